This design comes from an exercise in tuning for small area on the open sky130 flow, not from production work.
RTL that was checked went through simulation tests only; none was proved equivalent to the original.
The runs stand in the order in which they began. Some may have run side by side, so a run need not build on the results above it, and the first need not be the original design.
The series may have gaps, and a smaller design here may also do less where the tests do not look.
Function not checked in runs 2 to 6, 13 to 19, 21 to 27 and 36: the RTL went through the layout flow alone.

==> flow/design.v <==
module HR_estimator #(
        parameter CLK_FREQ = 200,  
        parameter NUM_PEAKS = 4
)(
    input  wire        clk,
    input  wire        rst,
    input  wire        sample_en,   
    input  signed [7:0] Xin,
    output wire [31:0] bpm
);
    wire signed [12:0] Yout;
    wire peak_detected;
    wire [31:0] avg_interval;
    preprocessing_stage filter_inst(
        .clk(clk),
        .ce(sample_en),
        .rst(rst),
        .Xin(Xin),
        .Yout(Yout)
    );
    peak_detector peak_detector_inst(
        .clk(clk),
        .ce(sample_en),
        .rst(rst),
        .transformed_signal(Yout),
        .peak_detected(peak_detected)
    );
    RR_Interval_Calc #(.NUM_PEAKS(NUM_PEAKS)) RR_inst(
        .clk(clk),
        .ce(sample_en),
        .rst(rst),
        .peak_detected(peak_detected),
        .avg_interval(avg_interval),
        .output_valid()
    );
     bpm_calc #(
        .CLK_FREQ(CLK_FREQ)
    ) bpm_calc (
        .clk(clk),
        .ce(sample_en),
        .rst(rst),
        .rr_cycles(avg_interval),
        .bpm(bpm)
    );
endmodule
module preprocessing_stage #(
    parameter signed [7:0] FLAT_THRESH = 8'sd20,
    parameter integer      FLAT_CYCLES = 16
)(
    input  wire              clk,
    input  wire              ce,
    input  wire              rst,
    input  wire signed [7:0] Xin,
    output wire signed [12:0] Yout
);
    reg  signed [7:0] Xin_prev;
    reg  [7:0]        flat_cnt;
    wire signed [8:0] diff     = Xin - Xin_prev;
    wire [8:0]        diff_abs = diff[8] ? (~diff + 9'sd1) : diff;
    always @(posedge clk or posedge rst) begin
        if (rst) begin
            Xin_prev <= 8'sd0;
            flat_cnt <= 8'd0;
        end else if (ce) begin
            Xin_prev <= Xin;
            if (diff_abs <= {1'b0, FLAT_THRESH}) begin
                    flat_cnt <= flat_cnt + 1'b1;
            end else begin
                flat_cnt <= 8'd0;
            end
        end
    end
    localparam STATE_ACTIVE = 1'b0;
    localparam STATE_SLEEP  = 1'b1;
    reg state;
    always @(posedge clk or posedge rst) begin
        if (rst) begin
            state <= STATE_ACTIVE;
        end else if (ce) begin
            case (state)
                STATE_ACTIVE:
                    if (flat_cnt >= FLAT_CYCLES[7:0])
                        state <= STATE_SLEEP;
                STATE_SLEEP:
                    if (diff_abs > {1'b0, FLAT_THRESH})
                        state <= STATE_ACTIVE;
            endcase
        end
    end
    wire pre_proc_ce = ce && (state == STATE_ACTIVE);
    reg signed [7:0] Xin_delay [4:0];
    integer k;
    always @(posedge clk or posedge rst) begin
        if (rst) begin
            for (k = 0; k < 5; k = k + 1)
                Xin_delay[k] <= 8'sd0;
        end else if (pre_proc_ce) begin
            Xin_delay[4] <= Xin_delay[3];
            Xin_delay[3] <= Xin_delay[2];
            Xin_delay[2] <= Xin_delay[1];
            Xin_delay[1] <= Xin_delay[0];
            Xin_delay[0] <= Xin;
        end
    end
    wire signed [12:0] diff_out;
    assign diff_out = ( -Xin_delay[2]
                        - (Xin_delay[1] <<< 1)
                        + (Xin_delay[3] <<< 1)
                        + Xin_delay[4] ) >>> 3;
    reg signed [8:0] rect_out;
    always @(posedge clk or posedge rst) begin
        if (rst) begin
            rect_out <= 9'd0;
        end else if (pre_proc_ce) begin
            rect_out <= (diff_out[12] ? (~diff_out[8:0] + 1'b1) : diff_out[8:0]);
        end
    end
    reg signed [8:0] Xin_Reg_Inte [15:0];
    integer i;
    always @(posedge clk or posedge rst) begin
        if (rst) begin
            for (i = 0; i < 16; i = i + 1)
                Xin_Reg_Inte[i] <= 9'd0;
        end else if (pre_proc_ce) begin
            for (i = 15; i > 0; i = i - 1)
                Xin_Reg_Inte[i] <= Xin_Reg_Inte[i - 1];
            Xin_Reg_Inte[0] <= rect_out;
        end
    end
    wire signed [12:0] sum_lvl_2;
    assign sum_lvl_2 = Xin_Reg_Inte[0]  + Xin_Reg_Inte[1]  + Xin_Reg_Inte[2]  +
                       Xin_Reg_Inte[3]  + Xin_Reg_Inte[4]  + Xin_Reg_Inte[5]  +
                       Xin_Reg_Inte[6]  + Xin_Reg_Inte[7]  + Xin_Reg_Inte[8]  +
                       Xin_Reg_Inte[9]  + Xin_Reg_Inte[10] + Xin_Reg_Inte[11] +
                       Xin_Reg_Inte[12] + Xin_Reg_Inte[13] + Xin_Reg_Inte[14] +
                       Xin_Reg_Inte[15];
    assign Yout = sum_lvl_2;
endmodule
module peak_detector #(
    parameter integer IDLE_SAMPLES = 50,    
    parameter integer DIV_SLOW    = 16
)(
    input  wire              clk,
    input  wire              ce,                   
    input  wire              rst,
    input  wire signed [12:0] transformed_signal,  
    output reg               peak_detected         
);
    reg signed [12:0] signal_buffer [0:255];
    reg [7:0]         index;
    integer           j;
    always @(posedge clk or posedge rst) begin
        if (rst)
            index <= 8'd0;
        else if (ce) begin
            if (index < 8'd255)
                index <= index + 8'd1;
            else
                index <= 8'd0;
        end
    end
    always @(posedge clk or posedge rst) begin
        if (rst) begin
            for (j = 0; j < 256; j = j + 1)
                signal_buffer[j] <= 13'd0;
        end else if (ce) begin
            signal_buffer[index] <= transformed_signal;
        end
    end
    wire slow_tick;
    clock_divider #(.DIV(DIV_SLOW)) u_div (
        .clk    (clk),
        .ce     (ce),
        .rst    (rst),
        .tick   (slow_tick)
    );
    localparam STATE_FAST = 1'b0;
    localparam STATE_SLOW = 1'b1;
    reg        ps_state;
    reg [15:0] idle_cnt;      
    reg  signed [12:0] threshold;
    wire       raw_peak;
    assign raw_peak = (transformed_signal > threshold);
    always @(posedge clk or posedge rst) begin
        if (rst) begin
            ps_state <= STATE_FAST;
            idle_cnt <= 16'd0;
        end else if (ce) begin
            case (ps_state)
                STATE_FAST: begin
                    if (raw_peak)
                        idle_cnt <= 16'd0;
                    else
                        idle_cnt <= idle_cnt + 16'd1;
                    if (idle_cnt >= IDLE_SAMPLES)
                        ps_state <= STATE_SLOW;   
                end
                STATE_SLOW: begin
                    if (raw_peak) begin
                        ps_state <= STATE_FAST;
                        idle_cnt <= 16'd0;
                    end
                end
            endcase
        end
    end
    wire heavy_ce = ce && ((ps_state == STATE_FAST) || slow_tick);
    reg signed [12:0] max_value, temp_max_value;
    always @(*) begin
        temp_max_value = 13'd0;
        for (j = 0; j < 256; j = j + 1)
            if (signal_buffer[j] > temp_max_value)
                temp_max_value = signal_buffer[j];
    end
    always @(posedge clk or posedge rst) begin
        if (rst) begin
            max_value      <= 13'd0;
        end else if (heavy_ce) begin
            max_value <= temp_max_value;
        end
    end
    always @(posedge clk or posedge rst) begin
        if (rst)
            threshold <= 13'd0;
        else if (heavy_ce)
            threshold <= (max_value >>> 1) + 13'd50;   
    end
    always @(posedge clk or posedge rst) begin
        if (rst)
            peak_detected <= 1'b0;
        else if (ce)
            peak_detected <= raw_peak;
    end
endmodule
module clock_divider #
(
    parameter integer DIV = 16       
)
(
    input  wire clk,
    input  wire ce,
    input  wire rst,
    output wire tick
);
    localparam HALF = DIV/2;
    reg [$clog2(DIV)-1:0] counter;
    reg clk_out;
    always @(posedge clk or posedge rst) begin
        if (rst) begin
            counter <= 0;
            clk_out <= 1'b0;
        end else if (ce) begin
            if (counter == DIV-1)
                counter <= 0;
            else
                counter <= counter + 1'b1;
            if (counter == HALF-1 || counter == DIV-1)
                clk_out <= ~clk_out;
        end
    end
    assign tick = !clk_out && (counter == HALF-1 || counter == DIV-1);
endmodule
module RR_Interval_Calc #(
    parameter integer NUM_PEAKS = 4  
)(
    input  wire       clk,
    input  wire       ce,              
    input  wire       rst,
    input  wire       peak_detected,   
    output reg [31:0] avg_interval,    
    output reg        output_valid     
);
    reg done;
    wire ce_rr = ce && !done;
    reg prev_peak_detected;
    wire peak_rising_edge = peak_detected && !prev_peak_detected;
    always @(posedge clk or posedge rst) begin
        if (rst)
            prev_peak_detected <= 1'b0;
        else if (ce_rr)
            prev_peak_detected <= peak_detected;
    end
    reg [15:0] current_time;
    reg [15:0] prev_time;
    always @(posedge clk or posedge rst) begin
        if (rst) begin
            current_time <= 16'd0;
        end else if (ce_rr) begin
            current_time <= current_time + 16'd1;
        end
    end
    reg [31:0] sum_intervals;
    reg [7:0]  interval_count;   
    always @(posedge clk or posedge rst) begin
        if (rst) begin
            prev_time      <= 16'd0;
            sum_intervals  <= 32'd0;
            interval_count <= 8'd0;
            avg_interval   <= 32'd0;
            output_valid   <= 1'b0;
            done           <= 1'b0;
        end else if (ce_rr) begin
            output_valid <= 1'b0;
            if (peak_rising_edge) begin
                if (prev_time != 16'd0) begin
                    sum_intervals  <= sum_intervals + (current_time - prev_time);
                    interval_count <= interval_count + 1'b1;
                    if (interval_count + 1 == NUM_PEAKS) begin
                        avg_interval <=
                            (sum_intervals + (current_time - prev_time)) / NUM_PEAKS;
                        output_valid <= 1'b1;
                        done         <= 1'b1;   
                    end
                end
                prev_time <= current_time;
            end
        end
    end
endmodule
module bpm_calc #(
    parameter CLK_FREQ = 200
)(
    input  wire        clk,
    input  wire        ce,
    input  wire        rst,
    input  wire [31:0] rr_cycles,
    output reg  [31:0] bpm
);
    always @(posedge clk or posedge rst) begin
        if (rst) begin
            bpm <= 0;
        end else if (ce && rr_cycles != 0) begin
            bpm <= (60 * CLK_FREQ) / rr_cycles;
        end
    end
endmodule
==> flow/run.sh <==
#!/bin/bash
# synth_recipe.tcl (not shown) runs the flow's synth.tcl, then flattens the netlist and writes it again
# the make line also repeats each setting of config.mk as NAME=value (left out here)
make -C /OpenROAD-flow-scripts/flow DESIGN_CONFIG=/design/flow/config.mk WORK_HOME=/design/flow/orfs CLKGATE_MAP_FILE= SYNTH_SCRIPT=/design/flow/synth_recipe.tcl finish
==> flow/config.mk <==
export PLATFORM = sky130hd
export DESIGN_NAME = HR_estimator
export DESIGN_NICKNAME = HR_estimator
export VERILOG_FILES = /design/flow/design.v
export SDC_FILE = /design/flow/constraint.sdc
export NUM_CORES = 8
export LEC_CHECK = 0
export CAP_MARGIN = 20
export CORE_MARGIN = 2
export CORE_UTILIZATION = 45
export PLACE_DENSITY = 0.6
export SLEW_MARGIN = 20
==> flow/constraint.sdc <==
create_clock -name core_clock -period 650.0 [get_ports {clk}]
set_input_delay 130.0000 -clock core_clock [delete_from_list [all_inputs] [get_ports {clk}]]
set_output_delay 130.0000 -clock core_clock [all_outputs]
set_load 0.01 [all_outputs]
==> flow_summary.yaml, run 1 <==
run_status:
  status: "timing/DRC/antenna clean"
clock_network:
  worstSkewPairLatency_ns: 1.10
  clk_path_buf_depth: 4
  clock-sinks: 3730
  cts-buffers-inserted: 447
  cts_tree: "built"
  root_buffer: "clkbuf_16"
  clkSlewWorstSetupHoldPaths_ns: 0.06
  htreeDepth: 5
min_path:
  min_path_cells: 1
  hold_start: "peak_detector_inst.u_div.clk_out$_DFFE_PP0P_"
  hold-path-endpoint: "peak_detector_inst.u_div.clk_out$_DFFE_PP0P_"
  hold_path.class: "register to register"
timing:
  skew_ns: 0.0656
  finalSetupViolCount: 0
  final.setup.tns_ns: 0
  period_share_pct: 92.7
  finalMaxSlewViolations: 0
  slew_headroom_pct: 21.8
  hold_slack_ns: 0.472
  fin_crit_ns: 602.85
  finalHoldViolCount: 0
  max_freq_mhz: 1.66
grt:
  gr-total-overflow: 0
  grt_pass1_wl_mm: 1700
  grt_use_total_pct: 26.1
  grt_max_degree: 169
  first_global_vias: 292597
  antenna_found_initial: 40
worst_setup_path:
  crit_top_cell: "ha_1"
  setup.worst_path.end_class: "register"
  critPathRequiredTime_ns: 650.98
  slowest_delay_ns: 0.86
  cp.arrival_ns: 603.83
  start_kind: "register"
  cp.depth: 684
  critPathBufInv: 12
  crit_end: "peak_detector_inst.max_value[11]$_DFFE_PP0P_"
  crit_family: "compound AO/OA/AOI/OAI gates"
  cp_max_fo: 29
  crit_slowest_cell: "mux2i_2"
  path_class: "register to register"
  cp-startpoint: "peak_detector_inst.signal_buffer[0][12]$_DFFE_PP0P_"
logic_synthesis:
  syn_avg_cell_area_um2: 8.56
  syn_inst: 41510
  netlist_area_um2: 355000
  synth_seq_cells: 3730
  seq_area_frac_synth_pct: 26.3
  yosysUniqueCellTypes: 259
  ys_warn_count: 8
  synth_edf_count: 0
  ys_async_sr_fraction_pct: 100
  synth-main-ff-cell: "dfrtp_1"
floorplan:
  dieArea_um2: 797000
  start_util_pct: 45.1
  core_area_um2: 788000
  die_h_um: 893
  num_rows: 326
  die_x_um: 893
  ios: 43
route:
  post_drt_wl_per_cell_um: 21.3
  vias: 303077
  antenna_left: 0
  initialDrtViolationCount: 23251
  routed_wl_mm: 1080
  via_per_inst: 5.95
  drc: 0
  dr.pass1.iters: 6
place:
  postPlaceCellArea_um2: 353000
  gp_congestion: 0.938
  hpwl_mm: 786
  port_buffers: 42
cells_and_area:
  syn_to_final_growth_pct: 4.10
  layout.nets: 42879
  layout-drive-gt1-share_pct: 15.9
  final_util_pct: 47.0
  stdcell_area_um2: 370000
job:
  maxCapViolCount: 0
[cell families (layout without fill, tap and decap cells)]
logic type	count (synthesis)	count (layout)	synth area share (%)
xor gates and xnor gates	1207	1207	3.04
other	2	39	0.00211
buffers and inverters	4442	3356	7.52
DFF	3730	3730	26.3
muxes	2572	2573	8.23
AOI/OAI and AO/OA	12382	12397	24.0
and+or+nand+nor	13992	13993	19.7
adders and majority gates	3183	3183	11.3
[metrics by stage]
stage	setup WS, ns	std cells
final	47.15	50974
after global routing	-0.0309	50941
after CTS	28.92	50888
after detailed placement	30.84	50059
after global placement	43.07	50058
after floorplan	121.65	41510
[cells in the final DEF, fill, tap and decap left out, drive strengths merged, types with 327 or more instances in the layout]
master	instances
nand3	1029
xnor2	908
mux2	1590
clkbuf	574
o21a	354
dfrtp	3730
a31oi	376
a21oi	2345
nand2	6139
nor3	723
inv	2212
a21o	628
o211ai	411
maj3	376
nand4	327
and2	424
a211oi	342
ha	2661
nor2	2766
mux2i	983
o21ai	5041
[sequential cells by signal, indices dropped and copies added (netlist names), 9 cells and up]
| signal | count |
|---|---|
| RR_inst.avg_interval | 30 |
| RR_inst.current_time | 16 |
| RR_inst.prev_time | 16 |
| RR_inst.sum_intervals | 32 |
| bpm_calc.bpm | 32 |
| filter_inst.Xin_Reg_Inte | 144 |
| filter_inst.Xin_delay | 40 |
| filter_inst.rect_out | 9 |
| peak_detector_inst.idle_cnt | 16 |
| peak_detector_inst.max_value | 12 |
| peak_detector_inst.signal_buffer | 3328 |
| peak_detector_inst.threshold | 13 |
[metal layers]
metal  vias up  wire length, um  global-route usage, %
li1     146951                -                      -
met1    146934           505000                   36.4
met2      7558           497000                   43.1
met3      1622            48500                   2.34
met4        12            32500                   7.40
met5         -               69                      0
[cells in the mapped netlist, drive strengths merged, types with 406 or more instances]
cell type	n	area [um2]
a21oi	2345	12600
nor2	2765	10900
xnor2	908	8140
nor3	723	4190
ha	2661	33300
mux2i	982	10700
clkbuf	1403	8490
a21o	628	4930
dfrtp	3730	93300
buf	705	7510
o211ai	406	3800
o21ai	5035	26000
nand3	1029	5560
and2	424	2970
nand2	6139	23800
inv	2177	8180
mux2	1590	18500
[area by class of cell]
cell class	count	area, um2
sequential	3730	93300
timing repair buffer	336	2810
inverter	2191	8310
fill	75974	418000
multi-input combinational	33355	236000
tap	10496	13100
clock inverter	255	3440
antenna	37	92.6
clock buffer	574	12500
[timing repair]
action / in CTS / in global routing
endpoints found under the hold margin: 0 / 0
resized for setup: 0 / 105
endpoints found under the setup margin: 0 / 12
hold buffers: 0 / 0
setup buffers: 0 / 30
Power of run 1 is not shown: the default activity estimate is doubtful for this run.
==> inputs of run 2 (changes only) <==
==> flow/design.v (replaced) <==
module HR_estimator #(
        parameter CLK_FREQ = 200,
        parameter NUM_PEAKS = 4
)(
    input  wire        clk,
    input  wire        rst,
    input  wire        sample_en,
    input  signed [7:0] Xin,
    output wire [31:0] bpm
);
    wire se = sample_en;
    reg        clr;
    reg  [7:0] c;         
    reg  [3:0] c2;        
    reg signed [7:0] xp;
    reg  [4:0] act;       
    wire signed [8:0] dx = Xin - xp;
    wire [8:0] dxa = dx[8] ? -dx : dx;
    wire flat = dxa <= 9'd20;
    wire sleep = (act == 5'd17);
    wire pre = se & ~sleep;
    always @(posedge clk or posedge rst) begin
        if (rst) begin
            xp  <= 8'sd0;
            act <= 5'd0;
        end else if (se) begin
            xp <= Xin;
            if (sleep)            act <= flat ? 5'd17 : 5'd0;
            else if (act == 5'd16) act <= 5'd17;
            else                  act <= flat ? act + 5'd1 : 5'd0;
        end
    end
    reg signed [7:0] d0, d1, d2, d3, d4;
    reg  [6:0] rect, hold;
    reg        wpend;
    wire signed [10:0] dsum = {{3{d4[7]}}, d4} + {{2{d3[7]}}, d3, 1'b0}
                            - {{3{d2[7]}}, d2} - {{2{d1[7]}}, d1, 1'b0};
    wire signed [7:0] dsh = dsum[10:3];
    wire [6:0] rnew = dsh[7] ? -dsh[6:0] : dsh[6:0];
    always @(posedge clk or posedge rst) begin
        if (rst) begin
            d0 <= 0; d1 <= 0; d2 <= 0; d3 <= 0; d4 <= 0;
            rect <= 0; hold <= 0;
        end else if (pre) begin
            d0 <= Xin; d1 <= d0; d2 <= d1; d3 <= d2; d4 <= d3;
            rect <= rnew;
            hold <= rect;
        end
    end
    reg  [6:0] w [0:15];
    reg [10:0] Y;
    wire       wins = wpend & (c2 == 4'd0);
    integer i;
    always @(posedge clk) begin
        for (i = 15; i > 0; i = i - 1)
            w[i] <= w[i-1];
        w[0] <= clr ? 7'd0 : (wins ? hold : w[15]);
    end
    always @(posedge clk or posedge rst) begin
        if (rst) begin
            c2    <= 4'd0;
            wpend <= 1'b0;
            Y     <= 11'd0;
        end else begin
            if (!wins) c2 <= c2 + 4'd1;
            if (pre) wpend <= 1'b1;
            else if (wins) wpend <= 1'b0;
            if (wins) Y <= Y + hold - w[15];
        end
    end
    reg  [9:0] thr, mv, mx;
    reg        pd;
    reg  [5:0] ps;        
    reg  [3:0] tcnt;
    wire slow = (ps == 6'd51);
    wire raw = {1'b0, Y} > ({2'b0, thr} + 12'd50);
    wire heavy = ~slow | (tcnt == 4'd7);
    always @(posedge clk or posedge rst) begin
        if (rst) begin
            thr <= 0; mv <= 0; pd <= 0; ps <= 0; tcnt <= 0;
        end else if (se) begin
            pd <= raw;
            tcnt <= tcnt + 4'd1;
            if (slow)             ps <= raw ? 6'd0 : 6'd51;
            else if (ps == 6'd50) ps <= 6'd51;
            else                  ps <= raw ? 6'd0 : ps + 6'd1;
            if (heavy) begin
                thr <= mv;
                mv  <= mx;
            end
        end
    end
    reg  [6:0] r [0:255];
    reg  [6:0] pend;
    reg        ipend, scan;
    reg  [9:0] base, acc;
    wire [6:0] tap = r[255];
    wire [6:0] dnew = Y[10:1] - acc;
    wire       ins = (c == 8'd0) & (ipend | se) & ~clr;
    wire [6:0] insv = se ? dnew : pend;
    wire [9:0] h = ((c == 8'd0) ? base : acc) + {{3{tap[6]}}, tap};
    integer j;
    always @(posedge clk) begin
        for (j = 255; j > 0; j = j - 1)
            r[j] <= r[j-1];
        r[0] <= clr ? 7'd0 : (ins ? insv : tap);
    end
    always @(posedge clk or posedge rst) begin
        if (rst) begin
            clr <= 1'b1; c <= 8'd0; pend <= 0; ipend <= 0; scan <= 0;
            base <= 0; acc <= 0; mx <= 0;
        end else begin
            if (clr & (c == 8'd255)) clr <= 1'b0;
            if (!ins) c <= c + 8'd1;
            if (se) pend <= dnew;
            if (ins) begin
                ipend <= 1'b0;
                scan  <= 1'b1;
                base  <= base + {{3{tap[6]}}, tap};
            end else begin
                if (se) ipend <= 1'b1;
                if (scan) begin
                    acc <= h;
                    if ((c == 8'd0) || (h > mx)) mx <= h;
                    if (c == 8'd255) scan <= 1'b0;
                end
            end
        end
    end
    reg        ppd, done, pz;
    reg [15:0] cur;
    reg [18:0] T;
    reg  [1:0] icnt;
    reg        run;
    reg  [3:0] dc;
    reg [13:0] q;
    wire rise = pd & ~ppd;
    wire [15:0] D = T[17:2];
    wire [13:0] DIVIDEND = 14'd12000;
    wire [16:0] R2 = {cur, DIVIDEND[dc]};
    wire [17:0] sub = {1'b0, R2} - {2'b0, D};
    wire ge = ~sub[17];
    always @(posedge clk or posedge rst) begin
        if (rst) begin
            ppd <= 0; done <= 0; pz <= 1'b1; cur <= 0; T <= 0; icnt <= 0;
            run <= 0; dc <= 0; q <= 0;
        end else if (!done) begin
            if (se) begin
                ppd <= pd;
                cur <= cur + 16'd1;
                if (rise) begin
                    pz <= (cur == 16'd0);
                    if (!pz) begin
                        icnt <= icnt + 2'd1;
                        if (icnt == 2'd3) begin
                            T <= T + {3'b0, cur};
                            done <= 1'b1;
                        end
                    end else begin
                        T <= T - {3'b0, cur};
                    end
                end
            end
        end else begin
            if (se && icnt == 2'd0) begin
                icnt <= 2'd1;
                if (!T[18] && D != 16'd0) begin
                    run <= 1'b1;
                    dc  <= 4'd13;
                    cur <= 16'd0;
                end
            end else if (run) begin
                cur <= ge ? sub[15:0] : R2[15:0];
                q   <= {q[12:0], ge};
                dc  <= dc - 4'd1;
                if (dc == 4'd0) run <= 1'b0;
            end
        end
    end
    assign bpm = {18'd0, q};
endmodule
==> run 2 against run 1 <==
Against the previous run:
- still clean on timing, DRC and antenna
- non-clock buffer count down 303
- die area decreased by 85%
- synthesized cell count down 92%
- count of clock-buffer cells in the layout shrank 304
- sequential share of layout area up 46 points
- design area is 83% lower
- global-route usage decreased by 14 points
- fmax rose to 4.5 times the previous value
- utilization increased by 5.7 points
- largest cell class is now sequential cells
- worst setup slack improved by 470 ns
==> flow_summary.yaml, run 2 <==
clock_network:
  clock-sinks: 2125
  cts_tree: "built"
  holdBufCountCts: 0
  clk_path_buf_depth: 3
  clkSlewWorstSetupHoldPaths_ns: 0.07
  htreeDepth: 4
  post-cts-setup-buffers: 0
  worstSkewPairLatency_ns: 0.76
  cts-buffers-inserted: 184
  root_buffer: "clkbuf_16"
  cts.repair.resized: 0
route:
  via_per_inst: 4.29
  drc: 0
  antenna_left: 0
  post_drt_wl_per_cell_um: 12.8
  dr.pass1.iters: 5
  vias: 22882
  routed_wl_mm: 68.3
  initialDrtViolationCount: 1060
grt:
  grt_pass1_wl_mm: 115
  first_global_vias: 22671
  antenna_found_initial: 3
  grt_use_total_pct: 11.7
  grt_max_degree: 88
  gr-total-overflow: 0
logic_synthesis:
  synth_edf_count: 0
  synth_area_leaders: "dfxtp_1 (72%), dfrtp_1 (10%), ha_1 (3.0%)"
  ys_warn_count: 3
  synth_commonest_cells: "dfxtp_1 (1,904), dfrtp_1 (219), nand2_1 (184), inv_1 (145), ha_1 (127)"
  syn_inst: 3495
  synth_largest_area_cell: "dfxtp_1"
  synth_seq_cells: 2125
  seq_area_frac_synth_pct: 82.3
  netlist_area_um2: 53000
  yosys.cell_count.top_type: "dfxtp_1"
  ys_async_sr_fraction_pct: 10.4
  synth-main-ff-cell: "dfxtp_1"
  syn_avg_cell_area_um2: 15.2
  yosysUniqueCellTypes: 71
  yosysTopAreaCellShare_pct: 71.9
worst_setup_path:
  cp.arrival_ns: 133.33
  setup.worst_path.end_class: "register"
  rr_endpoint: "mx[0]$_DFFE_PP0P_"
  critPathRequiredTime_ns: 650.66
  path_class: "input port to register"
  reg2reg_from: "c[0]$_DFFE_PP0N_"
  cp_max_fo: 8
  start_kind: "input port"
  worstRegToRegCells: 23
  rrSetupSlack_ns: 644.91
cells_and_area:
  final_cell_mix: "dfxtp_1 (1,904), dfrtp_1 (219), clkbuf_16 (192)"
  layout-drive-gt1-share_pct: 11.0
  layout.nets: 3827
  syn_to_final_growth_pct: 15.8
  reg_top3: "r x1792, w x112, T x19"
  largest_reg_flops: 1792
  layout_commonest_cell: "dfxtp_1"
  top_register: "r"
place:
  hpwl_mm: 38.8
  gp_congestion: 0.764
  port_buffers: 24
timing:
  final.setup.tns_ns: 0
  finalSetupViolCount: 0
  worst_slew_pin_slew_ns: 1.08
  finalHoldViolCount: 0
  skew_ns: 0.0667
  slew_headroom_pct: 27.5
  finalMaxSlewViolations: 0
  fin_crit_ns: 132.66
  hold_slack_ns: 0.280
  max_freq_mhz: 7.54
  rsz0062_at_grt: "no"
  period_share_pct: 20.4
min_path:
  min_path_cells: 0
  hold-path-endpoint: "r[248][4]$_DFF_P_"
  hold_path.class: "register to register"
  hold_start: "r[247][4]$_DFF_P_"
run_status:
  status: "timing/DRC/antenna clean"
floorplan:
  die_h_um: 347
  num_rows: 125
  start_util_pct: 45.5
  core_area_um2: 117000
  die_x_um: 347
  ios: 43
  dieArea_um2: 121000
job:
  maxCapViolCount: 0
==> run 2: through the flow <==
step	util (%)	setup slack, ns	std cells	instance area, um2
finish	52.7	517.34	5340	61400
CTS	52.7	517.43	5339	61400
global placement	47.2	516.63	4998	55000
floorplan	-	513.95	3512	53100
detailed placement	47.2	516.59	4998	55000
global route	52.7	517.12	5339	61400
==> run 2: cell families after synthesis <==
| logic type | after synthesis | synth area share, % |
|---|---|---|
| flops | 2125 | 82.3 |
| simple gates | 421 | 3.67 |
| compound gates | 362 | 4.24 |
| buf+inv | 216 | 1.67 |
| fa+ha+maj | 156 | 4.09 |
| xor+xnor | 110 | 1.82 |
| mux | 104 | 2.16 |
| other cells | 1 | 0.00707 |
==> run 2: worst max-delay path by stage <==
stage | from | cells after the start | end | slack, ns
3_3_place_gp | Xin[0] | 14 | act[2]$_DFFE_PP0P_ | 516.63
2_1_floorplan | rst | 1 | T[0]$_DFFE_PP0P_ | 513.95
5_1_grt | Xin[0] | 14 | act[2]$_DFFE_PP0P_ | 517.12
3_5_place_dp | Xin[0] | 14 | act[3]$_DFFE_PP0P_ | 516.59
6_report | Xin[0] | 14 | act[2]$_DFFE_PP0P_ | 517.34
4_1_cts | Xin[0] | 14 | act[3]$_DFFE_PP0P_ | 517.43
==> run 2: critical path, cell delays in order <==
cell and delay, ns:
clkdlybuf4s50_1 0.42, inv_1 0.08, ha_1 0.17, inv_1 0.05
fa_1 0.42, a21o_1 0.18, a21oi_1 0.16, xor2_1 0.30
o211ai_1 0.22, mux2i_1 0.16, o32a_1 0.29, a21oi_1 0.50
a41oi_1 0.19, a31oi_1 0.17
==> run 2: layout make-up <==
cell class / count / area [um2]
repair buffers: 33 / 303
diodes: 1 / 2.50
well taps: 1524 / 1910
clock inverters: 71 / 876
fillers: 9502 / 55100
multi-input cells: 1171 / 8560
flip-flops and latches: 2125 / 43600
clock buffers: 270 / 5530
inverters: 145 / 552
==> run 2: routing by layer <==
metal	share of wire, %	GRT usage [%]	routed length [um]	vias to the layer above
li1	-	-	-	11686
met1	53	17.3	36400	10752
met2	39	15.8	26600	311
met3	5.7	3.50	3900	131
met4	2.1	4.64	1460	2
met5	0.010	0	7	-
Power of run 2 is not shown: the default activity estimate is doubtful for this run.
==> inputs of run 3 (changes only) <==
--- a/flow/config.mk
+++ b/flow/config.mk
@@ -9,4 +9,5 @@
 export CORE_MARGIN = 2
 export CORE_UTILIZATION = 45
+export CTS_BUF_LIST = sky130_fd_sc_hd__clkbuf_4
 export PLACE_DENSITY = 0.6
 export SLEW_MARGIN = 20
==> run 3 against run 2 <==
Against the previous run:
- fmax grew 0.31%
- count of clock-buffer cells in the layout grew 479
- utilization shrank 0.38 points
- clock skew grew 0.068 ns
- register-to-register slack lost 0.10 ns
- hold slack lost 0.020 ns
- synthesized cell count is the same
- highest routed layer unchanged
==> flow_summary.yaml, run 3 <==
logic_synthesis:
  syn_avg_cell_area_um2: 15.2
  synth-main-ff-cell: "dfxtp_1"
  synth_edf_count: 0
  yosys.cell_count.top_type: "dfxtp_1"
  ys_async_sr_fraction_pct: 10.4
  synth_area_leaders: "dfxtp_1 (72%), dfrtp_1 (10%), ha_1 (3.0%)"
  synth_seq_cells: 2125
  seq_area_frac_synth_pct: 82.3
  ys_warn_count: 3
  synth_commonest_cells: "dfxtp_1 (1,904), dfrtp_1 (219), nand2_1 (184), inv_1 (145), ha_1 (127)"
  yosysTopAreaCellShare_pct: 71.9
  syn_inst: 3495
  yosysUniqueCellTypes: 71
  netlist_area_um2: 53000
  synth_largest_area_cell: "dfxtp_1"
clock_network:
  root_buffer: "clkbuf_4"
  cts_tree: "built"
  clock-sinks: 2125
  holdBufCountCts: 0
  worstSkewPairLatency_ns: 1.23
  htreeDepth: 5
  cts.repair.resized: 0
  clk_path_buf_depth: 4
  post-cts-setup-buffers: 0
  clkSlewWorstSetupHoldPaths_ns: 0.07
  cts-buffers-inserted: 477
worst_setup_path:
  crit_family: "buffers and inverters"
  cp_max_fo: 3
  reg2reg_from: "c[0]$_DFFE_PP0N_"
  slowest_delay_ns: 0.65
  crit_chain: "clkdlybuf4s50_1"
  critPathBufInv: 1
  cp.depth: 1
  worstRegToRegCells: 23
  path_class: "register to primary output"
  critPathRequiredTime_ns: 520.00
  setup.worst_path.end_class: "primary output"
  crit_slowest_cell: "clkdlybuf4s50_1"
  cp.arrival_ns: 2.25
  cp-startpoint: "q[7]$_DFFE_PP0P_"
  start_kind: "register"
cells_and_area:
  reg_top3: "r x1792, w x112, T x19"
  layout-drive-gt1-share_pct: 20.5
  top_register: "r"
  multi_input_area_um2: 8570
  syn_to_final_growth_pct: 14.9
  final_cell_mix: "dfxtp_1 (1,904), clkbuf_4 (749), dfrtp_1 (219)"
  layout.nets: 4120
  instances_no_fill: 5821
  ff_latch_area_um2: 43600
  nFillCells: 9838
  final_util_pct: 52.3
  largest_reg_flops: 1792
  layout_commonest_cell: "dfxtp_1"
  stdcell_area_um2: 60900
place:
  postPlaceCellArea_um2: 55000
  hpwl_mm: 38.8
  port_buffers: 24
  gp_congestion: 0.764
  place_inst: 4998
route:
  via_per_inst: 4.21
  dr.pass1.iters: 5
  post_drt_wl_per_cell_um: 12.1
  drc: 0
  routed_wl_mm: 70.7
  antenna_left: 0
  initialDrtViolationCount: 968
  vias: 24530
grt:
  gr-total-overflow: 0
  grt_use_total_pct: 12.2
  grt_max_degree: 88
  antenna_found_initial: 4
  grt_pass1_wl_mm: 121
  first_global_vias: 25321
timing:
  skew_ns: 0.135
  final.setup.tns_ns: 0
  rsz0062_at_grt: "no"
  worst_slew_pin_slew_ns: 0.991
  slew_headroom_pct: 33.9
  finalMaxSlewViolations: 0
  max_freq_mhz: 7.56
  fin_crit_ns: 132.26
  period_share_pct: 20.3
  finalHoldViolCount: 0
  finalSetupViolCount: 0
min_path:
  min_path_cells: 0
  hold_start: "r[61][3]$_DFF_P_"
  hold_path.class: "register to register"
floorplan:
  die_h_um: 347
  core_area_um2: 117000
  num_rows: 125
  start_util_pct: 45.5
  die_x_um: 347
  ios: 43
  dieArea_um2: 121000
run_status:
  status: "timing/DRC/antenna clean"
job:
  maxCapViolCount: 0
==> run 3: cell counts after synthesis <==
No cell type changed its count.
==> run 3: worst paths after layout <==
check	to	slack [ns]
setup / recovery	bpm[7]	517.75
hold / removal	r[62][3]$_DFF_P_	0.26
setup reg to reg	mx[0]$_DFFE_PP0P_	644.81
hold reg to reg	r[62][3]$_DFF_P_	0.26
max in group asynchronous	c[1]$_DFFE_PP0N_	519.17
min in group asynchronous	Y[10]$_DFFE_PP0P_	129.28
==> run 3: area by class of cell <==
cell class	count	area share, %
clock inverters	68	0.517
clock buffers	749	9.23
multi-input cells	1171	14.1
repair buffers	33	0.497
diodes	6	0.0246
inverters	145	0.906
flip-flops and latches	2125	71.6
well taps	1524	3.13
==> run 3: cells by family (layout without fill, tap and decap cells) <==
logic type      Yosys count  in the layout  share of synthesized area [%]
simple gates            421            421                           3.67
mux                     104            104                           2.16
flops                  2125           2125                           82.3
buf+inv                 216            995                           1.67
xor+xnor                110            110                           1.82
fa+ha+maj               156            156                           4.09
compound gates          362            362                           4.24
other cells               1             24                        0.00707
==> run 3: stage by stage <==
step           hold slack [ns]  setup WS [ns]
2_1_floorplan            0.310         513.95
6_report                 0.260         517.75
3_5_place_dp             0.312         516.59
4_1_cts                  0.247         517.50
5_1_grt                  0.252         517.50
3_3_place_gp             0.310         516.63
==> run 3: layer usage <==
| layer | up-vias | share of wire (%) | global-route usage (%) |
|---|---|---|---|
| li1 | 12563 | - | - |
| met1 | 11482 | 52 | 16.9 |
| met2 | 376 | 41 | 16.4 |
| met3 | 107 | 5.2 | 4.55 |
| met4 | 2 | 1.8 | 6.80 |
| met5 | - | 0.0099 | 0 |
Power of run 3 is not shown: the default activity estimate is doubtful for this run.
==> inputs of run 4 (changes only) <==
--- a/flow/design.v
+++ b/flow/design.v
@@ -11,5 +11,4 @@
     wire se = sample_en;
     reg        clr;
-    reg  [7:0] c;         
     reg  [3:0] c2;        
     reg signed [7:0] xp;
@@ -50,5 +49,5 @@
     reg  [6:0] w [0:15];
     reg [10:0] Y;
-    wire       wins = wpend & (c2 == 4'd0);
+    wire       wins = wpend & (c2 == 4'd0) & (mode == 2'd0) & ~se;
     integer i;
     always @(posedge clk) begin
@@ -69,5 +68,5 @@
         end
     end
-    reg  [9:0] thr, mv, mx;
+    reg  [9:0] thr, mv;
     reg        pd;
     reg  [5:0] ps;        
@@ -91,41 +90,100 @@
         end
     end
-    reg  [6:0] r [0:255];
-    reg  [6:0] pend;
-    reg        ipend, scan;
-    reg  [9:0] base, acc;
-    wire [6:0] tap = r[255];
-    wire [6:0] dnew = Y[10:1] - acc;
-    wire       ins = (c == 8'd0) & (ipend | se) & ~clr;
-    wire [6:0] insv = se ? dnew : pend;
-    wire [9:0] h = ((c == 8'd0) ? base : acc) + {{3{tap[6]}}, tap};
+    localparam NW = 198;                    
+    reg  [3:0] r [0:NW-1];
+    reg  [7:0] c;                           
+    reg  [1:0] f;                           
+    reg  [1:0] mode;                        
+    reg        fs;                          
+    reg  [9:0] V, MAXV;
+    reg  [8:0] z;
+    wire [3:0] tap = r[NW-1];
+    wire [9:0] H = Y[10:1];
+    wire       start = (mode == 2'd1) & (c == 8'd0);
+    wire [9:0]  X  = start ? MAXV : V;
+    wire [10:0] Dx = {1'b0, X} - {1'b0, H};
+    wire        lo = Dx[10];                  
+    wire [9:0]  v0 = lo ? H : X;
+    wire [9:0]  Dv  = lo ? 10'd0 : Dx[9:0];
+    wire [8:0]  z0 = start ? 9'd0 : z;
+    wire        Dhi = |Dv[9:3];
+    wire        zhi = (z0[8:3] == 6'b011111);  
+    wire        z256 = (z0 == 9'd256);
+    reg  [3:0] ow;
+    reg  [1:0] m;
+    reg  [2:0] o, zc;       
+    reg  [2:0] oat;         
+    reg        fsn, fnext, fhere;
+    reg  [1:0] fl;
+    reg  [3:0] lvl_gt;      
+    integer k;
+    function automatic deq(input [9:0] d, input dh, input [2:0] n);
+        deq = !dh && (d[2:0] == n);
+    endfunction
+    function automatic dgt(input [9:0] d, input dh, input [2:0] n);
+        dgt = dh || (d[2:0] > n);
+    endfunction
+    always @(*) begin
+        ow = tap; o = 3'd0; zc = 3'd0; oat = 3'd0; fsn = start ? 1'b0 : fs;
+        m = start ? 2'd2 : mode; fhere = 1'b0; fnext = 1'b0; fl = f;
+        for (k = 0; k < 4; k = k + 1) begin
+            if (!(start && k < f)) begin
+                if (m == 2'd2) begin
+                    if (!tap[k]) begin
+                        zc = zc + 3'd1;
+                        if (!fsn && (z0[8:2] == 7'd0) && (z0[1:0] + zc == 3'd2)) begin
+                            fsn = 1'b1; oat = o; fhere = 1'b1; fl = k;
+                        end
+                    end else begin
+                        o = o + 3'd1;
+                    end
+                    if (deq(Dv, Dhi, o) || (zhi && ({1'b0, z0[2:0]} + zc == 4'd8))) begin
+                        m = 2'd3;
+                        if (!fsn) begin
+                            fsn = 1'b1; oat = o;
+                            if (k == 3) begin fnext = 1'b1; fl = 2'd0; end
+                            else begin fhere = 1'b1; fl = k + 1; end
+                        end
+                    end
+                end else if (m == 2'd3) begin
+                    if (dgt(Dv, Dhi, o)) begin
+                        ow[k] = 1'b1; o = o + 3'd1;
+                    end else if (!((z256 && zc == 3'd1) || (zhi && ({1'b0, z0[2:0]} + zc == 4'd9)))) begin
+                        ow[k] = 1'b0; zc = zc + 3'd1;
+                    end else begin
+                        m = 2'd0;
+                    end
+                end
+            end
+        end
+        if (m == 2'd3 && !dgt(Dv, Dhi, o) && ((z256 && zc == 3'd1) || (zhi && ({1'b0, z0[2:0]} + zc == 4'd9)))) m = 2'd0;
+    end
+    wire [9:0] v  = v0 - {7'd0, o};
+    wire [8:0] zz = z0 + {6'd0, zc};
+    wire [9:0] mvx = fhere | fnext ? v0 - {7'd0, oat} : MAXV;
+    wire busy = start | mode[1];
     integer j;
     always @(posedge clk) begin
-        for (j = 255; j > 0; j = j - 1)
+        for (j = NW-1; j > 0; j = j - 1)
             r[j] <= r[j-1];
-        r[0] <= clr ? 7'd0 : (ins ? insv : tap);
-    end
-    always @(posedge clk or posedge rst) begin
-        if (rst) begin
-            clr <= 1'b1; c <= 8'd0; pend <= 0; ipend <= 0; scan <= 0;
-            base <= 0; acc <= 0; mx <= 0;
+        r[0] <= clr ? 4'd0 : (busy ? ow : tap);
+    end
+    always @(posedge clk or posedge rst) begin
+        if (rst) begin
+            clr <= 1'b1; c <= 8'd0; f <= 2'd0; mode <= 2'd0; fs <= 1'b0;
+            V <= 10'd0; MAXV <= 10'd0; z <= 9'd0;
         end else begin
-            if (clr & (c == 8'd255)) clr <= 1'b0;
-            if (!ins) c <= c + 8'd1;
-            if (se) pend <= dnew;
-            if (ins) begin
-                ipend <= 1'b0;
-                scan  <= 1'b1;
-                base  <= base + {{3{tap[6]}}, tap};
-            end else begin
-                if (se) ipend <= 1'b1;
-                if (scan) begin
-                    acc <= h;
-                    if ((c == 8'd0) || (h > mx)) mx <= h;
-                    if (c == 8'd255) scan <= 1'b0;
-                end
-            end
-        end
-    end
+            if (clr & (c == NW-1)) clr <= 1'b0;
+            if (busy & fhere)      c <= 8'd1;
+            else if (busy & fnext) c <= 8'd0;
+            else                   c <= (c == NW-1) ? 8'd0 : c + 8'd1;
+            if (busy) begin
+                mode <= m; V <= v; z <= zz; fs <= fsn; MAXV <= mvx; f <= fl;
+            end else if (se) begin
+                mode <= 2'd1;
+            end
+        end
+    end
+    wire [9:0] mx = MAXV;
     reg        ppd, done, pz;
     reg [15:0] cur;
--- a/flow/config.mk
+++ b/flow/config.mk
@@ -9,5 +9,7 @@
 export CORE_MARGIN = 2
 export CORE_UTILIZATION = 45
-export CTS_BUF_LIST = sky130_fd_sc_hd__clkbuf_4
+export CTS_BUF_LIST = sky130_fd_sc_hd__clkbuf_8
+export CTS_CLUSTER_DIAMETER = 50
+export CTS_CLUSTER_SIZE = 20
 export PLACE_DENSITY = 0.6
 export SLEW_MARGIN = 20
==> run 4 against run 3 <==
Against the previous run:
- fmax shrank 0.88%
- final cell count fell by 30%
- synthesized cell count fell by 18%
- via count shrank 20%
- register-to-register slack lost 8.2 ns
- critical path depth increased by 18
- first-iteration DRC count increased by 1.4%
- die area is 33% lower
- clock skew decreased by 0.078 ns
- worst setup slack lost 1.2 ns
- sequential share of layout area fell by 11 points
- non-clock buffer count up 6
==> flow_summary.yaml, run 4 <==
run_status:
  status: "timing/DRC/antenna clean"
timing:
  max_freq_mhz: 7.49
  worst_slew_pin_slew_ns: 0.937
  period_share_pct: 20.5
  finalSetupViolCount: 0
  final.setup.tns_ns: 0
  hold_slack_ns: 0.304
  slew_headroom_pct: 37.5
  rsz0062_at_grt: "no"
  skew_ns: 0.0562
  finalMaxSlewViolations: 0
  finalHoldViolCount: 0
  fin_crit_ns: 133.42
worst_setup_path:
  worstRegToRegCells: 52
  crit_top_cell: "o21ai_0"
  cp-startpoint: "Xin[0]"
  crit_family: "compound AO/OA/AOI/OAI gates"
  cp.arrival_ns: 134.09
  crit_slowest_cell: "or3b_2"
  setup.worst_path.end_class: "register"
  crit_end: "act[2]$_DFFE_PP0P_"
  cp.depth: 19
  rr_endpoint: "MAXV[7]$_DFFE_PP0P_"
  critPathBufInv: 2
  path_class: "input port to register"
  start_kind: "input port"
  cp_max_fo: 7
  critPathRequiredTime_ns: 650.66
  reg2reg_from: "c[3]$_DFF_PP0_"
  rrSetupSlack_ns: 636.64
  slowest_delay_ns: 0.50
  crit_chain: "clkdlybuf4s50_1, inv_1, ha_1, fa_1, nor2b_1, o21ai_0, a21boi_0, o21ai_0, a21o_1, a31oi_1, a21oi_1, o21ai_0, o21ai_0, a21oi_1, o21ai_0, a21o_1, or3b_2, nor3b_1, a21o_1"
cells_and_area:
  final_cell_mix: "dfxtp_1 (904), dfrtp_1 (214), nand2_1 (195)"
  top_register: "r"
  layout-drive-gt1-share_pct: 10.2
  largest_reg_flops: 792
  layout_commonest_cell: "dfxtp_1"
  syn_to_final_growth_pct: 9.69
  reg_top3: "r x792, w x112, T x19"
  final_util_pct: 49.6
  layout.nets: 3145
  instances_no_fill: 4062
  nFillCells: 6848
logic_synthesis:
  yosysTopAreaCellShare_pct: 50.9
  synth_area_leaders: "dfxtp_1 (51%), dfrtp_1 (15%), ha_1 (5.3%)"
  synth_compound_area_share_pct: 8.77
  syn_avg_cell_area_um2: 12.4
  seq_area_frac_synth_pct: 66.1
  synthXorXnorAreaFrac_pct: 3.23
  synth_largest_area_cell: "dfxtp_1"
  synthMuxAreaShare_pct: 3.50
  syn_inst: 2874
  yosys.cell_count.top_type: "dfxtp_1"
  synth_seq_cells: 1120
  synth-main-ff-cell: "dfxtp_1"
  synth_top_family_by_area: "compound AO/OA/AOI/OAI gates"
  synthAdderAreaFrac_pct: 7.48
  netlist_area_um2: 35600
  synth_edf_count: 0
  yosys.area_share.simple_pct: 8.13
  ys_warn_count: 3
  yosysUniqueCellTypes: 95
  synth_commonest_cells: "dfxtp_1 (904), dfrtp_1 (214), nand2_1 (196), inv_1 (160), nor2_1 (153)"
  ys_async_sr_fraction_pct: 19.3
floorplan:
  start_util_pct: 45.3
  dieArea_um2: 81300
  ios: 43
  die_x_um: 285
  num_rows: 103
  core_area_um2: 78600
  die_h_um: 285
clock_network:
  htreeDepth: 3
  clk_path_buf_depth: 3
  cts_tree: "built"
  cts.repair.resized: 0
  clkSlewWorstSetupHoldPaths_ns: 0.10
  holdBufCountCts: 0
  post-cts-setup-buffers: 0
  root_buffer: "clkbuf_8"
  clock-sinks: 1120
  worstSkewPairLatency_ns: 0.74
  cts-buffers-inserted: 92
grt:
  grt_use_total_pct: 15.2
  gr-total-overflow: 0
  first_global_vias: 19984
  antenna_found_initial: 3
  grt_max_degree: 95
  grt_pass1_wl_mm: 102
min_path:
  hold_path.class: "register to register"
  hold_start: "w[4][0]$_DFF_P_"
route:
  initialDrtViolationCount: 982
  antenna_left: 0
  dr.pass1.iters: 5
  post_drt_wl_per_cell_um: 14.9
  vias: 19592
  via_per_inst: 4.82
  routed_wl_mm: 60.6
  drc: 0
place:
  port_buffers: 24
  hpwl_mm: 41.1
  place_inst: 3900
  gp_congestion: 0.890
job:
  maxCapViolCount: 0
==> run 4: worst min-delay path by stage <==
stage,to,cells after the start
after CTS,w[5][0]$_DFF_P_,0
after floorplan,r[100][0]$_DFF_P_,0
after global placement,w[8][1]$_DFF_P_,0
final,w[5][0]$_DFF_P_,0
after detailed placement,r[102][1]$_DFF_P_,0
after global routing,w[5][0]$_DFF_P_,0
==> run 4: kinds of logic (layout without fill, tap and decap cells) <==
kind of cell	Yosys count	in the layout
compound gates	483	483
xor+xnor	128	128
mux	113	113
buf+inv	243	361
other cells	1	21
fa+ha+maj	190	190
simple gates	596	596
flops	1120	1120
==> run 4: through the flow <==
| stage | worst slack [ns] | cell area [um2] |
|---|---|---|
| final | 516.58 | 39000 |
| after global routing | 516.18 | 39000 |
| after floorplan | 514.10 | 35600 |
| after global placement | 515.82 | 36900 |
| after detailed placement | 515.82 | 36900 |
| after CTS | 516.62 | 39000 |
==> run 4: final cells by class <==
type,count,area [um2],area share (%)
Inverter,163,619,1.59
Clock buffer,97,1340,3.42
Multi-Input combinational cell,1528,11100,28.6
Antenna cell,3,7.51,0.0192
Tap cell,1050,1310,3.37
Sequential cell,1120,23500,60.2
Clock inverter,62,744,1.91
Timing Repair Buffer,39,353,0.904
==> run 4: metal layers <==
layer | global-route usage, % | routed length (um)
met5 | 0 | 0
met2 | 24.4 | 27200
met4 | 5.34 | 1980
met1 | 20.7 | 29100
met3 | 2.87 | 2320
==> run 4: worst reg2reg max path, delay by kind of cell, from the launching register on <==
family	cells	cell delay, ns
compound gates	18	3.72
xor+xnor	1	0.22
fa+ha+maj	8	2.58
buf+inv	4	0.62
flops	1	0.44
mux	4	1.00
simple gates	17	4.66
Power of run 4 is not shown: default switching activity piles up to over one toggle a cycle in this logic, so the estimate is an artifact.
==> inputs of run 5 (changes only) <==
--- a/flow/config.mk
+++ b/flow/config.mk
@@ -9,7 +9,4 @@
 export CORE_MARGIN = 2
 export CORE_UTILIZATION = 45
-export CTS_BUF_LIST = sky130_fd_sc_hd__clkbuf_8
-export CTS_CLUSTER_DIAMETER = 50
-export CTS_CLUSTER_SIZE = 20
 export PLACE_DENSITY = 0.6
 export SLEW_MARGIN = 20
==> run 5 against run 4 <==
Against the previous run:
- still clean
- synthesized cell count stayed put
- critical path depth stayed put
- first-iteration DRC count is 13% higher
- wire length is 2.4% higher
- area after synthesis stayed put
- critical endpoint is now act[3]$_DFFE_PP0P_
==> flow_summary.yaml, run 5 <==
timing:
  period_share_pct: 20.5
  finalSetupViolCount: 0
  hold_slack_ns: 0.274
  slew_headroom_pct: 37.8
  rsz0062_at_grt: "no"
  max_freq_mhz: 7.49
  skew_ns: 0.0653
  worst_slew_pin_slew_ns: 0.933
  finalMaxSlewViolations: 0
  final.setup.tns_ns: 0
  fin_crit_ns: 133.51
  finalHoldViolCount: 0
logic_synthesis:
  yosys.cell_count.top_type: "dfxtp_1"
  synth_edf_count: 0
  yosysUniqueCellTypes: 95
  synth_seq_cells: 1120
  synth-main-ff-cell: "dfxtp_1"
  netlist_area_um2: 35600
  syn_inst: 2874
  yosysTopAreaCellShare_pct: 50.9
  synth_commonest_cells: "dfxtp_1 (904), dfrtp_1 (214), nand2_1 (196), inv_1 (160), nor2_1 (153)"
  synth_area_leaders: "dfxtp_1 (51%), dfrtp_1 (15%), ha_1 (5.3%)"
  syn_avg_cell_area_um2: 12.4
  ys_warn_count: 3
  seq_area_frac_synth_pct: 66.1
  synth_largest_area_cell: "dfxtp_1"
  ys_async_sr_fraction_pct: 19.3
cells_and_area:
  layout.nets: 3157
  layout-drive-gt1-share_pct: 10.9
  instances_no_fill: 4094
  reg_top3: "r x792, w x112, T x19"
  n_antenna_cell: 0
  nFillCells: 6676
  layout_commonest_cell: "dfxtp_1"
  top_register: "r"
  final_cell_mix: "dfxtp_1 (904), dfrtp_1 (214), nand2_1 (195)"
  syn_to_final_growth_pct: 14.5
  largest_reg_flops: 792
route:
  antenna_left: 0
  routed_wl_mm: 62.1
  vias: 19710
  initialDrtViolationCount: 1107
  post_drt_wl_per_cell_um: 15.2
  drc: 0
  via_per_inst: 4.81
  dr.pass1.iters: 5
clock_network:
  cts.repair.resized: 0
  clock-sinks: 1120
  cts-buffers-inserted: 104
  post-cts-setup-buffers: 0
  htreeDepth: 3
  root_buffer: "clkbuf_16"
  cts_tree: "built"
  clkSlewWorstSetupHoldPaths_ns: 0.06
  worstSkewPairLatency_ns: 0.68
  holdBufCountCts: 0
  clk_path_buf_depth: 3
worst_setup_path:
  crit_slowest_cell: "or3b_2"
  path_class: "input port to register"
  crit_top_cell: "o21ai_0"
  critPathRequiredTime_ns: 650.58
  slowest_delay_ns: 0.50
  crit_chain: "clkdlybuf4s50_1, inv_1, ha_1, fa_1, nor2b_1, o21ai_0, a21boi_0, o21ai_0, a21o_1, a31oi_1, a21oi_1, o21ai_0, o21ai_0, a21oi_1, o21ai_0, a21o_1, or3b_2, nor3_1, a211o_1"
  setup.worst_path.end_class: "register"
  start_kind: "input port"
  cp_max_fo: 7
  cp.arrival_ns: 134.09
floorplan:
  dieArea_um2: 81300
  core_area_um2: 78600
  num_rows: 103
  start_util_pct: 45.3
  die_h_um: 285
  die_x_um: 285
  ios: 43
run_status:
  status: "timing/DRC/antenna clean"
place:
  gp_congestion: 0.890
  place_inst: 3900
  hpwl_mm: 41.1
  port_buffers: 24
job:
  maxCapViolCount: 0
grt:
  antenna_found_initial: 0
  grt_use_total_pct: 15.6
  gr-total-overflow: 0
  first_global_vias: 20345
  grt_max_degree: 95
  grt_pass1_wl_mm: 104
min_path:
  hold_path.class: "register to register"
==> run 5: cell counts after synthesis <==
No cell type changed its count.
==> run 5: through the flow <==
step	cell area [um2]	setup slack, ns	util [%]
3_5_place_dp	36900	515.82	47.0
6_report	40700	516.49	51.8
2_1_floorplan	35600	514.10	-
3_3_place_gp	36900	515.82	47.0
4_1_cts	40700	516.50	51.8
5_1_grt	40700	516.06	51.8
==> run 5: final timing paths <==
kind | cells after the start | slack, ns | to | startpoint
min in group asynchronous | 2 | 129.85 | z[0]$_DFFE_PP0N_ | rst
worst min-delay path | 0 | 0.27 | w[13][4]$_DFF_P_ | w[12][4]$_DFF_P_
worst max-delay path | 19 | 516.49 | act[3]$_DFFE_PP0P_ | Xin[0]
worst max register to register | 51 | 636.65 | MAXV[7]$_DFFE_PP0P_ | c[3]$_DFF_PP0_
worst min register to register | 0 | 0.27 | w[13][4]$_DFF_P_ | w[12][4]$_DFF_P_
max in group asynchronous | 4 | 518.00 | d0[0]$_DFFE_PP0P_ | rst
==> run 5: final cells by class <==
type	count	area [um2]	area share [%]
clock buffer	149	3100	7.61
inverter	163	619	1.52
tap	1050	1310	3.23
multi-input combinational	1528	11100	27.4
clock inverter	45	702	1.72
timing repair buffer	39	353	0.866
sequential	1120	23500	57.7
==> run 5: metal layers <==
metal  wire [um]  vias up  track usage (%)
met4        1770        0             5.59
met5           0        -                0
li1            -     9824                -
met1       29700     9438             21.2
met2       28500      331             25.3
met3        2090      117             2.46
==> run 5: cell families after synthesis <==
kind of cell | after synthesis | synth area share, %
xor+xnor | 128 | 3.23
mux | 113 | 3.50
compound gates | 483 | 8.77
other cells | 1 | 0.0105
buf+inv | 243 | 2.80
fa+ha+maj | 190 | 7.48
flops | 1120 | 66.1
simple gates | 596 | 8.13
==> run 5: critical path: cells and delay by family <==
| kind | cells | cell delay (ns) |
|---|---|---|
| compound gates | 12 | 2.12 |
| fa+ha+maj | 2 | 0.62 |
| buf+inv | 2 | 0.52 |
| simple gates | 3 | 0.82 |
Power of run 5 is left out for the same reason.
==> inputs of run 6 (changes only) <==
--- a/flow/design.v
+++ b/flow/design.v
@@ -9,7 +9,25 @@
     output wire [31:0] bpm
 );
-    wire se = sample_en;
-    reg        clr;
-    reg  [3:0] c2;        
+    wire [10:0] Y;
+    wire [9:0]  mx;
+    wire        pd, clr, idle;
+    wire [13:0] q;
+    hr_pre  u_pre  (.clk(clk), .rst(rst), .se(sample_en), .Xin(Xin), .clr(clr),
+                    .idle(idle), .Y(Y));
+    hr_peak u_peak (.clk(clk), .rst(rst), .se(sample_en), .Y(Y), .mx(mx), .pd(pd));
+    hr_ring u_ring (.clk(clk), .rst(rst), .se(sample_en), .H(Y[10:1]), .mx(mx),
+                    .idle(idle), .clr(clr));
+    hr_rr   u_rr   (.clk(clk), .rst(rst), .se(sample_en), .pd(pd), .q(q));
+    assign bpm = {18'd0, q};
+endmodule
+module hr_pre (
+    input  wire        clk,
+    input  wire        rst,
+    input  wire        se,
+    input  signed [7:0] Xin,
+    input  wire        clr,       
+    input  wire        idle,      
+    output reg  [10:0] Y
+);
     reg signed [7:0] xp;
     reg  [4:0] act;       
@@ -25,12 +43,11 @@
         end else if (se) begin
             xp <= Xin;
-            if (sleep)            act <= flat ? 5'd17 : 5'd0;
+            if (sleep)             act <= flat ? 5'd17 : 5'd0;
             else if (act == 5'd16) act <= 5'd17;
-            else                  act <= flat ? act + 5'd1 : 5'd0;
+            else                   act <= flat ? act + 5'd1 : 5'd0;
         end
     end
     reg signed [7:0] d0, d1, d2, d3, d4;
-    reg  [6:0] rect, hold;
-    reg        wpend;
+    reg  [6:0] rect;
     wire signed [10:0] dsum = {{3{d4[7]}}, d4} + {{2{d3[7]}}, d3, 1'b0}
                             - {{3{d2[7]}}, d2} - {{2{d1[7]}}, d1, 1'b0};
@@ -40,14 +57,15 @@
         if (rst) begin
             d0 <= 0; d1 <= 0; d2 <= 0; d3 <= 0; d4 <= 0;
-            rect <= 0; hold <= 0;
+            rect <= 0;
         end else if (pre) begin
             d0 <= Xin; d1 <= d0; d2 <= d1; d3 <= d2; d4 <= d3;
             rect <= rnew;
-            hold <= rect;
-        end
-    end
+        end
+    end
+    reg  [6:0] hold;
+    reg        wpend;
+    reg  [3:0] c2;
     reg  [6:0] w [0:15];
-    reg [10:0] Y;
-    wire       wins = wpend & (c2 == 4'd0) & (mode == 2'd0) & ~se;
+    wire       wins = wpend & (c2 == 4'd0) & idle;
     integer i;
     always @(posedge clk) begin
@@ -55,12 +73,12 @@
             w[i] <= w[i-1];
         w[0] <= clr ? 7'd0 : (wins ? hold : w[15]);
-    end
-    always @(posedge clk or posedge rst) begin
-        if (rst) begin
-            c2    <= 4'd0;
+        if (!wins) c2 <= c2 + 4'd1;
+        if (pre) hold <= rect;
+    end
+    always @(posedge clk or posedge rst) begin
+        if (rst) begin
             wpend <= 1'b0;
             Y     <= 11'd0;
         end else begin
-            if (!wins) c2 <= c2 + 4'd1;
             if (pre) wpend <= 1'b1;
             else if (wins) wpend <= 1'b0;
@@ -68,7 +86,15 @@
         end
     end
-    reg  [9:0] thr, mv;
-    reg        pd;
-    reg  [5:0] ps;        
+endmodule
+module hr_peak (
+    input  wire        clk,
+    input  wire        rst,
+    input  wire        se,
+    input  wire [10:0] Y,
+    input  wire [9:0]  mx,        
+    output reg         pd
+);
+    reg  [9:0] thr, mv;           
+    reg  [5:0] ps;                
     reg  [3:0] tcnt;
     wire slow = (ps == 6'd51);
@@ -90,4 +116,14 @@
         end
     end
+endmodule
+module hr_ring (
+    input  wire        clk,
+    input  wire        rst,
+    input  wire        se,
+    input  wire [9:0]  H,
+    output reg  [9:0]  mx,
+    output wire        idle,
+    output reg         clr
+);
     localparam NW = 198;                    
     reg  [3:0] r [0:NW-1];
@@ -96,17 +132,17 @@
     reg  [1:0] mode;                        
     reg        fs;                          
-    reg  [9:0] V, MAXV;
-    reg  [8:0] z;
+    reg  [9:0] V;                           
+    reg  [8:0] z;                           
     wire [3:0] tap = r[NW-1];
-    wire [9:0] H = Y[10:1];
     wire       start = (mode == 2'd1) & (c == 8'd0);
-    wire [9:0]  X  = start ? MAXV : V;
+    assign idle = (mode == 2'd0);
+    wire [9:0]  X  = start ? mx : V;
     wire [10:0] Dx = {1'b0, X} - {1'b0, H};
-    wire        lo = Dx[10];                  
+    wire        lo = Dx[10];                
     wire [9:0]  v0 = lo ? H : X;
-    wire [9:0]  Dv  = lo ? 10'd0 : Dx[9:0];
+    wire [9:0]  Dv = lo ? 10'd0 : Dx[9:0];  
     wire [8:0]  z0 = start ? 9'd0 : z;
     wire        Dhi = |Dv[9:3];
-    wire        zhi = (z0[8:3] == 6'b011111);  
+    wire        zhi = (z0[8:3] == 6'b011111);    
     wire        z256 = (z0 == 9'd256);
     reg  [3:0] ow;
@@ -116,12 +152,5 @@
     reg        fsn, fnext, fhere;
     reg  [1:0] fl;
-    reg  [3:0] lvl_gt;      
     integer k;
-    function automatic deq(input [9:0] d, input dh, input [2:0] n);
-        deq = !dh && (d[2:0] == n);
-    endfunction
-    function automatic dgt(input [9:0] d, input dh, input [2:0] n);
-        dgt = dh || (d[2:0] > n);
-    endfunction
     always @(*) begin
         ow = tap; o = 3'd0; zc = 3'd0; oat = 3'd0; fsn = start ? 1'b0 : fs;
@@ -138,5 +167,5 @@
                         o = o + 3'd1;
                     end
-                    if (deq(Dv, Dhi, o) || (zhi && ({1'b0, z0[2:0]} + zc == 4'd8))) begin
+                    if ((!Dhi && Dv[2:0] == o) || (zhi && ({1'b0, z0[2:0]} + zc == 4'd8))) begin
                         m = 2'd3;
                         if (!fsn) begin
@@ -147,5 +176,5 @@
                     end
                 end else if (m == 2'd3) begin
-                    if (dgt(Dv, Dhi, o)) begin
+                    if (Dhi || Dv[2:0] > o) begin
                         ow[k] = 1'b1; o = o + 3'd1;
                     end else if (!((z256 && zc == 3'd1) || (zhi && ({1'b0, z0[2:0]} + zc == 4'd9)))) begin
@@ -157,9 +186,8 @@
             end
         end
-        if (m == 2'd3 && !dgt(Dv, Dhi, o) && ((z256 && zc == 3'd1) || (zhi && ({1'b0, z0[2:0]} + zc == 4'd9)))) m = 2'd0;
-    end
-    wire [9:0] v  = v0 - {7'd0, o};
-    wire [8:0] zz = z0 + {6'd0, zc};
-    wire [9:0] mvx = fhere | fnext ? v0 - {7'd0, oat} : MAXV;
+        if (m == 2'd3 && !(Dhi || Dv[2:0] > o) &&
+            ((z256 && zc == 3'd1) || (zhi && ({1'b0, z0[2:0]} + zc == 4'd9))))
+            m = 2'd0;
+    end
     wire busy = start | mode[1];
     integer j;
@@ -168,9 +196,14 @@
             r[j] <= r[j-1];
         r[0] <= clr ? 4'd0 : (busy ? ow : tap);
-    end
-    always @(posedge clk or posedge rst) begin
-        if (rst) begin
-            clr <= 1'b1; c <= 8'd0; f <= 2'd0; mode <= 2'd0; fs <= 1'b0;
-            V <= 10'd0; MAXV <= 10'd0; z <= 9'd0;
+        if (busy) begin
+            V <= v0 - {7'd0, o};
+            z <= z0 + {6'd0, zc};
+            fs <= fsn;
+            f <= fl;
+        end
+    end
+    always @(posedge clk or posedge rst) begin
+        if (rst) begin
+            clr <= 1'b1; c <= 8'd0; mode <= 2'd0; mx <= 10'd0;
         end else begin
             if (clr & (c == NW-1)) clr <= 1'b0;
@@ -179,5 +212,6 @@
             else                   c <= (c == NW-1) ? 8'd0 : c + 8'd1;
             if (busy) begin
-                mode <= m; V <= v; z <= zz; fs <= fsn; MAXV <= mvx; f <= fl;
+                mode <= m;
+                if (fhere | fnext) mx <= v0 - {7'd0, oat};
             end else if (se) begin
                 mode <= 2'd1;
@@ -185,5 +219,12 @@
         end
     end
-    wire [9:0] mx = MAXV;
+endmodule
+module hr_rr (
+    input  wire        clk,
+    input  wire        rst,
+    input  wire        se,
+    input  wire        pd,
+    output reg  [13:0] q
+);
     reg        ppd, done, pz;
     reg [15:0] cur;
@@ -192,5 +233,4 @@
     reg        run;
     reg  [3:0] dc;
-    reg [13:0] q;
     wire rise = pd & ~ppd;
     wire [15:0] D = T[17:2];
@@ -199,8 +239,11 @@
     wire [17:0] sub = {1'b0, R2} - {2'b0, D};
     wire ge = ~sub[17];
+    always @(posedge clk)
+        if (run) dc <= dc - 4'd1;
+        else     dc <= 4'd13;
     always @(posedge clk or posedge rst) begin
         if (rst) begin
             ppd <= 0; done <= 0; pz <= 1'b1; cur <= 0; T <= 0; icnt <= 0;
-            run <= 0; dc <= 0; q <= 0;
+            run <= 0; q <= 0;
         end else if (!done) begin
             if (se) begin
@@ -225,5 +268,4 @@
                 if (!T[18] && D != 16'd0) begin
                     run <= 1'b1;
-                    dc  <= 4'd13;
                     cur <= 16'd0;
                 end
@@ -231,9 +273,7 @@
                 cur <= ge ? sub[15:0] : R2[15:0];
                 q   <= {q[12:0], ge};
-                dc  <= dc - 4'd1;
                 if (dc == 4'd0) run <= 1'b0;
             end
         end
     end
-    assign bpm = {18'd0, q};
-endmodule
+endmodule
--- a/flow/config.mk
+++ b/flow/config.mk
@@ -9,4 +9,7 @@
 export CORE_MARGIN = 2
 export CORE_UTILIZATION = 45
+export CTS_BUF_LIST = sky130_fd_sc_hd__clkbuf_8
+export CTS_CLUSTER_DIAMETER = 50
+export CTS_CLUSTER_SIZE = 20
 export PLACE_DENSITY = 0.6
 export SLEW_MARGIN = 20
==> run 6 against run 5 <==
Against the previous run:
- synthesized cell count shrank 0.24%
- wire length shrank 1.9%
- sequential cell count is the same
- via count shrank 0.62%
- register-to-register slack lost 0.55 ns
- hold slack gained 0.036 ns
- design area shrank 3.9%
- final cell count shrank 0.90%
- worst setup slack gained 0.17 ns
- clock skew shrank 0.039 ns
- critical path type unchanged
- largest cell class unchanged
==> flow_summary.yaml, run 6 <==
place:
  hpwl_mm: 40.9
  gp_congestion: 0.898
  port_buffers: 24
route:
  post_drt_wl_per_cell_um: 15.0
  antenna_left: 0
  routed_wl_mm: 60.9
  drc: 0
  via_per_inst: 4.83
  vias: 19587
  initialDrtViolationCount: 895
  dr.pass1.iters: 5
worst_setup_path:
  crit_chain: "clkdlybuf4s50_1, inv_1, ha_1, fa_1, inv_1, a21oi_1, o21bai_1, xnor2_1, nand3_1, or3b_2, nor3_1, o2111ai_1, a22o_1, or3b_2, or3_1, o221ai_1"
  rr_endpoint: "u_ring.mx[8]$_DFFE_PP0P_"
  reg2reg_from: "u_ring.c[0]$_DFF_PP0_"
  crit_family: "simple AND/OR/NAND/NOR gates"
  setup.worst_path.end_class: "register"
  slowest_delay_ns: 0.51
  start_kind: "input port"
  path_class: "input port to register"
  cp_max_fo: 6
  worstRegToRegCells: 56
  cp.arrival_ns: 133.97
  crit_slowest_cell: "or3b_2"
  critPathRequiredTime_ns: 650.62
  rrSetupSlack_ns: 636.10
  critPathBufInv: 3
grt:
  gr-total-overflow: 0
  grt_use_total_pct: 15.1
  antenna_found_initial: 1
  first_global_vias: 19630
  grt_pass1_wl_mm: 102
  grt_max_degree: 103
timing:
  final.setup.tns_ns: 0
  finalHoldViolCount: 0
  period_share_pct: 20.5
  finalSetupViolCount: 0
  skew_ns: 0.0267
  worst_slew_pin_slew_ns: 1.02
  max_freq_mhz: 7.50
  finalMaxSlewViolations: 0
  slew_headroom_pct: 31.1
  fin_crit_ns: 133.35
  rsz0062_at_grt: "no"
floorplan:
  die_h_um: 285
  start_util_pct: 45.3
  die_x_um: 285
  core_area_um2: 78700
  ios: 43
  num_rows: 103
  dieArea_um2: 81500
clock_network:
  holdBufCountCts: 0
  worstSkewPairLatency_ns: 0.71
  clock-sinks: 1120
  cts_tree: "built"
  clkSlewWorstSetupHoldPaths_ns: 0.11
  clk_path_buf_depth: 3
  cts-buffers-inserted: 93
  htreeDepth: 3
  cts.repair.resized: 0
  root_buffer: "clkbuf_8"
  post-cts-setup-buffers: 0
logic_synthesis:
  ys_async_sr_fraction_pct: 16.0
  yosysUniqueCellTypes: 98
  synth_area_leaders: "dfxtp_1 (51%), dfrtp_1 (12%), ha_1 (5.6%)"
  synth_largest_area_cell: "dfxtp_1"
  synth_edf_count: 33
  netlist_area_um2: 35700
  syn_avg_cell_area_um2: 12.4
  seq_area_frac_synth_pct: 66.3
  synth_seq_cells: 1120
  yosys.cell_count.top_type: "dfxtp_1"
  yosysTopAreaCellShare_pct: 51.0
  synth-main-ff-cell: "dfxtp_1"
  synth_commonest_cells: "dfxtp_1 (908), nand2_1 (193), dfrtp_1 (177), inv_1 (169), ha_1 (159)"
  ys_warn_count: 6
  syn_inst: 2867
run_status:
  status: "timing/DRC/antenna clean"
cells_and_area:
  layout_commonest_cell: "dfxtp_1"
  layout-drive-gt1-share_pct: 10.0
  largest_reg_flops: 792
  top_register: "u_ring.r"
  layout.nets: 3142
  reg_top3: "u_ring.r x792, u_pre.w x112, u_rr.T x19"
  final_cell_mix: "dfxtp_1 (908), nand2_1 (192), dfrtp_1 (177)"
  syn_to_final_growth_pct: 9.79
min_path:
  min_path_cells: 0
  hold_path.class: "register to register"
  hold-path-endpoint: "u_ring.r[197][0]$_DFF_P_"
  hold_start: "u_ring.r[196][0]$_DFF_P_"
job:
  maxCapViolCount: 0
==> run 6: area by class of cell <==
class | instances | area (um2)
Multi-Input combinational cell | 1515 | 11100
Clock buffer | 94 | 1290
Sequential cell | 1120 | 23700
Fill cell | 6813 | 39600
Inverter | 169 | 639
Timing Repair Buffer | 42 | 392
Antenna cell | 2 | 5.00
Clock inverter | 65 | 797
Tap cell | 1050 | 1310
==> run 6: cells by family (layout without fill, tap and decap cells) <==
family,count (synthesis),in the layout,synth area share (%)
fa+ha+maj,190,190,7.32
flops,1120,1120,66.3
mux,104,104,3.27
other cells,1,20,0.0105
compound gates,454,454,8.38
xor+xnor,139,139,3.49
simple gates,610,610,8.31
buf+inv,249,370,2.89
==> run 6: per-stage QoR <==
step | cell area (um2) | utilization (%) | cells | hold WS, ns | setup WS, ns
floorplan | 35700 | - | 2884 | 0.310 | 515.15
global placement | 37000 | 47.0 | 3895 | 0.310 | 515.98
detailed placement | 37000 | 47.0 | 3895 | 0.312 | 515.90
CTS | 39100 | 49.7 | 4054 | 0.310 | 516.72
global route | 39100 | 49.7 | 4057 | 0.308 | 516.42
finish | 39100 | 49.7 | 4057 | 0.310 | 516.65
==> run 6: worst max-delay path by stage <==
| stage | startpoint | to | slack [ns] | cells after the start |
|---|---|---|---|---|
| global placement | Xin[0] | u_pre.act[3]$_DFFE_PP0P_ | 515.98 | 16 |
| detailed placement | Xin[0] | u_pre.act[3]$_DFFE_PP0P_ | 515.90 | 16 |
| CTS | Xin[0] | u_pre.act[3]$_DFFE_PP0P_ | 516.72 | 16 |
| finish | Xin[0] | u_pre.act[3]$_DFFE_PP0P_ | 516.65 | 16 |
| global route | Xin[0] | u_pre.act[3]$_DFFE_PP0P_ | 516.42 | 16 |
| floorplan | rst | u_peak.mv[0]$_DFFE_PP0P_ | 515.15 | 1 |
==> run 6: metal layers <==
| layer | GRT usage [%] | up-vias | part of all wire [%] |
|---|---|---|---|
| met1 | 21.3 | 9377 | 49 |
| met4 | 4.88 | 0 | 2.6 |
| met5 | 0 | - | 0 |
| met2 | 23.8 | 316 | 45 |
| li1 | - | 9783 | - |
| met3 | 2.75 | 111 | 4.0 |
Power of run 6 is not shown: the default activity estimate is doubtful for this run.
==> inputs of run 7 (changes only) <==
--- a/flow/design.v
+++ b/flow/design.v
@@ -18,5 +18,5 @@
     hr_ring u_ring (.clk(clk), .rst(rst), .se(sample_en), .H(Y[10:1]), .mx(mx),
                     .idle(idle), .clr(clr));
-    hr_rr   u_rr   (.clk(clk), .rst(rst), .se(sample_en), .pd(pd), .q(q));
+    hr_rr   u_rr   (.clk(clk), .rst(rst), .se(sample_en), .pd(pd), .clr(clr), .q(q));
     assign bpm = {18'd0, q};
 endmodule
@@ -73,5 +73,6 @@
             w[i] <= w[i-1];
         w[0] <= clr ? 7'd0 : (wins ? hold : w[15]);
-        if (!wins) c2 <= c2 + 4'd1;
+        if (clr) c2 <= 4'd0;
+        else if (!wins) c2 <= c2 + 4'd1;
         if (pre) hold <= rect;
     end
@@ -196,4 +197,5 @@
             r[j] <= r[j-1];
         r[0] <= clr ? 4'd0 : (busy ? ow : tap);
+        if (clr) f <= 2'd0;
         if (busy) begin
             V <= v0 - {7'd0, o};
@@ -225,52 +227,81 @@
     input  wire        se,
     input  wire        pd,
+    input  wire        clr,
     output reg  [13:0] q
 );
-    reg        ppd, done, pz;
-    reg [15:0] cur;
-    reg [18:0] T;
-    reg  [1:0] icnt;
-    reg        run;
-    reg  [3:0] dc;
+    reg  [18:0] tr, cr;
+    reg  [4:0]  p;
+    reg         ppd, done, pz, pend, act, cya, cyb, sh, run, dpend;
+    reg  [1:0]  icnt, op;       
+    reg  [3:0]  dc;
     wire rise = pd & ~ppd;
-    wire [15:0] D = T[17:2];
+    wire go   = pend & (p == 5'd0);
+    wire en   = go | act;
+    wire p0   = (p == 5'd0);
+    wire tb   = tr[18];
+    wire cb   = cr[18];
+    wire low  = ~p[4];                           
     wire [13:0] DIVIDEND = 14'd12000;
-    wire [16:0] R2 = {cur, DIVIDEND[dc]};
-    wire [17:0] sub = {1'b0, R2} - {2'b0, D};
-    wire ge = ~sub[17];
-    always @(posedge clk)
-        if (run) dc <= dc - 4'd1;
-        else     dc <= 4'd13;
-    always @(posedge clk or posedge rst) begin
-        if (rst) begin
-            ppd <= 0; done <= 0; pz <= 1'b1; cur <= 0; T <= 0; icnt <= 0;
-            run <= 0; q <= 0;
-        end else if (!done) begin
-            if (se) begin
-                ppd <= pd;
-                cur <= cur + 16'd1;
-                if (rise) begin
-                    pz <= (cur == 16'd0);
-                    if (!pz) begin
-                        icnt <= icnt + 2'd1;
-                        if (icnt == 2'd3) begin
-                            T <= T + {3'b0, cur};
-                            done <= 1'b1;
-                        end
-                    end else begin
-                        T <= T - {3'b0, cur};
-                    end
+    wire tsub = (op == 2'd1);
+    wire tadd = (op[0] & ~tsub) | tsub;          
+    wire ta_b = cb ^ tsub;
+    wire ta_c = p0 ? tsub : cya;
+    wire tnew = tb ^ ta_b ^ ta_c;
+    wire first = (dc == 4'd13);
+    wire rold  = cb & ~first;
+    wire dsub  = first | q[0];
+    wire da    = p0 ? DIVIDEND[dc] : sh;
+    wire db    = (low & tr[16]) ^ dsub;
+    wire dcin  = p0 ? dsub : cyb;
+    wire dsum  = da ^ db ^ dcin;
+    wire icin  = p0 | cyb;
+    wire cinc  = low & (cb ^ icin);
+    always @(posedge clk) begin
+        p <= (p == 5'd18 || clr) ? 5'd0 : p + 5'd1;
+        tr <= {tr[17:0], clr ? 1'b0 : ((en & tadd) ? tnew : tb)};
+        cr <= {cr[17:0], clr ? 1'b0 : (run ? dsum : (en ? cinc : cb))};
+        cya <= (tb & ta_b) | (tb & ta_c) | (ta_b & ta_c);
+        cyb <= run ? ((da & db) | (da & dcin) | (db & dcin)) : (cb & icin);
+        sh  <= rold;
+        if (run) begin
+            if (p == 5'd18) dc <= dc - 4'd1;
+        end else dc <= 4'd13;
+    end
+    always @(posedge clk or posedge rst) begin
+        if (rst) begin
+            ppd <= 0; done <= 0; pz <= 1'b1; icnt <= 0; pend <= 0; act <= 0;
+            op <= 0; run <= 0; q <= 0; dpend <= 0;
+        end else begin
+            if (go) pend <= 1'b0;
+            if (go) act <= 1'b1;
+            else if (p == 5'd18) act <= 1'b0;
+            if (se && !done) begin
+                ppd  <= pd;
+                pend <= 1'b1;
+                op   <= !rise ? 2'd0 : pz ? 2'd1 : (icnt == 2'd3) ? 2'd3 : 2'd2;
+                if (rise && !pz) begin
+                    icnt <= icnt + 2'd1;
+                    if (icnt == 2'd3) done <= 1'b1;
                 end
             end
-        end else begin
-            if (se && icnt == 2'd0) begin
+            if (en && op != 2'd0) begin
+                if (op != 2'd3) begin
+                    if (low) pz <= (p0 | pz) & ~cb;
+                end else begin
+                    if (p == 5'd2)                  pz <= tnew;
+                    else if (p > 5'd2 && p < 5'd18) pz <= pz | tnew;
+                    else if (p == 5'd18)            pz <= pz & ~tnew;
+                end
+            end
+            if (done && se && icnt == 2'd0) begin
                 icnt <= 2'd1;
-                if (!T[18] && D != 16'd0) begin
-                    run <= 1'b1;
-                    cur <= 16'd0;
-                end
-            end else if (run) begin
-                cur <= ge ? sub[15:0] : R2[15:0];
-                q   <= {q[12:0], ge};
+                if (pz) dpend <= 1'b1;
+            end
+            if (dpend && p == 5'd18) begin
+                dpend <= 1'b0;
+                run <= 1'b1;
+            end
+            if (run && p == 5'd18) begin
+                q <= {q[12:0], ~dsum};
                 if (dc == 4'd0) run <= 1'b0;
             end
==> run 7 against run 6 <==
Against the previous run:
- die area shrank 5.0%
- non-clock buffer count shrank 8
- fmax is essentially flat
- sequential share of layout area grew 3.2 points
- still clean
- design area shrank 4.5%
- wire length shrank 9.9%
- final cell count shrank 7.0%
- area after synthesis shrank 5.0%
- critical endpoint unchanged
- hold slack gained 0.0031 ns
- sequential cell count grew 16
- critical path depth grew 1
==> flow_summary.yaml, run 7 <==
place:
  port_buffers: 24
  hpwl_mm: 35.8
  gp_congestion: 0.853
  place_inst: 3602
  postPlaceCellArea_um2: 35100
route:
  antenna_left: 0
  vias: 17912
  dr.pass1.iters: 7
  drc: 0
  via_per_inst: 4.75
  initialDrtViolationCount: 795
  routed_wl_mm: 54.9
  post_drt_wl_per_cell_um: 14.5
logic_synthesis:
  synth_seq_cells: 1136
  synth_largest_area_cell: "dfxtp_1"
  yosys.cell_count.top_type: "dfxtp_1"
  synth-main-ff-cell: "dfxtp_1"
  ys_warn_count: 6
  syn_inst: 2648
  synth_area_leaders: "dfxtp_1 (57%), dfrtp_1 (11%), ha_1 (4.7%)"
  ys_async_sr_fraction_pct: 13.1
  synth_commonest_cells: "dfxtp_1 (958), nand2_1 (280), dfrtp_1 (147), inv_1 (130), ha_1 (128)"
  syn_avg_cell_area_um2: 12.8
  yosysUniqueCellTypes: 101
  netlist_area_um2: 33900
  yosysTopAreaCellShare_pct: 56.6
  synth_edf_count: 29
  seq_area_frac_synth_pct: 70.2
worst_setup_path:
  setup.worst_path.end_class: "register"
  critPathRequiredTime_ns: 650.61
  cp.arrival_ns: 133.92
  cp_max_fo: 5
  start_kind: "input port"
  path_class: "input port to register"
  crit_slowest_cell: "clkdlybuf4s50_1"
  crit_chain: "clkdlybuf4s50_1, inv_1, ha_1, fa_1, nor2b_1, o21ai_0, a21boi_0, nor2_1, nor3_1, o21ai_0, mux2i_1, a21oi_1, nor3b_1, o221ai_1, a211o_1, or3_1, o221ai_1"
  slowest_delay_ns: 0.50
grt:
  gr-total-overflow: 0
  first_global_vias: 18186
  antenna_found_initial: 2
  grt_use_total_pct: 14.5
  grt_max_degree: 97
  grt_pass1_wl_mm: 92.4
cells_and_area:
  reg_top3: "u_ring.r x792, u_pre.w x112"
  final_cell_mix: "dfxtp_1 (958), nand2_1 (280), dfrtp_1 (147)"
  stdcell_area_um2: 37400
  largest_reg_flops: 792
  final_util_pct: 50.2
  layout_commonest_cell: "dfxtp_1"
  layout-drive-gt1-share_pct: 9.45
  top_register: "u_ring.r"
  layout.nets: 2899
  syn_to_final_growth_pct: 10.4
  instances_no_fill: 3773
timing:
  max_freq_mhz: 7.50
  slew_headroom_pct: 26.8
  period_share_pct: 20.5
  fin_crit_ns: 133.30
  finalHoldViolCount: 0
  worst_slew_pin_slew_ns: 1.10
  skew_ns: 0.0501
  final.setup.tns_ns: 0
  finalMaxSlewViolations: 0
  finalSetupViolCount: 0
  rsz0062_at_grt: "no"
floorplan:
  dieArea_um2: 77400
  core_area_um2: 74400
  ios: 43
  num_rows: 100
  die_x_um: 278
  start_util_pct: 45.5
  die_h_um: 278
clock_network:
  clk_path_buf_depth: 3
  cts.repair.resized: 0
  root_buffer: "clkbuf_8"
  htreeDepth: 3
  worstSkewPairLatency_ns: 0.74
  cts_tree: "built"
  post-cts-setup-buffers: 0
  cts-buffers-inserted: 94
  clkSlewWorstSetupHoldPaths_ns: 0.10
  clock-sinks: 1136
  holdBufCountCts: 0
min_path:
  hold_path.class: "register to register"
run_status:
  status: "timing/DRC/antenna clean"
job:
  maxCapViolCount: 0
## run 7: cell count changes after synthesis, moves of 37 or more
| cell | previous run | this run |
|---|---|---|
| dfxtp_1 | 908 | 958 |
| mux2_2 | 88 | 43 |
| a21oi_1 | 121 | 79 |
| nand2_1 | 193 | 280 |
| o21ai_0 | 122 | 85 |
| xnor2_1 | 98 | 57 |
| inv_1 | 169 | 130 |
## run 7: area by class of cell
class | count | area, um2
Clock buffer | 99 | 1360
Multi-Input combinational cell | 1330 | 9290
Fill cell | 6451 | 37100
Clock inverter | 71 | 913
Timing Repair Buffer | 34 | 315
Antenna cell | 1 | 2.50
Inverter | 133 | 504
Tap cell | 969 | 1210
Sequential cell | 1136 | 23800
## run 7: worst paths after layout
kind | from | end | slack, ns | cells after the start
setup / recovery | Xin[0] | u_pre.act[3]$_DFFE_PP0P_ | 516.70 | 17
hold / removal | u_rr.cr[13]$_DFF_P_ | u_rr.cr[14]$_DFF_P_ | 0.31 | 0
setup reg to reg | u_ring.c[0]$_DFF_PP0_ | u_ring.mx[6]$_DFFE_PP0P_ | 635.69 | 53
hold reg to reg | u_rr.cr[13]$_DFF_P_ | u_rr.cr[14]$_DFF_P_ | 0.31 | 0
max in group asynchronous | rst | u_rr.q[2]$_DFFE_PP0P_ | 518.87 | 3
min in group asynchronous | rst | u_ring.mode[0]$_DFFE_PP0P_ | 129.85 | 2
## run 7: per-stage QoR
step / hold WS (ns) / setup WS, ns
finish: 0.313 / 516.70
global route: 0.303 / 516.37
CTS: 0.303 / 516.76
detailed placement: 0.312 / 515.99
global placement: 0.310 / 516.12
floorplan: 0.310 / 516.00
## run 7: logic make-up (layout without fill, tap and decap cells)
group / count (synthesis) / in the layout / synth area share, %
flip-flops: 1136 / 1136 / 70.2
AND/OR/NAND/NOR: 647 / 647 / 9.07
AO/OA/AOI/OAI: 348 / 348 / 7.01
buffers and inverters: 199 / 337 / 2.51
adder cells (fa/ha/maj): 159 / 159 / 6.56
XOR/XNOR: 96 / 96 / 2.48
multiplexers: 62 / 62 / 2.11
other: 1 / 19 / 0.0111
## run 7: metal layers
| metal | vias up | track usage, % | wire [um] |
|---|---|---|---|
| met5 | - | 0 | 0 |
| met4 | 0 | 5.38 | 1700 |
| met3 | 112 | 2.70 | 1830 |
| met2 | 277 | 22.5 | 24000 |
| met1 | 8517 | 20.3 | 27300 |
| li1 | 9006 | - | - |
## run 7: worst max-delay path: cells and delay by family
kind / cells / cell delay, ns
AO/OA/AOI/OAI: 7 / 1.31
adder cells (fa/ha/maj): 2 / 0.64
buffers and inverters: 2 / 0.58
multiplexers: 1 / 0.16
AND/OR/NAND/NOR: 5 / 1.22
Power of run 7 is not shown: the default activity estimate is doubtful for this run.
==> inputs of run 8 (changes only) <==
--- a/flow/config.mk
+++ b/flow/config.mk
@@ -9,7 +9,7 @@
 export CORE_MARGIN = 2
 export CORE_UTILIZATION = 45
-export CTS_BUF_LIST = sky130_fd_sc_hd__clkbuf_8
+export CTS_BUF_LIST = sky130_fd_sc_hd__clkbuf_16
 export CTS_CLUSTER_DIAMETER = 50
-export CTS_CLUSTER_SIZE = 20
+export CTS_CLUSTER_SIZE = 30
 export PLACE_DENSITY = 0.6
 export SLEW_MARGIN = 20
==> run 8 against run 7 <==
Against the previous run:
- critical path type unchanged
- critical path depth unchanged
- largest cell class unchanged
- utilization increased by 1.8 points
- wire length increased by 0.17%
- register-to-register slack improved by 0.07 ns
- still clean
- area after synthesis unchanged
- via count increased by 0.38%
==> flow_summary.yaml, run 8 <==
route:
  vias: 17980
  via_per_inst: 4.76
  routed_wl_mm: 55.0
  dr.pass1.iters: 5
  initialDrtViolationCount: 848
  post_drt_wl_per_cell_um: 14.6
  antenna_left: 0
  drc: 0
cells_and_area:
  layout-drive-gt1-share_pct: 9.52
  layout.nets: 2897
  layout_commonest_cell: "dfxtp_1"
  final_cell_mix: "dfxtp_1 (958), nand2_1 (280), dfrtp_1 (147)"
  syn_to_final_growth_pct: 14.3
  reg_top3: "u_ring.r x792, u_pre.w x112"
  n_antenna_cell: 0
  top_register: "u_ring.r"
  instances_no_fill: 3775
  largest_reg_flops: 792
logic_synthesis:
  synth_area_leaders: "dfxtp_1 (57%), dfrtp_1 (11%), ha_1 (4.7%)"
  synth_seq_cells: 1136
  yosysUniqueCellTypes: 101
  synth_edf_count: 29
  synthAdderAreaFrac_pct: 6.56
  yosysTopAreaCellShare_pct: 56.6
  synth_commonest_cells: "dfxtp_1 (958), nand2_1 (280), dfrtp_1 (147), inv_1 (130), ha_1 (128)"
  ys_warn_count: 6
  synth_top_family_by_area: "simple AND/OR/NAND/NOR gates"
  ys_async_sr_fraction_pct: 13.1
  synth-main-ff-cell: "dfxtp_1"
  seq_area_frac_synth_pct: 70.2
  yosys.cell_count.top_type: "dfxtp_1"
  synth_largest_area_cell: "dfxtp_1"
  synthMuxAreaShare_pct: 2.11
  syn_avg_cell_area_um2: 12.8
  netlist_area_um2: 33900
  synthXorXnorAreaFrac_pct: 2.48
  yosys.area_share.simple_pct: 9.07
  synth_compound_area_share_pct: 7.01
  syn_inst: 2648
timing:
  final.setup.tns_ns: 0
  slew_headroom_pct: 27.6
  rsz0062_at_grt: "no"
  finalHoldViolCount: 0
  period_share_pct: 20.5
  finalSetupViolCount: 0
  skew_ns: 0.0285
  finalMaxSlewViolations: 0
  fin_crit_ns: 133.36
  max_freq_mhz: 7.50
  worst_slew_pin_slew_ns: 1.09
place:
  hpwl_mm: 35.8
  port_buffers: 24
  gp_congestion: 0.853
  place_inst: 3602
worst_setup_path:
  crit_family: "compound AO/OA/AOI/OAI gates"
  cp.arrival_ns: 133.90
  crit_slowest_cell: "clkdlybuf4s50_1"
  path_class: "input port to register"
  setup.worst_path.end_class: "register"
  crit_chain: "clkdlybuf4s50_1, inv_1, ha_1, fa_1, nor2b_1, o21ai_0, a21boi_0, nor2_1, nor3_1, o21ai_0, mux2i_1, a21oi_1, nor3b_1, o221ai_1, a211o_1, or3_1, o221ai_1"
  critPathBufInv: 2
  start_kind: "input port"
  critPathRequiredTime_ns: 650.55
  slowest_delay_ns: 0.50
  cp_max_fo: 5
floorplan:
  start_util_pct: 45.5
  ios: 43
  die_h_um: 278
  core_area_um2: 74400
  num_rows: 100
  dieArea_um2: 77400
  die_x_um: 278
clock_network:
  clock-sinks: 1136
  clkSlewWorstSetupHoldPaths_ns: 0.10
  post-cts-setup-buffers: 0
  clk_path_buf_depth: 3
  cts.repair.resized: 0
  htreeDepth: 3
  cts-buffers-inserted: 92
  worstSkewPairLatency_ns: 0.66
  holdBufCountCts: 0
  cts_tree: "built"
  root_buffer: "clkbuf_16"
grt:
  first_global_vias: 18201
  gr-total-overflow: 0
  antenna_found_initial: 1
  grt_use_total_pct: 14.6
  grt_max_degree: 97
  grt_pass1_wl_mm: 92.9
run_status:
  status: "timing/DRC/antenna clean"
min_path:
  hold_path.class: "register to register"
job:
  maxCapViolCount: 0
## run 8: cell counts after synthesis
No cell type changed its count.
## run 8: worst paths after layout
check / startpoint / slack, ns / to / cells past startpoint
max in group asynchronous: rst / 518.78 / u_pre.rect[0]$_DFFE_PP0P_ / 3
min in group asynchronous: rst / 129.93 / u_ring.mode[0]$_DFFE_PP0P_ / 2
worst min-delay path: u_ring.r[45][3]$_DFF_P_ / 0.31 / u_ring.r[46][3]$_DFF_P_ / 0
worst max register to register: u_ring.c[0]$_DFF_PP0_ / 635.76 / u_ring.mx[6]$_DFFE_PP0P_ / 53
worst min register to register: u_ring.r[45][3]$_DFF_P_ / 0.31 / u_ring.r[46][3]$_DFF_P_ / 0
worst max-delay path: Xin[0] / 516.64 / u_pre.act[3]$_DFFE_PP0P_ / 17
## run 8: cell families (layout without fill, tap and decap cells)
logic type / after synthesis / after routing
AND/OR/NAND/NOR: 647 / 647
multiplexers: 62 / 62
adder cells (fa/ha/maj): 159 / 159
other: 1 / 18
flip-flops: 1136 / 1136
XOR/XNOR: 96 / 96
buffers and inverters: 199 / 340
AO/OA/AOI/OAI: 348 / 348
## run 8: metal layers
layer	part of all wire, %	global-route usage, %
met1	49	20.4
met4	3.0	5.14
met5	0	0
met2	44	22.7
met3	3.6	2.84
## run 8: worst register-to-register path: cells and delay by family (launching register included)
kind / cells / cell delay, ns
XOR/XNOR: 2 / 0.53
flip-flops: 1 / 0.46
AND/OR/NAND/NOR: 21 / 5.46
multiplexers: 2 / 0.58
buffers and inverters: 5 / 0.53
adder cells (fa/ha/maj): 12 / 3.70
AO/OA/AOI/OAI: 11 / 2.89
## run 8: stage by stage
stage | utilization [%] | cell area, um2 | setup WS, ns | hold slack, ns
after floorplan | - | 33900 | 516.00 | 0.310
after global placement | 47.2 | 35100 | 516.12 | 0.310
after detailed placement | 47.2 | 35100 | 515.99 | 0.312
after CTS | 52.0 | 38700 | 516.67 | 0.308
after global routing | 52.0 | 38700 | 516.28 | 0.315
final | 52.0 | 38700 | 516.64 | 0.313
## run 8: layout make-up
| type | instances | area (um2) |
|---|---|---|
| Clock buffer | 93 | 2330 |
| Clock inverter | 80 | 1270 |
| Sequential cell | 1136 | 23800 |
| Tap cell | 969 | 1210 |
| Timing Repair Buffer | 34 | 315 |
| Multi-Input combinational cell | 1330 | 9290 |
| Fill cell | 6307 | 35700 |
| Inverter | 133 | 504 |
Power of run 8 is not shown: the default activity estimate is doubtful for this run.
==> inputs of run 9 (changes only) <==
--- a/flow/config.mk
+++ b/flow/config.mk
@@ -10,6 +10,6 @@
 export CORE_UTILIZATION = 45
 export CTS_BUF_LIST = sky130_fd_sc_hd__clkbuf_16
-export CTS_CLUSTER_DIAMETER = 50
-export CTS_CLUSTER_SIZE = 30
+export CTS_CLUSTER_DIAMETER = 60
+export CTS_CLUSTER_SIZE = 40
 export PLACE_DENSITY = 0.6
 export SLEW_MARGIN = 20
==> run 9 against run 8 <==
Against the previous run:
- sequential share of layout area is 1.8 points higher
- critical path depth is the same
- synthesized cell count stayed put
- area after synthesis unchanged
- final cell count decreased by 1.6%
- die area did not move
- via count shrank 1.7%
- critical path type unchanged
==> flow_summary.yaml, run 9 <==
floorplan:
  start_util_pct: 45.5
  core_area_um2: 74400
  dieArea_um2: 77400
  num_rows: 100
  die_x_um: 278
  ios: 43
  die_h_um: 278
timing:
  skew_ns: 0.0387
  finalHoldViolCount: 0
  max_freq_mhz: 7.50
  period_share_pct: 20.5
  finalSetupViolCount: 0
  slew_headroom_pct: 26.8
  rsz0062_at_grt: "no"
  worst_slew_pin_slew_ns: 1.10
  final.setup.tns_ns: 0
  finalMaxSlewViolations: 0
  fin_crit_ns: 133.36
worst_setup_path:
  setup.worst_path.end_class: "register"
  cp_max_fo: 5
  path_class: "input port to register"
  start_kind: "input port"
  cp-startpoint: "Xin[0]"
  worstRegToRegCells: 53
  reg2reg_from: "u_ring.c[1]$_DFF_PP0_"
  cp.arrival_ns: 133.93
  critPathRequiredTime_ns: 650.57
cells_and_area:
  layout_commonest_cell: "dfxtp_1"
  layout-drive-gt1-share_pct: 7.51
  n_antenna_cell: 0
  syn_to_final_growth_pct: 11.0
  final_cell_mix: "dfxtp_1 (958), nand2_1 (280), dfrtp_1 (147)"
  reg_top3: "u_ring.r x792, u_pre.w x112"
  top_register: "u_ring.r"
  layout.nets: 2864
  largest_reg_flops: 792
  nFillCells: 6420
logic_synthesis:
  yosys.cell_count.top_type: "dfxtp_1"
  synth-main-ff-cell: "dfxtp_1"
  ys_async_sr_fraction_pct: 13.1
  yosys.area_share.simple_pct: 9.07
  synthXorXnorAreaFrac_pct: 2.48
  synthMuxAreaShare_pct: 2.11
  syn_inst: 2648
  synth_compound_area_share_pct: 7.01
  yosysTopAreaCellShare_pct: 56.6
  ys_warn_count: 6
  synth_seq_cells: 1136
  synth_edf_count: 29
  synth_commonest_cells: "dfxtp_1 (958), nand2_1 (280), dfrtp_1 (147), inv_1 (130), ha_1 (128)"
  synthAdderAreaFrac_pct: 6.56
  yosysUniqueCellTypes: 101
  netlist_area_um2: 33900
  synth_area_leaders: "dfxtp_1 (57%), dfrtp_1 (11%), ha_1 (4.7%)"
  syn_avg_cell_area_um2: 12.8
  seq_area_frac_synth_pct: 70.2
  synth_top_family_by_area: "simple AND/OR/NAND/NOR gates"
  synth_largest_area_cell: "dfxtp_1"
route:
  post_drt_wl_per_cell_um: 14.7
  via_per_inst: 4.76
  antenna_left: 0
  drc: 0
  initialDrtViolationCount: 874
  routed_wl_mm: 54.4
  dr.pass1.iters: 5
  vias: 17668
grt:
  grt_use_total_pct: 14.3
  grt_pass1_wl_mm: 91.2
  gr-total-overflow: 0
  antenna_found_initial: 1
  grt_max_degree: 97
  first_global_vias: 17749
place:
  gp_congestion: 0.853
  hpwl_mm: 35.8
  port_buffers: 24
clock_network:
  post-cts-setup-buffers: 0
  worstSkewPairLatency_ns: 0.66
  clk_path_buf_depth: 3
  cts-buffers-inserted: 59
  root_buffer: "clkbuf_16"
  cts.repair.resized: 0
  holdBufCountCts: 0
  htreeDepth: 2
  cts_tree: "built"
  clock-sinks: 1136
  clkSlewWorstSetupHoldPaths_ns: 0.11
min_path:
  hold_path.class: "register to register"
  min_path_cells: 0
  hold_start: "u_ring.r[183][3]$_DFF_P_"
job:
  maxCapViolCount: 0
run_status:
  status: "timing/DRC/antenna clean"
[run 9: cell count changes in the layout (fill, tap and decap cells not counted), sizes merged]
cell      delta
clkbuf      -33
inv         -22
bufinv       -6
clkinvlp     -2
clkinv       +1
[run 9: final cells by class]
type                    instances  area [um2]  area share [%]
clock inverters                51         975            2.59
multi-input cells            1330        9290            24.7
inverters                     133         504            1.34
well taps                     969        1210            3.23
clock buffers                  60        1500            4.00
flip-flops and latches       1136       23800            63.3
repair buffers                 34         315           0.839
[run 9: routing by layer]
metal | up-vias | global-route usage, % | wire, um
li1 | 8889 | - | -
met1 | 8448 | 20.2 | 27300
met2 | 229 | 22.5 | 23800
met3 | 102 | 2.03 | 1680
met4 | 0 | 4.91 | 1620
met5 | - | 0 | 0
[run 9: kinds of logic (layout without fill, tap and decap cells)]
group,after synthesis,count (layout)
AO/OA/AOI/OAI,348,348
buffers and inverters,199,278
flip-flops,1136,1136
multiplexers,62,62
AND/OR/NAND/NOR,647,647
XOR/XNOR,96,96
other,1,18
adder cells (fa/ha/maj),159,159
[run 9: worst paths after layout]
check / end / slack [ns]
max: u_pre.act[3]$_DFFE_PP0P_ / 516.64
min: u_ring.r[184][3]$_DFF_P_ / 0.30
max reg2reg: u_ring.mx[6]$_DFFE_PP0P_ / 635.65
min reg2reg: u_ring.r[184][3]$_DFF_P_ / 0.30
max in group asynchronous: u_pre.rect[3]$_DFFE_PP0P_ / 518.79
min in group asynchronous: u_ring.mode[0]$_DFFE_PP0P_ / 129.90
[run 9: worst max-delay path: stages]
cell	delay (ns)
clkdlybuf4s50_1	0.50
inv_1	0.09
ha_1	0.24
fa_1	0.41
nor2b_1	0.13
o21ai_0	0.10
a21boi_0	0.26
nor2_1	0.13
nor3_1	0.39
o21ai_0	0.17
mux2i_1	0.16
a21oi_1	0.09
nor3b_1	0.19
o221ai_1	0.24
a211o_1	0.36
or3_1	0.37
o221ai_1	0.08
[run 9: through the flow]
stage	area [um2]	utilization [%]	setup slack, ns	hold slack [ns]	std cells
after global placement	35100	47.2	516.12	0.310	3602
after CTS	37600	50.5	516.69	0.308	3713
after detailed placement	35100	47.2	515.99	0.312	3602
final	37600	50.5	516.64	0.305	3713
after global routing	37600	50.5	516.30	0.299	3713
after floorplan	33900	-	516.00	0.310	2665
Power of run 9 is not shown: the default activity estimate is doubtful for this run.
==> inputs of run 10 (changes only) <==
--- a/flow/design.v
+++ b/flow/design.v
@@ -48,41 +48,45 @@
         end
     end
-    reg signed [7:0] d0, d1, d2, d3, d4;
-    reg  [6:0] rect;
-    wire signed [10:0] dsum = {{3{d4[7]}}, d4} + {{2{d3[7]}}, d3, 1'b0}
-                            - {{3{d2[7]}}, d2} - {{2{d1[7]}}, d1, 1'b0};
-    wire signed [7:0] dsh = dsum[10:3];
-    wire [6:0] rnew = dsh[7] ? -dsh[6:0] : dsh[6:0];
-    always @(posedge clk or posedge rst) begin
-        if (rst) begin
-            d0 <= 0; d1 <= 0; d2 <= 0; d3 <= 0; d4 <= 0;
-            rect <= 0;
-        end else if (pre) begin
-            d0 <= Xin; d1 <= d0; d2 <= d1; d3 <= d2; d4 <= d3;
-            rect <= rnew;
-        end
+    reg  [7:0] dr [0:5];
+    reg  [2:0] c6;
+    reg  [2:0] st;        
+    reg signed [10:0] acc;
+    wire [7:0] dt = dr[5];
+    wire       dins = (st == 3'd1) & (c6 == 3'd0);
+    integer i;
+    always @(posedge clk) begin
+        for (i = 5; i > 0; i = i - 1)
+            dr[i] <= dr[i-1];
+        dr[0] <= clr ? 8'd0 : (dins ? xp : dt);
+        if (clr) c6 <= 3'd0;
+        else if (!dins) c6 <= (c6 == 3'd5) ? 3'd0 : c6 + 3'd1;
     end
-    reg  [6:0] hold;
-    reg        wpend;
+    wire        dbl = (st == 3'd2) | (st == 3'd4);
+    wire        neg = (st == 3'd3) | (st == 3'd4);
+    wire [10:0] opd = dbl ? {{2{dt[7]}}, dt, 1'b0} : {{3{dt[7]}}, dt};
+    wire [10:0] sum = (dins ? 11'd0 : acc) + (neg ? ~opd : opd) + {10'd0, neg};
+    always @(posedge clk)
+        if (dins | (st == 3'd2) | (st == 3'd3) | (st == 3'd4)) acc <= sum;
+    wire signed [7:0] dsh = acc[10:3];
+    wire [6:0] rect = dsh[7] ? -dsh[6:0] : dsh[6:0];
     reg  [3:0] c2;
     reg  [6:0] w [0:15];
-    wire       wins = wpend & (c2 == 4'd0) & idle;
-    integer i;
+    wire       wins = (st == 3'd5) & (c2 == 4'd0) & idle;
     always @(posedge clk) begin
         for (i = 15; i > 0; i = i - 1)
             w[i] <= w[i-1];
-        w[0] <= clr ? 7'd0 : (wins ? hold : w[15]);
+        w[0] <= clr ? 7'd0 : (wins ? rect : w[15]);
         if (clr) c2 <= 4'd0;
         else if (!wins) c2 <= c2 + 4'd1;
-        if (pre) hold <= rect;
     end
     always @(posedge clk or posedge rst) begin
         if (rst) begin
-            wpend <= 1'b0;
-            Y     <= 11'd0;
+            st <= 3'd0;
+            Y  <= 11'd0;
         end else begin
-            if (pre) wpend <= 1'b1;
-            else if (wins) wpend <= 1'b0;
-            if (wins) Y <= Y + hold - w[15];
+            if (pre) st <= 3'd1;
+            else if (dins | (st == 3'd2) | (st == 3'd3) | (st == 3'd4)) st <= st + 3'd1;
+            else if (wins) st <= 3'd0;
+            if (wins) Y <= Y + rect - w[15];
         end
     end
--- a/flow/config.mk
+++ b/flow/config.mk
@@ -9,7 +9,7 @@
 export CORE_MARGIN = 2
 export CORE_UTILIZATION = 45
-export CTS_BUF_LIST = sky130_fd_sc_hd__clkbuf_16
-export CTS_CLUSTER_DIAMETER = 60
-export CTS_CLUSTER_SIZE = 40
+export CTS_BUF_LIST = sky130_fd_sc_hd__clkbuf_4
+export CTS_CLUSTER_DIAMETER = 30
+export CTS_CLUSTER_SIZE = 12
 export PLACE_DENSITY = 0.6
 export SLEW_MARGIN = 20
==> run 10 against run 9 <==
Against the previous run:
- global-route usage grew 0.78 points
- still clean on timing, DRC and antenna
- critical path type unchanged
- design area shrank 1.2%
- final cell count increased by 1.2%
- register-to-register slack got worse by 0.47 ns
- synthesized cell count decreased by 5.0%
- fmax rose by 0.22%
==> flow_summary.yaml, run 10 <==
cells_and_area:
  stdcell_area_um2: 37100
  top_register: "u_ring.r"
  reg_top3: "u_ring.r x792, u_pre.w x112, u_pre.dr x48"
  largest_reg_flops: 792
  layout-drive-gt1-share_pct: 13.2
  final_cell_mix: "dfxtp_1 (1,009), clkbuf_4 (188), nand2_1 (184)"
  layout.nets: 2827
  syn_to_final_growth_pct: 11.8
  layout_commonest_cell: "dfxtp_1"
logic_synthesis:
  synth_commonest_cells: "dfxtp_1 (1,009), nand2_1 (184), ha_1 (124), inv_1 (107)"
  netlist_area_um2: 33200
  ys_async_sr_fraction_pct: 9.08
  synth_seq_cells: 1146
  syn_avg_cell_area_um2: 13.2
  synth_edf_count: 33
  yosys.cell_count.top_type: "dfxtp_1"
  synth-main-ff-cell: "dfxtp_1"
  synth_area_leaders: "dfxtp_1 (61%), dfrtp_1 (7.7%), ha_1 (4.7%)"
  syn_inst: 2515
  yosysTopAreaCellShare_pct: 60.8
  yosysUniqueCellTypes: 95
  seq_area_frac_synth_pct: 71.7
  synth_largest_area_cell: "dfxtp_1"
  ys_warn_count: 7
worst_setup_path:
  rr_endpoint: "u_ring.mx[9]$_DFFE_PP0P_"
  reg2reg_from: "u_ring.mode[1]$_DFFE_PP0P_"
  start_kind: "input port"
  worstRegToRegCells: 51
  path_class: "input port to register"
  cp_max_fo: 5
  setup.worst_path.end_class: "register"
  critPathRequiredTime_ns: 650.88
  rrSetupSlack_ns: 635.18
  cp.arrival_ns: 133.95
clock_network:
  holdBufCountCts: 0
  worstSkewPairLatency_ns: 1.01
  cts.repair.resized: 0
  root_buffer: "clkbuf_4"
  clock-sinks: 1146
  post-cts-setup-buffers: 0
  cts-buffers-inserted: 164
  clkSlewWorstSetupHoldPaths_ns: 0.09
  htreeDepth: 4
  clk_path_buf_depth: 3
  cts_tree: "built"
timing:
  final.setup.tns_ns: 0
  finalSetupViolCount: 0
  skew_ns: 0.0737
  worst_slew_pin_slew_ns: 1.02
  finalHoldViolCount: 0
  rsz0062_at_grt: "no"
  max_freq_mhz: 7.52
  fin_crit_ns: 133.07
  finalMaxSlewViolations: 0
  period_share_pct: 20.5
  slew_headroom_pct: 31.6
min_path:
  hold_path.class: "register to register"
  hold-path-endpoint: "u_ring.r[8][3]$_DFF_P_"
  min_path_cells: 0
  hold_start: "u_ring.r[7][3]$_DFF_P_"
route:
  vias: 17779
  routed_wl_mm: 55.4
  antenna_left: 0
  initialDrtViolationCount: 867
  via_per_inst: 4.73
  post_drt_wl_per_cell_um: 14.7
  dr.pass1.iters: 5
  drc: 0
grt:
  use_met2_pct: 22.4
  grt_max_degree: 61
  grt_use_met3_pct: 3.71
  antenna_found_initial: 1
  gr-total-overflow: 0
  use_met1_pct: 20.7
  gr-max-usage-layer: "met2"
  first_global_vias: 18144
  grt_use_total_pct: 15.1
  grt_pass1_wl_mm: 91.9
floorplan:
  num_rows: 99
  start_util_pct: 45.5
  die_h_um: 276
  ios: 43
  core_area_um2: 73000
  dieArea_um2: 76000
  die_x_um: 276
run_status:
  status: "timing/DRC/antenna clean"
place:
  port_buffers: 24
  postPlaceCellArea_um2: 34500
  gp_congestion: 0.834
  hpwl_mm: 35.3
job:
  maxCapViolCount: 0
## run 10: cell types whose count changed after synthesis, sizes merged, moves of 22 or more
| cell | before | now |
|---|---|---|
| nand2 | 281 | 184 |
| dfxtp | 958 | 1009 |
| a21oi | 82 | 104 |
| inv | 131 | 107 |
| nor2 | 122 | 79 |
| dfrtp | 147 | 102 |
## run 10: logic make-up after synthesis
logic type               Yosys count  share of synthesized area [%]
flip-flops                      1146                           71.7
AND/OR/NAND/NOR                  499                           7.48
AO/OA/AOI/OAI                    366                           7.26
buffers and inverters            174                           2.25
adder cells (fa/ha/maj)          147                           6.06
XOR/XNOR                         107                           2.82
multiplexers                      75                           2.46
other                              1                         0.0113
## run 10: worst max-delay path by stage
stage	start	end	slack (ns)	cells after the start
finish	Xin[0]	u_pre.act[3]$_DFFE_PP0P_	516.93	17
global route	Xin[0]	u_pre.act[3]$_DFFE_PP0P_	516.80	17
CTS	Xin[0]	u_pre.act[3]$_DFFE_PP0P_	517.10	17
detailed placement	Xin[0]	u_pre.act[3]$_DFFE_PP0P_	515.97	17
global placement	Xin[0]	u_pre.act[3]$_DFFE_PP0P_	516.03	16
floorplan	Xin[0]	u_pre.act[3]$_DFFE_PP0P_	516.84	15
## run 10: critical path: stages
cell and delay, ns:
clkdlybuf4s50_1 0.48, inv_1 0.05, ha_1 0.22, fa_1 0.44
nor2b_1 0.13, o21ai_0 0.10, a21boi_0 0.26, o21a_1 0.17
o21ai_0 0.12, a31o_2 0.28, a31oi_1 0.17, a21oi_1 0.09
o21ai_0 0.25, nand3_1 0.17, or3b_2 0.55, or3_1 0.36
o221ai_1 0.08
## run 10: layout make-up
type                       instances  area, um2
fill                            6305      35800
sequential                      1146      23800
multi-input combinational       1212       8740
clock buffer                     188       1410
clock inverter                   107       1220
tap                              959       1200
inverter                         108        409
timing repair buffer              37        342
antenna                            2       5.00
## run 10: stage by stage
step                      hold slack, ns  util (%)  worst slack, ns  cells
final                              0.273      50.9           516.93   3759
after global placement             0.310      47.3           516.03   3461
after floorplan                    0.310         -           516.84   2532
after global routing               0.251      50.9           516.80   3759
after detailed placement           0.312      47.3           515.97   3462
after CTS                          0.244      50.9           517.10   3757
## run 10: routing by layer
metal | routed length (um) | vias up | share of wire, %
met5 | 0 | - | 0
met4 | 1440 | 0 | 2.6
met3 | 2510 | 117 | 4.5
met2 | 23800 | 337 | 43
met1 | 27700 | 8467 | 50
li1 | - | 8858 | -
Power of run 10 is not shown: the default activity estimate is doubtful for this run.
==> inputs of run 11 (changes only) <==
==> flow/flow/run.sh (new file) <==
#!/bin/bash
# The standard layout (standard.sh, which runs the ORFS flow unchanged),
# with two settings passed through the environment:
#  - the clock tree is built without dummy loads (CTS -dont_use_dummy_load);
#  - ports are buffered with the smallest buffer.
# Each tool's full output goes to standard_run.log in this folder.
set -euo pipefail
export CTS_ARGS="-sink_clustering_enable -repair_clock_nets -dont_use_dummy_load -sink_clustering_size 20 -sink_clustering_max_diameter 50 -buf_list sky130_fd_sc_hd__clkbuf_8"
export BUFFER_PORTS_ARGS="-buffer_cell sky130_fd_sc_hd__buf_1"
bash standard.sh > standard_run.log 2>&1
==> flow/standard.sh (new file) <==
#!/bin/bash
# synth_recipe.tcl (not shown) runs the flow's synth.tcl, then flattens the netlist and writes it again
# the make line also repeats each setting of config.mk as NAME=value (left out here)
make -C /OpenROAD-flow-scripts/flow DESIGN_CONFIG=/design/flow/config.mk WORK_HOME=/design/flow/orfs CLKGATE_MAP_FILE= SYNTH_SCRIPT=/design/flow/synth_recipe.tcl "${@:-finish}"
--- a/flow/config.mk
+++ b/flow/config.mk
@@ -9,7 +9,7 @@
 export CORE_MARGIN = 2
 export CORE_UTILIZATION = 45
-export CTS_BUF_LIST = sky130_fd_sc_hd__clkbuf_4
-export CTS_CLUSTER_DIAMETER = 30
-export CTS_CLUSTER_SIZE = 12
+export CTS_BUF_LIST = sky130_fd_sc_hd__clkbuf_8
+export CTS_CLUSTER_DIAMETER = 50
+export CTS_CLUSTER_SIZE = 20
 export PLACE_DENSITY = 0.6
 export SLEW_MARGIN = 20
removed: flow/run.sh
==> run 11 against run 10 <==
Against the previous run:
- critical path type unchanged
- via count decreased by 4.1%
- critical path depth decreased by 1
- non-clock buffer count fell by 3
- largest cell class unchanged
- utilization down 2.2 points
==> flow_summary.yaml, run 11 <==
run_status:
  status: "timing/DRC/antenna clean"
route:
  initialDrtViolationCount: 822
  routed_wl_mm: 53.7
  drc: 0
  via_per_inst: 4.80
  vias: 17042
  dr.pass1.iters: 5
  post_drt_wl_per_cell_um: 15.1
  antenna_left: 0
timing:
  finalHoldViolCount: 0
  worst_slew_pin_slew_ns: 1.12
  rsz0062_at_grt: "no"
  period_share_pct: 20.5
  skew_ns: 0.118
  finalMaxSlewViolations: 0
  final.setup.tns_ns: 0
  fin_crit_ns: 132.98
  slew_headroom_pct: 25.0
  finalSetupViolCount: 0
  max_freq_mhz: 7.52
logic_synthesis:
  synth_area_leaders: "dfxtp_1 (61%), dfrtp_1 (7.7%), ha_1 (4.7%)"
  synthMuxAreaShare_pct: 2.46
  seq_area_frac_synth_pct: 71.7
  yosysTopAreaCellShare_pct: 60.8
  synth-main-ff-cell: "dfxtp_1"
  synth_edf_count: 33
  synthAdderAreaFrac_pct: 6.06
  netlist_area_um2: 33200
  synth_commonest_cells: "dfxtp_1 (1,009), nand2_1 (184), ha_1 (124), inv_1 (107)"
  yosysUniqueCellTypes: 95
  syn_inst: 2515
  ys_warn_count: 7
  yosys.cell_count.top_type: "dfxtp_1"
  yosys.area_share.simple_pct: 7.48
  synth_top_family_by_area: "simple AND/OR/NAND/NOR gates"
  ys_async_sr_fraction_pct: 9.08
  syn_avg_cell_area_um2: 13.2
  synth_seq_cells: 1146
  synth_largest_area_cell: "dfxtp_1"
  synth_compound_area_share_pct: 7.26
  synthXorXnorAreaFrac_pct: 2.82
clock_network:
  clk_path_buf_depth: 3
  cts-buffers-inserted: 87
  worstSkewPairLatency_ns: 0.69
  post-cts-setup-buffers: 0
  cts_tree: "built"
  htreeDepth: 3
  clkSlewWorstSetupHoldPaths_ns: 0.10
  root_buffer: "clkbuf_8"
  cts.repair.resized: 0
  clock-sinks: 1146
  holdBufCountCts: 0
cells_and_area:
  nFillCells: 6379
  syn_to_final_growth_pct: 6.96
  top_register: "u_ring.r"
  layout_commonest_cell: "dfxtp_1"
  final_cell_mix: "dfxtp_1 (1,009), nand2_1 (184), ha_1 (124)"
  largest_reg_flops: 792
  reg_top3: "u_ring.r x792, u_pre.w x112, u_pre.dr x48"
  layout-drive-gt1-share_pct: 7.19
  layout.nets: 2747
grt:
  antenna_found_initial: 3
  grt_use_total_pct: 14.4
  grt_pass1_wl_mm: 88.6
  gr-total-overflow: 0
  grt_max_degree: 56
  first_global_vias: 17063
worst_setup_path:
  setup.worst_path.end_class: "register"
  path_class: "input port to register"
  start_kind: "input port"
  cp.arrival_ns: 133.53
  critPathRequiredTime_ns: 650.55
  cp_max_fo: 5
floorplan:
  start_util_pct: 45.5
  num_rows: 99
  die_x_um: 276
  ios: 43
  die_h_um: 276
  dieArea_um2: 76000
  core_area_um2: 73000
min_path:
  hold_path.class: "register to register"
job:
  maxCapViolCount: 0
place:
  hpwl_mm: 34.9
  port_buffers: 24
  gp_congestion: 0.847
-- run 11: cell count changes in the layout (fill, tap and decap cells not counted), sizes merged --
cell           previous run  this run
buf                      13        33
clkinv                   59         1
clkdlybuf4s50            24         0
bufinv                   21         0
clkinvlp                  9         0
clkbuf                  188        88
inv                     126       107
-- run 11: cell families (layout without fill, tap and decap cells) --
group	Yosys count	count (layout)
xor gates and xnor gates	107	107
DFF	1146	1146
adders and majority gates	147	147
other	1	20
buffers and inverters	174	229
and+or+nand+nor	499	499
AOI/OAI and AO/OA	366	366
muxes	75	75
-- run 11: worst paths after layout --
kind	endpoint	cells past startpoint	start	slack (ns)
max in group asynchronous	u_pre.xp[1]$_DFFE_PP0P_	3	rst	519.30
max	u_pre.act[3]$_DFFE_PP0P_	16	Xin[0]	517.02
min reg2reg	u_ring.r[180][0]$_DFF_P_	0	u_ring.r[179][0]$_DFF_P_	0.25
min in group asynchronous	u_pre.Y[5]$_DFFE_PP0P_	2	rst	129.44
min	u_ring.r[180][0]$_DFF_P_	0	u_ring.r[179][0]$_DFF_P_	0.25
max reg2reg	u_ring.mx[7]$_DFFE_PP0P_	51	u_ring.mode[0]$_DFFE_PP0P_	634.88
-- run 11: layout make-up --
cell class | instances | area (um2) | share of cell area (%)
Antenna cell | 2 | 5.00 | 0.0141
Clock buffer | 87 | 1200 | 3.37
Inverter | 108 | 409 | 1.15
Multi-Input combinational cell | 1212 | 8740 | 24.6
Sequential cell | 1146 | 23800 | 67.0
Timing Repair Buffer | 34 | 166 | 0.469
Tap cell | 959 | 1200 | 3.38
-- run 11: worst max-delay path, stage by stage --
cell and delay [ns]:
buf_1 0.10, inv_1 0.05, ha_1 0.22, fa_1 0.44, nor2b_1 0.12, o21ai_0 0.10
a21boi_0 0.27, o21a_1 0.16, o21ai_0 0.12, a31o_2 0.27, or3_1 0.34, mux2i_1 0.20
nand3_1 0.15, or3b_2 0.54, or3_1 0.36, o221ai_1 0.09
-- run 11: through the flow --
step	setup slack, ns	utilization [%]	hold slack (ns)	instance area [um2]	instances
after global routing	516.77	48.7	0.244	35500	3548
final	517.02	48.7	0.253	35500	3548
after detailed placement	516.33	47.0	0.312	34300	3459
after CTS	517.04	48.7	0.252	35500	3546
after global placement	516.42	47.0	0.310	34300	3459
after floorplan	516.84	-	0.310	33300	2532
-- run 11: routing by layer --
metal  share of wire (%)  vias up  track usage [%]
met2                  43      335             21.9
met1                  50     8082             20.5
li1                    -     8506                -
met4                 3.1        0             5.28
met5                   0        -                0
met3                 4.3      119             2.84
Power of run 11 is not shown: the default activity estimate is doubtful for this run.
==> inputs of run 12 (changes only) <==
--- a/flow/flow/run.sh
+++ b/flow/flow/run.sh
@@ -6,5 +6,5 @@
 # Each tool's full output goes to standard_run.log in this folder.
 set -euo pipefail
-export CTS_ARGS="-sink_clustering_enable -repair_clock_nets -dont_use_dummy_load -sink_clustering_size 20 -sink_clustering_max_diameter 50 -buf_list sky130_fd_sc_hd__clkbuf_8"
+export CTS_ARGS="-sink_clustering_enable -repair_clock_nets -dont_use_dummy_load -sink_clustering_size 40 -sink_clustering_max_diameter 60 -buf_list sky130_fd_sc_hd__clkbuf_16"
 export BUFFER_PORTS_ARGS="-buffer_cell sky130_fd_sc_hd__buf_1"
 bash standard.sh > standard_run.log 2>&1
==> run 12 against run 11 <==
Against the previous run:
- still clean
- utilization increased by 0.38 points
- synthesized cell count unchanged
- worst setup slack got worse by 0.040 ns
- area after synthesis unchanged
- fmax about the same
- largest cell class unchanged
==> flow_summary.yaml, run 12 <==
cells_and_area:
  layout.nets: 2719
  final_cell_mix: "dfxtp_1 (1,009), nand2_1 (184), ha_1 (124)"
  reg_top3: "u_ring.r x792, u_pre.w x112, u_pre.dr x48"
  layout-drive-gt1-share_pct: 6.17
  largest_reg_flops: 792
  stdcell_area_um2: 35800
  nFillCells: 6334
  n_antenna_cell: 0
  ff_latch_area_um2: 23800
  layout_commonest_cell: "dfxtp_1"
  multi_input_area_um2: 8740
  syn_to_final_growth_pct: 7.78
  top_register: "u_ring.r"
  instances_no_fill: 3518
timing:
  slew_headroom_pct: 23.1
  finalMaxSlewViolations: 0
  worst_slew_pin_slew_ns: 1.15
  period_share_pct: 20.5
  final.setup.tns_ns: 0
  skew_ns: 0.150
  fin_crit_ns: 133.02
  finalSetupViolCount: 0
  finalHoldViolCount: 0
  rsz0062_at_grt: "no"
  max_freq_mhz: 7.52
floorplan:
  die_x_um: 276
  start_util_pct: 45.5
  ios: 43
  dieArea_um2: 76000
  num_rows: 99
  core_area_um2: 73000
  die_h_um: 276
clock_network:
  clkSlewWorstSetupHoldPaths_ns: 0.12
  clk_path_buf_depth: 3
  cts.repair.resized: 0
  worstSkewPairLatency_ns: 0.69
  cts_tree: "built"
  holdBufCountCts: 0
  cts-buffers-inserted: 59
  post-cts-setup-buffers: 0
  clock-sinks: 1146
  htreeDepth: 2
  root_buffer: "clkbuf_16"
logic_synthesis:
  ys_warn_count: 7
  synth_edf_count: 33
  synth-main-ff-cell: "dfxtp_1"
  netlist_area_um2: 33200
  seq_area_frac_synth_pct: 71.7
  yosysUniqueCellTypes: 95
  ys_async_sr_fraction_pct: 9.08
  syn_avg_cell_area_um2: 13.2
  synth_seq_cells: 1146
  yosys.cell_count.top_type: "dfxtp_1"
  synth_largest_area_cell: "dfxtp_1"
  syn_inst: 2515
  yosysTopAreaCellShare_pct: 60.8
  synth_commonest_cells: "dfxtp_1 (1,009), nand2_1 (184), ha_1 (124), inv_1 (107)"
  synth_area_leaders: "dfxtp_1 (61%), dfrtp_1 (7.7%), ha_1 (4.7%)"
min_path:
  min_path_cells: 0
  hold_path.class: "register to register"
route:
  post_drt_wl_per_cell_um: 15.2
  initialDrtViolationCount: 881
  antenna_left: 0
  via_per_inst: 4.80
  dr.pass1.iters: 5
  drc: 0
  routed_wl_mm: 53.4
  vias: 16893
run_status:
  status: "timing/DRC/antenna clean"
grt:
  first_global_vias: 16774
  grt_max_degree: 56
  antenna_found_initial: 0
  grt_pass1_wl_mm: 88.0
  grt_use_total_pct: 14.3
  gr-total-overflow: 0
job:
  maxCapViolCount: 0
worst_setup_path:
  path_class: "input port to register"
  setup.worst_path.end_class: "register"
  cp_max_fo: 5
  crit_chain: "buf_1, inv_1, ha_1, fa_1, nor2b_1, o21ai_0, a21boi_0, o21a_1, o21ai_0, a31o_2, or3_1, mux2i_1, nand3_1, or3b_2, or3_1, o221ai_1"
  cp.depth: 16
  critPathBufInv: 2
  crit_slowest_cell: "or3b_2"
  worstRegToRegCells: 51
  cp.arrival_ns: 133.53
  slowest_delay_ns: 0.54
  crit_family: "simple AND/OR/NAND/NOR gates"
  start_kind: "input port"
  critPathRequiredTime_ns: 650.51
place:
  place_inst: 3459
  port_buffers: 24
  hpwl_mm: 34.9
  postPlaceCellArea_um2: 34300
  gp_congestion: 0.847
[run 12: cell count changes in the layout (fill, tap and decap cells not counted)]
cell       previous run  this run
clkbuf_16             0        59
diode_2               2         0
clkbuf_8             87         0
[run 12: cells by family (layout without fill, tap and decap cells)]
| group | after synthesis | count (layout) | synth area share [%] |
|---|---|---|---|
| flops | 1146 | 1146 | 71.7 |
| simple gates | 499 | 499 | 7.48 |
| compound gates | 366 | 366 | 7.26 |
| buf+inv | 174 | 201 | 2.25 |
| fa+ha+maj | 147 | 147 | 6.06 |
| xor+xnor | 107 | 107 | 2.82 |
| mux | 75 | 75 | 2.46 |
| other cells | 1 | 18 | 0.0113 |
[run 12: final cells by class]
class / count / share of cell area [%]
Tap cell: 959 / 3.35
Inverter: 108 / 1.14
Clock buffer: 59 / 4.13
Timing Repair Buffer: 34 / 0.465
Multi-Input combinational cell: 1212 / 24.4
Sequential cell: 1146 / 66.5
[run 12: path summary, 6_finish.rpt]
check | slack (ns) | start | to
min in group asynchronous | 129.45 | rst | u_pre.Y[5]$_DFFE_PP0P_
max in group asynchronous | 519.27 | rst | u_pre.xp[2]$_DFFE_PP0P_
worst min register to register | 0.25 | u_ring.r[2][2]$_DFF_P_ | u_ring.r[3][2]$_DFF_P_
worst max register to register | 634.93 | u_ring.mode[0]$_DFFE_PP0P_ | u_ring.mx[9]$_DFFE_PP0P_
worst max-delay path | 516.98 | Xin[0] | u_pre.act[3]$_DFFE_PP0P_
worst min-delay path | 0.25 | u_ring.r[2][2]$_DFF_P_ | u_ring.r[3][2]$_DFF_P_
[run 12: layer usage]
| metal | routed length (um) | GRT usage, % | part of all wire (%) |
|---|---|---|---|
| met5 | 0 | 0 | 0 |
| met4 | 1340 | 4.34 | 2.5 |
| met3 | 2050 | 2.44 | 3.8 |
| met1 | 26800 | 20.5 | 50 |
| met2 | 23200 | 22.0 | 44 |
[run 12: worst reg2reg max path, delay by kind of cell (launching register included)]
kind	cells	cell delay, ns
buffers and inverters	3	0.44
AOI/OAI and AO/OA	18	5.06
adders and majority gates	10	3.54
muxes	2	0.48
xor gates and xnor gates	1	0.08
DFF	1	0.79
and+or+nand+nor	17	4.62
[run 12: through the flow]
step / hold slack (ns) / worst slack (ns) / util [%]
finish: 0.251 / 516.98 / 49.1
global placement: 0.310 / 516.42 / 47.0
floorplan: 0.310 / 516.84 / -
CTS: 0.247 / 516.99 / 49.1
detailed placement: 0.312 / 516.33 / 47.0
global route: 0.238 / 516.71 / 49.1
Power of run 12 is not shown: the default activity estimate is doubtful for this run.
==> inputs of run 13 (changes only) <==
--- a/flow/design.v
+++ b/flow/design.v
@@ -127,5 +127,5 @@
     input  wire        se,
     input  wire [9:0]  H,
-    output reg  [9:0]  mx,
+    output wire [9:0]  mx,
     output wire        idle,
     output reg         clr
@@ -139,10 +139,12 @@
     reg  [9:0] V;                           
     reg  [8:0] z;                           
+    reg  [2:0] oatr;                        
     wire [3:0] tap = r[NW-1];
     wire       start = (mode == 2'd1) & (c == 8'd0);
     assign idle = (mode == 2'd0);
-    wire [9:0]  X  = start ? mx : V;
+    reg  [9:0]  mxr;                        
+    wire [9:0]  X  = mode[1] ? V : mxr;
     wire [10:0] Dx = {1'b0, X} - {1'b0, H};
-    wire        lo = Dx[10];                
+    wire        lo = Dx[10] & mode[0];      
     wire [9:0]  v0 = lo ? H : X;
     wire [9:0]  Dv = lo ? 10'd0 : Dx[9:0];  
@@ -150,5 +152,4 @@
     wire        Dhi = |Dv[9:3];
     wire        zhi = (z0[8:3] == 6'b011111);    
-    wire        z256 = (z0 == 9'd256);
     reg  [3:0] ow;
     reg  [1:0] m;
@@ -158,4 +159,6 @@
     reg  [1:0] fl;
     integer k;
+    wire [9:0] zn = {1'b0, z0} + {7'd0, zc};
+    wire       zdone = zn[8] & (|zn[7:0] | zn[9]);    
     always @(*) begin
         ow = tap; o = 3'd0; zc = 3'd0; oat = 3'd0; fsn = start ? 1'b0 : fs;
@@ -166,5 +169,5 @@
                     if (!tap[k]) begin
                         zc = zc + 3'd1;
-                        if (!fsn && (z0[8:2] == 7'd0) && (z0[1:0] + zc == 3'd2)) begin
+                        if (!fsn && !(start && k == f)) begin
                             fsn = 1'b1; oat = o; fhere = 1'b1; fl = k;
                         end
@@ -183,16 +186,14 @@
                     if (Dhi || Dv[2:0] > o) begin
                         ow[k] = 1'b1; o = o + 3'd1;
-                    end else if (!((z256 && zc == 3'd1) || (zhi && ({1'b0, z0[2:0]} + zc == 4'd9)))) begin
-                        ow[k] = 1'b0; zc = zc + 3'd1;
                     end else begin
-                        m = 2'd0;
+                        ow[k] = 1'b0; zc = zc + 3'd1;
                     end
                 end
             end
         end
-        if (m == 2'd3 && !(Dhi || Dv[2:0] > o) &&
-            ((z256 && zc == 3'd1) || (zhi && ({1'b0, z0[2:0]} + zc == 4'd9))))
-            m = 2'd0;
     end
+    wire [1:0] mnext = (m == 2'd3 && zdone) ? 2'd0 : m;
+    wire [9:0] vn = v0 - {7'd0, mode[1] | start ? o : oatr};
+    assign mx = vn;                         
     wire busy = start | mode[1];
     integer j;
@@ -203,5 +204,5 @@
         if (clr) f <= 2'd0;
         if (busy) begin
-            V <= v0 - {7'd0, o};
+            V <= vn;
             z <= z0 + {6'd0, zc};
             fs <= fsn;
@@ -211,5 +212,5 @@
     always @(posedge clk or posedge rst) begin
         if (rst) begin
-            clr <= 1'b1; c <= 8'd0; mode <= 2'd0; mx <= 10'd0;
+            clr <= 1'b1; c <= 8'd0; mode <= 2'd0; mxr <= 10'd0; oatr <= 3'd0;
         end else begin
             if (clr & (c == NW-1)) clr <= 1'b0;
@@ -218,8 +219,9 @@
             else                   c <= (c == NW-1) ? 8'd0 : c + 8'd1;
             if (busy) begin
-                mode <= m;
-                if (fhere | fnext) mx <= v0 - {7'd0, oat};
+                mode <= mnext;
+                if (fhere | fnext) begin mxr <= v0; oatr <= oat; end
             end else if (se) begin
                 mode <= 2'd1;
+                mxr <= vn; oatr <= 3'd0;
             end
         end
--- a/flow/flow/run.sh
+++ b/flow/flow/run.sh
@@ -6,5 +6,5 @@
 # Each tool's full output goes to standard_run.log in this folder.
 set -euo pipefail
-export CTS_ARGS="-sink_clustering_enable -repair_clock_nets -dont_use_dummy_load -sink_clustering_size 40 -sink_clustering_max_diameter 60 -buf_list sky130_fd_sc_hd__clkbuf_16"
+export CTS_ARGS="-sink_clustering_enable -repair_clock_nets -dont_use_dummy_load -sink_clustering_size 20 -sink_clustering_max_diameter 50 -buf_list sky130_fd_sc_hd__clkbuf_8"
 export BUFFER_PORTS_ARGS="-buffer_cell sky130_fd_sc_hd__buf_1"
 bash standard.sh > standard_run.log 2>&1
==> run 13 against run 12 <==
Against the previous run:
- still clean on timing, DRC and antenna
- non-clock buffer count down 1
- utilization down 0.15 points
- fmax up 0.11%
- sequential share of layout area up 1.6 points
- first-iteration DRC count up 1.7%
- critical endpoint unchanged
==> flow_summary.yaml, run 13 <==
cells_and_area:
  reg_top3: "u_ring.r x792, u_pre.w x112, u_pre.dr x48"
  nFillCells: 6207
  top_register: "u_ring.r"
  largest_reg_flops: 792
  layout_commonest_cell: "dfxtp_1"
  layout-drive-gt1-share_pct: 8.46
  syn_to_final_growth_pct: 7.19
  layout.nets: 2629
  final_cell_mix: "dfxtp_1 (1,009), nand2_1 (149), ha_1 (105), dfrtp_1 (105), nor2_1 (103)"
  stdcell_area_um2: 35100
clock_network:
  clk_path_buf_depth: 3
  worstSkewPairLatency_ns: 0.70
  cts.repair.resized: 0
  clock-sinks: 1149
  clkSlewWorstSetupHoldPaths_ns: 0.10
  holdBufCountCts: 0
  root_buffer: "clkbuf_8"
  cts_tree: "built"
  htreeDepth: 3
  post-cts-setup-buffers: 0
  cts-buffers-inserted: 90
timing:
  worst_slew_pin_slew_ns: 1.02
  finalSetupViolCount: 0
  skew_ns: 0.0922
  rsz0062_at_grt: "no"
  final.setup.tns_ns: 0
  period_share_pct: 20.4
  fin_crit_ns: 132.88
  hold_slack_ns: 0.243
  slew_headroom_pct: 31.2
  finalMaxSlewViolations: 0
  max_freq_mhz: 7.53
  finalHoldViolCount: 0
floorplan:
  num_rows: 98
  dieArea_um2: 74900
  core_area_um2: 71700
  start_util_pct: 45.6
  ios: 43
  die_h_um: 274
  die_x_um: 274
min_path:
  hold-path-endpoint: "u_ring.r[3][2]$_DFF_P_"
  min_path_cells: 0
  hold_path.class: "register to register"
  hold_start: "u_ring.r[2][2]$_DFF_P_"
worst_setup_path:
  crit_slowest_cell: "fa_1"
  crit_chain: "buf_1, inv_1, ha_1, fa_1, inv_1, a21oi_1, o21bai_1, xnor2_1, nand3_1, nor3_1, nand2_1, mux2i_1, nand3b_1, o31ai_1, nand3_1, a211o_1, or3_1, o221ai_1"
  setup.worst_path.end_class: "register"
  cp_max_fo: 5
  path_class: "input port to register"
  critPathBufInv: 3
  reg2reg_from: "u_ring.mode[1]$_DFFE_PP0P_"
  cp.arrival_ns: 133.39
  crit_family: "simple AND/OR/NAND/NOR gates"
  slowest_delay_ns: 0.41
  critPathRequiredTime_ns: 650.52
  rr_endpoint: "u_ring.mode[0]$_DFFE_PP0P_"
  start_kind: "input port"
  rrSetupSlack_ns: 638.04
  worstRegToRegCells: 40
route:
  routed_wl_mm: 51.0
  dr.pass1.iters: 5
  antenna_left: 0
  vias: 16502
  post_drt_wl_per_cell_um: 14.8
  initialDrtViolationCount: 896
  via_per_inst: 4.79
  drc: 0
logic_synthesis:
  synth-main-ff-cell: "dfxtp_1"
  ys_async_sr_fraction_pct: 9.31
  netlist_area_um2: 32700
  synth_seq_cells: 1149
  synth_area_leaders: "dfxtp_1 (62%), dfrtp_1 (8.0%), ha_1 (4.0%)"
  synth_edf_count: 33
  seq_area_frac_synth_pct: 72.9
  synth_largest_area_cell: "dfxtp_1"
  yosys.cell_count.top_type: "dfxtp_1"
  syn_inst: 2416
  syn_avg_cell_area_um2: 13.5
  yosysUniqueCellTypes: 92
  ys_warn_count: 7
  yosysTopAreaCellShare_pct: 61.7
  synth_commonest_cells: "dfxtp_1 (1,009), nand2_1 (149), dfrtp_1 (105), ha_1 (105), nor2_1 (103)"
grt:
  antenna_found_initial: 1
  first_global_vias: 16877
  grt_max_degree: 60
  grt_pass1_wl_mm: 85.2
  grt_use_total_pct: 13.9
  gr-total-overflow: 0
place:
  gp_congestion: 0.842
  postPlaceCellArea_um2: 33800
  port_buffers: 24
  hpwl_mm: 32.7
run_status:
  status: "timing/DRC/antenna clean"
job:
  maxCapViolCount: 0
==> run 13: cell count changes after synthesis, sizes merged, moves of 9 or more <==
| cell | delta |
|---|---|
| ha | -19 |
| a21oi | -13 |
| nand2 | -35 |
| inv | -16 |
| mux2 | +10 |
| o21ai | -25 |
| nand3 | -9 |
| nor2b | -12 |
| nor2 | +25 |
==> run 13: layout make-up <==
| class | instances | area [um2] | share of cell area (%) |
|---|---|---|---|
| inverter | 93 | 352 | 1.00 |
| timing repair buffer | 33 | 159 | 0.453 |
| antenna | 2 | 5.00 | 0.0143 |
| multi-input combinational | 1129 | 8270 | 23.6 |
| sequential | 1149 | 23900 | 68.0 |
| clock buffer | 90 | 1240 | 3.53 |
| tap | 950 | 1190 | 3.39 |
==> run 13: layer usage <==
| metal | GRT usage, % | share of wire [%] |
|---|---|---|
| met5 | 0 | 0 |
| met1 | 19.5 | 50 |
| met2 | 21.2 | 43 |
| met4 | 5.81 | 3.0 |
| met3 | 2.72 | 4.5 |
==> run 13: cell families (layout without fill, tap and decap cells) <==
logic type               count (synthesis)  count (layout)  share of synthesized area, %
XOR/XNOR                               106             106                          2.84
buffers and inverters                  155             216                          2.05
other                                    1              20                        0.0115
adder cells (fa/ha/maj)                122             122                          5.05
multiplexers                            91              91                          3.17
AO/OA/AOI/OAI                          334             334                          7.04
flip-flops                            1149            1149                          72.9
AND/OR/NAND/NOR                        458             458                          6.90
==> run 13: worst max path at each step <==
stage,from,end,slack (ns),cells after the start
floorplan,rst,u_peak.mv[0]$_DFFE_PP0P_,517.19,1
global placement,Xin[0],u_pre.act[3]$_DFFE_PP0P_,516.68,17
detailed placement,Xin[0],u_pre.act[3]$_DFFE_PP0P_,516.55,18
CTS,Xin[0],u_pre.act[3]$_DFFE_PP0P_,517.21,18
global route,Xin[0],u_pre.act[3]$_DFFE_PP0P_,516.89,18
finish,Xin[0],u_pre.act[3]$_DFFE_PP0P_,517.12,18
==> run 13: worst reg2reg max path: cells and delay by family (launching register included) <==
kind | cells | cell delay (ns)
AO/OA/AOI/OAI | 11 | 3.50
XOR/XNOR | 2 | 0.28
multiplexers | 2 | 0.82
flip-flops | 1 | 1.01
adder cells (fa/ha/maj) | 7 | 2.49
AND/OR/NAND/NOR | 16 | 3.56
buffers and inverters | 2 | 0.21
==> run 13: through the flow <==
| step | util [%] | instances | worst slack [ns] |
|---|---|---|---|
| 2_1_floorplan | - | 2433 | 517.19 |
| 3_3_place_gp | 47.2 | 3354 | 516.68 |
| 3_5_place_dp | 47.2 | 3354 | 516.55 |
| 4_1_cts | 48.9 | 3444 | 517.21 |
| 5_1_grt | 48.9 | 3446 | 516.89 |
| 6_report | 48.9 | 3446 | 517.12 |
Power of run 13 is not shown: the default activity estimate is doubtful for this run.
==> inputs of run 14 (changes only) <==
--- a/flow/flow/run.sh
+++ b/flow/flow/run.sh
@@ -6,5 +6,5 @@
 # Each tool's full output goes to standard_run.log in this folder.
 set -euo pipefail
-export CTS_ARGS="-sink_clustering_enable -repair_clock_nets -dont_use_dummy_load -sink_clustering_size 20 -sink_clustering_max_diameter 50 -buf_list sky130_fd_sc_hd__clkbuf_8"
+export CTS_ARGS="-sink_clustering_enable -repair_clock_nets -dont_use_dummy_load -sink_clustering_size 22 -sink_clustering_max_diameter 40 -buf_list {sky130_fd_sc_hd__clkbuf_8}"
 export BUFFER_PORTS_ARGS="-buffer_cell sky130_fd_sc_hd__buf_1"
 bash standard.sh > standard_run.log 2>&1
==> run 14 against run 13 <==
Against the previous run:
- final cell count rose by 0.38%
- hold slack improved by 0.010 ns
- clock skew fell by 0.0052 ns
==> flow_summary.yaml, run 14 <==
clock_network:
  post-cts-setup-buffers: 0
  cts_tree: "built"
  cts-buffers-inserted: 104
  holdBufCountCts: 0
  clkSlewWorstSetupHoldPaths_ns: 0.11
  worstSkewPairLatency_ns: 0.70
  clk_path_buf_depth: 3
  clock-sinks: 1149
  htreeDepth: 3
  cts.repair.resized: 0
  root_buffer: "clkbuf_8"
timing:
  skew_ns: 0.0870
  period_share_pct: 20.4
  slew_headroom_pct: 30.6
  max_freq_mhz: 7.53
  rsz0062_at_grt: "no"
  finalHoldViolCount: 0
  fin_crit_ns: 132.88
  finalMaxSlewViolations: 0
  worst_slew_pin_slew_ns: 1.04
  finalSetupViolCount: 0
  final.setup.tns_ns: 0
logic_synthesis:
  yosysTopAreaCellShare_pct: 61.7
  synth_commonest_cells: "dfxtp_1 (1,009), nand2_1 (149), dfrtp_1 (105), ha_1 (105), nor2_1 (103)"
  synth_area_leaders: "dfxtp_1 (62%), dfrtp_1 (8.0%), ha_1 (4.0%)"
  synth_edf_count: 33
  yosys.cell_count.top_type: "dfxtp_1"
  syn_inst: 2416
  synth-main-ff-cell: "dfxtp_1"
  netlist_area_um2: 32700
  syn_avg_cell_area_um2: 13.5
  yosysUniqueCellTypes: 92
  synth_seq_cells: 1149
  ys_async_sr_fraction_pct: 9.31
  seq_area_frac_synth_pct: 72.9
  synth_largest_area_cell: "dfxtp_1"
  ys_warn_count: 7
route:
  antenna_left: 0
  routed_wl_mm: 51.1
  dr.pass1.iters: 5
  vias: 16555
  initialDrtViolationCount: 875
  drc: 0
  via_per_inst: 4.79
  post_drt_wl_per_cell_um: 14.8
cells_and_area:
  final_cell_mix: "dfxtp_1 (1,009), nand2_1 (149), ha_1 (105), dfrtp_1 (105), clkbuf_8 (104)"
  stdcell_area_um2: 35300
  reg_top3: "u_ring.r x792, u_pre.w x112, u_pre.dr x48"
  layout.nets: 2643
  nFillCells: 6189
  largest_reg_flops: 792
  syn_to_final_growth_pct: 7.78
  top_register: "u_ring.r"
  layout-drive-gt1-share_pct: 8.97
  layout_commonest_cell: "dfxtp_1"
place:
  port_buffers: 24
  postPlaceCellArea_um2: 33800
  hpwl_mm: 32.7
  gp_congestion: 0.842
grt:
  grt_max_degree: 60
  grt_pass1_wl_mm: 85.1
  grt_use_total_pct: 13.9
  antenna_found_initial: 1
  gr-total-overflow: 0
  first_global_vias: 16945
worst_setup_path:
  critPathRequiredTime_ns: 650.53
  cp_max_fo: 5
  start_kind: "input port"
  cp.arrival_ns: 133.41
  setup.worst_path.end_class: "register"
  path_class: "input port to register"
floorplan:
  ios: 43
  die_x_um: 274
  core_area_um2: 71700
  start_util_pct: 45.6
  num_rows: 98
  dieArea_um2: 74900
  die_h_um: 274
job:
  maxCapViolCount: 0
min_path:
  hold_path.class: "register to register"
run_status:
  status: "timing/DRC/antenna clean"
==> run 14: metrics by stage <==
| step | utilization, % | hold WS, ns | setup slack (ns) | instances |
|---|---|---|---|---|
| 3_5_place_dp | 47.2 | 0.312 | 516.55 | 3354 |
| 5_1_grt | 49.2 | 0.238 | 516.90 | 3459 |
| 4_1_cts | 49.2 | 0.247 | 517.22 | 3458 |
| 3_3_place_gp | 47.2 | 0.310 | 516.68 | 3354 |
| 2_1_floorplan | - | 0.310 | 517.19 | 2433 |
| 6_report | 49.2 | 0.253 | 517.12 | 3459 |
==> run 14: cells by family after synthesis <==
kind of cell,after synthesis,synth area share [%]
buffers and inverters,155,2.05
multiplexers,91,3.17
AO/OA/AOI/OAI,334,7.04
other,1,0.0115
AND/OR/NAND/NOR,458,6.90
adder cells (fa/ha/maj),122,5.05
flip-flops,1149,72.9
XOR/XNOR,106,2.84
==> run 14: routing by layer <==
metal / vias up / wire [um] / GRT usage [%]
li1: 8192 / - / -
met1: 7937 / 25300 / 19.3
met2: 308 / 21900 / 21.1
met3: 118 / 2260 / 2.77
met4: 0 / 1630 / 6.14
met5: - / 0 / 0
==> run 14: critical path: stages <==
cell and delay [ns]:
buf_1 0.17, inv_1 0.07, ha_1 0.23, fa_1 0.41, inv_1 0.07, a21oi_1 0.08, o21bai_1 0.24, xnor2_1 0.21
nand3_1 0.11, nor3_1 0.38, nand2_1 0.11, mux2i_1 0.16, nand3b_1 0.10, o31ai_1 0.08, nand3_1 0.20, a211o_1 0.37
or3_1 0.35, o221ai_1 0.08
==> run 14: final timing paths <==
| kind | start | to | slack (ns) | cells after the start |
|---|---|---|---|---|
| worst max-delay path | Xin[0] | u_pre.act[3]$_DFFE_PP0P_ | 517.12 | 18 |
| worst min-delay path | u_ring.r[2][2]$_DFF_P_ | u_ring.r[3][2]$_DFF_P_ | 0.25 | 0 |
| worst max register to register | u_ring.mode[1]$_DFFE_PP0P_ | u_ring.mode[0]$_DFFE_PP0P_ | 637.97 | 40 |
| worst min register to register | u_ring.r[2][2]$_DFF_P_ | u_ring.r[3][2]$_DFF_P_ | 0.25 | 0 |
| max in group asynchronous | rst | u_peak.mv[1]$_DFFE_PP0P_ | 519.30 | 3 |
| min in group asynchronous | rst | u_rr.q[4]$_DFFE_PP0P_ | 129.48 | 2 |
==> run 14: area by class of cell <==
class | count | area [um2] | area share (%)
inverter | 93 | 352 | 0.997
antenna | 1 | 2.50 | 0.00709
clock buffer | 104 | 1430 | 4.06
sequential | 1149 | 23900 | 67.7
multi-input combinational | 1129 | 8270 | 23.4
tap | 950 | 1190 | 3.37
timing repair buffer | 33 | 159 | 0.450
Power of run 14 is not shown: the default activity estimate is doubtful for this run.
==> inputs of run 15 (changes only) <==
--- a/flow/flow/run.sh
+++ b/flow/flow/run.sh
@@ -6,5 +6,5 @@
 # Each tool's full output goes to standard_run.log in this folder.
 set -euo pipefail
-export CTS_ARGS="-sink_clustering_enable -repair_clock_nets -dont_use_dummy_load -sink_clustering_size 22 -sink_clustering_max_diameter 40 -buf_list {sky130_fd_sc_hd__clkbuf_8}"
+export CTS_ARGS="-sink_clustering_enable -repair_clock_nets -dont_use_dummy_load -sink_clustering_size 20 -sink_clustering_max_diameter 50 -buf_list {sky130_fd_sc_hd__clkbuf_4 sky130_fd_sc_hd__clkbuf_8 sky130_fd_sc_hd__clkbuf_16}"
 export BUFFER_PORTS_ARGS="-buffer_cell sky130_fd_sc_hd__buf_1"
 bash standard.sh > standard_run.log 2>&1
==> run 15 against run 14 <==
Against the previous run:
- fmax is essentially flat
- die area did not move
- utilization up 1.1 points
- synthesized cell count is the same
- worst setup slack got worse by 0.016 ns
==> flow_summary.yaml, run 15 <==
run_status:
  status: "timing/DRC/antenna clean"
grt:
  first_global_vias: 16955
  grt_max_degree: 60
  gr-total-overflow: 0
  grt_use_total_pct: 14.1
  grt_pass1_wl_mm: 85.9
  antenna_found_initial: 0
cells_and_area:
  syn_to_final_growth_pct: 10.3
  layout-drive-gt1-share_pct: 8.46
  stdcell_area_um2: 36100
  layout.nets: 2629
  n_antenna_cell: 0
  final_cell_mix: "dfxtp_1 (1,009), nand2_1 (149), ha_1 (105), dfrtp_1 (105), nor2_1 (103)"
  reg_top3: "u_ring.r x792, u_pre.w x112, u_pre.dr x48"
  layout_commonest_cell: "dfxtp_1"
  top_register: "u_ring.r"
  largest_reg_flops: 792
timing:
  finalSetupViolCount: 0
  rsz0062_at_grt: "no"
  max_freq_mhz: 7.52
  skew_ns: 0.0673
  final.setup.tns_ns: 0
  finalHoldViolCount: 0
  worst_slew_pin_slew_ns: 1.01
  slew_headroom_pct: 32.6
  finalWorstSetupSlack_ns: 517.10
  hold_slack_ns: 0.261
  period_share_pct: 20.4
  finalMaxSlewViolations: 0
  fin_crit_ns: 132.90
floorplan:
  die_h_um: 274
  dieArea_um2: 74900
  ios: 43
  core_area_um2: 71700
  die_x_um: 274
  start_util_pct: 45.6
  num_rows: 98
worst_setup_path:
  rrSetupSlack_ns: 637.99
  slowest_delay_ns: 0.43
  setup.worst_path.end_class: "register"
  cp_max_fo: 6
  crit_slowest_cell: "a31oi_1"
  crit_chain: "buf_1, inv_1, ha_1, fa_1, inv_1, a21oi_1, o21bai_1, a21o_1, a21o_1, nand2_1, a31oi_1, a31oi_1, o31ai_1, nand3_1, a211o_1, or3_1, o221ai_1"
  critPathRequiredTime_ns: 650.48
  start_kind: "input port"
  path_class: "input port to register"
  cp.arrival_ns: 133.37
logic_synthesis:
  synth_compound_area_share_pct: 7.04
  netlist_area_um2: 32700
  yosysTopAreaCellShare_pct: 61.7
  synthAdderAreaFrac_pct: 5.05
  synth_area_leaders: "dfxtp_1 (62%), dfrtp_1 (8.0%), ha_1 (4.0%)"
  ys_async_sr_fraction_pct: 9.31
  yosysUniqueCellTypes: 92
  synth_edf_count: 33
  seq_area_frac_synth_pct: 72.9
  synth-main-ff-cell: "dfxtp_1"
  yosys.cell_count.top_type: "dfxtp_1"
  ys_warn_count: 7
  syn_avg_cell_area_um2: 13.5
  synth_seq_cells: 1149
  synthXorXnorAreaFrac_pct: 2.84
  synth_top_family_by_area: "compound AO/OA/AOI/OAI gates"
  synth_commonest_cells: "dfxtp_1 (1,009), nand2_1 (149), dfrtp_1 (105), ha_1 (105), nor2_1 (103)"
  yosys.area_share.simple_pct: 6.90
  synthMuxAreaShare_pct: 3.17
  synth_largest_area_cell: "dfxtp_1"
  syn_inst: 2416
route:
  dr.pass1.iters: 5
  vias: 16561
  drc: 0
  initialDrtViolationCount: 916
  post_drt_wl_per_cell_um: 14.9
  via_per_inst: 4.81
  antenna_left: 0
  routed_wl_mm: 51.4
place:
  gp_congestion: 0.842
  port_buffers: 24
  hpwl_mm: 32.7
  postPlaceCellArea_um2: 33800
  preCtsSetupSlack_ns: 516.55
clock_network:
  htreeDepth: 3
  post-cts-setup-buffers: 0
  worstSkewPairLatency_ns: 0.63
  cts-buffers-inserted: 90
  holdBufCountCts: 0
  clkSlewWorstSetupHoldPaths_ns: 0.07
  cts_tree: "built"
  clock-sinks: 1149
  clk_path_buf_depth: 3
  root_buffer: "clkbuf_16"
  cts.repair.resized: 0
min_path:
  hold_path.class: "register to register"
job:
  maxCapViolCount: 0
## run 15: cell count changes in the layout (fill, tap and decap cells not counted)
| cell | delta |
|---|---|
| clkbuf_8 | -104 |
| diode_2 | -1 |
| clkbuf_16 | +90 |
## run 15: metrics by stage
step,utilization [%],cells
final,50.3,3444
after global routing,50.3,3444
after CTS,50.3,3444
after detailed placement,47.2,3354
after global placement,47.2,3354
after floorplan,-,2433
## run 15: final timing paths
path,endpoint,from,cells after the start
max in group asynchronous,u_pre.act[2]$_DFFE_PP0P_,rst,3
setup / recovery,u_pre.act[3]$_DFFE_PP0P_,Xin[0],17
hold reg to reg,u_ring.r[3][2]$_DFF_P_,u_ring.r[2][2]$_DFF_P_,0
setup reg to reg,u_ring.mode[0]$_DFFE_PP0P_,u_ring.mode[1]$_DFFE_PP0P_,40
min in group asynchronous,u_rr.q[10]$_DFFE_PP0P_,rst,2
hold / removal,u_ring.r[3][2]$_DFF_P_,u_ring.r[2][2]$_DFF_P_,0
## run 15: layer usage
metal | wire length [um] | global-route usage [%]
met5 | 0 | 0
met4 | 1550 | 5.98
met3 | 2400 | 2.72
met2 | 22200 | 21.5
met1 | 25200 | 19.5
## run 15: final cells by class
class                   count  area, um2
multi-input cells        1129       8270
flip-flops and latches   1149      23900
fillers                  6087      35600
clock buffers              90       2250
well taps                 950       1190
repair buffers             33        159
inverters                  93        352
## run 15: cell families (layout without fill, tap and decap cells)
group,count (synthesis),in the layout
mux,91,91
simple gates,458,458
flops,1149,1149
buf+inv,155,216
fa+ha+maj,122,122
compound gates,334,334
other cells,1,18
xor+xnor,106,106
## run 15: worst max-delay path, delay by kind of cell
| kind | cells | cell delay (ns) |
|---|---|---|
| compound gates | 9 | 1.83 |
| buf+inv | 3 | 0.30 |
| simple gates | 3 | 0.61 |
| fa+ha+maj | 2 | 0.64 |
Power of run 15 is not shown: the default activity estimate is doubtful for this run.
==> inputs of run 16 (changes only) <==
--- a/flow/design.v
+++ b/flow/design.v
@@ -31,19 +31,20 @@
 );
     reg signed [7:0] xp;
-    reg  [4:0] act;       
+    reg  [4:0] act;
+    wire [4:0] astep = {act[3:0], act[4] ^ act[2]};
     wire signed [8:0] dx = Xin - xp;
-    wire [8:0] dxa = dx[8] ? -dx : dx;
-    wire flat = dxa <= 9'd20;
+    wire flat = (dx <= 9'sd20) && (dx >= -9'sd20);
     wire sleep = (act == 5'd17);
+    wire a16   = (act == 5'd24);
     wire pre = se & ~sleep;
     always @(posedge clk or posedge rst) begin
         if (rst) begin
             xp  <= 8'sd0;
-            act <= 5'd0;
+            act <= 5'd1;
         end else if (se) begin
             xp <= Xin;
-            if (sleep)             act <= flat ? 5'd17 : 5'd0;
-            else if (act == 5'd16) act <= 5'd17;
-            else                   act <= flat ? act + 5'd1 : 5'd0;
+            if (sleep)      act <= flat ? 5'd17 : 5'd1;
+            else if (a16)   act <= 5'd17;
+            else            act <= flat ? astep : 5'd1;
         end
     end
@@ -101,18 +102,18 @@
 );
     reg  [9:0] thr, mv;           
-    reg  [5:0] ps;                
+    reg  [5:0] ps;
     reg  [3:0] tcnt;
-    wire slow = (ps == 6'd51);
+    wire slow = (ps == 6'd42);
     wire raw = {1'b0, Y} > ({2'b0, thr} + 12'd50);
     wire heavy = ~slow | (tcnt == 4'd7);
     always @(posedge clk or posedge rst) begin
         if (rst) begin
-            thr <= 0; mv <= 0; pd <= 0; ps <= 0; tcnt <= 0;
+            thr <= 0; mv <= 0; pd <= 0; ps <= 6'd1; tcnt <= 0;
         end else if (se) begin
             pd <= raw;
             tcnt <= tcnt + 4'd1;
-            if (slow)             ps <= raw ? 6'd0 : 6'd51;
-            else if (ps == 6'd50) ps <= 6'd51;
-            else                  ps <= raw ? 6'd0 : ps + 6'd1;
+            if (ps == 6'd53)  ps <= 6'd42;      
+            else if (raw)     ps <= 6'd1;
+            else if (!slow)   ps <= {ps[4:0], ps[5] ^ ps[4]};
             if (heavy) begin
                 thr <= mv;
==> flow/flow/run.sh (replaced) <==
#!/bin/bash
# The standard layout (standard.sh, which runs the ORFS flow unchanged),
# with two settings passed through the environment:
#  - the clock tree is built without dummy loads (CTS -dont_use_dummy_load);
#  - ports are buffered with the smallest buffer.
# Each tool's full output goes to standard_run.log in this folder.
set -euo pipefail
export CTS_ARGS="-sink_clustering_enable -repair_clock_nets -dont_use_dummy_load -sink_clustering_size 20 -sink_clustering_max_diameter 50 -buf_list sky130_fd_sc_hd__clkbuf_8"
export BUFFER_PORTS_ARGS="-buffer_cell sky130_fd_sc_hd__buf_1"
bash standard.sh > standard_run.log 2>&1
==> run 16 against run 15 <==
Against the previous run:
- area after synthesis shrank 1.3%
- sequential share of layout area grew 2.8 points
- count of clock-buffer cells in the layout shrank 1
- first-iteration DRC count shrank 4.7%
- register-to-register slack gained 1.0 ns
==> flow_summary.yaml, run 16 <==
cells_and_area:
  multi_input_area_um2: 7790
  syn_to_final_growth_pct: 7.17
  final_cell_mix: "dfxtp_1 (1,009), nand2_1 (148), nor2_1 (103), dfrtp_1 (103), ha_1 (102)"
  stdcell_area_um2: 34600
  top_register: "u_ring.r"
  largest_reg_flops: 792
  ff_latch_area_um2: 23900
  reg_top3: "u_ring.r x792, u_pre.w x112, u_pre.dr x48"
  layout_commonest_cell: "dfxtp_1"
  layout-drive-gt1-share_pct: 7.85
  layout.nets: 2577
  nFillCells: 6185
route:
  routed_wl_mm: 48.0
  antenna_left: 0
  via_per_inst: 4.70
  vias: 15948
  post_drt_wl_per_cell_um: 14.1
  dr.pass1.iters: 5
  drc: 0
  initialDrtViolationCount: 873
logic_synthesis:
  synth_area_leaders: "dfxtp_1 (63%), dfrtp_1 (8.0%), ha_1 (4.0%)"
  synth-main-ff-cell: "dfxtp_1"
  yosysTopAreaCellShare_pct: 62.5
  synth_commonest_cells: "dfxtp_1 (1,009), nand2_1 (148), dfrtp_1 (103), nor2_1 (103), ha_1 (102)"
  syn_inst: 2370
  synth_largest_area_cell: "dfxtp_1"
  syn_avg_cell_area_um2: 13.6
  ys_warn_count: 7
  synth_seq_cells: 1149
  netlist_area_um2: 32300
  synth_edf_count: 33
  ys_async_sr_fraction_pct: 9.31
  yosys.cell_count.top_type: "dfxtp_1"
  yosysUniqueCellTypes: 98
  seq_area_frac_synth_pct: 73.9
grt:
  grt_max_degree: 80
  antenna_found_initial: 1
  use_met1_pct: 19.2
  grt_use_met3_pct: 2.66
  first_global_vias: 16047
  gr-total-overflow: 0
  use_met2_pct: 19.8
  grt_pass1_wl_mm: 81.4
  grt_use_total_pct: 13.3
  gr-max-usage-layer: "met2"
timing:
  worst_slew_pin_slew_ns: 0.978
  finalHoldViolCount: 0
  rsz0062_at_grt: "no"
  finalMaxSlewViolations: 0
  final.setup.tns_ns: 0
  max_freq_mhz: 7.56
  period_share_pct: 20.3
  hold_slack_ns: 0.206
  skew_ns: 0.117
  finalSetupViolCount: 0
  slew_headroom_pct: 34.8
  fin_crit_ns: 132.20
worst_setup_path:
  start_kind: "input port"
  cp.arrival_ns: 132.80
  crit_chain: "buf_1, inv_1, ha_1, fa_1, nor2b_1, o21ai_0, nand2b_1, a21o_1, a21o_1, a2111oi_0, a21oi_1, o41a_1, nand2b_1, o21ai_0, a21oi_1, a21oi_1"
  critPathBufInv: 2
  crit_slowest_cell: "o41a_1"
  crit_family: "compound AO/OA/AOI/OAI gates"
  cp_max_fo: 5
  crit_top_cell: "a21oi_1"
  setup.worst_path.end_class: "register"
  slowest_delay_ns: 0.50
  path_class: "input port to register"
  critPathRequiredTime_ns: 650.61
min_path:
  hold_path.class: "register to register"
clock_network:
  htreeDepth: 3
  holdBufCountCts: 0
  clkSlewWorstSetupHoldPaths_ns: 0.10
  root_buffer: "clkbuf_8"
  worstSkewPairLatency_ns: 0.71
  post-cts-setup-buffers: 0
  cts-buffers-inserted: 89
  clock-sinks: 1149
  clk_path_buf_depth: 3
  cts_tree: "built"
  cts.repair.resized: 0
floorplan:
  die_x_um: 272
  ios: 43
  die_h_um: 272
  core_area_um2: 71200
  dieArea_um2: 73900
  num_rows: 98
  start_util_pct: 45.3
run_status:
  status: "timing/DRC/antenna clean"
job:
  maxCapViolCount: 0
place:
  postPlaceCellArea_um2: 33400
  port_buffers: 24
  gp_congestion: 0.804
  hpwl_mm: 30.0
-- run 16: cell count changes after synthesis, sizes merged, moves of 5 or more --
cell,delta
xnor2,-11
nor3,-8
o211ai,-8
xor2,+8
a21oi,-6
o31ai,-6
or2,-6
buf,+5
inv,+5
o2111ai,+5
o211a,-5
o21a,-5
-- run 16: cell families after synthesis --
group	share of synthesized area, %
xor gates and xnor gates	2.79
and+or+nand+nor	6.52
other	0.0116
AOI/OAI and AO/OA	6.54
adders and majority gates	5.01
buffers and inverters	2.16
DFF	73.9
muxes	3.05
-- run 16: worst paths after layout --
path / slack [ns] / endpoint / cells after the start / from
min: 0.21 / u_ring.r[186][1]$_DFF_P_ / 0 / u_ring.r[185][1]$_DFF_P_
min in group asynchronous: 129.27 / u_peak.pd$_DFFE_PP0P_ / 2 / rst
max in group asynchronous: 519.58 / u_pre.Y[1]$_DFFE_PP0P_ / 3 / rst
min reg2reg: 0.21 / u_ring.r[186][1]$_DFF_P_ / 0 / u_ring.r[185][1]$_DFF_P_
max: 517.80 / u_pre.act[4]$_DFFE_PP0P_ / 16 / Xin[0]
max reg2reg: 639.00 / u_ring.mode[0]$_DFFE_PP0P_ / 42 / u_ring.mode[1]$_DFFE_PP0P_
-- run 16: layout make-up --
class | instances | share of cell area, %
antenna | 1 | 0.00723
inverter | 96 | 1.05
sequential | 1149 | 69.0
multi-input combinational | 1077 | 22.5
tap | 950 | 3.43
clock buffer | 89 | 3.54
timing repair buffer | 34 | 0.492
-- run 16: worst reg2reg max path, delay by kind of cell (launching register included) --
kind                     cells  cell delay [ns]
adder cells (fa/ha/maj)      7             2.52
buffers and inverters        2             0.37
AND/OR/NAND/NOR             16             2.65
multiplexers                 3             0.98
XOR/XNOR                     1             0.16
AO/OA/AOI/OAI               13             3.60
flip-flops                   1             0.62
-- run 16: stage by stage --
stage	util (%)	worst slack (ns)	cells
global route	48.6	517.45	3396
global placement	46.9	517.22	3306
floorplan	-	517.19	2387
detailed placement	46.9	517.05	3306
finish	48.6	517.80	3396
CTS	48.6	517.84	3395
-- run 16: per-layer routing --
metal / up-vias / wire length, um
li1: 7973 / -
met1: 7597 / 24400
met2: 269 / 20300
met3: 109 / 1770
met4: 0 / 1490
met5: - / 0
Power of run 16 is not shown: the default activity estimate is doubtful for this run.
==> inputs of run 17 (changes only) <==
--- a/flow/flow/run.sh
+++ b/flow/flow/run.sh
@@ -6,5 +6,5 @@
 # Each tool's full output goes to standard_run.log in this folder.
 set -euo pipefail
-export CTS_ARGS="-sink_clustering_enable -repair_clock_nets -dont_use_dummy_load -sink_clustering_size 20 -sink_clustering_max_diameter 50 -buf_list sky130_fd_sc_hd__clkbuf_8"
+export CTS_ARGS="-sink_clustering_enable -repair_clock_nets -dont_use_dummy_load -sink_clustering_size 30 -sink_clustering_max_diameter 30 -buf_list {sky130_fd_sc_hd__clkbuf_16}"
 export BUFFER_PORTS_ARGS="-buffer_cell sky130_fd_sc_hd__buf_1"
 bash standard.sh > standard_run.log 2>&1
==> run 17 against run 16 <==
Against the previous run:
- still clean
- global-route usage up 0.70 points
- wire length up 3.8%
- worst setup slack better by 0.018 ns
- synthesized cell count unchanged
- via count up 2.7%
- count of clock-buffer cells in the layout up 65
- sequential cell count unchanged
- design area up 7.6%
- hold slack better by 0.039 ns
- register-to-register slack better by 0.02 ns
- clock skew down 0.022 ns
- largest cell class unchanged
==> flow_summary.yaml, run 17 <==
run_status:
  status: "timing/DRC/antenna clean"
place:
  hpwl_mm: 30.0
  gp_congestion: 0.804
  port_buffers: 24
cells_and_area:
  final_cell_mix: "dfxtp_1 (1,009), clkbuf_16 (154), nand2_1 (148)"
  top_register: "u_ring.r"
  layout-drive-gt1-share_pct: 10.2
  syn_to_final_growth_pct: 15.3
  reg_top3: "u_ring.r x792, u_pre.w x112, u_pre.dr x48"
  layout.nets: 2642
  largest_reg_flops: 792
  layout_commonest_cell: "dfxtp_1"
  n_antenna_cell: 0
timing:
  fin_crit_ns: 132.18
  rsz0062_at_grt: "no"
  finalSetupViolCount: 0
  period_share_pct: 20.3
  slew_headroom_pct: 34.7
  finalHoldViolCount: 0
  max_freq_mhz: 7.57
  finalMaxSlewViolations: 0
  worst_slew_pin_slew_ns: 0.979
  skew_ns: 0.0949
  final.setup.tns_ns: 0
worst_setup_path:
  cp.depth: 16
  path_class: "input port to register"
  crit_family: "compound AO/OA/AOI/OAI gates"
  worstRegToRegCells: 42
  slowest_delay_ns: 0.50
  critPathRequiredTime_ns: 650.59
  cp_max_fo: 5
  start_kind: "input port"
  crit_top_cell: "a21oi_1"
  crit_slowest_cell: "o41a_1"
  crit_chain: "buf_1, inv_1, ha_1, fa_1, nor2b_1, o21ai_0, nand2b_1, a21o_1, a21o_1, a2111oi_0, a21oi_1, o41a_1, nand2b_1, o21ai_0, a21oi_1, a21oi_1"
  cp.arrival_ns: 132.77
  setup.worst_path.end_class: "register"
  critPathBufInv: 2
route:
  vias: 16373
  via_per_inst: 4.73
  drc: 0
  routed_wl_mm: 49.8
  post_drt_wl_per_cell_um: 14.4
  antenna_left: 0
  initialDrtViolationCount: 908
  dr.pass1.iters: 7
logic_synthesis:
  synth_area_leaders: "dfxtp_1 (63%), dfrtp_1 (8.0%), ha_1 (4.0%)"
  seq_area_frac_synth_pct: 73.9
  netlist_area_um2: 32300
  synth_commonest_cells: "dfxtp_1 (1,009), nand2_1 (148), dfrtp_1 (103), nor2_1 (103), ha_1 (102)"
  synthAdderAreaFrac_pct: 5.01
  synth_compound_area_share_pct: 6.54
  synth_edf_count: 33
  yosys.cell_count.top_type: "dfxtp_1"
  syn_inst: 2370
  synth_seq_cells: 1149
  yosysTopAreaCellShare_pct: 62.5
  synth_largest_area_cell: "dfxtp_1"
  synthXorXnorAreaFrac_pct: 2.79
  syn_avg_cell_area_um2: 13.6
  yosysUniqueCellTypes: 98
  synth-main-ff-cell: "dfxtp_1"
  synthMuxAreaShare_pct: 3.05
  synth_top_family_by_area: "compound AO/OA/AOI/OAI gates"
  yosys.area_share.simple_pct: 6.52
  ys_warn_count: 7
  ys_async_sr_fraction_pct: 9.31
clock_network:
  root_buffer: "clkbuf_16"
  holdBufCountCts: 0
  clkSlewWorstSetupHoldPaths_ns: 0.06
  cts.repair.resized: 0
  post-cts-setup-buffers: 0
  clock-sinks: 1149
  cts_tree: "built"
  cts-buffers-inserted: 154
  clk_path_buf_depth: 3
  htreeDepth: 4
  worstSkewPairLatency_ns: 0.69
grt:
  grt_max_degree: 80
  gr-total-overflow: 0
  grt_pass1_wl_mm: 84.9
  antenna_found_initial: 0
  grt_use_total_pct: 14.0
  first_global_vias: 16882
min_path:
  hold_path.class: "register to register"
  min_path_cells: 0
floorplan:
  ios: 43
  die_x_um: 272
  die_h_um: 272
  start_util_pct: 45.3
  core_area_um2: 71200
  num_rows: 98
  dieArea_um2: 73900
job:
  maxCapViolCount: 0
-- run 17: metal layers --
metal / GRT usage [%] / share of wire [%] / up-vias
li1: - / - / 8116
met1: 19.3 / 50 / 7791
met2: 20.6 / 42 / 335
met3: 3.42 / 4.5 / 131
met4: 6.97 / 3.4 / 0
met5: 0 / 0 / -
-- run 17: path summary, 6_finish.rpt --
path | startpoint | slack, ns | endpoint
max reg2reg | u_ring.mode[1]$_DFFE_PP0P_ | 639.02 | u_ring.mode[0]$_DFFE_PP0P_
min | u_ring.r[56][0]$_DFF_P_ | 0.25 | u_ring.r[57][0]$_DFF_P_
max | Xin[0] | 517.82 | u_pre.act[4]$_DFFE_PP0P_
min in group asynchronous | rst | 129.30 | u_peak.ps[2]$_DFFE_PP0P_
min reg2reg | u_ring.r[56][0]$_DFF_P_ | 0.25 | u_ring.r[57][0]$_DFF_P_
max in group asynchronous | rst | 519.57 | u_pre.Y[1]$_DFFE_PP0P_
-- run 17: kinds of logic after synthesis --
family                     count (synthesis)
DFF                                     1149
xor gates and xnor gates                 103
AOI/OAI and AO/OA                        311
buffers and inverters                    161
and+or+nand+nor                          437
muxes                                     89
other                                      1
adders and majority gates                119
-- run 17: cell type report --
cell class | instances | area (um2)
Sequential cell | 1149 | 23900
Inverter | 96 | 363
Tap cell | 950 | 1190
Multi-Input combinational cell | 1077 | 7790
Timing Repair Buffer | 34 | 170
Clock buffer | 154 | 3850
Fill cell | 5903 | 34000
-- run 17: through the flow --
stage,hold WS (ns),worst slack (ns),util (%),cell area [um2],instances
CTS,0.246,517.85,52.3,37200,3460
detailed placement,0.312,517.05,46.9,33400,3306
finish,0.246,517.82,52.3,37200,3460
floorplan,0.310,517.19,-,32400,2387
global route,0.243,517.54,52.3,37200,3460
global placement,0.311,517.22,46.9,33400,3306
Power of run 17 is not shown: the default activity estimate is doubtful for this run.
==> inputs of run 18 (changes only) <==
--- a/flow/flow/run.sh
+++ b/flow/flow/run.sh
@@ -6,5 +6,5 @@
 # Each tool's full output goes to standard_run.log in this folder.
 set -euo pipefail
-export CTS_ARGS="-sink_clustering_enable -repair_clock_nets -dont_use_dummy_load -sink_clustering_size 30 -sink_clustering_max_diameter 30 -buf_list {sky130_fd_sc_hd__clkbuf_16}"
+export CTS_ARGS="-sink_clustering_enable -repair_clock_nets -dont_use_dummy_load -sink_clustering_size 16 -sink_clustering_max_diameter 35 -buf_list {sky130_fd_sc_hd__clkbuf_8}"
 export BUFFER_PORTS_ARGS="-buffer_cell sky130_fd_sc_hd__buf_1"
 bash standard.sh > standard_run.log 2>&1
==> run 18 against run 17 <==
Against the previous run:
- still clean
- area after synthesis did not move
- wire length down 1.9%
- die area did not move
- first-iteration DRC count decreased by 5.9%
- highest routed layer unchanged
- worst setup slack improved by 0.0050 ns
- fmax is essentially flat
- global-route usage shrank 0.35 points
- clock skew down 0.0038 ns
- design area shrank 5.4%
- critical path type unchanged
- sequential cell count stayed put
- register-to-register slack about the same
- count of clock-buffer cells in the layout shrank 19
- critical endpoint unchanged
==> flow_summary.yaml, run 18 <==
run_status:
  status: "timing/DRC/antenna clean"
logic_synthesis:
  synth-main-ff-cell: "dfxtp_1"
  ys_async_sr_fraction_pct: 9.31
  synth_seq_cells: 1149
  synth_commonest_cells: "dfxtp_1 (1,009), nand2_1 (148), dfrtp_1 (103), nor2_1 (103), ha_1 (102)"
  yosysTopAreaCellShare_pct: 62.5
  ys_warn_count: 7
  yosysUniqueCellTypes: 98
  seq_area_frac_synth_pct: 73.9
  synth_area_leaders: "dfxtp_1 (63%), dfrtp_1 (8.0%), ha_1 (4.0%)"
  synth_edf_count: 33
  syn_inst: 2370
  syn_avg_cell_area_um2: 13.6
  netlist_area_um2: 32300
  synth_largest_area_cell: "dfxtp_1"
  yosys.cell_count.top_type: "dfxtp_1"
cells_and_area:
  largest_reg_flops: 792
  reg_top3: "u_ring.r x792, u_pre.w x112, u_pre.dr x48"
  syn_to_final_growth_pct: 9.13
  multi_input_area_um2: 7790
  top_register: "u_ring.r"
  ff_latch_area_um2: 23900
  layout-drive-gt1-share_pct: 9.55
  layout_commonest_cell: "dfxtp_1"
  layout.nets: 2623
  final_cell_mix: "dfxtp_1 (1,009), nand2_1 (148), clkbuf_8 (135)"
  nFillCells: 6112
floorplan:
  die_h_um: 272
  start_util_pct: 45.3
  num_rows: 98
  core_area_um2: 71200
  ios: 43
  die_x_um: 272
  dieArea_um2: 73900
timing:
  finalHoldViolCount: 0
  period_share_pct: 20.3
  max_freq_mhz: 7.57
  finalMaxSlewViolations: 0
  rsz0062_at_grt: "no"
  finalSetupViolCount: 0
  skew_ns: 0.0911
  final.setup.tns_ns: 0
  worst_slew_pin_slew_ns: 0.978
  fin_crit_ns: 132.17
  slew_headroom_pct: 34.8
worst_setup_path:
  path_class: "input port to register"
  reg2reg_from: "u_ring.mode[1]$_DFFE_PP0P_"
  start_kind: "input port"
  critPathRequiredTime_ns: 650.63
  rrSetupSlack_ns: 639.01
  worstRegToRegCells: 42
  crit_slowest_cell: "o41a_1"
  setup.worst_path.end_class: "register"
  rr_endpoint: "u_ring.mode[0]$_DFFE_PP0P_"
  slowest_delay_ns: 0.50
  crit_chain: "buf_1, inv_1, ha_1, fa_1, nor2b_1, o21ai_0, nand2b_1, a21o_1, a21o_1, a2111oi_0, a21oi_1, o41a_1, nand2b_1, o21ai_0, a21oi_1, a21oi_1"
  cp.arrival_ns: 132.80
  cp_max_fo: 5
  crit_top_cell: "a21oi_1"
route:
  routed_wl_mm: 48.9
  vias: 16190
  initialDrtViolationCount: 854
  dr.pass1.iters: 5
  antenna_left: 0
  via_per_inst: 4.70
  post_drt_wl_per_cell_um: 14.2
  drc: 0
place:
  gp_congestion: 0.804
  hpwl_mm: 30.0
  port_buffers: 24
grt:
  gr-total-overflow: 0
  grt_pass1_wl_mm: 82.7
  grt_max_degree: 80
  antenna_found_initial: 1
  first_global_vias: 16466
  grt_use_total_pct: 13.6
job:
  maxCapViolCount: 0
clock_network:
  cts_tree: "built"
  root_buffer: "clkbuf_8"
  cts.repair.resized: 0
  clock-sinks: 1149
  post-cts-setup-buffers: 0
  holdBufCountCts: 0
  cts-buffers-inserted: 135
  clkSlewWorstSetupHoldPaths_ns: 0.09
  worstSkewPairLatency_ns: 0.75
  htreeDepth: 4
  clk_path_buf_depth: 3
min_path:
  min_path_cells: 0
  hold_path.class: "register to register"
  hold_start: "u_ring.r[58][1]$_DFF_P_"
  hold-path-endpoint: "u_ring.r[59][1]$_DFF_P_"
run 18: cell counts after synthesis:
No cell type changed its count.
run 18: metrics by stage:
stage          setup slack, ns  utilization (%)  hold WS, ns  area (um2)  instances
6_report                517.83             49.5        0.241       35200       3442
5_1_grt                 517.47             49.5        0.224       35200       3442
4_1_cts                 517.87             49.5        0.219       35200       3441
3_5_place_dp            517.05             46.9        0.312       33400       3306
3_3_place_gp            517.22             46.9        0.311       33400       3306
2_1_floorplan           517.19                -        0.310       32400       2387
run 18: how the worst max path moves through the flow:
stage | start | endpoint | cells past startpoint
6_report | Xin[0] | u_pre.act[4]$_DFFE_PP0P_ | 16
5_1_grt | Xin[0] | u_pre.act[4]$_DFFE_PP0P_ | 16
4_1_cts | Xin[0] | u_pre.act[4]$_DFFE_PP0P_ | 16
3_5_place_dp | Xin[0] | u_pre.act[4]$_DFFE_PP0P_ | 16
3_3_place_gp | Xin[0] | u_pre.act[4]$_DFFE_PP0P_ | 16
2_1_floorplan | rst | u_peak.mv[0]$_DFFE_PP0P_ | 1
run 18: logic make-up after synthesis:
logic type	Yosys count	synth area share (%)
DFF	1149	73.9
xor gates and xnor gates	103	2.79
muxes	89	3.05
adders and majority gates	119	5.01
buffers and inverters	161	2.16
AOI/OAI and AO/OA	311	6.54
and+or+nand+nor	437	6.52
other	1	0.0116
run 18: critical path: cells and delay by family:
kind,cells,cell delay [ns]
and+or+nand+nor,3,0.36
adders and majority gates,2,0.41
buffers and inverters,2,0.13
AOI/OAI and AO/OA,9,1.91
run 18: per-layer routing:
layer  vias to the layer above  wire length, um  global-route usage [%]  share of wire [%]
met5                         -                0                       0                  0
met4                         0             1670                    6.80                3.4
met3                       137             2300                    3.25                4.7
met2                       318            20200                    19.8                 41
met1                      7664            24700                    19.1                 50
li1                       8071                -                       -                  -
run 18: layout make-up:
class	instances	share of cell area, %
antenna	1	0.00710
clock buffer	135	5.27
inverter	96	1.03
multi-input combinational	1077	22.1
sequential	1149	67.7
tap	950	3.37
timing repair buffer	34	0.483
Power of run 18 is not shown: the default activity estimate is doubtful for this run.
==> inputs of run 19 (changes only) <==
--- a/flow/flow/run.sh
+++ b/flow/flow/run.sh
@@ -6,5 +6,5 @@
 # Each tool's full output goes to standard_run.log in this folder.
 set -euo pipefail
-export CTS_ARGS="-sink_clustering_enable -repair_clock_nets -dont_use_dummy_load -sink_clustering_size 16 -sink_clustering_max_diameter 35 -buf_list {sky130_fd_sc_hd__clkbuf_8}"
+export CTS_ARGS="-sink_clustering_enable -repair_clock_nets -dont_use_dummy_load -sink_clustering_size 12 -sink_clustering_max_diameter 30 -buf_list {sky130_fd_sc_hd__clkbuf_4 sky130_fd_sc_hd__clkbuf_8} -sink_clustering_buffer sky130_fd_sc_hd__clkbuf_4 -tree_buf sky130_fd_sc_hd__clkbuf_8 -root_buf sky130_fd_sc_hd__clkbuf_8"
 export BUFFER_PORTS_ARGS="-buffer_cell sky130_fd_sc_hd__buf_1"
 bash standard.sh > standard_run.log 2>&1
==> run 19 against run 18 <==
Against the previous run:
- global-route usage about the same
- final cell count increased by 0.67%
- synthesized cell count unchanged
- critical path type unchanged
==> flow_summary.yaml, run 19 <==
run_status:
  status: "timing/DRC/antenna clean"
place:
  place_inst: 3306
  gp_congestion: 0.804
  port_buffers: 24
  hpwl_mm: 30.0
clock_network:
  cts.repair.resized: 0
  holdBufCountCts: 0
  cts-buffers-inserted: 158
  worstSkewPairLatency_ns: 0.76
  htreeDepth: 4
  post-cts-setup-buffers: 0
  clkSlewWorstSetupHoldPaths_ns: 0.10
  clk_path_buf_depth: 3
  clock-sinks: 1149
  cts_tree: "built"
  root_buffer: "clkbuf_8"
timing:
  slew_headroom_pct: 34.8
  finalSetupViolCount: 0
  rsz0062_at_grt: "no"
  finalHoldViolCount: 0
  final.setup.tns_ns: 0
  fin_crit_ns: 132.19
  hold_slack_ns: 0.254
  max_freq_mhz: 7.56
  worst_slew_pin_slew_ns: 0.978
  period_share_pct: 20.3
  skew_ns: 0.113
  finalMaxSlewViolations: 0
route:
  dr.pass1.iters: 5
  wl_met2_mm: 20.4
  vias: 16406
  wl_met1_mm: 24.2
  routed_wl_mm: 48.3
  drc: 0
  via_per_inst: 4.73
  met3_length_mm: 2.33
  dr.max_layer_used: "met4"
  initialDrtViolationCount: 771
  antenna_left: 0
  post_drt_wl_per_cell_um: 14.0
worst_setup_path:
  worstRegToRegCells: 42
  rr_endpoint: "u_ring.mode[0]$_DFFE_PP0P_"
  rrSetupSlack_ns: 639.02
  path_class: "input port to register"
  start_kind: "input port"
  cp_max_fo: 5
  cp.arrival_ns: 132.80
  critPathRequiredTime_ns: 650.61
  setup.worst_path.end_class: "register"
  reg2reg_from: "u_ring.mode[1]$_DFFE_PP0P_"
logic_synthesis:
  ys_warn_count: 7
  yosys.cell_count.top_type: "dfxtp_1"
  synthAdderAreaFrac_pct: 5.01
  synth_seq_cells: 1149
  synthXorXnorAreaFrac_pct: 2.79
  ys_async_sr_fraction_pct: 9.31
  yosys.area_share.simple_pct: 6.52
  synth_largest_area_cell: "dfxtp_1"
  syn_avg_cell_area_um2: 13.6
  synthMuxAreaShare_pct: 3.05
  synth_area_leaders: "dfxtp_1 (63%), dfrtp_1 (8.0%), ha_1 (4.0%)"
  seq_area_frac_synth_pct: 73.9
  yosysUniqueCellTypes: 98
  netlist_area_um2: 32300
  synth_compound_area_share_pct: 6.54
  synth_top_family_by_area: "compound AO/OA/AOI/OAI gates"
  synth_edf_count: 33
  yosysTopAreaCellShare_pct: 62.5
  syn_inst: 2370
  synth_commonest_cells: "dfxtp_1 (1,009), nand2_1 (148), dfrtp_1 (103), nor2_1 (103), ha_1 (102)"
  synth-main-ff-cell: "dfxtp_1"
grt:
  grt_pass1_wl_mm: 82.8
  antenna_found_initial: 1
  first_global_vias: 16706
  grt_use_total_pct: 13.6
  grt_max_degree: 80
  gr-total-overflow: 0
cells_and_area:
  top_register: "u_ring.r"
  instances_no_fill: 3465
  syn_to_final_growth_pct: 7.38
  layout_commonest_cell: "dfxtp_1"
  final_cell_mix: "dfxtp_1 (1,009), nand2_1 (148), clkbuf_4 (141)"
  nFillCells: 6223
  largest_reg_flops: 792
  reg_top3: "u_ring.r x792, u_pre.w x112, u_pre.dr x48"
  layout.nets: 2646
  final_util_pct: 48.7
  layout-drive-gt1-share_pct: 10.4
floorplan:
  ios: 43
  num_rows: 98
  die_h_um: 272
  die_x_um: 272
  core_area_um2: 71200
  start_util_pct: 45.3
  dieArea_um2: 73900
min_path:
  hold-path-endpoint: "u_ring.r[5][0]$_DFF_P_"
  hold_start: "u_ring.r[4][0]$_DFF_P_"
  hold_path.class: "register to register"
  min_path_cells: 0
job:
  maxCapViolCount: 0
[run 19: kinds of logic after synthesis]
kind of cell | after synthesis
flops | 1149
simple gates | 437
compound gates | 311
buf+inv | 161
fa+ha+maj | 119
xor+xnor | 103
mux | 89
other cells | 1
[run 19: per-stage QoR]
| step | setup slack [ns] | cell area [um2] |
|---|---|---|
| 2_1_floorplan | 517.19 | 32400 |
| 3_3_place_gp | 517.22 | 33400 |
| 3_5_place_dp | 517.05 | 33400 |
| 4_1_cts | 517.86 | 34700 |
| 5_1_grt | 517.46 | 34700 |
| 6_report | 517.81 | 34700 |
[run 19: how the worst max path moves through the flow]
stage | from | endpoint
6_report | Xin[0] | u_pre.act[4]$_DFFE_PP0P_
5_1_grt | Xin[0] | u_pre.act[4]$_DFFE_PP0P_
4_1_cts | Xin[0] | u_pre.act[4]$_DFFE_PP0P_
3_5_place_dp | Xin[0] | u_pre.act[4]$_DFFE_PP0P_
3_3_place_gp | Xin[0] | u_pre.act[4]$_DFFE_PP0P_
2_1_floorplan | rst | u_peak.mv[0]$_DFFE_PP0P_
[run 19: per-layer routing]
metal	GRT usage (%)	up-vias
met5	0	-
met4	6.77	0
met1	19.0	7768
li1	-	8160
met3	3.44	116
met2	19.8	362
[run 19: layout make-up]
| type | count | area (um2) | share of cell area [%] |
|---|---|---|---|
| diodes | 1 | 2.50 | 0.00722 |
| clock buffers | 158 | 1290 | 3.73 |
| inverters | 96 | 363 | 1.05 |
| multi-input cells | 1077 | 7790 | 22.5 |
| flip-flops and latches | 1149 | 23900 | 68.8 |
| well taps | 950 | 1190 | 3.43 |
| repair buffers | 34 | 170 | 0.491 |
[run 19: critical path: stages]
cell       delay (ns)
buf_1            0.08
inv_1            0.05
ha_1             0.19
fa_1             0.22
nor2b_1          0.05
o21ai_0          0.14
nand2b_1         0.11
a21o_1           0.19
a21o_1           0.19
a2111oi_0        0.43
a21oi_1          0.13
o41a_1           0.50
nand2b_1         0.20
o21ai_0          0.10
a21oi_1          0.09
a21oi_1          0.14
Power of run 19 is not shown: the default activity estimate is doubtful for this run.
==> inputs of run 20 (changes only) <==
--- a/flow/design.v
+++ b/flow/design.v
@@ -49,15 +49,12 @@
         end
     end
-    reg  [7:0] dr [0:5];
+    reg  [47:0] dr;       
     reg  [2:0] c6;
     reg  [2:0] st;        
     reg signed [10:0] acc;
-    wire [7:0] dt = dr[5];
+    wire [7:0] dt = dr[47:40];
     wire       dins = (st == 3'd1) & (c6 == 3'd0);
-    integer i;
     always @(posedge clk) begin
-        for (i = 5; i > 0; i = i - 1)
-            dr[i] <= dr[i-1];
-        dr[0] <= clr ? 8'd0 : (dins ? xp : dt);
+        dr <= {dr[39:0], clr ? 8'd0 : (dins ? xp : dt)};
         if (clr) c6 <= 3'd0;
         else if (!dins) c6 <= (c6 == 3'd5) ? 3'd0 : c6 + 3'd1;
@@ -72,10 +69,9 @@
     wire [6:0] rect = dsh[7] ? -dsh[6:0] : dsh[6:0];
     reg  [3:0] c2;
-    reg  [6:0] w [0:15];
+    reg  [111:0] w;       
+    wire [6:0] wt = w[111:105];
     wire       wins = (st == 3'd5) & (c2 == 4'd0) & idle;
     always @(posedge clk) begin
-        for (i = 15; i > 0; i = i - 1)
-            w[i] <= w[i-1];
-        w[0] <= clr ? 7'd0 : (wins ? rect : w[15]);
+        w <= {w[104:0], clr ? 7'd0 : (wins ? rect : wt)};
         if (clr) c2 <= 4'd0;
         else if (!wins) c2 <= c2 + 4'd1;
@@ -89,5 +85,5 @@
             else if (dins | (st == 3'd2) | (st == 3'd3) | (st == 3'd4)) st <= st + 3'd1;
             else if (wins) st <= 3'd0;
-            if (wins) Y <= Y + rect - w[15];
+            if (wins) Y <= Y + rect - wt;
         end
     end
@@ -133,5 +129,5 @@
 );
     localparam NW = 198;                    
-    reg  [3:0] r [0:NW-1];
+    reg  [4*NW-1:0] r;                      
     reg  [7:0] c;                           
     reg  [1:0] f;                           
@@ -141,5 +137,5 @@
     reg  [8:0] z;                           
     reg  [2:0] oatr;                        
-    wire [3:0] tap = r[NW-1];
+    wire [3:0] tap = r[4*NW-1:4*NW-4];
     wire       start = (mode == 2'd1) & (c == 8'd0);
     assign idle = (mode == 2'd0);
@@ -198,9 +194,6 @@
     assign mx = vn;                         
     wire busy = start | mode[1];
-    integer j;
     always @(posedge clk) begin
-        for (j = NW-1; j > 0; j = j - 1)
-            r[j] <= r[j-1];
-        r[0] <= clr ? 4'd0 : (busy ? ow : tap);
+        r <= {r[4*NW-5:0], clr ? 4'd0 : (busy ? ow : tap)};
         if (clr) f <= 2'd0;
         if (busy) begin
==> flow/flow/run.sh (replaced) <==
#!/bin/bash
# The standard layout (standard.sh, which runs the ORFS flow unchanged),
# with two settings passed through the environment:
#  - the clock tree is built without dummy loads (CTS -dont_use_dummy_load);
#  - ports are buffered with the smallest buffer.
# Each tool's full output goes to standard_run.log in this folder.
set -euo pipefail
export CTS_ARGS="-sink_clustering_enable -repair_clock_nets -dont_use_dummy_load -sink_clustering_size 20 -sink_clustering_max_diameter 50 -buf_list sky130_fd_sc_hd__clkbuf_8"
export BUFFER_PORTS_ARGS="-buffer_cell sky130_fd_sc_hd__buf_1"
bash standard.sh > standard_run.log 2>&1
==> run 20 against run 19 <==
Against the previous run:
- worst setup slack better by 0.19 ns
- hold slack got worse by 0.0022 ns
- die area shrank 0.20%
- final cell count is 2.2% lower
- via count down 3.0%
- sequential share of layout area rose by 0.22 points
- synthesized cell count is 0.34% lower
- global-route usage up 0.074 points
- fmax up 0.15%
- largest cell class unchanged
==> flow_summary.yaml, run 20 <==
logic_synthesis:
  synthAdderAreaFrac_pct: 5.02
  synth_largest_area_cell: "dfxtp_1"
  seq_area_frac_synth_pct: 74.1
  synth_seq_cells: 1149
  synth_area_leaders: "dfxtp_1 (63%), dfrtp_1 (8.0%), ha_1 (4.0%)"
  synth-main-ff-cell: "dfxtp_1"
  netlist_area_um2: 32200
  synth_commonest_cells: "dfxtp_1 (1,009), nand2_1 (134), nor2_1 (106), dfrtp_1 (103)"
  syn_avg_cell_area_um2: 13.6
  yosysTopAreaCellShare_pct: 62.7
  synthXorXnorAreaFrac_pct: 2.77
  ys_async_sr_fraction_pct: 9.31
  yosysUniqueCellTypes: 87
  synth_edf_count: 33
  synth_compound_area_share_pct: 6.57
  yosys.area_share.simple_pct: 6.17
  syn_inst: 2362
  synth_top_family_by_area: "compound AO/OA/AOI/OAI gates"
  yosys.cell_count.top_type: "dfxtp_1"
  synthMuxAreaShare_pct: 3.11
  ys_warn_count: 4
route:
  routed_wl_mm: 49.2
  dr.pass1.iters: 5
  via_per_inst: 4.70
  vias: 15912
  wl_met1_mm: 24.9
  wl_met2_mm: 21.2
  post_drt_wl_per_cell_um: 14.5
  initialDrtViolationCount: 679
  met3_length_mm: 1.82
  drc: 0
  antenna_left: 0
  dr.max_layer_used: "met4"
timing:
  finalSetupViolCount: 0
  worst_slew_pin_slew_ns: 1.04
  slew_headroom_pct: 30.6
  period_share_pct: 20.3
  max_freq_mhz: 7.58
  rsz0062_at_grt: "no"
  fin_crit_ns: 132.00
  hold_slack_ns: 0.252
  skew_ns: 0.101
  finalHoldViolCount: 0
  final.setup.tns_ns: 0
  finalMaxSlewViolations: 0
cells_and_area:
  reg_top3: "u_ring.r x792, u_pre.w x112, u_pre.dr x48"
  final_cell_mix: "dfxtp_1 (1,009), nand2_1 (134), nor2_1 (105)"
  layout.nets: 2569
  nFillCells: 6142
  largest_reg_flops: 792
  syn_to_final_growth_pct: 7.25
  layout_commonest_cell: "dfxtp_1"
  stdcell_area_um2: 34600
  layout-drive-gt1-share_pct: 7.96
  top_register: "u_ring.r"
clock_network:
  htreeDepth: 3
  cts-buffers-inserted: 93
  worstSkewPairLatency_ns: 0.70
  cts_tree: "built"
  clock-sinks: 1149
  clk_path_buf_depth: 3
  post-cts-setup-buffers: 0
  root_buffer: "clkbuf_8"
  cts.repair.resized: 0
  holdBufCountCts: 0
  clkSlewWorstSetupHoldPaths_ns: 0.10
place:
  gp_congestion: 0.839
  hpwl_mm: 31.3
  postPlaceCellArea_um2: 33300
  port_buffers: 24
grt:
  first_global_vias: 16248
  grt_pass1_wl_mm: 83.4
  grt_use_total_pct: 13.7
  gr-total-overflow: 0
  antenna_found_initial: 2
  grt_max_degree: 60
worst_setup_path:
  critPathRequiredTime_ns: 650.60
  setup.worst_path.end_class: "register"
  crit_chain: "buf_1, inv_1, ha_1, fa_1, nor2b_1, o21ai_0, nand2b_1, a21o_1, a21o_1, a211oi_1, mux2_2, o31a_1, nand2b_1, o21ai_0, a21oi_1, a21oi_1"
  path_class: "input port to register"
  cp_max_fo: 5
  cp-startpoint: "Xin[0]"
  start_kind: "input port"
  slowest_delay_ns: 0.42
  reg2reg_from: "u_ring.mode[1]$_DFFE_PP0P_"
  crit_slowest_cell: "fa_1"
  cp.arrival_ns: 132.59
  critPathBufInv: 2
  crit_family: "compound AO/OA/AOI/OAI gates"
min_path:
  hold_path.class: "register to register"
  hold_start: "u_ring.r[773]$_DFF_P_"
floorplan:
  core_area_um2: 71200
  num_rows: 98
  start_util_pct: 45.2
  die_x_um: 272
  ios: 43
  dieArea_um2: 73800
  die_h_um: 272
run_status:
  status: "timing/DRC/antenna clean"
job:
  maxCapViolCount: 0
-- run 20: cell types whose count changed after synthesis, sizes merged, moves of 6 or more --
cell / previous run / this run
nand2: 149 / 134
buf: 33 / 25
xnor2: 56 / 65
inv: 96 / 103
a21oi: 85 / 77
clkbuf: 32 / 41
nor3: 19 / 27
o21a: 5 / 11
xor2: 47 / 37
-- run 20: final timing paths --
check / to / slack (ns) / cells past startpoint
setup reg to reg: u_ring.mode[0]$_DFFE_PP0P_ / 638.83 / 42
max in group asynchronous: u_ring.mxr[1]$_DFFE_PP0P_ / 519.34 / 3
hold reg to reg: u_ring.r[777]$_DFF_P_ / 0.25 / 0
setup / recovery: u_pre.act[4]$_DFFE_PP0P_ / 518.00 / 16
hold / removal: u_ring.r[777]$_DFF_P_ / 0.25 / 0
min in group asynchronous: u_pre.act[3]$_DFFE_PP0P_ / 129.43 / 2
-- run 20: metrics by stage --
step | std cells | setup WS, ns | utilization, %
after floorplan | 2379 | 517.19 | -
after global placement | 3294 | 517.47 | 46.7
after detailed placement | 3294 | 517.32 | 46.7
after CTS | 3387 | 518.07 | 48.5
after global routing | 3388 | 517.86 | 48.5
final | 3388 | 518.00 | 48.5
-- run 20: cell type report --
type | count | area (um2) | share of cell area [%]
Sequential cell | 1149 | 23900 | 69.1
Multi-Input combinational cell | 1061 | 7690 | 22.2
Clock buffer | 93 | 1280 | 3.70
Tap cell | 950 | 1190 | 3.44
Inverter | 103 | 389 | 1.13
Timing Repair Buffer | 31 | 144 | 0.416
Antenna cell | 1 | 2.50 | 0.00724
-- run 20: kinds of logic (layout without fill, tap and decap cells) --
| group | Yosys count | count (layout) |
|---|---|---|
| DFF | 1149 | 1149 |
| and+or+nand+nor | 417 | 417 |
| AOI/OAI and AO/OA | 316 | 316 |
| adders and majority gates | 119 | 119 |
| other | 1 | 19 |
| buffers and inverters | 169 | 227 |
| muxes | 89 | 89 |
| xor gates and xnor gates | 102 | 102 |
-- run 20: layer usage --
metal / track usage (%) / up-vias
li1: - / 7933
met3: 2.83 / 94
met4: 4.96 / 0
met2: 21.0 / 240
met5: 0 / -
met1: 19.2 / 7645
Power of run 20 is not shown: the default activity estimate is doubtful for this run.
==> inputs of run 21 (changes only) <==
--- a/flow/design.v
+++ b/flow/design.v
@@ -128,5 +128,5 @@
     output reg         clr
 );
-    localparam NW = 198;                    
+    localparam NW = 197;                    
     reg  [4*NW-1:0] r;                      
     reg  [7:0] c;                           
==> run 21 against run 20 <==
Against the previous run:
- count of clock-buffer cells in the layout is 9 lower
- clock skew up 0.028 ns
- hold slack better by 0.011 ns
- die area increased by 0.56%
- critical endpoint unchanged
- largest cell class unchanged
- still clean
- critical path depth grew 1
- wire length is 1.3% higher
- fmax shrank 0.31%
- worst setup slack worse by 0.40 ns
- global-route usage rose by 0.11 points
- sequential cell count fell by 4
==> flow_summary.yaml, run 21 <==
route:
  vias: 16199
  via_per_inst: 4.74
  drc: 0
  dr.pass1.iters: 8
  antenna_left: 0
  post_drt_wl_per_cell_um: 14.6
  initialDrtViolationCount: 864
  routed_wl_mm: 49.9
place:
  preCtsSetupSlack_ns: 516.90
  hpwl_mm: 31.8
  port_buffers: 24
  gp_congestion: 0.817
clock_network:
  clkSlewWorstSetupHoldPaths_ns: 0.11
  cts.repair.resized: 0
  holdBufCountCts: 0
  post-cts-setup-buffers: 0
  worstSkewPairLatency_ns: 0.72
  root_buffer: "clkbuf_8"
  clock-sinks: 1145
  cts-buffers-inserted: 84
  clk_path_buf_depth: 3
  cts_tree: "built"
  htreeDepth: 3
logic_synthesis:
  yosys.cell_count.top_type: "dfxtp_1"
  syn_inst: 2395
  synth-main-ff-cell: "dfxtp_1"
  synth_seq_cells: 1145
  synth_edf_count: 33
  ys_warn_count: 4
  syn_avg_cell_area_um2: 13.5
  synth_area_leaders: "dfxtp_1 (62%), dfrtp_1 (8.0%), ha_1 (3.9%)"
  synth_commonest_cells: "dfxtp_1 (1,005), nand2_1 (137), nor2_1 (113), dfrtp_1 (103), ha_1 (101)"
  netlist_area_um2: 32400
  yosysUniqueCellTypes: 94
  yosysTopAreaCellShare_pct: 62.1
  synth_largest_area_cell: "dfxtp_1"
  seq_area_frac_synth_pct: 73.4
  ys_async_sr_fraction_pct: 9.34
grt:
  grt_pass1_wl_mm: 84.1
  first_global_vias: 16314
  grt_use_total_pct: 13.8
  antenna_found_initial: 2
  gr-total-overflow: 0
  grt_max_degree: 59
min_path:
  hold_path.class: "register to register"
job:
  maxCapViolCount: 0
worst_setup_path:
  setup.worst_path.end_class: "register"
  cp_max_fo: 6
  start_kind: "input port"
  critPathRequiredTime_ns: 650.60
  path_class: "input port to register"
  cp.arrival_ns: 133.00
timing:
  period_share_pct: 20.4
  worst_slew_pin_slew_ns: 1.07
  skew_ns: 0.129
  slew_headroom_pct: 28.1
  finalMaxSlewViolations: 0
  finalWorstSetupSlack_ns: 517.60
  finalSetupViolCount: 0
  final.setup.tns_ns: 0
  finalHoldViolCount: 0
  max_freq_mhz: 7.55
  fin_crit_ns: 132.40
  rsz0062_at_grt: "no"
cells_and_area:
  syn_to_final_growth_pct: 6.89
  reg_top3: "u_ring.r x788, u_pre.w x112, u_pre.dr x48"
  largest_reg_flops: 788
  layout_commonest_cell: "dfxtp_1"
  final_cell_mix: "dfxtp_1 (1,005), nand2_1 (137), nor2_1 (113)"
  layout-drive-gt1-share_pct: 7.87
  layout.nets: 2597
  top_register: "u_ring.r"
floorplan:
  die_h_um: 272
  ios: 43
  die_x_um: 272
  start_util_pct: 45.4
  dieArea_um2: 74200
  core_area_um2: 71400
  num_rows: 98
run_status:
  status: "timing/DRC/antenna clean"
==> run 21: layer usage <==
layer | share of wire, % | wire length [um] | GRT usage (%) | up-vias
met5 | 0 | 0 | 0 | -
met4 | 3.1 | 1560 | 5.06 | 0
met3 | 4.3 | 2140 | 2.87 | 106
met2 | 41 | 20600 | 20.1 | 274
met1 | 51 | 25500 | 20.3 | 7760
li1 | - | - | - | 8059
==> run 21: final cells by class <==
cell class                 instances  area (um2)
antenna                            2        5.00
clock buffer                      84        1160
fill                            6202       36700
inverter                          97         367
multi-input combinational       1106        7970
sequential                      1145       23800
tap                              950        1190
timing repair buffer              34         166
==> run 21: worst max-delay path: stages <==
cell and delay (ns):
buf_1 0.11, inv_1 0.05, ha_1 0.22, fa_1 0.42
nor2b_1 0.13, o21ai_0 0.08, nand2b_1 0.12, a21o_1 0.14
a21o_1 0.14, xor2_1 0.19, nand2_1 0.07, or3_1 0.30
mux2i_1 0.39, mux2i_1 0.15, nor4b_1 0.28, a21oi_1 0.07
a21oi_1 0.15
==> run 21: path summary, 6_finish.rpt <==
| path | from | end | slack [ns] | cells past startpoint |
|---|---|---|---|---|
| setup / recovery | Xin[0] | u_pre.act[4]$_DFFE_PP0P_ | 517.60 | 17 |
| hold / removal | u_ring.r[773]$_DFF_P_ | u_ring.r[777]$_DFF_P_ | 0.26 | 0 |
| setup reg to reg | u_ring.mode[1]$_DFFE_PP0P_ | u_ring.mxr[9]$_DFFE_PP0P_ | 638.59 | 42 |
| hold reg to reg | u_ring.r[773]$_DFF_P_ | u_ring.r[777]$_DFF_P_ | 0.26 | 0 |
| max in group asynchronous | rst | u_pre.Y[2]$_DFFE_PP0P_ | 519.37 | 3 |
| min in group asynchronous | rst | u_ring.mxr[3]$_DFFE_PP0P_ | 129.49 | 2 |
==> run 21: through the flow <==
stage | cell area (um2) | std cells | hold slack (ns) | utilization [%]
floorplan | 32500 | 2412 | 0.310 | -
global placement | 33500 | 3332 | 0.310 | 46.9
detailed placement | 33500 | 3332 | 0.312 | 46.9
CTS | 34600 | 3416 | 0.266 | 48.5
global route | 34600 | 3418 | 0.273 | 48.5
finish | 34600 | 3418 | 0.263 | 48.5
==> run 21: logic make-up (layout without fill, tap and decap cells) <==
kind of cell             count (synthesis)  count (layout)  synth area share (%)
multiplexers                            86              86                  2.98
other                                    1              20                0.0116
buffers and inverters                  161             215                  2.22
AO/OA/AOI/OAI                          335             335                  7.04
AND/OR/NAND/NOR                        454             454                  6.83
adder cells (fa/ha/maj)                118             118                  4.95
flip-flops                            1145            1145                  73.4
XOR/XNOR                                95              95                  2.57
Power of run 21 is not shown: the default activity estimate is doubtful for this run.
==> inputs of run 22 (changes only) <==
--- a/flow/config.mk
+++ b/flow/config.mk
@@ -6,5 +6,5 @@
 export NUM_CORES = 8
 export LEC_CHECK = 0
-export CAP_MARGIN = 20
+export CAP_MARGIN = 0
 export CORE_MARGIN = 2
 export CORE_UTILIZATION = 45
@@ -13,3 +13,3 @@
 export CTS_CLUSTER_SIZE = 20
 export PLACE_DENSITY = 0.6
-export SLEW_MARGIN = 20
+export SLEW_MARGIN = 0
==> run 22 against run 21 <==
Against the previous run:
- via count is 0.36% lower
- largest cell class unchanged
- worst setup slack worse by 0.0030 ns
- global-route usage stayed put
- still clean on timing, DRC and antenna
==> flow_summary.yaml, run 22 <==
run_status:
  status: "timing/DRC/antenna clean"
timing:
  skew_ns: 0.127
  finalMaxSlewViolations: 0
  finalSetupViolCount: 0
  period_share_pct: 20.4
  max_freq_mhz: 7.55
  fin_crit_ns: 132.40
  final.setup.tns_ns: 0
  finalHoldViolCount: 0
  slew_headroom_pct: 27.4
  rsz0062_at_grt: "no"
  worst_slew_pin_slew_ns: 1.06
logic_synthesis:
  synth_largest_area_cell: "dfxtp_1"
  yosysUniqueCellTypes: 94
  yosys.area_share.simple_pct: 6.83
  synth_commonest_cells: "dfxtp_1 (1,005), nand2_1 (137), nor2_1 (113), dfrtp_1 (103), ha_1 (101)"
  ys_warn_count: 4
  synth_area_leaders: "dfxtp_1 (62%), dfrtp_1 (8.0%), ha_1 (3.9%)"
  syn_avg_cell_area_um2: 13.5
  seq_area_frac_synth_pct: 73.4
  synthXorXnorAreaFrac_pct: 2.57
  synth-main-ff-cell: "dfxtp_1"
  yosysTopAreaCellShare_pct: 62.1
  synthAdderAreaFrac_pct: 4.95
  synth_edf_count: 33
  synth_compound_area_share_pct: 7.04
  syn_inst: 2395
  ys_async_sr_fraction_pct: 9.34
  synth_seq_cells: 1145
  synth_top_family_by_area: "compound AO/OA/AOI/OAI gates"
  synthMuxAreaShare_pct: 2.98
  netlist_area_um2: 32400
  yosys.cell_count.top_type: "dfxtp_1"
cells_and_area:
  layout-drive-gt1-share_pct: 7.83
  final_cell_mix: "dfxtp_1 (1,005), nand2_1 (137), nor2_1 (113)"
  stdcell_area_um2: 34600
  nFillCells: 6203
  layout.nets: 2597
  layout_commonest_cell: "dfxtp_1"
  largest_reg_flops: 788
  top_register: "u_ring.r"
  syn_to_final_growth_pct: 6.88
  reg_top3: "u_ring.r x788, u_pre.w x112, u_pre.dr x48"
grt:
  grt_use_total_pct: 13.8
  antenna_found_initial: 2
  gr-total-overflow: 0
  grt_pass1_wl_mm: 84.1
  first_global_vias: 16314
  grt_max_degree: 59
clock_network:
  root_buffer: "clkbuf_8"
  cts_tree: "built"
  clk_path_buf_depth: 3
  worstSkewPairLatency_ns: 0.72
  holdBufCountCts: 0
  post-cts-setup-buffers: 0
  cts-buffers-inserted: 84
  clkSlewWorstSetupHoldPaths_ns: 0.11
  clock-sinks: 1145
  cts.repair.resized: 0
  htreeDepth: 3
floorplan:
  core_area_um2: 71400
  die_h_um: 272
  ios: 43
  die_x_um: 272
  num_rows: 98
  start_util_pct: 45.4
  dieArea_um2: 74200
job:
  maxCapViolCount: 0
route:
  via_per_inst: 4.72
  routed_wl_mm: 49.8
  post_drt_wl_per_cell_um: 14.6
  drc: 0
  dr.pass1.iters: 8
  vias: 16141
  initialDrtViolationCount: 911
  antenna_left: 0
worst_setup_path:
  cp.arrival_ns: 133.00
  critPathRequiredTime_ns: 650.60
  start_kind: "input port"
  path_class: "input port to register"
  setup.worst_path.end_class: "register"
  cp_max_fo: 6
min_path:
  hold_path.class: "register to register"
place:
  port_buffers: 24
  hpwl_mm: 31.8
  gp_congestion: 0.817
  postPlaceCellArea_um2: 33500
## run 22: cell count changes in the layout (fill, tap and decap cells not counted)
cell | previous run | this run
diode_2 | 2 | 3
mux2i_2 | 1 | 0
mux2i_1 | 22 | 23
## run 22: layout make-up
cell class	count	area, um2	share of cell area, %
antenna	3	7.51	0.0217
clock buffer	84	1160	3.34
inverter	97	367	1.06
multi-input combinational	1106	7970	23.0
sequential	1145	23800	68.7
tap	950	1190	3.43
timing repair buffer	34	166	0.480
## run 22: layer usage
metal	GRT usage, %	vias to the layer above	wire length [um]
met2	20.1	273	20700
met4	5.06	0	1480
met5	0	-	0
met3	2.87	107	2170
li1	-	8063	-
met1	20.3	7698	25500
## run 22: path summary, 6_finish.rpt
check | startpoint | endpoint | slack [ns] | cells past startpoint
setup / recovery | Xin[0] | u_pre.act[4]$_DFFE_PP0P_ | 517.60 | 17
hold / removal | u_ring.r[773]$_DFF_P_ | u_ring.r[777]$_DFF_P_ | 0.26 | 0
setup reg to reg | u_ring.mode[1]$_DFFE_PP0P_ | u_ring.mxr[9]$_DFFE_PP0P_ | 638.58 | 42
hold reg to reg | u_ring.r[773]$_DFF_P_ | u_ring.r[777]$_DFF_P_ | 0.26 | 0
max in group asynchronous | rst | u_pre.Y[2]$_DFFE_PP0P_ | 519.36 | 3
min in group asynchronous | rst | u_ring.mxr[3]$_DFFE_PP0P_ | 129.49 | 2
## run 22: worst max-delay path, stage by stage
cell	delay (ns)
buf_1	0.11
inv_1	0.05
ha_1	0.22
fa_1	0.41
nor2b_1	0.13
o21ai_0	0.08
nand2b_1	0.12
a21o_1	0.14
a21o_1	0.14
xor2_1	0.19
nand2_1	0.07
or3_1	0.30
mux2i_1	0.39
mux2i_1	0.15
nor4b_1	0.28
a21oi_1	0.07
a21oi_1	0.15
## run 22: cell families after synthesis
family,Yosys count
xor gates and xnor gates,95
adders and majority gates,118
AOI/OAI and AO/OA,335
muxes,86
DFF,1145
buffers and inverters,161
other,1
and+or+nand+nor,454
## run 22: stage by stage
step / hold WS, ns / utilization, % / instances / setup slack (ns)
floorplan: 0.310 / - / 2412 / 517.19
global placement: 0.310 / 46.9 / 3332 / 516.88
detailed placement: 0.312 / 46.9 / 3332 / 516.90
CTS: 0.266 / 48.5 / 3416 / 517.64
global route: 0.273 / 48.5 / 3418 / 517.42
finish: 0.265 / 48.5 / 3419 / 517.60
Power of run 22 is not shown: the default activity estimate is doubtful for this run.
==> inputs of run 23 (changes only) <==
--- a/flow/config.mk
+++ b/flow/config.mk
@@ -6,10 +6,10 @@
 export NUM_CORES = 8
 export LEC_CHECK = 0
-export CAP_MARGIN = 0
+export CAP_MARGIN = 20
 export CORE_MARGIN = 2
-export CORE_UTILIZATION = 45
+export CORE_UTILIZATION = 60
 export CTS_BUF_LIST = sky130_fd_sc_hd__clkbuf_8
 export CTS_CLUSTER_DIAMETER = 50
 export CTS_CLUSTER_SIZE = 20
-export PLACE_DENSITY = 0.6
-export SLEW_MARGIN = 0
+export PLACE_DENSITY = 0.75
+export SLEW_MARGIN = 20
==> run 23 against run 22 <==
Against the previous run:
- utilization grew 15 points
- register-to-register slack worse by 0.39 ns
- critical path type unchanged
- global-route usage up 4.7 points
- count of clock-buffer cells in the layout is 4 lower
- still clean on timing, DRC and antenna
- final cell count shrank 7.7%
- hold slack worse by 0.059 ns
- critical path depth unchanged
==> flow_summary.yaml, run 23 <==
clock_network:
  root_buffer: "clkbuf_8"
  clkSlewWorstSetupHoldPaths_ns: 0.11
  htreeDepth: 3
  cts_tree: "built"
  holdBufCountCts: 0
  post-cts-setup-buffers: 0
  worstSkewPairLatency_ns: 0.69
  clock-sinks: 1145
  cts.repair.resized: 0
  cts-buffers-inserted: 80
  clk_path_buf_depth: 3
floorplan:
  core_area_um2: 53600
  die_h_um: 236
  ios: 43
  dieArea_um2: 55900
  num_rows: 85
  die_x_um: 236
  start_util_pct: 60.5
logic_synthesis:
  synth_largest_area_cell: "dfxtp_1"
  ys_warn_count: 4
  syn_inst: 2395
  syn_avg_cell_area_um2: 13.5
  synth_commonest_cells: "dfxtp_1 (1,005), nand2_1 (137), nor2_1 (113), dfrtp_1 (103), ha_1 (101)"
  netlist_area_um2: 32400
  seq_area_frac_synth_pct: 73.4
  yosys.cell_count.top_type: "dfxtp_1"
  synth-main-ff-cell: "dfxtp_1"
  synth_area_leaders: "dfxtp_1 (62%), dfrtp_1 (8.0%), ha_1 (3.9%)"
  yosysUniqueCellTypes: 94
  yosysTopAreaCellShare_pct: 62.1
  ys_async_sr_fraction_pct: 9.34
  synth_edf_count: 33
  synth_seq_cells: 1145
cells_and_area:
  reg_top3: "u_ring.r x788, u_pre.w x112, u_pre.dr x48"
  nFillCells: 3887
  layout-drive-gt1-share_pct: 7.49
  largest_reg_flops: 788
  multi_input_area_um2: 7970
  layout.nets: 2587
  ff_latch_area_um2: 23800
  layout_commonest_cell: "dfxtp_1"
  syn_to_final_growth_pct: 5.61
  final_cell_mix: "dfxtp_1 (1,005), nand2_1 (137), nor2_1 (113)"
  top_register: "u_ring.r"
worst_setup_path:
  path_class: "input port to register"
  setup.worst_path.end_class: "register"
  critPathRequiredTime_ns: 650.59
  cp_max_fo: 6
  start_kind: "input port"
  cp.arrival_ns: 132.95
grt:
  grt_use_total_pct: 18.6
  gr-total-overflow: 0
  grt_max_degree: 69
  grt_pass1_wl_mm: 84.0
  antenna_found_initial: 4
  first_global_vias: 16486
job:
  maxCapViolCount: 0
route:
  dr.pass1.iters: 5
  initialDrtViolationCount: 939
  drc: 0
  routed_wl_mm: 50.6
  post_drt_wl_per_cell_um: 16.1
  vias: 16220
  antenna_left: 0
  via_per_inst: 5.14
timing:
  max_freq_mhz: 7.55
  slew_headroom_pct: 26.6
  finalMaxSlewViolations: 0
  finalSetupViolCount: 0
  rsz0062_at_grt: "no"
  period_share_pct: 20.4
  fin_crit_ns: 132.36
  worst_slew_pin_slew_ns: 1.10
  skew_ns: 0.111
  finalHoldViolCount: 0
  final.setup.tns_ns: 0
run_status:
  status: "timing/DRC/antenna clean"
min_path:
  hold_path.class: "register to register"
place:
  hpwl_mm: 32.6
  gp_congestion: 0.852
  port_buffers: 24
## run 23: final timing paths
| path | depth (start not counted) | start | slack [ns] | endpoint |
|---|---|---|---|---|
| worst min-delay path | 0 | u_ring.r[4]$_DFF_P_ | 0.21 | u_ring.r[8]$_DFF_P_ |
| min in group asynchronous | 2 | rst | 129.36 | u_ring.c[4]$_DFF_PP0_ |
| worst max register to register | 42 | u_ring.mode[1]$_DFFE_PP0P_ | 638.19 | u_ring.mxr[9]$_DFFE_PP0P_ |
| worst max-delay path | 17 | Xin[0] | 517.64 | u_pre.act[4]$_DFFE_PP0P_ |
| worst min register to register | 0 | u_ring.r[4]$_DFF_P_ | 0.21 | u_ring.r[8]$_DFF_P_ |
| max in group asynchronous | 3 | rst | 519.32 | u_rr.icnt[0]$_DFFE_PP0P_ |
## run 23: critical path: stages
cell      delay, ns
buf_1          0.10
inv_1          0.05
ha_1           0.22
fa_1           0.42
nor2b_1        0.12
o21ai_0        0.09
nand2b_1       0.12
a21o_1         0.13
a21o_1         0.15
xor2_1         0.19
nand2_1        0.07
or3_1          0.30
mux2i_1        0.38
mux2i_1        0.15
nor4b_1        0.28
a21oi_1        0.07
a21oi_1        0.14
## run 23: metrics by stage
stage | setup WS, ns | instances | util [%] | area, um2 | hold slack (ns)
floorplan | 517.19 | 2412 | - | 32500 | 0.310
global placement | 517.08 | 3072 | 61.8 | 33100 | 0.310
detailed placement | 516.99 | 3072 | 61.8 | 33100 | 0.312
CTS | 517.72 | 3152 | 63.8 | 34200 | 0.194
global route | 517.31 | 3155 | 63.9 | 34200 | 0.201
finish | 517.64 | 3155 | 63.9 | 34200 | 0.205
## run 23: area by class of cell
cell class                 instances  area share [%]
antenna                            3          0.0219
timing repair buffer              28           0.355
multi-input combinational       1106            23.3
clock buffer                      80            3.22
sequential                      1145            69.5
inverter                          97            1.07
tap                              696            2.54
## run 23: routing by layer
metal | up-vias | share of wire (%) | track usage, %
met4 | 2 | 2.8 | 6.50
met2 | 304 | 44 | 27.9
met1 | 7762 | 49 | 27.0
li1 | 8056 | - | -
met3 | 96 | 4.1 | 3.66
met5 | - | 0.026 | 0
## run 23: cells by family (layout without fill, tap and decap cells)
logic type,after synthesis,after routing,synth area share [%]
xor gates and xnor gates,95,95,2.57
other,1,21,0.0116
AOI/OAI and AO/OA,335,335,7.04
DFF,1145,1145,73.4
adders and majority gates,118,118,4.95
buffers and inverters,161,205,2.22
and+or+nand+nor,454,454,6.83
muxes,86,86,2.98
Power of run 23 is not shown: the default activity estimate is doubtful for this run.
==> inputs of run 24 (changes only) <==
--- a/flow/config.mk
+++ b/flow/config.mk
@@ -8,8 +8,8 @@
 export CAP_MARGIN = 20
 export CORE_MARGIN = 2
-export CORE_UTILIZATION = 60
+export CORE_UTILIZATION = 75
 export CTS_BUF_LIST = sky130_fd_sc_hd__clkbuf_8
 export CTS_CLUSTER_DIAMETER = 50
 export CTS_CLUSTER_SIZE = 20
-export PLACE_DENSITY = 0.75
+export PLACE_DENSITY = 0.9
 export SLEW_MARGIN = 20
==> run 24 against run 23 <==
Against the previous run:
- sequential cell count unchanged
- wire length up 10%
- final cell count down 3.7%
- sequential share of layout area up 0.42 points
- clock skew down 0.040 ns
- first-iteration DRC count up 60%
- count of clock-buffer cells in the layout down 8
- non-clock buffer count up 6
- hold slack better by 0.065 ns
- worst setup slack worse by 0.086 ns
- die area down 20%
- fmax about the same
==> flow_summary.yaml, run 24 <==
clock_network:
  clk_path_buf_depth: 3
  cts_tree: "built"
  clkSlewWorstSetupHoldPaths_ns: 0.12
  clock-sinks: 1145
  cts-buffers-inserted: 72
  root_buffer: "clkbuf_8"
  holdBufCountCts: 0
  worstSkewPairLatency_ns: 0.65
  htreeDepth: 3
  cts.repair.resized: 0
  post-cts-setup-buffers: 0
cells_and_area:
  layout_commonest_cell: "dfxtp_1"
  syn_to_final_growth_pct: 4.97
  layout.nets: 2585
  reg_top3: "u_ring.r x788, u_pre.w x112, u_pre.dr x48"
  n_antenna_cell: 0
  layout-drive-gt1-share_pct: 7.46
  largest_reg_flops: 788
  top_register: "u_ring.r"
  final_cell_mix: "dfxtp_1 (1,005), nand2_1 (137), nor2_1 (113)"
  final_util_pct: 79.3
logic_synthesis:
  syn_avg_cell_area_um2: 13.5
  synth-main-ff-cell: "dfxtp_1"
  synth_area_leaders: "dfxtp_1 (62%), dfrtp_1 (8.0%), ha_1 (3.9%)"
  netlist_area_um2: 32400
  yosysUniqueCellTypes: 94
  ys_warn_count: 4
  yosysTopAreaCellShare_pct: 62.1
  synth_seq_cells: 1145
  ys_async_sr_fraction_pct: 9.34
  seq_area_frac_synth_pct: 73.4
  syn_inst: 2395
  synth_largest_area_cell: "dfxtp_1"
  synth_edf_count: 33
  synth_commonest_cells: "dfxtp_1 (1,005), nand2_1 (137), nor2_1 (113), dfrtp_1 (103), ha_1 (101)"
  yosys.cell_count.top_type: "dfxtp_1"
route:
  post_drt_wl_per_cell_um: 18.4
  via_per_inst: 5.53
  initialDrtViolationCount: 1500
  routed_wl_mm: 55.8
  antenna_left: 0
  dr.pass1.iters: 8
  vias: 16791
  drc: 0
timing:
  finalHoldViolCount: 0
  worst_slew_pin_slew_ns: 0.901
  finalSetupViolCount: 0
  finalMaxSlewViolations: 0
  max_freq_mhz: 7.55
  fin_crit_ns: 132.45
  rsz0062_at_grt: "no"
  skew_ns: 0.0706
  final.setup.tns_ns: 0
  slew_headroom_pct: 39.4
  period_share_pct: 20.4
worst_setup_path:
  critPathRequiredTime_ns: 650.58
  crit_slowest_cell: "fa_1"
  setup.worst_path.end_class: "register"
  slowest_delay_ns: 0.42
  crit_chain: "buf_1, inv_1, ha_1, fa_1, nor2b_1, o21ai_0, nand2b_1, a21o_1, a21o_1, xor2_1, nand2_1, or3_1, mux2i_1, mux2i_1, nor4b_1, a21oi_1, a21oi_1"
  crit_family: "simple AND/OR/NAND/NOR gates"
  start_kind: "input port"
  cp_max_fo: 6
  path_class: "input port to register"
  critPathBufInv: 2
  cp.arrival_ns: 133.03
job:
  maxCapViolCount: 0
floorplan:
  dieArea_um2: 44900
  core_area_um2: 42900
  die_h_um: 212
  start_util_pct: 75.6
  die_x_um: 212
  ios: 43
  num_rows: 76
grt:
  first_global_vias: 17325
  grt_max_degree: 73
  gr-total-overflow: 0
  antenna_found_initial: 3
  grt_pass1_wl_mm: 90.4
  grt_use_total_pct: 25.7
run_status:
  status: "timing/DRC/antenna clean"
place:
  gp_congestion: 0.896
  port_buffers: 24
  hpwl_mm: 37.7
min_path:
  hold_path.class: "register to register"
[run 24: worst paths after layout]
path,start,endpoint,slack [ns],cells after the start
min reg2reg,u_pre.dr[25]$_DFF_P_,u_pre.dr[33]$_DFF_P_,0.27,0
max,Xin[0],u_pre.act[4]$_DFFE_PP0P_,517.55,17
max in group asynchronous,rst,u_pre.xp[2]$_DFFE_PP0P_,519.31,3
min,u_pre.dr[25]$_DFF_P_,u_pre.dr[33]$_DFF_P_,0.27,0
min in group asynchronous,rst,u_pre.Y[1]$_DFFE_PP0P_,129.35,2
max reg2reg,u_ring.mode[1]$_DFFE_PP0P_,u_ring.mxr[9]$_DFFE_PP0P_,638.64,42
[run 24: through the flow]
step	setup slack, ns	std cells	hold WS, ns	instance area (um2)
finish	517.55	3039	0.270	34000
global route	517.27	3039	0.278	34000
floorplan	517.19	2412	0.310	32500
CTS	517.59	3039	0.275	34000
global placement	517.12	2967	0.310	33000
detailed placement	516.90	2967	0.312	33000
[run 24: layer usage]
layer / share of wire (%) / global-route usage, % / vias up
li1: - / - / 8031
met1: 44 / 35.2 / 8025
met2: 47 / 41.4 / 583
met3: 6.0 / 4.94 / 150
met4: 3.3 / 9.18 / 2
met5: 0.020 / 0 / -
[run 24: kinds of logic after synthesis]
group,count (synthesis),share of synthesized area [%]
flip-flops,1145,73.4
multiplexers,86,2.98
AND/OR/NAND/NOR,454,6.83
AO/OA/AOI/OAI,335,7.04
other,1,0.0116
buffers and inverters,161,2.22
adder cells (fa/ha/maj),118,4.95
XOR/XNOR,95,2.57
[run 24: final cells by class]
class | instances | area (um2)
clock buffers | 72 | 991
fillers | 2245 | 8860
inverters | 97 | 367
multi-input cells | 1106 | 7970
flip-flops and latches | 1145 | 23800
well taps | 585 | 732
repair buffers | 34 | 166
[run 24: worst register-to-register path, delay by kind of cell, from the launching register on]
kind	cells	cell delay (ns)
xor+xnor	1	0.16
compound gates	20	4.83
mux	2	0.70
simple gates	11	2.65
flops	1	0.90
buf+inv	2	0.26
fa+ha+maj	6	1.79
Power of run 24 is not shown: the default activity estimate is doubtful for this run.
==> inputs of run 25 (changes only) <==
--- a/flow/config.mk
+++ b/flow/config.mk
@@ -8,8 +8,8 @@
 export CAP_MARGIN = 20
 export CORE_MARGIN = 2
-export CORE_UTILIZATION = 75
+export CORE_UTILIZATION = 68
 export CTS_BUF_LIST = sky130_fd_sc_hd__clkbuf_8
 export CTS_CLUSTER_DIAMETER = 50
 export CTS_CLUSTER_SIZE = 20
-export PLACE_DENSITY = 0.9
+export PLACE_DENSITY = 0.82
 export SLEW_MARGIN = 20
==> run 25 against run 24 <==
Against the previous run:
- largest cell class unchanged
- critical path depth unchanged
- final cell count rose by 1.1%
- utilization down 7.3 points
- die area up 10%
- count of clock-buffer cells in the layout grew 5
==> flow_summary.yaml, run 25 <==
cells_and_area:
  syn_to_final_growth_pct: 5.22
  n_antenna_cell: 0
  layout-drive-gt1-share_pct: 7.49
  reg_top3: "u_ring.r x788, u_pre.w x112, u_pre.dr x48"
  final_util_pct: 72.0
  layout_commonest_cell: "dfxtp_1"
  largest_reg_flops: 788
  layout.nets: 2587
  final_cell_mix: "dfxtp_1 (1,005), nand2_1 (137), nor2_1 (113)"
  top_register: "u_ring.r"
  stdcell_area_um2: 34100
clock_network:
  cts-buffers-inserted: 77
  clock-sinks: 1145
  cts.repair.resized: 0
  worstSkewPairLatency_ns: 0.67
  holdBufCountCts: 0
  clkSlewWorstSetupHoldPaths_ns: 0.10
  clk_path_buf_depth: 3
  htreeDepth: 3
  cts_tree: "built"
  root_buffer: "clkbuf_8"
  post-cts-setup-buffers: 0
route:
  initialDrtViolationCount: 888
  vias: 16254
  antenna_left: 0
  routed_wl_mm: 50.8
  drc: 0
  post_drt_wl_per_cell_um: 16.5
  dr.pass1.iters: 5
  via_per_inst: 5.29
logic_synthesis:
  syn_inst: 2395
  synthMuxAreaShare_pct: 2.98
  ys_warn_count: 4
  synth_compound_area_share_pct: 7.04
  synth_largest_area_cell: "dfxtp_1"
  synthXorXnorAreaFrac_pct: 2.57
  seq_area_frac_synth_pct: 73.4
  synth_edf_count: 33
  synth_top_family_by_area: "compound AO/OA/AOI/OAI gates"
  synthAdderAreaFrac_pct: 4.95
  synth_area_leaders: "dfxtp_1 (62%), dfrtp_1 (8.0%), ha_1 (3.9%)"
  yosys.area_share.simple_pct: 6.83
  ys_async_sr_fraction_pct: 9.34
  synth-main-ff-cell: "dfxtp_1"
  synth_seq_cells: 1145
  yosys.cell_count.top_type: "dfxtp_1"
  yosysTopAreaCellShare_pct: 62.1
  netlist_area_um2: 32400
  syn_avg_cell_area_um2: 13.5
  synth_commonest_cells: "dfxtp_1 (1,005), nand2_1 (137), nor2_1 (113), dfrtp_1 (103), ha_1 (101)"
  yosysUniqueCellTypes: 94
timing:
  slew_headroom_pct: 37.6
  rsz0062_at_grt: "no"
  max_freq_mhz: 7.55
  worst_slew_pin_slew_ns: 0.937
  finalHoldViolCount: 0
  skew_ns: 0.0995
  final.setup.tns_ns: 0
  period_share_pct: 20.4
  finalSetupViolCount: 0
  fin_crit_ns: 132.47
  finalMaxSlewViolations: 0
worst_setup_path:
  setup.worst_path.end_class: "register"
  reg2reg_from: "u_ring.mode[1]$_DFFE_PP0P_"
  rr_endpoint: "u_ring.mxr[9]$_DFFE_PP0P_"
  worstRegToRegCells: 42
  cp_max_fo: 6
  start_kind: "input port"
  cp.arrival_ns: 133.01
  critPathRequiredTime_ns: 650.54
  rrSetupSlack_ns: 638.31
  path_class: "input port to register"
min_path:
  hold_start: "u_ring.r[747]$_DFF_P_"
  hold_path.class: "register to register"
  hold-path-endpoint: "u_ring.r[751]$_DFF_P_"
  min_path_cells: 0
place:
  port_buffers: 24
  postPlaceCellArea_um2: 33000
  hpwl_mm: 32.5
  gp_congestion: 0.892
floorplan:
  die_h_um: 222
  dieArea_um2: 49400
  die_x_um: 222
  start_util_pct: 68.5
  ios: 43
  core_area_um2: 47300
  num_rows: 80
grt:
  first_global_vias: 16549
  antenna_found_initial: 0
  grt_use_total_pct: 21.0
  gr-total-overflow: 0
  grt_max_degree: 87
  grt_pass1_wl_mm: 83.6
job:
  maxCapViolCount: 0
run_status:
  status: "timing/DRC/antenna clean"
==> run 25: final cells by class <==
type	count	area, um2
Tap cell	615	769
Sequential cell	1145	23800
Multi-Input combinational cell	1106	7970
Fill cell	3034	13200
Clock buffer	77	1060
Inverter	97	367
Timing Repair Buffer	31	148
==> run 25: worst max-delay path by stage <==
stage                       from  cells past startpoint                  endpoint
after detailed placement  Xin[0]                     17  u_pre.act[4]$_DFFE_PP0P_
after global routing      Xin[0]                     17  u_pre.act[4]$_DFFE_PP0P_
after CTS                 Xin[0]                     17  u_pre.act[4]$_DFFE_PP0P_
after global placement    Xin[0]                     17  u_pre.act[4]$_DFFE_PP0P_
final                     Xin[0]                     17  u_pre.act[4]$_DFFE_PP0P_
after floorplan              rst                      1  u_peak.mv[0]$_DFFE_PP0P_
==> run 25: cells by family after synthesis <==
group | after synthesis
multiplexers | 86
flip-flops | 1145
adder cells (fa/ha/maj) | 118
AND/OR/NAND/NOR | 454
other | 1
XOR/XNOR | 95
AO/OA/AOI/OAI | 335
buffers and inverters | 161
==> run 25: metal layers <==
metal	GRT usage [%]	vias up	share of wire (%)
met2	32.9	292	45
met3	4.09	107	4.3
li1	-	8037	-
met1	29.6	7818	48
met4	7.11	0	2.5
met5	0	-	0
==> run 25: per-stage QoR <==
stage	setup WS [ns]	hold slack, ns	instances
2_1_floorplan	517.19	0.310	2412
3_3_place_gp	517.04	0.310	2994
3_5_place_dp	516.91	0.312	2994
4_1_cts	517.58	0.240	3071
5_1_grt	517.21	0.230	3071
6_report	517.53	0.255	3071
==> run 25: worst max-delay path: stages <==
cell and delay (ns):
buf_1 0.09, inv_1 0.06, ha_1 0.23, fa_1 0.42, nor2b_1 0.13, o21ai_0 0.09, nand2b_1 0.12, a21o_1 0.12
a21o_1 0.13, xor2_1 0.19, nand2_1 0.07, or3_1 0.31, mux2i_1 0.39, mux2i_1 0.14, nor4b_1 0.28, a21oi_1 0.07
a21oi_1 0.16
Power of run 25 is not shown: the default activity estimate is doubtful for this run.
==> inputs of run 26 (changes only) <==
--- a/flow/flow/run.sh
+++ b/flow/flow/run.sh
@@ -6,5 +6,5 @@
 # Each tool's full output goes to standard_run.log in this folder.
 set -euo pipefail
-export CTS_ARGS="-sink_clustering_enable -repair_clock_nets -dont_use_dummy_load -sink_clustering_size 20 -sink_clustering_max_diameter 50 -buf_list sky130_fd_sc_hd__clkbuf_8"
+export CTS_ARGS="-sink_clustering_enable -repair_clock_nets -dont_use_dummy_load -sink_clustering_size 18 -sink_clustering_max_diameter 45 -buf_list sky130_fd_sc_hd__clkbuf_8"
 export BUFFER_PORTS_ARGS="-buffer_cell sky130_fd_sc_hd__buf_1"
 bash standard.sh > standard_run.log 2>&1
--- a/flow/config.mk
+++ b/flow/config.mk
@@ -8,8 +8,8 @@
 export CAP_MARGIN = 20
 export CORE_MARGIN = 2
-export CORE_UTILIZATION = 68
+export CORE_UTILIZATION = 75
 export CTS_BUF_LIST = sky130_fd_sc_hd__clkbuf_8
-export CTS_CLUSTER_DIAMETER = 50
-export CTS_CLUSTER_SIZE = 20
-export PLACE_DENSITY = 0.82
+export CTS_CLUSTER_DIAMETER = 45
+export CTS_CLUSTER_SIZE = 18
+export PLACE_DENSITY = 0.9
 export SLEW_MARGIN = 20
==> run 26 against run 25 <==
Against the previous run:
- still clean
- critical path depth stayed put
- fmax hardly changed
- sequential cell count stayed put
- hold slack better by 0.013 ns
- synthesized cell count stayed put
- utilization is 7.7 points higher
- worst setup slack better by 0.022 ns
- via count is 7.1% higher
- final cell count is 0.65% lower
==> flow_summary.yaml, run 26 <==
clock_network:
  post-cts-setup-buffers: 0
  cts.repair.resized: 0
  holdBufCountCts: 0
  worstSkewPairLatency_ns: 0.68
  cts_tree: "built"
  clock-sinks: 1145
  clkSlewWorstSetupHoldPaths_ns: 0.11
  htreeDepth: 3
  clk_path_buf_depth: 3
  cts-buffers-inserted: 83
  root_buffer: "clkbuf_8"
timing:
  final.setup.tns_ns: 0
  hold_slack_ns: 0.268
  worst_slew_pin_slew_ns: 1.01
  fin_crit_ns: 132.45
  max_freq_mhz: 7.55
  skew_ns: 0.0740
  finalMaxSlewViolations: 0
  period_share_pct: 20.4
  finalHoldViolCount: 0
  finalSetupViolCount: 0
  finalWorstSetupSlack_ns: 517.55
  slew_headroom_pct: 32.2
  rsz0062_at_grt: "no"
route:
  via_per_inst: 5.71
  antenna_left: 0
  drc: 0
  dr.pass1.iters: 6
  routed_wl_mm: 61.8
  post_drt_wl_per_cell_um: 20.3
  vias: 17410
  initialDrtViolationCount: 1755
cells_and_area:
  layout-drive-gt1-share_pct: 7.87
  top_register: "u_ring.r"
  nFillCells: 2175
  syn_to_final_growth_pct: 5.44
  reg_top3: "u_ring.r x788, u_pre.w x112, u_pre.dr x48"
  layout_commonest_cell: "dfxtp_1"
  final_cell_mix: "dfxtp_1 (1,005), nand2_1 (137), nor2_1 (113)"
  layout.nets: 2596
  largest_reg_flops: 788
worst_setup_path:
  path_class: "input port to register"
  crit_chain: "buf_1, inv_1, ha_1, fa_1, nor2b_1, o21ai_0, nand2b_1, a21o_1, a21o_1, xor2_1, nand2_1, or3_1, mux2i_1, mux2i_1, nor4b_1, a21oi_1, a21oi_1"
  crit_slowest_cell: "fa_1"
  critPathBufInv: 2
  start_kind: "input port"
  cp.arrival_ns: 133.03
  setup.worst_path.end_class: "register"
  critPathRequiredTime_ns: 650.58
  crit_family: "simple AND/OR/NAND/NOR gates"
  cp_max_fo: 6
  slowest_delay_ns: 0.42
logic_synthesis:
  synth_edf_count: 33
  yosysTopAreaCellShare_pct: 62.1
  syn_avg_cell_area_um2: 13.5
  ys_async_sr_fraction_pct: 9.34
  synth_seq_cells: 1145
  ys_warn_count: 4
  yosys.cell_count.top_type: "dfxtp_1"
  seq_area_frac_synth_pct: 73.4
  netlist_area_um2: 32400
  synth_largest_area_cell: "dfxtp_1"
  yosysUniqueCellTypes: 94
  synth_area_leaders: "dfxtp_1 (62%), dfrtp_1 (8.0%), ha_1 (3.9%)"
  synth_commonest_cells: "dfxtp_1 (1,005), nand2_1 (137), nor2_1 (113), dfrtp_1 (103), ha_1 (101)"
  synth-main-ff-cell: "dfxtp_1"
  syn_inst: 2395
place:
  port_buffers: 24
  hpwl_mm: 37.7
  gp_congestion: 0.896
  preCtsSetupSlack_ns: 516.90
floorplan:
  die_x_um: 212
  core_area_um2: 42900
  start_util_pct: 75.6
  num_rows: 76
  dieArea_um2: 44900
  die_h_um: 212
  ios: 43
run_status:
  status: "timing/DRC/antenna clean"
grt:
  grt_max_degree: 73
  antenna_found_initial: 1
  grt_pass1_wl_mm: 98.7
  gr-total-overflow: 0
  grt_use_total_pct: 28.5
  first_global_vias: 18254
min_path:
  hold_path.class: "register to register"
job:
  maxCapViolCount: 0
==> run 26: cell types whose count changed in the layout (fill, tap and decap cells not counted), sizes merged <==
cell	previous run	this run
clkbuf	78	84
diode	0	1
buf	30	33
==> run 26: worst paths after layout <==
path                                            startpoint                         to  slack, ns  cells past startpoint
worst min register to register       u_ring.r[769]$_DFF_P_      u_ring.r[773]$_DFF_P_       0.27                      0
min in group asynchronous                              rst     u_pre.Y[1]$_DFFE_PP0P_     129.34                      2
worst max-delay path                                Xin[0]   u_pre.act[4]$_DFFE_PP0P_     517.55                     17
worst min-delay path                 u_ring.r[769]$_DFF_P_      u_ring.r[773]$_DFF_P_       0.27                      0
max in group asynchronous                              rst   u_rr.icnt[0]$_DFFE_PP0P_     519.35                      3
worst max register to register  u_ring.mode[1]$_DFFE_PP0P_  u_ring.mxr[9]$_DFFE_PP0P_     638.51                     42
==> run 26: worst register-to-register path, delay by kind of cell (launching register included) <==
kind / cells / cell delay (ns)
flip-flops: 1 / 0.92
multiplexers: 2 / 0.71
adder cells (fa/ha/maj): 6 / 1.80
XOR/XNOR: 1 / 0.16
buffers and inverters: 2 / 0.26
AND/OR/NAND/NOR: 11 / 2.65
AO/OA/AOI/OAI: 20 / 4.89
==> run 26: cells by family (layout without fill, tap and decap cells) <==
group	Yosys count	in the layout	synth area share, %
AO/OA/AOI/OAI	335	335	7.04
multiplexers	86	86	2.98
adder cells (fa/ha/maj)	118	118	4.95
other	1	19	0.0116
flip-flops	1145	1145	73.4
AND/OR/NAND/NOR	454	454	6.83
XOR/XNOR	95	95	2.57
buffers and inverters	161	214	2.22
==> run 26: cell type report <==
cell class	instances	area, um2	share of cell area [%]
multi-input combinational	1106	7970	23.3
inverter	97	367	1.07
sequential	1145	23800	69.6
clock buffer	83	1140	3.34
timing repair buffer	34	166	0.487
antenna	1	2.50	0.00732
tap	585	732	2.14
==> run 26: layer usage <==
metal,vias up,track usage [%],wire (um)
met3,220,5.25,3960
met1,8401,37.0,25600
met2,728,46.9,29700
met4,2,12.8,2540
li1,8059,-,-
met5,-,0,55
==> run 26: through the flow <==
stage | area [um2] | instances | util (%)
final | 34200 | 3051 | 79.7
after global routing | 34200 | 3050 | 79.7
after CTS | 34200 | 3050 | 79.7
after detailed placement | 33000 | 2967 | 77.0
after global placement | 33000 | 2967 | 77.0
after floorplan | 32500 | 2412 | -
Power of run 26 is not shown: the default activity estimate is doubtful for this run.
==> inputs of run 27 (changes only) <==
--- a/flow/design.v
+++ b/flow/design.v
@@ -133,5 +133,4 @@
     reg  [1:0] f;                           
     reg  [1:0] mode;                        
-    reg        fs;                          
     reg  [9:0] V;                           
     reg  [8:0] z;                           
@@ -158,10 +157,11 @@
     wire [9:0] zn = {1'b0, z0} + {7'd0, zc};
     wire       zdone = zn[8] & (|zn[7:0] | zn[9]);    
+    reg        wr;                          
     always @(*) begin
-        ow = tap; o = 3'd0; zc = 3'd0; oat = 3'd0; fsn = start ? 1'b0 : fs;
-        m = start ? 2'd2 : mode; fhere = 1'b0; fnext = 1'b0; fl = f;
+        ow = tap; o = 3'd0; zc = 3'd0; oat = 3'd0; fsn = ~start & (|z[8:1]);    
+        wr = ~start & mode[0]; fhere = 1'b0; fnext = 1'b0; fl = f;
         for (k = 0; k < 4; k = k + 1) begin
             if (!(start && k < f)) begin
-                if (m == 2'd2) begin
+                if (!wr) begin
                     if (!tap[k]) begin
                         zc = zc + 3'd1;
@@ -173,5 +173,5 @@
                     end
                     if ((!Dhi && Dv[2:0] == o) || (zhi && ({1'b0, z0[2:0]} + zc == 4'd8))) begin
-                        m = 2'd3;
+                        wr = 1'b1;
                         if (!fsn) begin
                             fsn = 1'b1; oat = o;
@@ -180,5 +180,5 @@
                         end
                     end
-                end else if (m == 2'd3) begin
+                end else begin
                     if (Dhi || Dv[2:0] > o) begin
                         ow[k] = 1'b1; o = o + 3'd1;
@@ -189,4 +189,5 @@
             end
         end
+        m = {1'b1, wr};
     end
     wire [1:0] mnext = (m == 2'd3 && zdone) ? 2'd0 : m;
@@ -200,5 +201,4 @@
             V <= vn;
             z <= z0 + {6'd0, zc};
-            fs <= fsn;
             f <= fl;
         end
--- a/flow/flow/run.sh
+++ b/flow/flow/run.sh
@@ -6,5 +6,5 @@
 # Each tool's full output goes to standard_run.log in this folder.
 set -euo pipefail
-export CTS_ARGS="-sink_clustering_enable -repair_clock_nets -dont_use_dummy_load -sink_clustering_size 18 -sink_clustering_max_diameter 45 -buf_list sky130_fd_sc_hd__clkbuf_8"
+export CTS_ARGS="-sink_clustering_enable -repair_clock_nets -dont_use_dummy_load -sink_clustering_size 20 -sink_clustering_max_diameter 50 -buf_list sky130_fd_sc_hd__clkbuf_8"
 export BUFFER_PORTS_ARGS="-buffer_cell sky130_fd_sc_hd__buf_1"
 bash standard.sh > standard_run.log 2>&1
--- a/flow/config.mk
+++ b/flow/config.mk
@@ -8,8 +8,8 @@
 export CAP_MARGIN = 20
 export CORE_MARGIN = 2
-export CORE_UTILIZATION = 75
+export CORE_UTILIZATION = 60
 export CTS_BUF_LIST = sky130_fd_sc_hd__clkbuf_8
-export CTS_CLUSTER_DIAMETER = 45
-export CTS_CLUSTER_SIZE = 18
-export PLACE_DENSITY = 0.9
+export CTS_CLUSTER_DIAMETER = 50
+export CTS_CLUSTER_SIZE = 20
+export PLACE_DENSITY = 0.75
 export SLEW_MARGIN = 20
==> run 27 against run 26 <==
Against the previous run:
- critical path depth grew 1
- hold slack lost 0.0051 ns
- non-clock buffer count grew 4
- die area grew 23%
==> flow_summary.yaml, run 27 <==
floorplan:
  die_x_um: 235
  num_rows: 84
  start_util_pct: 60.9
  core_area_um2: 52800
  dieArea_um2: 55400
  die_h_um: 235
  ios: 43
cells_and_area:
  layout_commonest_cell: "dfxtp_1"
  layout.nets: 2575
  nFillCells: 3914
  top_register: "u_ring.r"
  layout-drive-gt1-share_pct: 6.67
  reg_top3: "u_ring.r x788, u_pre.w x112, u_pre.dr x48"
  largest_reg_flops: 788
  syn_to_final_growth_pct: 5.65
  final_cell_mix: "dfxtp_1 (1,005), nand2_1 (129), nor2_1 (118)"
worst_setup_path:
  cp-startpoint: "Xin[0]"
  reg2reg_from: "u_ring.mode[1]$_DFFE_PP0P_"
  crit_slowest_cell: "fa_1"
  critPathRequiredTime_ns: 650.56
  start_kind: "input port"
  critPathBufInv: 2
  slowest_delay_ns: 0.41
  path_class: "input port to register"
  crit_family: "compound AO/OA/AOI/OAI gates"
  setup.worst_path.end_class: "register"
  worstRegToRegCells: 40
  crit_chain: "buf_1, inv_1, ha_1, fa_1, nor2b_1, o21ai_0, nand2b_1, a21o_1, a21o_1, nand2_1, a31oi_1, and4_1, mux2_2, nand2_1, a21boi_0, nor4b_1, a21oi_1, a21oi_1"
  rr_endpoint: "u_ring.mxr[8]$_DFFE_PP0P_"
  cp.arrival_ns: 132.78
  rrSetupSlack_ns: 638.14
  cp_max_fo: 5
timing:
  worst_slew_pin_slew_ns: 0.968
  skew_ns: 0.0981
  finalMaxSlewViolations: 0
  rsz0062_at_grt: "no"
  period_share_pct: 20.3
  final.setup.tns_ns: 0
  fin_crit_ns: 132.22
  finalHoldViolCount: 0
  max_freq_mhz: 7.56
  slew_headroom_pct: 35.5
  finalSetupViolCount: 0
route:
  routed_wl_mm: 48.9
  vias: 16008
  drc: 0
  post_drt_wl_per_cell_um: 15.6
  initialDrtViolationCount: 810
  dr.pass1.iters: 5
  via_per_inst: 5.11
  antenna_left: 0
grt:
  grt_pass1_wl_mm: 82.2
  first_global_vias: 16276
  grt_use_total_pct: 18.1
  antenna_found_initial: 1
  grt_max_degree: 77
  gr-total-overflow: 0
run_status:
  status: "timing/DRC/antenna clean"
clock_network:
  holdBufCountCts: 0
  clk_path_buf_depth: 3
  cts.repair.resized: 0
  post-cts-setup-buffers: 0
  worstSkewPairLatency_ns: 0.70
  cts-buffers-inserted: 79
  clkSlewWorstSetupHoldPaths_ns: 0.10
  clock-sinks: 1144
  root_buffer: "clkbuf_8"
  cts_tree: "built"
  htreeDepth: 3
logic_synthesis:
  ys_async_sr_fraction_pct: 9.35
  syn_inst: 2376
  synth_area_leaders: "dfxtp_1 (63%), dfrtp_1 (8.0%), ha_1 (4.0%)"
  yosysUniqueCellTypes: 82
  netlist_area_um2: 32100
  yosys.cell_count.top_type: "dfxtp_1"
  ys_warn_count: 4
  synth_edf_count: 32
  synth_seq_cells: 1144
  synth_commonest_cells: "dfxtp_1 (1,005), nand2_1 (129), nor2_1 (118), inv_1 (105), dfrtp_1 (103)"
  yosysTopAreaCellShare_pct: 62.6
  synth_largest_area_cell: "dfxtp_1"
  syn_avg_cell_area_um2: 13.5
  synth-main-ff-cell: "dfxtp_1"
  seq_area_frac_synth_pct: 73.9
job:
  maxCapViolCount: 0
place:
  hpwl_mm: 31.7
  port_buffers: 24
  gp_congestion: 0.878
min_path:
  hold_start: "u_ring.r[112]$_DFF_P_"
  hold_path.class: "register to register"
  hold-path-endpoint: "u_ring.r[116]$_DFF_P_"
  min_path_cells: 0
-- run 27: through the flow --
stage,hold WS [ns],util (%),cell area [um2],worst slack (ns),cells
2_1_floorplan,0.310,-,32200,517.19,2393
3_3_place_gp,0.310,62.3,32900,517.32,3051
3_5_place_dp,0.312,62.3,32900,517.16,3051
4_1_cts,0.241,64.3,34000,517.84,3130
5_1_grt,0.235,64.4,34000,517.42,3132
6_report,0.263,64.4,34000,517.78,3132
-- run 27: cell families (layout without fill, tap and decap cells) --
family	Yosys count	after routing	synth area share [%]
muxes	76	76	2.55
and+or+nand+nor	425	425	6.28
buffers and inverters	173	223	2.47
adders and majority gates	120	120	5.06
xor gates and xnor gates	101	101	2.79
DFF	1144	1144	73.9
AOI/OAI and AO/OA	336	336	6.91
other	1	19	0.0117
-- run 27: area by class of cell --
| class | instances | area [um2] | share of cell area, % |
|---|---|---|---|
| antenna | 1 | 2.50 | 0.00737 |
| sequential | 1144 | 23800 | 70.0 |
| clock buffer | 79 | 1090 | 3.20 |
| timing repair buffer | 38 | 194 | 0.571 |
| inverter | 106 | 400 | 1.18 |
| tap | 688 | 861 | 2.53 |
| multi-input combinational | 1076 | 7650 | 22.5 |
-- run 27: worst max-delay path by stage --
stage / endpoint / cells past startpoint
2_1_floorplan: u_peak.mv[0]$_DFFE_PP0P_ / 1
3_3_place_gp: u_pre.act[4]$_DFFE_PP0P_ / 18
3_5_place_dp: u_pre.act[4]$_DFFE_PP0P_ / 18
4_1_cts: u_pre.act[4]$_DFFE_PP0P_ / 18
5_1_grt: u_pre.act[4]$_DFFE_PP0P_ / 18
6_report: u_pre.act[4]$_DFFE_PP0P_ / 18
-- run 27: per-layer routing --
metal / GRT usage (%) / vias up / share of wire [%]
li1: - / 7962 / -
met1: 25.4 / 7645 / 48
met2: 28.3 / 299 / 44
met3: 3.39 / 102 / 4.2
met4: 6.47 / 0 / 2.9
met5: 0 / - / 0
Power of run 27 is not shown: the default activity estimate is doubtful for this run.
==> inputs of run 28 (changes only) <==
--- a/flow/design.v
+++ b/flow/design.v
@@ -133,4 +133,5 @@
     reg  [1:0] f;                           
     reg  [1:0] mode;                        
+    reg        fs;                          
     reg  [9:0] V;                           
     reg  [8:0] z;                           
@@ -159,5 +160,5 @@
     reg        wr;                          
     always @(*) begin
-        ow = tap; o = 3'd0; zc = 3'd0; oat = 3'd0; fsn = ~start & (|z[8:1]);    
+        ow = tap; o = 3'd0; zc = 3'd0; oat = 3'd0; fsn = start ? 1'b0 : fs;
         wr = ~start & mode[0]; fhere = 1'b0; fnext = 1'b0; fl = f;
         for (k = 0; k < 4; k = k + 1) begin
@@ -201,4 +202,5 @@
             V <= vn;
             z <= z0 + {6'd0, zc};
+            fs <= fsn;
             f <= fl;
         end
==> run 28 against run 27 <==
Against the previous run:
- clock skew down 0.015 ns
- largest cell class unchanged
- utilization about the same
- global-route usage down 0.79 points
- area after synthesis down 0.29%
- register-to-register slack better by 0.15 ns
==> flow_summary.yaml, run 28 <==
floorplan:
  dieArea_um2: 55300
  die_x_um: 235
  die_h_um: 235
  start_util_pct: 60.9
  core_area_um2: 52700
  num_rows: 84
  ios: 43
timing:
  finalSetupViolCount: 0
  finalHoldViolCount: 0
  worst_slew_pin_slew_ns: 0.996
  slew_headroom_pct: 33.6
  final.setup.tns_ns: 0
  rsz0062_at_grt: "no"
  skew_ns: 0.0835
  finalMaxSlewViolations: 0
  period_share_pct: 20.4
  max_freq_mhz: 7.55
  fin_crit_ns: 132.50
worst_setup_path:
  crit_family: "compound AO/OA/AOI/OAI gates"
  slowest_delay_ns: 0.66
  setup.worst_path.end_class: "register"
  crit_top_cell: "a21oi_1"
  start_kind: "input port"
  critPathBufInv: 2
  rrSetupSlack_ns: 638.29
  crit_chain: "buf_1, inv_1, ha_1, fa_1, nor2b_1, o21ai_0, nand2b_1, a21o_1, a21o_1, a2111oi_0, a21oi_1, o41ai_2, mux2i_1, nor4b_1, a21oi_1, a21oi_1"
  crit_slowest_cell: "o41ai_2"
  cp.arrival_ns: 133.05
  cp_max_fo: 6
  path_class: "input port to register"
  critPathRequiredTime_ns: 650.55
clock_network:
  holdBufCountCts: 0
  clock-sinks: 1145
  htreeDepth: 3
  cts.repair.resized: 0
  clkSlewWorstSetupHoldPaths_ns: 0.10
  cts-buffers-inserted: 79
  post-cts-setup-buffers: 0
  worstSkewPairLatency_ns: 0.68
  clk_path_buf_depth: 3
  cts_tree: "built"
  root_buffer: "clkbuf_8"
route:
  dr.pass1.iters: 7
  post_drt_wl_per_cell_um: 15.3
  vias: 15453
  antenna_left: 0
  routed_wl_mm: 46.9
  initialDrtViolationCount: 847
  drc: 0
  via_per_inst: 5.02
place:
  hpwl_mm: 30.3
  gp_congestion: 0.847
  port_buffers: 24
min_path:
  hold_path.class: "register to register"
cells_and_area:
  layout-drive-gt1-share_pct: 7.53
  reg_top3: "u_ring.r x788, u_pre.w x112, u_pre.dr x48"
  top_register: "u_ring.r"
  final_cell_mix: "dfxtp_1 (1,005), nand2_1 (124), dfrtp_1 (103)"
  layout.nets: 2520
  layout_commonest_cell: "dfxtp_1"
  syn_to_final_growth_pct: 5.79
  largest_reg_flops: 788
  n_antenna_cell: 0
run_status:
  status: "timing/DRC/antenna clean"
logic_synthesis:
  syn_inst: 2325
  synth_area_leaders: "dfxtp_1 (63%), dfrtp_1 (8.0%), ha_1 (3.9%)"
  seq_area_frac_synth_pct: 74.2
  synth_seq_cells: 1145
  yosys.cell_count.top_type: "dfxtp_1"
  synth_commonest_cells: "dfxtp_1 (1,005), nand2_1 (124), dfrtp_1 (103), ha_1 (101), inv_1 (94)"
  netlist_area_um2: 32000
  yosysUniqueCellTypes: 86
  ys_warn_count: 4
  synth-main-ff-cell: "dfxtp_1"
  syn_avg_cell_area_um2: 13.8
  synth_largest_area_cell: "dfxtp_1"
  synth_edf_count: 33
  yosysTopAreaCellShare_pct: 62.8
  ys_async_sr_fraction_pct: 9.34
grt:
  first_global_vias: 15638
  grt_use_total_pct: 17.3
  antenna_found_initial: 0
  grt_max_degree: 57
  grt_pass1_wl_mm: 78.9
  gr-total-overflow: 0
job:
  maxCapViolCount: 0
## run 28: cell count changes after synthesis, moves of 7 or more
cell / before / now
a21oi_1: 91 / 80
a221o_1: 9 / 2
and2_1: 12 / 20
buf_4: 25 / 18
clkbuf_1: 31 / 38
inv_1: 105 / 94
mux2_2: 47 / 55
mux2_4: 0 / 9
mux2i_1: 29 / 22
nor2_1: 118 / 86
## run 28: kinds of logic (layout without fill, tap and decap cells)
| kind of cell | count (synthesis) | in the layout | share of synthesized area [%] |
|---|---|---|---|
| adders and majority gates | 119 | 119 | 5.04 |
| other | 1 | 18 | 0.0117 |
| DFF | 1145 | 1145 | 74.2 |
| AOI/OAI and AO/OA | 313 | 313 | 6.63 |
| xor gates and xnor gates | 104 | 104 | 2.84 |
| buffers and inverters | 161 | 208 | 2.18 |
| muxes | 87 | 87 | 3.08 |
| and+or+nand+nor | 395 | 395 | 5.98 |
## run 28: path summary, 6_finish.rpt
check	depth (start not counted)	end	startpoint
max in group asynchronous	3	u_pre.st[0]$_DFFE_PP0P_	rst
setup / recovery	16	u_pre.act[4]$_DFFE_PP0P_	Xin[0]
hold reg to reg	0	u_ring.r[4]$_DFF_P_	u_ring.r[0]$_SDFF_PP0_
min in group asynchronous	2	u_rr.q[3]$_DFFE_PP0P_	rst
hold / removal	0	u_ring.r[4]$_DFF_P_	u_ring.r[0]$_SDFF_PP0_
setup reg to reg	43	u_ring.mxr[9]$_DFFE_PP0P_	u_ring.mode[1]$_DFFE_PP0P_
## run 28: through the flow
stage	std cells	util [%]	instance area [um2]	hold slack (ns)	worst slack, ns
2_1_floorplan	2342	-	32100	0.310	517.14
3_3_place_gp	2998	62.3	32800	0.310	516.73
3_5_place_dp	2998	62.3	32800	0.312	516.57
4_1_cts	3077	64.4	33900	0.255	517.24
5_1_grt	3077	64.4	33900	0.251	517.24
6_report	3077	64.4	33900	0.259	517.50
## run 28: worst reg2reg max path, delay by kind of cell, from the launching register on
kind	cells	cell delay, ns
compound gates	12	2.92
mux	6	2.16
xor+xnor	2	0.32
flops	1	0.80
fa+ha+maj	8	2.45
buf+inv	3	0.32
simple gates	12	2.65
## run 28: metal layers
| metal | up-vias | part of all wire [%] | global-route usage [%] |
|---|---|---|---|
| met3 | 102 | 3.6 | 3.53 |
| met1 | 7316 | 50 | 24.7 |
| met5 | - | 0 | 0 |
| li1 | 7805 | - | - |
| met2 | 230 | 43 | 26.5 |
| met4 | 0 | 3.2 | 6.14 |
## run 28: layout make-up
class | instances | area, um2
flip-flops and latches | 1145 | 23800
fillers | 3748 | 18700
multi-input cells | 1036 | 7640
clock buffers | 79 | 1090
well taps | 688 | 861
inverters | 96 | 363
repair buffers | 33 | 159
Power of run 28 is not shown: the default activity estimate is doubtful for this run.
==> inputs of run 29 (changes only) <==
--- a/flow/flow/run.sh
+++ b/flow/flow/run.sh
@@ -6,5 +6,5 @@
 # Each tool's full output goes to standard_run.log in this folder.
 set -euo pipefail
-export CTS_ARGS="-sink_clustering_enable -repair_clock_nets -dont_use_dummy_load -sink_clustering_size 20 -sink_clustering_max_diameter 50 -buf_list sky130_fd_sc_hd__clkbuf_8"
+export CTS_ARGS="-sink_clustering_enable -repair_clock_nets -dont_use_dummy_load -sink_clustering_size 10 -sink_clustering_max_diameter 60 -buf_list {sky130_fd_sc_hd__clkbuf_4 sky130_fd_sc_hd__clkbuf_8} -sink_clustering_buffer sky130_fd_sc_hd__clkbuf_4 -tree_buf sky130_fd_sc_hd__clkbuf_8 -root_buf sky130_fd_sc_hd__clkbuf_8"
 export BUFFER_PORTS_ARGS="-buffer_cell sky130_fd_sc_hd__buf_1"
 bash standard.sh > standard_run.log 2>&1
==> run 29 against run 28 <==
Against the previous run:
- die area is the same
- via count grew 2.5%
- design area is essentially flat
- hold slack improved by 0.024 ns
- sequential cell count stayed put
- largest cell class unchanged
- fmax barely moved
- area after synthesis is the same
- global-route usage increased by 0.62 points
==> flow_summary.yaml, run 29 <==
run_status:
  status: "timing/DRC/antenna clean"
cells_and_area:
  syn_to_final_growth_pct: 5.85
  top_register: "u_ring.r"
  n_antenna_cell: 0
  largest_reg_flops: 788
  layout_commonest_cell: "dfxtp_1"
  reg_top3: "u_ring.r x788, u_pre.w x112, u_pre.dr x48"
  layout.nets: 2574
  nFillCells: 3776
  final_cell_mix: "dfxtp_1 (1,005), nand2_1 (124), clkbuf_4 (116)"
  layout-drive-gt1-share_pct: 9.58
clock_network:
  root_buffer: "clkbuf_8"
  clkSlewWorstSetupHoldPaths_ns: 0.11
  holdBufCountCts: 0
  htreeDepth: 4
  cts-buffers-inserted: 133
  cts.repair.resized: 0
  cts_tree: "built"
  clk_path_buf_depth: 3
  clock-sinks: 1145
  worstSkewPairLatency_ns: 0.76
  post-cts-setup-buffers: 0
place:
  hpwl_mm: 30.3
  port_buffers: 24
  gp_congestion: 0.847
grt:
  grt_max_degree: 57
  grt_use_total_pct: 17.9
  first_global_vias: 16211
  gr-total-overflow: 0
  antenna_found_initial: 0
  grt_pass1_wl_mm: 80.6
floorplan:
  core_area_um2: 52700
  dieArea_um2: 55300
  start_util_pct: 60.9
  num_rows: 84
  die_h_um: 235
  die_x_um: 235
  ios: 43
logic_synthesis:
  synth_top_family_by_area: "compound AO/OA/AOI/OAI gates"
  synth_largest_area_cell: "dfxtp_1"
  yosysUniqueCellTypes: 86
  yosys.area_share.simple_pct: 5.98
  synth_seq_cells: 1145
  syn_inst: 2325
  syn_avg_cell_area_um2: 13.8
  netlist_area_um2: 32000
  ys_async_sr_fraction_pct: 9.34
  yosys.cell_count.top_type: "dfxtp_1"
  ys_warn_count: 4
  synthXorXnorAreaFrac_pct: 2.84
  synth-main-ff-cell: "dfxtp_1"
  yosysTopAreaCellShare_pct: 62.8
  seq_area_frac_synth_pct: 74.2
  synthAdderAreaFrac_pct: 5.04
  synthMuxAreaShare_pct: 3.08
  synth_area_leaders: "dfxtp_1 (63%), dfrtp_1 (8.0%), ha_1 (3.9%)"
  synth_commonest_cells: "dfxtp_1 (1,005), nand2_1 (124), dfrtp_1 (103), ha_1 (101), inv_1 (94)"
  synth_compound_area_share_pct: 6.63
  synth_edf_count: 33
worst_setup_path:
  critPathRequiredTime_ns: 650.65
  cp-startpoint: "Xin[0]"
  reg2reg_from: "u_ring.mode[1]$_DFFE_PP0P_"
  crit_top_cell: "a21oi_1"
  rrSetupSlack_ns: 638.40
  slowest_delay_ns: 0.67
  crit_chain: "buf_1, inv_1, ha_1, fa_1, nor2b_1, o21ai_0, nand2b_1, a21o_1, a21o_1, a2111oi_0, a21oi_1, o41ai_2, mux2i_1, nor4b_1, a21oi_1, a21oi_1"
  start_kind: "input port"
  path_class: "input port to register"
  cp.arrival_ns: 133.05
  crit_slowest_cell: "o41ai_2"
  setup.worst_path.end_class: "register"
  cp_max_fo: 6
timing:
  slew_headroom_pct: 33.1
  rsz0062_at_grt: "no"
  fin_crit_ns: 132.40
  skew_ns: 0.0675
  max_freq_mhz: 7.55
  period_share_pct: 20.4
  finalMaxSlewViolations: 0
  final.setup.tns_ns: 0
  finalHoldViolCount: 0
  finalSetupViolCount: 0
  worst_slew_pin_slew_ns: 1.00
route:
  antenna_left: 0
  post_drt_wl_per_cell_um: 15.2
  initialDrtViolationCount: 775
  dr.pass1.iters: 5
  via_per_inst: 5.06
  vias: 15834
  routed_wl_mm: 47.7
  drc: 0
min_path:
  hold_path.class: "register to register"
  hold_start: "u_ring.r[17]$_DFF_P_"
job:
  maxCapViolCount: 0
-- run 29: cell counts after synthesis --
No cell type changed its count.
-- run 29: cell families after synthesis --
family / after synthesis
muxes: 87
and+or+nand+nor: 395
adders and majority gates: 119
other: 1
AOI/OAI and AO/OA: 313
DFF: 1145
buffers and inverters: 161
xor gates and xnor gates: 104
-- run 29: layout make-up --
class | count | area [um2] | area share (%)
sequential | 1145 | 23800 | 70.1
multi-input combinational | 1036 | 7640 | 22.5
clock buffer | 133 | 1100 | 3.26
tap | 688 | 861 | 2.54
inverter | 96 | 363 | 1.07
timing repair buffer | 33 | 159 | 0.468
-- run 29: per-layer routing --
| metal | wire [um] | track usage (%) | vias up |
|---|---|---|---|
| met2 | 20800 | 26.7 | 292 |
| met5 | 0 | 0 | - |
| met3 | 2060 | 4.82 | 109 |
| met4 | 1470 | 7.88 | 0 |
| li1 | - | - | 7942 |
| met1 | 23400 | 24.8 | 7491 |
-- run 29: through the flow --
stage	std cells	hold WS, ns	util, %	setup WS [ns]	cell area [um2]
after global routing	3131	0.267	64.4	517.37	33900
after detailed placement	2998	0.312	62.3	516.57	32800
final	3131	0.283	64.4	517.60	33900
after CTS	3131	0.278	64.4	517.37	33900
after global placement	2998	0.310	62.3	516.73	32800
after floorplan	2342	0.310	-	517.14	32100
-- run 29: critical path, delay by kind of cell --
kind            cells  cell delay [ns]
fa+ha+maj           2             0.40
buf+inv             2             0.13
simple gates        3             0.41
mux                 1             0.16
compound gates      8             1.95
-- run 29: final timing paths --
| check | endpoint | cells after the start |
|---|---|---|
| max | u_pre.act[4]$_DFFE_PP0P_ | 16 |
| min | u_ring.r[21]$_DFF_P_ | 0 |
| max reg2reg | u_ring.mxr[9]$_DFFE_PP0P_ | 43 |
| min reg2reg | u_ring.r[21]$_DFF_P_ | 0 |
| max in group asynchronous | u_pre.xp[7]$_DFFE_PP0P_ | 3 |
| min in group asynchronous | u_rr.q[12]$_DFFE_PP0P_ | 2 |
Power of run 29 is not shown: the default activity estimate is doubtful for this run.
==> inputs of run 30 (changes only) <==
==> flow/flow/run.sh (replaced) <==
#!/bin/bash
# The standard layout (standard.sh, which runs the ORFS flow unchanged),
# with two settings passed through the environment:
#  - the clock tree is built without dummy loads (CTS -dont_use_dummy_load);
#  - ports are buffered with the smallest buffer.
# Each tool's full output goes to standard_run.log in this folder.
set -euo pipefail
export CTS_ARGS="-sink_clustering_enable -repair_clock_nets -dont_use_dummy_load -sink_clustering_size 11 -sink_clustering_max_diameter 40 -buf_list {sky130_fd_sc_hd__clkbuf_4 sky130_fd_sc_hd__clkbuf_8} -sink_clustering_buffer sky130_fd_sc_hd__clkbuf_4 -tree_buf sky130_fd_sc_hd__clkbuf_8 -root_buf sky130_fd_sc_hd__clkbuf_8"
export BUFFER_PORTS_ARGS="-buffer_cell sky130_fd_sc_hd__buf_1"
bash standard.sh > standard_run.log 2>&1
==> run 30 against run 29 <==
Against the previous run:
- via count is 0.38% lower
- highest routed layer unchanged
- critical path type unchanged
- largest cell class unchanged
- wire length down 0.43%
- sequential cell count unchanged
- still clean on timing, DRC and antenna
==> flow_summary.yaml, run 30 <==
logic_synthesis:
  yosysUniqueCellTypes: 86
  seq_area_frac_synth_pct: 74.2
  synth_commonest_cells: "dfxtp_1 (1,005), nand2_1 (124), dfrtp_1 (103), ha_1 (101), inv_1 (94)"
  yosysTopAreaCellShare_pct: 62.8
  syn_avg_cell_area_um2: 13.8
  synth_compound_area_share_pct: 6.63
  synthAdderAreaFrac_pct: 5.04
  synth_edf_count: 33
  yosys.cell_count.top_type: "dfxtp_1"
  syn_inst: 2325
  yosys.area_share.simple_pct: 5.98
  synth_top_family_by_area: "compound AO/OA/AOI/OAI gates"
  ys_async_sr_fraction_pct: 9.34
  synth-main-ff-cell: "dfxtp_1"
  synthXorXnorAreaFrac_pct: 2.84
  synth_largest_area_cell: "dfxtp_1"
  synthMuxAreaShare_pct: 3.08
  netlist_area_um2: 32000
  synth_seq_cells: 1145
  synth_area_leaders: "dfxtp_1 (63%), dfrtp_1 (8.0%), ha_1 (3.9%)"
  ys_warn_count: 4
timing:
  rsz0062_at_grt: "no"
  final.setup.tns_ns: 0
  worst_slew_pin_slew_ns: 1.00
  finalSetupViolCount: 0
  period_share_pct: 20.4
  finalMaxSlewViolations: 0
  max_freq_mhz: 7.55
  hold_slack_ns: 0.267
  finalHoldViolCount: 0
  skew_ns: 0.0768
  finalWorstSetupSlack_ns: 517.60
  slew_headroom_pct: 33.3
  fin_crit_ns: 132.40
grt:
  use_met2_pct: 26.4
  grt_use_total_pct: 17.8
  first_global_vias: 16170
  grt_max_degree: 57
  gr-total-overflow: 0
  grt_pass1_wl_mm: 80.1
  gr-max-usage-layer: "met2"
  antenna_found_initial: 0
  grt_use_met3_pct: 4.58
  use_met1_pct: 24.7
worst_setup_path:
  crit_slowest_cell: "o41ai_2"
  start_kind: "input port"
  critPathBufInv: 2
  crit_family: "compound AO/OA/AOI/OAI gates"
  setup.worst_path.end_class: "register"
  rrSetupSlack_ns: 638.34
  path_class: "input port to register"
  cp.arrival_ns: 133.04
  crit_chain: "buf_1, inv_1, ha_1, fa_1, nor2b_1, o21ai_0, nand2b_1, a21o_1, a21o_1, a2111oi_0, a21oi_1, o41ai_2, mux2i_1, nor4b_1, a21oi_1, a21oi_1"
  critPathRequiredTime_ns: 650.64
  crit_top_cell: "a21oi_1"
  slowest_delay_ns: 0.66
  cp_max_fo: 6
min_path:
  hold_path.class: "register to register"
floorplan:
  die_x_um: 235
  start_util_pct: 60.9
  die_h_um: 235
  core_area_um2: 52700
  ios: 43
  dieArea_um2: 55300
  num_rows: 84
route:
  vias: 15774
  via_per_inst: 5.04
  dr.pass1.iters: 5
  initialDrtViolationCount: 946
  routed_wl_mm: 47.5
  post_drt_wl_per_cell_um: 15.2
  antenna_left: 0
  drc: 0
cells_and_area:
  nFillCells: 3803
  n_antenna_cell: 0
  layout-drive-gt1-share_pct: 9.58
  top_register: "u_ring.r"
  largest_reg_flops: 788
  syn_to_final_growth_pct: 5.85
  layout_commonest_cell: "dfxtp_1"
  final_cell_mix: "dfxtp_1 (1,005), nand2_1 (124), clkbuf_4 (116)"
  instances_no_fill: 3131
  layout.nets: 2574
  reg_top3: "u_ring.r x788, u_pre.w x112, u_pre.dr x48"
job:
  maxCapViolCount: 0
place:
  preCtsSetupSlack_ns: 516.57
  hpwl_mm: 30.3
  port_buffers: 24
  gp_congestion: 0.847
  place_inst: 2998
clock_network:
  htreeDepth: 4
  root_buffer: "clkbuf_8"
  holdBufCountCts: 0
  cts_tree: "built"
  clkSlewWorstSetupHoldPaths_ns: 0.10
  clk_path_buf_depth: 3
  cts-buffers-inserted: 133
  clock-sinks: 1145
  post-cts-setup-buffers: 0
  cts.repair.resized: 0
  worstSkewPairLatency_ns: 0.76
run_status:
  status: "timing/DRC/antenna clean"
run 30: cell counts in the layout (fill, tap and decap cells not counted):
Identical to the previous run, type by type.
run 30: kinds of logic (layout without fill, tap and decap cells):
kind of cell,Yosys count,count (layout)
AOI/OAI and AO/OA,313,313
and+or+nand+nor,395,395
buffers and inverters,161,262
xor gates and xnor gates,104,104
DFF,1145,1145
adders and majority gates,119,119
muxes,87,87
other,1,18
run 30: stage by stage:
| step | cell area, um2 | util (%) |
|---|---|---|
| global route | 33900 | 64.4 |
| CTS | 33900 | 64.4 |
| floorplan | 32100 | - |
| detailed placement | 32800 | 62.3 |
| global placement | 32800 | 62.3 |
| finish | 33900 | 64.4 |
run 30: area by class of cell:
cell class                      count  area [um2]  area share, %
Tap cell                          688         861           2.54
Timing Repair Buffer               33         159          0.468
Clock buffer                      133        1100           3.26
Multi-Input combinational cell   1036        7640           22.5
Sequential cell                  1145       23800           70.1
Inverter                           96         363           1.07
run 30: routing by layer:
layer  up-vias  share of wire [%]  wire, um
met3       108                4.1      1950
met5         -                  0         0
met1      7433                 50     23500
met4         0                3.2      1510
met2       275                 43     20500
li1       7958                  -         -
run 30: path summary, 6_finish.rpt:
| check | from | depth (start not counted) | to |
|---|---|---|---|
| min in group asynchronous | rst | 2 | u_rr.q[4]$_DFFE_PP0P_ |
| worst max register to register | u_ring.mode[1]$_DFFE_PP0P_ | 43 | u_ring.mxr[9]$_DFFE_PP0P_ |
| worst max-delay path | Xin[0] | 16 | u_pre.act[4]$_DFFE_PP0P_ |
| worst min register to register | u_pre.w[47]$_DFF_P_ | 0 | u_pre.w[54]$_DFF_P_ |
| max in group asynchronous | rst | 3 | u_pre.st[0]$_DFFE_PP0P_ |
| worst min-delay path | u_pre.w[47]$_DFF_P_ | 0 | u_pre.w[54]$_DFF_P_ |
Power of run 30 is not shown: the default activity estimate is doubtful for this run.
==> inputs of run 31 (changes only) <==
--- a/flow/design.v
+++ b/flow/design.v
@@ -198,11 +198,9 @@
     always @(posedge clk) begin
         r <= {r[4*NW-5:0], clr ? 4'd0 : (busy ? ow : tap)};
+        V <= vn;
+        z <= zn[8:0];
+        fs <= fsn;
         if (clr) f <= 2'd0;
-        if (busy) begin
-            V <= vn;
-            z <= z0 + {6'd0, zc};
-            fs <= fsn;
-            f <= fl;
-        end
+        else if (busy) f <= fl;
     end
     always @(posedge clk or posedge rst) begin
==> flow/flow/run.sh (replaced) <==
#!/bin/bash
# The standard layout (standard.sh, which runs the ORFS flow unchanged),
# with two settings passed through the environment:
#  - the clock tree is built without dummy loads (CTS -dont_use_dummy_load);
#  - ports are buffered with the smallest buffer.
# Each tool's full output goes to standard_run.log in this folder.
set -euo pipefail
export CTS_ARGS="-sink_clustering_enable -repair_clock_nets -dont_use_dummy_load -sink_clustering_size 20 -sink_clustering_max_diameter 50 -buf_list sky130_fd_sc_hd__clkbuf_8"
export BUFFER_PORTS_ARGS="-buffer_cell sky130_fd_sc_hd__buf_1"
bash standard.sh > standard_run.log 2>&1
==> run 31 against run 30 <==
Against the previous run:
- first-iteration DRC count shrank 14%
- area after synthesis shrank 0.61%
- hold slack worse by 0.033 ns
- highest routed layer is now met5
- die area fell by 0.60%
- count of clock-buffer cells in the layout fell by 58
- sequential cell count did not move
- still clean
- clock skew rose by 0.0091 ns
==> flow_summary.yaml, run 31 <==
route:
  initialDrtViolationCount: 818
  drc: 0
  routed_wl_mm: 46.4
  vias: 15470
  via_per_inst: 5.02
  dr.pass1.iters: 5
  antenna_left: 0
  post_drt_wl_per_cell_um: 15.1
worst_setup_path:
  crit_family: "compound AO/OA/AOI/OAI gates"
  critPathRequiredTime_ns: 650.59
  setup.worst_path.end_class: "register"
  slowest_delay_ns: 0.83
  cp_max_fo: 5
  critPathBufInv: 2
  crit_top_cell: "a21oi_1"
  crit_slowest_cell: "o41ai_1"
  crit_chain: "buf_1, inv_1, ha_1, fa_1, nor2b_1, o21ai_0, nand2b_1, a21o_1, a21o_1, a2111oi_0, a21oi_1, o41ai_1, nand2_1, a21oi_1, a21oi_1, a21oi_1"
  cp.arrival_ns: 133.20
  path_class: "input port to register"
  start_kind: "input port"
timing:
  finalMaxSlewViolations: 0
  worst_slew_pin_slew_ns: 0.965
  rsz0062_at_grt: "no"
  finalSetupViolCount: 0
  final.setup.tns_ns: 0
  period_share_pct: 20.4
  slew_headroom_pct: 35.6
  finalHoldViolCount: 0
  max_freq_mhz: 7.54
  hold_slack_ns: 0.234
  skew_ns: 0.0859
  fin_crit_ns: 132.61
floorplan:
  start_util_pct: 60.6
  dieArea_um2: 54900
  core_area_um2: 52600
  die_h_um: 234
  die_x_um: 234
  num_rows: 84
  ios: 43
job:
  maxCapViolCount: 0
cells_and_area:
  largest_reg_flops: 788
  syn_to_final_growth_pct: 5.75
  layout_commonest_cell: "dfxtp_1"
  stdcell_area_um2: 33700
  reg_top3: "u_ring.r x788, u_pre.w x112, u_pre.dr x48"
  final_cell_mix: "dfxtp_1 (1,027), nand2_1 (122), nor2_1 (109)"
  instances_no_fill: 3083
  layout.nets: 2525
  layout-drive-gt1-share_pct: 7.89
  nFillCells: 3870
  top_register: "u_ring.r"
clock_network:
  clk_path_buf_depth: 3
  post-cts-setup-buffers: 0
  cts_tree: "built"
  root_buffer: "clkbuf_8"
  holdBufCountCts: 0
  clock-sinks: 1145
  clkSlewWorstSetupHoldPaths_ns: 0.11
  htreeDepth: 3
  cts.repair.resized: 0
  cts-buffers-inserted: 75
  worstSkewPairLatency_ns: 0.65
min_path:
  hold_path.class: "register to register"
place:
  gp_congestion: 0.841
  postPlaceCellArea_um2: 32600
  port_buffers: 24
  hpwl_mm: 29.5
  place_inst: 3006
grt:
  gr-total-overflow: 0
  antenna_found_initial: 2
  grt_pass1_wl_mm: 77.4
  grt_use_total_pct: 17.5
  grt_max_degree: 60
  first_global_vias: 15741
logic_synthesis:
  synth_area_leaders: "dfxtp_1 (65%), dfrtp_1 (8.1%), ha_1 (4.0%)"
  ys_warn_count: 4
  seq_area_frac_synth_pct: 74.0
  netlist_area_um2: 31900
  yosysTopAreaCellShare_pct: 64.5
  syn_inst: 2326
  syn_avg_cell_area_um2: 13.7
  synth_edf_count: 11
  synth_largest_area_cell: "dfxtp_1"
  synth-main-ff-cell: "dfxtp_1"
  synth_commonest_cells: "dfxtp_1 (1,027), nand2_1 (122), nor2_1 (110), dfrtp_1 (103), ha_1 (101)"
  yosysUniqueCellTypes: 90
  ys_async_sr_fraction_pct: 9.34
  yosys.cell_count.top_type: "dfxtp_1"
  synth_seq_cells: 1145
run_status:
  status: "timing/DRC/antenna clean"
[run 31: cell count changes in the layout (fill, tap and decap cells not counted), sizes merged, moves of 7 or more]
cell    change
edfxtp     -22
nor2       +25
clkbuf     -57
a21o        +7
nor3       -10
mux2i      +10
dfxtp      +22
and2        -7
[run 31: worst paths after layout]
kind / from / end / slack (ns) / cells after the start
min in group asynchronous: rst / u_rr.q[9]$_DFFE_PP0P_ / 129.38 / 2
max: Xin[0] / u_pre.act[4]$_DFFE_PP0P_ / 517.40 / 16
min reg2reg: u_ring.r[26]$_DFF_P_ / u_ring.r[30]$_DFF_P_ / 0.23 / 0
min: u_ring.r[26]$_DFF_P_ / u_ring.r[30]$_DFF_P_ / 0.23 / 0
max in group asynchronous: rst / u_ring.oatr[1]$_DFFE_PP0P_ / 519.36 / 3
max reg2reg: u_ring.mode[1]$_DFFE_PP0P_ / u_ring.mode[0]$_DFFE_PP0P_ / 638.79 / 40
[run 31: cell families after synthesis]
logic type | count (synthesis) | share of synthesized area (%)
buffers and inverters | 154 | 2.09
AND/OR/NAND/NOR | 396 | 5.99
other | 1 | 0.0118
XOR/XNOR | 109 | 3.00
adder cells (fa/ha/maj) | 118 | 5.04
flip-flops | 1145 | 74.0
multiplexers | 99 | 3.47
AO/OA/AOI/OAI | 304 | 6.40
[run 31: layout make-up]
type	instances	area (um2)	share of cell area [%]
Sequential cell	1145	23600	70.0
Timing Repair Buffer	36	181	0.539
Multi-Input combinational cell	1044	7680	22.8
Clock buffer	75	1030	3.06
Inverter	94	355	1.05
Tap cell	688	861	2.56
Antenna cell	1	2.50	0.00743
[run 31: stage by stage]
step	util (%)	worst slack (ns)
2_1_floorplan	-	517.19
3_3_place_gp	62.1	516.91
3_5_place_dp	62.1	516.79
4_1_cts	64.1	517.50
5_1_grt	64.1	517.03
6_report	64.1	517.40
[run 31: metal layers]
layer,track usage [%],routed length [um],up-vias
met5,0,14,-
met4,6.35,1200,2
met3,3.77,1790,90
met2,26.9,19900,237
met1,24.7,23500,7379
li1,-,-,7762
Power of run 31 is not shown: the default activity estimate is doubtful for this run.
==> inputs of run 32 (changes only) <==
--- a/flow/flow/run.sh
+++ b/flow/flow/run.sh
@@ -6,5 +6,5 @@
 # Each tool's full output goes to standard_run.log in this folder.
 set -euo pipefail
-export CTS_ARGS="-sink_clustering_enable -repair_clock_nets -dont_use_dummy_load -sink_clustering_size 20 -sink_clustering_max_diameter 50 -buf_list sky130_fd_sc_hd__clkbuf_8"
+export CTS_ARGS="-sink_clustering_enable -repair_clock_nets -dont_use_dummy_load -sink_clustering_size 18 -sink_clustering_max_diameter 80 -buf_list sky130_fd_sc_hd__clkbuf_8"
 export BUFFER_PORTS_ARGS="-buffer_cell sky130_fd_sc_hd__buf_1"
 bash standard.sh > standard_run.log 2>&1
==> run 32 against run 31 <==
Against the previous run:
- via count increased by 0.32%
- design area about the same
- clock skew down 0.033 ns
- sequential share of layout area is essentially flat
- worst setup slack worse by 0.015 ns
- first-iteration DRC count increased by 4.9%
- area after synthesis unchanged
- non-clock buffer count stayed put
- highest routed layer unchanged
==> flow_summary.yaml, run 32 <==
run_status:
  status: "timing/DRC/antenna clean"
logic_synthesis:
  synth_commonest_cells: "dfxtp_1 (1,027), nand2_1 (122), nor2_1 (110), dfrtp_1 (103), ha_1 (101)"
  synth_edf_count: 11
  ys_warn_count: 4
  syn_avg_cell_area_um2: 13.7
  synth_seq_cells: 1145
  syn_inst: 2326
  synth-main-ff-cell: "dfxtp_1"
  yosysUniqueCellTypes: 90
  synth_area_leaders: "dfxtp_1 (65%), dfrtp_1 (8.1%), ha_1 (4.0%)"
  yosys.cell_count.top_type: "dfxtp_1"
  yosysTopAreaCellShare_pct: 64.5
  seq_area_frac_synth_pct: 74.0
  ys_async_sr_fraction_pct: 9.34
  netlist_area_um2: 31900
  synth_largest_area_cell: "dfxtp_1"
route:
  met3_length_mm: 1.79
  via_per_inst: 5.04
  drc: 0
  wl_met2_mm: 20.1
  initialDrtViolationCount: 858
  antenna_left: 0
  wl_met1_mm: 23.8
  dr.max_layer_used: "met5"
  routed_wl_mm: 47.0
  post_drt_wl_per_cell_um: 15.2
  dr.pass1.iters: 5
  vias: 15520
floorplan:
  num_rows: 84
  core_area_um2: 52600
  die_x_um: 234
  start_util_pct: 60.6
  die_h_um: 234
  ios: 43
  dieArea_um2: 54900
cells_and_area:
  final_cell_mix: "dfxtp_1 (1,027), nand2_1 (122), nor2_1 (109)"
  nFillCells: 3868
  stdcell_area_um2: 33700
  top_register: "u_ring.r"
  layout.nets: 2524
  layout-drive-gt1-share_pct: 7.86
  reg_top3: "u_ring.r x788, u_pre.w x112, u_pre.dr x48"
  largest_reg_flops: 788
  syn_to_final_growth_pct: 5.71
  layout_commonest_cell: "dfxtp_1"
worst_setup_path:
  start_kind: "input port"
  crit_family: "compound AO/OA/AOI/OAI gates"
  cp.arrival_ns: 133.22
  crit_slowest_cell: "o41ai_1"
  critPathBufInv: 2
  crit_top_cell: "a21oi_1"
  slowest_delay_ns: 0.85
  critPathRequiredTime_ns: 650.60
  path_class: "input port to register"
  cp_max_fo: 5
  crit_chain: "buf_1, inv_1, ha_1, fa_1, nor2b_1, o21ai_0, nand2b_1, a21o_1, a21o_1, a2111oi_0, a21oi_1, o41ai_1, nand2_1, a21oi_1, a21oi_1, a21oi_1"
  setup.worst_path.end_class: "register"
grt:
  antenna_found_initial: 2
  gr-total-overflow: 0
  grt_use_total_pct: 17.8
  first_global_vias: 15841
  grt_max_degree: 60
  grt_pass1_wl_mm: 78.6
timing:
  slew_headroom_pct: 35.1
  rsz0062_at_grt: "no"
  worst_slew_pin_slew_ns: 0.971
  finalMaxSlewViolations: 0
  finalWorstSetupSlack_ns: 517.38
  max_freq_mhz: 7.54
  finalSetupViolCount: 0
  final.setup.tns_ns: 0
  skew_ns: 0.0530
  period_share_pct: 20.4
  fin_crit_ns: 132.62
  finalHoldViolCount: 0
clock_network:
  clk_path_buf_depth: 3
  holdBufCountCts: 0
  post-cts-setup-buffers: 0
  root_buffer: "clkbuf_8"
  cts.repair.resized: 0
  cts_tree: "built"
  clkSlewWorstSetupHoldPaths_ns: 0.11
  worstSkewPairLatency_ns: 0.67
  cts-buffers-inserted: 74
  clock-sinks: 1145
  htreeDepth: 3
min_path:
  hold_path.class: "register to register"
place:
  hpwl_mm: 29.5
  preCtsSetupSlack_ns: 516.79
  port_buffers: 24
  gp_congestion: 0.841
  postPlaceCellArea_um2: 32600
job:
  maxCapViolCount: 0
-- run 32: cells by family after synthesis --
kind of cell | count (synthesis) | share of synthesized area, %
compound gates | 304 | 6.40
other cells | 1 | 0.0118
simple gates | 396 | 5.99
xor+xnor | 109 | 3.00
fa+ha+maj | 118 | 5.04
buf+inv | 154 | 2.09
flops | 1145 | 74.0
mux | 99 | 3.47
-- run 32: final timing paths --
| kind | startpoint | endpoint | slack, ns | cells past startpoint |
|---|---|---|---|---|
| min in group asynchronous | rst | u_peak.ps[5]$_DFFE_PP0P_ | 129.40 | 2 |
| max reg2reg | u_ring.mode[1]$_DFFE_PP0P_ | u_ring.mode[0]$_DFFE_PP0P_ | 638.75 | 40 |
| max in group asynchronous | rst | u_pre.Y[1]$_DFFE_PP0P_ | 519.39 | 3 |
| min reg2reg | u_ring.r[244]$_DFF_P_ | u_ring.r[248]$_DFF_P_ | 0.29 | 0 |
| min | u_ring.r[244]$_DFF_P_ | u_ring.r[248]$_DFF_P_ | 0.29 | 0 |
| max | Xin[0] | u_pre.act[4]$_DFFE_PP0P_ | 517.38 | 16 |
-- run 32: per-layer routing --
| metal | track usage (%) | up-vias |
|---|---|---|
| met1 | 25.2 | 7425 |
| met5 | 0 | - |
| li1 | - | 7753 |
| met4 | 6.45 | 2 |
| met2 | 27.2 | 239 |
| met3 | 3.88 | 101 |
-- run 32: layout make-up --
class	count	area [um2]	area share [%]
Antenna cell	1	2.50	0.00743
Clock buffer	74	1020	3.02
Tap cell	688	861	2.56
Multi-Input combinational cell	1044	7680	22.8
Timing Repair Buffer	36	181	0.539
Sequential cell	1145	23600	70.0
Inverter	94	355	1.06
-- run 32: through the flow --
stage	hold slack (ns)	util, %	instances
floorplan	0.310	-	2343
global placement	0.310	62.1	3006
detailed placement	0.312	62.1	3006
CTS	0.283	64.1	3080
global route	0.291	64.1	3082
finish	0.291	64.1	3082
Power of run 32 is not shown: the default activity estimate is doubtful for this run.
==> inputs of run 33 (changes only) <==
--- a/flow/flow/run.sh
+++ b/flow/flow/run.sh
@@ -6,5 +6,5 @@
 # Each tool's full output goes to standard_run.log in this folder.
 set -euo pipefail
-export CTS_ARGS="-sink_clustering_enable -repair_clock_nets -dont_use_dummy_load -sink_clustering_size 18 -sink_clustering_max_diameter 80 -buf_list sky130_fd_sc_hd__clkbuf_8"
+export CTS_ARGS="-sink_clustering_enable -repair_clock_nets -dont_use_dummy_load -sink_clustering_size 17 -sink_clustering_max_diameter 60 -buf_list sky130_fd_sc_hd__clkbuf_8"
 export BUFFER_PORTS_ARGS="-buffer_cell sky130_fd_sc_hd__buf_1"
 bash standard.sh > standard_run.log 2>&1
==> run 33 against run 32 <==
Against the previous run:
- clock skew increased by 0.041 ns
- via count about the same
- final cell count rose by 0.19%
- count of clock-buffer cells in the layout up 6
- critical path type unchanged
- sequential share of layout area decreased by 0.17 points
- die area stayed put
- non-clock buffer count did not move
- worst setup slack worse by 0.013 ns
- highest routed layer unchanged
==> flow_summary.yaml, run 33 <==
worst_setup_path:
  cp.arrival_ns: 133.20
  slowest_delay_ns: 0.83
  worstRegToRegCells: 40
  start_kind: "input port"
  crit_slowest_cell: "o41ai_1"
  crit_top_cell: "a21oi_1"
  cp-startpoint: "Xin[0]"
  crit_chain: "buf_1, inv_1, ha_1, fa_1, nor2b_1, o21ai_0, nand2b_1, a21o_1, a21o_1, a2111oi_0, a21oi_1, o41ai_1, nand2_1, a21oi_1, a21oi_1, a21oi_1"
  cp_max_fo: 5
  setup.worst_path.end_class: "register"
  reg2reg_from: "u_ring.mode[1]$_DFFE_PP0P_"
  path_class: "input port to register"
  critPathRequiredTime_ns: 650.57
cells_and_area:
  largest_reg_flops: 788
  nFillCells: 3867
  layout-drive-gt1-share_pct: 8.09
  final_util_pct: 64.2
  top_register: "u_ring.r"
  reg_top3: "u_ring.r x788, u_pre.w x112, u_pre.dr x48"
  instances_no_fill: 3088
  layout_commonest_cell: "dfxtp_1"
  syn_to_final_growth_pct: 5.97
  final_cell_mix: "dfxtp_1 (1,027), nand2_1 (122), nor2_1 (109)"
  layout.nets: 2530
min_path:
  hold_start: "u_pre.dr[11]$_DFF_P_"
  min_path_cells: 0
  hold_path.class: "register to register"
logic_synthesis:
  synthAdderAreaFrac_pct: 5.04
  yosys.cell_count.top_type: "dfxtp_1"
  syn_inst: 2326
  synth-main-ff-cell: "dfxtp_1"
  netlist_area_um2: 31900
  ys_async_sr_fraction_pct: 9.34
  seq_area_frac_synth_pct: 74.0
  synth_top_family_by_area: "compound AO/OA/AOI/OAI gates"
  synth_commonest_cells: "dfxtp_1 (1,027), nand2_1 (122), nor2_1 (110), dfrtp_1 (103), ha_1 (101)"
  synthMuxAreaShare_pct: 3.47
  synth_seq_cells: 1145
  synth_edf_count: 11
  yosys.area_share.simple_pct: 5.99
  yosysUniqueCellTypes: 90
  synth_area_leaders: "dfxtp_1 (65%), dfrtp_1 (8.1%), ha_1 (4.0%)"
  ys_warn_count: 4
  yosysTopAreaCellShare_pct: 64.5
  synth_compound_area_share_pct: 6.40
  synthXorXnorAreaFrac_pct: 3.00
  syn_avg_cell_area_um2: 13.7
  synth_largest_area_cell: "dfxtp_1"
place:
  port_buffers: 24
  preCtsSetupSlack_ns: 516.79
  hpwl_mm: 29.5
  place_inst: 3006
  gp_congestion: 0.841
clock_network:
  cts-buffers-inserted: 80
  clock-sinks: 1145
  root_buffer: "clkbuf_8"
  clkSlewWorstSetupHoldPaths_ns: 0.10
  holdBufCountCts: 0
  clk_path_buf_depth: 3
  cts_tree: "built"
  post-cts-setup-buffers: 0
  htreeDepth: 3
  worstSkewPairLatency_ns: 0.69
  cts.repair.resized: 0
timing:
  rsz0062_at_grt: "no"
  period_share_pct: 20.4
  finalMaxSlewViolations: 0
  finalHoldViolCount: 0
  finalSetupViolCount: 0
  worst_slew_pin_slew_ns: 0.968
  skew_ns: 0.0942
  finalWorstSetupSlack_ns: 517.37
  slew_headroom_pct: 35.3
  max_freq_mhz: 7.54
  fin_crit_ns: 132.63
  final.setup.tns_ns: 0
grt:
  grt_max_degree: 60
  grt_use_total_pct: 17.6
  first_global_vias: 15856
  antenna_found_initial: 2
  gr-total-overflow: 0
  grt_pass1_wl_mm: 77.9
floorplan:
  dieArea_um2: 54900
  start_util_pct: 60.6
  die_x_um: 234
  ios: 43
  num_rows: 84
  die_h_um: 234
  core_area_um2: 52600
route:
  dr.pass1.iters: 5
  via_per_inst: 5.03
  initialDrtViolationCount: 769
  routed_wl_mm: 46.5
  post_drt_wl_per_cell_um: 15.1
  vias: 15532
  drc: 0
  antenna_left: 0
job:
  maxCapViolCount: 0
run_status:
  status: "timing/DRC/antenna clean"
==> run 33: cell counts after synthesis <==
No cell type changed its count.
==> run 33: critical path: cells and delay by family <==
kind	cells	cell delay, ns
buf+inv	2	0.14
fa+ha+maj	2	0.41
compound gates	9	2.31
simple gates	3	0.32
==> run 33: area by class of cell <==
type	instances	area, um2	area share (%)
Timing Repair Buffer	36	181	0.537
Clock buffer	80	1100	3.26
Tap cell	688	861	2.55
Sequential cell	1145	23600	69.8
Multi-Input combinational cell	1044	7680	22.8
Inverter	94	355	1.05
Antenna cell	1	2.50	0.00741
==> run 33: final timing paths <==
check | endpoint | slack, ns
min in group asynchronous | u_rr.q[5]$_DFFE_PP0P_ | 129.41
max in group asynchronous | u_pre.Y[9]$_DFFE_PP0P_ | 519.37
min | u_pre.dr[19]$_DFF_P_ | 0.29
max | u_pre.act[4]$_DFFE_PP0P_ | 517.37
max reg2reg | u_ring.mode[0]$_DFFE_PP0P_ | 638.86
min reg2reg | u_pre.dr[19]$_DFF_P_ | 0.29
==> run 33: stage by stage <==
step	hold WS [ns]	cell area [um2]
2_1_floorplan	0.310	31900
3_5_place_dp	0.312	32600
5_1_grt	0.283	33800
3_3_place_gp	0.310	32600
6_report	0.286	33800
4_1_cts	0.288	33700
==> run 33: layer usage <==
metal / GRT usage (%) / up-vias / wire length, um
met2: 26.8 / 259 / 19900
met3: 3.86 / 95 / 1810
met1: 25.0 / 7414 / 23500
met4: 6.39 / 2 / 1320
li1: - / 7762 / -
met5: 0 / - / 12
==> run 33: cells by family (layout without fill, tap and decap cells) <==
kind of cell,after synthesis,in the layout
buf+inv,154,210
xor+xnor,109,109
flops,1145,1145
compound gates,304,304
fa+ha+maj,118,118
other cells,1,19
simple gates,396,396
mux,99,99
Power of run 33 is not shown: the default activity estimate is doubtful for this run.
==> inputs of run 34 (changes only) <==
--- a/flow/flow/run.sh
+++ b/flow/flow/run.sh
@@ -6,5 +6,6 @@
 # Each tool's full output goes to standard_run.log in this folder.
 set -euo pipefail
-export CTS_ARGS="-sink_clustering_enable -repair_clock_nets -dont_use_dummy_load -sink_clustering_size 17 -sink_clustering_max_diameter 60 -buf_list sky130_fd_sc_hd__clkbuf_8"
+export CTS_ARGS="-sink_clustering_enable -repair_clock_nets -dont_use_dummy_load -sink_clustering_size 20 -sink_clustering_max_diameter 50 -buf_list sky130_fd_sc_hd__clkbuf_8"
 export BUFFER_PORTS_ARGS="-buffer_cell sky130_fd_sc_hd__buf_1"
+export SKIP_REPAIR_TIE_FANOUT=1
 bash standard.sh > standard_run.log 2>&1
==> run 34 against run 33 <==
Against the previous run:
- global-route usage is 0.22 points lower
- area after synthesis did not move
- first-iteration DRC count shrank 12%
- sequential share of layout area rose by 0.21 points
- die area unchanged
- sequential cell count did not move
==> flow_summary.yaml, run 34 <==
cells_and_area:
  layout-drive-gt1-share_pct: 8.03
  reg_top3: "u_ring.r x788, u_pre.w x112, u_pre.dr x48"
  syn_to_final_growth_pct: 5.66
  layout_commonest_cell: "dfxtp_1"
  final_cell_mix: "dfxtp_1 (1,027), nand2_1 (122), nor2_1 (109)"
  top_register: "u_ring.r"
  ff_latch_area_um2: 23600
  layout.nets: 2509
  largest_reg_flops: 788
  instances_no_fill: 3067
  nFillCells: 3898
  multi_input_area_um2: 7620
run_status:
  status: "timing/DRC/antenna clean"
worst_setup_path:
  critPathBufInv: 2
  rrSetupSlack_ns: 638.73
  slowest_delay_ns: 0.90
  critPathRequiredTime_ns: 650.58
  rr_endpoint: "u_ring.mode[0]$_DFFE_PP0P_"
  crit_family: "compound AO/OA/AOI/OAI gates"
  path_class: "input port to register"
  worstRegToRegCells: 40
  cp.arrival_ns: 133.25
  setup.worst_path.end_class: "register"
  crit_slowest_cell: "o41ai_1"
  reg2reg_from: "u_ring.mode[1]$_DFFE_PP0P_"
  cp_max_fo: 5
  crit_top_cell: "a21oi_1"
  crit_chain: "buf_1, inv_1, ha_1, fa_1, nor2b_1, o21ai_0, nand2b_1, a21o_1, a21o_1, a2111oi_0, a21oi_1, o41ai_1, nand2_1, a21oi_1, a21oi_1, a21oi_1"
  start_kind: "input port"
route:
  initialDrtViolationCount: 677
  routed_wl_mm: 45.7
  via_per_inst: 5.02
  antenna_left: 0
  post_drt_wl_per_cell_um: 14.9
  vias: 15398
  dr.pass1.iters: 5
  drc: 0
min_path:
  hold_path.class: "register to register"
  hold-path-endpoint: "u_ring.r[78]$_DFF_P_"
  min_path_cells: 0
  hold_start: "u_ring.r[74]$_DFF_P_"
logic_synthesis:
  netlist_area_um2: 31900
  synth_largest_area_cell: "dfxtp_1"
  ys_async_sr_fraction_pct: 9.34
  yosysUniqueCellTypes: 90
  ys_warn_count: 4
  syn_inst: 2326
  synth_edf_count: 11
  synth_seq_cells: 1145
  yosysTopAreaCellShare_pct: 64.5
  synth-main-ff-cell: "dfxtp_1"
  syn_avg_cell_area_um2: 13.7
  synth_commonest_cells: "dfxtp_1 (1,027), nand2_1 (122), nor2_1 (110), dfrtp_1 (103), ha_1 (101)"
  yosys.cell_count.top_type: "dfxtp_1"
  synth_area_leaders: "dfxtp_1 (65%), dfrtp_1 (8.1%), ha_1 (4.0%)"
  seq_area_frac_synth_pct: 74.0
timing:
  finalSetupViolCount: 0
  period_share_pct: 20.4
  finalHoldViolCount: 0
  finalMaxSlewViolations: 0
  rsz0062_at_grt: "no"
  final.setup.tns_ns: 0
  slew_headroom_pct: 33.9
  skew_ns: 0.0849
  max_freq_mhz: 7.54
  fin_crit_ns: 132.67
  worst_slew_pin_slew_ns: 0.979
clock_network:
  clk_path_buf_depth: 3
  cts-buffers-inserted: 78
  htreeDepth: 3
  holdBufCountCts: 0
  root_buffer: "clkbuf_8"
  cts_tree: "built"
  cts.repair.resized: 0
  clock-sinks: 1145
  clkSlewWorstSetupHoldPaths_ns: 0.10
  post-cts-setup-buffers: 0
  worstSkewPairLatency_ns: 0.68
grt:
  grt_max_degree: 78
  antenna_found_initial: 2
  gr-total-overflow: 0
  first_global_vias: 15661
  grt_use_total_pct: 17.4
  grt_pass1_wl_mm: 77.1
place:
  gp_congestion: 0.834
  place_inst: 2988
  port_buffers: 24
  hpwl_mm: 29.1
floorplan:
  num_rows: 84
  die_x_um: 234
  ios: 43
  core_area_um2: 52600
  start_util_pct: 60.6
  dieArea_um2: 54900
  die_h_um: 234
job:
  maxCapViolCount: 0
-- run 34: per-layer routing --
layer  part of all wire (%)  track usage (%)  up-vias
met1                     51             24.9     7318
li1                       -                -     7748
met5                      0                0        -
met4                    2.4             6.31        0
met3                    4.0             3.61       90
met2                     43             26.3      242
-- run 34: worst max-delay path by stage --
| stage | from | to | slack, ns | depth (start not counted) |
|---|---|---|---|---|
| floorplan | rst | u_peak.mv[0]$_DFFE_PP0P_ | 517.19 | 1 |
| global placement | Xin[0] | u_pre.act[4]$_DFFE_PP0P_ | 516.92 | 16 |
| detailed placement | Xin[0] | u_pre.act[4]$_DFFE_PP0P_ | 516.71 | 16 |
| CTS | Xin[0] | u_pre.act[4]$_DFFE_PP0P_ | 517.42 | 16 |
| global route | Xin[0] | u_pre.act[4]$_DFFE_PP0P_ | 517.07 | 16 |
| finish | Xin[0] | u_pre.act[4]$_DFFE_PP0P_ | 517.33 | 16 |
-- run 34: per-stage QoR --
| stage | instance area, um2 | setup WS [ns] | hold slack [ns] | util, % |
|---|---|---|---|---|
| 2_1_floorplan | 31900 | 517.19 | 0.310 | - |
| 6_report | 33700 | 517.33 | 0.286 | 64.0 |
| 3_3_place_gp | 32600 | 516.92 | 0.310 | 62.0 |
| 5_1_grt | 33700 | 517.07 | 0.281 | 64.0 |
| 3_5_place_dp | 32600 | 516.71 | 0.312 | 62.0 |
| 4_1_cts | 33600 | 517.42 | 0.286 | 64.0 |
-- run 34: worst reg2reg max path: cells and delay by family, from the launching register on --
family / cells / cell delay (ns)
AO/OA/AOI/OAI: 17 / 4.34
XOR/XNOR: 1 / 0.24
adder cells (fa/ha/maj): 7 / 2.09
buffers and inverters: 4 / 0.53
flip-flops: 1 / 0.87
multiplexers: 6 / 2.57
AND/OR/NAND/NOR: 5 / 0.50
-- run 34: cells by family after synthesis --
kind of cell             Yosys count  share of synthesized area [%]
other                              1                         0.0118
AO/OA/AOI/OAI                    304                           6.40
buffers and inverters            154                           2.09
adder cells (fa/ha/maj)          118                           5.04
multiplexers                      99                           3.47
XOR/XNOR                         109                           3.00
AND/OR/NAND/NOR                  396                           5.99
flip-flops                      1145                           74.0
-- run 34: layout make-up --
| cell class | count | area share, % |
|---|---|---|
| multi-input cells | 1027 | 22.6 |
| diodes | 1 | 0.00744 |
| well taps | 688 | 2.56 |
| inverters | 94 | 1.06 |
| clock buffers | 78 | 3.19 |
| repair buffers | 34 | 0.506 |
| flip-flops and latches | 1145 | 70.0 |
Power of run 34 is not shown: the default activity estimate is doubtful for this run.
==> inputs of run 35 (changes only) <==
--- a/flow/flow/run.sh
+++ b/flow/flow/run.sh
@@ -1,7 +1,8 @@
 #!/bin/bash
 # The standard layout (standard.sh, which runs the ORFS flow unchanged),
-# with two settings passed through the environment:
+# with three settings passed through the environment:
 #  - the clock tree is built without dummy loads (CTS -dont_use_dummy_load);
-#  - ports are buffered with the smallest buffer.
+#  - ports are buffered with the smallest buffer;
+#  - one tie cell drives all constant outputs (no tie fanout repair).
 # Each tool's full output goes to standard_run.log in this folder.
 set -euo pipefail
==> run 35 against run 34 <==
Against the previous run:
- sequential share of layout area stayed put
- hold slack stayed put
- utilization stayed put
- via count stayed put
- wire length stayed put
==> flow_summary.yaml, run 35 <==
clock_network:
  htreeDepth: 3
  clkSlewWorstSetupHoldPaths_ns: 0.10
  cts_tree: "built"
  cts-buffers-inserted: 78
  worstSkewPairLatency_ns: 0.68
  root_buffer: "clkbuf_8"
  cts.repair.resized: 0
  holdBufCountCts: 0
  clk_path_buf_depth: 3
  post-cts-setup-buffers: 0
  clock-sinks: 1145
timing:
  period_share_pct: 20.4
  finalMaxSlewViolations: 0
  finalHoldViolCount: 0
  max_freq_mhz: 7.54
  skew_ns: 0.0849
  rsz0062_at_grt: "no"
  finalWorstSetupSlack_ns: 517.33
  final.setup.tns_ns: 0
  fin_crit_ns: 132.67
  finalSetupViolCount: 0
  slew_headroom_pct: 33.9
  worst_slew_pin_slew_ns: 0.979
place:
  place_inst: 2988
  port_buffers: 24
  preCtsSetupSlack_ns: 516.71
  gp_congestion: 0.834
  hpwl_mm: 29.1
route:
  dr.pass1.iters: 5
  routed_wl_mm: 45.7
  vias: 15398
  via_per_inst: 5.02
  post_drt_wl_per_cell_um: 14.9
  initialDrtViolationCount: 677
  drc: 0
  antenna_left: 0
logic_synthesis:
  yosysUniqueCellTypes: 90
  ys_async_sr_fraction_pct: 9.34
  synth_seq_cells: 1145
  syn_inst: 2326
  seq_area_frac_synth_pct: 74.0
  yosysTopAreaCellShare_pct: 64.5
  synth_edf_count: 11
  synth_area_leaders: "dfxtp_1 (65%), dfrtp_1 (8.1%), ha_1 (4.0%)"
  synth-main-ff-cell: "dfxtp_1"
  syn_avg_cell_area_um2: 13.7
  ys_warn_count: 4
  yosys.cell_count.top_type: "dfxtp_1"
  netlist_area_um2: 31900
  synth_commonest_cells: "dfxtp_1 (1,027), nand2_1 (122), nor2_1 (110), dfrtp_1 (103), ha_1 (101)"
  synth_largest_area_cell: "dfxtp_1"
worst_setup_path:
  rrSetupSlack_ns: 638.73
  setup.worst_path.end_class: "register"
  path_class: "input port to register"
  start_kind: "input port"
  cp_max_fo: 5
  cp.arrival_ns: 133.25
  reg2reg_from: "u_ring.mode[1]$_DFFE_PP0P_"
  critPathRequiredTime_ns: 650.58
  rr_endpoint: "u_ring.mode[0]$_DFFE_PP0P_"
  worstRegToRegCells: 40
cells_and_area:
  layout_commonest_cell: "dfxtp_1"
  nFillCells: 3898
  syn_to_final_growth_pct: 5.66
  layout.nets: 2509
  top_register: "u_ring.r"
  final_cell_mix: "dfxtp_1 (1,027), nand2_1 (122), nor2_1 (109)"
  layout-drive-gt1-share_pct: 8.03
  reg_top3: "u_ring.r x788, u_pre.w x112, u_pre.dr x48"
  instances_no_fill: 3067
  largest_reg_flops: 788
min_path:
  hold_start: "u_ring.r[74]$_DFF_P_"
  hold-path-endpoint: "u_ring.r[78]$_DFF_P_"
  min_path_cells: 0
  hold_path.class: "register to register"
grt:
  antenna_found_initial: 2
  grt_max_degree: 78
  gr-total-overflow: 0
  grt_use_total_pct: 17.4
  first_global_vias: 15661
  grt_pass1_wl_mm: 77.1
job:
  maxCapViolCount: 0
floorplan:
  num_rows: 84
  dieArea_um2: 54900
  die_h_um: 234
  ios: 43
  core_area_um2: 52600
  die_x_um: 234
  start_util_pct: 60.6
run_status:
  status: "timing/DRC/antenna clean"
## run 35: cell counts in the layout (fill, tap and decap cells not counted)
No cell type changed its count.
## run 35: cell type report
| type | instances | area [um2] | share of cell area, % |
|---|---|---|---|
| sequential | 1145 | 23600 | 70.0 |
| antenna | 1 | 2.50 | 0.00744 |
| timing repair buffer | 34 | 170 | 0.506 |
| clock buffer | 78 | 1070 | 3.19 |
| tap | 688 | 861 | 2.56 |
| multi-input combinational | 1027 | 7620 | 22.6 |
| inverter | 94 | 355 | 1.06 |
## run 35: worst max-delay path by stage
stage	startpoint	end	slack (ns)	cells after the start
2_1_floorplan	rst	u_peak.mv[0]$_DFFE_PP0P_	517.19	1
3_3_place_gp	Xin[0]	u_pre.act[4]$_DFFE_PP0P_	516.92	16
3_5_place_dp	Xin[0]	u_pre.act[4]$_DFFE_PP0P_	516.71	16
4_1_cts	Xin[0]	u_pre.act[4]$_DFFE_PP0P_	517.42	16
5_1_grt	Xin[0]	u_pre.act[4]$_DFFE_PP0P_	517.07	16
6_report	Xin[0]	u_pre.act[4]$_DFFE_PP0P_	517.33	16
## run 35: logic make-up after synthesis
kind of cell	count (synthesis)	share of synthesized area (%)
compound gates	304	6.40
buf+inv	154	2.09
other cells	1	0.0118
flops	1145	74.0
mux	99	3.47
fa+ha+maj	118	5.04
xor+xnor	109	3.00
simple gates	396	5.99
## run 35: stage by stage
step                      hold WS, ns  area [um2]  util, %
after global routing            0.281       33700     64.0
final                           0.286       33700     64.0
after global placement          0.310       32600     62.0
after CTS                       0.286       33600     64.0
after floorplan                 0.310       31900        -
after detailed placement        0.312       32600     62.0
## run 35: metal layers
metal / share of wire, % / GRT usage, % / vias up
li1: - / - / 7748
met1: 51 / 24.9 / 7318
met2: 43 / 26.3 / 242
met3: 4.0 / 3.61 / 90
met4: 2.4 / 6.31 / 0
met5: 0 / 0 / -
## run 35: critical path, stage by stage
cell and delay (ns):
buf_1 0.09, inv_1 0.06, ha_1 0.18, fa_1 0.22, nor2b_1 0.06, o21ai_0 0.15
nand2b_1 0.10, a21o_1 0.19, a21o_1 0.19, a2111oi_0 0.39, a21oi_1 0.11, o41ai_1 0.90
nand2_1 0.20, a21oi_1 0.18, a21oi_1 0.06, a21oi_1 0.17
Power of run 35 is not shown: the default activity estimate is doubtful for this run.
==> inputs of run 36 (changes only) <==
--- a/flow/design.v
+++ b/flow/design.v
@@ -64,6 +64,8 @@
     wire [10:0] opd = dbl ? {{2{dt[7]}}, dt, 1'b0} : {{3{dt[7]}}, dt};
     wire [10:0] sum = (dins ? 11'd0 : acc) + (neg ? ~opd : opd) + {10'd0, neg};
-    always @(posedge clk)
-        if (dins | (st == 3'd2) | (st == 3'd3) | (st == 3'd4)) acc <= sum;
+    always @(posedge clk) begin
+        acc[2:0] <= sum[2:0];
+        if (dins | (st == 3'd2) | (st == 3'd3) | (st == 3'd4)) acc[10:3] <= sum[10:3];
+    end
     wire signed [7:0] dsh = acc[10:3];
     wire [6:0] rect = dsh[7] ? -dsh[6:0] : dsh[6:0];
@@ -133,5 +135,4 @@
     reg  [1:0] f;                           
     reg  [1:0] mode;                        
-    reg        fs;                          
     reg  [9:0] V;                           
     reg  [8:0] z;                           
@@ -160,5 +161,5 @@
     reg        wr;                          
     always @(*) begin
-        ow = tap; o = 3'd0; zc = 3'd0; oat = 3'd0; fsn = start ? 1'b0 : fs;
+        ow = tap; o = 3'd0; zc = 3'd0; oat = 3'd0; fsn = ~start & (|z[8:1]);    
         wr = ~start & mode[0]; fhere = 1'b0; fnext = 1'b0; fl = f;
         for (k = 0; k < 4; k = k + 1) begin
@@ -200,5 +201,4 @@
         V <= vn;
         z <= zn[8:0];
-        fs <= fsn;
         if (clr) f <= 2'd0;
         else if (busy) f <= fl;
@@ -257,4 +257,6 @@
     wire icin  = p0 | cyb;
     wire cinc  = low & (cb ^ icin);
+    always @(posedge clk)
+        if (se && !done) op <= !rise ? 2'd0 : pz ? 2'd1 : (icnt == 2'd3) ? 2'd3 : 2'd2;
     always @(posedge clk) begin
         p <= (p == 5'd18 || clr) ? 5'd0 : p + 5'd1;
@@ -271,5 +273,5 @@
         if (rst) begin
             ppd <= 0; done <= 0; pz <= 1'b1; icnt <= 0; pend <= 0; act <= 0;
-            op <= 0; run <= 0; q <= 0; dpend <= 0;
+            run <= 0; q <= 0; dpend <= 0;
         end else begin
             if (go) pend <= 1'b0;
@@ -279,5 +281,4 @@
                 ppd  <= pd;
                 pend <= 1'b1;
-                op   <= !rise ? 2'd0 : pz ? 2'd1 : (icnt == 2'd3) ? 2'd3 : 2'd2;
                 if (rise && !pz) begin
                     icnt <= icnt + 2'd1;
==> run 36 against run 35 <==
Against the previous run:
- area after synthesis barely moved
- clock skew up 0.013 ns
- critical path depth rose by 2
- register-to-register slack worse by 0.06 ns
- largest cell class unchanged
- highest routed layer unchanged
==> flow_summary.yaml, run 36 <==
floorplan:
  dieArea_um2: 55000
  start_util_pct: 60.7
  die_x_um: 234
  ios: 43
  num_rows: 84
  core_area_um2: 52600
  die_h_um: 234
route:
  post_drt_wl_per_cell_um: 15.3
  initialDrtViolationCount: 829
  antenna_left: 0
  routed_wl_mm: 47.0
  drc: 0
  dr.pass1.iters: 5
  via_per_inst: 5.06
  vias: 15568
logic_synthesis:
  seq_area_frac_synth_pct: 73.8
  yosysUniqueCellTypes: 94
  yosysTopAreaCellShare_pct: 64.6
  synth-main-ff-cell: "dfxtp_1"
  synth_area_leaders: "dfxtp_1 (65%), dfrtp_1 (7.9%), ha_1 (4.0%)"
  ys_async_sr_fraction_pct: 9.18
  netlist_area_um2: 31900
  synth_edf_count: 10
  synth_largest_area_cell: "dfxtp_1"
  synth_commonest_cells: "dfxtp_1 (1,029), nand2_1 (132), dfrtp_1 (101), ha_1 (101), inv_1 (95)"
  syn_avg_cell_area_um2: 13.6
  syn_inst: 2341
  ys_warn_count: 4
  synth_seq_cells: 1144
  yosys.cell_count.top_type: "dfxtp_1"
cells_and_area:
  final_cell_mix: "dfxtp_1 (1,029), nand2_1 (132), ha_1 (101), dfrtp_1 (101), inv_1 (94)"
  layout-drive-gt1-share_pct: 7.99
  reg_top3: "u_ring.r x788, u_pre.w x112, u_pre.dr x48"
  layout.nets: 2522
  top_register: "u_ring.r"
  largest_reg_flops: 788
  ff_latch_area_um2: 23500
  multi_input_area_um2: 7650
  nFillCells: 3864
  n_antenna_cell: 0
  syn_to_final_growth_pct: 5.64
  layout_commonest_cell: "dfxtp_1"
clock_network:
  worstSkewPairLatency_ns: 0.69
  root_buffer: "clkbuf_8"
  cts_tree: "built"
  clock-sinks: 1144
  cts.repair.resized: 0
  htreeDepth: 3
  post-cts-setup-buffers: 0
  holdBufCountCts: 0
  clk_path_buf_depth: 3
  clkSlewWorstSetupHoldPaths_ns: 0.10
  cts-buffers-inserted: 80
worst_setup_path:
  rrSetupSlack_ns: 638.67
  critPathRequiredTime_ns: 650.57
  cp_max_fo: 5
  cp.arrival_ns: 132.78
  setup.worst_path.end_class: "register"
  start_kind: "input port"
  rr_endpoint: "u_ring.mxr[9]$_DFFE_PP0P_"
  reg2reg_from: "u_ring.mode[1]$_DFFE_PP0P_"
  cp-startpoint: "Xin[0]"
  worstRegToRegCells: 42
  path_class: "input port to register"
  crit_end: "u_pre.act[4]$_DFFE_PP0P_"
timing:
  max_freq_mhz: 7.56
  finalHoldViolCount: 0
  period_share_pct: 20.3
  slew_headroom_pct: 41.5
  skew_ns: 0.0975
  rsz0062_at_grt: "no"
  worst_slew_pin_slew_ns: 0.878
  finalMaxSlewViolations: 0
  finalSetupViolCount: 0
  hold_slack_ns: 0.251
  fin_crit_ns: 132.21
  final.setup.tns_ns: 0
grt:
  grt_pass1_wl_mm: 77.7
  gr-total-overflow: 0
  first_global_vias: 15422
  grt_max_degree: 64
  grt_use_total_pct: 17.6
  antenna_found_initial: 0
place:
  gp_congestion: 0.858
  port_buffers: 24
  hpwl_mm: 30.7
min_path:
  hold_path.class: "register to register"
job:
  maxCapViolCount: 0
run_status:
  status: "timing/DRC/antenna clean"
-- run 36: how the worst min path moves through the flow --
stage / startpoint / endpoint / slack, ns / cells after the start
2_1_floorplan: u_pre.dr[2]$_SDFF_PP0_ / u_pre.dr[10]$_DFF_P_ / 0.31 / 0
3_3_place_gp: u_pre.dr[29]$_DFF_P_ / u_pre.dr[37]$_DFF_P_ / 0.31 / 0
3_5_place_dp: u_ring.r[308]$_DFF_P_ / u_ring.r[312]$_DFF_P_ / 0.31 / 0
4_1_cts: u_ring.r[1]$_SDFF_PP0_ / u_ring.r[5]$_DFF_P_ / 0.24 / 0
5_1_grt: u_ring.r[1]$_SDFF_PP0_ / u_ring.r[5]$_DFF_P_ / 0.25 / 0
6_report: u_ring.r[1]$_SDFF_PP0_ / u_ring.r[5]$_DFF_P_ / 0.25 / 0
-- run 36: area by class of cell --
| type | instances | area share (%) |
|---|---|---|
| Multi-Input combinational cell | 1038 | 22.7 |
| Sequential cell | 1144 | 69.9 |
| Tap cell | 688 | 2.56 |
| Timing Repair Buffer | 34 | 0.494 |
| Clock buffer | 80 | 3.27 |
| Inverter | 95 | 1.07 |
-- run 36: layer usage --
layer / part of all wire [%] / up-vias / wire length [um] / track usage (%)
met5: 0 / - / 0 / 0
met4: 2.8 / 0 / 1330 / 6.09
met3: 3.5 / 99 / 1660 / 3.43
met2: 43 / 266 / 20400 / 27.0
met1: 50 / 7396 / 23600 / 25.1
li1: - / 7807 / - / -
-- run 36: cell families after synthesis --
family	after synthesis	share of synthesized area, %
AOI/OAI and AO/OA	301	6.21
xor gates and xnor gates	105	2.95
adders and majority gates	118	5.03
buffers and inverters	159	2.18
DFF	1144	73.8
muxes	86	3.00
other	1	0.0118
and+or+nand+nor	427	6.79
-- run 36: worst max-delay path: stages --
cell and delay [ns]:
buf_1 0.08, inv_1 0.05, ha_1 0.22, fa_1 0.41, nor2b_1 0.12, o21ai_0 0.08
nand2b_1 0.11, a21o_1 0.13, a21o_1 0.14, nand2_1 0.07, a31oi_1 0.21, and4_1 0.21
mux2_2 0.21, nand2_1 0.09, a21boi_0 0.13, nor4b_1 0.29, a21oi_1 0.08, a21oi_1 0.17
-- run 36: through the flow --
stage	utilization [%]	std cells	worst slack [ns]	area [um2]
after floorplan	-	2341	517.25	31900
after global placement	62.0	2999	517.24	32600
after detailed placement	62.0	2999	517.13	32600
after CTS	64.1	3079	517.85	33700
after global routing	64.1	3079	517.52	33700
final	64.1	3079	517.79	33700
Power of run 36 is not shown: the default activity estimate is doubtful for this run.

==> static timing again, ports no longer ideal <==
How much do the figures lean on ideal ports? The routed layouts below were timed once more, with nothing changed but the port constraints.
Step 1 (the two cells are an assumption about what drives the block):
set clk [get_ports {clk}]
set_driving_cell -lib_cell sky130_fd_sc_hd__clkbuf_16 $clk
set_driving_cell -lib_cell sky130_fd_sc_hd__buf_2 [delete_from_list [all_inputs] $clk]
Step 2, shift: input delay + t, output delay - t, t = (earliest + latest rising clock arrival at the registers) / 2. This alone moves slack from input paths to output paths.
Three values: ideal ports, drivers, drivers and shift; two values: the first two.
run	t, ns	setup slack, ns	hold WS [ns]	latest minus earliest clock arrival (ns)	worst slew at a driven data input, ns
run 1	1.210	47.146 / 47.146 / 47.146	0.472 / 0.472 / 0.472	0.078 / 0.077	0.06
run 2	0.791	517.336 / 517.379 / 516.588	0.280 / 0.280 / 0.280	0.066 / 0.067	0.10
run 3	1.233	517.745 / 517.682 / 516.600	0.260 / 0.260 / 0.260	0.150 / 0.150	0.10
run 4	0.772	516.576 / 516.606 / 515.834	0.304 / 0.304 / 0.304	0.056 / 0.057	0.06
run 5	0.716	516.486 / 516.519 / 515.803	0.274 / 0.274 / 0.274	0.082 / 0.082	0.06
run 6	0.750	516.652 / 516.679 / 515.928	0.310 / 0.310 / 0.310	0.040 / 0.039	0.04
run 7	0.770	516.697 / 516.700 / 515.930	0.313 / 0.313 / 0.313	0.056 / 0.055	0.05
run 8	0.704	516.644 / 516.654 / 515.949	0.313 / 0.313 / 0.313	0.030 / 0.030	0.05
run 9	0.709	516.640 / 516.648 / 515.940	0.305 / 0.305 / 0.305	0.047 / 0.047	0.05
run 10	1.039	516.934 / 516.922 / 515.882	0.273 / 0.273 / 0.273	0.087 / 0.087	0.07
run 11	0.712	517.019 / 517.019 / 516.307	0.253 / 0.253 / 0.253	0.156 / 0.157	0.06
run 12	0.678	516.979 / 516.981 / 516.303	0.251 / 0.251 / 0.251	0.152 / 0.152	0.06
run 13	0.702	517.124 / 517.164 / 516.462	0.243 / 0.243 / 0.243	0.118 / 0.118	0.05
run 14	0.709	517.117 / 517.149 / 516.441	0.253 / 0.253 / 0.253	0.112 / 0.113	0.05
run 15	0.649	517.101 / 517.137 / 516.488	0.261 / 0.261 / 0.261	0.083 / 0.084	0.05
run 16	0.719	517.803 / 517.840 / 517.121	0.206 / 0.206 / 0.206	0.141 / 0.142	0.03
run 17	0.722	517.821 / 517.858 / 517.136	0.246 / 0.246 / 0.246	0.133 / 0.134	0.03
run 18	0.781	517.826 / 517.863 / 517.082	0.241 / 0.241 / 0.241	0.127 / 0.127	0.03
run 19	0.770	517.810 / 517.848 / 517.077	0.254 / 0.254 / 0.254	0.138 / 0.137	0.03
run 20	0.720	518.004 / 518.045 / 517.326	0.252 / 0.252 / 0.252	0.117 / 0.117	0.03
run 21	0.715	517.600 / 517.630 / 516.915	0.263 / 0.263 / 0.263	0.130 / 0.130	0.03
run 22	0.714	517.597 / 517.628 / 516.914	0.265 / 0.265 / 0.265	0.129 / 0.129	0.03
run 23	0.700	517.636 / 517.606 / 516.907	0.205 / 0.205 / 0.205	0.113 / 0.113	0.09
run 24	0.684	517.550 / 517.577 / 516.893	0.270 / 0.270 / 0.270	0.094 / 0.094	0.03
run 25	0.686	517.530 / 517.562 / 516.876	0.255 / 0.255 / 0.255	0.123 / 0.123	0.04
run 26	0.691	517.552 / 517.576 / 516.885	0.268 / 0.268 / 0.268	0.078 / 0.078	0.03
run 27	0.706	517.778 / 517.812 / 517.106	0.263 / 0.263 / 0.263	0.106 / 0.106	0.03
run 28	0.699	517.501 / 517.527 / 516.828	0.259 / 0.259 / 0.259	0.090 / 0.091	0.07
run 29	0.779	517.602 / 517.629 / 516.850	0.283 / 0.283 / 0.283	0.068 / 0.068	0.07
run 30	0.776	517.600 / 517.625 / 516.849	0.267 / 0.267 / 0.267	0.083 / 0.082	0.07
run 31	0.682	517.395 / 517.427 / 516.745	0.234 / 0.234 / 0.234	0.137 / 0.138	0.14
run 32	0.700	517.380 / 517.412 / 516.712	0.291 / 0.291 / 0.291	0.065 / 0.065	0.13
run 33	0.691	517.367 / 517.398 / 516.707	0.286 / 0.286 / 0.286	0.096 / 0.096	0.14
run 34	0.692	517.329 / 517.362 / 516.670	0.286 / 0.286 / 0.286	0.090 / 0.090	0.16
run 35	0.692	517.329 / 517.362 / 516.670	0.286 / 0.286 / 0.286	0.090 / 0.090	0.16
run 36	0.692	517.791 / 517.818 / 517.126	0.251 / 0.251 / 0.251	0.102 / 0.103	0.05
After both steps every run listed still meets setup and hold. For run 3, which loses most, drivers alone change the setup slack by -0.063 ns; drivers and shift together by -1.145 ns.
